Source: an optimization exercise on an open RTL-to-GDS flow (aim: small area, a short achievable clock period and few clock cycles). Production flows keep margins and buffers that such runs may drop. Where RTL was checked, it was by simulation tests only, not by an equivalence proof against the original. Order is by start time. A run may have started before the one above it ended, and the first run may already hold edits. Some runs may be left out. An edit can pass the tests and still lose a function that they never use. The RTL of runs 4 to 6, 9 to 13, 17, 19, 24, 26, 28, 34 and 35 was laid out without a check of its function. Power figures rest on the tool's default switching activity, not on a simulated workload.

--- flow/run.sh ---
#!/bin/bash
# synth_recipe.tcl (not shown) runs the flow's synth.tcl, then flattens the netlist and writes it again
# the make line also repeats each setting of config.mk as NAME=value (left out here)
make -C /OpenROAD-flow-scripts/flow DESIGN_CONFIG=/design/flow/config.mk WORK_HOME=/design/flow/orfs CLKGATE_MAP_FILE= SYNTH_SCRIPT=/design/flow/synth_recipe.tcl finish
--- flow/config.mk ---
export PLATFORM = sky130hd
export DESIGN_NAME = booth_mul64
export DESIGN_NICKNAME = booth_mul64
export VERILOG_FILES = /design/flow/design.v
export SDC_FILE = /design/flow/constraint.sdc
export NUM_CORES = 4
export LEC_CHECK = 0
export CAP_MARGIN = 20
export CORE_MARGIN = 2
export CORE_UTILIZATION = 40
export SLEW_MARGIN = 20
--- flow/constraint.sdc ---
create_clock -name core_clock -period 7.0 [get_ports {clk}]
set_input_delay 1.4000 -clock core_clock [delete_from_list [all_inputs] [get_ports {clk}]]
set_output_delay 1.4000 -clock core_clock [all_outputs]
set_load 0.01 [all_outputs]
--- flow/design.v ---
module _inv(a,y); 
input a;
output y;
assign y=~a;
endmodule
module _nand2(a,b,y);
input a,b;
output y;
assign y=~(a&b);
endmodule
module _and2(a,b,y);
input a,b;
output y;
assign y=a&b;
endmodule
module _or2(a,b,y);
input a,b;
output y;
assign y=a|b;
endmodule
module _xor2(a,b,y);
input a, b;
output y;
wire inv_a, inv_b;
wire w0, w1;
_inv U0_inv(.a(a), .y(inv_a));
_inv U1_inv(.a(b), .y(inv_b));
_and2 U2_and2(.a(inv_a), .b(b), .y(w0));
_and2 U3_and2(.a(a),.b(inv_b), .y(w1));
_or2 U4_or2(.a(w0), .b(w1),.y(y));
endmodule
module _and3(a,b,c,y);
input a,b,c;
output y;
assign y=a&b&c;
endmodule
module _and4(a,b,c,d,y);
input a,b,c,d;
output y;
assign y=a&b&c&d;
endmodule
module _and5(a,b,c,d,e,y);
input a,b,c,d,e;
output y;
assign y=a&b&c&d&e;
endmodule
module _or3(a,b,c,y);
input a,b,c;
output y;
assign y=a|b|c;
endmodule
module _or4(a,b,c,d,y);
input a,b,c,d;
output y;
assign y=a|b|c|d;
endmodule
module _or5(a,b,c,d,e,y);
input a,b,c,d,e;
output y;
assign y=a|b|c|d|e;
endmodule
module _inv_4bits(a,y);
input [3:0] a;
output [3:0] y;
assign y=~a;
endmodule
module _and2_4bits(a,b,y);
input [3:0] a,b;
output [3:0] y;
assign y=a&b;
endmodule
module _or2_4bits(a,b,y);
input [3:0] a,b;
output [3:0] y;
assign y=a|b;
endmodule
module _xor2_4bits(a,b,y);
input [3:0] a,b;
output [3:0] y;
_xor2 U0_xor2(.a(a[0]), .b(b[0]), .y(y[0]));
_xor2 U1_xor2(.a(a[1]), .b(b[1]), .y(y[1]));
_xor2 U2_xor2(.a(a[2]), .b(b[2]), .y(y[2]));
_xor2 U3_xor2(.a(a[3]), .b(b[3]), .y(y[3]));
endmodule
module _xnor2_4bits(a,b,y);
input [3:0] a,b;
output [3:0] y;
wire [3:0] w0;
_xor2_4bits U0_xor2_4bits(.a(a), .b(b), .y(w0));
_inv_4bits U1_inv_4bits(.a(w0), .y(y));
endmodule
module _inv_32bits(a,y);
input [31:0] a;
output [31:0] y;
assign y=~a;
endmodule
module _and2_32bits(a,b,y);
input [31:0] a,b;
output [31:0] y;
assign y=a&b;
endmodule
module _or2_32bits(a,b,y);
input [31:0] a,b;
output [31:0] y;
assign y=a|b;
endmodule
module _xor2_32bits(a, b, y);
input [31:0] a, b;
output [31:0] y;
_xor2_4bits U0_xor2_4bits(.a(a[3:0]), .b(b[3:0]), .y(y[3:0]));
_xor2_4bits U1_xor2_4bits(.a(a[7:4]), .b(b[7:4]), .y(y[7:4]));
_xor2_4bits U2_xor2_4bits(.a(a[11:8]), .b(b[11:8]), .y(y[11:8]));
_xor2_4bits U3_xor2_4bits(.a(a[15:12]), .b(b[15:12]), .y(y[15:12]));
_xor2_4bits U4_xor2_4bits(.a(a[19:16]), .b(b[19:16]), .y(y[19:16]));
_xor2_4bits U5_xor2_4bits(.a(a[23:20]), .b(b[23:20]), .y(y[23:20]));
_xor2_4bits U6_xor2_4bits(.a(a[27:24]), .b(b[27:24]), .y(y[27:24]));
_xor2_4bits U7_xor2_4bits(.a(a[31:28]), .b(b[31:28]), .y(y[31:28]));
endmodule
module _xnor2_32bits(a, b, y);
input [31:0] a, b;
output [31:0] y;
_xnor2_4bits U0_xnor2_4bits(.a(a[3:0]), .b(b[3:0]), .y(y[3:0]));
_xnor2_4bits U1_xnor2_4bits(.a(a[7:4]), .b(b[7:4]), .y(y[7:4]));
_xnor2_4bits U2_xnor2_4bits(.a(a[11:8]), .b(b[11:8]), .y(y[11:8]));
_xnor2_4bits U3_xnor2_4bits(.a(a[15:12]), .b(b[15:12]), .y(y[15:12]));
_xnor2_4bits U4_xnor2_4bits(.a(a[19:16]), .b(b[19:16]), .y(y[19:16]));
_xnor2_4bits U5_xnor2_4bits(.a(a[23:20]), .b(b[23:20]), .y(y[23:20]));
_xnor2_4bits U6_xnor2_4bits(.a(a[27:24]), .b(b[27:24]), .y(y[27:24]));
_xnor2_4bits U7_xnor2_4bits(.a(a[31:28]), .b(b[31:28]), .y(y[31:28]));
endmodule
module fa_v2(a,b,ci,s);
input a,b,ci;
output s;
wire w0;
_xor2 xor20(.a(a), .b(b), .y(w0));
_xor2 xor21(.a(w0), .b(ci), .y(s));
endmodule
module clb4(a, b, ci, c1, c2, c3, co);	 
	input [3:0] a, b;							 
	input ci;									 
	output c1, c2, c3, co;					 
	wire [3:0] g, p;							 
	wire w0_c1;									 
	wire w0_c2, w1_c2;						 
	wire w0_c3, w1_c3, w2_c3;				 
	wire w0_co, w1_co, w2_co, w3_co; 	 
	_and2 U0_and2(a[0], b[0], g[0]);		 
	_and2 U1_and2(a[1], b[1], g[1]);		 
	_and2 U2_and2(a[2], b[2], g[2]);		 
	_and2 U3_and2(a[3], b[3], g[3]);		 
	_or2 	U4_or2(a[0], b[0], p[0]);		 
	_or2 	U5_or2(a[1], b[1], p[1]);		 
	_or2 	U6_or2(a[2], b[2], p[2]);		 
	_or2 	U7_or2(a[3], b[3], p[3]);		 
	_and2 U8_and2(p[0], ci, w0_c1);		 
	_or2 U9_or2(g[0], w0_c1, c1);			 
	_and2 U10_and2(p[1], g[0], w0_c2);	 
	_and3 U11_and3(p[1], p[0], ci, w1_c2 );  
	_or3 U12_or3(g[1], w0_c2, w1_c2, c2);	  
	_and2 U13_and2(p[2], g[1], w0_c3);	 
	_and3 U14_and3(p[2], p[1], g[0], w1_c3);	 
	_and4 U15_and4(p[2], p[1], p[0], ci, w2_c3);	 
	_or4 U16_or4(g[2], w0_c3, w1_c3, w2_c3, c3);	 
	_and2 U17_and2(p[3], g[2], w0_co);								 
	_and3 U18_and3(p[3], p[2], g[1], w1_co);						 
	_and4 U19_and4(p[3], p[2], p[1], g[0], w2_co);				 
	_and5 U20_and6(p[3], p[2], p[1], p[0], ci, w3_co);			 
	_or5 U21_or6(g[3], w0_co, w1_co, w2_co, w3_co, co);		 
endmodule									 
module cla4(a, b, ci, s, co);
input [3:0] a, b;
input ci;
output [3:0] s;
output co;
wire [3:0] c;
fa_v2 fa0 (.a(a[0]), .b(b[0]), .ci(ci), .s(s[0]));
fa_v2 fa1 (.a(a[1]), .b(b[1]), .ci(c[0]), .s(s[1]));
fa_v2 fa2 (.a(a[2]), .b(b[2]), .ci(c[1]), .s(s[2]));
fa_v2 fa3 (.a(a[3]), .b(b[3]), .ci(c[2]), .s(s[3]));
clb4 clb4 (.a(a), .b(b), .ci(ci), .c1(c[0]), .c2(c[1]), .c3(c[2]), .co(co));
endmodule
module cla32 (a, b, s, ci, co);
	input[31:0] a, b;
	input ci;
	output [31:0] s;
	output co;
	wire w0, w1, w2, w3, w4, w5, w6;
	cla4 U0_cla4(.a(a[3:0]), .b(b[3:0]), .s(s[3:0]), .ci(ci), .co(w0));
	cla4 U1_cla4(.a(a[7:4]), .b(b[7:4]), .s(s[7:4]), .ci(w0), .co(w1));
	cla4 U2_cla4(.a(a[11:8]), .b(b[11:8]), .s(s[11:8]), .ci(w1), .co(w2));
	cla4 U3_cla4(.a(a[15:12]), .b(b[15:12]), .s(s[15:12]), .ci(w2), .co(w3));
	cla4 U4_cla4(.a(a[19:16]), .b(b[19:16]), .s(s[19:16]), .ci(w3), .co(w4));
	cla4 U5_cla4(.a(a[23:20]), .b(b[23:20]), .s(s[23:20]), .ci(w4), .co(w5));
	cla4 U6_cla4(.a(a[27:24]), .b(b[27:24]), .s(s[27:24]), .ci(w5), .co(w6));
	cla4 U7_cla4(.a(a[31:28]), .b(b[31:28]), .s(s[31:28]), .ci(w6), .co(co));
endmodule
module cla64 (a, b, s, ci, co);
	input [63:0] a, b;
	input ci;
	output [63:0] s;
	output co;
	wire w;
	cla32 U0_cla32(.a(a[31:0]),.b(b[31:0]),.ci(ci),.s(s[31:0]),.co(w));
	cla32 U1_cla32(.a(a[63:32]),.b(b[63:32]),.ci(w),.s(s[63:32]),.co(co));
endmodule
module booth_mul64(clk, reset_n, multiplier, multiplicand, op_start, op_clear, op_done, result);
  input clk, reset_n;
  input op_start, op_clear;
  input [63:0] multiplier, multiplicand;
  output reg op_done;
  output [127:0] result;
  reg[1:0] state;
  reg[1:0] next_state;
  reg signed [127:0] result;
  reg [127:0] next_result;
  reg[63:0] count;
  reg[63:0] next_count;
  reg [64:0] r_multiplier;
  reg [64:0] next_r_multiplier;
  reg [63:0] r_multiplicand;
  wire w0;
  wire w_co;
  wire w_sign;
  parameter IDLE = 2'b00;
  parameter MULTIPLYING = 2'b01;
  parameter DONE = 2'b10;
	always @ (*) begin
	if(r_multiplier[1] == 1'b1 && r_multiplier[0] == 1'b0) begin
	r_multiplicand = ~(multiplicand);
	end
	else if(r_multiplier[1] == 1'b0 && r_multiplier[0] == 1'b1) begin
	r_multiplicand = multiplicand;
	end
	else if(r_multiplier[1] == 1'b0 && r_multiplier[0] == 1'b0) begin
	r_multiplicand = 64'b0;
	end
	else begin
	r_multiplicand = 64'b0;
	end
	end
  assign w0 = (r_multiplier[1] == 1'b1 && r_multiplier[0] == 1'b0);
  wire [127:0] w_result;
  assign w_result[63:0] = result[63:0];
  cla64 U0_cla64(.a(r_multiplicand[63:0]), .b(result[127:64]), .ci(w0), .s(w_result[127:64]), .co(w_co));
  assign w_sign = r_multiplicand[63] ^ result[127] ^ w_co;
  always @(posedge clk or negedge reset_n)
    if (reset_n == 0) begin
      state <= IDLE;
      result <= 128'b0;
      count <= 64'h8000_0000_0000_0000;
      r_multiplier <= 65'b0;
    end
    else begin
      state <= next_state;
      result <= next_result;
      count <= next_count;
      r_multiplier <= next_r_multiplier;
    end
  always @(*)
    case (state)
      IDLE :
			if (op_start == 1'b1)
				next_state = MULTIPLYING; 
			else
				next_state = IDLE;
      MULTIPLYING :
			if (op_clear == 1'b1) 
				next_state = IDLE; 
			else if (op_done == 1'b1) 
				next_state = DONE; 
			else
				next_state = MULTIPLYING;
      DONE :
			if (op_clear == 1'b1)
				next_state = IDLE; 
			else 
				next_state = DONE;
      default : next_state = 2'bx;
    endcase
  always @(*)
    case (state)
      IDLE : next_result = 128'b0;
      MULTIPLYING : 	if (count == 64'b0) next_result = result;
							else
									next_result={w_sign, w_result[127:1]};
      DONE : next_result = result;
      default : next_result = 128'bx;
    endcase
  always @(*)
	case(state)
		IDLE : next_count = 64'h8000_0000_0000_0000;
		MULTIPLYING : next_count = {1'b0, count[63:1]};
		DONE: if (op_clear == 1) next_count = 64'h8000_0000_0000_0000; else next_count = count;
		default : next_count = 64'bx;
  endcase
  always @(*)
    case (state)
      IDLE : next_r_multiplier = {multiplier[63:0], 1'b0};
      MULTIPLYING : next_r_multiplier = {r_multiplier[64], r_multiplier[64:1]};  
      DONE : next_r_multiplier = r_multiplier;
      default : next_r_multiplier = 65'bx;
    endcase
  always @(*) begin
    if (op_clear == 1) op_done = 0;
    else if (count == 64'b0) op_done = 1;
    else op_done = 0;
	end
endmodule
==> results of run 1 <==
worst register-to-register path, delay by kind of cell (launching register included):
family / cells / cell delay, ns
buffers and inverters: 2 / 0.69
AND/OR/NAND/NOR: 7 / 1.49
XOR/XNOR: 1 / 0.14
AO/OA/AOI/OAI: 7 / 1.51
adder cells (fa/ha/maj): 2 / 0.65
flip-flops: 1 / 0.48
layer usage:
metal,wire (um),up-vias
li1,-,6317
met1,18020,5978
met2,18770,277
met3,2453,59
met4,1048,2
met5,12,-
worst paths after layout:
| check | from | end | cells past startpoint |
|---|---|---|---|
| min in group asynchronous | reset_n | result[83]$_DFFE_PN0P_ | 1 |
| max reg2reg | r_multiplier[1]$_DFFE_PN0P_ | result[124]$_DFFE_PN0P_ | 19 |
| min | r_multiplier[4]$_DFFE_PN0P_ | r_multiplier[4]$_DFFE_PN0P_ | 2 |
| max in group asynchronous | reset_n | result[1]$_DFFE_PN0P_ | 2 |
| max | multiplicand[8] | result[124]$_DFFE_PN0P_ | 17 |
| min reg2reg | r_multiplier[4]$_DFFE_PN0P_ | r_multiplier[4]$_DFFE_PN0P_ | 2 |
cell families (layout without fill, tap and decap cells):
logic type	count (synthesis)	count (layout)	share of synthesized area, %
simple gates	620	620	16.79
compound gates	374	374	14.08
buf+inv	334	504	9.487
flops	259	259	41.13
fa+ha+maj	145	145	12.27
mux	64	64	4.073
xor+xnor	39	39	2.167
registers in the layout, indices dropped and copies added (netlist names):
register      cells
state             2
result          128
count            64
r_multiplier     65
layout make-up:
type	count	area, um2
Clock buffer	41	852.1
Sequential cell	259	6482
Timing Repair Buffer	274	2729
Fill cell	3708	19380
Clock inverter	15	158.9
Multi-Input combinational cell	1242	7838
Inverter	174	653.1
Tap cell	518	648.1
metrics by stage:
stage	setup WS [ns]	area, um2	power [mW]	cells
3_5_place_dp	1.142	18350	4.115	2467
6_report	1.698	19360	5.667	2523
3_3_place_gp	1.177	18340	4.063	2467
2_1_floorplan	2.060	15760	3.469	1835
5_1_grt	1.331	19360	6.077	2523
4_1_cts	1.731	19360	5.742	2523
layout by cell type (no fill, tap or decap), drive strengths merged, types with 31 or more instances in the layout:
cell	instances
a21oi	39
clkbuf	41
clkdlybuf4s50	259
dfrtp	258
ha	129
inv	173
mux2i	63
nand2	421
nand3	84
nor2	31
o21ai	219
xnor2	31
power by group through the flow:
stage / logic (mW) / clock network, mW / registers, mW
after floorplan: 1.56 / 0 / 1.91
after global placement: 2.08 / 0 / 1.98
after detailed placement: 2.12 / 0 / 1.99
after CTS: 2.14 / 1.64 / 1.97
after global routing: 2.38 / 1.70 / 2.00
final: 2.11 / 1.59 / 1.96
==> notes.md, run 1 <==
clock sink total 259; Post-CTS Setup Bufs 0; register area share after synthesis 41.13%; met1 GRT Util 26.28%; Slew HR 40.99%; layout cells sized above 1 4.339%; worst path arrival time 5.74 ns; vias per cell 5.007; DR iter-0 viols 786; Mapped Area 0.01576 mm2; Clock Tree Buf Depth 3; Distinct cells, synth 62; post-synth top area cell dfrtp_1; M2 GR Usage 32.31%; Post-synth EDFFs 0; Cell Chain, Critical Path clkdlybuf4s50_1 -> o21ai_0 -> inv_1 -> ha_1 -> or4_1 -> or4_1 -> a21o_1 -> a2111o_1 -> a21oi_2 -> nor2_1 -> o21bai_1 -> a21o_1 -> a21oi_1 -> fa_1 -> xnor2_1 -> nand3_1 -> o21ai_0; post-synthesis net count 2112; Finished Core Util 49.98%; height of the die 202.5 um; initial antenna violation count 1; Net Sw Frac 36.24%; # diodes 0; CTS tree yes; setup violators final 0; Slew @ Worst Pin 0.8852 ns; Hold Vio Cnt, Final 0; cell count after synthesis 1835; status finished clean; nets 2258; slowest CP cell or4_1; CTS Hold Bufs 0; Area Overhead vs Synth 22.85%; Clock Latency Late Sink 0.60 ns; Die Width 202.5 um; setup TNS 0 ns; Final period util 75.74%; highest clock rate 188.6 MHz; Worst R2R Setup Slack 1.88 ns; CTS clk-pin slew, worst paths 0.06 ns; largest net degree at the start of global routing 142; Initial Utilization 40.68%; HPWL after DPL 27.82 mm; CTS root buffer clkbuf_16; die footprint 0.04100 mm2; Routed WL 40.31 mm; hold_ws 0.4786 ns; top-count cell post-synth nand2_1; GP Congestion 0.8415; port bufs 260; commonest cells in the netlist nand2_1, dfrtp_1, o21ai_0; crit path kind in2reg; MaxCap Viol Count 0; Post-synth ARST share 100.0%; largest fanout on the critical path 4; DR WL/cell 15.98 um; vias in the first global route 12.61k; Synth Flop Type dfrtp_1; P_int 3.614 mW; I/O pin count 261; Syn Area/Cell 8.589 um2; met3 Resource Use GR 4.446%; Vias 12.63k; # DRC 0; Leak Pwr 8.465 nW; PostCTS Resize Cnt 0; CTS H-tree depth 1; pwr dens 292.7 mW/mm2; min Tclk post-route 5.302 ns; Synth Register Bits 259; post-synth top area share 40.97%; final setup skew 0.02930 ns; row count 72; core area 0.03874 mm2; top cells by area, synth dfrtp_1, ha_1, nand2_1; Pre-antenna DRT Iters 5; Seq pwr share 34.6%; worst min-delay path class reg2reg; Final ANT Viol Nets 0; GR Overflow Total 0; first-pass GRT wire length 65.96 mm; Crit path max-delay family compound AO/OA/AOI/OAI gates; Gate power share 37.3%; gr usage total 19.66%; Slew Limit Fails 0; NetSw 2.054 mW; TritonCTS Buffers 30; peak-usage layer in the global routing report met2; Yosys warning total 1; worst path bufs/invs 2; RSZ-0062 raised after global routing no; Clk pwr share 28.1%; Worst VDD drop 0.2057 mV; WP data required 7.44 ns; CP Capture Type register; crit-path max cell delay 0.56 ns; Startpoint Class input port
Testbench counts, summed over its fixed seeds: cycles 34,304.
==> run 2, diff against run 1 <==
==> flow/design.v (replaced) <==
module booth_mul64(clk, reset_n, multiplier, multiplicand, op_start, op_clear, op_done, result);
  input clk, reset_n;
  input op_start, op_clear;
  input [63:0] multiplier, multiplicand;
  output op_done;
  output [127:0] result;
  reg st_idle, st_busy, st_cpa, st_done;
  reg [2:0] cnt;
  reg [63:0] M;         
  reg [63:0] PL;        
  reg [64:0] S, C;      
  reg [7:0] SL, CL;     
  reg cin;
  reg [3:0] bone, btwo, bneg;   
  assign op_done = st_done;
  assign result = {S[63:0], PL};
  wire [65:0] xe  = {M[63], M[63], M};
  wire [65:0] x2e = {M[63], M, 1'b0};
  wire [64:0] sel0 = ({65{bone[0]}} & xe[64:0]) | ({65{btwo[0]}} & x2e[64:0]);
  wire [65:0] pp0;
  assign pp0[64:0] = sel0 ^ {65{bneg[0]}};
  assign pp0[65] = ~pp0[64];
  wire [64:0] sel1 = ({65{bone[1]}} & xe[64:0]) | ({65{btwo[1]}} & x2e[64:0]);
  wire [65:0] pp1;
  assign pp1[64:0] = sel1 ^ {65{bneg[1]}};
  assign pp1[65] = ~pp1[64];
  wire [64:0] sel2 = ({65{bone[2]}} & xe[64:0]) | ({65{btwo[2]}} & x2e[64:0]);
  wire [65:0] pp2;
  assign pp2[64:0] = sel2 ^ {65{bneg[2]}};
  assign pp2[65] = ~pp2[64];
  wire [64:0] sel3 = ({65{bone[3]}} & xe[64:0]) | ({65{btwo[3]}} & x2e[64:0]);
  wire [65:0] pp3;
  assign pp3[64:0] = sel3 ^ {65{bneg[3]}};
  assign pp3[65] = ~pp3[64];
  wire fs0, fc0, fs1, fc1, fs2, fc2, fs3, fc3, fs4, fc4, fs5, fc5, fs6, fc6, fs7, fc7, fs8, fc8, fs9, fc9, fs10, fc10, fs11, fc11, fs12, fc12, fs13, fc13, fs14, fc14, fs15, fc15, fs16, fc16, fs17, fc17, fs18, fc18, fs19, fc19, fs20, fc20, fs21, fc21, fs22, fc22, fs23, fc23, fs24, fc24, fs25, fc25, fs26, fc26, fs27, fc27, fs28, fc28, fs29, fc29, fs30, fc30, fs31, fc31, fs32, fc32, fs33, fc33, fs34, fc34, fs35, fc35, fs36, fc36, fs37, fc37, fs38, fc38, fs39, fc39, fs40, fc40, fs41, fc41, fs42, fc42, fs43, fc43, fs44, fc44, fs45, fc45, fs46, fc46, fs47, fc47, fs48, fc48, fs49, fc49, fs50, fc50, fs51, fc51, fs52, fc52, fs53, fc53, fs54, fc54, fs55, fc55, fs56, fc56, fs57, fc57, fs58, fc58, fs59, fc59, fs60, fc60, fs61, fc61, fs62, fc62, fs63, fc63, fs64, fc64, fs65, fc65, fs66, fc66, fs67, fc67, fs68, fc68, fs69, fc69, fs70, fc70, fs71, fc71, fs72, fc72, fs73, fc73, fs74, fc74, fs75, fc75, fs76, fc76, fs77, fc77, fs78, fc78, fs79, fc79, fs80, fc80, fs81, fc81, fs82, fc82, fs83, fc83, fs84, fc84, fs85, fc85, fs86, fc86, fs87, fc87, fs88, fc88, fs89, fc89, fs90, fc90, fs91, fc91, fs92, fc92, fs93, fc93, fs94, fc94, fs95, fc95, fs96, fc96, fs97, fc97, fs98, fc98, fs99, fc99, fs100, fc100, fs101, fc101, fs102, fc102, fs103, fc103, fs104, fc104, fs105, fc105, fs106, fc106, fs107, fc107, fs108, fc108, fs109, fc109, fs110, fc110, fs111, fc111, fs112, fc112, fs113, fc113, fs114, fc114, fs115, fc115, fs116, fc116, fs117, fc117, fs118, fc118, fs119, fc119, fs120, fc120, fs121, fc121, fs122, fc122, fs123, fc123, fs124, fc124, fs125, fc125, fs126, fc126, fs127, fc127, fs128, fc128, fs129, fc129, fs130, fc130, fs131, fc131, fs132, fc132, fs133, fc133, fs134, fc134, fs135, fc135, fs136, fc136, fs137, fc137, fs138, fc138, fs139, fc139, fs140, fc140, fs141, fc141, fs142, fc142, fs143, fc143, fs144, fc144, fs145, fc145, fs146, fc146, fs147, fc147, fs148, fc148, fs149, fc149, fs150, fc150, fs151, fc151, fs152, fc152, fs153, fc153, fs154, fc154, fs155, fc155, fs156, fc156, fs157, fc157, fs158, fc158, fs159, fc159, fs160, fc160, fs161, fc161, fs162, fc162, fs163, fc163, fs164, fc164, fs165, fc165, fs166, fc166, fs167, fc167, fs168, fc168, fs169, fc169, fs170, fc170, fs171, fc171, fs172, fc172, fs173, fc173, fs174, fc174, fs175, fc175, fs176, fc176, fs177, fc177, fs178, fc178, fs179, fc179, fs180, fc180, fs181, fc181, fs182, fc182, fs183, fc183, fs184, fc184, fs185, fc185, fs186, fc186, fs187, fc187, fs188, fc188, fs189, fc189, fs190, fc190, fs191, fc191, fs192, fc192, fs193, fc193, fs194, fc194, fs195, fc195, fs196, fc196, fs197, fc197, fs198, fc198, fs199, fc199, fs200, fc200, fs201, fc201, fs202, fc202, fs203, fc203, fs204, fc204, fs205, fc205, fs206, fc206, fs207, fc207, fs208, fc208, fs209, fc209, fs210, fc210, fs211, fc211, fs212, fc212, fs213, fc213, fs214, fc214, fs215, fc215, fs216, fc216, fs217, fc217, fs218, fc218, fs219, fc219, fs220, fc220, fs221, fc221, fs222, fc222, fs223, fc223, fs224, fc224, fs225, fc225, fs226, fc226, fs227, fc227, fs228, fc228, fs229, fc229, fs230, fc230, fs231, fc231, fs232, fc232, fs233, fc233, fs234, fc234, fs235, fc235, fs236, fc236, fs237, fc237, fs238, fc238, fs239, fc239, fs240, fc240, fs241, fc241, fs242, fc242, fs243, fc243, fs244, fc244, fs245, fc245, fs246, fc246, fs247, fc247, fs248, fc248, fs249, fc249, fs250, fc250, fs251, fc251, fs252, fc252, fs253, fc253, fs254, fc254, fs255, fc255, fs256, fc256;
  assign fs0 = S[0] ^ C[0] ^ bneg[0];
  assign fc0 = (S[0] & C[0]) | (S[0] & bneg[0]) | (C[0] & bneg[0]);
  assign fs1 = S[1] ^ C[1] ^ pp0[1];
  assign fc1 = (S[1] & C[1]) | (S[1] & pp0[1]) | (C[1] & pp0[1]);
  assign fs2 = S[2] ^ C[2] ^ bneg[1];
  assign fc2 = (S[2] & C[2]) | (S[2] & bneg[1]) | (C[2] & bneg[1]);
  assign fs3 = pp0[2] ^ pp1[0] ^ fs2;
  assign fc3 = (pp0[2] & pp1[0]) | (pp0[2] & fs2) | (pp1[0] & fs2);
  assign fs4 = S[3] ^ C[3] ^ pp0[3];
  assign fc4 = (S[3] & C[3]) | (S[3] & pp0[3]) | (C[3] & pp0[3]);
  assign fs5 = pp1[1] ^ fc2 ^ fs4;
  assign fc5 = (pp1[1] & fc2) | (pp1[1] & fs4) | (fc2 & fs4);
  assign fs6 = S[4] ^ C[4] ^ bneg[2];
  assign fc6 = (S[4] & C[4]) | (S[4] & bneg[2]) | (C[4] & bneg[2]);
  assign fs7 = pp0[4] ^ pp1[2] ^ pp2[0];
  assign fc7 = (pp0[4] & pp1[2]) | (pp0[4] & pp2[0]) | (pp1[2] & pp2[0]);
  assign fs8 = fs6 ^ fc4 ^ fs7;
  assign fc8 = (fs6 & fc4) | (fs6 & fs7) | (fc4 & fs7);
  assign fs9 = S[5] ^ C[5] ^ pp0[5];
  assign fc9 = (S[5] & C[5]) | (S[5] & pp0[5]) | (C[5] & pp0[5]);
  assign fs10 = pp1[3] ^ pp2[1] ^ fc6;
  assign fc10 = (pp1[3] & pp2[1]) | (pp1[3] & fc6) | (pp2[1] & fc6);
  assign fs11 = fc7 ^ fs9 ^ fs10;
  assign fc11 = (fc7 & fs9) | (fc7 & fs10) | (fs9 & fs10);
  assign fs12 = S[6] ^ C[6] ^ bneg[3];
  assign fc12 = (S[6] & C[6]) | (S[6] & bneg[3]) | (C[6] & bneg[3]);
  assign fs13 = pp0[6] ^ pp1[4] ^ pp2[2];
  assign fc13 = (pp0[6] & pp1[4]) | (pp0[6] & pp2[2]) | (pp1[4] & pp2[2]);
  assign fs14 = pp3[0] ^ fs12 ^ fc9;
  assign fc14 = (pp3[0] & fs12) | (pp3[0] & fc9) | (fs12 & fc9);
  assign fs15 = fc10 ^ fs13 ^ fs14;
  assign fc15 = (fc10 & fs13) | (fc10 & fs14) | (fs13 & fs14);
  assign fs16 = S[7] ^ C[7] ^ pp0[7];
  assign fc16 = (S[7] & C[7]) | (S[7] & pp0[7]) | (C[7] & pp0[7]);
  assign fs17 = pp1[5] ^ pp2[3] ^ pp3[1];
  assign fc17 = (pp1[5] & pp2[3]) | (pp1[5] & pp3[1]) | (pp2[3] & pp3[1]);
  assign fs18 = fc12 ^ fc13 ^ fs16;
  assign fc18 = (fc12 & fc13) | (fc12 & fs16) | (fc13 & fs16);
  assign fs19 = fs17 ^ fc14 ^ fs18;
  assign fc19 = (fs17 & fc14) | (fs17 & fs18) | (fc14 & fs18);
  assign fs20 = S[8] ^ C[8] ^ pp0[8];
  assign fc20 = (S[8] & C[8]) | (S[8] & pp0[8]) | (C[8] & pp0[8]);
  assign fs21 = pp1[6] ^ pp2[4] ^ pp3[2];
  assign fc21 = (pp1[6] & pp2[4]) | (pp1[6] & pp3[2]) | (pp2[4] & pp3[2]);
  assign fs22 = fc16 ^ fc17 ^ fs20;
  assign fc22 = (fc16 & fc17) | (fc16 & fs20) | (fc17 & fs20);
  assign fs23 = fs21 ^ fc18 ^ fs22;
  assign fc23 = (fs21 & fc18) | (fs21 & fs22) | (fc18 & fs22);
  assign fs24 = S[9] ^ C[9] ^ pp0[9];
  assign fc24 = (S[9] & C[9]) | (S[9] & pp0[9]) | (C[9] & pp0[9]);
  assign fs25 = pp1[7] ^ pp2[5] ^ pp3[3];
  assign fc25 = (pp1[7] & pp2[5]) | (pp1[7] & pp3[3]) | (pp2[5] & pp3[3]);
  assign fs26 = fc20 ^ fc21 ^ fs24;
  assign fc26 = (fc20 & fc21) | (fc20 & fs24) | (fc21 & fs24);
  assign fs27 = fs25 ^ fc22 ^ fs26;
  assign fc27 = (fs25 & fc22) | (fs25 & fs26) | (fc22 & fs26);
  assign fs28 = S[10] ^ C[10] ^ pp0[10];
  assign fc28 = (S[10] & C[10]) | (S[10] & pp0[10]) | (C[10] & pp0[10]);
  assign fs29 = pp1[8] ^ pp2[6] ^ pp3[4];
  assign fc29 = (pp1[8] & pp2[6]) | (pp1[8] & pp3[4]) | (pp2[6] & pp3[4]);
  assign fs30 = fc24 ^ fc25 ^ fs28;
  assign fc30 = (fc24 & fc25) | (fc24 & fs28) | (fc25 & fs28);
  assign fs31 = fs29 ^ fc26 ^ fs30;
  assign fc31 = (fs29 & fc26) | (fs29 & fs30) | (fc26 & fs30);
  assign fs32 = S[11] ^ C[11] ^ pp0[11];
  assign fc32 = (S[11] & C[11]) | (S[11] & pp0[11]) | (C[11] & pp0[11]);
  assign fs33 = pp1[9] ^ pp2[7] ^ pp3[5];
  assign fc33 = (pp1[9] & pp2[7]) | (pp1[9] & pp3[5]) | (pp2[7] & pp3[5]);
  assign fs34 = fc28 ^ fc29 ^ fs32;
  assign fc34 = (fc28 & fc29) | (fc28 & fs32) | (fc29 & fs32);
  assign fs35 = fs33 ^ fc30 ^ fs34;
  assign fc35 = (fs33 & fc30) | (fs33 & fs34) | (fc30 & fs34);
  assign fs36 = S[12] ^ C[12] ^ pp0[12];
  assign fc36 = (S[12] & C[12]) | (S[12] & pp0[12]) | (C[12] & pp0[12]);
  assign fs37 = pp1[10] ^ pp2[8] ^ pp3[6];
  assign fc37 = (pp1[10] & pp2[8]) | (pp1[10] & pp3[6]) | (pp2[8] & pp3[6]);
  assign fs38 = fc32 ^ fc33 ^ fs36;
  assign fc38 = (fc32 & fc33) | (fc32 & fs36) | (fc33 & fs36);
  assign fs39 = fs37 ^ fc34 ^ fs38;
  assign fc39 = (fs37 & fc34) | (fs37 & fs38) | (fc34 & fs38);
  assign fs40 = S[13] ^ C[13] ^ pp0[13];
  assign fc40 = (S[13] & C[13]) | (S[13] & pp0[13]) | (C[13] & pp0[13]);
  assign fs41 = pp1[11] ^ pp2[9] ^ pp3[7];
  assign fc41 = (pp1[11] & pp2[9]) | (pp1[11] & pp3[7]) | (pp2[9] & pp3[7]);
  assign fs42 = fc36 ^ fc37 ^ fs40;
  assign fc42 = (fc36 & fc37) | (fc36 & fs40) | (fc37 & fs40);
  assign fs43 = fs41 ^ fc38 ^ fs42;
  assign fc43 = (fs41 & fc38) | (fs41 & fs42) | (fc38 & fs42);
  assign fs44 = S[14] ^ C[14] ^ pp0[14];
  assign fc44 = (S[14] & C[14]) | (S[14] & pp0[14]) | (C[14] & pp0[14]);
  assign fs45 = pp1[12] ^ pp2[10] ^ pp3[8];
  assign fc45 = (pp1[12] & pp2[10]) | (pp1[12] & pp3[8]) | (pp2[10] & pp3[8]);
  assign fs46 = fc40 ^ fc41 ^ fs44;
  assign fc46 = (fc40 & fc41) | (fc40 & fs44) | (fc41 & fs44);
  assign fs47 = fs45 ^ fc42 ^ fs46;
  assign fc47 = (fs45 & fc42) | (fs45 & fs46) | (fc42 & fs46);
  assign fs48 = S[15] ^ C[15] ^ pp0[15];
  assign fc48 = (S[15] & C[15]) | (S[15] & pp0[15]) | (C[15] & pp0[15]);
  assign fs49 = pp1[13] ^ pp2[11] ^ pp3[9];
  assign fc49 = (pp1[13] & pp2[11]) | (pp1[13] & pp3[9]) | (pp2[11] & pp3[9]);
  assign fs50 = fc44 ^ fc45 ^ fs48;
  assign fc50 = (fc44 & fc45) | (fc44 & fs48) | (fc45 & fs48);
  assign fs51 = fs49 ^ fc46 ^ fs50;
  assign fc51 = (fs49 & fc46) | (fs49 & fs50) | (fc46 & fs50);
  assign fs52 = S[16] ^ C[16] ^ pp0[16];
  assign fc52 = (S[16] & C[16]) | (S[16] & pp0[16]) | (C[16] & pp0[16]);
  assign fs53 = pp1[14] ^ pp2[12] ^ pp3[10];
  assign fc53 = (pp1[14] & pp2[12]) | (pp1[14] & pp3[10]) | (pp2[12] & pp3[10]);
  assign fs54 = fc48 ^ fc49 ^ fs52;
  assign fc54 = (fc48 & fc49) | (fc48 & fs52) | (fc49 & fs52);
  assign fs55 = fs53 ^ fc50 ^ fs54;
  assign fc55 = (fs53 & fc50) | (fs53 & fs54) | (fc50 & fs54);
  assign fs56 = S[17] ^ C[17] ^ pp0[17];
  assign fc56 = (S[17] & C[17]) | (S[17] & pp0[17]) | (C[17] & pp0[17]);
  assign fs57 = pp1[15] ^ pp2[13] ^ pp3[11];
  assign fc57 = (pp1[15] & pp2[13]) | (pp1[15] & pp3[11]) | (pp2[13] & pp3[11]);
  assign fs58 = fc52 ^ fc53 ^ fs56;
  assign fc58 = (fc52 & fc53) | (fc52 & fs56) | (fc53 & fs56);
  assign fs59 = fs57 ^ fc54 ^ fs58;
  assign fc59 = (fs57 & fc54) | (fs57 & fs58) | (fc54 & fs58);
  assign fs60 = S[18] ^ C[18] ^ pp0[18];
  assign fc60 = (S[18] & C[18]) | (S[18] & pp0[18]) | (C[18] & pp0[18]);
  assign fs61 = pp1[16] ^ pp2[14] ^ pp3[12];
  assign fc61 = (pp1[16] & pp2[14]) | (pp1[16] & pp3[12]) | (pp2[14] & pp3[12]);
  assign fs62 = fc56 ^ fc57 ^ fs60;
  assign fc62 = (fc56 & fc57) | (fc56 & fs60) | (fc57 & fs60);
  assign fs63 = fs61 ^ fc58 ^ fs62;
  assign fc63 = (fs61 & fc58) | (fs61 & fs62) | (fc58 & fs62);
  assign fs64 = S[19] ^ C[19] ^ pp0[19];
  assign fc64 = (S[19] & C[19]) | (S[19] & pp0[19]) | (C[19] & pp0[19]);
  assign fs65 = pp1[17] ^ pp2[15] ^ pp3[13];
  assign fc65 = (pp1[17] & pp2[15]) | (pp1[17] & pp3[13]) | (pp2[15] & pp3[13]);
  assign fs66 = fc60 ^ fc61 ^ fs64;
  assign fc66 = (fc60 & fc61) | (fc60 & fs64) | (fc61 & fs64);
  assign fs67 = fs65 ^ fc62 ^ fs66;
  assign fc67 = (fs65 & fc62) | (fs65 & fs66) | (fc62 & fs66);
  assign fs68 = S[20] ^ C[20] ^ pp0[20];
  assign fc68 = (S[20] & C[20]) | (S[20] & pp0[20]) | (C[20] & pp0[20]);
  assign fs69 = pp1[18] ^ pp2[16] ^ pp3[14];
  assign fc69 = (pp1[18] & pp2[16]) | (pp1[18] & pp3[14]) | (pp2[16] & pp3[14]);
  assign fs70 = fc64 ^ fc65 ^ fs68;
  assign fc70 = (fc64 & fc65) | (fc64 & fs68) | (fc65 & fs68);
  assign fs71 = fs69 ^ fc66 ^ fs70;
  assign fc71 = (fs69 & fc66) | (fs69 & fs70) | (fc66 & fs70);
  assign fs72 = S[21] ^ C[21] ^ pp0[21];
  assign fc72 = (S[21] & C[21]) | (S[21] & pp0[21]) | (C[21] & pp0[21]);
  assign fs73 = pp1[19] ^ pp2[17] ^ pp3[15];
  assign fc73 = (pp1[19] & pp2[17]) | (pp1[19] & pp3[15]) | (pp2[17] & pp3[15]);
  assign fs74 = fc68 ^ fc69 ^ fs72;
  assign fc74 = (fc68 & fc69) | (fc68 & fs72) | (fc69 & fs72);
  assign fs75 = fs73 ^ fc70 ^ fs74;
  assign fc75 = (fs73 & fc70) | (fs73 & fs74) | (fc70 & fs74);
  assign fs76 = S[22] ^ C[22] ^ pp0[22];
  assign fc76 = (S[22] & C[22]) | (S[22] & pp0[22]) | (C[22] & pp0[22]);
  assign fs77 = pp1[20] ^ pp2[18] ^ pp3[16];
  assign fc77 = (pp1[20] & pp2[18]) | (pp1[20] & pp3[16]) | (pp2[18] & pp3[16]);
  assign fs78 = fc72 ^ fc73 ^ fs76;
  assign fc78 = (fc72 & fc73) | (fc72 & fs76) | (fc73 & fs76);
  assign fs79 = fs77 ^ fc74 ^ fs78;
  assign fc79 = (fs77 & fc74) | (fs77 & fs78) | (fc74 & fs78);
  assign fs80 = S[23] ^ C[23] ^ pp0[23];
  assign fc80 = (S[23] & C[23]) | (S[23] & pp0[23]) | (C[23] & pp0[23]);
  assign fs81 = pp1[21] ^ pp2[19] ^ pp3[17];
  assign fc81 = (pp1[21] & pp2[19]) | (pp1[21] & pp3[17]) | (pp2[19] & pp3[17]);
  assign fs82 = fc76 ^ fc77 ^ fs80;
  assign fc82 = (fc76 & fc77) | (fc76 & fs80) | (fc77 & fs80);
  assign fs83 = fs81 ^ fc78 ^ fs82;
  assign fc83 = (fs81 & fc78) | (fs81 & fs82) | (fc78 & fs82);
  assign fs84 = S[24] ^ C[24] ^ pp0[24];
  assign fc84 = (S[24] & C[24]) | (S[24] & pp0[24]) | (C[24] & pp0[24]);
  assign fs85 = pp1[22] ^ pp2[20] ^ pp3[18];
  assign fc85 = (pp1[22] & pp2[20]) | (pp1[22] & pp3[18]) | (pp2[20] & pp3[18]);
  assign fs86 = fc80 ^ fc81 ^ fs84;
  assign fc86 = (fc80 & fc81) | (fc80 & fs84) | (fc81 & fs84);
  assign fs87 = fs85 ^ fc82 ^ fs86;
  assign fc87 = (fs85 & fc82) | (fs85 & fs86) | (fc82 & fs86);
  assign fs88 = S[25] ^ C[25] ^ pp0[25];
  assign fc88 = (S[25] & C[25]) | (S[25] & pp0[25]) | (C[25] & pp0[25]);
  assign fs89 = pp1[23] ^ pp2[21] ^ pp3[19];
  assign fc89 = (pp1[23] & pp2[21]) | (pp1[23] & pp3[19]) | (pp2[21] & pp3[19]);
  assign fs90 = fc84 ^ fc85 ^ fs88;
  assign fc90 = (fc84 & fc85) | (fc84 & fs88) | (fc85 & fs88);
  assign fs91 = fs89 ^ fc86 ^ fs90;
  assign fc91 = (fs89 & fc86) | (fs89 & fs90) | (fc86 & fs90);
  assign fs92 = S[26] ^ C[26] ^ pp0[26];
  assign fc92 = (S[26] & C[26]) | (S[26] & pp0[26]) | (C[26] & pp0[26]);
  assign fs93 = pp1[24] ^ pp2[22] ^ pp3[20];
  assign fc93 = (pp1[24] & pp2[22]) | (pp1[24] & pp3[20]) | (pp2[22] & pp3[20]);
  assign fs94 = fc88 ^ fc89 ^ fs92;
  assign fc94 = (fc88 & fc89) | (fc88 & fs92) | (fc89 & fs92);
  assign fs95 = fs93 ^ fc90 ^ fs94;
  assign fc95 = (fs93 & fc90) | (fs93 & fs94) | (fc90 & fs94);
  assign fs96 = S[27] ^ C[27] ^ pp0[27];
  assign fc96 = (S[27] & C[27]) | (S[27] & pp0[27]) | (C[27] & pp0[27]);
  assign fs97 = pp1[25] ^ pp2[23] ^ pp3[21];
  assign fc97 = (pp1[25] & pp2[23]) | (pp1[25] & pp3[21]) | (pp2[23] & pp3[21]);
  assign fs98 = fc92 ^ fc93 ^ fs96;
  assign fc98 = (fc92 & fc93) | (fc92 & fs96) | (fc93 & fs96);
  assign fs99 = fs97 ^ fc94 ^ fs98;
  assign fc99 = (fs97 & fc94) | (fs97 & fs98) | (fc94 & fs98);
  assign fs100 = S[28] ^ C[28] ^ pp0[28];
  assign fc100 = (S[28] & C[28]) | (S[28] & pp0[28]) | (C[28] & pp0[28]);
  assign fs101 = pp1[26] ^ pp2[24] ^ pp3[22];
  assign fc101 = (pp1[26] & pp2[24]) | (pp1[26] & pp3[22]) | (pp2[24] & pp3[22]);
  assign fs102 = fc96 ^ fc97 ^ fs100;
  assign fc102 = (fc96 & fc97) | (fc96 & fs100) | (fc97 & fs100);
  assign fs103 = fs101 ^ fc98 ^ fs102;
  assign fc103 = (fs101 & fc98) | (fs101 & fs102) | (fc98 & fs102);
  assign fs104 = S[29] ^ C[29] ^ pp0[29];
  assign fc104 = (S[29] & C[29]) | (S[29] & pp0[29]) | (C[29] & pp0[29]);
  assign fs105 = pp1[27] ^ pp2[25] ^ pp3[23];
  assign fc105 = (pp1[27] & pp2[25]) | (pp1[27] & pp3[23]) | (pp2[25] & pp3[23]);
  assign fs106 = fc100 ^ fc101 ^ fs104;
  assign fc106 = (fc100 & fc101) | (fc100 & fs104) | (fc101 & fs104);
  assign fs107 = fs105 ^ fc102 ^ fs106;
  assign fc107 = (fs105 & fc102) | (fs105 & fs106) | (fc102 & fs106);
  assign fs108 = S[30] ^ C[30] ^ pp0[30];
  assign fc108 = (S[30] & C[30]) | (S[30] & pp0[30]) | (C[30] & pp0[30]);
  assign fs109 = pp1[28] ^ pp2[26] ^ pp3[24];
  assign fc109 = (pp1[28] & pp2[26]) | (pp1[28] & pp3[24]) | (pp2[26] & pp3[24]);
  assign fs110 = fc104 ^ fc105 ^ fs108;
  assign fc110 = (fc104 & fc105) | (fc104 & fs108) | (fc105 & fs108);
  assign fs111 = fs109 ^ fc106 ^ fs110;
  assign fc111 = (fs109 & fc106) | (fs109 & fs110) | (fc106 & fs110);
  assign fs112 = S[31] ^ C[31] ^ pp0[31];
  assign fc112 = (S[31] & C[31]) | (S[31] & pp0[31]) | (C[31] & pp0[31]);
  assign fs113 = pp1[29] ^ pp2[27] ^ pp3[25];
  assign fc113 = (pp1[29] & pp2[27]) | (pp1[29] & pp3[25]) | (pp2[27] & pp3[25]);
  assign fs114 = fc108 ^ fc109 ^ fs112;
  assign fc114 = (fc108 & fc109) | (fc108 & fs112) | (fc109 & fs112);
  assign fs115 = fs113 ^ fc110 ^ fs114;
  assign fc115 = (fs113 & fc110) | (fs113 & fs114) | (fc110 & fs114);
  assign fs116 = S[32] ^ C[32] ^ pp0[32];
  assign fc116 = (S[32] & C[32]) | (S[32] & pp0[32]) | (C[32] & pp0[32]);
  assign fs117 = pp1[30] ^ pp2[28] ^ pp3[26];
  assign fc117 = (pp1[30] & pp2[28]) | (pp1[30] & pp3[26]) | (pp2[28] & pp3[26]);
  assign fs118 = fc112 ^ fc113 ^ fs116;
  assign fc118 = (fc112 & fc113) | (fc112 & fs116) | (fc113 & fs116);
  assign fs119 = fs117 ^ fc114 ^ fs118;
  assign fc119 = (fs117 & fc114) | (fs117 & fs118) | (fc114 & fs118);
  assign fs120 = S[33] ^ C[33] ^ pp0[33];
  assign fc120 = (S[33] & C[33]) | (S[33] & pp0[33]) | (C[33] & pp0[33]);
  assign fs121 = pp1[31] ^ pp2[29] ^ pp3[27];
  assign fc121 = (pp1[31] & pp2[29]) | (pp1[31] & pp3[27]) | (pp2[29] & pp3[27]);
  assign fs122 = fc116 ^ fc117 ^ fs120;
  assign fc122 = (fc116 & fc117) | (fc116 & fs120) | (fc117 & fs120);
  assign fs123 = fs121 ^ fc118 ^ fs122;
  assign fc123 = (fs121 & fc118) | (fs121 & fs122) | (fc118 & fs122);
  assign fs124 = S[34] ^ C[34] ^ pp0[34];
  assign fc124 = (S[34] & C[34]) | (S[34] & pp0[34]) | (C[34] & pp0[34]);
  assign fs125 = pp1[32] ^ pp2[30] ^ pp3[28];
  assign fc125 = (pp1[32] & pp2[30]) | (pp1[32] & pp3[28]) | (pp2[30] & pp3[28]);
  assign fs126 = fc120 ^ fc121 ^ fs124;
  assign fc126 = (fc120 & fc121) | (fc120 & fs124) | (fc121 & fs124);
  assign fs127 = fs125 ^ fc122 ^ fs126;
  assign fc127 = (fs125 & fc122) | (fs125 & fs126) | (fc122 & fs126);
  assign fs128 = S[35] ^ C[35] ^ pp0[35];
  assign fc128 = (S[35] & C[35]) | (S[35] & pp0[35]) | (C[35] & pp0[35]);
  assign fs129 = pp1[33] ^ pp2[31] ^ pp3[29];
  assign fc129 = (pp1[33] & pp2[31]) | (pp1[33] & pp3[29]) | (pp2[31] & pp3[29]);
  assign fs130 = fc124 ^ fc125 ^ fs128;
  assign fc130 = (fc124 & fc125) | (fc124 & fs128) | (fc125 & fs128);
  assign fs131 = fs129 ^ fc126 ^ fs130;
  assign fc131 = (fs129 & fc126) | (fs129 & fs130) | (fc126 & fs130);
  assign fs132 = S[36] ^ C[36] ^ pp0[36];
  assign fc132 = (S[36] & C[36]) | (S[36] & pp0[36]) | (C[36] & pp0[36]);
  assign fs133 = pp1[34] ^ pp2[32] ^ pp3[30];
  assign fc133 = (pp1[34] & pp2[32]) | (pp1[34] & pp3[30]) | (pp2[32] & pp3[30]);
  assign fs134 = fc128 ^ fc129 ^ fs132;
  assign fc134 = (fc128 & fc129) | (fc128 & fs132) | (fc129 & fs132);
  assign fs135 = fs133 ^ fc130 ^ fs134;
  assign fc135 = (fs133 & fc130) | (fs133 & fs134) | (fc130 & fs134);
  assign fs136 = S[37] ^ C[37] ^ pp0[37];
  assign fc136 = (S[37] & C[37]) | (S[37] & pp0[37]) | (C[37] & pp0[37]);
  assign fs137 = pp1[35] ^ pp2[33] ^ pp3[31];
  assign fc137 = (pp1[35] & pp2[33]) | (pp1[35] & pp3[31]) | (pp2[33] & pp3[31]);
  assign fs138 = fc132 ^ fc133 ^ fs136;
  assign fc138 = (fc132 & fc133) | (fc132 & fs136) | (fc133 & fs136);
  assign fs139 = fs137 ^ fc134 ^ fs138;
  assign fc139 = (fs137 & fc134) | (fs137 & fs138) | (fc134 & fs138);
  assign fs140 = S[38] ^ C[38] ^ pp0[38];
  assign fc140 = (S[38] & C[38]) | (S[38] & pp0[38]) | (C[38] & pp0[38]);
  assign fs141 = pp1[36] ^ pp2[34] ^ pp3[32];
  assign fc141 = (pp1[36] & pp2[34]) | (pp1[36] & pp3[32]) | (pp2[34] & pp3[32]);
  assign fs142 = fc136 ^ fc137 ^ fs140;
  assign fc142 = (fc136 & fc137) | (fc136 & fs140) | (fc137 & fs140);
  assign fs143 = fs141 ^ fc138 ^ fs142;
  assign fc143 = (fs141 & fc138) | (fs141 & fs142) | (fc138 & fs142);
  assign fs144 = S[39] ^ C[39] ^ pp0[39];
  assign fc144 = (S[39] & C[39]) | (S[39] & pp0[39]) | (C[39] & pp0[39]);
  assign fs145 = pp1[37] ^ pp2[35] ^ pp3[33];
  assign fc145 = (pp1[37] & pp2[35]) | (pp1[37] & pp3[33]) | (pp2[35] & pp3[33]);
  assign fs146 = fc140 ^ fc141 ^ fs144;
  assign fc146 = (fc140 & fc141) | (fc140 & fs144) | (fc141 & fs144);
  assign fs147 = fs145 ^ fc142 ^ fs146;
  assign fc147 = (fs145 & fc142) | (fs145 & fs146) | (fc142 & fs146);
  assign fs148 = S[40] ^ C[40] ^ pp0[40];
  assign fc148 = (S[40] & C[40]) | (S[40] & pp0[40]) | (C[40] & pp0[40]);
  assign fs149 = pp1[38] ^ pp2[36] ^ pp3[34];
  assign fc149 = (pp1[38] & pp2[36]) | (pp1[38] & pp3[34]) | (pp2[36] & pp3[34]);
  assign fs150 = fc144 ^ fc145 ^ fs148;
  assign fc150 = (fc144 & fc145) | (fc144 & fs148) | (fc145 & fs148);
  assign fs151 = fs149 ^ fc146 ^ fs150;
  assign fc151 = (fs149 & fc146) | (fs149 & fs150) | (fc146 & fs150);
  assign fs152 = S[41] ^ C[41] ^ pp0[41];
  assign fc152 = (S[41] & C[41]) | (S[41] & pp0[41]) | (C[41] & pp0[41]);
  assign fs153 = pp1[39] ^ pp2[37] ^ pp3[35];
  assign fc153 = (pp1[39] & pp2[37]) | (pp1[39] & pp3[35]) | (pp2[37] & pp3[35]);
  assign fs154 = fc148 ^ fc149 ^ fs152;
  assign fc154 = (fc148 & fc149) | (fc148 & fs152) | (fc149 & fs152);
  assign fs155 = fs153 ^ fc150 ^ fs154;
  assign fc155 = (fs153 & fc150) | (fs153 & fs154) | (fc150 & fs154);
  assign fs156 = S[42] ^ C[42] ^ pp0[42];
  assign fc156 = (S[42] & C[42]) | (S[42] & pp0[42]) | (C[42] & pp0[42]);
  assign fs157 = pp1[40] ^ pp2[38] ^ pp3[36];
  assign fc157 = (pp1[40] & pp2[38]) | (pp1[40] & pp3[36]) | (pp2[38] & pp3[36]);
  assign fs158 = fc152 ^ fc153 ^ fs156;
  assign fc158 = (fc152 & fc153) | (fc152 & fs156) | (fc153 & fs156);
  assign fs159 = fs157 ^ fc154 ^ fs158;
  assign fc159 = (fs157 & fc154) | (fs157 & fs158) | (fc154 & fs158);
  assign fs160 = S[43] ^ C[43] ^ pp0[43];
  assign fc160 = (S[43] & C[43]) | (S[43] & pp0[43]) | (C[43] & pp0[43]);
  assign fs161 = pp1[41] ^ pp2[39] ^ pp3[37];
  assign fc161 = (pp1[41] & pp2[39]) | (pp1[41] & pp3[37]) | (pp2[39] & pp3[37]);
  assign fs162 = fc156 ^ fc157 ^ fs160;
  assign fc162 = (fc156 & fc157) | (fc156 & fs160) | (fc157 & fs160);
  assign fs163 = fs161 ^ fc158 ^ fs162;
  assign fc163 = (fs161 & fc158) | (fs161 & fs162) | (fc158 & fs162);
  assign fs164 = S[44] ^ C[44] ^ pp0[44];
  assign fc164 = (S[44] & C[44]) | (S[44] & pp0[44]) | (C[44] & pp0[44]);
  assign fs165 = pp1[42] ^ pp2[40] ^ pp3[38];
  assign fc165 = (pp1[42] & pp2[40]) | (pp1[42] & pp3[38]) | (pp2[40] & pp3[38]);
  assign fs166 = fc160 ^ fc161 ^ fs164;
  assign fc166 = (fc160 & fc161) | (fc160 & fs164) | (fc161 & fs164);
  assign fs167 = fs165 ^ fc162 ^ fs166;
  assign fc167 = (fs165 & fc162) | (fs165 & fs166) | (fc162 & fs166);
  assign fs168 = S[45] ^ C[45] ^ pp0[45];
  assign fc168 = (S[45] & C[45]) | (S[45] & pp0[45]) | (C[45] & pp0[45]);
  assign fs169 = pp1[43] ^ pp2[41] ^ pp3[39];
  assign fc169 = (pp1[43] & pp2[41]) | (pp1[43] & pp3[39]) | (pp2[41] & pp3[39]);
  assign fs170 = fc164 ^ fc165 ^ fs168;
  assign fc170 = (fc164 & fc165) | (fc164 & fs168) | (fc165 & fs168);
  assign fs171 = fs169 ^ fc166 ^ fs170;
  assign fc171 = (fs169 & fc166) | (fs169 & fs170) | (fc166 & fs170);
  assign fs172 = S[46] ^ C[46] ^ pp0[46];
  assign fc172 = (S[46] & C[46]) | (S[46] & pp0[46]) | (C[46] & pp0[46]);
  assign fs173 = pp1[44] ^ pp2[42] ^ pp3[40];
  assign fc173 = (pp1[44] & pp2[42]) | (pp1[44] & pp3[40]) | (pp2[42] & pp3[40]);
  assign fs174 = fc168 ^ fc169 ^ fs172;
  assign fc174 = (fc168 & fc169) | (fc168 & fs172) | (fc169 & fs172);
  assign fs175 = fs173 ^ fc170 ^ fs174;
  assign fc175 = (fs173 & fc170) | (fs173 & fs174) | (fc170 & fs174);
  assign fs176 = S[47] ^ C[47] ^ pp0[47];
  assign fc176 = (S[47] & C[47]) | (S[47] & pp0[47]) | (C[47] & pp0[47]);
  assign fs177 = pp1[45] ^ pp2[43] ^ pp3[41];
  assign fc177 = (pp1[45] & pp2[43]) | (pp1[45] & pp3[41]) | (pp2[43] & pp3[41]);
  assign fs178 = fc172 ^ fc173 ^ fs176;
  assign fc178 = (fc172 & fc173) | (fc172 & fs176) | (fc173 & fs176);
  assign fs179 = fs177 ^ fc174 ^ fs178;
  assign fc179 = (fs177 & fc174) | (fs177 & fs178) | (fc174 & fs178);
  assign fs180 = S[48] ^ C[48] ^ pp0[48];
  assign fc180 = (S[48] & C[48]) | (S[48] & pp0[48]) | (C[48] & pp0[48]);
  assign fs181 = pp1[46] ^ pp2[44] ^ pp3[42];
  assign fc181 = (pp1[46] & pp2[44]) | (pp1[46] & pp3[42]) | (pp2[44] & pp3[42]);
  assign fs182 = fc176 ^ fc177 ^ fs180;
  assign fc182 = (fc176 & fc177) | (fc176 & fs180) | (fc177 & fs180);
  assign fs183 = fs181 ^ fc178 ^ fs182;
  assign fc183 = (fs181 & fc178) | (fs181 & fs182) | (fc178 & fs182);
  assign fs184 = S[49] ^ C[49] ^ pp0[49];
  assign fc184 = (S[49] & C[49]) | (S[49] & pp0[49]) | (C[49] & pp0[49]);
  assign fs185 = pp1[47] ^ pp2[45] ^ pp3[43];
  assign fc185 = (pp1[47] & pp2[45]) | (pp1[47] & pp3[43]) | (pp2[45] & pp3[43]);
  assign fs186 = fc180 ^ fc181 ^ fs184;
  assign fc186 = (fc180 & fc181) | (fc180 & fs184) | (fc181 & fs184);
  assign fs187 = fs185 ^ fc182 ^ fs186;
  assign fc187 = (fs185 & fc182) | (fs185 & fs186) | (fc182 & fs186);
  assign fs188 = S[50] ^ C[50] ^ pp0[50];
  assign fc188 = (S[50] & C[50]) | (S[50] & pp0[50]) | (C[50] & pp0[50]);
  assign fs189 = pp1[48] ^ pp2[46] ^ pp3[44];
  assign fc189 = (pp1[48] & pp2[46]) | (pp1[48] & pp3[44]) | (pp2[46] & pp3[44]);
  assign fs190 = fc184 ^ fc185 ^ fs188;
  assign fc190 = (fc184 & fc185) | (fc184 & fs188) | (fc185 & fs188);
  assign fs191 = fs189 ^ fc186 ^ fs190;
  assign fc191 = (fs189 & fc186) | (fs189 & fs190) | (fc186 & fs190);
  assign fs192 = S[51] ^ C[51] ^ pp0[51];
  assign fc192 = (S[51] & C[51]) | (S[51] & pp0[51]) | (C[51] & pp0[51]);
  assign fs193 = pp1[49] ^ pp2[47] ^ pp3[45];
  assign fc193 = (pp1[49] & pp2[47]) | (pp1[49] & pp3[45]) | (pp2[47] & pp3[45]);
  assign fs194 = fc188 ^ fc189 ^ fs192;
  assign fc194 = (fc188 & fc189) | (fc188 & fs192) | (fc189 & fs192);
  assign fs195 = fs193 ^ fc190 ^ fs194;
  assign fc195 = (fs193 & fc190) | (fs193 & fs194) | (fc190 & fs194);
  assign fs196 = S[52] ^ C[52] ^ pp0[52];
  assign fc196 = (S[52] & C[52]) | (S[52] & pp0[52]) | (C[52] & pp0[52]);
  assign fs197 = pp1[50] ^ pp2[48] ^ pp3[46];
  assign fc197 = (pp1[50] & pp2[48]) | (pp1[50] & pp3[46]) | (pp2[48] & pp3[46]);
  assign fs198 = fc192 ^ fc193 ^ fs196;
  assign fc198 = (fc192 & fc193) | (fc192 & fs196) | (fc193 & fs196);
  assign fs199 = fs197 ^ fc194 ^ fs198;
  assign fc199 = (fs197 & fc194) | (fs197 & fs198) | (fc194 & fs198);
  assign fs200 = S[53] ^ C[53] ^ pp0[53];
  assign fc200 = (S[53] & C[53]) | (S[53] & pp0[53]) | (C[53] & pp0[53]);
  assign fs201 = pp1[51] ^ pp2[49] ^ pp3[47];
  assign fc201 = (pp1[51] & pp2[49]) | (pp1[51] & pp3[47]) | (pp2[49] & pp3[47]);
  assign fs202 = fc196 ^ fc197 ^ fs200;
  assign fc202 = (fc196 & fc197) | (fc196 & fs200) | (fc197 & fs200);
  assign fs203 = fs201 ^ fc198 ^ fs202;
  assign fc203 = (fs201 & fc198) | (fs201 & fs202) | (fc198 & fs202);
  assign fs204 = S[54] ^ C[54] ^ pp0[54];
  assign fc204 = (S[54] & C[54]) | (S[54] & pp0[54]) | (C[54] & pp0[54]);
  assign fs205 = pp1[52] ^ pp2[50] ^ pp3[48];
  assign fc205 = (pp1[52] & pp2[50]) | (pp1[52] & pp3[48]) | (pp2[50] & pp3[48]);
  assign fs206 = fc200 ^ fc201 ^ fs204;
  assign fc206 = (fc200 & fc201) | (fc200 & fs204) | (fc201 & fs204);
  assign fs207 = fs205 ^ fc202 ^ fs206;
  assign fc207 = (fs205 & fc202) | (fs205 & fs206) | (fc202 & fs206);
  assign fs208 = S[55] ^ C[55] ^ pp0[55];
  assign fc208 = (S[55] & C[55]) | (S[55] & pp0[55]) | (C[55] & pp0[55]);
  assign fs209 = pp1[53] ^ pp2[51] ^ pp3[49];
  assign fc209 = (pp1[53] & pp2[51]) | (pp1[53] & pp3[49]) | (pp2[51] & pp3[49]);
  assign fs210 = fc204 ^ fc205 ^ fs208;
  assign fc210 = (fc204 & fc205) | (fc204 & fs208) | (fc205 & fs208);
  assign fs211 = fs209 ^ fc206 ^ fs210;
  assign fc211 = (fs209 & fc206) | (fs209 & fs210) | (fc206 & fs210);
  assign fs212 = S[56] ^ C[56] ^ pp0[56];
  assign fc212 = (S[56] & C[56]) | (S[56] & pp0[56]) | (C[56] & pp0[56]);
  assign fs213 = pp1[54] ^ pp2[52] ^ pp3[50];
  assign fc213 = (pp1[54] & pp2[52]) | (pp1[54] & pp3[50]) | (pp2[52] & pp3[50]);
  assign fs214 = fc208 ^ fc209 ^ fs212;
  assign fc214 = (fc208 & fc209) | (fc208 & fs212) | (fc209 & fs212);
  assign fs215 = fs213 ^ fc210 ^ fs214;
  assign fc215 = (fs213 & fc210) | (fs213 & fs214) | (fc210 & fs214);
  assign fs216 = S[57] ^ C[57] ^ pp0[57];
  assign fc216 = (S[57] & C[57]) | (S[57] & pp0[57]) | (C[57] & pp0[57]);
  assign fs217 = pp1[55] ^ pp2[53] ^ pp3[51];
  assign fc217 = (pp1[55] & pp2[53]) | (pp1[55] & pp3[51]) | (pp2[53] & pp3[51]);
  assign fs218 = fc212 ^ fc213 ^ fs216;
  assign fc218 = (fc212 & fc213) | (fc212 & fs216) | (fc213 & fs216);
  assign fs219 = fs217 ^ fc214 ^ fs218;
  assign fc219 = (fs217 & fc214) | (fs217 & fs218) | (fc214 & fs218);
  assign fs220 = S[58] ^ C[58] ^ pp0[58];
  assign fc220 = (S[58] & C[58]) | (S[58] & pp0[58]) | (C[58] & pp0[58]);
  assign fs221 = pp1[56] ^ pp2[54] ^ pp3[52];
  assign fc221 = (pp1[56] & pp2[54]) | (pp1[56] & pp3[52]) | (pp2[54] & pp3[52]);
  assign fs222 = fc216 ^ fc217 ^ fs220;
  assign fc222 = (fc216 & fc217) | (fc216 & fs220) | (fc217 & fs220);
  assign fs223 = fs221 ^ fc218 ^ fs222;
  assign fc223 = (fs221 & fc218) | (fs221 & fs222) | (fc218 & fs222);
  assign fs224 = S[59] ^ C[59] ^ pp0[59];
  assign fc224 = (S[59] & C[59]) | (S[59] & pp0[59]) | (C[59] & pp0[59]);
  assign fs225 = pp1[57] ^ pp2[55] ^ pp3[53];
  assign fc225 = (pp1[57] & pp2[55]) | (pp1[57] & pp3[53]) | (pp2[55] & pp3[53]);
  assign fs226 = fc220 ^ fc221 ^ fs224;
  assign fc226 = (fc220 & fc221) | (fc220 & fs224) | (fc221 & fs224);
  assign fs227 = fs225 ^ fc222 ^ fs226;
  assign fc227 = (fs225 & fc222) | (fs225 & fs226) | (fc222 & fs226);
  assign fs228 = S[60] ^ C[60] ^ pp0[60];
  assign fc228 = (S[60] & C[60]) | (S[60] & pp0[60]) | (C[60] & pp0[60]);
  assign fs229 = pp1[58] ^ pp2[56] ^ pp3[54];
  assign fc229 = (pp1[58] & pp2[56]) | (pp1[58] & pp3[54]) | (pp2[56] & pp3[54]);
  assign fs230 = fc224 ^ fc225 ^ fs228;
  assign fc230 = (fc224 & fc225) | (fc224 & fs228) | (fc225 & fs228);
  assign fs231 = fs229 ^ fc226 ^ fs230;
  assign fc231 = (fs229 & fc226) | (fs229 & fs230) | (fc226 & fs230);
  assign fs232 = S[61] ^ C[61] ^ pp0[61];
  assign fc232 = (S[61] & C[61]) | (S[61] & pp0[61]) | (C[61] & pp0[61]);
  assign fs233 = pp1[59] ^ pp2[57] ^ pp3[55];
  assign fc233 = (pp1[59] & pp2[57]) | (pp1[59] & pp3[55]) | (pp2[57] & pp3[55]);
  assign fs234 = fc228 ^ fc229 ^ fs232;
  assign fc234 = (fc228 & fc229) | (fc228 & fs232) | (fc229 & fs232);
  assign fs235 = fs233 ^ fc230 ^ fs234;
  assign fc235 = (fs233 & fc230) | (fs233 & fs234) | (fc230 & fs234);
  assign fs236 = S[62] ^ C[62] ^ pp0[62];
  assign fc236 = (S[62] & C[62]) | (S[62] & pp0[62]) | (C[62] & pp0[62]);
  assign fs237 = pp1[60] ^ pp2[58] ^ pp3[56];
  assign fc237 = (pp1[60] & pp2[58]) | (pp1[60] & pp3[56]) | (pp2[58] & pp3[56]);
  assign fs238 = fc232 ^ fc233 ^ fs236;
  assign fc238 = (fc232 & fc233) | (fc232 & fs236) | (fc233 & fs236);
  assign fs239 = fs237 ^ fc234 ^ fs238;
  assign fc239 = (fs237 & fc234) | (fs237 & fs238) | (fc234 & fs238);
  assign fs240 = S[63] ^ C[63] ^ pp0[63];
  assign fc240 = (S[63] & C[63]) | (S[63] & pp0[63]) | (C[63] & pp0[63]);
  assign fs241 = pp1[61] ^ pp2[59] ^ pp3[57];
  assign fc241 = (pp1[61] & pp2[59]) | (pp1[61] & pp3[57]) | (pp2[59] & pp3[57]);
  assign fs242 = fc236 ^ fc237 ^ fs240;
  assign fc242 = (fc236 & fc237) | (fc236 & fs240) | (fc237 & fs240);
  assign fs243 = fs241 ^ fc238 ^ fs242;
  assign fc243 = (fs241 & fc238) | (fs241 & fs242) | (fc238 & fs242);
  assign fs244 = S[64] ^ C[64] ^ pp0[64];
  assign fc244 = (S[64] & C[64]) | (S[64] & pp0[64]) | (C[64] & pp0[64]);
  assign fs245 = pp1[62] ^ pp2[60] ^ pp3[58];
  assign fc245 = (pp1[62] & pp2[60]) | (pp1[62] & pp3[58]) | (pp2[60] & pp3[58]);
  assign fs246 = fc240 ^ fc241 ^ fs244;
  assign fc246 = (fc240 & fc241) | (fc240 & fs244) | (fc241 & fs244);
  assign fs247 = fs245 ^ fc242 ^ fs246;
  assign fc247 = (fs245 & fc242) | (fs245 & fs246) | (fc242 & fs246);
  assign fs248 = pp0[65] ^ pp1[63] ^ pp2[61];
  assign fc248 = (pp0[65] & pp1[63]) | (pp0[65] & pp2[61]) | (pp1[63] & pp2[61]);
  assign fs249 = pp3[59] ^ fc244 ^ fc245;
  assign fc249 = (pp3[59] & fc244) | (pp3[59] & fc245) | (fc244 & fc245);
  assign fs250 = fs248 ^ fc246 ^ fs249;
  assign fc250 = (fs248 & fc246) | (fs248 & fs249) | (fc246 & fs249);
  assign fs251 = pp1[64] ^ pp2[62] ^ pp3[60];
  assign fc251 = (pp1[64] & pp2[62]) | (pp1[64] & pp3[60]) | (pp2[62] & pp3[60]);
  assign fs252 = fc248 ^ fs251 ^ fc249;
  assign fc252 = (fc248 & fs251) | (fc248 & fc249) | (fs251 & fc249);
  assign fs253 = pp1[65] ^ pp2[63] ^ pp3[61];
  assign fc253 = (pp1[65] & pp2[63]) | (pp1[65] & pp3[61]) | (pp2[63] & pp3[61]);
  assign fs254 = fc251 ^ fs253 ^ fc252;
  assign fc254 = (fc251 & fs253) | (fc251 & fc252) | (fs253 & fc252);
  assign fs255 = pp2[64] ^ pp3[62] ^ fc253;
  assign fc255 = (pp2[64] & pp3[62]) | (pp2[64] & fc253) | (pp3[62] & fc253);
  assign fs256 = pp2[65] ^ pp3[63] ^ fc255;
  assign fc256 = (pp2[65] & pp3[63]) | (pp2[65] & fc255) | (pp3[63] & fc255);
  wire [72:0] TS = {1'b0, pp3[65], pp3[64], fs256, fc254, fs254, fc250, fc247, fc243, fc239, fc235, fc231, fc227, fc223, fc219, fc215, fc211, fc207, fc203, fc199, fc195, fc191, fc187, fc183, fc179, fc175, fc171, fc167, fc163, fc159, fc155, fc151, fc147, fc143, fc139, fc135, fc131, fc127, fc123, fc119, fc115, fc111, fc107, fc103, fc99, fc95, fc91, fc87, fc83, fc79, fc75, fc71, fc67, fc63, fc59, fc55, fc51, fc47, fc43, fc39, fc35, fc31, fc27, fc23, fc19, fc15, fc11, fc8, fc5, fc3, fc1, fc0, pp0[0]};
  wire [72:0] TC = {1'b0, 1'b0, fc256, 1'b0, fs255, 1'b0, fs252, fs250, fs247, fs243, fs239, fs235, fs231, fs227, fs223, fs219, fs215, fs211, fs207, fs203, fs199, fs195, fs191, fs187, fs183, fs179, fs175, fs171, fs167, fs163, fs159, fs155, fs151, fs147, fs143, fs139, fs135, fs131, fs127, fs123, fs119, fs115, fs111, fs107, fs103, fs99, fs95, fs91, fs87, fs83, fs79, fs75, fs71, fs67, fs63, fs59, fs55, fs51, fs47, fs43, fs39, fs35, fs31, fs27, fs23, fs19, fs15, fs11, fs8, fs5, fs3, fs1, fs0};
  wire [8:0] lsum = {1'b0, SL} + {1'b0, CL} + {8'd0, cin};
  localparam [63:0] KHI = 64'h5555555555555556;
  wire [63:0] k_s = S[63:0] ^ C[63:0] ^ KHI;
  wire [63:0] k_c = (S[63:0] & C[63:0]) | (S[63:0] & KHI) | (C[63:0] & KHI);
  wire [63:0] hi = k_s + {k_c[62:0], lsum[8]};
  wire [8:0] win = st_idle ? {multiplier[7:0], 1'b0} : PL[15:7];
  wire [3:0] n_one, n_two, n_neg;
  genvar g;
  generate for (g = 0; g < 4; g = g + 1) begin : enc
    wire b0 = win[2*g], b1 = win[2*g+1], b2 = win[2*g+2];
    assign n_one[g] = b1 ^ b0;
    assign n_two[g] = (b2 & ~b1 & ~b0) | (~b2 & b1 & b0);
    assign n_neg[g] = b2 & ~(b1 & b0);
  end endgenerate
  always @(posedge clk or negedge reset_n)
    if (!reset_n) begin
      st_idle <= 1'b1; st_busy <= 1'b0; st_cpa <= 1'b0; st_done <= 1'b0;
      cnt <= 3'd0;
    end else begin
      st_idle <= op_clear | (st_idle & ~op_start);
      st_busy <= ~op_clear & ((st_idle & op_start) | (st_busy & (cnt != 3'd7)));
      st_cpa  <= ~op_clear & st_busy & (cnt == 3'd7);
      st_done <= ~op_clear & (st_cpa | st_done);
      cnt <= st_busy ? cnt + 3'd1 : 3'd0;
    end
  always @(posedge clk) begin
    M <= multiplicand;
    bone <= n_one; btwo <= n_two; bneg <= n_neg;
    if (st_idle) PL <= multiplier;
    else if (st_busy | st_cpa) PL <= {lsum[7:0], PL[63:8]};
    if (st_idle) begin
      S <= 65'd0; C <= 65'd0; SL <= 8'd0; CL <= 8'd0; cin <= 1'b0;
    end else if (st_busy) begin
      S <= TS[72:8]; C <= TC[72:8];
      SL <= TS[7:0]; CL <= TC[7:0]; cin <= lsum[8];
    end else if (st_cpa) begin
      S[63:0] <= hi;
    end
  end
endmodule
==> run 2 against run 1 <==
  * Cell area grew 54%
  * Synthesized cell count grew 43%
  * Via count grew 59%
  * Largest cell class unchanged
  * Sequential power grew 33%
  * Sequential cell count grew 30
  * Critical path type is now reg2reg
  * Clock power grew 32%
  * Register-to-register slack is essentially flat
==> notes.md, run 2 <==
post-synth top area cell fa_1; Worst VDD drop 0.1736 mV; Post-synth ARST share 2.422%; MaxCap Viol Count 0; WP data required 7.48 ns; DR WL/cell 21.95 um; Slew HR 31.28%; most common cell after layout, fill and taps aside xnor2_1; largest net degree at the start of global routing 81; Cell Chain, Critical Path inv_1 -> fa_1 -> inv_1 -> fa_1 -> nand2_1 -> nand2_1 -> a21oi_1 -> o21bai_1 -> a21oi_1 -> o21bai_1 -> a21o_1 -> ha_1 -> inv_1 -> fa_1 -> nand2b_1 -> a21oi_1 -> o211ai_2 -> a211oi_2 -> or3_1 -> a21oi_2 -> o21ba_2 -> o31a_1 -> xnor2_1 -> a2111oi_2; layout cells sized above 1 6.650%; Synth Flop Type dfxtp_1; Startpoint Class register; top-count cell post-synth xnor2_1; RSZ-0062 raised after global routing no; # DRC 0; Post-synth EDFFs 64; Hold Vio Cnt, Final 0; PostCTS Resize Cnt 0; min Tclk post-route 5.106 ns; pre-CTS WS 1.936 ns; CTS clk-pin slew, worst paths 0.06 ns; worst min-delay path class reg2reg; core area 0.06308 mm2; top cells by area, synth fa_1, dfxtp_1, xnor2_1; gr usage total 23.63%; port bufs 260; Area after DPL 0.02844 mm2; Leak Pwr 11.73 nW; Post-CTS Setup Bufs 0; Routed WL 78.65 mm; crit path kind reg2reg; Clock Tree Buf Depth 3; worst path arrival time 5.59 ns; Distinct cells, synth 82; nets 3234; initial antenna violation count 1; Area Overhead vs Synth 16.56%; register area 0.006499 mm2; Vias 20.13k; register area share after synthesis 25.28%; Die Width 256.8 um; CTS tree yes; DR iter-0 viols 2025; post-synthesis net count 3147; total power 12.18 mW; HPWL after DPL 59.99 mm; I/O pin count 261; crit-path max cell delay 0.46 ns; CP Capture Type register; pwr dens 408.9 mW/mm2; setup violators final 0; GP Congestion 0.9006; setup TNS 0 ns; hold_ws 0.4485 ns; height of the die 256.8 um; slowest CP cell fa_1; CTS H-tree depth 2; status finished clean; # diodes 0; Pre-antenna DRT Iters 6; first-pass GRT wire length 122.9 mm; Synth Register Bits 289; PnR worst setup slack 1.894 ns; multi-input logic area 0.01738 mm2; final setup skew 0.04266 ns; fillcell total 5947; GR Overflow Total 0; CTS root buffer clkbuf_16; vias per cell 5.617; Final period util 72.94%; Final ANT Viol Nets 0; Slew Limit Fails 0; commonest cells after routing, fill and taps aside xnor2_1, clkdlybuf4s50_1, fa_1, a22oi_1, dfxtp_1; Yosys warning total 1; Finished Cell Area 0.02979 mm2; commonest cells in the netlist xnor2_1, fa_1, a22oi_1; vias in the first global route 20.61k; Initial Utilization 40.52%; row count 92; highest clock rate 195.9 MHz; largest fanout on the critical path 4; Clock Latency Late Sink 0.60 ns; Mapped Area 0.02556 mm2; TritonCTS Buffers 39; clock sink total 289; Slew @ Worst Pin 1.031 ns; CTS Hold Bufs 0; die footprint 0.06594 mm2; post-synth top area share 19.97%; cell count after synthesis 2621; Syn Area/Cell 9.752 um2
-- run 2: worst paths after layout --
path,end,cells after the start,from,slack (ns)
max reg2reg,S[38]$_SDFFE_PP0P_,24,SL[0]$_SDFFE_PP0P_,1.89
max in group asynchronous,st_idle$_DFF_PN1_,1,reset_n,5.66
max,S[38]$_SDFFE_PP0P_,24,SL[0]$_SDFFE_PP0P_,1.89
min in group asynchronous,cnt[1]$_DFF_PN0_,1,reset_n,1.06
min reg2reg,cnt[0]$_DFF_PN0_,1,cnt[0]$_DFF_PN0_,0.45
min,cnt[0]$_DFF_PN0_,1,cnt[0]$_DFF_PN0_,0.45
-- run 2: worst max-delay path, delay by kind of cell, from the launching register on --
kind	cells	cell delay, ns
xor gates and xnor gates	1	0.14
AOI/OAI and AO/OA	12	2.48
and+or+nand+nor	4	0.54
adders and majority gates	4	1.27
DFF	1	0.33
buffers and inverters	3	0.23
-- run 2: cells by family after synthesis --
| group | count (synthesis) | synth area share [%] |
|---|---|---|
| buffers and inverters | 436 | 6.721 |
| flip-flops | 289 | 25.28 |
| multiplexers | 151 | 6.173 |
| adder cells (fa/ha/maj) | 394 | 26.78 |
| AO/OA/AOI/OAI | 625 | 16.99 |
| AND/OR/NAND/NOR | 407 | 7.127 |
| XOR/XNOR | 319 | 10.93 |
-- run 2: through the flow --
step,cells,util [%]
floorplan,2621,-
global placement,3513,45.09
detailed placement,3513,45.09
CTS,3583,47.23
global route,3583,47.23
finish,3583,47.23
-- run 2: cell type report --
class | count | area share (%)
clock inverters | 18 | 0.7979
well taps | 846 | 3.553
flip-flops and latches | 289 | 21.81
repair buffers | 278 | 9.188
multi-input cells | 1896 | 58.34
inverters | 204 | 2.570
clock buffers | 52 | 3.742
-- run 2: power by group --
group,total (mW),switching (mW),internal [mW]
combinational,7.48,4.10,3.39
sequential,2.60,0.584,2.01
clock,2.10,0.856,1.25
total,12.2,5.54,6.65
-- run 2: per-layer routing --
metal,global-route usage [%],share of wire (%)
met1,33.31,45
met2,38.30,47
met3,3.233,6.2
met4,5.782,2.0
met5,0,0
Testbench counts for the RTL of run 2, summed over its fixed seeds: cycles 6,144.
==> run 3, diff against run 2 <==
--- a/flow/config.mk
+++ b/flow/config.mk
@@ -5,7 +5,9 @@
 export SDC_FILE = /design/flow/constraint.sdc
 export NUM_CORES = 4
 export LEC_CHECK = 0
+export ABC_CLOCK_PERIOD_IN_PS = 2200
 export CAP_MARGIN = 20
 export CORE_MARGIN = 2
 export CORE_UTILIZATION = 40
+export SETUP_SLACK_MARGIN = 4.6
 export SLEW_MARGIN = 20
==> run 3 against run 2 <==
  * Still clean on timing, DRC and antenna
  * Global-route usage up 5.5 points
  * Count of clock-buffer cells in the layout is the same
  * Register-to-register slack better by 0.62 ns
  * Routed wire length grew 24%
  * Synthesized area stayed put
  * Utilization grew 8.5 points
  * Sequential cell count stayed put
  * Fmax rose by 14%
  * Power increased by 12%
  * Largest cell class unchanged
  * Highest routed layer unchanged
==> notes.md, run 3 <==
status finished clean; Worst R2R Setup Slack 2.52 ns; Clk pwr share 16.4%; # DRC 0; largest fanout on the critical path 3; Mapped Area 0.02556 mm2; WP data required 7.47 ns; Highest Signal Layer met4; DR WL/cell 25.34 um; pwr dens 389.4 mW/mm2; nets 3483; post-synth top area share 19.97%; RSZ-0062 raised after global routing yes; met2 wire len 46.59 mm; NetSw 6.178 mW; setup TNS 0 ns; Post-synth EDFFs 64; Area Overhead vs Synth 37.55%; port bufs 260; HP Start cnt[0]$_DFF_PN0_; Slew HR 29.08%; Final period util 64.02%; Final ANT Viol Nets 0; I/O pin count 261; P_int 7.512 mW; CP Capture Type register; CTS root buffer clkbuf_16; fillcell total 5450; post-synthesis net count 3147; vias in the first global route 23.17k; hold_ws 0.4309 ns; setup violators final 0; Routed WL 97.20 mm; Distinct cells, synth 82; Yosys warning total 1; crit path kind reg2reg; TritonCTS Buffers 40; Net Sw Frac 45.13%; worst path arrival time 4.95 ns; register area 0.006769 mm2; Syn Area/Cell 9.752 um2; Hold Vio Cnt, Final 0; gr usage total 29.11%; largest net degree at the start of global routing 76; die footprint 0.06594 mm2; Critical Path Source SL[0]$_SDFFE_PP0P_; top cells by area, synth fa_1, dfxtp_1, xnor2_1; CTS H-tree depth 2; Die Width 256.8 um; Pre-antenna DRT Iters 6; commonest cells in the netlist xnor2_1, fa_1, a22oi_1; Synth Flop Type dfxtp_1; min Tclk post-route 4.482 ns; HPWL after DPL 61.53 mm; total power 13.69 mW; initial antenna violation count 6; register area share after synthesis 25.28%; Slew Limit Fails 0; GP Congestion 0.9162; Worst VDD drop 0.1975 mV; Leak Pwr 14.05 nW; Vias 22.16k; Post-synth ARST share 2.422%; Startpoint Class register; Clock Latency Late Sink 0.59 ns; CTS tree yes; most common cell after layout, fill and taps aside xnor2_1; Gate power share 65.6%; multi-input logic area 0.01956 mm2; CTS clk-pin slew, worst paths 0.06 ns; MaxCap Viol Count 0; core area 0.06308 mm2; clock sink total 289; Clock Tree Buf Depth 3; CTS Hold Bufs 0; commonest cells after routing, fill and taps aside xnor2_1, inv_1, nor2_1, a22oi_2, ha_1; top-count cell post-synth xnor2_1; layout cells sized above 1 35.54%; DRT met1 WL 39.01 mm; GR Overflow Total 0; Initial Utilization 40.52%; Synth Register Bits 289; final setup skew 0.02784 ns; length of routed met3 wiring 6.916 mm; post-synth top area cell fa_1; vias per cell 5.778; CP Capture Point S[63]$_SDFFE_PP0P_; Slew @ Worst Pin 1.064 ns; DR iter-0 viols 1948; worst r2r dst S[63]$_SDFFE_PP0P_; FF-to-FF Start SL[0]$_SDFFE_PP0P_; row count 92; worst min-delay path class reg2reg; height of the die 256.8 um; first-pass GRT wire length 147.1 mm; cell count after synthesis 2621; Seq pwr share 18.0%; R2R cell count 25; highest clock rate 223.1 MHz
[run 3: what timing repair did]
action                     4_1_cts  5_1_grt
gates cloned                    16        1
setup buffers                  192       37
setup endpoints to repair      335      265
pin swaps                      195      121
gates resized for setup       1002      144
[run 3: cell type report]
type	instances	share of cell area (%)
Clock buffer	52	3.206
Inverter	204	2.178
Sequential cell	289	19.25
Multi-Input combinational cell	1898	55.62
Tap cell	846	3.011
Timing Repair Buffer	524	15.83
Antenna cell	2	0.01423
Clock inverter	21	0.8861
[run 3: through the flow]
step,util [%],std cells,worst slack (ns),cell area (um2)
CTS,54.43,3796,2.547,34330
global route,55.74,3836,2.323,35160
global placement,46.33,3515,2.404,29220
floorplan,-,2621,2.870,26840
detailed placement,46.33,3515,2.302,29220
finish,55.74,3836,2.518,35160
[run 3: worst min path at each step]
stage | to | cells past startpoint
after global routing | cnt[0]$_DFF_PN0_ | 1
after detailed placement | cnt[0]$_DFF_PN0_ | 1
final | cnt[0]$_DFF_PN0_ | 1
after global placement | cnt[0]$_DFF_PN0_ | 1
after CTS | cnt[0]$_DFF_PN0_ | 1
after floorplan | cnt[0]$_DFF_PN0_ | 1
[run 3: layer usage]
layer,up-vias,global-route usage [%]
li1,9715,-
met1,11160,37.76
met2,1035,48.26
met3,254,3.954
met4,0,13.19
met5,-,0.2193
[run 3: critical path, cell delays in order (launching register included)]
cell and delay [ns]:
dfxtp_2 0.32, inv_2 0.06, fa_2 0.19, inv_2 0.04, fa_2 0.34, nand2_2 0.07, nand2_2 0.05, a21oi_2 0.16
o21bai_1 0.10, a21oi_2 0.16, o21bai_1 0.09, a21o_1 0.23, ha_4 0.19, buf_4 0.13, buf_6 0.11, a211oi_4 0.23
nor3_2 0.08, o2111ai_1 0.26, nand3_2 0.17, o22ai_4 0.28, buf_6 0.15, o21ba_4 0.17, o311ai_4 0.13, o31ai_2 0.29
nor4_2 0.08, a211o_1 0.26
[run 3: cells by family after synthesis]
group | synth area share (%)
simple gates | 7.127
compound gates | 16.99
buf+inv | 6.721
xor+xnor | 10.93
flops | 25.28
fa+ha+maj | 26.78
mux | 6.173
[run 3: power by group through the flow]
stage | Clock [mW] | Sequential [mW] | Combinational, mW
2_1_floorplan | 0 | 2.28 | 5.63
3_3_place_gp | 0 | 2.65 | 7.37
3_5_place_dp | 0 | 2.65 | 7.48
4_1_cts | 2.26 | 2.45 | 8.70
5_1_grt | 2.33 | 2.50 | 9.87
6_report | 2.24 | 2.47 | 8.99
## Run 4: large edit since run 3, in outline
flow/design.v: 591 -> 581 lines; modules unchanged: 0
  booth_mul64: edited, 591 -> 581 lines, shown in part
==> module booth_mul64, changes in run 4, first 35 of 980 lines <==
@@ -6,554 +6,544 @@
   output [127:0] result;
   reg st_idle, st_busy, st_cpa, st_done;
   reg [2:0] cnt;
-  reg [63:0] M;         
-  reg [63:0] PL;        
-  reg [64:0] S, C;      
-  reg [7:0] SL, CL;     
+  reg [63:0] M;           
+  reg [63:0] PL;          
+  reg [63:0] S, C;        
+  reg [7:0] SL, CL;       
   reg cin;
-  reg [3:0] bone, btwo, bneg;   
+  reg [3:0] bone0, btwo0, bneg0;   
   assign op_done = st_done;
-  assign result = {S[63:0], PL};
-  wire [65:0] xe  = {M[63], M[63], M};
-  wire [65:0] x2e = {M[63], M, 1'b0};
-  wire [64:0] sel0 = ({65{bone[0]}} & xe[64:0]) | ({65{btwo[0]}} & x2e[64:0]);
-  wire [65:0] pp0;
-  assign pp0[64:0] = sel0 ^ {65{bneg[0]}};
-  assign pp0[65] = ~pp0[64];
-  wire [64:0] sel1 = ({65{bone[1]}} & xe[64:0]) | ({65{btwo[1]}} & x2e[64:0]);
-  wire [65:0] pp1;
-  assign pp1[64:0] = sel1 ^ {65{bneg[1]}};
-  assign pp1[65] = ~pp1[64];
-  wire [64:0] sel2 = ({65{bone[2]}} & xe[64:0]) | ({65{btwo[2]}} & x2e[64:0]);
-  wire [65:0] pp2;
-  assign pp2[64:0] = sel2 ^ {65{bneg[2]}};
-  assign pp2[65] = ~pp2[64];
-  wire [64:0] sel3 = ({65{bone[3]}} & xe[64:0]) | ({65{btwo[3]}} & x2e[64:0]);
-  wire [65:0] pp3;
-  assign pp3[64:0] = sel3 ^ {65{bneg[3]}};
-  assign pp3[65] = ~pp3[64];
--- a/flow/config.mk
+++ b/flow/config.mk
@@ -5,9 +5,8 @@
 export SDC_FILE = /design/flow/constraint.sdc
 export NUM_CORES = 4
 export LEC_CHECK = 0
-export ABC_CLOCK_PERIOD_IN_PS = 2200
 export CAP_MARGIN = 20
 export CORE_MARGIN = 2
 export CORE_UTILIZATION = 40
-export SETUP_SLACK_MARGIN = 4.6
+export SETUP_SLACK_MARGIN = 4.3
 export SLEW_MARGIN = 20
==> run 4 against run 3 <==
  * Still clean
  * Clock skew rose by 0.011 ns
  * Combinational power rose by about 10%
  * Fmax rose by 27%
  * Die area rose by 2.1%
  * Utilization rose by 1.8 points
  * Non-clock buffer count rose by 9
  * Clock power fell by 5%
  * Critical path depth fell by 13
  * Critical endpoint is now S[62]$_SDFFE_PP0P_
  * Largest power group unchanged
==> notes.md, run 4 <==
status finished clean; worst path arrival time 3.97 ns; clock sink total 289; Post-synth EDFFs 64; post-synth top area share 19.18%; Pre-antenna DRT Iters 6; Slew @ Worst Pin 1.058 ns; HP Start cnt[0]$_DFF_PN0_; NetSw 6.684 mW; Area after DPL 0.02972 mm2; top-count cell post-synth inv_1; RSZ-0062 raised after global routing yes; Leak Pwr 15.16 nW; GP Congestion 0.9117; TritonCTS Buffers 38; pre-CTS WS 3.093 ns; Die Width 259.4 um; I/O pin count 261; Vias 23.75k; Slew Limit Fails 0; Hold Vio Cnt, Final 0; min Tclk post-route 3.531 ns; Area Overhead vs Synth 42.06%; Clk pwr share 14.7%; DR WL/cell 27.30 um; peak-usage layer in the global routing report met2; first-pass GRT wire length 158.6 mm; HPWL after DPL 66.56 mm; P_int 7.825 mW; Synth Flop Type dfxtp_1; Syn Area/Cell 9.484 um2; Yosys warning total 1; crit path kind reg2reg; most common cell after layout, fill and taps aside inv_1; Startpoint Class register; row count 93; CTS Hold Bufs 0; Synth Register Bits 289; post-synth top area cell fa_1; gr usage total 31.44%; Clock Tree Buf Depth 3; worst min-delay path class reg2reg; commonest cells in the netlist inv_1, a22oi_1, fa_1; WP data required 7.44 ns; CTS tree yes; Initial Utilization 40.49%; largest fanout on the critical path 4; core area 0.06446 mm2; nets 3621; layout cells sized above 1 35.51%; Worst VDD drop 0.2558 mV; MaxCap Viol Count 0; GR Overflow Total 0; Clock Latency Late Sink 0.60 ns; commonest cells after routing, fill and taps aside inv_1, nor2_1, fa_1, xnor2_1, buf_4; final setup skew 0.03871 ns; Distinct cells, synth 79; CTS clk-pin slew, worst paths 0.07 ns; highest clock rate 283.2 MHz; top cells by area, synth fa_1, dfxtp_1, xnor2_1; R2R cell count 12; die footprint 0.06731 mm2; setup violators final 0; Min-Delay Endpoint cnt[0]$_DFF_PN0_; Final period util 50.44%; M2 GR Usage 49.59%; port bufs 260; register area share after synthesis 24.76%; PnR worst setup slack 3.469 ns; Slew HR 29.50%; FF-to-FF Start S[7]$_SDFFE_PP0P_; vias in the first global route 24.62k; met1 GRT Util 39.93%; Finished Cell Area 0.03708 mm2; DR iter-0 viols 2423; height of the die 259.4 um; initial antenna violation count 3; post-synthesis net count 3282; pwr dens 391.3 mW/mm2; setup TNS 0 ns; Post-synth ARST share 2.422%; Gate power share 68.3%; Net Sw Frac 46.07%; Routed WL 108.6 mm; worst r2r dst S[62]$_SDFFE_PP0P_; Worst R2R Setup Slack 3.47 ns; Seq pwr share 17.0%; CTS H-tree depth 2; met3 Resource Use GR 8.807%; Mapped Area 0.02610 mm2; Final ANT Viol Nets 0; vias per cell 5.972; CTS root buffer clkbuf_16; largest net degree at the start of global routing 68; cell count after synthesis 2752; # DRC 0; CP Capture Type register; worst hold stages 1
-- run 4: repair_timing --
item,in CTS,in global routing
gates resized for setup,762,264
endpoints found under the setup margin,278,158
pin swaps,310,264
gates cloned,27,1
buffers inserted,168,52
-- run 4: per-stage QoR --
step,hold WS [ns],power (mW),std cells,utilization [%]
2_1_floorplan,0.4031,7.892,2752,-
3_3_place_gp,0.4148,10.02,3658,46.10
3_5_place_dp,0.4280,10.12,3658,46.10
4_1_cts,0.4371,13.71,3922,55.09
5_1_grt,0.4508,15.49,3975,57.51
6_report,0.4399,14.51,3977,57.52
-- run 4: kinds of logic after synthesis --
group / after synthesis / synth area share [%]
compound gates: 621 / 16.39
buf+inv: 545 / 8.207
simple gates: 420 / 7.244
xor+xnor: 321 / 10.80
mux: 156 / 6.247
fa+ha+maj: 400 / 26.35
flops: 289 / 24.76
-- run 4: layout make-up --
class / count / area (um2)
Clock inverter: 17 / 241.5
Antenna cell: 2 / 5.005
Multi-Input combinational cell: 1918 / 20830
Timing Repair Buffer: 533 / 5892
Clock buffer: 52 / 1086
Fill cell: 5322 / 27390
Tap cell: 855 / 1070
Inverter: 311 / 1217
Sequential cell: 289 / 6738
-- run 4: worst max-delay path by stage --
stage / startpoint / to / slack (ns) / cells past startpoint
after floorplan: S[13]$_SDFFE_PP0P_ / S[62]$_SDFFE_PP0P_ / 3.79 / 13
after detailed placement: S[2]$_SDFFE_PP0P_ / S[63]$_SDFFE_PP0P_ / 3.09 / 12
final: S[7]$_SDFFE_PP0P_ / S[62]$_SDFFE_PP0P_ / 3.47 / 12
after global placement: S[2]$_SDFFE_PP0P_ / S[63]$_SDFFE_PP0P_ / 3.07 / 12
after CTS: CL[0]$_SDFFE_PP0P_ / S[62]$_SDFFE_PP0P_ / 3.51 / 14
after global routing: SL[0]$_SDFFE_PP0P_ / S[20]$_SDFFE_PP0P_ / 3.41 / 17
-- run 4: power by group through the flow --
| stage | logic (mW) | registers [mW] | clock network, mW |
|---|---|---|---|
| 2_1_floorplan | 5.64 | 2.25 | 0 |
| 3_3_place_gp | 7.48 | 2.53 | 0 |
| 3_5_place_dp | 7.58 | 2.54 | 0 |
| 4_1_cts | 9.10 | 2.44 | 2.16 |
| 5_1_grt | 10.8 | 2.50 | 2.23 |
| 6_report | 9.90 | 2.47 | 2.13 |
-- run 4: layer usage --
| metal | vias to the layer above | wire, um |
|---|---|---|
| met2 | 1555 | 48700 |
| met3 | 404 | 12230 |
| met4 | 4 | 5902 |
| li1 | 10090 | - |
| met5 | - | 34 |
| met1 | 11700 | 41700 |
-- run 4: worst max-delay path, cell delays in order (launching register included) --
cell and delay [ns]:
dfxtp_4 0.37, inv_4 0.04, ha_4 0.28, inv_4 0.04
ha_4 0.28, nand4_4 0.08, or4_4 0.58, o311ai_4 0.41
a41oi_4 0.21, o41a_1 0.46, a21oi_2 0.26, mux2i_1 0.26
o311ai_2 0.10
==> run 5, diff against run 4 <==
--- a/flow/design.v
+++ b/flow/design.v
@@ -12,22 +12,27 @@
   reg [7:0] SL, CL;       
   reg cin;
   reg [3:0] bone0, btwo0, bneg0;   
+  reg [3:0] bone1, btwo1, bneg1;   
   assign op_done = st_done;
   assign result = {S, PL};
   wire [64:0] xe  = {M[63], M};
   wire [64:0] x2e = {M, 1'b0};
   wire [64:0] pp0;
   wire nb0 = bneg0[0];
-  assign pp0[64:0] = (({65{bone0[0]}} & xe[64:0]) | ({65{btwo0[0]}} & x2e[64:0])) ^ {65{bneg0[0]}};
+  assign pp0[32:0] = (({33{bone0[0]}} & xe[32:0]) | ({33{btwo0[0]}} & x2e[32:0])) ^ {33{bneg0[0]}};
+  assign pp0[64:33] = (({32{bone1[0]}} | ~xe[64:33]) & ({32{btwo1[0]}} | ~x2e[64:33])) ^ {32{bneg1[0]}};
   wire [64:0] pp1;
   wire nb1 = bneg0[1];
-  assign pp1[64:0] = (({65{bone0[1]}} & xe[64:0]) | ({65{btwo0[1]}} & x2e[64:0])) ^ {65{bneg0[1]}};
+  assign pp1[32:0] = (({33{bone0[1]}} & xe[32:0]) | ({33{btwo0[1]}} & x2e[32:0])) ^ {33{bneg0[1]}};
+  assign pp1[64:33] = (({32{bone1[1]}} | ~xe[64:33]) & ({32{btwo1[1]}} | ~x2e[64:33])) ^ {32{bneg1[1]}};
   wire [64:0] pp2;
   wire nb2 = bneg0[2];
-  assign pp2[64:0] = (({65{bone0[2]}} & xe[64:0]) | ({65{btwo0[2]}} & x2e[64:0])) ^ {65{bneg0[2]}};
+  assign pp2[32:0] = (({33{bone0[2]}} & xe[32:0]) | ({33{btwo0[2]}} & x2e[32:0])) ^ {33{bneg0[2]}};
+  assign pp2[64:33] = (({32{bone1[2]}} | ~xe[64:33]) & ({32{btwo1[2]}} | ~x2e[64:33])) ^ {32{bneg1[2]}};
   wire [64:0] pp3;
   wire nb3 = bneg0[3];
-  assign pp3[64:0] = (({65{bone0[3]}} & xe[64:0]) | ({65{btwo0[3]}} & x2e[64:0])) ^ {65{bneg0[3]}};
+  assign pp3[32:0] = (({33{bone0[3]}} & xe[32:0]) | ({33{btwo0[3]}} & x2e[32:0])) ^ {33{bneg0[3]}};
+  assign pp3[64:33] = (({32{bone1[3]}} | ~xe[64:33]) & ({32{btwo1[3]}} | ~x2e[64:33])) ^ {32{bneg1[3]}};
   wire fs0, fc0, fs1, fc1, fs2, fc2, fs3, fc3, fs4, fc4, fs5, fc5, fs6, fc6, fs7, fc7, fs8, fc8, fs9, fc9, fs10, fc10, fs11, fc11, fs12, fc12, fs13, fc13, fs14, fc14, fs15, fc15, fs16, fc16, fs17, fc17, fs18, fc18, fs19, fc19, fs20, fc20, fs21, fc21, fs22, fc22, fs23, fc23, fs24, fc24, fs25, fc25, fs26, fc26, fs27, fc27, fs28, fc28, fs29, fc29, fs30, fc30, fs31, fc31, fs32, fc32, fs33, fc33, fs34, fc34, fs35, fc35, fs36, fc36, fs37, fc37, fs38, fc38, fs39, fc39, fs40, fc40, fs41, fc41, fs42, fc42, fs43, fc43, fs44, fc44, fs45, fc45, fs46, fc46, fs47, fc47, fs48, fc48, fs49, fc49, fs50, fc50, fs51, fc51, fs52, fc52, fs53, fc53, fs54, fc54, fs55, fc55, fs56, fc56, fs57, fc57, fs58, fc58, fs59, fc59, fs60, fc60, fs61, fc61, fs62, fc62, fs63, fc63, fs64, fc64, fs65, fc65, fs66, fc66, fs67, fc67, fs68, fc68, fs69, fc69, fs70, fc70, fs71, fc71, fs72, fc72, fs73, fc73, fs74, fc74, fs75, fc75, fs76, fc76, fs77, fc77, fs78, fc78, fs79, fc79, fs80, fc80, fs81, fc81, fs82, fc82, fs83, fc83, fs84, fc84, fs85, fc85, fs86, fc86, fs87, fc87, fs88, fc88, fs89, fc89, fs90, fc90, fs91, fc91, fs92, fc92, fs93, fc93, fs94, fc94, fs95, fc95, fs96, fc96, fs97, fc97, fs98, fc98, fs99, fc99, fs100, fc100, fs101, fc101, fs102, fc102, fs103, fc103, fs104, fc104, fs105, fc105, fs106, fc106, fs107, fc107, fs108, fc108, fs109, fc109, fs110, fc110, fs111, fc111, fs112, fc112, fs113, fc113, fs114, fc114, fs115, fc115, fs116, fc116, fs117, fc117, fs118, fc118, fs119, fc119, fs120, fc120, fs121, fc121, fs122, fc122, fs123, fc123, fs124, fc124, fs125, fc125, fs126, fc126, fs127, fc127, fs128, fc128, fs129, fc129, fs130, fc130, fs131, fc131, fs132, fc132, fs133, fc133, fs134, fc134, fs135, fc135, fs136, fc136, fs137, fc137, fs138, fc138, fs139, fc139, fs140, fc140, fs141, fc141, fs142, fc142, fs143, fc143, fs144, fc144, fs145, fc145, fs146, fc146, fs147, fc147, fs148, fc148, fs149, fc149, fs150, fc150, fs151, fc151, fs152, fc152, fs153, fc153, fs154, fc154, fs155, fc155, fs156, fc156, fs157, fc157, fs158, fc158, fs159, fc159, fs160, fc160, fs161, fc161, fs162, fc162, fs163, fc163, fs164, fc164, fs165, fc165, fs166, fc166, fs167, fc167, fs168, fc168, fs169, fc169, fs170, fc170, fs171, fc171, fs172, fc172, fs173, fc173, fs174, fc174, fs175, fc175, fs176, fc176, fs177, fc177, fs178, fc178, fs179, fc179, fs180, fc180, fs181, fc181, fs182, fc182, fs183, fc183, fs184, fc184, fs185, fc185, fs186, fc186, fs187, fc187, fs188, fc188, fs189, fc189, fs190, fc190, fs191, fc191, fs192, fc192, fs193, fc193, fs194, fc194, fs195, fc195, fs196, fc196, fs197, fc197, fs198, fc198, fs199, fc199, fs200, fc200, fs201, fc201, fs202, fc202, fs203, fc203, fs204, fc204, fs205, fc205, fs206, fc206, fs207, fc207, fs208, fc208, fs209, fc209, fs210, fc210, fs211, fc211, fs212, fc212, fs213, fc213, fs214, fc214, fs215, fc215, fs216, fc216, fs217, fc217, fs218, fc218, fs219, fc219, fs220, fc220, fs221, fc221, fs222, fc222, fs223, fc223, fs224, fc224, fs225, fc225, fs226, fc226, fs227, fc227, fs228, fc228, fs229, fc229, fs230, fc230, fs231, fc231, fs232, fc232, fs233, fc233, fs234, fc234, fs235, fc235, fs236, fc236, fs237, fc237, fs238, fc238, fs239, fc239, fs240, fc240, fs241, fc241, fs242, fc242, fs243, fc243, fs244, fc244, fs245, fc245, fs246, fc246, fs247, fc247, fs248, fc248, fs249, fc249, hs250, hc250, fs251, fc251, fs252, fc252;
   assign fs0 = C[0] ^ S[0] ^ nb0;
   assign fc0 = (C[0] & S[0]) | (C[0] & nb0) | (S[0] & nb0);
@@ -567,6 +572,7 @@
   always @(posedge clk) begin
     M <= multiplicand;
     bone0 <= n_one; btwo0 <= n_two; bneg0 <= n_neg;
+    bone1 <= ~n_one; btwo1 <= ~n_two; bneg1 <= ~n_neg;
     if (st_idle) PL <= multiplier;
     else if (st_busy | st_cpa) PL <= {sum[7:0], PL[63:8]};
     if (st_idle) begin
==> run 5 against run 4 <==
  * Sequential share of layout area is 0.19 points higher
  * Setup slack gained 0.076 ns
  * Cell count is 2.3% higher
  * Critical endpoint is now S[52]$_SDFFE_PP0P_
  * Synthesized area up 1.5%
  * Combinational power down 1%
  * Largest cell class unchanged
  * Via count shrank 1.7%
  * Clock skew shrank 0.015 ns
  * Largest power group unchanged
  * Critical path depth increased by 2
  * Highest routed layer unchanged
  * Global-route usage down 3.0 points
  * Fmax increased by 2.2%
==> notes.md, run 5 <==
commonest cells in the netlist inv_1, fa_1, dfxtp_1; GR Overflow Total 0; die footprint 0.06830 mm2; GP Congestion 0.8796; Initial Utilization 40.36%; HPWL after DPL 61.27 mm; P_int 7.947 mW; Post-synth ARST share 2.326%; core area 0.06563 mm2; largest fanout on the critical path 6; Crit path max-delay family compound AO/OA/AOI/OAI gates; clock sink total 301; Leak Pwr 15.63 nW; fillcell total 5412; DR iter-0 viols 1611; Finished Core Util 57.53%; hold_ws 0.4325 ns; # diodes 0; Startpoint Class register; Slew HR 22.75%; status finished clean; row count 94; register area share after synthesis 25.30%; post-synth top area share 18.89%; Yosys warning total 1; final setup skew 0.02401 ns; pwr dens 386.3 mW/mm2; Cell Chain, Critical Path ha_1 -> ha_4 -> a21o_1 -> nand3_1 -> a32oi_2 -> o21ba_4 -> buf_4 -> o2111ai_2 -> nor3b_4 -> a21oi_4 -> o21ai_1 -> nand2b_1 -> xnor2_1 -> a2111oi_0; setup TNS 0 ns; CTS root buffer clkbuf_16; I/O pin count 261; port bufs 260; Worst R2R Setup Slack 3.55 ns; nets 3706; Vias 23.35k; post-synth top area cell fa_1; CTS clk-pin slew, worst paths 0.07 ns; Post-synth EDFFs 64; commonest cells after routing, fill and taps aside inv_1, fa_1, nor2_1, xnor2_1, buf_4; CTS tree yes; largest net degree at the start of global routing 87; Seq pwr share 17.3%; PnR worst setup slack 3.545 ns; highest clock rate 289.5 MHz; Mapped Area 0.02649 mm2; slowest CP cell nor3b_4; Area Overhead vs Synth 42.52%; crit path kind reg2reg; Final period util 49.35%; # DRC 0; vias in the first global route 24.30k; Synth Register Bits 301; register area 0.006934 mm2; top-count cell post-synth inv_1; Clk pwr share 15.7%; Clock Tree Buf Depth 3; Clock Latency Late Sink 0.58 ns; Placed Instances 3755; Syn Area/Cell 9.451 um2; TritonCTS Buffers 39; crit-path max cell delay 0.41 ns; DR WL/cell 24.95 um; Finished Cell Area 0.03776 mm2; Die Width 261.3 um; MaxCap Viol Count 0; Gate power share 67.0%; CTS H-tree depth 2; post-synthesis net count 3333; multi-input logic area 0.02086 mm2; Final ANT Viol Nets 0; Non-Filler Instances 4070; initial antenna violation count 1; top cells by area, synth fa_1, dfxtp_1, edfxtp_1; pre-CTS WS 3.365 ns; Pre-antenna DRT Iters 5; Distinct cells, synth 84; Routed WL 101.6 mm; Slew @ Worst Pin 1.159 ns; RSZ-0062 raised after global routing yes; height of the die 261.3 um; worst path bufs/invs 1; gr usage total 28.43%; CP Capture Type register; Synth Flop Type dfxtp_1; layout cells sized above 1 34.34%; min Tclk post-route 3.455 ns; cell count after synthesis 2803; most common cell after layout, fill and taps aside inv_1; Slew Limit Fails 0; Net Sw Frac 45.51%; Worst VDD drop 0.2143 mV; vias per cell 5.736; worst path arrival time 3.91 ns; setup violators final 0; first-pass GRT wire length 147.3 mm; NetSw 6.637 mW; worst min-delay path class reg2reg; Area after DPL 0.03005 mm2; WP data required 7.46 ns; total power 14.58 mW; Hold Vio Cnt, Final 0
==> run 5: cell types whose count changed in the layout (fill, tap and decap cells not counted), moves of 18 or more <==
| cell | change |
|---|---|
| a21oi_1 | +35 |
| a221oi_2 | +18 |
| a22oi_1 | -70 |
| a22oi_2 | -63 |
| buf_6 | +18 |
| dfxtp_1 | +27 |
| ha_1 | +27 |
| ha_4 | -30 |
| inv_1 | +49 |
| o22ai_1 | +44 |
| o22ai_2 | +39 |
| o22ai_4 | +36 |
| xnor2_1 | -28 |
| xor2_2 | +23 |
==> run 5: layer usage <==
metal	GRT usage [%]	vias to the layer above	share of wire [%]
met5	0	-	0.065
met4	11.74	2	5.5
met3	7.743	358	9.2
met2	47.74	1148	48
met1	34.44	11610	38
li1	-	10230	-
==> run 5: path summary, 6_finish.rpt <==
kind | from | end | cells past startpoint
worst max-delay path | CL[7]$_SDFFE_PP0P_ | S[52]$_SDFFE_PP0P_ | 14
worst min-delay path | cnt[0]$_DFF_PN0_ | cnt[0]$_DFF_PN0_ | 1
worst max register to register | CL[7]$_SDFFE_PP0P_ | S[52]$_SDFFE_PP0P_ | 14
worst min register to register | cnt[0]$_DFF_PN0_ | cnt[0]$_DFF_PN0_ | 1
max in group asynchronous | reset_n | st_idle$_DFF_PN1_ | 1
min in group asynchronous | reset_n | st_done$_DFF_PN0_ | 1
==> run 5: layout make-up <==
cell class | instances | area share (%)
multi-input cells | 1932 | 55.25
flip-flops and latches | 301 | 18.37
repair buffers | 532 | 15.87
inverters | 370 | 3.848
clock buffers | 54 | 3.062
well taps | 864 | 2.863
clock inverters | 17 | 0.7456
==> run 5: timing repair <==
item	CTS	global route
endpoints found under the setup margin	258	237
cloned	26	6
hold buffers	0	0
buffers inserted	139	71
pin swaps	262	219
gates resized for setup	698	365
==> run 5: logic make-up after synthesis <==
logic type                 Yosys count  share of synthesized area (%)
AOI/OAI and AO/OA                  634                          16.40
xor gates and xnor gates           324                          10.78
adders and majority gates          399                          25.92
buffers and inverters              571                          8.369
DFF                                301                          25.30
muxes                              150                          5.923
and+or+nand+nor                    424                          7.297
==> run 5: power groups by stage <==
stage          combinational (mW)  sequential [mW]  clock, mW
6_report                     9.77             2.53       2.29
5_1_grt                      10.7             2.56       2.39
2_1_floorplan                5.71             2.35          0
3_3_place_gp                 7.86             2.50          0
4_1_cts                      9.01             2.50       2.31
3_5_place_dp                 7.93             2.50          0
## Run 6: large edit since run 5, in outline
flow/design.v: 587 -> 588 lines; modules unchanged: 0
  booth_mul64: edited, 587 -> 588 lines, shown in part
==> module booth_mul64, changes in run 6, first 34 of 976 lines <==
@@ -8,547 +8,547 @@
   reg [2:0] cnt;
   reg [63:0] M;           
   reg [63:0] PL;          
-  reg [63:0] S, C;        
+  reg [64:0] S, C;        
   reg [7:0] SL, CL;       
   reg cin;
   reg [3:0] bone0, btwo0, bneg0;   
-  reg [3:0] bone1, btwo1, bneg1;   
   assign op_done = st_done;
-  assign result = {S, PL};
+  assign result = {S[63:0], PL};
   wire [64:0] xe  = {M[63], M};
   wire [64:0] x2e = {M, 1'b0};
   wire [64:0] pp0;
   wire nb0 = bneg0[0];
-  assign pp0[32:0] = (({33{bone0[0]}} & xe[32:0]) | ({33{btwo0[0]}} & x2e[32:0])) ^ {33{bneg0[0]}};
-  assign pp0[64:33] = (({32{bone1[0]}} | ~xe[64:33]) & ({32{btwo1[0]}} | ~x2e[64:33])) ^ {32{bneg1[0]}};
+  assign pp0[64:0] = (({65{bone0[0]}} & xe[64:0]) | ({65{btwo0[0]}} & x2e[64:0])) ^ {65{bneg0[0]}};
   wire [64:0] pp1;
   wire nb1 = bneg0[1];
-  assign pp1[32:0] = (({33{bone0[1]}} & xe[32:0]) | ({33{btwo0[1]}} & x2e[32:0])) ^ {33{bneg0[1]}};
-  assign pp1[64:33] = (({32{bone1[1]}} | ~xe[64:33]) & ({32{btwo1[1]}} | ~x2e[64:33])) ^ {32{bneg1[1]}};
+  assign pp1[64:0] = (({65{bone0[1]}} & xe[64:0]) | ({65{btwo0[1]}} & x2e[64:0])) ^ {65{bneg0[1]}};
   wire [64:0] pp2;
   wire nb2 = bneg0[2];
-  assign pp2[32:0] = (({33{bone0[2]}} & xe[32:0]) | ({33{btwo0[2]}} & x2e[32:0])) ^ {33{bneg0[2]}};
-  assign pp2[64:33] = (({32{bone1[2]}} | ~xe[64:33]) & ({32{btwo1[2]}} | ~x2e[64:33])) ^ {32{bneg1[2]}};
+  assign pp2[64:0] = (({65{bone0[2]}} & xe[64:0]) | ({65{btwo0[2]}} & x2e[64:0])) ^ {65{bneg0[2]}};
   wire [64:0] pp3;
   wire nb3 = bneg0[3];
-  assign pp3[32:0] = (({33{bone0[3]}} & xe[32:0]) | ({33{btwo0[3]}} & x2e[32:0])) ^ {33{bneg0[3]}};
-  assign pp3[64:33] = (({32{bone1[3]}} | ~xe[64:33]) & ({32{btwo1[3]}} | ~x2e[64:33])) ^ {32{bneg1[3]}};
==> run 6 against run 5 <==
  * Power decreased by 14%
  * Sequential cell count down 10
  * Combinational power decreased by 22%
  * Setup slack lost 0.081 ns
  * Synthesized area down 8.9%
  * Still clean on timing, DRC and antenna
  * Largest cell class unchanged
  * Sequential power is 3% higher
  * Die area decreased by 8.8%
  * Routed wire length shrank 1.6%
  * Critical path depth is 2 lower
==> notes.md, run 6 <==
status finished clean; setup TNS 0 ns; Die Width 249.6 um; Pre-antenna DRT Iters 6; initial antenna violation count 3; crit path kind reg2reg; Slew Limit Fails 0; HPWL after DPL 56.86 mm; Mapped Area 0.02413 mm2; MaxCap Viol Count 0; Clock Latency Late Sink 0.59 ns; I/O pin count 261; vias in the first global route 21.86k; Clock Tree Buf Depth 3; Final period util 50.51%; Worst VDD drop 0.2080 mV; height of the die 249.6 um; DR WL/cell 28.03 um; top cells by area, synth fa_1, dfxtp_1, xnor2_1; CP Capture Point S[56]$_SDFF_PP0_; mux share of post-synthesis cell area 2.774%; hold_ws 0.4516 ns; worst r2r dst S[56]$_SDFF_PP0_; Seq pwr share 20.8%; CTS clk-pin slew, worst paths 0.06 ns; CTS tree yes; Startpoint Class register; Yosys warning total 1; Vias 20.99k; WP data required 7.47 ns; NetSw 5.448 mW; post-synthesis net count 2950; total power 12.50 mW; RSZ-0062 raised after global routing yes; Net Sw Frac 43.59%; DR iter-0 viols 1867; Hold Vio Cnt, Final 0; CTS H-tree depth 2; Worst R2R Setup Slack 3.46 ns; highest clock rate 282.8 MHz; largest reg by FF count S; row count 90; final setup skew 0.01983 ns; nets 3216; vias per cell 5.884; GR Overflow Total 0; setup violators final 0; Initial Utilization 40.20%; top-count cell post-synth a22oi_1; pwr dens 368.2 mW/mm2; FF-to-FF Start SL[0]$_SDFF_PP0_; Compound-Gate Fraction of Synth Area 16.59%; layout cells sized above 1 34.21%; post-synth top area share 20.91%; P_int 7.050 mW; port bufs 260; largest net degree at the start of global routing 83; Routed WL 99.97 mm; area share of fa/ha/maj cells after synthesis 25.16%; Clk pwr share 18.2%; xor/xnor share of the synthesized area 11.69%; worst min-delay path class reg2reg; Syn Area/Cell 9.713 um2; commonest cells after routing, fill and taps aside inv_1, xnor2_1, a22oi_2, fa_1, clkdlybuf4s50_1; R2R cell count 12; # DRC 0; main combinational cell family by area after synthesis adder cells; clock sink total 291; min Tclk post-route 3.536 ns; Finished Core Util 56.56%; most common cell after layout, fill and taps aside inv_1; max reg flops 65; gr usage total 31.12%; Leak Pwr 13.47 nW; Critical Path Source SL[0]$_SDFF_PP0_; die footprint 0.06230 mm2; TritonCTS Buffers 41; Gate power share 61.0%; Synth Flop Type dfxtp_1; synthesized-area fraction occupied by and/or/nand/nor cells 7.867%; Synth Register Bits 291; Slew @ Worst Pin 0.9553 ns; Post-synth ARST share 2.405%; Slew HR 36.25%; CTS root buffer clkbuf_16; Distinct cells, synth 68; core area 0.06002 mm2; Post-synth EDFFs 64; Final ANT Viol Nets 0; commonest cells in the netlist a22oi_1, fa_1, xnor2_1; CP Capture Type register; post-synth top area cell fa_1; first-pass GRT wire length 144.0 mm; largest fanout on the critical path 3; register area share after synthesis 26.95%; GP Congestion 0.8839; Area Overhead vs Synth 40.69%; cell count after synthesis 2484; worst path arrival time 4.00 ns
## run 6: power by group through the flow
| stage | clock (mW) | combinational [mW] | sequential [mW] |
|---|---|---|---|
| 2_1_floorplan | 0 | 4.48 | 2.28 |
| 3_3_place_gp | 0 | 5.84 | 2.60 |
| 3_5_place_dp | 0 | 5.98 | 2.60 |
| 4_1_cts | 2.29 | 7.19 | 2.58 |
| 5_1_grt | 2.36 | 8.41 | 2.62 |
| 6_report | 2.27 | 7.62 | 2.60 |
## run 6: kinds of logic (layout without fill, tap and decap cells)
| kind of cell | count (synthesis) | after routing |
|---|---|---|
| fa+ha+maj | 334 | 334 |
| flops | 291 | 291 |
| xor+xnor | 322 | 322 |
| other cells | 0 | 2 |
| simple gates | 391 | 392 |
| mux | 60 | 60 |
| compound gates | 597 | 597 |
| buf+inv | 489 | 787 |
## run 6: worst min path at each step
| stage | from | endpoint | slack [ns] | depth (start not counted) |
|---|---|---|---|---|
| final | cnt[0]$_DFF_PN0_ | cnt[0]$_DFF_PN0_ | 0.45 | 1 |
| after global routing | cnt[0]$_DFF_PN0_ | cnt[0]$_DFF_PN0_ | 0.49 | 1 |
| after CTS | cnt[0]$_DFF_PN0_ | cnt[0]$_DFF_PN0_ | 0.46 | 1 |
| after detailed placement | cnt[0]$_DFF_PN0_ | cnt[0]$_DFF_PN0_ | 0.43 | 1 |
| after global placement | cnt[0]$_DFF_PN0_ | cnt[0]$_DFF_PN0_ | 0.41 | 1 |
| after floorplan | cnt[0]$_DFF_PN0_ | cnt[0]$_DFF_PN0_ | 0.40 | 1 |
## run 6: metal layers
metal / track usage [%] / routed length (um)
met5: 0 / 0
met3: 6.393 / 9252
met1: 38.59 / 37550
met4: 19.26 / 6936
met2: 49.85 / 46240
## run 6: repair_timing
item,4_1_cts,5_1_grt
gates cloned,35,3
resized for setup,750,243
pin swaps,270,213
endpoints found under the setup margin,278,162
buffers inserted,153,28
hold buffers,0,0
## run 6: cell type report
| cell class | instances | area (um2) |
|---|---|---|
| repair buffers | 496 | 6051 |
| inverters | 215 | 835.8 |
| clock buffers | 54 | 1197 |
| flip-flops and latches | 291 | 6698 |
| diodes | 2 | 5.005 |
| clock inverters | 22 | 281.5 |
| well taps | 782 | 978.4 |
| fillers | 4886 | 26080 |
| multi-input cells | 1705 | 17900 |
## run 6: through the flow
step / cells / setup slack [ns] / cell area (um2)
global placement: 3270 / 3.157 / 26630
CTS: 3534 / 3.528 / 32720
global route: 3566 / 3.446 / 33940
floorplan: 2484 / 3.794 / 24380
detailed placement: 3270 / 3.117 / 26630
finish: 3567 / 3.464 / 33950
## run 6: critical path, stage by stage, from the launching register on
cell,delay [ns]
dfxtp_2,0.32
fa_2,0.40
fa_2,0.36
a211o_1,0.28
a211o_1,0.35
a211o_1,0.38
a31oi_4,0.23
or4_4,0.20
a21oi_4,0.08
a21oi_4,0.21
o31a_1,0.28
mux2i_1,0.27
nand2_1,0.07
## Run 7: large edit since run 6, in outline
flow/design.v: 588 -> 1016 lines; modules unchanged: 0
  booth_mul64: edited, 588 -> 1016 lines, shown in part
==> module booth_mul64, changes in run 7, first 33 of 437 lines <==
@@ -547,7 +547,435 @@
   wire [72:0] TC = {1'b0, 1'b0, fc256, 1'b0, fs255, hs254, fs252, fs250, fs247, fs243, fs239, fs235, fs231, fs227, fs223, fs219, fs215, fs211, fs207, fs203, fs199, fs195, fs191, fs187, fs183, fs179, fs175, fs171, fs167, fs163, fs159, fs155, fs151, fs147, fs143, fs139, fs135, fs131, fs127, fs123, fs119, fs115, fs111, fs107, fs103, fs99, fs95, fs91, fs87, fs83, fs79, fs75, fs71, fs67, fs63, fs59, fs55, fs51, fs47, fs43, fs39, fs35, fs31, fs27, fs23, fs19, fs15, fs11, fs8, fs5, fs3, fs1, fs0};
   wire [71:0] aa = {S[63:0], SL};
   wire [71:0] bb = {C[63:0], CL};
-  wire [71:0] sum = aa + bb + {71'd0, cin};
+  wire [71:0] pg_p = aa ^ bb;
+  wire [71:0] pg_g = aa & bb;
+  wire g0c = pg_g[0] | (pg_p[0] & cin);
+  wire G1_1 = pg_g[1] | (pg_p[1] & g0c);
+  wire P1_1 = pg_p[1] & pg_p[0];
+  wire G1_3 = pg_g[3] | (pg_p[3] & pg_g[2]);
+  wire P1_3 = pg_p[3] & pg_p[2];
+  wire G1_5 = pg_g[5] | (pg_p[5] & pg_g[4]);
+  wire P1_5 = pg_p[5] & pg_p[4];
+  wire G1_7 = pg_g[7] | (pg_p[7] & pg_g[6]);
+  wire P1_7 = pg_p[7] & pg_p[6];
+  wire G1_9 = pg_g[9] | (pg_p[9] & pg_g[8]);
+  wire P1_9 = pg_p[9] & pg_p[8];
+  wire G1_11 = pg_g[11] | (pg_p[11] & pg_g[10]);
+  wire P1_11 = pg_p[11] & pg_p[10];
+  wire G1_13 = pg_g[13] | (pg_p[13] & pg_g[12]);
+  wire P1_13 = pg_p[13] & pg_p[12];
+  wire G1_15 = pg_g[15] | (pg_p[15] & pg_g[14]);
+  wire P1_15 = pg_p[15] & pg_p[14];
+  wire G1_17 = pg_g[17] | (pg_p[17] & pg_g[16]);
+  wire P1_17 = pg_p[17] & pg_p[16];
+  wire G1_19 = pg_g[19] | (pg_p[19] & pg_g[18]);
+  wire P1_19 = pg_p[19] & pg_p[18];
+  wire G1_21 = pg_g[21] | (pg_p[21] & pg_g[20]);
+  wire P1_21 = pg_p[21] & pg_p[20];
+  wire G1_23 = pg_g[23] | (pg_p[23] & pg_g[22]);
+  wire P1_23 = pg_p[23] & pg_p[22];
+  wire G1_25 = pg_g[25] | (pg_p[25] & pg_g[24]);
==> run 7 against run 6 <==
  * Still clean on timing, DRC and antenna
  * Sequential cell count unchanged
  * Fmax up 5.6%
  * Count of clock-buffer cells in the layout decreased by 2
  * Die area decreased by 4.4%
  * Critical path depth rose by 4
  * Clock skew grew 0.0044 ns
  * Clock power decreased by 8.8%
  * Register-to-register slack better by 0.19 ns
  * Worst hold slack got worse by 0.016 ns
  * Critical endpoint unchanged
  * Largest power group unchanged
==> notes.md, run 7 <==
min Tclk post-route 3.349 ns; gr usage total 28.73%; Mapped Area 0.02304 mm2; I/O pin count 261; crit-path max cell delay 0.56 ns; WP data required 7.43 ns; vias in the first global route 19.97k; Final period util 47.84%; post-synth top area share 22.42%; post-synth top area cell fa_1; TritonCTS Buffers 37; largest reg by FF count S; top-count cell post-synth fa_1; peak-usage layer in the global routing report met2; max reg flops 65; initial antenna violation count 3; largest fanout on the critical path 2; status finished clean; highest clock rate 298.6 MHz; register area share after synthesis 28.22%; critical path's most frequent cell fa_2; Post-synth EDFFs 64; Routed WL 88.12 mm; pwr dens 376.4 mW/mm2; Die Width 244.0 um; core area 0.05671 mm2; M2 GR Usage 46.71%; Post-synth ARST share 2.405%; clock sink total 291; Worst VDD drop 0.2096 mV; Area Overhead vs Synth 38.61%; Vias 19.03k; setup violators final 0; Initial Utilization 40.62%; die footprint 0.05953 mm2; CTS clk-pin slew, worst paths 0.06 ns; CP Capture Type register; row count 87; vias per cell 5.790; Leak Pwr 13.13 nW; register area 0.006640 mm2; met1 GRT Util 35.73%; RSZ-0062 raised after global routing yes; port bufs 260; Final ANT Viol Nets 0; multi-input logic area 0.01636 mm2; Crit path max-delay family compound AO/OA/AOI/OAI gates; largest net degree at the start of global routing 78; CTS root buffer clkbuf_16; cell count after synthesis 2225; Synth Register Bits 291; height of the die 244.0 um; Synth Flop Type dfxtp_1; GR Overflow Total 0; Slew @ Worst Pin 1.106 ns; setup TNS 0 ns; post-synthesis net count 2696; GP Congestion 0.9479; Pre-antenna DRT Iters 6; most common cell after layout, fill and taps aside inv_1; fillcell total 4673; Cell Chain, Critical Path inv_2 -> fa_2 -> inv_2 -> fa_2 -> nand2_4 -> a211oi_4 -> o21ai_2 -> a2111oi_4 -> buf_6 -> o2111ai_4 -> a21oi_2 -> nor2_2 -> fa_2 -> nor2_2 -> a21oi_1 -> nor2_1; CTS tree yes; Slew HR 25.78%; total power 12.02 mW; worst path arrival time 3.78 ns; Hold Vio Cnt, Final 0; commonest cells after routing, fill and taps aside inv_1, xnor2_1, fa_1, dfxtp_1, a22oi_2; Clock Latency Late Sink 0.58 ns; DR WL/cell 26.81 um; Slew Limit Fails 0; top cells by area, synth fa_1, dfxtp_1, edfxtp_1; Distinct cells, synth 69; HPWL after DPL 52.16 mm; Clock Tree Buf Depth 3; CTS H-tree depth 2; commonest cells in the netlist fa_1, a22oi_1, dfxtp_1; Syn Area/Cell 10.35 um2; final setup skew 0.02427 ns; DR iter-0 viols 1890; nets 2971; worst min-delay path class reg2reg; MaxCap Viol Count 0; # DRC 0; first-pass GRT wire length 127.9 mm; Yosys warning total 1; Startpoint Class register; met3 Resource Use GR 6.563%; crit path kind reg2reg; layout cells sized above 1 34.12%; worst path bufs/invs 3; slowest CP cell fa_2
run 7: changes by cell type after synthesis, sizes merged, moves of 11 or more:
cell / delta
buf: -21
a21o: -11
nor2: -26
nand4: -20
o21ai: -47
or3: +12
a31oi: -11
a32o: +15
xnor2: -28
a21oi: -67
o21bai: -12
nand2: -54
run 7: kinds of logic (layout without fill, tap and decap cells):
logic type / count (synthesis) / after routing / share of synthesized area (%)
compound gates: 479 / 479 / 15.40
buf+inv: 463 / 767 / 8.890
fa+ha+maj: 339 / 339 / 26.82
simple gates: 303 / 303 / 6.745
flops: 291 / 291 / 28.22
xor+xnor: 286 / 286 / 10.87
mux: 64 / 64 / 3.052
other cells: 0 / 2 / 0
run 7: stage by stage:
| stage | hold slack [ns] | area (um2) | setup slack, ns | std cells | utilization, % |
|---|---|---|---|---|---|
| CTS | 0.4308 | 30650 | 3.705 | 3236 | 54.04 |
| finish | 0.4356 | 31930 | 3.651 | 3287 | 56.31 |
| global route | 0.4559 | 31930 | 3.508 | 3287 | 56.31 |
| global placement | 0.4155 | 25720 | 3.373 | 3016 | 45.35 |
| floorplan | 0.4031 | 23530 | 3.931 | 2225 | - |
| detailed placement | 0.4220 | 25720 | 3.348 | 3016 | 45.35 |
run 7: layer usage:
metal / part of all wire (%) / vias to the layer above
met5: 0 / -
met4: 6.1 / 0
met3: 9.4 / 321
met2: 47 / 1094
met1: 38 / 9581
li1: - / 8037
run 7: cell type report:
cell class,count,share of cell area (%)
Clock inverter,16,0.6857
Timing Repair Buffer,481,18.28
Antenna cell,2,0.01567
Multi-Input combinational cell,1471,51.22
Inverter,218,2.617
Clock buffer,52,3.428
Tap cell,756,2.962
Sequential cell,291,20.79
run 7: path summary, 6_finish.rpt:
path                       cells past startpoint           endpoint  slack [ns]             start
hold / removal                                 1   cnt[0]$_DFF_PN0_        0.44  cnt[0]$_DFF_PN0_
setup reg to reg                              16   S[56]$_SDFF_PP0_        3.65  SL[0]$_SDFF_PP0_
max in group asynchronous                      1  st_idle$_DFF_PN1_        5.63           reset_n
hold reg to reg                                1   cnt[0]$_DFF_PN0_        0.44  cnt[0]$_DFF_PN0_
setup / recovery                              16   S[56]$_SDFF_PP0_        3.65  SL[0]$_SDFF_PP0_
min in group asynchronous                      1   cnt[1]$_DFF_PN0_        1.08           reset_n
run 7: where the power goes:
part           leakage [nW]  switching [mW]  total [mW]  internal [mW]
sequential             2.58           0.417        2.48           2.06
clock                 0.641           0.852        2.07           1.22
combinational          9.91            3.88        7.46           3.59
run 7: timing repair:
action,CTS,global route
endpoints found under the setup margin,269,165
resized for setup,580,244
hold buffers,0,0
buffers inserted,108,46
pin swaps,269,191
cloned,44,3
Testbench counts for the RTL of run 7, summed over its fixed seeds: cycles 6,144.
--- run 8: outline of the changes from run 7 ---
flow/design.v: 1016 -> 1083 lines; modules unchanged: 0
  booth_mul64: edited, 1016 -> 1083 lines, shown in part
==> module booth_mul64 as of run 8, first 30 of 1083 lines <==
module booth_mul64(clk, reset_n, multiplier, multiplicand, op_start, op_clear, op_done, result);
  input clk, reset_n;
  input op_start, op_clear;
  input [63:0] multiplier, multiplicand;
  output op_done;
  output [127:0] result;
  reg st_idle, st_busy, st_cpa, st_done;
  reg [2:0] cnt;
  reg [63:0] M;           
  reg [63:0] PL;          
  reg [64:0] S, C;        
  reg [7:0] SL, CL;       
  reg [3:0] bone0, btwo0, bneg0;   
  assign op_done = st_done;
  assign result = {S[63:0], PL};
  wire [64:0] xe  = {M[63], M};
  wire [64:0] x2e = {M, 1'b0};
  wire [64:0] pp0;
  wire nb0 = bneg0[0];
  assign pp0[64:0] = (({65{bone0[0]}} & xe[64:0]) | ({65{btwo0[0]}} & x2e[64:0])) ^ {65{bneg0[0]}};
  wire [64:0] pp1;
  wire nb1 = bneg0[1];
  assign pp1[64:0] = (({65{bone0[1]}} & xe[64:0]) | ({65{btwo0[1]}} & x2e[64:0])) ^ {65{bneg0[1]}};
  wire [64:0] pp2;
  wire nb2 = bneg0[2];
  assign pp2[64:0] = (({65{bone0[2]}} & xe[64:0]) | ({65{btwo0[2]}} & x2e[64:0])) ^ {65{bneg0[2]}};
  wire [64:0] pp3;
  wire nb3 = bneg0[3];
  assign pp3[64:0] = (({65{bone0[3]}} & xe[64:0]) | ({65{btwo0[3]}} & x2e[64:0])) ^ {65{bneg0[3]}};
  wire c8;
removed: flow/run.sh
==> flow/flow/run.sh (new file) <==
#!/bin/bash
# Layout flow: the standard flow, with the port buffers made of the
# smallest plain buffer instead of the default delay buffer, and no dummy
# loads in the clock tree.
set -o pipefail
export BUFFER_PORTS_ARGS="-buffer_cell sky130_fd_sc_hd__buf_1"
export CTS_ARGS="-sink_clustering_enable -repair_clock_nets -dont_use_dummy_load"
bash standard.sh > standard.log 2>&1
==> flow/standard.sh (new file) <==
#!/bin/bash
# synth_recipe.tcl (not shown) runs the flow's synth.tcl, then flattens the netlist and writes it again
# the make line also repeats each setting of config.mk as NAME=value (left out here)
make -C /OpenROAD-flow-scripts/flow DESIGN_CONFIG=/design/flow/config.mk WORK_HOME=/design/flow/orfs CLKGATE_MAP_FILE= SYNTH_SCRIPT=/design/flow/synth_recipe.tcl "${@:-finish}"
--- a/flow/config.mk
+++ b/flow/config.mk
@@ -8,5 +8,5 @@
 export CAP_MARGIN = 20
 export CORE_MARGIN = 2
 export CORE_UTILIZATION = 40
-export SETUP_SLACK_MARGIN = 4.3
+export SETUP_SLACK_MARGIN = 4.0
 export SLEW_MARGIN = 20
==> run 8 against run 7 <==
  * Still clean
  * Fmax up 9.5%
  * Sequential power fell by 3%
  * Non-clock buffer count shrank 135
  * Via count decreased by 10%
  * Cell area down 16%
  * Highest routed layer unchanged
==> notes.md, run 8 <==
Clock Tree Buf Depth 3; Net Sw Frac 44.02%; CP Capture Type register; worst path arrival time 3.46 ns; Initial Utilization 40.51%; post-synthesis net count 2642; Post-synth EDFFs 64; synthesized-area fraction occupied by and/or/nand/nor cells 6.146%; Seq pwr share 23.2%; first-pass GRT wire length 107.1 mm; Mapped Area 0.02284 mm2; Slew @ Worst Pin 1.044 ns; Distinct cells, synth 71; highest clock rate 327.0 MHz; Startpoint Class register; mux share of post-synthesis cell area 3.084%; WP data required 7.40 ns; Final period util 43.69%; min Tclk post-route 3.058 ns; xor/xnor share of the synthesized area 12.04%; Compound-Gate Fraction of Synth Area 13.70%; HP Start cnt[0]$_DFF_PN0_; I/O pin count 261; register area 0.006571 mm2; layout cells sized above 1 13.60%; Synth Flop Type dfxtp_1; Worst R2R Setup Slack 3.94 ns; most common cell after layout, fill and taps aside fa_1; Finished Core Util 47.44%; post-synth top area share 25.07%; FF-to-FF Start S[49]$_SDFF_PP0_; vias in the first global route 17.53k; row count 87; Clk pwr share 15.8%; multi-input logic area 0.01546 mm2; DR iter-0 viols 1620; Gate power share 61.0%; Slew HR 30.43%; CTS tree yes; Clock Latency Late Sink 0.56 ns; GP Congestion 0.9134; top-count cell post-synth fa_1; Worst VDD drop 0.2009 mV; setup TNS 0 ns; Synth Register Bits 291; Leak Pwr 10.48 nW; area share of fa/ha/maj cells after synthesis 29.78%; nets 2845; register area share after synthesis 28.47%; commonest cells in the netlist fa_1, a22oi_1, xnor2_1; crit path kind reg2reg; height of the die 243.0 um; RSZ-0062 raised after global routing yes; cell count after synthesis 2138; Critical Path Source S[49]$_SDFF_PP0_; # DRC 0; P_int 5.808 mW; clock sink total 291; worst min-delay path class reg2reg; largest fanout on the critical path 3; main combinational cell family by area after synthesis adder cells; HPWL after DPL 49.55 mm; Area Overhead vs Synth 17.12%; Pre-antenna DRT Iters 6; CTS root buffer clkbuf_16; Vias 17.04k; Area after DPL 0.02417 mm2; setup violators final 0; R2R cell count 10; core area 0.05639 mm2; TritonCTS Buffers 37; vias per cell 5.500; Routed WL 72.04 mm; CTS clk-pin slew, worst paths 0.05 ns; gr usage total 23.64%; CTS H-tree depth 2; Finished Cell Area 0.02675 mm2; Min-Delay Endpoint cnt[0]$_DFF_PN0_; initial antenna violation count 4; DR WL/cell 23.24 um; top cells by area, synth fa_1, dfxtp_1, xnor2_1; Final ANT Viol Nets 0; largest net degree at the start of global routing 94; Hold Vio Cnt, Final 0; Slew Limit Fails 0; Syn Area/Cell 10.68 um2; status finished clean; port bufs 260; worst hold stages 1; post-synth top area cell fa_1; MaxCap Viol Count 0; max reg flops 65; Die Width 243.0 um; worst r2r dst S[61]$_SDFF_PP0_; GR Overflow Total 0; final setup skew 0.05541 ns; fillcell total 5272; NetSw 4.568 mW; pwr dens 387.9 mW/mm2; Yosys warning total 1; die footprint 0.05903 mm2; commonest cells after routing, fill and taps aside fa_1, buf_1, xnor2_1, a22oi_1, inv_1; largest reg by FF count S; Post-synth ARST share 2.405%
==> run 8: changes by cell type after synthesis, sizes merged, moves of 15 or more <==
| cell | change |
|---|---|
| fa | +28 |
| buf | -65 |
| nand2 | +15 |
| or3 | -19 |
| a21oi | -17 |
| xnor2 | +37 |
==> run 8: cells by family (layout without fill, tap and decap cells) <==
kind of cell,after synthesis,in the layout
xor+xnor,314,314
fa+ha+maj,372,372
mux,64,64
other cells,0,4
flops,291,291
buf+inv,392,593
simple gates,276,276
compound gates,429,429
==> run 8: critical path, cell delays in order (launching register included) <==
cell and delay (ns):
dfxtp_1 0.33, ha_1 0.26, fa_1 0.41, a31o_4 0.23
and3_4 0.18, o21ba_4 0.20, a211oi_4 0.36, o21ai_2 0.14
a31o_2 0.27, or3_1 0.30, a32o_1 0.25
==> run 8: timing repair <==
item / 4_1_cts / 5_1_grt
pin swaps: 27 / 76
buffers inserted: 26 / 37
setup endpoints to repair: 194 / 88
gates resized for setup: 92 / 96
hold buffers: 0 / 0
gates cloned: 2 / 4
==> run 8: final cells by class <==
cell class | count | share of cell area, %
diodes | 4 | 0.03742
clock buffers | 37 | 3.461
inverters | 210 | 2.947
multi-input cells | 1455 | 57.78
flip-flops and latches | 291 | 24.56
well taps | 756 | 3.536
repair buffers | 346 | 7.675
==> run 8: power by group through the flow <==
stage | clock network (mW) | logic [mW] | registers, mW
after floorplan | 0 | 4.28 | 2.33
after global placement | 0 | 5.87 | 2.45
after detailed placement | 0 | 5.93 | 2.46
after CTS | 1.68 | 6.19 | 2.41
after global routing | 1.73 | 7.18 | 2.45
final | 1.64 | 6.33 | 2.41
==> run 8: how the worst max path moves through the flow <==
stage,depth (start not counted),end,slack [ns]
finish,10,S[61]$_SDFF_PP0_,3.94
global route,10,S[62]$_SDFF_PP0_,3.89
CTS,10,S[62]$_SDFF_PP0_,3.96
detailed placement,8,S[42]$_SDFF_PP0_,3.45
global placement,10,S[31]$_SDFF_PP0_,3.44
floorplan,10,S[54]$_SDFF_PP0_,3.93
==> run 8: through the flow <==
stage                     hold slack [ns]  total power, mW  instances  worst slack, ns
after floorplan                    0.4031            6.613       2138            3.931
after global placement             0.4143            8.321       2989            3.445
after detailed placement           0.4186            8.391       2989            3.448
after CTS                          0.4261            10.27       3054            3.961
after global routing               0.4501            11.36       3097            3.885
final                              0.4248            10.38       3099            3.942
==> run 8: per-layer routing <==
| layer | track usage [%] | part of all wire (%) | vias to the layer above |
|---|---|---|---|
| li1 | - | - | 7504 |
| met2 | 38.13 | 48 | 750 |
| met4 | 7.055 | 2.5 | 0 |
| met3 | 3.826 | 7.1 | 112 |
| met1 | 32.73 | 43 | 8678 |
| met5 | 0 | 0 | - |
==> run 9, diff against run 8 <==
--- a/flow/design.v
+++ b/flow/design.v
@@ -28,137 +28,141 @@
   wire nb3 = bneg0[3];
   assign pp3[64:0] = (({65{bone0[3]}} & xe[64:0]) | ({65{btwo0[3]}} & x2e[64:0])) ^ {65{bneg0[3]}};
   wire c8;
+  reg first;
+  wire [64:0] Si = first ? {1'b1, 64'd0} : S;
+  wire [64:0] Ci = first ? 65'd0 : C;
+  wire gl = (st_busy & ~first) | st_cpa;
   wire hs0, hc0, hs1, hc1, hs2, hc2, hs3, hc3, hs4, hc4, hs5, hc5, hs6, hc6, hs7, hc7, hs8, hc8, hs9, hc9, hs10, hc10, hs11, hc11, hs12, hc12, hs13, hc13, hs14, hc14, hs15, hc15, hs16, hc16, hs17, hc17, hs18, hc18, hs19, hc19, hs20, hc20, hs21, hc21, hs22, hc22, hs23, hc23, hs24, hc24, hs25, hc25, hs26, hc26, hs27, hc27, hs28, hc28, hs29, hc29, hs30, hc30, hs31, hc31, hs32, hc32, hs33, hc33, hs34, hc34, hs35, hc35, hs36, hc36, hs37, hc37, hs38, hc38, hs39, hc39, hs40, hc40, hs41, hc41, hs42, hc42, hs43, hc43, hs44, hc44, hs45, hc45, hs46, hc46, hs47, hc47, hs48, hc48, hs49, hc49, hs50, hc50, hs51, hc51, hs52, hc52, hs53, hc53, hs54, hc54, hs55, hc55, hs56, hc56, hs57, hc57, hs58, hc58, hs59, hc59, hs60, hc60, hs61, hc61, fs62, fc62, hs63, hc63, fs64, fc64, hs65, hc65, fs66, fc66, fs67, fc67, fs68, fc68, fs69, fc69, fs70, fc70, fs71, fc71, fs72, fc72, fs73, fc73, fs74, fc74, fs75, fc75, fs76, fc76, fs77, fc77, fs78, fc78, fs79, fc79, fs80, fc80, fs81, fc81, fs82, fc82, fs83, fc83, fs84, fc84, fs85, fc85, fs86, fc86, fs87, fc87, fs88, fc88, fs89, fc89, fs90, fc90, fs91, fc91, fs92, fc92, fs93, fc93, fs94, fc94, fs95, fc95, fs96, fc96, fs97, fc97, fs98, fc98, fs99, fc99, fs100, fc100, fs101, fc101, fs102, fc102, fs103, fc103, fs104, fc104, fs105, fc105, fs106, fc106, fs107, fc107, fs108, fc108, fs109, fc109, fs110, fc110, fs111, fc111, fs112, fc112, fs113, fc113, fs114, fc114, fs115, fc115, fs116, fc116, fs117, fc117, fs118, fc118, fs119, fc119, fs120, fc120, fs121, fc121, fs122, fc122, fs123, fc123, fs124, fc124, fs125, fc125, fs126, fc126, fs127, fc127, fs128, fc128, fs129, fc129, fs130, fc130, fs131, fc131, fs132, fc132, fs133, fc133, fs134, fc134, fs135, fc135, fs136, fc136, fs137, fc137, fs138, fc138, fs139, fc139, fs140, fc140, fs141, fc141, fs142, fc142, fs143, fc143, fs144, fc144, fs145, fc145, fs146, fc146, fs147, fc147, fs148, fc148, fs149, fc149, fs150, fc150, fs151, fc151, fs152, fc152, fs153, fc153, fs154, fc154, fs155, fc155, fs156, fc156, fs157, fc157, fs158, fc158, fs159, fc159, fs160, fc160, fs161, fc161, fs162, fc162, fs163, fc163, fs164, fc164, fs165, fc165, fs166, fc166, fs167, fc167, fs168, fc168, fs169, fc169, fs170, fc170, fs171, fc171, fs172, fc172, fs173, fc173, fs174, fc174, fs175, fc175, fs176, fc176, fs177, fc177, fs178, fc178, fs179, fc179, fs180, fc180, fs181, fc181, fs182, fc182, fs183, fc183, fs184, fc184, hs185, hc185, hs186, hc186, hs187, hc187, fs188, fc188, fs189, fc189, fs190, fc190, fs191, fc191, fs192, fc192, fs193, fc193, fs194, fc194, fs195, fc195, fs196, fc196, fs197, fc197, fs198, fc198, fs199, fc199, fs200, fc200, fs201, fc201, fs202, fc202, fs203, fc203, fs204, fc204, fs205, fc205, fs206, fc206, fs207, fc207, fs208, fc208, fs209, fc209, fs210, fc210, fs211, fc211, fs212, fc212, fs213, fc213, fs214, fc214, fs215, fc215, fs216, fc216, fs217, fc217, fs218, fc218, fs219, fc219, fs220, fc220, fs221, fc221, fs222, fc222, fs223, fc223, fs224, fc224, fs225, fc225, fs226, fc226, fs227, fc227, fs228, fc228, fs229, fc229, fs230, fc230, fs231, fc231, fs232, fc232, fs233, fc233, fs234, fc234, fs235, fc235, fs236, fc236, fs237, fc237, fs238, fc238, fs239, fc239, fs240, fc240, fs241, fc241, fs242, fc242, fs243, fc243, fs244, fc244, fs245, fc245, fs246, fc246, fs247, fc247, fs248, fc248, fs249, fc249, fs250, fc250, fs251, fc251, fs252, fc252, fs253, fc253, fs254, fc254, hs255, hc255, fs256, fc256, fs257, fc257, fs258, fc258, fs259, fc259, fs260, fc260, fs261, fc261, fs262, fc262, fs263, fc263, fs264, fc264, fs265, fc265, fs266, fc266, fs267, fc267, fs268, fc268, fs269, fc269, fs270, fc270, fs271, fc271, fs272, fc272, fs273, fc273, fs274, fc274, fs275, fc275, fs276, fc276, fs277, fc277, fs278, fc278, fs279, fc279, fs280, fc280, fs281, fc281, fs282, fc282, fs283, fc283, fs284, fc284, fs285, fc285, fs286, fc286, fs287, fc287, fs288, fc288, fs289, fc289, fs290, fc290, fs291, fc291, fs292, fc292, fs293, fc293, fs294, fc294, fs295, fc295, fs296, fc296, fs297, fc297, fs298, fc298, fs299, fc299, fs300, fc300, fs301, fc301, fs302, fc302, fs303, fc303, fs304, fc304, fs305, fc305, fs306, fc306, fs307, fc307, fs308, fc308, fs309, fc309, fs310, fc310, fs311, fc311, fs312, fc312, fs313, fc313, fs314, fc314, fs315, fc315, fs316, fc316, fs317, fc317, fs318, fc318, fs319, fc319, fs320, fc320, fs321, fc321, fs322, fc322, fs323, fc323, hs324, hc324;
-  assign hs0 = S[6] ^ C[6];
-  assign hc0 = S[6] & C[6];
-  assign hs1 = S[7] ^ C[7];
-  assign hc1 = S[7] & C[7];
-  assign hs2 = S[8] ^ C[8];
-  assign hc2 = S[8] & C[8];
-  assign hs3 = S[9] ^ C[9];
-  assign hc3 = S[9] & C[9];
-  assign hs4 = S[10] ^ C[10];
-  assign hc4 = S[10] & C[10];
-  assign hs5 = S[11] ^ C[11];
-  assign hc5 = S[11] & C[11];
-  assign hs6 = S[12] ^ C[12];
-  assign hc6 = S[12] & C[12];
-  assign hs7 = S[13] ^ C[13];
-  assign hc7 = S[13] & C[13];
-  assign hs8 = S[14] ^ C[14];
-  assign hc8 = S[14] & C[14];
-  assign hs9 = S[15] ^ C[15];
-  assign hc9 = S[15] & C[15];
-  assign hs10 = S[16] ^ C[16];
-  assign hc10 = S[16] & C[16];
-  assign hs11 = S[17] ^ C[17];
-  assign hc11 = S[17] & C[17];
-  assign hs12 = S[18] ^ C[18];
-  assign hc12 = S[18] & C[18];
-  assign hs13 = S[19] ^ C[19];
-  assign hc13 = S[19] & C[19];
-  assign hs14 = S[20] ^ C[20];
-  assign hc14 = S[20] & C[20];
-  assign hs15 = S[21] ^ C[21];
-  assign hc15 = S[21] & C[21];
-  assign hs16 = S[22] ^ C[22];
-  assign hc16 = S[22] & C[22];
-  assign hs17 = S[23] ^ C[23];
-  assign hc17 = S[23] & C[23];
-  assign hs18 = S[24] ^ C[24];
-  assign hc18 = S[24] & C[24];
-  assign hs19 = S[25] ^ C[25];
-  assign hc19 = S[25] & C[25];
-  assign hs20 = S[26] ^ C[26];
-  assign hc20 = S[26] & C[26];
-  assign hs21 = S[27] ^ C[27];
-  assign hc21 = S[27] & C[27];
-  assign hs22 = S[28] ^ C[28];
-  assign hc22 = S[28] & C[28];
-  assign hs23 = S[29] ^ C[29];
-  assign hc23 = S[29] & C[29];
-  assign hs24 = S[30] ^ C[30];
-  assign hc24 = S[30] & C[30];
-  assign hs25 = S[31] ^ C[31];
-  assign hc25 = S[31] & C[31];
-  assign hs26 = S[32] ^ C[32];
-  assign hc26 = S[32] & C[32];
-  assign hs27 = S[33] ^ C[33];
-  assign hc27 = S[33] & C[33];
-  assign hs28 = S[34] ^ C[34];
-  assign hc28 = S[34] & C[34];
-  assign hs29 = S[35] ^ C[35];
-  assign hc29 = S[35] & C[35];
-  assign hs30 = S[36] ^ C[36];
-  assign hc30 = S[36] & C[36];
-  assign hs31 = S[37] ^ C[37];
-  assign hc31 = S[37] & C[37];
-  assign hs32 = S[38] ^ C[38];
-  assign hc32 = S[38] & C[38];
-  assign hs33 = S[39] ^ C[39];
-  assign hc33 = S[39] & C[39];
-  assign hs34 = S[40] ^ C[40];
-  assign hc34 = S[40] & C[40];
-  assign hs35 = S[41] ^ C[41];
-  assign hc35 = S[41] & C[41];
-  assign hs36 = S[42] ^ C[42];
-  assign hc36 = S[42] & C[42];
-  assign hs37 = S[43] ^ C[43];
-  assign hc37 = S[43] & C[43];
-  assign hs38 = S[44] ^ C[44];
-  assign hc38 = S[44] & C[44];
-  assign hs39 = S[45] ^ C[45];
-  assign hc39 = S[45] & C[45];
-  assign hs40 = S[46] ^ C[46];
-  assign hc40 = S[46] & C[46];
-  assign hs41 = S[47] ^ C[47];
-  assign hc41 = S[47] & C[47];
-  assign hs42 = S[48] ^ C[48];
-  assign hc42 = S[48] & C[48];
-  assign hs43 = S[49] ^ C[49];
-  assign hc43 = S[49] & C[49];
-  assign hs44 = S[50] ^ C[50];
-  assign hc44 = S[50] & C[50];
-  assign hs45 = S[51] ^ C[51];
-  assign hc45 = S[51] & C[51];
-  assign hs46 = S[52] ^ C[52];
-  assign hc46 = S[52] & C[52];
-  assign hs47 = S[53] ^ C[53];
-  assign hc47 = S[53] & C[53];
-  assign hs48 = S[54] ^ C[54];
-  assign hc48 = S[54] & C[54];
-  assign hs49 = S[55] ^ C[55];
-  assign hc49 = S[55] & C[55];
-  assign hs50 = S[56] ^ C[56];
-  assign hc50 = S[56] & C[56];
-  assign hs51 = S[57] ^ C[57];
-  assign hc51 = S[57] & C[57];
-  assign hs52 = S[58] ^ C[58];
-  assign hc52 = S[58] & C[58];
-  assign hs53 = S[59] ^ C[59];
-  assign hc53 = S[59] & C[59];
-  assign hs54 = S[60] ^ C[60];
-  assign hc54 = S[60] & C[60];
-  assign hs55 = S[61] ^ C[61];
-  assign hc55 = S[61] & C[61];
-  assign hs56 = S[62] ^ C[62];
-  assign hc56 = S[62] & C[62];
-  assign hs57 = S[63] ^ C[63];
-  assign hc57 = S[63] & C[63];
-  assign hs58 = S[64] ^ C[64];
-  assign hc58 = S[64] & C[64];
-  assign hs59 = S[0] ^ C[0];
-  assign hc59 = S[0] & C[0];
-  assign hs60 = S[2] ^ C[2];
-  assign hc60 = S[2] & C[2];
-  assign hs61 = S[3] ^ C[3];
-  assign hc61 = S[3] & C[3];
-  assign fs62 = S[4] ^ C[4] ^ nb2;
-  assign fc62 = (S[4] & C[4]) | (S[4] & nb2) | (C[4] & nb2);
+  assign hs0 = Si[6] ^ Ci[6];
+  assign hc0 = Si[6] & Ci[6];
+  assign hs1 = Si[7] ^ Ci[7];
+  assign hc1 = Si[7] & Ci[7];
+  assign hs2 = Si[8] ^ Ci[8];
+  assign hc2 = Si[8] & Ci[8];
+  assign hs3 = Si[9] ^ Ci[9];
+  assign hc3 = Si[9] & Ci[9];
+  assign hs4 = Si[10] ^ Ci[10];
+  assign hc4 = Si[10] & Ci[10];
+  assign hs5 = Si[11] ^ Ci[11];
+  assign hc5 = Si[11] & Ci[11];
+  assign hs6 = Si[12] ^ Ci[12];
+  assign hc6 = Si[12] & Ci[12];
+  assign hs7 = Si[13] ^ Ci[13];
+  assign hc7 = Si[13] & Ci[13];
+  assign hs8 = Si[14] ^ Ci[14];
+  assign hc8 = Si[14] & Ci[14];
+  assign hs9 = Si[15] ^ Ci[15];
+  assign hc9 = Si[15] & Ci[15];
+  assign hs10 = Si[16] ^ Ci[16];
+  assign hc10 = Si[16] & Ci[16];
+  assign hs11 = Si[17] ^ Ci[17];
+  assign hc11 = Si[17] & Ci[17];
+  assign hs12 = Si[18] ^ Ci[18];
+  assign hc12 = Si[18] & Ci[18];
+  assign hs13 = Si[19] ^ Ci[19];
+  assign hc13 = Si[19] & Ci[19];
+  assign hs14 = Si[20] ^ Ci[20];
+  assign hc14 = Si[20] & Ci[20];
+  assign hs15 = Si[21] ^ Ci[21];
+  assign hc15 = Si[21] & Ci[21];
+  assign hs16 = Si[22] ^ Ci[22];
+  assign hc16 = Si[22] & Ci[22];
+  assign hs17 = Si[23] ^ Ci[23];
+  assign hc17 = Si[23] & Ci[23];
+  assign hs18 = Si[24] ^ Ci[24];
+  assign hc18 = Si[24] & Ci[24];
+  assign hs19 = Si[25] ^ Ci[25];
+  assign hc19 = Si[25] & Ci[25];
+  assign hs20 = Si[26] ^ Ci[26];
+  assign hc20 = Si[26] & Ci[26];
+  assign hs21 = Si[27] ^ Ci[27];
+  assign hc21 = Si[27] & Ci[27];
+  assign hs22 = Si[28] ^ Ci[28];
+  assign hc22 = Si[28] & Ci[28];
+  assign hs23 = Si[29] ^ Ci[29];
+  assign hc23 = Si[29] & Ci[29];
+  assign hs24 = Si[30] ^ Ci[30];
+  assign hc24 = Si[30] & Ci[30];
+  assign hs25 = Si[31] ^ Ci[31];
+  assign hc25 = Si[31] & Ci[31];
+  assign hs26 = Si[32] ^ Ci[32];
+  assign hc26 = Si[32] & Ci[32];
+  assign hs27 = Si[33] ^ Ci[33];
+  assign hc27 = Si[33] & Ci[33];
+  assign hs28 = Si[34] ^ Ci[34];
+  assign hc28 = Si[34] & Ci[34];
+  assign hs29 = Si[35] ^ Ci[35];
+  assign hc29 = Si[35] & Ci[35];
+  assign hs30 = Si[36] ^ Ci[36];
+  assign hc30 = Si[36] & Ci[36];
+  assign hs31 = Si[37] ^ Ci[37];
+  assign hc31 = Si[37] & Ci[37];
+  assign hs32 = Si[38] ^ Ci[38];
+  assign hc32 = Si[38] & Ci[38];
+  assign hs33 = Si[39] ^ Ci[39];
+  assign hc33 = Si[39] & Ci[39];
+  assign hs34 = Si[40] ^ Ci[40];
+  assign hc34 = Si[40] & Ci[40];
+  assign hs35 = Si[41] ^ Ci[41];
+  assign hc35 = Si[41] & Ci[41];
+  assign hs36 = Si[42] ^ Ci[42];
+  assign hc36 = Si[42] & Ci[42];
+  assign hs37 = Si[43] ^ Ci[43];
+  assign hc37 = Si[43] & Ci[43];
+  assign hs38 = Si[44] ^ Ci[44];
+  assign hc38 = Si[44] & Ci[44];
+  assign hs39 = Si[45] ^ Ci[45];
+  assign hc39 = Si[45] & Ci[45];
+  assign hs40 = Si[46] ^ Ci[46];
+  assign hc40 = Si[46] & Ci[46];
+  assign hs41 = Si[47] ^ Ci[47];
+  assign hc41 = Si[47] & Ci[47];
+  assign hs42 = Si[48] ^ Ci[48];
+  assign hc42 = Si[48] & Ci[48];
+  assign hs43 = Si[49] ^ Ci[49];
+  assign hc43 = Si[49] & Ci[49];
+  assign hs44 = Si[50] ^ Ci[50];
+  assign hc44 = Si[50] & Ci[50];
+  assign hs45 = Si[51] ^ Ci[51];
+  assign hc45 = Si[51] & Ci[51];
+  assign hs46 = Si[52] ^ Ci[52];
+  assign hc46 = Si[52] & Ci[52];
+  assign hs47 = Si[53] ^ Ci[53];
+  assign hc47 = Si[53] & Ci[53];
+  assign hs48 = Si[54] ^ Ci[54];
+  assign hc48 = Si[54] & Ci[54];
+  assign hs49 = Si[55] ^ Ci[55];
+  assign hc49 = Si[55] & Ci[55];
+  assign hs50 = Si[56] ^ Ci[56];
+  assign hc50 = Si[56] & Ci[56];
+  assign hs51 = Si[57] ^ Ci[57];
+  assign hc51 = Si[57] & Ci[57];
+  assign hs52 = Si[58] ^ Ci[58];
+  assign hc52 = Si[58] & Ci[58];
+  assign hs53 = Si[59] ^ Ci[59];
+  assign hc53 = Si[59] & Ci[59];
+  assign hs54 = Si[60] ^ Ci[60];
+  assign hc54 = Si[60] & Ci[60];
+  assign hs55 = Si[61] ^ Ci[61];
+  assign hc55 = Si[61] & Ci[61];
+  assign hs56 = Si[62] ^ Ci[62];
+  assign hc56 = Si[62] & Ci[62];
+  assign hs57 = Si[63] ^ Ci[63];
+  assign hc57 = Si[63] & Ci[63];
+  assign hs58 = Si[64] ^ Ci[64];
+  assign hc58 = Si[64] & Ci[64];
+  assign hs59 = Si[0] ^ Ci[0];
+  assign hc59 = Si[0] & Ci[0];
+  assign hs60 = Si[2] ^ Ci[2];
+  assign hc60 = Si[2] & Ci[2];
+  assign hs61 = Si[3] ^ Ci[3];
+  assign hc61 = Si[3] & Ci[3];
+  assign fs62 = Si[4] ^ Ci[4] ^ nb2;
+  assign fc62 = (Si[4] & Ci[4]) | (Si[4] & nb2) | (Ci[4] & nb2);
   assign hs63 = pp0[4] ^ pp1[2];
   assign hc63 = pp0[4] & pp1[2];
-  assign fs64 = S[5] ^ C[5] ^ pp0[5];
-  assign fc64 = (S[5] & C[5]) | (S[5] & pp0[5]) | (C[5] & pp0[5]);
+  assign fs64 = Si[5] ^ Ci[5] ^ pp0[5];
+  assign fc64 = (Si[5] & Ci[5]) | (Si[5] & pp0[5]) | (Ci[5] & pp0[5]);
   assign hs65 = pp1[3] ^ pp2[1];
   assign hc65 = pp1[3] & pp2[1];
   assign fs66 = nb3 ^ hs0 ^ pp0[6];
@@ -405,8 +409,8 @@
   assign hc186 = ~pp1[64] & pp2[62];
   assign hs187 = nb0 ^ hs59;
   assign hc187 = nb0 & hs59;
-  assign fs188 = S[1] ^ C[1] ^ hc59;
-  assign fc188 = (S[1] & C[1]) | (S[1] & hc59) | (C[1] & hc59);
+  assign fs188 = Si[1] ^ Ci[1] ^ hc59;
+  assign fc188 = (Si[1] & Ci[1]) | (Si[1] & hc59) | (Ci[1] & hc59);
   assign fs189 = nb1 ^ hs60 ^ pp0[2];
   assign fc189 = (nb1 & hs60) | (nb1 & pp0[2]) | (hs60 & pp0[2]);
   assign fs190 = hc60 ^ hs61 ^ pp0[3];
@@ -681,8 +685,8 @@
   assign hc324 = 1'b1 & pp3[63];
   wire [72:0] TS = {1'b0, 1'b1, hc324, fc323, fc322, fc321, fc320, fc319, fc318, fc317, fc316, fc315, fc314, fc313, fc312, fc311, fc310, fc309, fc308, fc307, fc306, fc305, fc304, fc303, fc302, fc301, fc300, fc299, fc298, fc297, fc296, fc295, fc294, fc293, fc292, fc291, fc290, fc289, fc288, fc287, fc286, fc285, fc284, fc283, fc282, fc281, fc280, fc279, fc278, fc277, fc276, fc275, fc274, fc273, fc272, fc271, fc270, fc269, fc268, fc267, fc266, fc265, fc264, fc263, fc262, fc261, fc260, fc259, fc258, fc257, fc256, hc255, hs255};
   wire [72:0] TC = {1'b0, 1'b0, ~pp3[64], hs324, fs323, fs322, fs321, fs320, fs319, fs318, fs317, fs316, fs315, fs314, fs313, fs312, fs311, fs310, fs309, fs308, fs307, fs306, fs305, fs304, fs303, fs302, fs301, fs300, fs299, fs298, fs297, fs296, fs295, fs294, fs293, fs292, fs291, fs290, fs289, fs288, fs287, fs286, fs285, fs284, fs283, fs282, fs281, fs280, fs279, fs278, fs277, fs276, fs275, fs274, fs273, fs272, fs271, fs270, fs269, fs268, fs267, fs266, fs265, fs264, fs263, fs262, fs261, fs260, fs259, fs258, fs257, fs256, c8};
-  wire [71:0] aa = {S[63:0], SL};
-  wire [71:0] bb = {C[63:0], CL};
+  wire [71:0] aa = {S[63:0], SL & {8{gl}}};
+  wire [71:0] bb = {C[63:0] & {64{st_cpa}}, CL & {8{gl}}};
   wire [71:0] pg_p = aa ^ bb;
   wire [71:0] pg_g = aa & bb;
   wire G1_1 = pg_g[0] | (pg_p[0] & 1'b0);
@@ -1043,7 +1047,7 @@
   wire G7_72 = G4_72 | (P4_72 & G6_63);
   wire [71:0] carry = {G7_71, G7_70, G7_69, G7_68, G7_67, G7_66, G7_65, G7_64, G6_63, G6_62, G6_61, G6_60, G6_59, G6_58, G6_57, G6_56, G6_55, G6_54, G6_53, G6_52, G6_51, G6_50, G6_49, G6_48, G6_47, G6_46, G6_45, G6_44, G6_43, G6_42, G6_41, G6_40, G6_39, G6_38, G6_37, G6_36, G6_35, G6_34, G6_33, G6_32, G5_31, G5_30, G5_29, G5_28, G5_27, G5_26, G5_25, G5_24, G5_23, G5_22, G5_21, G5_20, G5_19, G5_18, G5_17, G5_16, G4_15, G4_14, G4_13, G4_12, G4_11, G4_10, G4_9, G4_8, G3_7, G3_6, G3_5, G3_4, G2_3, G2_2, G1_1, 1'b0};
   wire [71:0] sum = pg_p ^ carry;
-  assign c8 = sum[8] ^ S[0] ^ C[0];    
+  assign c8 = carry[8];    
   wire [8:0] win = st_idle ? {multiplier[7:0], 1'b0} : PL[15:7];
   wire [3:0] n_one, n_two, n_neg;
   genvar g;
@@ -1057,27 +1061,23 @@
     if (!reset_n) begin
       st_idle <= 1'b1; st_busy <= 1'b0; st_cpa <= 1'b0; st_done <= 1'b0;
       cnt <= 3'd0;
+      first <= 1'b0;
     end else begin
       st_idle <= op_clear | (st_idle & ~op_start);
       st_busy <= ~op_clear & ((st_idle & op_start) | (st_busy & (cnt != 3'd7)));
       st_cpa  <= ~op_clear & st_busy & (cnt == 3'd7);
       st_done <= ~op_clear & (st_cpa | st_done);
       cnt <= st_busy ? cnt + 3'd1 : 3'd0;
+      first <= st_idle;
     end
   always @(posedge clk) begin
     M <= multiplicand;
     bone0 <= n_one; btwo0 <= n_two; bneg0 <= n_neg;
     if (st_idle) PL <= multiplier;
     else if (st_busy | st_cpa) PL <= {sum[7:0], PL[63:8]};
-    if (st_idle) begin
-      S <= {1'b1, 64'd0};
-      C <= 65'd0; SL <= 8'd0; CL <= 8'd0;
-    end else if (st_busy) begin
-      S <= TS[72:8]; C <= TC[72:8];
-      SL <= TS[7:0]; CL <= TC[7:0];
-    end else begin
-      S[63:0] <= sum[71:8];
-      C <= 65'd0; SL <= 8'd0; CL <= 8'd0;
-    end
+    if (st_busy) S <= TS[72:8];
+    else S[63:0] <= sum[71:8];
+    C <= TC[72:8];
+    SL <= TS[7:0]; CL <= TC[7:0];
   end
 endmodule
==> run 9 against run 8 <==
  * Die area up 5.4%
  * Count of clock-buffer cells in the layout is 2 higher
  * Critical path depth increased by 6
  * Sequential power increased by 18%
  * Global-route usage up 0.54 points
  * Combinational power down 0.9%
  * Sequential share of layout area shrank 2.2 points
  * Clock skew rose by 0.018 ns
  * Utilization grew 2.1 points
  * Routed wire length grew 7.3%
  * Power is 4.2% higher
==> notes.md, run 9 <==
critical path's most frequent cell a21oi_1; DR WL/cell 22.80 um; Worst R2R Setup Slack 3.18 ns; Synth Register Bits 291; Post-synth ARST share 2.749%; vias per cell 5.488; Slew HR 41.20%; Crit path max-delay family compound AO/OA/AOI/OAI gates; post-synth top area cell fa_1; Routed WL 77.30 mm; MaxCap Viol Count 0; Vias 18.61k; Syn Area/Cell 10.15 um2; status finished clean; top cells by area, synth fa_1, dfxtp_1, xnor2_1; register area share after synthesis 27.00%; Min-Delay Endpoint cnt[0]$_DFF_PN0_; Distinct cells, synth 68; Area Overhead vs Synth 21.73%; crit path kind reg2reg; row count 89; hold_ws 0.4254 ns; worst min-delay path class reg2reg; CP Capture Type register; HPWL after DPL 50.72 mm; Slew Limit Fails 0; DR iter-0 viols 1146; gr usage total 24.19%; cell count after synthesis 2375; FF-to-FF Start st_cpa$_DFF_PN0_; first-pass GRT wire length 116.3 mm; I/O pin count 261; CTS clk-pin slew, worst paths 0.06 ns; HP Start cnt[0]$_DFF_PN0_; Worst VDD drop 0.2089 mV; height of the die 249.5 um; TritonCTS Buffers 39; worst r2r dst result[119]$_DFF_P_; WP data required 7.48 ns; GR Overflow Total 0; Pre-antenna DRT Iters 5; Final period util 54.60%; Clock Latency Late Sink 0.59 ns; worst hold stages 1; CTS H-tree depth 2; post-synthesis net count 2911; Slew @ Worst Pin 0.8821 ns; CTS tree yes; vias in the first global route 19.49k; die footprint 0.06223 mm2; GP Congestion 0.8791; Synth Flop Type dfxtp_1; R2R cell count 16; Post-synth EDFFs 64; port bufs 260; clock sink total 291; largest fanout on the critical path 13; worst path arrival time 4.30 ns; Die Width 249.5 um; CTS Hold Bufs 0; Hold Vio Cnt, Final 0; setup violators final 0; highest clock rate 261.6 MHz; post-synth top area share 21.51%; final setup skew 0.07359 ns; Clock Tree Buf Depth 3; largest net degree at the start of global routing 69; # DRC 0; core area 0.05924 mm2; CTS root buffer clkbuf_16; Final ANT Viol Nets 0; pwr dens 368.7 mW/mm2; Mapped Area 0.02410 mm2; top-count cell post-synth inv_1; total power 10.82 mW; slowest CP cell dfrtp_4; min Tclk post-route 3.822 ns; crit-path max cell delay 0.52 ns; Startpoint Class register; Initial Utilization 40.68%; nets 3154; most common cell after layout, fill and taps aside buf_1; RSZ-0062 raised after global routing yes; layout cells sized above 1 19.53%; Cell Chain, Critical Path buf_6 -> buf_12 -> bufbuf_16 -> and2_1 -> ha_1 -> a21oi_1 -> o21ai_0 -> a21oi_1 -> o21ai_1 -> a2bb2oi_4 -> a21oi_2 -> nor3_2 -> o21ai_2 -> a21o_1 -> fa_2 -> mux2_4; commonest cells in the netlist inv_1, fa_1, a22oi_1; Leak Pwr 11.90 nW; initial antenna violation count 4; Yosys warning total 1; worst path bufs/invs 3; commonest cells after routing, fill and taps aside buf_1, a22oi_1, fa_1, xnor2_1, inv_1; setup TNS 0 ns
## run 9: per-layer routing
| layer | part of all wire [%] | global-route usage, % |
|---|---|---|
| met4 | 4.0 | 8.640 |
| met3 | 6.7 | 2.931 |
| met1 | 41 | 32.07 |
| met5 | 0 | 0 |
| met2 | 48 | 40.73 |
## run 9: where the power goes
part | internal (mW) | switching (mW)
Clock | 0.971 | 0.722
Combinational | 2.86 | 3.41
Sequential | 2.33 | 0.522
Total | 6.16 | 4.65
## run 9: what timing repair did
| item | 4_1_cts | 5_1_grt |
|---|---|---|
| gates resized for setup | 181 | 206 |
| buffers inserted | 60 | 41 |
| gates cloned | 11 | 5 |
| pin swaps | 86 | 140 |
| endpoints found under the setup margin | 137 | 109 |
## run 9: through the flow
stage	setup WS (ns)	std cells	utilization (%)	area (um2)
after floorplan	3.468	2375	-	24300
after global placement	2.355	3233	43.12	25550
after detailed placement	2.249	3233	43.12	25550
after CTS	3.237	3343	47.50	28140
after global routing	3.051	3390	49.52	29340
final	3.178	3390	49.52	29340
## run 9: worst max path at each step
stage	start	to	slack, ns	cells past startpoint
6_report	st_cpa$_DFF_PN0_	result[119]$_DFF_P_	3.18	16
3_5_place_dp	st_cpa$_DFF_PN0_	result[119]$_DFF_P_	2.25	15
5_1_grt	st_cpa$_DFF_PN0_	result[123]$_DFF_P_	3.05	17
2_1_floorplan	first$_DFF_PN0_	result[119]$_DFF_P_	3.47	16
4_1_cts	st_cpa$_DFF_PN0_	result[119]$_DFF_P_	3.24	15
3_3_place_gp	st_cpa$_DFF_PN0_	result[119]$_DFF_P_	2.36	15
## run 9: layout make-up
type	instances	area (um2)
Multi-Input combinational cell	1623	17000
Clock buffer	39	975.9
Timing Repair Buffer	393	2818
Inverter	270	1018
Tap cell	773	967.2
Antenna cell	1	2.502
Sequential cell	291	6554
Fill cell	5392	29910
## run 9: cells by family (layout without fill, tap and decap cells)
group | count (synthesis) | after routing | synth area share (%)
buffers and inverters | 462 | 702 | 7.502
AOI/OAI and AO/OA | 460 | 461 | 13.67
adders and majority gates | 404 | 404 | 29.04
and+or+nand+nor | 392 | 392 | 8.883
xor gates and xnor gates | 305 | 305 | 11.08
DFF | 291 | 291 | 27.00
muxes | 61 | 61 | 2.814
other | 0 | 1 | 0
==> run 10, diff against run 9 <==
--- a/flow/design.v
+++ b/flow/design.v
@@ -11,158 +11,161 @@
   reg [64:0] S, C;        
   reg [7:0] SL, CL;       
   reg [3:0] bone0, btwo0, bneg0;   
+  reg [3:0] bone1, btwo1, bneg1;   
   assign op_done = st_done;
   assign result = {S[63:0], PL};
   wire [64:0] xe  = {M[63], M};
   wire [64:0] x2e = {M, 1'b0};
   wire [64:0] pp0;
   wire nb0 = bneg0[0];
-  assign pp0[64:0] = (({65{bone0[0]}} & xe[64:0]) | ({65{btwo0[0]}} & x2e[64:0])) ^ {65{bneg0[0]}};
+  assign pp0[32:0] = (({33{bone0[0]}} & xe[32:0]) | ({33{btwo0[0]}} & x2e[32:0])) ^ {33{bneg0[0]}};
+  assign pp0[64:33] = (({32{bone1[0]}} | ~xe[64:33]) & ({32{btwo1[0]}} | ~x2e[64:33])) ^ {32{bneg1[0]}};
   wire [64:0] pp1;
   wire nb1 = bneg0[1];
-  assign pp1[64:0] = (({65{bone0[1]}} & xe[64:0]) | ({65{btwo0[1]}} & x2e[64:0])) ^ {65{bneg0[1]}};
+  assign pp1[32:0] = (({33{bone0[1]}} & xe[32:0]) | ({33{btwo0[1]}} & x2e[32:0])) ^ {33{bneg0[1]}};
+  assign pp1[64:33] = (({32{bone1[1]}} | ~xe[64:33]) & ({32{btwo1[1]}} | ~x2e[64:33])) ^ {32{bneg1[1]}};
   wire [64:0] pp2;
   wire nb2 = bneg0[2];
-  assign pp2[64:0] = (({65{bone0[2]}} & xe[64:0]) | ({65{btwo0[2]}} & x2e[64:0])) ^ {65{bneg0[2]}};
+  assign pp2[32:0] = (({33{bone0[2]}} & xe[32:0]) | ({33{btwo0[2]}} & x2e[32:0])) ^ {33{bneg0[2]}};
+  assign pp2[64:33] = (({32{bone1[2]}} | ~xe[64:33]) & ({32{btwo1[2]}} | ~x2e[64:33])) ^ {32{bneg1[2]}};
   wire [64:0] pp3;
   wire nb3 = bneg0[3];
-  assign pp3[64:0] = (({65{bone0[3]}} & xe[64:0]) | ({65{btwo0[3]}} & x2e[64:0])) ^ {65{bneg0[3]}};
+  assign pp3[32:0] = (({33{bone0[3]}} & xe[32:0]) | ({33{btwo0[3]}} & x2e[32:0])) ^ {33{bneg0[3]}};
+  assign pp3[64:33] = (({32{bone1[3]}} | ~xe[64:33]) & ({32{btwo1[3]}} | ~x2e[64:33])) ^ {32{bneg1[3]}};
   wire c8;
   reg first;
   wire [64:0] Si = first ? {1'b1, 64'd0} : S;
-  wire [64:0] Ci = first ? 65'd0 : C;
-  wire gl = (st_busy & ~first) | st_cpa;
   wire hs0, hc0, hs1, hc1, hs2, hc2, hs3, hc3, hs4, hc4, hs5, hc5, hs6, hc6, hs7, hc7, hs8, hc8, hs9, hc9, hs10, hc10, hs11, hc11, hs12, hc12, hs13, hc13, hs14, hc14, hs15, hc15, hs16, hc16, hs17, hc17, hs18, hc18, hs19, hc19, hs20, hc20, hs21, hc21, hs22, hc22, hs23, hc23, hs24, hc24, hs25, hc25, hs26, hc26, hs27, hc27, hs28, hc28, hs29, hc29, hs30, hc30, hs31, hc31, hs32, hc32, hs33, hc33, hs34, hc34, hs35, hc35, hs36, hc36, hs37, hc37, hs38, hc38, hs39, hc39, hs40, hc40, hs41, hc41, hs42, hc42, hs43, hc43, hs44, hc44, hs45, hc45, hs46, hc46, hs47, hc47, hs48, hc48, hs49, hc49, hs50, hc50, hs51, hc51, hs52, hc52, hs53, hc53, hs54, hc54, hs55, hc55, hs56, hc56, hs57, hc57, hs58, hc58, hs59, hc59, hs60, hc60, hs61, hc61, fs62, fc62, hs63, hc63, fs64, fc64, hs65, hc65, fs66, fc66, fs67, fc67, fs68, fc68, fs69, fc69, fs70, fc70, fs71, fc71, fs72, fc72, fs73, fc73, fs74, fc74, fs75, fc75, fs76, fc76, fs77, fc77, fs78, fc78, fs79, fc79, fs80, fc80, fs81, fc81, fs82, fc82, fs83, fc83, fs84, fc84, fs85, fc85, fs86, fc86, fs87, fc87, fs88, fc88, fs89, fc89, fs90, fc90, fs91, fc91, fs92, fc92, fs93, fc93, fs94, fc94, fs95, fc95, fs96, fc96, fs97, fc97, fs98, fc98, fs99, fc99, fs100, fc100, fs101, fc101, fs102, fc102, fs103, fc103, fs104, fc104, fs105, fc105, fs106, fc106, fs107, fc107, fs108, fc108, fs109, fc109, fs110, fc110, fs111, fc111, fs112, fc112, fs113, fc113, fs114, fc114, fs115, fc115, fs116, fc116, fs117, fc117, fs118, fc118, fs119, fc119, fs120, fc120, fs121, fc121, fs122, fc122, fs123, fc123, fs124, fc124, fs125, fc125, fs126, fc126, fs127, fc127, fs128, fc128, fs129, fc129, fs130, fc130, fs131, fc131, fs132, fc132, fs133, fc133, fs134, fc134, fs135, fc135, fs136, fc136, fs137, fc137, fs138, fc138, fs139, fc139, fs140, fc140, fs141, fc141, fs142, fc142, fs143, fc143, fs144, fc144, fs145, fc145, fs146, fc146, fs147, fc147, fs148, fc148, fs149, fc149, fs150, fc150, fs151, fc151, fs152, fc152, fs153, fc153, fs154, fc154, fs155, fc155, fs156, fc156, fs157, fc157, fs158, fc158, fs159, fc159, fs160, fc160, fs161, fc161, fs162, fc162, fs163, fc163, fs164, fc164, fs165, fc165, fs166, fc166, fs167, fc167, fs168, fc168, fs169, fc169, fs170, fc170, fs171, fc171, fs172, fc172, fs173, fc173, fs174, fc174, fs175, fc175, fs176, fc176, fs177, fc177, fs178, fc178, fs179, fc179, fs180, fc180, fs181, fc181, fs182, fc182, fs183, fc183, fs184, fc184, hs185, hc185, hs186, hc186, hs187, hc187, fs188, fc188, fs189, fc189, fs190, fc190, fs191, fc191, fs192, fc192, fs193, fc193, fs194, fc194, fs195, fc195, fs196, fc196, fs197, fc197, fs198, fc198, fs199, fc199, fs200, fc200, fs201, fc201, fs202, fc202, fs203, fc203, fs204, fc204, fs205, fc205, fs206, fc206, fs207, fc207, fs208, fc208, fs209, fc209, fs210, fc210, fs211, fc211, fs212, fc212, fs213, fc213, fs214, fc214, fs215, fc215, fs216, fc216, fs217, fc217, fs218, fc218, fs219, fc219, fs220, fc220, fs221, fc221, fs222, fc222, fs223, fc223, fs224, fc224, fs225, fc225, fs226, fc226, fs227, fc227, fs228, fc228, fs229, fc229, fs230, fc230, fs231, fc231, fs232, fc232, fs233, fc233, fs234, fc234, fs235, fc235, fs236, fc236, fs237, fc237, fs238, fc238, fs239, fc239, fs240, fc240, fs241, fc241, fs242, fc242, fs243, fc243, fs244, fc244, fs245, fc245, fs246, fc246, fs247, fc247, fs248, fc248, fs249, fc249, fs250, fc250, fs251, fc251, fs252, fc252, fs253, fc253, fs254, fc254, hs255, hc255, fs256, fc256, fs257, fc257, fs258, fc258, fs259, fc259, fs260, fc260, fs261, fc261, fs262, fc262, fs263, fc263, fs264, fc264, fs265, fc265, fs266, fc266, fs267, fc267, fs268, fc268, fs269, fc269, fs270, fc270, fs271, fc271, fs272, fc272, fs273, fc273, fs274, fc274, fs275, fc275, fs276, fc276, fs277, fc277, fs278, fc278, fs279, fc279, fs280, fc280, fs281, fc281, fs282, fc282, fs283, fc283, fs284, fc284, fs285, fc285, fs286, fc286, fs287, fc287, fs288, fc288, fs289, fc289, fs290, fc290, fs291, fc291, fs292, fc292, fs293, fc293, fs294, fc294, fs295, fc295, fs296, fc296, fs297, fc297, fs298, fc298, fs299, fc299, fs300, fc300, fs301, fc301, fs302, fc302, fs303, fc303, fs304, fc304, fs305, fc305, fs306, fc306, fs307, fc307, fs308, fc308, fs309, fc309, fs310, fc310, fs311, fc311, fs312, fc312, fs313, fc313, fs314, fc314, fs315, fc315, fs316, fc316, fs317, fc317, fs318, fc318, fs319, fc319, fs320, fc320, fs321, fc321, fs322, fc322, fs323, fc323, hs324, hc324;
-  assign hs0 = Si[6] ^ Ci[6];
-  assign hc0 = Si[6] & Ci[6];
-  assign hs1 = Si[7] ^ Ci[7];
-  assign hc1 = Si[7] & Ci[7];
-  assign hs2 = Si[8] ^ Ci[8];
-  assign hc2 = Si[8] & Ci[8];
-  assign hs3 = Si[9] ^ Ci[9];
-  assign hc3 = Si[9] & Ci[9];
-  assign hs4 = Si[10] ^ Ci[10];
-  assign hc4 = Si[10] & Ci[10];
-  assign hs5 = Si[11] ^ Ci[11];
-  assign hc5 = Si[11] & Ci[11];
-  assign hs6 = Si[12] ^ Ci[12];
-  assign hc6 = Si[12] & Ci[12];
-  assign hs7 = Si[13] ^ Ci[13];
-  assign hc7 = Si[13] & Ci[13];
-  assign hs8 = Si[14] ^ Ci[14];
-  assign hc8 = Si[14] & Ci[14];
-  assign hs9 = Si[15] ^ Ci[15];
-  assign hc9 = Si[15] & Ci[15];
-  assign hs10 = Si[16] ^ Ci[16];
-  assign hc10 = Si[16] & Ci[16];
-  assign hs11 = Si[17] ^ Ci[17];
-  assign hc11 = Si[17] & Ci[17];
-  assign hs12 = Si[18] ^ Ci[18];
-  assign hc12 = Si[18] & Ci[18];
-  assign hs13 = Si[19] ^ Ci[19];
-  assign hc13 = Si[19] & Ci[19];
-  assign hs14 = Si[20] ^ Ci[20];
-  assign hc14 = Si[20] & Ci[20];
-  assign hs15 = Si[21] ^ Ci[21];
-  assign hc15 = Si[21] & Ci[21];
-  assign hs16 = Si[22] ^ Ci[22];
-  assign hc16 = Si[22] & Ci[22];
-  assign hs17 = Si[23] ^ Ci[23];
-  assign hc17 = Si[23] & Ci[23];
-  assign hs18 = Si[24] ^ Ci[24];
-  assign hc18 = Si[24] & Ci[24];
-  assign hs19 = Si[25] ^ Ci[25];
-  assign hc19 = Si[25] & Ci[25];
-  assign hs20 = Si[26] ^ Ci[26];
-  assign hc20 = Si[26] & Ci[26];
-  assign hs21 = Si[27] ^ Ci[27];
-  assign hc21 = Si[27] & Ci[27];
-  assign hs22 = Si[28] ^ Ci[28];
-  assign hc22 = Si[28] & Ci[28];
-  assign hs23 = Si[29] ^ Ci[29];
-  assign hc23 = Si[29] & Ci[29];
-  assign hs24 = Si[30] ^ Ci[30];
-  assign hc24 = Si[30] & Ci[30];
-  assign hs25 = Si[31] ^ Ci[31];
-  assign hc25 = Si[31] & Ci[31];
-  assign hs26 = Si[32] ^ Ci[32];
-  assign hc26 = Si[32] & Ci[32];
-  assign hs27 = Si[33] ^ Ci[33];
-  assign hc27 = Si[33] & Ci[33];
-  assign hs28 = Si[34] ^ Ci[34];
-  assign hc28 = Si[34] & Ci[34];
-  assign hs29 = Si[35] ^ Ci[35];
-  assign hc29 = Si[35] & Ci[35];
-  assign hs30 = Si[36] ^ Ci[36];
-  assign hc30 = Si[36] & Ci[36];
-  assign hs31 = Si[37] ^ Ci[37];
-  assign hc31 = Si[37] & Ci[37];
-  assign hs32 = Si[38] ^ Ci[38];
-  assign hc32 = Si[38] & Ci[38];
-  assign hs33 = Si[39] ^ Ci[39];
-  assign hc33 = Si[39] & Ci[39];
-  assign hs34 = Si[40] ^ Ci[40];
-  assign hc34 = Si[40] & Ci[40];
-  assign hs35 = Si[41] ^ Ci[41];
-  assign hc35 = Si[41] & Ci[41];
-  assign hs36 = Si[42] ^ Ci[42];
-  assign hc36 = Si[42] & Ci[42];
-  assign hs37 = Si[43] ^ Ci[43];
-  assign hc37 = Si[43] & Ci[43];
-  assign hs38 = Si[44] ^ Ci[44];
-  assign hc38 = Si[44] & Ci[44];
-  assign hs39 = Si[45] ^ Ci[45];
-  assign hc39 = Si[45] & Ci[45];
-  assign hs40 = Si[46] ^ Ci[46];
-  assign hc40 = Si[46] & Ci[46];
-  assign hs41 = Si[47] ^ Ci[47];
-  assign hc41 = Si[47] & Ci[47];
-  assign hs42 = Si[48] ^ Ci[48];
-  assign hc42 = Si[48] & Ci[48];
-  assign hs43 = Si[49] ^ Ci[49];
-  assign hc43 = Si[49] & Ci[49];
-  assign hs44 = Si[50] ^ Ci[50];
-  assign hc44 = Si[50] & Ci[50];
-  assign hs45 = Si[51] ^ Ci[51];
-  assign hc45 = Si[51] & Ci[51];
-  assign hs46 = Si[52] ^ Ci[52];
-  assign hc46 = Si[52] & Ci[52];
-  assign hs47 = Si[53] ^ Ci[53];
-  assign hc47 = Si[53] & Ci[53];
-  assign hs48 = Si[54] ^ Ci[54];
-  assign hc48 = Si[54] & Ci[54];
-  assign hs49 = Si[55] ^ Ci[55];
-  assign hc49 = Si[55] & Ci[55];
-  assign hs50 = Si[56] ^ Ci[56];
-  assign hc50 = Si[56] & Ci[56];
-  assign hs51 = Si[57] ^ Ci[57];
-  assign hc51 = Si[57] & Ci[57];
-  assign hs52 = Si[58] ^ Ci[58];
-  assign hc52 = Si[58] & Ci[58];
-  assign hs53 = Si[59] ^ Ci[59];
-  assign hc53 = Si[59] & Ci[59];
-  assign hs54 = Si[60] ^ Ci[60];
-  assign hc54 = Si[60] & Ci[60];
-  assign hs55 = Si[61] ^ Ci[61];
-  assign hc55 = Si[61] & Ci[61];
-  assign hs56 = Si[62] ^ Ci[62];
-  assign hc56 = Si[62] & Ci[62];
-  assign hs57 = Si[63] ^ Ci[63];
-  assign hc57 = Si[63] & Ci[63];
-  assign hs58 = Si[64] ^ Ci[64];
-  assign hc58 = Si[64] & Ci[64];
-  assign hs59 = Si[0] ^ Ci[0];
-  assign hc59 = Si[0] & Ci[0];
-  assign hs60 = Si[2] ^ Ci[2];
-  assign hc60 = Si[2] & Ci[2];
-  assign hs61 = Si[3] ^ Ci[3];
-  assign hc61 = Si[3] & Ci[3];
-  assign fs62 = Si[4] ^ Ci[4] ^ nb2;
-  assign fc62 = (Si[4] & Ci[4]) | (Si[4] & nb2) | (Ci[4] & nb2);
+  assign hs0 = Si[6] ^ C[6];
+  assign hc0 = Si[6] & C[6];
+  assign hs1 = Si[7] ^ C[7];
+  assign hc1 = Si[7] & C[7];
+  assign hs2 = Si[8] ^ C[8];
+  assign hc2 = Si[8] & C[8];
+  assign hs3 = Si[9] ^ C[9];
+  assign hc3 = Si[9] & C[9];
+  assign hs4 = Si[10] ^ C[10];
+  assign hc4 = Si[10] & C[10];
+  assign hs5 = Si[11] ^ C[11];
+  assign hc5 = Si[11] & C[11];
+  assign hs6 = Si[12] ^ C[12];
+  assign hc6 = Si[12] & C[12];
+  assign hs7 = Si[13] ^ C[13];
+  assign hc7 = Si[13] & C[13];
+  assign hs8 = Si[14] ^ C[14];
+  assign hc8 = Si[14] & C[14];
+  assign hs9 = Si[15] ^ C[15];
+  assign hc9 = Si[15] & C[15];
+  assign hs10 = Si[16] ^ C[16];
+  assign hc10 = Si[16] & C[16];
+  assign hs11 = Si[17] ^ C[17];
+  assign hc11 = Si[17] & C[17];
+  assign hs12 = Si[18] ^ C[18];
+  assign hc12 = Si[18] & C[18];
+  assign hs13 = Si[19] ^ C[19];
+  assign hc13 = Si[19] & C[19];
+  assign hs14 = Si[20] ^ C[20];
+  assign hc14 = Si[20] & C[20];
+  assign hs15 = Si[21] ^ C[21];
+  assign hc15 = Si[21] & C[21];
+  assign hs16 = Si[22] ^ C[22];
+  assign hc16 = Si[22] & C[22];
+  assign hs17 = Si[23] ^ C[23];
+  assign hc17 = Si[23] & C[23];
+  assign hs18 = Si[24] ^ C[24];
+  assign hc18 = Si[24] & C[24];
+  assign hs19 = Si[25] ^ C[25];
+  assign hc19 = Si[25] & C[25];
+  assign hs20 = Si[26] ^ C[26];
+  assign hc20 = Si[26] & C[26];
+  assign hs21 = Si[27] ^ C[27];
+  assign hc21 = Si[27] & C[27];
+  assign hs22 = Si[28] ^ C[28];
+  assign hc22 = Si[28] & C[28];
+  assign hs23 = Si[29] ^ C[29];
+  assign hc23 = Si[29] & C[29];
+  assign hs24 = Si[30] ^ C[30];
+  assign hc24 = Si[30] & C[30];
+  assign hs25 = Si[31] ^ C[31];
+  assign hc25 = Si[31] & C[31];
+  assign hs26 = Si[32] ^ C[32];
+  assign hc26 = Si[32] & C[32];
+  assign hs27 = Si[33] ^ C[33];
+  assign hc27 = Si[33] & C[33];
+  assign hs28 = Si[34] ^ C[34];
+  assign hc28 = Si[34] & C[34];
+  assign hs29 = Si[35] ^ C[35];
+  assign hc29 = Si[35] & C[35];
+  assign hs30 = Si[36] ^ C[36];
+  assign hc30 = Si[36] & C[36];
+  assign hs31 = Si[37] ^ C[37];
+  assign hc31 = Si[37] & C[37];
+  assign hs32 = Si[38] ^ C[38];
+  assign hc32 = Si[38] & C[38];
+  assign hs33 = Si[39] ^ C[39];
+  assign hc33 = Si[39] & C[39];
+  assign hs34 = Si[40] ^ C[40];
+  assign hc34 = Si[40] & C[40];
+  assign hs35 = Si[41] ^ C[41];
+  assign hc35 = Si[41] & C[41];
+  assign hs36 = Si[42] ^ C[42];
+  assign hc36 = Si[42] & C[42];
+  assign hs37 = Si[43] ^ C[43];
+  assign hc37 = Si[43] & C[43];
+  assign hs38 = Si[44] ^ C[44];
+  assign hc38 = Si[44] & C[44];
+  assign hs39 = Si[45] ^ C[45];
+  assign hc39 = Si[45] & C[45];
+  assign hs40 = Si[46] ^ C[46];
+  assign hc40 = Si[46] & C[46];
+  assign hs41 = Si[47] ^ C[47];
+  assign hc41 = Si[47] & C[47];
+  assign hs42 = Si[48] ^ C[48];
+  assign hc42 = Si[48] & C[48];
+  assign hs43 = Si[49] ^ C[49];
+  assign hc43 = Si[49] & C[49];
+  assign hs44 = Si[50] ^ C[50];
+  assign hc44 = Si[50] & C[50];
+  assign hs45 = Si[51] ^ C[51];
+  assign hc45 = Si[51] & C[51];
+  assign hs46 = Si[52] ^ C[52];
+  assign hc46 = Si[52] & C[52];
+  assign hs47 = Si[53] ^ C[53];
+  assign hc47 = Si[53] & C[53];
+  assign hs48 = Si[54] ^ C[54];
+  assign hc48 = Si[54] & C[54];
+  assign hs49 = Si[55] ^ C[55];
+  assign hc49 = Si[55] & C[55];
+  assign hs50 = Si[56] ^ C[56];
+  assign hc50 = Si[56] & C[56];
+  assign hs51 = Si[57] ^ C[57];
+  assign hc51 = Si[57] & C[57];
+  assign hs52 = Si[58] ^ C[58];
+  assign hc52 = Si[58] & C[58];
+  assign hs53 = Si[59] ^ C[59];
+  assign hc53 = Si[59] & C[59];
+  assign hs54 = Si[60] ^ C[60];
+  assign hc54 = Si[60] & C[60];
+  assign hs55 = Si[61] ^ C[61];
+  assign hc55 = Si[61] & C[61];
+  assign hs56 = Si[62] ^ C[62];
+  assign hc56 = Si[62] & C[62];
+  assign hs57 = Si[63] ^ C[63];
+  assign hc57 = Si[63] & C[63];
+  assign hs58 = Si[64] ^ C[64];
+  assign hc58 = Si[64] & C[64];
+  assign hs59 = Si[0] ^ C[0];
+  assign hc59 = Si[0] & C[0];
+  assign hs60 = Si[2] ^ C[2];
+  assign hc60 = Si[2] & C[2];
+  assign hs61 = Si[3] ^ C[3];
+  assign hc61 = Si[3] & C[3];
+  assign fs62 = Si[4] ^ C[4] ^ nb2;
+  assign fc62 = (Si[4] & C[4]) | (Si[4] & nb2) | (C[4] & nb2);
   assign hs63 = pp0[4] ^ pp1[2];
   assign hc63 = pp0[4] & pp1[2];
-  assign fs64 = Si[5] ^ Ci[5] ^ pp0[5];
-  assign fc64 = (Si[5] & Ci[5]) | (Si[5] & pp0[5]) | (Ci[5] & pp0[5]);
+  assign fs64 = Si[5] ^ C[5] ^ pp0[5];
+  assign fc64 = (Si[5] & C[5]) | (Si[5] & pp0[5]) | (C[5] & pp0[5]);
   assign hs65 = pp1[3] ^ pp2[1];
   assign hc65 = pp1[3] & pp2[1];
   assign fs66 = nb3 ^ hs0 ^ pp0[6];
@@ -409,8 +412,8 @@
   assign hc186 = ~pp1[64] & pp2[62];
   assign hs187 = nb0 ^ hs59;
   assign hc187 = nb0 & hs59;
-  assign fs188 = Si[1] ^ Ci[1] ^ hc59;
-  assign fc188 = (Si[1] & Ci[1]) | (Si[1] & hc59) | (Ci[1] & hc59);
+  assign fs188 = Si[1] ^ C[1] ^ hc59;
+  assign fc188 = (Si[1] & C[1]) | (Si[1] & hc59) | (C[1] & hc59);
   assign fs189 = nb1 ^ hs60 ^ pp0[2];
   assign fc189 = (nb1 & hs60) | (nb1 & pp0[2]) | (hs60 & pp0[2]);
   assign fs190 = hc60 ^ hs61 ^ pp0[3];
@@ -685,8 +688,8 @@
   assign hc324 = 1'b1 & pp3[63];
   wire [72:0] TS = {1'b0, 1'b1, hc324, fc323, fc322, fc321, fc320, fc319, fc318, fc317, fc316, fc315, fc314, fc313, fc312, fc311, fc310, fc309, fc308, fc307, fc306, fc305, fc304, fc303, fc302, fc301, fc300, fc299, fc298, fc297, fc296, fc295, fc294, fc293, fc292, fc291, fc290, fc289, fc288, fc287, fc286, fc285, fc284, fc283, fc282, fc281, fc280, fc279, fc278, fc277, fc276, fc275, fc274, fc273, fc272, fc271, fc270, fc269, fc268, fc267, fc266, fc265, fc264, fc263, fc262, fc261, fc260, fc259, fc258, fc257, fc256, hc255, hs255};
   wire [72:0] TC = {1'b0, 1'b0, ~pp3[64], hs324, fs323, fs322, fs321, fs320, fs319, fs318, fs317, fs316, fs315, fs314, fs313, fs312, fs311, fs310, fs309, fs308, fs307, fs306, fs305, fs304, fs303, fs302, fs301, fs300, fs299, fs298, fs297, fs296, fs295, fs294, fs293, fs292, fs291, fs290, fs289, fs288, fs287, fs286, fs285, fs284, fs283, fs282, fs281, fs280, fs279, fs278, fs277, fs276, fs275, fs274, fs273, fs272, fs271, fs270, fs269, fs268, fs267, fs266, fs265, fs264, fs263, fs262, fs261, fs260, fs259, fs258, fs257, fs256, c8};
-  wire [71:0] aa = {S[63:0], SL & {8{gl}}};
-  wire [71:0] bb = {C[63:0] & {64{st_cpa}}, CL & {8{gl}}};
+  wire [71:0] aa = {S[63:0], SL};
+  wire [71:0] bb = {C[63:0], CL};
   wire [71:0] pg_p = aa ^ bb;
   wire [71:0] pg_g = aa & bb;
   wire G1_1 = pg_g[0] | (pg_p[0] & 1'b0);
@@ -1073,11 +1076,15 @@
   always @(posedge clk) begin
     M <= multiplicand;
     bone0 <= n_one; btwo0 <= n_two; bneg0 <= n_neg;
+    bone1 <= ~n_one; btwo1 <= ~n_two; bneg1 <= ~n_neg;
     if (st_idle) PL <= multiplier;
     else if (st_busy | st_cpa) PL <= {sum[7:0], PL[63:8]};
     if (st_busy) S <= TS[72:8];
     else S[63:0] <= sum[71:8];
-    C <= TC[72:8];
-    SL <= TS[7:0]; CL <= TC[7:0];
+    if (st_busy) begin
+      C <= TC[72:8]; SL <= TS[7:0]; CL <= TC[7:0];
+    end else begin
+      C <= 65'd0; SL <= 8'd0; CL <= 8'd0;
+    end
   end
 endmodule
==> run 10 against run 9 <==
  * Sequential cell count grew 12
  * Cell area down 4.1%
  * Register-to-register slack gained 0.70 ns
  * Critical path type unchanged
  * First-iteration DRC count decreased by 1.0%
  * Setup slack gained 0.70 ns
  * Sequential share of layout area grew 1.8 points
  * Count of clock-buffer cells in the layout unchanged
  * Combinational power grew 24%
  * Synthesized area down 0.99%
  * Die area is 0.97% lower
  * Largest power group unchanged
  * Largest cell class unchanged
==> notes.md, run 10 <==
status finished clean; Post-synth EDFFs 64; final setup skew 0.05748 ns; DR iter-0 viols 1134; slowest CP cell fa_2; post-synth top area share 21.73%; I/O pin count 261; pwr dens 437.3 mW/mm2; core area 0.05902 mm2; Hold Vio Cnt, Final 0; Routed WL 70.81 mm; Vias 17.90k; setup violators final 0; met3 Resource Use GR 5.171%; largest net degree at the start of global routing 87; Cell Chain, Critical Path buf_12 -> buf_12 -> buf_16 -> nor2b_2 -> ha_1 -> inv_2 -> fa_1 -> inv_2 -> fa_2 -> fa_2 -> and2_1; Worst VDD drop 0.2449 mV; PnR worst setup slack 3.882 ns; Startpoint Class register; P_int 6.890 mW; CTS H-tree depth 2; CP Capture Type register; # diodes 0; Initial Utilization 40.43%; CTS root buffer clkbuf_16; Distinct cells, synth 74; commonest cells in the netlist inv_1, fa_1, dfxtp_1; first-pass GRT wire length 107.7 mm; clock sink total 303; Post-synth ARST share 2.640%; cell count after synthesis 2343; Seq pwr share 22.8%; height of the die 248.2 um; TritonCTS Buffers 39; row count 89; Syn Area/Cell 10.18 um2; register area share after synthesis 28.28%; Worst R2R Setup Slack 3.88 ns; M2 GR Usage 38.13%; WP data required 7.43 ns; top-count cell post-synth inv_1; met1 GRT Util 28.67%; Leak Pwr 11.19 nW; nets 3072; setup TNS 0 ns; GP Congestion 0.9095; peak-usage layer in the global routing report met2; Slew @ Worst Pin 0.9124 ns; largest fanout on the critical path 8; Die Width 248.2 um; NetSw 5.419 mW; Area Overhead vs Synth 17.95%; Slew HR 39.17%; highest clock rate 320.7 MHz; Net Sw Frac 44.02%; die footprint 0.06162 mm2; Area after DPL 0.02537 mm2; port bufs 260; Synth Register Bits 303; # DRC 0; CTS clk-pin slew, worst paths 0.05 ns; initial antenna violation count 0; top cells by area, synth fa_1, dfxtp_1, xnor2_1; Gate power share 63.4%; vias per cell 5.412; Clock Latency Late Sink 0.58 ns; DR WL/cell 21.41 um; total power 12.31 mW; CTS tree yes; commonest cells after routing, fill and taps aside buf_1, inv_1, xnor2_1, dfxtp_1, fa_1; Slew Limit Fails 0; Final period util 44.54%; crit path kind reg2reg; MaxCap Viol Count 0; worst path arrival time 3.55 ns; pre-CTS WS 3.424 ns; CTS Hold Bufs 0; crit-path max cell delay 0.57 ns; RSZ-0062 raised after global routing yes; post-synthesis net count 2879; GR Overflow Total 0; worst min-delay path class reg2reg; Yosys warning total 1; Finished Cell Area 0.02815 mm2; HPWL after DPL 50.22 mm; layout cells sized above 1 19.10%; Final ANT Viol Nets 0; Synth Flop Type dfxtp_1; vias in the first global route 18.77k; Crit path max-delay family adder cells; post-synth top area cell fa_1; Pre-antenna DRT Iters 7; Clock Tree Buf Depth 3; Mapped Area 0.02386 mm2; worst path bufs/invs 5; gr usage total 22.73%; most common cell after layout, fill and taps aside buf_1; min Tclk post-route 3.118 ns; Clk pwr share 13.8%
==> run 10: final timing paths <==
path | from | cells after the start | to
max | first$_DFF_PN0_ | 11 | C[36]$_SDFF_PN0_
min | cnt[0]$_DFF_PN0_ | 1 | cnt[0]$_DFF_PN0_
max reg2reg | first$_DFF_PN0_ | 11 | C[36]$_SDFF_PN0_
min reg2reg | cnt[0]$_DFF_PN0_ | 1 | cnt[0]$_DFF_PN0_
max in group asynchronous | reset_n | 1 | st_busy$_DFF_PN0_
min in group asynchronous | reset_n | 1 | st_done$_DFF_PN0_
==> run 10: routing by layer <==
layer | vias to the layer above | part of all wire [%]
met5 | - | 0
met4 | 0 | 3.5
met3 | 134 | 7.9
met2 | 687 | 48
met1 | 8934 | 40
li1 | 8142 | -
==> run 10: cells by family after synthesis <==
logic type | count (synthesis) | share of synthesized area [%]
XOR/XNOR | 297 | 10.90
flip-flops | 303 | 28.28
adder cells (fa/ha/maj) | 404 | 29.33
multiplexers | 64 | 2.978
AO/OA/AOI/OAI | 460 | 13.29
AND/OR/NAND/NOR | 349 | 7.771
buffers and inverters | 466 | 7.451
==> run 10: stage by stage <==
step	utilization (%)	hold slack, ns	instances
2_1_floorplan	-	0.3879	2343
3_3_place_gp	42.98	0.4139	3242
3_5_place_dp	42.98	0.4280	3242
4_1_cts	45.88	0.4362	3299
5_1_grt	47.69	0.4512	3307
6_report	47.69	0.4367	3307
==> run 10: power by group through the flow <==
| stage | logic (mW) | registers, mW | clock network (mW) |
|---|---|---|---|
| final | 7.80 | 2.80 | 1.70 |
| after global routing | 8.77 | 2.85 | 1.81 |
| after CTS | 7.33 | 2.75 | 1.75 |
| after detailed placement | 7.01 | 2.77 | 0 |
| after global placement | 6.92 | 2.76 | 0 |
| after floorplan | 4.87 | 2.60 | 0 |
==> run 10: what timing repair did <==
item	4_1_cts	5_1_grt
pin swaps	139	86
hold endpoints to repair	0	0
gates resized for setup	143	256
cloned	6	1
setup buffers	12	7
endpoints found under the setup margin	127	123
==> run 10: layout make-up <==
cell class	instances	area, um2
fillers	5444	30870
repair buffers	307	1608
well taps	773	967.2
multi-input cells	1574	16620
flip-flops and latches	303	6804
clock buffers	39	975.9
inverters	311	1167
==> run 11, diff against run 10 <==
--- a/flow/design.v
+++ b/flow/design.v
@@ -6,7 +6,6 @@
   output [127:0] result;
   reg st_idle, st_busy, st_cpa, st_done;
   reg [2:0] cnt;
-  reg [63:0] M;           
   reg [63:0] PL;          
   reg [64:0] S, C;        
   reg [7:0] SL, CL;       
@@ -14,6 +13,7 @@
   reg [3:0] bone1, btwo1, bneg1;   
   assign op_done = st_done;
   assign result = {S[63:0], PL};
+  wire [63:0] M = multiplicand;
   wire [64:0] xe  = {M[63], M};
   wire [64:0] x2e = {M, 1'b0};
   wire [64:0] pp0;
@@ -1074,7 +1074,6 @@
       first <= st_idle;
     end
   always @(posedge clk) begin
-    M <= multiplicand;
     bone0 <= n_one; btwo0 <= n_two; bneg0 <= n_neg;
     bone1 <= ~n_one; btwo1 <= ~n_two; bneg1 <= ~n_neg;
     if (st_idle) PL <= multiplier;
==> run 11 against run 10 <==
  * Count of clock-buffer cells in the layout decreased by 10
  * Cell count decreased by 0.45%
  * Power decreased by 6.4%
  * Die area decreased by 4.9%
  * Worst hold slack got worse by 0.011 ns
  * Non-clock buffer count increased by 80
  * Synthesized area decreased by 5.0%
  * Clock skew decreased by 0.031 ns
  * Critical endpoint is now C[42]$_SDFF_PN0_
  * Largest cell class unchanged
  * Highest routed layer is now met5
==> notes.md, run 11 <==
Syn Area/Cell 9.975 um2; area share of fa/ha/maj cells after synthesis 30.87%; post-synth top area cell fa_1; # DRC 0; initial antenna violation count 6; Synth Register Bits 239; worst hold stages 1; multi-input logic area 0.01761 mm2; top cells by area, synth fa_1, dfxtp_1, edfxtp_1; synthesized-area fraction occupied by and/or/nand/nor cells 8.256%; layout cells sized above 1 32.58%; Finished Cell Area 0.02871 mm2; Vias 17.63k; Clock Latency Late Sink 0.58 ns; post-synth top area share 22.87%; pwr dens 401.4 mW/mm2; fillcell total 5049; setup violators final 0; Slew Limit Fails 0; CTS clk-pin slew, worst paths 0.06 ns; Clock Tree Buf Depth 3; xor/xnor share of the synthesized area 11.74%; Final ANT Viol Nets 0; nets 3073; HP Start cnt[0]$_DFF_PN0_; Compound-Gate Fraction of Synth Area 14.11%; Min-Delay Endpoint cnt[0]$_DFF_PN0_; Post-synth EDFFs 64; hold_ws 0.4256 ns; Final period util 48.70%; worst path arrival time 3.86 ns; Synth Flop Type dfxtp_1; min Tclk post-route 3.409 ns; worst r2r dst result[117]$_DFF_P_; height of the die 242.1 um; row count 87; commonest cells after routing, fill and taps aside inv_1, buf_1, xnor2_1, fa_2, dfxtp_1; TritonCTS Buffers 29; port bufs 260; Worst VDD drop 0.2891 mV; worst min-delay path class reg2reg; R2R cell count 6; commonest cells in the netlist inv_1, fa_1, xnor2_1; DR iter-0 viols 1257; RSZ-0062 raised after global routing yes; Distinct cells, synth 80; top-count cell post-synth inv_1; main combinational cell family by area after synthesis adder cells; first-pass GRT wire length 105.8 mm; highest clock rate 293.3 MHz; setup TNS 0 ns; Yosys warning total 1; DR WL/cell 20.98 um; crit path kind in2reg; Mapped Area 0.02267 mm2; HPWL after DPL 48.78 mm; Pre-antenna DRT Iters 5; Hold Vio Cnt, Final 0; post-synthesis net count 2809; Initial Utilization 40.37%; CTS root buffer clkbuf_16; GP Congestion 0.9056; Routed WL 69.05 mm; largest fanout on the critical path 3; pre-CTS WS 2.832 ns; Die Width 242.1 um; Startpoint Class input port; WP data required 7.45 ns; Area Overhead vs Synth 26.63%; Area after DPL 0.02492 mm2; Worst R2R Setup Slack 3.65 ns; total power 11.53 mW; gr usage total 22.78%; Slew HR 18.64%; vias in the first global route 18.65k; CTS tree yes; PnR worst setup slack 3.591 ns; largest net degree at the start of global routing 87; Post-synth ARST share 3.347%; Leak Pwr 11.36 nW; mux share of post-synthesis cell area 3.090%; I/O pin count 261; CTS H-tree depth 1; FF-to-FF Start bneg1[3]$_DFF_P_; most common cell after layout, fill and taps aside inv_1; register area 0.005509 mm2; Slew @ Worst Pin 1.220 ns; cell count after synthesis 2273; MaxCap Viol Count 0; GR Overflow Total 0; status finished clean; final setup skew 0.02669 ns; register area share after synthesis 24.11%; die footprint 0.05860 mm2; vias per cell 5.355; core area 0.05617 mm2; clock sink total 239; CP Capture Type register
[run 11: cell count changes after synthesis, sizes merged, moves of 5 or more]
cell   change
a21oi     -11
a21o      +10
xnor2      -8
nand2      -6
nor2       +9
xor2      +15
o21ai      -5
dfxtp     -64
[run 11: cell type report]
class	count	area share [%]
well taps	756	3.295
repair buffers	387	9.230
diodes	1	0.008716
multi-input cells	1571	61.32
inverters	309	4.428
clock buffers	29	2.528
flip-flops and latches	239	19.19
[run 11: stage by stage]
stage,std cells,utilization (%)
finish,3292,51.11
global route,3291,51.11
CTS,3258,48.74
detailed placement,3158,44.36
global placement,3158,44.36
floorplan,2273,-
[run 11: repair_timing]
item / CTS / global route
setup endpoints to repair: 127 / 123
hold buffers: 0 / 0
gates resized for setup: 318 / 240
gates cloned: 0 / 3
pin swaps: 110 / 105
setup buffers: 71 / 30
[run 11: logic make-up (layout without fill, tap and decap cells)]
group,after synthesis,in the layout
buf+inv,463,725
compound gates,449,449
fa+ha+maj,404,404
simple gates,351,351
xor+xnor,304,304
flops,239,239
mux,63,63
other cells,0,1
[run 11: worst max path at each step]
stage | start | end | cells past startpoint
floorplan | multiplicand[60] | result[117]$_DFF_P_ | 9
global placement | multiplicand[62] | result[119]$_DFF_P_ | 9
detailed placement | multiplicand[60] | result[117]$_DFF_P_ | 10
CTS | multiplicand[59] | result[117]$_DFF_P_ | 11
global route | multiplicand[49] | C[42]$_SDFF_PN0_ | 11
finish | multiplicand[49] | C[42]$_SDFF_PN0_ | 11
[run 11: worst max-delay path: stages]
cell and delay, ns:
buf_6 0.08, clkinvlp_4 0.11, buf_6 0.14, buf_6 0.11, o22ai_2 0.21, xor2_2 0.12
fa_1 0.52, inv_1 0.06, fa_2 0.52, fa_2 0.44, and2_1 0.15
[run 11: power by group]
part	switching (mW)	leakage, nW	internal, mW
logic	4.18	8.86	3.73
registers	0.454	2.15	1.87
clock network	0.577	0.357	0.718
total	5.21	11.4	6.31
[run 11: metal layers]
metal  wire, um  part of all wire (%)  global-route usage (%)  vias up
met5         63                 0.091                       0        -
met4       2169                   3.1                   6.681       10
met3       4035                   5.8                   4.531      138
met2      34700                    50                   39.07      575
met1      28080                    41                   29.03     8874
li1           -                     -                       -     8031
--- run 12: outline of the changes from run 11 ---
flow/design.v: 1089 -> 953 lines; modules unchanged: 0
  booth_mul64: edited, 1089 -> 953 lines, shown in part
==> module booth_mul64, changes in run 12, first 34 of 1259 lines <==
@@ -6,688 +6,545 @@
   output [127:0] result;
   reg st_idle, st_busy, st_cpa, st_done;
   reg [2:0] cnt;
+  reg [63:0] M;           
   reg [63:0] PL;          
   reg [64:0] S, C;        
   reg [7:0] SL, CL;       
   reg [3:0] bone0, btwo0, bneg0;   
-  reg [3:0] bone1, btwo1, bneg1;   
   assign op_done = st_done;
   assign result = {S[63:0], PL};
-  wire [63:0] M = multiplicand;
   wire [64:0] xe  = {M[63], M};
   wire [64:0] x2e = {M, 1'b0};
   wire [64:0] pp0;
-  wire nb0 = bneg0[0];
-  assign pp0[32:0] = (({33{bone0[0]}} & xe[32:0]) | ({33{btwo0[0]}} & x2e[32:0])) ^ {33{bneg0[0]}};
-  assign pp0[64:33] = (({32{bone1[0]}} | ~xe[64:33]) & ({32{btwo1[0]}} | ~x2e[64:33])) ^ {32{bneg1[0]}};
+  assign pp0[64:0] = (({65{bone0[0]}} & xe[64:0]) | ({65{btwo0[0]}} & x2e[64:0])) ^ {65{bneg0[0]}};
   wire [64:0] pp1;
-  wire nb1 = bneg0[1];
-  assign pp1[32:0] = (({33{bone0[1]}} & xe[32:0]) | ({33{btwo0[1]}} & x2e[32:0])) ^ {33{bneg0[1]}};
-  assign pp1[64:33] = (({32{bone1[1]}} | ~xe[64:33]) & ({32{btwo1[1]}} | ~x2e[64:33])) ^ {32{bneg1[1]}};
+  assign pp1[64:0] = (({65{bone0[1]}} & xe[64:0]) | ({65{btwo0[1]}} & x2e[64:0])) ^ {65{bneg0[1]}};
   wire [64:0] pp2;
-  wire nb2 = bneg0[2];
-  assign pp2[32:0] = (({33{bone0[2]}} & xe[32:0]) | ({33{btwo0[2]}} & x2e[32:0])) ^ {33{bneg0[2]}};
-  assign pp2[64:33] = (({32{bone1[2]}} | ~xe[64:33]) & ({32{btwo1[2]}} | ~x2e[64:33])) ^ {32{bneg1[2]}};
+  assign pp2[64:0] = (({65{bone0[2]}} & xe[64:0]) | ({65{btwo0[2]}} & x2e[64:0])) ^ {65{bneg0[2]}};
   wire [64:0] pp3;
-  wire nb3 = bneg0[3];
-  assign pp3[32:0] = (({33{bone0[3]}} & xe[32:0]) | ({33{btwo0[3]}} & x2e[32:0])) ^ {33{bneg0[3]}};
-  assign pp3[64:33] = (({32{bone1[3]}} | ~xe[64:33]) & ({32{btwo1[3]}} | ~x2e[64:33])) ^ {32{bneg1[3]}};
==> run 12 against run 11 <==
  * Clock power increased by 28%
  * Combinational power decreased by 11%
  * Register-to-register slack improved by 0.24 ns
  * Via count increased by 6.4%
  * Cell count decreased by 0.97%
  * Synthesized cell count increased by 2.2%
  * Clock skew increased by 0.018 ns
  * Worst hold slack improved by 0.021 ns
  * Synthesized area increased by 2.9%
  * Global-route usage increased by 5.1 points
  * Power decreased by 2.8%
==> notes.md, run 12 <==
status finished clean; largest net degree at the start of global routing 65; Hold Vio Cnt, Final 0; largest reg by FF count S; setup TNS 0 ns; MaxCap Viol Count 0; largest fanout on the critical path 4; worst hold stages 1; CTS root buffer clkbuf_16; main combinational cell family by area after synthesis adder cells; pwr dens 403.4 mW/mm2; most common cell after layout, fill and taps aside buf_1; Slew HR 38.94%; nets 2966; Net Sw Frac 45.96%; row count 88; height of the die 245.5 um; die footprint 0.06028 mm2; area share of fa/ha/maj cells after synthesis 26.28%; vias in the first global route 19.23k; Yosys warning total 1; met1 GRT Util 37.08%; total power 11.20 mW; crit-path max cell delay 0.41 ns; Initial Utilization 40.44%; CTS clk-pin slew, worst paths 0.06 ns; Routed WL 87.02 mm; P_int 6.053 mW; CTS Hold Bufs 0; Area after DPL 0.02423 mm2; Final ANT Viol Nets 0; Clock Tree Buf Depth 3; Gate power share 62.5%; Post-synth ARST share 2.405%; xor/xnor share of the synthesized area 11.71%; Cell Chain, Critical Path ha_2 -> a21oi_2 -> o21ai_2 -> a221o_1 -> a211o_4 -> o21ai_4 -> o21ai_4 -> nand3_1 -> o21ai_2 -> fa_2 -> xnor2_2 -> nor2_1 -> a21oi_2 -> o21ai_1; layout cells sized above 1 19.12%; Final period util 44.42%; post-synthesis net count 2793; Synth Flop Type dfxtp_1; slowest CP cell a211o_4; register area share after synthesis 27.87%; Die Width 245.5 um; worst path arrival time 3.52 ns; Synth Register Bits 291; NetSw 5.148 mW; commonest cells after routing, fill and taps aside buf_1, inv_1, fa_1, a22oi_1, dfxtp_1; I/O pin count 261; GR Overflow Total 0; Pre-antenna DRT Iters 5; initial antenna violation count 0; hold_ws 0.4467 ns; mux share of post-synthesis cell area 3.089%; peak-usage layer in the global routing report met2; post-synth top area cell fa_1; GP Congestion 0.8988; Leak Pwr 11.34 nW; top-count cell post-synth inv_1; Slew @ Worst Pin 0.9159 ns; Compound-Gate Fraction of Synth Area 14.98%; met3 Resource Use GR 8.065%; clock sink total 291; crit path kind reg2reg; M2 GR Usage 41.99%; CP Capture Type register; CTS tree yes; DR iter-0 viols 1777; Syn Area/Cell 10.04 um2; Distinct cells, synth 70; Worst VDD drop 0.1609 mV; synthesized-area fraction occupied by and/or/nand/nor cells 6.403%; cell count after synthesis 2324; Finished Cell Area 0.02777 mm2; Startpoint Class register; # diodes 0; DR WL/cell 26.69 um; Mapped Area 0.02333 mm2; RSZ-0062 raised after global routing yes; first-pass GRT wire length 124.9 mm; Seq pwr share 22.7%; setup violators final 0; Clock Latency Late Sink 0.57 ns; Clk pwr share 14.8%; commonest cells in the netlist inv_1, a22oi_1, fa_1; Slew Limit Fails 0; post-synth top area share 21.88%; HPWL after DPL 54.62 mm; max reg flops 65; Post-synth EDFFs 64; final setup skew 0.04422 ns; top cells by area, synth fa_1, dfxtp_1, a22oi_1; # DRC 0; fillcell total 5374; vias per cell 5.756; min Tclk post-route 3.110 ns; port bufs 260; core area 0.05770 mm2; highest clock rate 321.6 MHz; worst min-delay path class reg2reg; Non-Filler Instances 3260; TritonCTS Buffers 37; gr usage total 27.91%; Placed Instances 3123; CTS H-tree depth 2; Vias 18.76k; R2R cell count 14; Area Overhead vs Synth 19.02%; WP data required 7.41 ns
-- run 12: repair_timing --
| action | in CTS | in global routing |
|---|---|---|
| setup buffers | 57 | 23 |
| cloned | 11 | 9 |
| setup endpoints to repair | 127 | 162 |
| pin swaps | 26 | 132 |
| resized for setup | 133 | 197 |
-- run 12: layer usage --
layer	vias to the layer above	wire length [um]
li1	7982	-
met1	9400	34660
met2	1105	38130
met3	277	9546
met4	0	4691
met5	-	0
-- run 12: critical path, delay by kind of cell (launching register included) --
| kind | cells | cell delay, ns |
|---|---|---|
| compound gates | 9 | 1.68 |
| xor+xnor | 1 | 0.14 |
| fa+ha+maj | 2 | 0.60 |
| flops | 1 | 0.37 |
| simple gates | 2 | 0.18 |
-- run 12: power by group through the flow --
stage	Sequential, mW	Clock, mW	Combinational, mW
3_5_place_dp	2.58	0	5.90
4_1_cts	2.51	1.67	6.53
6_report	2.54	1.65	7.01
3_3_place_gp	2.58	0	5.84
2_1_floorplan	2.28	0	4.43
5_1_grt	2.58	1.73	7.86
-- run 12: cell families (layout without fill, tap and decap cells) --
kind of cell | after synthesis | after routing
buffers and inverters | 519 | 689
and+or+nand+nor | 307 | 308
xor gates and xnor gates | 312 | 312
AOI/OAI and AO/OA | 493 | 493
adders and majority gates | 337 | 337
muxes | 65 | 65
DFF | 291 | 291
-- run 12: area by class of cell --
class / count / area [um2] / share of cell area, %
multi-input combinational: 1515 / 15580 / 56.12
sequential: 291 / 6599 / 23.76
clock buffer: 37 / 925.9 / 3.334
timing repair buffer: 381 / 2686 / 9.674
tap: 765 / 957.2 / 3.447
inverter: 271 / 1017 / 3.663
-- run 12: through the flow --
stage / util, % / setup WS [ns]
floorplan: - / 3.888
CTS: 46.19 / 3.947
global route: 48.13 / 3.789
global placement: 42.00 / 3.275
finish: 48.13 / 3.890
detailed placement: 42.00 / 3.225
-- run 12: final timing paths --
kind	start	end	slack [ns]
setup reg to reg	C[7]$_SDFF_PP0_	S[56]$_DFF_P_	3.89
setup / recovery	C[7]$_SDFF_PP0_	S[56]$_DFF_P_	3.89
min in group asynchronous	reset_n	st_cpa$_DFF_PN0_	0.78
max in group asynchronous	reset_n	st_busy$_DFF_PN0_	5.85
hold reg to reg	cnt[0]$_DFF_PN0_	cnt[0]$_DFF_PN0_	0.45
hold / removal	cnt[0]$_DFF_PN0_	cnt[0]$_DFF_PN0_	0.45
==> run 13, diff against run 12 <==
--- a/flow/design.v
+++ b/flow/design.v
@@ -11,18 +11,23 @@
   reg [64:0] S, C;        
   reg [7:0] SL, CL;       
   reg [3:0] bone0, btwo0, bneg0;   
+  reg [3:0] bone1, btwo1, bneg1;   
   assign op_done = st_done;
   assign result = {S[63:0], PL};
   wire [64:0] xe  = {M[63], M};
   wire [64:0] x2e = {M, 1'b0};
   wire [64:0] pp0;
-  assign pp0[64:0] = (({65{bone0[0]}} & xe[64:0]) | ({65{btwo0[0]}} & x2e[64:0])) ^ {65{bneg0[0]}};
+  assign pp0[32:0] = (({33{bone0[0]}} & xe[32:0]) | ({33{btwo0[0]}} & x2e[32:0])) ^ {33{bneg0[0]}};
+  assign pp0[64:33] = (({32{bone1[0]}} | ~xe[64:33]) & ({32{btwo1[0]}} | ~x2e[64:33])) ^ {32{bneg1[0]}};
   wire [64:0] pp1;
-  assign pp1[64:0] = (({65{bone0[1]}} & xe[64:0]) | ({65{btwo0[1]}} & x2e[64:0])) ^ {65{bneg0[1]}};
+  assign pp1[32:0] = (({33{bone0[1]}} & xe[32:0]) | ({33{btwo0[1]}} & x2e[32:0])) ^ {33{bneg0[1]}};
+  assign pp1[64:33] = (({32{bone1[1]}} | ~xe[64:33]) & ({32{btwo1[1]}} | ~x2e[64:33])) ^ {32{bneg1[1]}};
   wire [64:0] pp2;
-  assign pp2[64:0] = (({65{bone0[2]}} & xe[64:0]) | ({65{btwo0[2]}} & x2e[64:0])) ^ {65{bneg0[2]}};
+  assign pp2[32:0] = (({33{bone0[2]}} & xe[32:0]) | ({33{btwo0[2]}} & x2e[32:0])) ^ {33{bneg0[2]}};
+  assign pp2[64:33] = (({32{bone1[2]}} | ~xe[64:33]) & ({32{btwo1[2]}} | ~x2e[64:33])) ^ {32{bneg1[2]}};
   wire [64:0] pp3;
-  assign pp3[64:0] = (({65{bone0[3]}} & xe[64:0]) | ({65{btwo0[3]}} & x2e[64:0])) ^ {65{bneg0[3]}};
+  assign pp3[32:0] = (({33{bone0[3]}} & xe[32:0]) | ({33{btwo0[3]}} & x2e[32:0])) ^ {33{bneg0[3]}};
+  assign pp3[64:33] = (({32{bone1[3]}} | ~xe[64:33]) & ({32{btwo1[3]}} | ~x2e[64:33])) ^ {32{bneg1[3]}};
   wire c8;
   wire hs0, hc0, fs1, fc1, fs2, fc2, hs3, hc3, fs4, fc4, fs5, fc5, fs6, fc6, fs7, fc7, fs8, fc8, fs9, fc9, fs10, fc10, fs11, fc11, fs12, fc12, fs13, fc13, fs14, fc14, fs15, fc15, fs16, fc16, fs17, fc17, fs18, fc18, fs19, fc19, fs20, fc20, fs21, fc21, fs22, fc22, fs23, fc23, fs24, fc24, fs25, fc25, fs26, fc26, fs27, fc27, fs28, fc28, fs29, fc29, fs30, fc30, fs31, fc31, fs32, fc32, fs33, fc33, fs34, fc34, fs35, fc35, fs36, fc36, fs37, fc37, fs38, fc38, fs39, fc39, fs40, fc40, fs41, fc41, fs42, fc42, fs43, fc43, fs44, fc44, fs45, fc45, fs46, fc46, fs47, fc47, fs48, fc48, fs49, fc49, fs50, fc50, fs51, fc51, fs52, fc52, fs53, fc53, fs54, fc54, fs55, fc55, fs56, fc56, fs57, fc57, fs58, fc58, fs59, fc59, fs60, fc60, fs61, fc61, fs62, fc62, fs63, fc63, fs64, fc64, fs65, fc65, fs66, fc66, fs67, fc67, fs68, fc68, fs69, fc69, fs70, fc70, fs71, fc71, fs72, fc72, fs73, fc73, fs74, fc74, fs75, fc75, fs76, fc76, fs77, fc77, fs78, fc78, fs79, fc79, fs80, fc80, fs81, fc81, fs82, fc82, fs83, fc83, fs84, fc84, fs85, fc85, fs86, fc86, fs87, fc87, fs88, fc88, fs89, fc89, fs90, fc90, fs91, fc91, fs92, fc92, fs93, fc93, fs94, fc94, fs95, fc95, fs96, fc96, fs97, fc97, fs98, fc98, fs99, fc99, fs100, fc100, fs101, fc101, fs102, fc102, fs103, fc103, fs104, fc104, fs105, fc105, fs106, fc106, fs107, fc107, fs108, fc108, fs109, fc109, fs110, fc110, fs111, fc111, fs112, fc112, fs113, fc113, fs114, fc114, fs115, fc115, fs116, fc116, fs117, fc117, fs118, fc118, fs119, fc119, fs120, fc120, hs121, hc121, hs122, hc122, fs123, fc123, fs124, fc124, fs125, fc125, fs126, fc126, fs127, fc127, fs128, fc128, fs129, fc129, fs130, fc130, fs131, fc131, fs132, fc132, fs133, fc133, fs134, fc134, fs135, fc135, fs136, fc136, fs137, fc137, fs138, fc138, fs139, fc139, fs140, fc140, fs141, fc141, fs142, fc142, fs143, fc143, fs144, fc144, fs145, fc145, fs146, fc146, fs147, fc147, fs148, fc148, fs149, fc149, fs150, fc150, fs151, fc151, fs152, fc152, fs153, fc153, fs154, fc154, fs155, fc155, fs156, fc156, fs157, fc157, fs158, fc158, fs159, fc159, fs160, fc160, fs161, fc161, fs162, fc162, fs163, fc163, fs164, fc164, fs165, fc165, fs166, fc166, fs167, fc167, fs168, fc168, fs169, fc169, fs170, fc170, fs171, fc171, fs172, fc172, fs173, fc173, fs174, fc174, fs175, fc175, fs176, fc176, fs177, fc177, fs178, fc178, fs179, fc179, fs180, fc180, fs181, fc181, fs182, fc182, fs183, fc183, fs184, fc184, fs185, fc185, fs186, fc186, fs187, fc187, hs188, hc188, hs189, hc189, fs190, fc190, fs191, fc191, fs192, fc192, fs193, fc193, fs194, fc194, fs195, fc195, fs196, fc196, fs197, fc197, fs198, fc198, fs199, fc199, fs200, fc200, fs201, fc201, fs202, fc202, fs203, fc203, fs204, fc204, fs205, fc205, fs206, fc206, fs207, fc207, fs208, fc208, fs209, fc209, fs210, fc210, fs211, fc211, fs212, fc212, fs213, fc213, fs214, fc214, fs215, fc215, fs216, fc216, fs217, fc217, fs218, fc218, fs219, fc219, fs220, fc220, fs221, fc221, fs222, fc222, fs223, fc223, fs224, fc224, fs225, fc225, fs226, fc226, fs227, fc227, fs228, fc228, fs229, fc229, fs230, fc230, fs231, fc231, fs232, fc232, fs233, fc233, fs234, fc234, fs235, fc235, fs236, fc236, fs237, fc237, fs238, fc238, fs239, fc239, fs240, fc240, fs241, fc241, fs242, fc242, fs243, fc243, fs244, fc244, fs245, fc245, fs246, fc246, fs247, fc247, fs248, fc248, fs249, fc249, fs250, fc250, fs251, fc251, fs252, fc252, fs253, fc253, fs254, fc254, fs255, fc255, fs256, fc256, fs257, fc257, hs258, hc258;
   assign hs0 = S[4] ^ C[4];
@@ -937,6 +942,7 @@
   always @(posedge clk) begin
     M <= multiplicand;
     bone0 <= n_one; btwo0 <= n_two; bneg0 <= n_neg;
+    bone1 <= ~n_one; btwo1 <= ~n_two; bneg1 <= ~n_neg;
     if (st_idle) PL <= multiplier;
     else if (st_busy | st_cpa) PL <= {sum[7:0], PL[63:8]};
     if (st_idle) begin
==> run 13 against run 12 <==
  * Still clean on timing, DRC and antenna
  * Utilization is 1.9 points lower
  * Non-clock buffer count is 43 lower
  * Clock skew is 0.020 ns lower
==> notes.md, run 13 <==
I/O pin count 261; Hold Vio Cnt, Final 0; Min-Delay Endpoint cnt[0]$_DFF_PN0_; Worst R2R Setup Slack 3.99 ns; HP Start cnt[0]$_DFF_PN0_; CP Capture Type register; top-count cell post-synth inv_1; die footprint 0.06103 mm2; DR WL/cell 24.00 um; Worst VDD drop 0.2209 mV; WP data required 7.47 ns; vias in the first global route 18.86k; Area Overhead vs Synth 14.80%; commonest cells in the netlist inv_1, fa_1, dfxtp_1; post-synth top area share 21.60%; Clk pwr share 15.4%; post-synthesis net count 2869; hold_ws 0.4286 ns; # DRC 0; Synth Register Bits 303; worst min-delay path class reg2reg; MaxCap Viol Count 0; worst r2r dst S[50]$_DFF_P_; cell count after synthesis 2400; Post-synth ARST share 2.310%; Mapped Area 0.02363 mm2; Post-synth EDFFs 64; FF-to-FF Start C[17]$_SDFF_PP0_; Leak Pwr 11.26 nW; height of the die 247.0 um; Vias 18.46k; largest fanout on the critical path 5; worst hold stages 1; nets 3031; Clock Latency Late Sink 0.56 ns; post-synth top area cell fa_1; DR iter-0 viols 1788; crit path kind reg2reg; final setup skew 0.02381 ns; Final ANT Viol Nets 0; initial antenna violation count 0; Gate power share 60.7%; gr usage total 25.09%; Startpoint Class register; register area share after synthesis 28.54%; status finished clean; CTS tree yes; most common cell after layout, fill and taps aside inv_1; setup violators final 0; Syn Area/Cell 9.845 um2; Clock Tree Buf Depth 3; Synth Flop Type dfxtp_1; NetSw 4.897 mW; setup TNS 0 ns; min Tclk post-route 3.008 ns; Routed WL 80.00 mm; highest clock rate 332.5 MHz; GR Overflow Total 0; TritonCTS Buffers 37; RSZ-0062 raised after global routing yes; row count 89; Slew Limit Fails 0; layout cells sized above 1 12.62%; CTS root buffer clkbuf_16; Distinct cells, synth 72; HPWL after DPL 55.96 mm; Pre-antenna DRT Iters 5; first-pass GRT wire length 115.8 mm; total power 10.72 mW; Critical Path Source C[17]$_SDFF_PP0_; Seq pwr share 23.9%; vias per cell 5.536; Die Width 247.0 um; commonest cells after routing, fill and taps aside inv_1, buf_1, fa_1, dfxtp_1, xor2_1; clock sink total 303; pwr dens 395.2 mW/mm2; Net Sw Frac 45.68%; largest net degree at the start of global routing 65; Slew HR 25.77%; core area 0.05869 mm2; largest reg by FF count S; max reg flops 65; GP Congestion 0.9371; port bufs 260; Yosys warning total 1; CTS clk-pin slew, worst paths 0.06 ns; Slew @ Worst Pin 1.111 ns; CTS H-tree depth 2; Final period util 42.97%; P_int 5.822 mW; top cells by area, synth fa_1, dfxtp_1, edfxtp_1; R2R cell count 12; worst path arrival time 3.48 ns; Initial Utilization 40.26%
==> run 13: cell type report <==
cell class                      count  area, um2
Antenna cell                        1      2.502
Clock buffer                       37      925.9
Fill cell                        5545      31560
Inverter                          346       1303
Multi-Input combinational cell   1536      15090
Sequential cell                   303       6843
Tap cell                          773      967.2
Timing Repair Buffer              338       1991
==> run 13: power groups by stage <==
stage | logic, mW | registers [mW] | clock network (mW)
floorplan | 4.47 | 2.36 | 0
global placement | 6.08 | 2.53 | 0
detailed placement | 6.12 | 2.54 | 0
CTS | 6.29 | 2.52 | 1.69
global route | 7.48 | 2.59 | 1.74
finish | 6.51 | 2.56 | 1.66
==> run 13: how the worst max path moves through the flow <==
stage                          endpoint  slack [ns]  cells past startpoint
after floorplan           S[22]$_DFF_P_        4.01                     10
after global placement    S[18]$_DFF_P_        3.43                      7
after detailed placement  S[18]$_DFF_P_        3.42                      7
after CTS                 S[18]$_DFF_P_        3.97                      9
after global routing      S[50]$_DFF_P_        3.91                     11
final                     S[50]$_DFF_P_        3.99                     12
==> run 13: cells by family after synthesis <==
kind of cell	share of synthesized area (%)
XOR/XNOR	11.60
buffers and inverters	10.08
AND/OR/NAND/NOR	6.873
AO/OA/AOI/OAI	13.92
multiplexers	3.050
flip-flops	28.54
adder cells (fa/ha/maj)	25.95
==> run 13: through the flow <==
step	instance area [um2]	std cells	utilization [%]	worst slack [ns]
floorplan	23630	2400	-	4.007
global placement	24740	3246	42.16	3.427
detailed placement	24740	3246	42.16	3.416
CTS	26180	3299	44.61	3.969
global route	27120	3333	46.22	3.912
finish	27130	3334	46.22	3.992
==> run 13: worst max-delay path: stages, from the launching register on <==
cell	delay, ns
dfxtp_1	0.33
ha_1	0.37
nand4_1	0.27
nor2_2	0.08
buf_4	0.15
a2bb2oi_2	0.20
o21ai_4	0.12
o21ai_4	0.22
o21bai_4	0.11
a211o_4	0.35
o311ai_4	0.23
mux2_4	0.33
o221ai_2	0.15
==> run 13: timing repair <==
action,CTS,global route
pin swaps,21,30
hold buffers,0,0
gates cloned,1,11
gates resized for setup,81,143
endpoints found under the setup margin,123,57
setup buffers,15,22
==> run 13: routing by layer <==
metal | vias up | wire length (um) | global-route usage [%] | share of wire [%]
met5 | - | 0 | 0 | 0
met1 | 9169 | 32210 | 33.51 | 40
met3 | 199 | 6639 | 3.657 | 8.3
met2 | 957 | 36970 | 39.81 | 46
li1 | 8133 | - | - | -
met4 | 0 | 4183 | 12.26 | 5.2
## Run 14: large edit since run 13, in outline
flow/design.v: 959 -> 960 lines; modules unchanged: 0
  booth_mul64: edited, 959 -> 960 lines, shown in part
==> module booth_mul64, changes in run 14, first 6 of 474 lines <==
@@ -29,261 +29,263 @@
   assign pp3[32:0] = (({33{bone0[3]}} & xe[32:0]) | ({33{btwo0[3]}} & x2e[32:0])) ^ {33{bneg0[3]}};
   assign pp3[64:33] = (({32{bone1[3]}} | ~xe[64:33]) & ({32{btwo1[3]}} | ~x2e[64:33])) ^ {32{bneg1[3]}};
   wire c8;
+  reg first;
+  wire [64:0] Si = S & {65{~first}};
--- a/flow/config.mk
+++ b/flow/config.mk
@@ -8,5 +8,5 @@
 export CAP_MARGIN = 20
 export CORE_MARGIN = 2
 export CORE_UTILIZATION = 40
-export SETUP_SLACK_MARGIN = 4.0
+export SETUP_SLACK_MARGIN = 3.7
 export SLEW_MARGIN = 20
==> run 14 against run 13 <==
  * Still clean
  * Sequential share of layout area is 2.0 points higher
  * Critical path depth is 3 lower
  * Die area is 4.7% lower
  * Synthesized cell count is 10% lower
  * Routed wire length is 13% lower
  * Clock skew is 0.0031 ns lower
  * Sequential power is 12% higher
  * Critical endpoint is now result[119]$_DFF_P_
  * Largest cell class unchanged
==> notes.md, run 14 <==
Die Width 241.2 um; final setup skew 0.02073 ns; Synth Register Bits 304; DR iter-0 viols 1368; status finished clean; Clock Tree Buf Depth 3; vias per cell 5.574; Clock Latency Late Sink 0.56 ns; FF-to-FF Start C[21]$_SDFF_PN0_; most common cell after layout, fill and taps aside xnor2_1; total power 11.95 mW; gr usage total 24.30%; post-synth top area share 22.69%; clock sink total 304; Final period util 45.73%; CTS H-tree depth 2; Post-CTS Setup Bufs 0; Leak Pwr 9.597 nW; crit path kind reg2reg; Slew Limit Fails 0; Post-synth ARST share 2.632%; Mapped Area 0.02250 mm2; CTS clk-pin slew, worst paths 0.06 ns; CP Capture Type register; nets 2780; pwr dens 477.4 mW/mm2; HPWL after DPL 52.73 mm; Worst VDD drop 0.2315 mV; HP Start cnt[0]$_DFF_PN0_; commonest cells after routing, fill and taps aside xnor2_1, buf_1, fa_1, dfxtp_1, nand2_1; Pre-antenna DRT Iters 6; Area Overhead vs Synth 11.25%; fillcell total 5347; initial antenna violation count 1; Slew HR 29.31%; Gate power share 61.7%; hold_ws 0.4456 ns; port bufs 260; Net Sw Frac 44.98%; Post-synth EDFFs 64; commonest cells in the netlist xnor2_1, fa_1, dfxtp_1; Critical Path Source C[21]$_SDFF_PN0_; Startpoint Class register; Initial Utilization 40.68%; CTS tree yes; WP data required 7.44 ns; Distinct cells, synth 61; GP Congestion 0.9084; PnR worst setup slack 3.799 ns; Synth Flop Type dfxtp_1; register area share after synthesis 30.08%; Clk pwr share 14.3%; cell count after synthesis 2149; MaxCap Viol Count 0; CTS root buffer clkbuf_16; first-pass GRT wire length 106.7 mm; Slew @ Worst Pin 1.060 ns; Seq pwr share 23.9%; Finished Cell Area 0.02503 mm2; min Tclk post-route 3.201 ns; largest fanout on the critical path 4; core area 0.05531 mm2; P_int 6.575 mW; RSZ-0062 raised after global routing yes; top-count cell post-synth xnor2_1; highest clock rate 312.4 MHz; Final ANT Viol Nets 0; worst min-delay path class reg2reg; setup TNS 0 ns; post-synthesis net count 2621; Area after DPL 0.02394 mm2; height of the die 241.2 um; Hold Vio Cnt, Final 0; Yosys warning total 1; worst path arrival time 3.65 ns; post-synth top area cell fa_1; Syn Area/Cell 10.47 um2; layout cells sized above 1 6.852%; die footprint 0.05817 mm2; row count 86; top cells by area, synth fa_1, dfxtp_1, xnor2_1; I/O pin count 261; Vias 17.02k; TritonCTS Buffers 39; vias in the first global route 17.43k; Routed WL 69.90 mm; # DRC 0; largest net degree at the start of global routing 93; DR WL/cell 22.89 um; NetSw 5.376 mW; GR Overflow Total 0; pre-CTS WS 3.433 ns; # diodes 0; setup violators final 0
==> run 14: what timing repair did <==
action,in CTS,in global routing
gates cloned,0,0
pin swaps,0,2
resized for setup,11,17
hold buffers,0,0
endpoints found under the setup margin,80,38
==> run 14: worst max-delay path: stages (launching register included) <==
cell and delay, ns:
dfxtp_1 0.33, ha_1 0.35, and4_1 0.27, nand2_1 0.16
nor4_4 0.39, o21ai_2 0.18, a2111oi_4 0.44, a21o_1 0.27
fa_1 0.44, mux2_2 0.26
==> run 14: logic make-up (layout without fill, tap and decap cells) <==
| logic type | count (synthesis) | in the layout | share of synthesized area (%) |
|---|---|---|---|
| AOI/OAI and AO/OA | 488 | 488 | 14.31 |
| buffers and inverters | 250 | 407 | 4.304 |
| muxes | 62 | 62 | 3.069 |
| DFF | 304 | 304 | 30.08 |
| and+or+nand+nor | 390 | 390 | 8.563 |
| xor gates and xnor gates | 315 | 315 | 12.26 |
| adders and majority gates | 340 | 340 | 27.41 |
==> run 14: layer usage <==
layer	vias up	track usage, %	share of wire, %
met2	681	41.15	50
met5	-	0	0.014
li1	7693	-	-
met1	8524	31.63	41
met3	123	3.832	6.2
met4	2	8.268	3.4
==> run 14: layout make-up <==
class | count | area, um2 | share of cell area, %
Clock buffer | 39 | 975.9 | 3.899
Inverter | 89 | 334.1 | 1.335
Multi-Input combinational cell | 1595 | 14850 | 59.33
Tap cell | 748 | 935.9 | 3.739
Timing Repair Buffer | 279 | 1122 | 4.483
Sequential cell | 304 | 6813 | 27.22
==> run 14: metrics by stage <==
stage / cells / util, %
2_1_floorplan: 2149 / -
3_3_place_gp: 3015 / 43.29
3_5_place_dp: 3015 / 43.29
4_1_cts: 3054 / 45.14
5_1_grt: 3054 / 45.26
6_report: 3054 / 45.26
==> run 14: power by group through the flow <==
stage	Sequential (mW)	Combinational, mW	Clock, mW
final	2.86	7.38	1.71
after CTS	2.86	7.41	1.77
after global placement	2.87	7.23	0
after floorplan	2.70	5.12	0
after detailed placement	2.89	7.33	0
after global routing	2.92	8.27	1.83
==> run 14: worst paths after layout <==
path	to	slack (ns)	cells past startpoint
worst max-delay path	result[119]$_DFF_P_	3.80	9
worst min-delay path	cnt[0]$_DFF_PN0_	0.45	1
worst max register to register	result[119]$_DFF_P_	3.80	9
worst min register to register	cnt[0]$_DFF_PN0_	0.45	1
max in group asynchronous	st_busy$_DFF_PN0_	5.90	1
min in group asynchronous	st_cpa$_DFF_PN0_	0.75	1
Testbench counts for the RTL of run 14, summed over its fixed seeds: cycles 6,144.
==> run 15, diff against run 14 <==
--- a/flow/config.mk
+++ b/flow/config.mk
@@ -8,5 +8,5 @@
 export CAP_MARGIN = 20
 export CORE_MARGIN = 2
 export CORE_UTILIZATION = 40
-export SETUP_SLACK_MARGIN = 3.7
+export SETUP_SLACK_MARGIN = 4.0
 export SLEW_MARGIN = 20
==> run 15 against run 14 <==
  * Routed wire length increased by 4.2%
  * Highest routed layer unchanged
  * Sequential cell count unchanged
  * Still clean
  * Global-route usage increased by 0.34 points
==> notes.md, run 15 <==
status finished clean; Slew Limit Fails 0; top cells by area, synth fa_1, dfxtp_1, xnor2_1; vias in the first global route 17.68k; Final period util 42.99%; Seq pwr share 23.7%; CTS root buffer clkbuf_16; TritonCTS Buffers 38; P_int 6.803 mW; highest clock rate 332.3 MHz; Post-synth EDFFs 64; post-synth top area cell fa_1; Synth Flop Type dfxtp_1; GR Overflow Total 0; multi-input logic area 0.01536 mm2; row count 86; gr usage total 24.65%; fillcell total 5283; Vias 17.36k; cell count after synthesis 2149; met3 Resource Use GR 3.500%; register area share after synthesis 30.08%; largest fanout on the critical path 5; post-synthesis net count 2621; vias per cell 5.639; Net Sw Frac 44.82%; largest net degree at the start of global routing 87; Die Width 241.2 um; Worst VDD drop 0.2867 mV; layout cells sized above 1 11.93%; DR WL/cell 23.64 um; final setup skew 0.04748 ns; Yosys warning total 1; commonest cells in the netlist xnor2_1, fa_1, dfxtp_1; Gate power share 62.5%; Initial Utilization 40.68%; Hold Vio Cnt, Final 0; # diodes 0; Pre-antenna DRT Iters 6; Clock Latency Late Sink 0.57 ns; Post-synth ARST share 2.632%; post-synth top area share 22.69%; Syn Area/Cell 10.47 um2; I/O pin count 261; commonest cells after routing, fill and taps aside xnor2_1, buf_1, fa_1, dfxtp_1, nand2_1; setup violators final 0; met1 GRT Util 32.29%; core area 0.05531 mm2; Mapped Area 0.02250 mm2; Leak Pwr 9.821 nW; setup TNS 0 ns; worst min-delay path class reg2reg; Non-Filler Instances 3079; NetSw 5.526 mW; Area Overhead vs Synth 15.38%; CTS Hold Bufs 0; nets 2805; CTS clk-pin slew, worst paths 0.05 ns; crit path kind reg2reg; clock sink total 304; pwr dens 474.9 mW/mm2; worst path arrival time 3.45 ns; Distinct cells, synth 61; RSZ-0062 raised after global routing yes; min Tclk post-route 3.009 ns; first-pass GRT wire length 108.7 mm; HPWL after DPL 52.86 mm; # DRC 0; die footprint 0.05817 mm2; DR iter-0 viols 1582; Slew @ Worst Pin 0.7812 ns; Slew HR 46.43%; Final ANT Viol Nets 0; Startpoint Class register; Clk pwr share 13.7%; most common cell after layout, fill and taps aside xnor2_1; height of the die 241.2 um; CTS tree yes; WP data required 7.45 ns; top-count cell post-synth xnor2_1; port bufs 260; M2 GR Usage 41.94%; Clock Tree Buf Depth 3; CP Capture Type register; peak-usage layer in the global routing report met2; Placed Instances 3017; Routed WL 72.80 mm; MaxCap Viol Count 0; GP Congestion 0.9125; CTS H-tree depth 2; Synth Register Bits 304; register area 0.006863 mm2; initial antenna violation count 1
-- run 15: cell counts after synthesis --
No cell type changed its count.
-- run 15: worst paths after layout --
path | end | start | cells after the start | slack (ns)
max | result[119]$_DFF_P_ | result[107]$_DFF_P_ | 7 | 3.99
min reg2reg | cnt[0]$_DFF_PN0_ | cnt[0]$_DFF_PN0_ | 1 | 0.43
min | cnt[0]$_DFF_PN0_ | cnt[0]$_DFF_PN0_ | 1 | 0.43
min in group asynchronous | cnt[2]$_DFF_PN0_ | reset_n | 1 | 0.74
max reg2reg | result[119]$_DFF_P_ | result[107]$_DFF_P_ | 7 | 3.99
max in group asynchronous | first$_DFF_PN0_ | reset_n | 1 | 5.92
-- run 15: layer usage --
metal  wire [um]  share of wire [%]
met5          13              0.018
met4        2558                3.5
met3        4611                6.3
met2       35810                 49
met1       29810                 41
-- run 15: final cells by class --
| cell class | instances | share of cell area (%) |
|---|---|---|
| Sequential cell | 304 | 26.43 |
| Timing Repair Buffer | 305 | 5.860 |
| Clock buffer | 38 | 3.663 |
| Tap cell | 748 | 3.605 |
| Inverter | 89 | 1.287 |
| Multi-Input combinational cell | 1595 | 59.15 |
-- run 15: kinds of logic (layout without fill, tap and decap cells) --
group	count (synthesis)	in the layout	share of synthesized area, %
AOI/OAI and AO/OA	488	488	14.31
xor gates and xnor gates	315	315	12.26
adders and majority gates	340	340	27.41
buffers and inverters	250	432	4.304
DFF	304	304	30.08
muxes	62	62	3.069
and+or+nand+nor	390	390	8.563
-- run 15: power groups by stage --
stage / Clock [mW] / Combinational, mW / Sequential (mW)
CTS: 1.74 / 7.44 / 2.86
finish: 1.69 / 7.71 / 2.93
detailed placement: 0 / 7.27 / 2.88
global placement: 0 / 7.19 / 2.86
global route: 1.79 / 8.63 / 2.99
floorplan: 0 / 5.12 / 2.70
-- run 15: repair_timing --
action | 4_1_cts | 5_1_grt
gates resized for setup | 59 | 117
pin swaps | 11 | 33
setup buffers | 7 | 13
gates cloned | 0 | 4
setup endpoints to repair | 135 | 81
-- run 15: per-stage QoR --
stage                     instance area [um2]  util (%)  power (mW)  hold slack [ns]  setup slack, ns
final                                   25960     46.94       12.33           0.4313            3.991
after global routing                    25960     46.94       13.41           0.4544            3.914
after CTS                               25230     45.62       12.04           0.4378            3.970
after detailed placement                23960     43.32       10.16           0.4270            3.393
after global placement                  23960     43.32       10.05           0.4140            3.411
after floorplan                         22510         -       7.826           0.4031            3.972
-- run 15: worst max-delay path: stages (launching register included) --
cell and delay [ns]:
dfxtp_1 0.36, ha_4 0.31, nand4_1 0.21, or4_4 0.62, a2111oi_4 0.41, a21o_1 0.27, fa_1 0.43, mux2_2 0.27
==> run 16, diff against run 15 <==
==> flow/flow/run.sh (replaced) <==
#!/bin/bash
# Layout flow: the standard flow, with the port buffers made of the
# smallest plain buffer instead of the default delay buffer, and a clock tree
# of fewer, smaller buffers without dummy loads.
set -o pipefail
export BUFFER_PORTS_ARGS="-buffer_cell sky130_fd_sc_hd__buf_1"
export CTS_ARGS="-sink_clustering_enable -repair_clock_nets -dont_use_dummy_load -buf_list {sky130_fd_sc_hd__clkbuf_8 sky130_fd_sc_hd__clkbuf_16} -sink_clustering_size 20"
bash standard.sh > standard.log 2>&1
==> run 16 against run 15 <==
  * Still clean on timing, DRC and antenna
  * Register-to-register slack is essentially flat
  * Power is the same
  * Sequential share of layout area unchanged
  * Clock skew is the same
  * Sequential cell count unchanged
  * Sequential power hardly changed
  * Clock power barely moved
  * Combinational power hardly changed
  * Critical path depth did not move
  * Critical endpoint unchanged
==> notes.md, run 16 <==
status finished clean; Worst VDD drop 0.2867 mV; Synth Flop Type dfxtp_1; pre-CTS WS 3.393 ns; final setup skew 0.04748 ns; Final period util 42.99%; fillcell total 5283; RSZ-0062 raised after global routing yes; slowest CP cell or4_4; worst path bufs/invs 0; CTS H-tree depth 2; Highest Signal Layer met5; CTS tree yes; Pre-antenna DRT Iters 6; # diodes 0; CTS clk-pin slew, worst paths 0.05 ns; most common cell after layout, fill and taps aside xnor2_1; CTS Hold Bufs 0; register area share after synthesis 30.08%; worst path arrival time 3.45 ns; crit-path max cell delay 0.62 ns; layout cells sized above 1 11.93%; DR WL/cell 23.64 um; largest fanout on the critical path 5; largest net degree at the start of global routing 87; row count 86; initial antenna violation count 1; multi-input logic area 0.01536 mm2; crit path kind reg2reg; Mapped Area 0.02250 mm2; Vias 17.36k; Syn Area/Cell 10.47 um2; Yosys warning total 1; Non-Filler Instances 3079; MaxCap Viol Count 0; pwr dens 474.9 mW/mm2; setup TNS 0 ns; Routed WL 72.80 mm; min Tclk post-route 3.009 ns; top-count cell post-synth xnor2_1; register area 0.006863 mm2; Clock Tree Buf Depth 3; Clock Latency Late Sink 0.57 ns; Leak Pwr 9.821 nW; commonest cells in the netlist xnor2_1, fa_1, dfxtp_1; height of the die 241.2 um; Distinct cells, synth 61; WP data required 7.45 ns; Slew Limit Fails 0; setup violators final 0; CTS root buffer clkbuf_16; vias in the first global route 17.68k; Cell Chain, Critical Path ha_4 -> nand4_1 -> or4_4 -> a2111oi_4 -> a21o_1 -> fa_1 -> mux2_2; Synth Register Bits 304; cell count after synthesis 2149; post-synth top area share 22.69%; highest clock rate 332.3 MHz; post-synth top area cell fa_1; GP Congestion 0.9125; PnR worst setup slack 3.991 ns; GR Overflow Total 0; met2 wire len 35.81 mm; port bufs 260; HPWL after DPL 52.86 mm; TritonCTS Buffers 38; Slew HR 46.43%; post-synthesis net count 2621; clock sink total 304; Post-synth EDFFs 64; commonest cells after routing, fill and taps aside xnor2_1, buf_1, fa_1, dfxtp_1, nand2_1; DR iter-0 viols 1582; Hold Vio Cnt, Final 0; Startpoint Class register; nets 2805; die footprint 0.05817 mm2; I/O pin count 261; Post-synth ARST share 2.632%; Initial Utilization 40.68%; Slew @ Worst Pin 0.7812 ns; # DRC 0; top cells by area, synth fa_1, dfxtp_1, xnor2_1; length of routed met3 wiring 4.611 mm; CP Capture Type register; Placed Instances 3017; worst min-delay path class reg2reg; Die Width 241.2 um; vias per cell 5.639; gr usage total 24.65%; Final ANT Viol Nets 0; DRT met1 WL 29.81 mm; first-pass GRT wire length 108.7 mm; Crit path max-delay family simple AND/OR/NAND/NOR gates; Area Overhead vs Synth 15.38%; core area 0.05531 mm2
run 16: cell counts after synthesis:
No cell type changed its count.
run 16: metal layers:
layer / up-vias / global-route usage (%)
met1: 8833 / 32.29
met4: 2 / 8.025
met5: - / 0
met2: 671 / 41.94
li1: 7725 / -
met3: 131 / 3.500
run 16: logic make-up after synthesis:
group	after synthesis	synth area share, %
adder cells (fa/ha/maj)	340	27.41
multiplexers	62	3.069
XOR/XNOR	315	12.26
flip-flops	304	30.08
AND/OR/NAND/NOR	390	8.563
AO/OA/AOI/OAI	488	14.31
buffers and inverters	250	4.304
run 16: where the power goes:
group / internal (mW) / switching, mW
Clock: 0.949 / 0.744
Sequential: 2.31 / 0.613
Combinational: 3.54 / 4.17
run 16: worst paths after layout:
path / startpoint / end / slack [ns] / cells after the start
setup / recovery: result[107]$_DFF_P_ / result[119]$_DFF_P_ / 3.99 / 7
hold / removal: cnt[0]$_DFF_PN0_ / cnt[0]$_DFF_PN0_ / 0.43 / 1
setup reg to reg: result[107]$_DFF_P_ / result[119]$_DFF_P_ / 3.99 / 7
hold reg to reg: cnt[0]$_DFF_PN0_ / cnt[0]$_DFF_PN0_ / 0.43 / 1
max in group asynchronous: reset_n / first$_DFF_PN0_ / 5.92 / 1
min in group asynchronous: reset_n / cnt[2]$_DFF_PN0_ / 0.74 / 1
run 16: repair_timing:
action / in CTS / in global routing
gates cloned: 0 / 4
setup endpoints to repair: 135 / 81
pin swaps: 11 / 33
buffers inserted: 7 / 13
gates resized for setup: 59 / 117
run 16: metrics by stage:
stage / cell area, um2 / hold slack, ns / total power [mW] / util, %
after floorplan: 22510 / 0.4031 / 7.826 / -
after global placement: 23960 / 0.4140 / 10.05 / 43.32
after detailed placement: 23960 / 0.4270 / 10.16 / 43.32
after CTS: 25230 / 0.4378 / 12.04 / 45.62
after global routing: 25960 / 0.4544 / 13.41 / 46.94
final: 25960 / 0.4313 / 12.33 / 46.94
run 16: worst register-to-register path: cells and delay by family (launching register included):
kind | cells | cell delay, ns
muxes | 1 | 0.27
and+or+nand+nor | 2 | 0.83
DFF | 1 | 0.36
AOI/OAI and AO/OA | 2 | 0.68
adders and majority gates | 2 | 0.75
run 16: layout make-up:
cell class	instances	share of cell area, %
clock buffers	38	3.663
well taps	748	3.605
multi-input cells	1595	59.15
inverters	89	1.287
flip-flops and latches	304	26.43
repair buffers	305	5.860
## Run 17: large edit since run 16, in outline
flow/design.v: 960 -> 957 lines; modules unchanged: 0
  booth_mul64: edited, 960 -> 957 lines, shown in part
==> module booth_mul64, changes in run 17, first 43 of 424 lines <==
@@ -556,216 +556,216 @@
   wire [71:0] bb = {C[63:0], CL};
   wire [71:0] pg_p = aa ^ bb;
   wire [71:0] pg_g = aa & bb;
-  wire G1_1 = pg_g[0] | (pg_p[0] & 1'b0);
-  wire G1_3 = pg_g[2] | (pg_p[2] & pg_g[1]);
-  wire P1_3 = pg_p[2] & pg_p[1];
-  wire G1_5 = pg_g[4] | (pg_p[4] & pg_g[3]);
-  wire P1_5 = pg_p[4] & pg_p[3];
-  wire G1_7 = pg_g[6] | (pg_p[6] & pg_g[5]);
-  wire P1_7 = pg_p[6] & pg_p[5];
-  wire G1_9 = pg_g[8] | (pg_p[8] & pg_g[7]);
-  wire P1_9 = pg_p[8] & pg_p[7];
-  wire G1_11 = pg_g[10] | (pg_p[10] & pg_g[9]);
-  wire P1_11 = pg_p[10] & pg_p[9];
-  wire G1_13 = pg_g[12] | (pg_p[12] & pg_g[11]);
-  wire P1_13 = pg_p[12] & pg_p[11];
-  wire G1_15 = pg_g[14] | (pg_p[14] & pg_g[13]);
-  wire P1_15 = pg_p[14] & pg_p[13];
-  wire G1_17 = pg_g[16] | (pg_p[16] & pg_g[15]);
-  wire P1_17 = pg_p[16] & pg_p[15];
-  wire G1_19 = pg_g[18] | (pg_p[18] & pg_g[17]);
-  wire P1_19 = pg_p[18] & pg_p[17];
-  wire G1_21 = pg_g[20] | (pg_p[20] & pg_g[19]);
-  wire P1_21 = pg_p[20] & pg_p[19];
-  wire G1_23 = pg_g[22] | (pg_p[22] & pg_g[21]);
-  wire P1_23 = pg_p[22] & pg_p[21];
-  wire G1_25 = pg_g[24] | (pg_p[24] & pg_g[23]);
-  wire P1_25 = pg_p[24] & pg_p[23];
-  wire G1_27 = pg_g[26] | (pg_p[26] & pg_g[25]);
-  wire P1_27 = pg_p[26] & pg_p[25];
-  wire G1_29 = pg_g[28] | (pg_p[28] & pg_g[27]);
-  wire P1_29 = pg_p[28] & pg_p[27];
-  wire G1_31 = pg_g[30] | (pg_p[30] & pg_g[29]);
-  wire P1_31 = pg_p[30] & pg_p[29];
-  wire G1_33 = pg_g[32] | (pg_p[32] & pg_g[31]);
-  wire P1_33 = pg_p[32] & pg_p[31];
-  wire G1_35 = pg_g[34] | (pg_p[34] & pg_g[33]);
-  wire P1_35 = pg_p[34] & pg_p[33];
-  wire G1_37 = pg_g[36] | (pg_p[36] & pg_g[35]);
-  wire P1_37 = pg_p[36] & pg_p[35];
-  wire G1_39 = pg_g[38] | (pg_p[38] & pg_g[37]);
-  wire P1_39 = pg_p[38] & pg_p[37];
==> flow/flow/run.sh (replaced) <==
#!/bin/bash
# Layout flow: the standard flow, with the port buffers made of the
# smallest plain buffer instead of the default delay buffer, and no dummy
# loads in the clock tree.
set -o pipefail
export BUFFER_PORTS_ARGS="-buffer_cell sky130_fd_sc_hd__buf_1"
export CTS_ARGS="-sink_clustering_enable -repair_clock_nets -dont_use_dummy_load"
bash standard.sh > standard.log 2>&1
==> run 17 against run 16 <==
  * Still clean
  * Setup slack got worse by 0.18 ns
  * Utilization decreased by 0.28 points
  * Routed wire length increased by 1.9%
  * Critical path depth increased by 6
  * Fmax decreased by 5.7%
  * Sequential cell count unchanged
  * Sequential share of layout area decreased by 0.67 points
  * Global-route usage decreased by 0.21 points
==> notes.md, run 17 <==
status finished clean; Mapped Area 0.02308 mm2; setup violators final 0; Post-synth EDFFs 64; pwr dens 467.2 mW/mm2; die footprint 0.05964 mm2; HP Start cnt[0]$_DFF_PN0_; register area share after synthesis 29.32%; nets 2977; crit path kind reg2reg; DR iter-0 viols 1605; Cell Chain, Critical Path ha_4 -> a21o_1 -> a21o_1 -> a221o_1 -> a221oi_4 -> buf_12 -> buf_6 -> a21o_4 -> a21oi_4 -> o21a_1 -> o21a_2 -> or4_4 -> nand3_1; Crit path max-delay family compound AO/OA/AOI/OAI gates; Leak Pwr 11.08 nW; worst path bufs/invs 2; Hold Vio Cnt, Final 0; top-count cell post-synth fa_1; gr usage total 24.44%; port bufs 260; Initial Utilization 40.24%; CTS H-tree depth 2; worst r2r dst result[103]$_DFF_P_; # DRC 0; cell count after synthesis 2296; I/O pin count 261; min Tclk post-route 3.192 ns; Vias 18.24k; # diodes 0; worst hold stages 1; Slew @ Worst Pin 1.082 ns; CTS clk-pin slew, worst paths 0.06 ns; FF-to-FF Start C[21]$_SDFF_PN0_; Syn Area/Cell 10.05 um2; GR Overflow Total 0; mux share of post-synthesis cell area 2.846%; xor/xnor share of the synthesized area 10.97%; layout cells sized above 1 12.92%; Finished Core Util 46.66%; R2R cell count 13; setup TNS 0 ns; DR WL/cell 22.67 um; synthesized-area fraction occupied by and/or/nand/nor cells 9.551%; CP Capture Type register; initial antenna violation count 0; post-synth top area cell fa_1; top cells by area, synth fa_1, dfxtp_1, edfxtp_1; final setup skew 0.04570 ns; post-synthesis net count 2763; crit-path max cell delay 0.48 ns; WP data required 7.47 ns; Min-Delay Endpoint cnt[0]$_DFF_PN0_; Slew Limit Fails 0; Final period util 45.59%; Final ANT Viol Nets 0; Post-synth ARST share 2.632%; PnR worst setup slack 3.809 ns; Compound-Gate Fraction of Synth Area 14.86%; largest fanout on the critical path 5; worst min-delay path class reg2reg; GP Congestion 0.9074; row count 88; hold_ws 0.4380 ns; fillcell total 5400; HPWL after DPL 54.65 mm; clock sink total 304; Non-Filler Instances 3273; total power 12.51 mW; Worst VDD drop 0.2181 mV; worst path arrival time 3.66 ns; Worst R2R Setup Slack 3.81 ns; critical path's most frequent cell a21o_1; Distinct cells, synth 73; largest net degree at the start of global routing 111; MaxCap Viol Count 0; Routed WL 74.20 mm; slowest CP cell or4_4; highest clock rate 313.3 MHz; post-synth top area share 21.68%; Area after DPL 0.02457 mm2; vias per cell 5.572; CTS Hold Bufs 0; Die Width 244.2 um; first-pass GRT wire length 112.3 mm; CTS root buffer clkbuf_16; Pre-antenna DRT Iters 6; Synth Flop Type dfxtp_1; commonest cells after routing, fill and taps aside buf_1, fa_1, inv_1, xor2_1, dfxtp_1; area share of fa/ha/maj cells after synthesis 26.29%; Synth Register Bits 304; most common cell after layout, fill and taps aside buf_1; main combinational cell family by area after synthesis adder cells; TritonCTS Buffers 39; Area Overhead vs Synth 15.96%; height of the die 244.2 um; CTS tree yes; RSZ-0062 raised after global routing yes; Startpoint Class register; Yosys warning total 1; commonest cells in the netlist fa_1, dfxtp_1, inv_1; Placed Instances 3182; core area 0.05737 mm2; Finished Cell Area 0.02677 mm2; Clock Latency Late Sink 0.57 ns; Slew HR 27.90%; Clock Tree Buf Depth 3; pre-CTS WS 3.412 ns; vias in the first global route 18.64k
## run 17: report_power, final
group          switching (mW)  internal [mW]
combinational            4.37           3.53
clock                   0.731          0.973
sequential              0.580           2.32
## run 17: routing by layer
layer	track usage (%)	vias to the layer above	wire length, um
li1	-	8167	-
met5	0	-	0
met1	33.20	9094	31270
met3	3.907	149	5387
met4	10.37	0	3267
met2	38.68	827	34270
## run 17: kinds of logic (layout without fill, tap and decap cells)
logic type                 count (synthesis)  in the layout
DFF                                      304            304
xor gates and xnor gates                 289            289
buffers and inverters                    371            583
AOI/OAI and AO/OA                        505            505
adders and majority gates                335            335
and+or+nand+nor                          433            433
muxes                                     59             59
## run 17: worst max path at each step
stage               cells after the start              from                   to
detailed placement                      8  btwo0[0]$_DFF_P_        C[22]$_DFF_P_
CTS                                    14  C[19]$_SDFF_PN0_  result[123]$_DFF_P_
finish                                 13  C[21]$_SDFF_PN0_  result[103]$_DFF_P_
global placement                        8  btwo0[0]$_DFF_P_        C[22]$_DFF_P_
floorplan                               9  bneg1[3]$_DFF_P_  result[103]$_DFF_P_
global route                           14  C[21]$_SDFF_PN0_  result[126]$_DFF_P_
## run 17: repair_timing
item                                   4_1_cts  5_1_grt
buffers inserted                            33       17
endpoints found under the hold margin        0        0
gates resized for setup                    119       69
pin swaps                                   32       43
setup endpoints to repair                  119       72
gates cloned                                 0        2
## run 17: layout make-up
| class | count | area (um2) | share of cell area, % |
|---|---|---|---|
| well taps | 765 | 957.2 | 3.576 |
| inverters | 209 | 784.5 | 2.931 |
| repair buffers | 335 | 1738 | 6.493 |
| multi-input cells | 1621 | 15420 | 57.59 |
| flip-flops and latches | 304 | 6895 | 25.76 |
| clock buffers | 39 | 975.9 | 3.646 |
==> run 18, diff against run 17 <==
==> flow/design.v: back to that of run 14 <==
==> flow/flow/run.sh (replaced) <==
#!/bin/bash
# Layout flow: the standard flow, with the port buffers made of the
# smallest plain buffer instead of the default delay buffer, and a clock tree
# of fewer buffers without dummy loads.
set -o pipefail
export BUFFER_PORTS_ARGS="-buffer_cell sky130_fd_sc_hd__buf_1"
export CTS_ARGS="-sink_clustering_enable -repair_clock_nets -dont_use_dummy_load -buf_list sky130_fd_sc_hd__clkbuf_16 -sink_clustering_size 22 -sink_clustering_max_diameter 110"
bash standard.sh > standard.log 2>&1
==> run 18 against run 17 <==
  * Clock skew decreased by 0.0051 ns
  * Routed wire length down 2.0%
  * Synthesized cell count decreased by 6.4%
  * Sequential cell count unchanged
  * Cell area is 4.9% lower
  * Die area shrank 2.5%
==> notes.md, run 18 <==
status finished clean; height of the die 241.2 um; Critical Path Source C[37]$_SDFF_PN0_; Worst VDD drop 0.2091 mV; largest net degree at the start of global routing 87; CTS clk-pin slew, worst paths 0.09 ns; RSZ-0062 raised after global routing yes; worst path bufs/invs 0; met1 GRT Util 32.55%; Distinct cells, synth 61; FF-to-FF Start C[37]$_SDFF_PN0_; Yosys warning total 1; register area share after synthesis 30.08%; port bufs 260; DR WL/cell 23.78 um; top cells by area, synth fa_1, dfxtp_1, xnor2_1; R2R cell count 11; post-synthesis net count 2621; fillcell total 5353; vias per cell 5.663; CP Capture Type register; HPWL after DPL 52.86 mm; Initial Utilization 40.68%; min Tclk post-route 3.036 ns; met3 Resource Use GR 2.333%; worst path arrival time 3.45 ns; cell count after synthesis 2149; Non-Filler Instances 3058; setup TNS 0 ns; CTS H-tree depth 1; Slew HR 46.34%; M2 GR Usage 42.05%; final setup skew 0.04063 ns; setup violators final 0; worst hold stages 1; Startpoint Class register; commonest cells after routing, fill and taps aside xnor2_1, buf_1, fa_1, dfxtp_1, nand2_1; Post-synth EDFFs 64; Worst R2R Setup Slack 3.96 ns; Routed WL 72.71 mm; pwr dens 460.8 mW/mm2; initial antenna violation count 1; first-pass GRT wire length 108.3 mm; Mapped Area 0.02250 mm2; Placed Instances 3017; highest clock rate 329.4 MHz; TritonCTS Buffers 19; peak-usage layer in the global routing report met2; I/O pin count 261; commonest cells in the netlist xnor2_1, fa_1, dfxtp_1; multi-input logic area 0.01532 mm2; Crit path max-delay family compound AO/OA/AOI/OAI gates; worst min-delay path class reg2reg; GP Congestion 0.9125; post-synth top area share 22.69%; layout cells sized above 1 10.95%; Post-synth ARST share 2.632%; Syn Area/Cell 10.47 um2; Die Width 241.2 um; Final period util 43.37%; MaxCap Viol Count 0; Cell Chain, Critical Path ha_2 -> nor4_2 -> nand3_1 -> a21oi_2 -> a31oi_4 -> a211o_1 -> a21o_1 -> a221o_2 -> a211oi_2 -> xor2_1 -> a21oi_1; nets 2784; crit path kind reg2reg; Final ANT Viol Nets 0; crit-path max cell delay 0.45 ns; Min-Delay Endpoint cnt[0]$_DFF_PN0_; CTS tree yes; post-synth top area cell fa_1; # diodes 0; Slew Limit Fails 0; core area 0.05531 mm2; row count 86; Clock Latency Late Sink 0.55 ns; Clock Tree Buf Depth 3; # DRC 0; clock sink total 304; DR iter-0 viols 1684; slowest CP cell a221o_2; vias in the first global route 17.55k; top-count cell post-synth xnor2_1; Area Overhead vs Synth 13.18%; most common cell after layout, fill and taps aside xnor2_1; die footprint 0.05817 mm2; Pre-antenna DRT Iters 6; Hold Vio Cnt, Final 0; GR Overflow Total 0; worst r2r dst result[126]$_DFF_P_; Vias 17.32k; Leak Pwr 9.564 nW; Synth Flop Type dfxtp_1; WP data required 7.41 ns; HP Start cnt[0]$_DFF_PN0_; largest fanout on the critical path 5; gr usage total 24.43%; CTS root buffer clkbuf_16; Synth Register Bits 304; Slew @ Worst Pin 0.8049 ns; register area 0.006869 mm2
run 18: what timing repair did:
item                       in CTS  in global routing
setup endpoints to repair     126                111
hold buffers                    0                  0
pin swaps                      12                 27
gates resized for setup        77                 93
gates cloned                    0                  4
buffers inserted                9                  9
run 18: stage by stage:
stage	power [mW]	worst slack (ns)	area (um2)	utilization, %	hold slack, ns
CTS	11.53	3.967	24910	45.04	0.4425
finish	11.74	3.964	25470	46.05	0.4445
global route	12.78	3.857	25470	46.05	0.4599
global placement	10.05	3.411	23960	43.32	0.4140
detailed placement	10.16	3.393	23960	43.32	0.4270
floorplan	7.826	3.972	22510	-	0.4031
run 18: cell type report:
cell class / count / area share [%]
Sequential cell: 304 / 26.97
Multi-Input combinational cell: 1595 / 60.17
Inverter: 89 / 1.312
Tap cell: 748 / 3.675
Clock buffer: 19 / 1.867
Timing Repair Buffer: 303 / 5.999
run 18: metal layers:
layer  vias up  share of wire [%]  routed length, um
li1       7685                  -                  -
met1      8804                 41              29880
met2       698                 50              36100
met3       127                5.6               4066
met4         2                3.6               2639
met5         -              0.033                 24
run 18: worst max path at each step:
stage                                      to  cells after the start
after floorplan            result[93]$_DFF_P_                      8
after global placement     result[93]$_DFF_P_                      7
after detailed placement   result[93]$_DFF_P_                      7
after CTS                  result[93]$_DFF_P_                      8
after global routing       result[93]$_DFF_P_                      8
final                     result[126]$_DFF_P_                     11
run 18: cells by family after synthesis:
kind of cell | share of synthesized area (%)
multiplexers | 3.069
AND/OR/NAND/NOR | 8.563
XOR/XNOR | 12.26
adder cells (fa/ha/maj) | 27.41
AO/OA/AOI/OAI | 14.31
flip-flops | 30.08
buffers and inverters | 4.304
run 18: power by group:
part           switching (mW)  total (mW)  internal [mW]
registers               0.603        2.91           2.31
clock network           0.634        1.12          0.485
logic                    4.18        7.70           3.52
Testbench counts for the RTL of run 18, summed over its fixed seeds: cycles 6,144.
==> run 19, diff against run 18 <==
--- a/flow/design.v
+++ b/flow/design.v
@@ -554,367 +554,9 @@
   wire [72:0] TC = {1'b0, 1'b0, ~pp3[64], hs258, fs257, fs256, fs255, fs254, fs253, fs252, fs251, fs250, fs249, fs248, fs247, fs246, fs245, fs244, fs243, fs242, fs241, fs240, fs239, fs238, fs237, fs236, fs235, fs234, fs233, fs232, fs231, fs230, fs229, fs228, fs227, fs226, fs225, fs224, fs223, fs222, fs221, fs220, fs219, fs218, fs217, fs216, fs215, fs214, fs213, fs212, fs211, fs210, fs209, fs208, fs207, fs206, fs205, fs204, fs203, fs202, fs201, fs200, fs199, fs198, fs197, fs196, fs195, fs194, fs193, fs192, fs191, fs190, hs189};
   wire [71:0] aa = {S[63:0], SL};
   wire [71:0] bb = {C[63:0], CL};
-  wire [71:0] pg_p = aa ^ bb;
-  wire [71:0] pg_g = aa & bb;
-  wire G1_1 = pg_g[0] | (pg_p[0] & 1'b0);
-  wire G1_3 = pg_g[2] | (pg_p[2] & pg_g[1]);
-  wire P1_3 = pg_p[2] & pg_p[1];
-  wire G1_5 = pg_g[4] | (pg_p[4] & pg_g[3]);
-  wire P1_5 = pg_p[4] & pg_p[3];
-  wire G1_7 = pg_g[6] | (pg_p[6] & pg_g[5]);
-  wire P1_7 = pg_p[6] & pg_p[5];
-  wire G1_9 = pg_g[8] | (pg_p[8] & pg_g[7]);
-  wire P1_9 = pg_p[8] & pg_p[7];
-  wire G1_11 = pg_g[10] | (pg_p[10] & pg_g[9]);
-  wire P1_11 = pg_p[10] & pg_p[9];
-  wire G1_13 = pg_g[12] | (pg_p[12] & pg_g[11]);
-  wire P1_13 = pg_p[12] & pg_p[11];
-  wire G1_15 = pg_g[14] | (pg_p[14] & pg_g[13]);
-  wire P1_15 = pg_p[14] & pg_p[13];
-  wire G1_17 = pg_g[16] | (pg_p[16] & pg_g[15]);
-  wire P1_17 = pg_p[16] & pg_p[15];
-  wire G1_19 = pg_g[18] | (pg_p[18] & pg_g[17]);
-  wire P1_19 = pg_p[18] & pg_p[17];
-  wire G1_21 = pg_g[20] | (pg_p[20] & pg_g[19]);
-  wire P1_21 = pg_p[20] & pg_p[19];
-  wire G1_23 = pg_g[22] | (pg_p[22] & pg_g[21]);
-  wire P1_23 = pg_p[22] & pg_p[21];
-  wire G1_25 = pg_g[24] | (pg_p[24] & pg_g[23]);
-  wire P1_25 = pg_p[24] & pg_p[23];
-  wire G1_27 = pg_g[26] | (pg_p[26] & pg_g[25]);
-  wire P1_27 = pg_p[26] & pg_p[25];
-  wire G1_29 = pg_g[28] | (pg_p[28] & pg_g[27]);
-  wire P1_29 = pg_p[28] & pg_p[27];
-  wire G1_31 = pg_g[30] | (pg_p[30] & pg_g[29]);
-  wire P1_31 = pg_p[30] & pg_p[29];
-  wire G1_33 = pg_g[32] | (pg_p[32] & pg_g[31]);
-  wire P1_33 = pg_p[32] & pg_p[31];
-  wire G1_35 = pg_g[34] | (pg_p[34] & pg_g[33]);
-  wire P1_35 = pg_p[34] & pg_p[33];
-  wire G1_37 = pg_g[36] | (pg_p[36] & pg_g[35]);
-  wire P1_37 = pg_p[36] & pg_p[35];
-  wire G1_39 = pg_g[38] | (pg_p[38] & pg_g[37]);
-  wire P1_39 = pg_p[38] & pg_p[37];
-  wire G1_41 = pg_g[40] | (pg_p[40] & pg_g[39]);
-  wire P1_41 = pg_p[40] & pg_p[39];
-  wire G1_43 = pg_g[42] | (pg_p[42] & pg_g[41]);
-  wire P1_43 = pg_p[42] & pg_p[41];
-  wire G1_45 = pg_g[44] | (pg_p[44] & pg_g[43]);
-  wire P1_45 = pg_p[44] & pg_p[43];
-  wire G1_47 = pg_g[46] | (pg_p[46] & pg_g[45]);
-  wire P1_47 = pg_p[46] & pg_p[45];
-  wire G1_49 = pg_g[48] | (pg_p[48] & pg_g[47]);
-  wire P1_49 = pg_p[48] & pg_p[47];
-  wire G1_51 = pg_g[50] | (pg_p[50] & pg_g[49]);
-  wire P1_51 = pg_p[50] & pg_p[49];
-  wire G1_53 = pg_g[52] | (pg_p[52] & pg_g[51]);
-  wire P1_53 = pg_p[52] & pg_p[51];
-  wire G1_55 = pg_g[54] | (pg_p[54] & pg_g[53]);
-  wire P1_55 = pg_p[54] & pg_p[53];
-  wire G1_57 = pg_g[56] | (pg_p[56] & pg_g[55]);
-  wire P1_57 = pg_p[56] & pg_p[55];
-  wire G1_59 = pg_g[58] | (pg_p[58] & pg_g[57]);
-  wire P1_59 = pg_p[58] & pg_p[57];
-  wire G1_61 = pg_g[60] | (pg_p[60] & pg_g[59]);
-  wire P1_61 = pg_p[60] & pg_p[59];
-  wire G1_63 = pg_g[62] | (pg_p[62] & pg_g[61]);
-  wire P1_63 = pg_p[62] & pg_p[61];
-  wire G1_65 = pg_g[64] | (pg_p[64] & pg_g[63]);
-  wire P1_65 = pg_p[64] & pg_p[63];
-  wire G1_67 = pg_g[66] | (pg_p[66] & pg_g[65]);
-  wire P1_67 = pg_p[66] & pg_p[65];
-  wire G1_69 = pg_g[68] | (pg_p[68] & pg_g[67]);
-  wire P1_69 = pg_p[68] & pg_p[67];
-  wire G1_71 = pg_g[70] | (pg_p[70] & pg_g[69]);
-  wire P1_71 = pg_p[70] & pg_p[69];
-  wire G2_2 = pg_g[1] | (pg_p[1] & G1_1);
-  wire G2_3 = G1_3 | (P1_3 & G1_1);
-  wire G2_6 = pg_g[5] | (pg_p[5] & G1_5);
-  wire P2_6 = pg_p[5] & P1_5;
-  wire G2_7 = G1_7 | (P1_7 & G1_5);
-  wire P2_7 = P1_7 & P1_5;
-  wire G2_10 = pg_g[9] | (pg_p[9] & G1_9);
-  wire P2_10 = pg_p[9] & P1_9;
-  wire G2_11 = G1_11 | (P1_11 & G1_9);
-  wire P2_11 = P1_11 & P1_9;
-  wire G2_14 = pg_g[13] | (pg_p[13] & G1_13);
-  wire P2_14 = pg_p[13] & P1_13;
-  wire G2_15 = G1_15 | (P1_15 & G1_13);
-  wire P2_15 = P1_15 & P1_13;
-  wire G2_18 = pg_g[17] | (pg_p[17] & G1_17);
-  wire P2_18 = pg_p[17] & P1_17;
-  wire G2_19 = G1_19 | (P1_19 & G1_17);
-  wire P2_19 = P1_19 & P1_17;
-  wire G2_22 = pg_g[21] | (pg_p[21] & G1_21);
-  wire P2_22 = pg_p[21] & P1_21;
-  wire G2_23 = G1_23 | (P1_23 & G1_21);
-  wire P2_23 = P1_23 & P1_21;
-  wire G2_26 = pg_g[25] | (pg_p[25] & G1_25);
-  wire P2_26 = pg_p[25] & P1_25;
-  wire G2_27 = G1_27 | (P1_27 & G1_25);
-  wire P2_27 = P1_27 & P1_25;
-  wire G2_30 = pg_g[29] | (pg_p[29] & G1_29);
-  wire P2_30 = pg_p[29] & P1_29;
-  wire G2_31 = G1_31 | (P1_31 & G1_29);
-  wire P2_31 = P1_31 & P1_29;
-  wire G2_34 = pg_g[33] | (pg_p[33] & G1_33);
-  wire P2_34 = pg_p[33] & P1_33;
-  wire G2_35 = G1_35 | (P1_35 & G1_33);
-  wire P2_35 = P1_35 & P1_33;
-  wire G2_38 = pg_g[37] | (pg_p[37] & G1_37);
-  wire P2_38 = pg_p[37] & P1_37;
-  wire G2_39 = G1_39 | (P1_39 & G1_37);
-  wire P2_39 = P1_39 & P1_37;
-  wire G2_42 = pg_g[41] | (pg_p[41] & G1_41);
-  wire P2_42 = pg_p[41] & P1_41;
-  wire G2_43 = G1_43 | (P1_43 & G1_41);
-  wire P2_43 = P1_43 & P1_41;
-  wire G2_46 = pg_g[45] | (pg_p[45] & G1_45);
-  wire P2_46 = pg_p[45] & P1_45;
-  wire G2_47 = G1_47 | (P1_47 & G1_45);
-  wire P2_47 = P1_47 & P1_45;
-  wire G2_50 = pg_g[49] | (pg_p[49] & G1_49);
-  wire P2_50 = pg_p[49] & P1_49;
-  wire G2_51 = G1_51 | (P1_51 & G1_49);
-  wire P2_51 = P1_51 & P1_49;
-  wire G2_54 = pg_g[53] | (pg_p[53] & G1_53);
-  wire P2_54 = pg_p[53] & P1_53;
-  wire G2_55 = G1_55 | (P1_55 & G1_53);
-  wire P2_55 = P1_55 & P1_53;
-  wire G2_58 = pg_g[57] | (pg_p[57] & G1_57);
-  wire P2_58 = pg_p[57] & P1_57;
-  wire G2_59 = G1_59 | (P1_59 & G1_57);
-  wire P2_59 = P1_59 & P1_57;
-  wire G2_62 = pg_g[61] | (pg_p[61] & G1_61);
-  wire P2_62 = pg_p[61] & P1_61;
-  wire G2_63 = G1_63 | (P1_63 & G1_61);
-  wire P2_63 = P1_63 & P1_61;
-  wire G2_66 = pg_g[65] | (pg_p[65] & G1_65);
-  wire P2_66 = pg_p[65] & P1_65;
-  wire G2_67 = G1_67 | (P1_67 & G1_65);
-  wire P2_67 = P1_67 & P1_65;
-  wire G2_70 = pg_g[69] | (pg_p[69] & G1_69);
-  wire P2_70 = pg_p[69] & P1_69;
-  wire G2_71 = G1_71 | (P1_71 & G1_69);
-  wire P2_71 = P1_71 & P1_69;
-  wire G3_4 = pg_g[3] | (pg_p[3] & G2_3);
-  wire G3_5 = G1_5 | (P1_5 & G2_3);
-  wire G3_6 = G2_6 | (P2_6 & G2_3);
-  wire G3_7 = G2_7 | (P2_7 & G2_3);
-  wire G3_12 = pg_g[11] | (pg_p[11] & G2_11);
-  wire P3_12 = pg_p[11] & P2_11;
-  wire G3_13 = G1_13 | (P1_13 & G2_11);
-  wire P3_13 = P1_13 & P2_11;
-  wire G3_14 = G2_14 | (P2_14 & G2_11);
-  wire P3_14 = P2_14 & P2_11;
-  wire G3_15 = G2_15 | (P2_15 & G2_11);
-  wire P3_15 = P2_15 & P2_11;
-  wire G3_20 = pg_g[19] | (pg_p[19] & G2_19);
-  wire P3_20 = pg_p[19] & P2_19;
-  wire G3_21 = G1_21 | (P1_21 & G2_19);
-  wire P3_21 = P1_21 & P2_19;
-  wire G3_22 = G2_22 | (P2_22 & G2_19);
-  wire P3_22 = P2_22 & P2_19;
-  wire G3_23 = G2_23 | (P2_23 & G2_19);
-  wire P3_23 = P2_23 & P2_19;
-  wire G3_28 = pg_g[27] | (pg_p[27] & G2_27);
-  wire P3_28 = pg_p[27] & P2_27;
-  wire G3_29 = G1_29 | (P1_29 & G2_27);
-  wire P3_29 = P1_29 & P2_27;
-  wire G3_30 = G2_30 | (P2_30 & G2_27);
-  wire P3_30 = P2_30 & P2_27;
-  wire G3_31 = G2_31 | (P2_31 & G2_27);
-  wire P3_31 = P2_31 & P2_27;
-  wire G3_36 = pg_g[35] | (pg_p[35] & G2_35);
-  wire P3_36 = pg_p[35] & P2_35;
-  wire G3_37 = G1_37 | (P1_37 & G2_35);
-  wire P3_37 = P1_37 & P2_35;
-  wire G3_38 = G2_38 | (P2_38 & G2_35);
-  wire P3_38 = P2_38 & P2_35;
-  wire G3_39 = G2_39 | (P2_39 & G2_35);
-  wire P3_39 = P2_39 & P2_35;
-  wire G3_44 = pg_g[43] | (pg_p[43] & G2_43);
-  wire P3_44 = pg_p[43] & P2_43;
-  wire G3_45 = G1_45 | (P1_45 & G2_43);
-  wire P3_45 = P1_45 & P2_43;
-  wire G3_46 = G2_46 | (P2_46 & G2_43);
-  wire P3_46 = P2_46 & P2_43;
-  wire G3_47 = G2_47 | (P2_47 & G2_43);
-  wire P3_47 = P2_47 & P2_43;
-  wire G3_52 = pg_g[51] | (pg_p[51] & G2_51);
-  wire P3_52 = pg_p[51] & P2_51;
-  wire G3_53 = G1_53 | (P1_53 & G2_51);
-  wire P3_53 = P1_53 & P2_51;
-  wire G3_54 = G2_54 | (P2_54 & G2_51);
-  wire P3_54 = P2_54 & P2_51;
-  wire G3_55 = G2_55 | (P2_55 & G2_51);
-  wire P3_55 = P2_55 & P2_51;
-  wire G3_60 = pg_g[59] | (pg_p[59] & G2_59);
-  wire P3_60 = pg_p[59] & P2_59;
-  wire G3_61 = G1_61 | (P1_61 & G2_59);
-  wire P3_61 = P1_61 & P2_59;
-  wire G3_62 = G2_62 | (P2_62 & G2_59);
-  wire P3_62 = P2_62 & P2_59;
-  wire G3_63 = G2_63 | (P2_63 & G2_59);
-  wire P3_63 = P2_63 & P2_59;
-  wire G3_68 = pg_g[67] | (pg_p[67] & G2_67);
-  wire P3_68 = pg_p[67] & P2_67;
-  wire G3_69 = G1_69 | (P1_69 & G2_67);
-  wire P3_69 = P1_69 & P2_67;
-  wire G3_70 = G2_70 | (P2_70 & G2_67);
-  wire P3_70 = P2_70 & P2_67;
-  wire G3_71 = G2_71 | (P2_71 & G2_67);
-  wire P3_71 = P2_71 & P2_67;
-  wire G4_8 = pg_g[7] | (pg_p[7] & G3_7);
-  wire G4_9 = G1_9 | (P1_9 & G3_7);
-  wire G4_10 = G2_10 | (P2_10 & G3_7);
-  wire G4_11 = G2_11 | (P2_11 & G3_7);
-  wire G4_12 = G3_12 | (P3_12 & G3_7);
-  wire G4_13 = G3_13 | (P3_13 & G3_7);
-  wire G4_14 = G3_14 | (P3_14 & G3_7);
-  wire G4_15 = G3_15 | (P3_15 & G3_7);
-  wire G4_24 = pg_g[23] | (pg_p[23] & G3_23);
-  wire P4_24 = pg_p[23] & P3_23;
-  wire G4_25 = G1_25 | (P1_25 & G3_23);
-  wire P4_25 = P1_25 & P3_23;
-  wire G4_26 = G2_26 | (P2_26 & G3_23);
-  wire P4_26 = P2_26 & P3_23;
-  wire G4_27 = G2_27 | (P2_27 & G3_23);
-  wire P4_27 = P2_27 & P3_23;
-  wire G4_28 = G3_28 | (P3_28 & G3_23);
-  wire P4_28 = P3_28 & P3_23;
-  wire G4_29 = G3_29 | (P3_29 & G3_23);
-  wire P4_29 = P3_29 & P3_23;
-  wire G4_30 = G3_30 | (P3_30 & G3_23);
-  wire P4_30 = P3_30 & P3_23;
-  wire G4_31 = G3_31 | (P3_31 & G3_23);
-  wire P4_31 = P3_31 & P3_23;
-  wire G4_40 = pg_g[39] | (pg_p[39] & G3_39);
-  wire P4_40 = pg_p[39] & P3_39;
-  wire G4_41 = G1_41 | (P1_41 & G3_39);
-  wire P4_41 = P1_41 & P3_39;
-  wire G4_42 = G2_42 | (P2_42 & G3_39);
-  wire P4_42 = P2_42 & P3_39;
-  wire G4_43 = G2_43 | (P2_43 & G3_39);
-  wire P4_43 = P2_43 & P3_39;
-  wire G4_44 = G3_44 | (P3_44 & G3_39);
-  wire P4_44 = P3_44 & P3_39;
-  wire G4_45 = G3_45 | (P3_45 & G3_39);
-  wire P4_45 = P3_45 & P3_39;
-  wire G4_46 = G3_46 | (P3_46 & G3_39);
-  wire P4_46 = P3_46 & P3_39;
-  wire G4_47 = G3_47 | (P3_47 & G3_39);
-  wire P4_47 = P3_47 & P3_39;
-  wire G4_56 = pg_g[55] | (pg_p[55] & G3_55);
-  wire P4_56 = pg_p[55] & P3_55;
-  wire G4_57 = G1_57 | (P1_57 & G3_55);
-  wire P4_57 = P1_57 & P3_55;
-  wire G4_58 = G2_58 | (P2_58 & G3_55);
-  wire P4_58 = P2_58 & P3_55;
-  wire G4_59 = G2_59 | (P2_59 & G3_55);
-  wire P4_59 = P2_59 & P3_55;
-  wire G4_60 = G3_60 | (P3_60 & G3_55);
-  wire P4_60 = P3_60 & P3_55;
-  wire G4_61 = G3_61 | (P3_61 & G3_55);
-  wire P4_61 = P3_61 & P3_55;
-  wire G4_62 = G3_62 | (P3_62 & G3_55);
-  wire P4_62 = P3_62 & P3_55;
-  wire G4_63 = G3_63 | (P3_63 & G3_55);
-  wire P4_63 = P3_63 & P3_55;
-  wire G4_72 = pg_g[71] | (pg_p[71] & G3_71);
-  wire P4_72 = pg_p[71] & P3_71;
-  wire G5_16 = pg_g[15] | (pg_p[15] & G4_15);
-  wire G5_17 = G1_17 | (P1_17 & G4_15);
-  wire G5_18 = G2_18 | (P2_18 & G4_15);
-  wire G5_19 = G2_19 | (P2_19 & G4_15);
-  wire G5_20 = G3_20 | (P3_20 & G4_15);
-  wire G5_21 = G3_21 | (P3_21 & G4_15);
-  wire G5_22 = G3_22 | (P3_22 & G4_15);
-  wire G5_23 = G3_23 | (P3_23 & G4_15);
-  wire G5_24 = G4_24 | (P4_24 & G4_15);
-  wire G5_25 = G4_25 | (P4_25 & G4_15);
-  wire G5_26 = G4_26 | (P4_26 & G4_15);
-  wire G5_27 = G4_27 | (P4_27 & G4_15);
-  wire G5_28 = G4_28 | (P4_28 & G4_15);
-  wire G5_29 = G4_29 | (P4_29 & G4_15);
-  wire G5_30 = G4_30 | (P4_30 & G4_15);
-  wire G5_31 = G4_31 | (P4_31 & G4_15);
-  wire G5_48 = pg_g[47] | (pg_p[47] & G4_47);
-  wire P5_48 = pg_p[47] & P4_47;
-  wire G5_49 = G1_49 | (P1_49 & G4_47);
-  wire P5_49 = P1_49 & P4_47;
-  wire G5_50 = G2_50 | (P2_50 & G4_47);
-  wire P5_50 = P2_50 & P4_47;
-  wire G5_51 = G2_51 | (P2_51 & G4_47);
-  wire P5_51 = P2_51 & P4_47;
-  wire G5_52 = G3_52 | (P3_52 & G4_47);
-  wire P5_52 = P3_52 & P4_47;
-  wire G5_53 = G3_53 | (P3_53 & G4_47);
-  wire P5_53 = P3_53 & P4_47;
-  wire G5_54 = G3_54 | (P3_54 & G4_47);
-  wire P5_54 = P3_54 & P4_47;
-  wire G5_55 = G3_55 | (P3_55 & G4_47);
-  wire P5_55 = P3_55 & P4_47;
-  wire G5_56 = G4_56 | (P4_56 & G4_47);
-  wire P5_56 = P4_56 & P4_47;
-  wire G5_57 = G4_57 | (P4_57 & G4_47);
-  wire P5_57 = P4_57 & P4_47;
-  wire G5_58 = G4_58 | (P4_58 & G4_47);
-  wire P5_58 = P4_58 & P4_47;
-  wire G5_59 = G4_59 | (P4_59 & G4_47);
-  wire P5_59 = P4_59 & P4_47;
-  wire G5_60 = G4_60 | (P4_60 & G4_47);
-  wire P5_60 = P4_60 & P4_47;
-  wire G5_61 = G4_61 | (P4_61 & G4_47);
-  wire P5_61 = P4_61 & P4_47;
-  wire G5_62 = G4_62 | (P4_62 & G4_47);
-  wire P5_62 = P4_62 & P4_47;
-  wire G5_63 = G4_63 | (P4_63 & G4_47);
-  wire P5_63 = P4_63 & P4_47;
-  wire G6_32 = pg_g[31] | (pg_p[31] & G5_31);
-  wire G6_33 = G1_33 | (P1_33 & G5_31);
-  wire G6_34 = G2_34 | (P2_34 & G5_31);
-  wire G6_35 = G2_35 | (P2_35 & G5_31);
-  wire G6_36 = G3_36 | (P3_36 & G5_31);
-  wire G6_37 = G3_37 | (P3_37 & G5_31);
-  wire G6_38 = G3_38 | (P3_38 & G5_31);
-  wire G6_39 = G3_39 | (P3_39 & G5_31);
-  wire G6_40 = G4_40 | (P4_40 & G5_31);
-  wire G6_41 = G4_41 | (P4_41 & G5_31);
-  wire G6_42 = G4_42 | (P4_42 & G5_31);
-  wire G6_43 = G4_43 | (P4_43 & G5_31);
-  wire G6_44 = G4_44 | (P4_44 & G5_31);
-  wire G6_45 = G4_45 | (P4_45 & G5_31);
-  wire G6_46 = G4_46 | (P4_46 & G5_31);
-  wire G6_47 = G4_47 | (P4_47 & G5_31);
-  wire G6_48 = G5_48 | (P5_48 & G5_31);
-  wire G6_49 = G5_49 | (P5_49 & G5_31);
-  wire G6_50 = G5_50 | (P5_50 & G5_31);
-  wire G6_51 = G5_51 | (P5_51 & G5_31);
-  wire G6_52 = G5_52 | (P5_52 & G5_31);
-  wire G6_53 = G5_53 | (P5_53 & G5_31);
-  wire G6_54 = G5_54 | (P5_54 & G5_31);
-  wire G6_55 = G5_55 | (P5_55 & G5_31);
-  wire G6_56 = G5_56 | (P5_56 & G5_31);
-  wire G6_57 = G5_57 | (P5_57 & G5_31);
-  wire G6_58 = G5_58 | (P5_58 & G5_31);
-  wire G6_59 = G5_59 | (P5_59 & G5_31);
-  wire G6_60 = G5_60 | (P5_60 & G5_31);
-  wire G6_61 = G5_61 | (P5_61 & G5_31);
-  wire G6_62 = G5_62 | (P5_62 & G5_31);
-  wire G6_63 = G5_63 | (P5_63 & G5_31);
-  wire G7_64 = pg_g[63] | (pg_p[63] & G6_63);
-  wire G7_65 = G1_65 | (P1_65 & G6_63);
-  wire G7_66 = G2_66 | (P2_66 & G6_63);
-  wire G7_67 = G2_67 | (P2_67 & G6_63);
-  wire G7_68 = G3_68 | (P3_68 & G6_63);
-  wire G7_69 = G3_69 | (P3_69 & G6_63);
-  wire G7_70 = G3_70 | (P3_70 & G6_63);
-  wire G7_71 = G3_71 | (P3_71 & G6_63);
-  wire G7_72 = G4_72 | (P4_72 & G6_63);
-  wire [71:0] carry = {G7_71, G7_70, G7_69, G7_68, G7_67, G7_66, G7_65, G7_64, G6_63, G6_62, G6_61, G6_60, G6_59, G6_58, G6_57, G6_56, G6_55, G6_54, G6_53, G6_52, G6_51, G6_50, G6_49, G6_48, G6_47, G6_46, G6_45, G6_44, G6_43, G6_42, G6_41, G6_40, G6_39, G6_38, G6_37, G6_36, G6_35, G6_34, G6_33, G6_32, G5_31, G5_30, G5_29, G5_28, G5_27, G5_26, G5_25, G5_24, G5_23, G5_22, G5_21, G5_20, G5_19, G5_18, G5_17, G5_16, G4_15, G4_14, G4_13, G4_12, G4_11, G4_10, G4_9, G4_8, G3_7, G3_6, G3_5, G3_4, G2_3, G2_2, G1_1, 1'b0};
-  wire [71:0] sum = pg_p ^ carry;
-  assign c8 = carry[8];    
+  wire [71:0] sum = aa + bb;
+  wire [8:0] lowsum = {1'b0, aa[7:0]} + {1'b0, bb[7:0]};
+  assign c8 = lowsum[8];    
   wire [8:0] win = st_idle ? {multiplier[7:0], 1'b0} : PL[15:7];
   wire [3:0] n_one, n_two, n_neg;
   genvar g;
==> flow/flow/run.sh (replaced) <==
#!/bin/bash
# Layout flow: the standard flow, with the port buffers made of the
# smallest plain buffer instead of the default delay buffer, and no dummy
# loads in the clock tree.
set -o pipefail
export BUFFER_PORTS_ARGS="-buffer_cell sky130_fd_sc_hd__buf_1"
export CTS_ARGS="-sink_clustering_enable -repair_clock_nets -dont_use_dummy_load"
bash standard.sh > standard.log 2>&1
==> run 19 against run 18 <==
  * Power is 13% higher
  * Via count up 10%
  * Sequential share of layout area is 2.1 points lower
  * Setup slack gained 0.022 ns
  * Largest power group unchanged
  * Clock power grew 55%
  * Cell count grew 9.1%
  * Synthesized area grew 6.6%
  * Sequential power rose by 2%
  * First-iteration DRC count shrank 9.7%
==> notes.md, run 19 <==
Hold Vio Cnt, Final 0; Clock Tree Buf Depth 3; Final ANT Viol Nets 0; Area Overhead vs Synth 14.54%; fillcell total 5554; Worst VDD drop 0.2187 mV; Vias 19.12k; vias in the first global route 19.31k; pre-CTS WS 3.395 ns; top cells by area, synth fa_1, dfxtp_1, xnor2_1; gr usage total 24.69%; cell count after synthesis 2396; GP Congestion 0.9697; nets 3032; Syn Area/Cell 10.01 um2; FF-to-FF Start result[92]$_DFF_P_; CTS tree yes; PnR worst setup slack 3.986 ns; Leak Pwr 10.44 nW; Post-synth ARST share 2.632%; status finished clean; Yosys warning total 1; Clock Latency Late Sink 0.58 ns; Slew HR 49.28%; die footprint 0.06192 mm2; post-synth top area share 20.87%; TritonCTS Buffers 40; setup TNS 0 ns; Synth Register Bits 304; Post-synth EDFFs 64; DR iter-0 viols 1521; CTS H-tree depth 2; MaxCap Viol Count 0; Finished Cell Area 0.02747 mm2; clock sink total 304; core area 0.05913 mm2; Critical Path Source result[92]$_DFF_P_; Area after DPL 0.02524 mm2; first-pass GRT wire length 118.6 mm; commonest cells in the netlist xnor2_1, fa_1, dfxtp_1; crit path kind reg2reg; commonest cells after routing, fill and taps aside xnor2_1, buf_1, fa_1, dfxtp_1, nand2_1; pwr dens 481.5 mW/mm2; largest net degree at the start of global routing 125; Pre-antenna DRT Iters 6; Routed WL 78.31 mm; port bufs 260; Slew @ Worst Pin 0.7608 ns; total power 13.22 mW; vias per cell 5.731; Slew Limit Fails 0; GR Overflow Total 0; largest fanout on the critical path 10; highest clock rate 331.8 MHz; worst path arrival time 3.46 ns; Die Width 248.8 um; Startpoint Class register; RSZ-0062 raised after global routing yes; Final period util 43.06%; setup violators final 0; register area share after synthesis 28.22%; # DRC 0; worst r2r dst result[126]$_DFF_P_; post-synthesis net count 2863; layout cells sized above 1 12.25%; R2R cell count 11; CTS root buffer clkbuf_16; CP Capture Type register; I/O pin count 261; min Tclk post-route 3.014 ns; Initial Utilization 40.55%; height of the die 248.8 um; top-count cell post-synth xnor2_1; Synth Flop Type dfxtp_1; HPWL after DPL 59.05 mm; WP data required 7.44 ns; row count 89; Distinct cells, synth 79; DR WL/cell 23.47 um; CP Capture Point result[126]$_DFF_P_; post-synth top area cell fa_1; most common cell after layout, fill and taps aside xnor2_1; Worst R2R Setup Slack 3.99 ns; initial antenna violation count 0; final setup skew 0.05214 ns; CTS clk-pin slew, worst paths 0.06 ns; worst min-delay path class reg2reg; Mapped Area 0.02398 mm2
[run 19: cell types whose count changed in the layout (fill, tap and decap cells not counted), sizes merged, moves of 10 or more]
| cell | delta |
|---|---|
| a21o | +34 |
| nand2 | +39 |
| a21oi | +35 |
| o21ai | +28 |
| and3 | +10 |
| nand4 | +16 |
| clkbuf | +16 |
| buf | +25 |
[run 19: metrics by stage]
stage                     instances  hold WS [ns]  utilization [%]
after floorplan                2396        0.4031                -
after global placement         3256        0.4137            42.66
after detailed placement       3257        0.4373            42.69
after CTS                      3312        0.4463            45.26
after global routing           3336        0.4636            46.45
final                          3337        0.4404            46.45
[run 19: where the power goes]
| part | leakage, nW | internal (mW) | switching, mW |
|---|---|---|---|
| combinational | 7.24 | 3.84 | 4.66 |
| sequential | 2.71 | 2.31 | 0.670 |
| clock | 0.493 | 0.996 | 0.746 |
| total | 10.4 | 7.14 | 6.08 |
[run 19: worst max-delay path, cell delays in order (launching register included)]
cell and delay, ns:
dfxtp_1 0.36, ha_4 0.36, nand4_1 0.20, or4_4 0.63, o22ai_4 0.22, o21ai_4 0.11
a311oi_2 0.33, o211ai_1 0.12, buf_4 0.16, a21oi_4 0.16, nor3_1 0.07, nand3b_1 0.16
[run 19: layout make-up]
type                            instances  area [um2]  area share, %
Multi-Input combinational cell       1810       16740          60.96
Sequential cell                       304        6842          24.91
Timing Repair Buffer                  323        1587          5.776
Clock buffer                           40        1001          3.644
Tap cell                              773       967.2          3.521
Inverter                               86       322.8          1.175
Antenna cell                            1       2.502       0.009111
[run 19: layer usage]
layer | vias to the layer above | GRT usage, % | part of all wire (%)
met3 | 134 | 3.887 | 6.7
li1 | 8612 | - | -
met2 | 804 | 41.46 | 49
met5 | - | 0 | 0
met4 | 0 | 9.177 | 3.6
met1 | 9574 | 32.12 | 41
[run 19: cell families after synthesis]
| kind of cell | Yosys count | synth area share, % |
|---|---|---|
| muxes | 58 | 2.698 |
| adders and majority gates | 335 | 25.31 |
| and+or+nand+nor | 478 | 9.867 |
| buffers and inverters | 282 | 5.067 |
| xor gates and xnor gates | 327 | 11.94 |
| AOI/OAI and AO/OA | 612 | 16.90 |
| DFF | 304 | 28.22 |
[run 19: worst min-delay path by stage]
stage | start | end | slack [ns] | cells past startpoint
floorplan | cnt[0]$_DFF_PN0_ | cnt[0]$_DFF_PN0_ | 0.40 | 1
global placement | cnt[0]$_DFF_PN0_ | cnt[0]$_DFF_PN0_ | 0.41 | 1
detailed placement | cnt[0]$_DFF_PN0_ | cnt[0]$_DFF_PN0_ | 0.44 | 1
CTS | cnt[0]$_DFF_PN0_ | cnt[0]$_DFF_PN0_ | 0.45 | 1
global route | cnt[0]$_DFF_PN0_ | cnt[0]$_DFF_PN0_ | 0.46 | 1
finish | cnt[0]$_DFF_PN0_ | cnt[0]$_DFF_PN0_ | 0.44 | 1
[run 19: repair_timing]
item | 4_1_cts | 5_1_grt
endpoints found under the setup margin | 126 | 82
setup buffers | 15 | 23
endpoints found under the hold margin | 0 | 0
hold buffers | 0 | 0
gates resized for setup | 84 | 112
pin swaps | 27 | 41
==> run 20, diff against run 19 <==
==> flow/design.v: back to that of run 14 <==
==> flow/flow/run.sh (replaced) <==
#!/bin/bash
# Layout flow: the standard flow, with the port buffers made of the
# smallest plain buffer instead of the default delay buffer, and a clock tree
# of fewer buffers without dummy loads.
set -o pipefail
export BUFFER_PORTS_ARGS="-buffer_cell sky130_fd_sc_hd__buf_1"
export CTS_ARGS="-sink_clustering_enable -repair_clock_nets -dont_use_dummy_load -buf_list sky130_fd_sc_hd__clkbuf_16 -sink_clustering_size 22 -sink_clustering_max_diameter 110"
bash standard.sh > standard.log 2>&1
--- a/flow/config.mk
+++ b/flow/config.mk
@@ -8,5 +8,5 @@
 export CAP_MARGIN = 20
 export CORE_MARGIN = 2
 export CORE_UTILIZATION = 40
-export SETUP_SLACK_MARGIN = 4.0
+export SETUP_SLACK_MARGIN = 4.2
 export SLEW_MARGIN = 20
==> run 20 against run 19 <==
  * Die area decreased by 6.1%
  * Sequential power decreased by 3%
  * Critical endpoint is now result[119]$_DFF_P_
  * Largest cell class unchanged
  * Cell area increased by 4.9%
  * Cell count decreased by 4.6%
  * Still clean on timing, DRC and antenna
==> notes.md, run 20 <==
MaxCap Viol Count 0; Final period util 43.41%; Initial Utilization 40.68%; # diodes 0; min Tclk post-route 3.039 ns; crit path kind reg2reg; cell count after synthesis 2149; TritonCTS Buffers 19; Min-Delay Endpoint cnt[0]$_DFF_PN0_; Placed Instances 3015; post-synth top area share 22.69%; height of the die 241.2 um; setup TNS 0 ns; top-count cell post-synth xnor2_1; Die Width 241.2 um; Synth Flop Type dfxtp_1; worst hold stages 1; Vias 18.40k; PnR worst setup slack 3.961 ns; worst path arrival time 3.48 ns; Leak Pwr 10.80 nW; die footprint 0.05817 mm2; CTS Hold Bufs 0; row count 86; Worst R2R Setup Slack 3.96 ns; port bufs 260; layout cells sized above 1 29.62%; FF-to-FF Start C[46]$_DFF_P_; core area 0.05531 mm2; Yosys warning total 1; DR iter-0 viols 1923; Mapped Area 0.02250 mm2; worst min-delay path class reg2reg; register area share after synthesis 30.08%; Clock Tree Buf Depth 3; initial antenna violation count 1; status finished clean; vias in the first global route 18.14k; worst r2r dst result[119]$_DFF_P_; vias per cell 5.783; Startpoint Class register; Non-Filler Instances 3182; Area Overhead vs Synth 27.99%; CP Capture Type register; pre-CTS WS 3.365 ns; Distinct cells, synth 61; Worst VDD drop 0.2488 mV; I/O pin count 261; CTS tree yes; WP data required 7.44 ns; HP Start cnt[0]$_DFF_PN0_; highest clock rate 329.1 MHz; Post-synth ARST share 2.632%; largest net degree at the start of global routing 107; post-synthesis net count 2621; R2R cell count 9; Final ANT Viol Nets 0; CTS clk-pin slew, worst paths 0.11 ns; first-pass GRT wire length 113.0 mm; Slew HR 40.79%; nets 2908; final setup skew 0.05996 ns; Synth Register Bits 304; Slew @ Worst Pin 0.8872 ns; Clock Latency Late Sink 0.57 ns; CTS H-tree depth 1; most common cell after layout, fill and taps aside buf_1; commonest cells after routing, fill and taps aside buf_1, xnor2_1, fa_1, nand2_1, dfxtp_1; # DRC 0; hold_ws 0.4378 ns; pwr dens 450.7 mW/mm2; Routed WL 80.76 mm; commonest cells in the netlist xnor2_1, fa_1, dfxtp_1; GR Overflow Total 0; RSZ-0062 raised after global routing yes; Hold Vio Cnt, Final 0; gr usage total 25.94%; largest fanout on the critical path 4; Slew Limit Fails 0; top cells by area, synth fa_1, dfxtp_1, xnor2_1; Post-synth EDFFs 64; CTS root buffer clkbuf_16; clock sink total 304; post-synth top area cell fa_1; Critical Path Source C[46]$_DFF_P_; Syn Area/Cell 10.47 um2; HPWL after DPL 52.68 mm; GP Congestion 0.9245; Pre-antenna DRT Iters 5; DR WL/cell 25.38 um; setup violators final 0
## run 20: cell types whose count changed after synthesis, moves of 8 or more
cell | before | now
nand2_1 | 201 | 162
nor2b_1 | 72 | 64
nand4_1 | 25 | 9
a211oi_1 | 14 | 3
a21oi_1 | 74 | 40
and3_1 | 10 | 1
clkbuf_1 | 122 | 112
nor2_1 | 32 | 24
buf_2 | 12 | 0
o21ai_0 | 121 | 95
a21o_1 | 55 | 22
## run 20: how the worst max path moves through the flow
stage / endpoint / depth (start not counted)
CTS: result[119]$_DFF_P_ / 9
detailed placement: result[93]$_DFF_P_ / 7
global placement: result[93]$_DFF_P_ / 7
global route: result[126]$_DFF_P_ / 11
floorplan: result[93]$_DFF_P_ / 8
finish: result[119]$_DFF_P_ / 9
## run 20: kinds of logic after synthesis
kind of cell / after synthesis / share of synthesized area [%]
buffers and inverters: 250 / 4.304
AOI/OAI and AO/OA: 488 / 14.31
muxes: 62 / 3.069
DFF: 304 / 30.08
adders and majority gates: 340 / 27.41
and+or+nand+nor: 390 / 8.563
xor gates and xnor gates: 315 / 12.26
## run 20: worst max-delay path, stage by stage, from the launching register on
cell	delay, ns
dfxtp_4	0.38
ha_4	0.28
nand4_1	0.21
nor2_2	0.24
nand4_1	0.38
a31oi_4	0.41
a211o_1	0.15
a21o_1	0.17
fa_1	0.43
mux2_2	0.26
## run 20: layout make-up
cell class	count	area (um2)
fill	4873	26510
inverter	89	380.4
tap	748	935.9
sequential	304	6954
timing repair buffer	427	3273
clock buffer	19	475.5
multi-input combinational	1595	16780
## run 20: stage by stage
step	power [mW]	instance area, um2	utilization, %
floorplan	7.830	22520	-
global placement	10.09	23940	43.29
detailed placement	10.17	23940	43.29
CTS	11.97	26140	47.26
global route	14.01	28800	52.07
finish	12.98	28800	52.07
## run 20: where the power goes
part | switching (mW) | internal [mW]
Combinational | 4.66 | 4.30
Sequential | 0.571 | 2.33
Clock | 0.630 | 0.485
Total | 5.87 | 7.11
## run 20: per-layer routing
metal  share of wire, %  track usage (%)  vias up
li1                   -                -     7944
met1                 38            33.01     9291
met2                 48            42.13      939
met3                8.1            5.101      226
met4                6.0            12.98        0
met5                  0                0        -
## run 20: what timing repair did
item	in CTS	in global routing
setup buffers	32	96
resized for setup	249	420
hold endpoints to repair	0	0
endpoints found under the setup margin	129	128
gates cloned	9	11
pin swaps	120	254
Testbench counts for the RTL of run 20, summed over its fixed seeds: cycles 6,144.
==> run 21, diff against run 20 <==
--- a/flow/config.mk
+++ b/flow/config.mk
@@ -7,6 +7,6 @@
 export LEC_CHECK = 0
 export CAP_MARGIN = 20
 export CORE_MARGIN = 2
-export CORE_UTILIZATION = 40
-export SETUP_SLACK_MARGIN = 4.2
+export CORE_UTILIZATION = 55
+export SETUP_SLACK_MARGIN = 4.0
 export SLEW_MARGIN = 20
==> run 21 against run 20 <==
  * Still clean on timing, DRC and antenna
  * Cell count shrank 10%
  * Synthesized area is the same
  * Sequential cell count is the same
  * Sequential power is essentially flat
  * Worst hold slack gained 0.0090 ns
  * Synthesized cell count is the same
  * Critical path type unchanged
  * Critical endpoint unchanged
  * Largest power group unchanged
==> notes.md, run 21 <==
Final period util 42.66%; vias in the first global route 16.98k; status finished clean; Synth Flop Type dfxtp_1; Post-synth EDFFs 64; Syn Area/Cell 10.47 um2; height of the die 206.3 um; Die Width 206.3 um; GP Congestion 0.9150; WP data required 7.40 ns; Leak Pwr 9.627 nW; TritonCTS Buffers 18; worst path bufs/invs 0; Crit path max-delay family compound AO/OA/AOI/OAI gates; first-pass GRT wire length 102.6 mm; Routed WL 69.33 mm; Area Overhead vs Synth 12.69%; total power 11.70 mW; highest clock rate 334.9 MHz; gr usage total 31.95%; most common cell after layout, fill and taps aside xnor2_1; Slew HR 43.01%; DR WL/cell 24.34 um; Placed Instances 2801; Post-synth ARST share 2.632%; crit path kind reg2reg; Hold Vio Cnt, Final 0; setup violators final 0; largest fanout on the critical path 4; core area 0.04065 mm2; Startpoint Class register; Vias 17.25k; row count 74; CTS clk-pin slew, worst paths 0.09 ns; setup TNS 0 ns; Synth Register Bits 304; HPWL after DPL 50.14 mm; Slew Limit Fails 0; Finished Core Util 62.38%; initial antenna violation count 1; port bufs 260; register area share after synthesis 30.08%; CTS tree yes; Clock Tree Buf Depth 3; commonest cells in the netlist xnor2_1, fa_1, dfxtp_1; # diodes 0; pwr dens 461.3 mW/mm2; Cell Chain, Critical Path ha_4 -> and4_4 -> nand2_2 -> nor4_4 -> o21ai_4 -> a2111oi_4 -> a21o_4 -> fa_1 -> mux2_4; Slew @ Worst Pin 0.8548 ns; CTS Hold Bufs 0; final setup skew 0.04404 ns; CTS H-tree depth 1; CTS root buffer clkbuf_16; Area after DPL 0.02369 mm2; Pre-antenna DRT Iters 6; Distinct cells, synth 61; Clock Latency Late Sink 0.55 ns; top cells by area, synth fa_1, dfxtp_1, xnor2_1; Non-Filler Instances 2848; RSZ-0062 raised after global routing yes; clock sink total 304; slowest CP cell fa_1; top-count cell post-synth xnor2_1; crit-path max cell delay 0.42 ns; die footprint 0.04255 mm2; largest net degree at the start of global routing 87; multi-input logic area 0.01541 mm2; post-synthesis net count 2621; register area 0.006903 mm2; commonest cells after routing, fill and taps aside xnor2_1, buf_1, fa_1, dfxtp_1, nand2_1; layout cells sized above 1 12.39%; MaxCap Viol Count 0; Final ANT Viol Nets 0; Worst VDD drop 0.2770 mV; I/O pin count 261; Finished Cell Area 0.02536 mm2; nets 2790; post-synth top area share 22.69%; vias per cell 6.058; DR iter-0 viols 1500; min Tclk post-route 2.986 ns; CP Capture Type register; # DRC 0; Initial Utilization 55.36%; fillcell total 3481; worst min-delay path class reg2reg; Yosys warning total 1; Mapped Area 0.02250 mm2; worst path arrival time 3.39 ns; cell count after synthesis 2149; GR Overflow Total 0; post-synth top area cell fa_1
run 21: changes by cell type in the layout (fill, tap and decap cells not counted), moves of 33 or more:
cell / previous run / this run
xnor2_2: 37 / 1
nor2b_1: 23 / 64
o22ai_1: 90 / 123
o21ai_1: 44 / 8
xnor2_1: 250 / 286
fa_2: 81 / 0
buf_4: 81 / 25
o21ai_0: 48 / 89
fa_1: 174 / 255
run 21: path summary, 6_finish.rpt:
| kind | startpoint | to | slack, ns | cells after the start |
|---|---|---|---|---|
| max | C[19]$_SDFF_PN0_ | result[119]$_DFF_P_ | 4.01 | 9 |
| min | cnt[0]$_DFF_PN0_ | cnt[0]$_DFF_PN0_ | 0.45 | 1 |
| max reg2reg | C[19]$_SDFF_PN0_ | result[119]$_DFF_P_ | 4.01 | 9 |
| min reg2reg | cnt[0]$_DFF_PN0_ | cnt[0]$_DFF_PN0_ | 0.45 | 1 |
| max in group asynchronous | reset_n | first$_DFF_PN0_ | 5.87 | 1 |
| min in group asynchronous | reset_n | st_busy$_DFF_PN0_ | 0.77 | 1 |
run 21: layer usage:
| metal | wire [um] | global-route usage, % |
|---|---|---|
| met1 | 29720 | 45.38 |
| met2 | 33140 | 52.29 |
| met3 | 4362 | 3.374 |
| met4 | 2088 | 8.520 |
| met5 | 13 | 0 |
run 21: what timing repair did:
item | CTS | global route
gates resized for setup | 82 | 130
pin swaps | 19 | 32
gates cloned | 0 | 3
endpoints found under the setup margin | 126 | 55
buffers inserted | 12 | 14
run 21: kinds of logic (layout without fill, tap and decap cells):
group                      count (synthesis)  in the layout  synth area share, %
DFF                                      304            304                30.08
muxes                                     62             62                3.069
AOI/OAI and AO/OA                        488            488                14.31
buffers and inverters                    250            417                4.304
xor gates and xnor gates                 315            315                12.26
and+or+nand+nor                          390            390                8.563
adders and majority gates                340            340                27.41
run 21: area by class of cell:
| cell class | count | share of cell area, % |
|---|---|---|
| clock buffer | 18 | 1.776 |
| inverter | 89 | 1.317 |
| tap | 532 | 2.625 |
| sequential | 304 | 27.22 |
| multi-input combinational | 1595 | 60.76 |
| timing repair buffer | 310 | 6.301 |
run 21: through the flow:
stage / hold WS, ns / worst slack, ns
floorplan: 0.4031 / 3.972
global placement: 0.4167 / 3.502
detailed placement: 0.4323 / 3.392
CTS: 0.4462 / 3.935
global route: 0.4978 / 3.946
finish: 0.4467 / 4.014
run 21: where the power goes:
group | switching [mW] | internal (mW)
logic | 4.14 | 3.56
clock network | 0.610 | 0.461
registers | 0.599 | 2.33
run 21: worst reg2reg max path, stage by stage, from the launching register on:
cell	delay [ns]
dfxtp_1	0.36
ha_4	0.30
and4_4	0.26
nand2_2	0.11
nor4_4	0.35
o21ai_4	0.15
a2111oi_4	0.39
a21o_4	0.22
fa_1	0.43
mux2_4	0.27
==> run 22, diff against run 21 <==
--- a/flow/config.mk
+++ b/flow/config.mk
@@ -5,8 +5,9 @@
 export SDC_FILE = /design/flow/constraint.sdc
 export NUM_CORES = 4
 export LEC_CHECK = 0
+export ABC_AREA = 1
 export CAP_MARGIN = 20
 export CORE_MARGIN = 2
-export CORE_UTILIZATION = 55
+export CORE_UTILIZATION = 40
 export SETUP_SLACK_MARGIN = 4.0
 export SLEW_MARGIN = 20
==> run 22 against run 21 <==
  * Largest power group unchanged
  * Clock skew is 0.0082 ns higher
  * Global-route usage is 6.1 points lower
  * Still clean on timing, DRC and antenna
  * Count of clock-buffer cells in the layout is 1 higher
  * Fmax is 1.2% higher
  * Cell count is 27% higher
  * Highest routed layer unchanged
  * Worst hold slack better by 0.0054 ns
==> notes.md, run 22 <==
CTS root buffer clkbuf_16; gr usage total 25.81%; CTS tree yes; vias in the first global route 19.86k; post-synth top area cell fa_1; CTS H-tree depth 1; setup violators final 0; Die Width 244.7 um; crit path kind reg2reg; Final ANT Viol Nets 0; Clock Latency Late Sink 0.56 ns; R2R cell count 6; row count 88; worst hold stages 1; pwr dens 450.9 mW/mm2; vias per cell 5.433; TritonCTS Buffers 19; Final period util 42.15%; Syn Area/Cell 8.778 um2; worst path bufs/invs 1; nets 3328; main combinational cell family by area after synthesis adder cells; Worst VDD drop 0.2230 mV; slowest CP cell fa_1; Slew Limit Fails 0; DR WL/cell 21.80 um; HPWL after DPL 58.03 mm; largest net degree at the start of global routing 65; Finished Core Util 44.97%; CP Capture Point C[26]$_DFF_P_; Cell Chain, Critical Path clkbuf_8 -> nor2_1 -> fa_1 -> fa_1 -> fa_1 -> a32o_1; Compound-Gate Fraction of Synth Area 11.22%; HP Start cnt[0]$_DFF_PN0_; Leak Pwr 12.38 nW; Hold Vio Cnt, Final 0; cell count after synthesis 2640; most common cell after layout, fill and taps aside nand2_1; Area Overhead vs Synth 11.54%; DR iter-0 viols 1803; Post-synth EDFFs 64; area share of fa/ha/maj cells after synthesis 26.62%; critical path's most frequent cell fa_1; GR Overflow Total 0; final setup skew 0.05228 ns; I/O pin count 261; mux share of post-synthesis cell area 0%; initial antenna violation count 2; CTS clk-pin slew, worst paths 0.09 ns; GP Congestion 0.9360; port bufs 260; top-count cell post-synth nand2_1; Slew HR 33.73%; first-pass GRT wire length 119.4 mm; min Tclk post-route 2.950 ns; FF-to-FF Start first$_DFF_PN0_; commonest cells after routing, fill and taps aside nand2_1, inv_1, xor2_1, buf_1, fa_1; top cells by area, synth fa_1, dfxtp_1, xor2_1; largest fanout on the critical path 62; CTS Hold Bufs 0; Worst R2R Setup Slack 4.05 ns; post-synthesis net count 3112; MaxCap Viol Count 0; highest clock rate 338.9 MHz; status finished clean; CP Capture Type register; Mapped Area 0.02317 mm2; worst path arrival time 3.39 ns; Slew @ Worst Pin 0.9836 ns; crit-path max cell delay 0.52 ns; post-synth top area share 22.03%; register area share after synthesis 29.20%; Post-synth ARST share 2.632%; Distinct cells, synth 46; Vias 19.67k; Critical Path Source first$_DFF_PN0_; die footprint 0.05988 mm2; height of the die 244.7 um; # DRC 0; worst min-delay path class reg2reg; Yosys warning total 1; Crit path max-delay family adder cells; layout cells sized above 1 5.781%; Routed WL 78.91 mm; core area 0.05748 mm2; Clock Tree Buf Depth 3; RSZ-0062 raised after global routing yes; worst r2r dst C[26]$_DFF_P_; Levels on crit path 6; commonest cells in the netlist nand2_1, inv_1, xor2_1; Pre-antenna DRT Iters 7; synthesized-area fraction occupied by and/or/nand/nor cells 14.91%; Startpoint Class register; WP data required 7.44 ns; clock sink total 304; setup TNS 0 ns; Synth Register Bits 304; Synth Flop Type dfxtp_1; xor/xnor share of the synthesized area 10.39%; Initial Utilization 40.32%
==> run 22: changes by cell type after synthesis, sizes merged, moves of 122 or more <==
| cell | before | now |
|---|---|---|
| nand2 | 162 | 606 |
| xnor2 | 287 | 4 |
| inv | 89 | 333 |
| xor2 | 28 | 271 |
| a22oi | 129 | 0 |
| o22ai | 124 | 252 |
| nor2 | 24 | 146 |
==> run 22: cell families after synthesis <==
| logic type | after synthesis |
|---|---|
| AND/OR/NAND/NOR | 847 |
| flip-flops | 304 |
| AO/OA/AOI/OAI | 411 |
| buffers and inverters | 463 |
| adder cells (fa/ha/maj) | 340 |
| XOR/XNOR | 275 |
==> run 22: timing repair <==
item	in CTS	in global routing
setup endpoints to repair	179	78
resized for setup	26	32
buffers inserted	22	8
pin swaps	0	13
cloned	8	1
==> run 22: layer usage <==
metal	GRT usage [%]	up-vias	part of all wire, %
met5	0	-	0.019
met2	42.26	924	46
met3	4.428	138	8.7
li1	-	8924	-
met4	8.411	2	3.7
met1	34.67	9680	41
==> run 22: power by group <==
| group | switching, mW | internal (mW) | total (mW) | leakage (nW) |
|---|---|---|---|---|
| Combinational | 4.47 | 3.21 | 7.68 | 9.43 |
| Sequential | 0.562 | 2.29 | 2.86 | 2.71 |
| Clock | 0.631 | 0.485 | 1.12 | 0.234 |
==> run 22: metrics by stage <==
step | instances | hold WS [ns] | setup WS [ns] | area, um2 | power [mW]
2_1_floorplan | 2640 | 0.3953 | 4.151 | 23170 | 8.029
3_3_place_gp | 3561 | 0.4238 | 3.290 | 24790 | 10.11
3_5_place_dp | 3561 | 0.4284 | 3.214 | 24790 | 10.28
4_1_cts | 3610 | 0.4479 | 4.002 | 25660 | 11.58
5_1_grt | 3620 | 0.4629 | 3.975 | 25850 | 12.77
6_report | 3620 | 0.4522 | 4.050 | 25850 | 11.66
==> run 22: cell type report <==
type / instances / area (um2)
Antenna cell: 1 / 2.502
Clock buffer: 19 / 475.5
Fill cell: 5617 / 31630
Inverter: 337 / 1301
Multi-Input combinational cell: 1874 / 14730
Sequential cell: 304 / 6798
Tap cell: 765 / 957.2
Timing Repair Buffer: 312 / 1523
Timing Repair inverter: 8 / 57.56
==> run 22: worst register-to-register path: cells and delay by family, from the launching register on <==
kind	cells	cell delay (ns)
fa+ha+maj	3	1.50
flops	1	0.40
simple gates	1	0.39
buf+inv	1	0.32
compound gates	1	0.22
==> run 22: worst min-delay path by stage <==
stage               slack (ns)          endpoint
CTS                       0.45  cnt[0]$_DFF_PN0_
detailed placement        0.43  cnt[0]$_DFF_PN0_
floorplan                 0.40   first$_DFF_PN0_
finish                    0.45  cnt[0]$_DFF_PN0_
global placement          0.42  cnt[0]$_DFF_PN0_
global route              0.46  cnt[0]$_DFF_PN0_
==> run 23, diff against run 22 <==
==> flow/flow/run.sh (replaced) <==
#!/bin/bash
# Layout flow: the standard flow, with the port buffers made of the
# smallest plain buffer instead of the default delay buffer, a clock tree of
# fewer buffers without dummy loads, and no four-high transistor stacks
# (slow under load) among the cells the mapper and resizer may pick.
set -o pipefail
export BUFFER_PORTS_ARGS="-buffer_cell sky130_fd_sc_hd__buf_1"
export CTS_ARGS="-sink_clustering_enable -repair_clock_nets -dont_use_dummy_load -buf_list sky130_fd_sc_hd__clkbuf_16 -sink_clustering_size 22 -sink_clustering_max_diameter 110"
export DONT_USE_CELLS="sky130_fd_sc_hd__a2111o_1 sky130_fd_sc_hd__a2111o_2 sky130_fd_sc_hd__a2111o_4 sky130_fd_sc_hd__a2111oi_0 sky130_fd_sc_hd__a2111oi_1 sky130_fd_sc_hd__a2111oi_2 sky130_fd_sc_hd__a2111oi_4 sky130_fd_sc_hd__a41o_1 sky130_fd_sc_hd__a41o_2 sky130_fd_sc_hd__a41o_4 sky130_fd_sc_hd__a41oi_1 sky130_fd_sc_hd__a41oi_2 sky130_fd_sc_hd__a41oi_4 sky130_fd_sc_hd__nor4_1 sky130_fd_sc_hd__nor4_2 sky130_fd_sc_hd__nor4_4 sky130_fd_sc_hd__nor4b_1 sky130_fd_sc_hd__nor4b_2 sky130_fd_sc_hd__nor4b_4 sky130_fd_sc_hd__nor4bb_1 sky130_fd_sc_hd__nor4bb_2 sky130_fd_sc_hd__nor4bb_4 sky130_fd_sc_hd__o2111a_1 sky130_fd_sc_hd__o2111a_2 sky130_fd_sc_hd__o2111a_4 sky130_fd_sc_hd__o2111ai_1 sky130_fd_sc_hd__o2111ai_2 sky130_fd_sc_hd__o2111ai_4 sky130_fd_sc_hd__o41a_1 sky130_fd_sc_hd__o41a_2 sky130_fd_sc_hd__o41a_4 sky130_fd_sc_hd__o41ai_1 sky130_fd_sc_hd__o41ai_2 sky130_fd_sc_hd__o41ai_4 sky130_fd_sc_hd__or4_1 sky130_fd_sc_hd__or4_2 sky130_fd_sc_hd__or4_4 sky130_fd_sc_hd__or4b_1 sky130_fd_sc_hd__or4b_2 sky130_fd_sc_hd__or4b_4 sky130_fd_sc_hd__or4bb_1 sky130_fd_sc_hd__or4bb_2 sky130_fd_sc_hd__or4bb_4 "
bash standard.sh > standard.log 2>&1
--- a/flow/config.mk
+++ b/flow/config.mk
@@ -5,7 +5,6 @@
 export SDC_FILE = /design/flow/constraint.sdc
 export NUM_CORES = 4
 export LEC_CHECK = 0
-export ABC_AREA = 1
 export CAP_MARGIN = 20
 export CORE_MARGIN = 2
 export CORE_UTILIZATION = 40
==> run 23 against run 22 <==
  * Utilization grew 1.1 points
  * Die area fell by 2.9%
  * Power rose by 0.69%
  * Via count fell by 12%
  * Setup slack got worse by 0.085 ns
  * Still clean on timing, DRC and antenna
==> notes.md, run 23 <==
Area Overhead vs Synth 13.18%; gr usage total 24.43%; Final period util 43.37%; GP Congestion 0.9125; CP Capture Type register; Clk pwr share 9.5%; # diodes 0; Clock Latency Late Sink 0.55 ns; post-synth top area cell fa_1; most common cell after layout, fill and taps aside xnor2_1; MaxCap Viol Count 0; core area 0.05531 mm2; CTS root buffer clkbuf_16; DR WL/cell 23.78 um; Final ANT Viol Nets 0; peak-usage layer in the global routing report met2; Post-synth EDFFs 64; largest fanout on the critical path 5; vias per cell 5.663; met3 Resource Use GR 2.333%; first-pass GRT wire length 108.3 mm; Gate power share 65.6%; pwr dens 460.8 mW/mm2; worst path arrival time 3.45 ns; Mapped Area 0.02250 mm2; Pre-antenna DRT Iters 6; # DRC 0; Finished Cell Area 0.02547 mm2; Area after DPL 0.02396 mm2; CTS clk-pin slew, worst paths 0.09 ns; I/O pin count 261; P_int 6.318 mW; min Tclk post-route 3.036 ns; Distinct cells, synth 61; Worst VDD drop 0.2091 mV; Initial Utilization 40.68%; cell count after synthesis 2149; post-synthesis net count 2621; Synth Flop Type dfxtp_1; commonest cells in the netlist xnor2_1, fa_1, dfxtp_1; row count 86; NetSw 5.418 mW; Slew Limit Fails 0; DR iter-0 viols 1684; status finished clean; GR Overflow Total 0; top-count cell post-synth xnor2_1; Post-synth ARST share 2.632%; Syn Area/Cell 10.47 um2; crit path kind reg2reg; setup violators final 0; Die Width 241.2 um; Clock Tree Buf Depth 3; Startpoint Class register; CTS Hold Bufs 0; Net Sw Frac 46.16%; Non-Filler Instances 3058; Leak Pwr 9.564 nW; CTS tree yes; top cells by area, synth fa_1, dfxtp_1, xnor2_1; WP data required 7.41 ns; Synth Register Bits 304; setup TNS 0 ns; Vias 17.32k; post-synth top area share 22.69%; register area share after synthesis 30.08%; HPWL after DPL 52.86 mm; worst min-delay path class reg2reg; highest clock rate 329.4 MHz; port bufs 260; vias in the first global route 17.55k; Yosys warning total 1; CTS H-tree depth 1; nets 2784; die footprint 0.05817 mm2; met1 GRT Util 32.55%; Seq pwr share 24.8%; height of the die 241.2 um; final setup skew 0.04063 ns; Slew @ Worst Pin 0.8049 ns; Hold Vio Cnt, Final 0; layout cells sized above 1 10.95%; Routed WL 72.71 mm; Placed Instances 3017; clock sink total 304; commonest cells after routing, fill and taps aside xnor2_1, buf_1, fa_1, dfxtp_1, nand2_1; initial antenna violation count 1; M2 GR Usage 42.05%; RSZ-0062 raised after global routing yes; Slew HR 46.34%; TritonCTS Buffers 19; largest net degree at the start of global routing 87
==> run 23: per-layer routing <==
metal  vias to the layer above  share of wire (%)  routed length [um]
met5                         -              0.033                  24
met4                         2                3.6                2639
met3                       127                5.6                4066
met2                       698                 50               36100
met1                      8804                 41               29880
li1                       7685                  -                   -
==> run 23: layout make-up <==
type,instances,area (um2)
well taps,748,935.9
repair buffers,303,1528
flip-flops and latches,304,6869
fillers,5353,29840
clock buffers,19,475.5
multi-input cells,1595,15320
inverters,89,334.1
==> run 23: power by group through the flow <==
| stage | clock, mW | sequential (mW) | combinational, mW |
|---|---|---|---|
| 6_report | 1.12 | 2.91 | 7.70 |
| 5_1_grt | 1.20 | 2.97 | 8.61 |
| 4_1_cts | 1.15 | 2.87 | 7.51 |
| 3_5_place_dp | 0 | 2.88 | 7.27 |
| 3_3_place_gp | 0 | 2.86 | 7.19 |
| 2_1_floorplan | 0 | 2.70 | 5.12 |
==> run 23: final timing paths <==
check / start / end / slack (ns) / cells past startpoint
worst min-delay path: cnt[0]$_DFF_PN0_ / cnt[0]$_DFF_PN0_ / 0.44 / 1
worst max register to register: C[37]$_SDFF_PN0_ / result[126]$_DFF_P_ / 3.96 / 11
worst min register to register: cnt[0]$_DFF_PN0_ / cnt[0]$_DFF_PN0_ / 0.44 / 1
max in group asynchronous: reset_n / first$_DFF_PN0_ / 5.89 / 1
min in group asynchronous: reset_n / st_done$_DFF_PN0_ / 0.76 / 1
worst max-delay path: C[37]$_SDFF_PN0_ / result[126]$_DFF_P_ / 3.96 / 11
==> run 23: critical path: stages, from the launching register on <==
cell	delay (ns)
dfxtp_1	0.37
ha_2	0.25
nor4_2	0.30
nand3_1	0.14
a21oi_2	0.23
a31oi_4	0.16
a211o_1	0.29
a21o_1	0.21
a221o_2	0.45
a211oi_2	0.26
xor2_1	0.17
a21oi_1	0.08
==> run 23: per-stage QoR <==
step | total power [mW] | setup WS (ns) | hold slack, ns | util [%]
6_report | 11.74 | 3.964 | 0.4445 | 46.05
2_1_floorplan | 7.826 | 3.972 | 0.4031 | -
3_3_place_gp | 10.05 | 3.411 | 0.4140 | 43.32
5_1_grt | 12.78 | 3.857 | 0.4599 | 46.05
3_5_place_dp | 10.16 | 3.393 | 0.4270 | 43.32
4_1_cts | 11.53 | 3.967 | 0.4425 | 45.04
==> run 23: repair_timing <==
item,CTS,global route
gates resized for setup,77,93
gates cloned,0,4
pin swaps,12,27
endpoints found under the setup margin,126,111
buffers inserted,9,9
==> run 23: kinds of logic (layout without fill, tap and decap cells) <==
logic type,Yosys count,after routing,share of synthesized area [%]
xor gates and xnor gates,315,315,12.26
adders and majority gates,340,340,27.41
buffers and inverters,250,411,4.304
muxes,62,62,3.069
and+or+nand+nor,390,390,8.563
AOI/OAI and AO/OA,488,488,14.31
DFF,304,304,30.08
==> run 24, diff against run 23 <==
==> flow/design.v: back to that of run 17 <==
==> flow/flow/run.sh (replaced) <==
#!/bin/bash
# Layout flow: the standard flow, with the port buffers made of the
# smallest plain buffer instead of the default delay buffer, and a clock tree
# of fewer buffers without dummy loads.
set -o pipefail
export BUFFER_PORTS_ARGS="-buffer_cell sky130_fd_sc_hd__buf_1"
export CTS_ARGS="-sink_clustering_enable -repair_clock_nets -dont_use_dummy_load -buf_list sky130_fd_sc_hd__clkbuf_16 -sink_clustering_size 22 -sink_clustering_max_diameter 110"
bash standard.sh > standard.log 2>&1
--- a/flow/config.mk
+++ b/flow/config.mk
@@ -5,6 +5,7 @@
 export SDC_FILE = /design/flow/constraint.sdc
 export NUM_CORES = 4
 export LEC_CHECK = 0
+export ABC_AREA = 1
 export CAP_MARGIN = 20
 export CORE_MARGIN = 2
 export CORE_UTILIZATION = 40
==> run 24 against run 23 <==
  * Register-to-register slack better by 0.09 ns
  * Fmax up 3.1%
  * Setup slack better by 0.092 ns
  * Sequential cell count unchanged
  * Cell count up 22%
  * Non-clock buffer count down 3
  * Sequential share of layout area down 0.87 points
  * Combinational power about the same
  * Worst hold slack better by 0.0055 ns
  * Count of clock-buffer cells in the layout unchanged
  * Clock skew down 0.013 ns
  * Largest power group unchanged
  * Via count up 16%
==> notes.md, run 24 <==
Die Width 246.7 um; Synth Register Bits 304; register area share after synthesis 28.72%; DR WL/cell 20.80 um; initial antenna violation count 0; RSZ-0062 raised after global routing no; nets 3440; first-pass GRT wire length 117.6 mm; Finished Core Util 45.04%; die footprint 0.06087 mm2; hold_ws 0.4501 ns; core area 0.05803 mm2; gr usage total 25.10%; Hold Vio Cnt, Final 0; I/O pin count 261; post-synth top area share 21.24%; pre-CTS WS 3.524 ns; vias in the first global route 19.95k; commonest cells after routing, fill and taps aside nand2_1, inv_1, xor2_1, buf_1, fa_1; WP data required 7.44 ns; layout cells sized above 1 4.847%; Routed WL 77.69 mm; MaxCap Viol Count 0; CTS clk-pin slew, worst paths 0.10 ns; # diodes 0; worst min-delay path class reg2reg; Min-Delay Endpoint cnt[0]$_DFF_PN0_; GP Congestion 0.9163; clock sink total 304; top cells by area, synth fa_1, dfxtp_1, nand2_1; Distinct cells, synth 43; Startpoint Class register; post-synth top area cell fa_1; Non-Filler Instances 3736; # DRC 0; Syn Area/Cell 8.511 um2; Slew Limit Fails 0; top-count cell post-synth nand2_1; Initial Utilization 40.61%; Pre-antenna DRT Iters 5; GR Overflow Total 0; Area Overhead vs Synth 10.91%; crit path kind reg2reg; height of the die 246.7 um; Worst VDD drop 0.2076 mV; final setup skew 0.02744 ns; largest fanout on the critical path 25; highest clock rate 339.7 MHz; Placed Instances 3687; cell count after synthesis 2769; row count 88; Mapped Area 0.02357 mm2; Clock Tree Buf Depth 3; Leak Pwr 12.76 nW; largest net degree at the start of global routing 64; Final period util 42.05%; Finished Cell Area 0.02614 mm2; total power 11.68 mW; worst hold stages 1; CP Capture Type register; CTS Hold Bufs 0; Final ANT Viol Nets 0; Post-synth EDFFs 64; Synth Flop Type dfxtp_1; Slew HR 21.47%; TritonCTS Buffers 19; min Tclk post-route 2.944 ns; pwr dens 447.0 mW/mm2; Area after DPL 0.02516 mm2; Slew @ Worst Pin 1.166 ns; commonest cells in the netlist nand2_1, inv_1, xor2_1; status finished clean; HPWL after DPL 58.35 mm; R2R cell count 8; Yosys warning total 1; setup TNS 0 ns; CTS root buffer clkbuf_16; vias per cell 5.360; Clock Latency Late Sink 0.56 ns; FF-to-FF Start bneg0[2]$_DFF_P_; Vias 20.03k; setup violators final 0; port bufs 260; worst path arrival time 3.38 ns; DR iter-0 viols 1864; CTS H-tree depth 1; PnR worst setup slack 4.056 ns; Post-synth ARST share 2.632%; CTS tree yes; post-synthesis net count 3236; worst r2r dst C[2]$_DFF_P_; most common cell after layout, fill and taps aside nand2_1; Worst R2R Setup Slack 4.06 ns; HP Start cnt[0]$_DFF_PN0_
==> run 24: timing repair <==
| item | in CTS | in global routing |
|---|---|---|
| gates resized for setup | 38 | 33 |
| setup buffers | 19 | 4 |
| endpoints found under the setup margin | 127 | 87 |
| pin swaps | 3 | 4 |
| gates cloned | 6 | 1 |
==> run 24: worst max path at each step <==
stage	from	endpoint	slack, ns
global route	bone1[0]$_DFF_P_	C[50]$_DFF_P_	3.98
floorplan	bneg1[3]$_DFF_P_	C[32]$_DFF_P_	4.14
finish	bneg0[2]$_DFF_P_	C[2]$_DFF_P_	4.06
CTS	bone0[1]$_DFF_P_	C[2]$_DFF_P_	4.00
global placement	btwo0[3]$_DFF_P_	C[2]$_DFF_P_	3.55
detailed placement	btwo0[2]$_DFF_P_	C[2]$_DFF_P_	3.52
==> run 24: cell families after synthesis <==
| family | share of synthesized area (%) |
|---|---|
| xor+xnor | 9.997 |
| simple gates | 15.35 |
| fa+ha+maj | 25.75 |
| buf+inv | 9.360 |
| compound gates | 10.82 |
| flops | 28.72 |
==> run 24: area by class of cell <==
| type | instances | area, um2 |
|---|---|---|
| fillers | 5801 | 31890 |
| multi-input cells | 1889 | 14650 |
| flip-flops and latches | 304 | 6823 |
| inverters | 453 | 1733 |
| repair buffers | 300 | 1454 |
| well taps | 765 | 957.2 |
| clock buffers | 19 | 475.5 |
| repair inverters | 6 | 45.04 |
==> run 24: layer usage <==
layer	vias to the layer above	routed length [um]	GRT usage (%)
li1	9195	-	-
met1	9728	32270	34.16
met2	970	35900	40.65
met3	132	6640	4.406
met4	0	2890	7.814
met5	-	0	0
==> run 24: power breakdown <==
group | switching [mW] | leakage [nW] | total, mW | internal, mW
combinational | 4.53 | 9.82 | 7.70 | 3.17
clock | 0.640 | 0.234 | 1.12 | 0.485
sequential | 0.562 | 2.71 | 2.86 | 2.30
==> run 24: critical path, stage by stage (launching register included) <==
cell and delay (ns):
dfxtp_2 0.41, clkinv_2 0.17, buf_6 0.25, xor2_1 0.22, fa_1 0.43, inv_1 0.10, fa_1 0.45, fa_1 0.51
a32o_1 0.28
==> run 25, diff against run 24 <==
==> flow/design.v: back to that of run 14 <==
--- a/flow/config.mk
+++ b/flow/config.mk
@@ -9,5 +9,5 @@
 export CAP_MARGIN = 20
 export CORE_MARGIN = 2
 export CORE_UTILIZATION = 40
-export SETUP_SLACK_MARGIN = 4.0
+export SETUP_SLACK_MARGIN = 4.2
 export SLEW_MARGIN = 20
==> run 25 against run 24 <==
  * Still clean on timing, DRC and antenna
  * Sequential share of layout area fell by 0.52 points
  * Global-route usage rose by 1.0 points
  * Die area fell by 1.6%
  * Synthesized area fell by 1.7%
==> notes.md, run 25 <==
GP Congestion 0.9549; Worst VDD drop 0.2139 mV; top cells by area, synth fa_1, dfxtp_1, xor2_1; Finished Cell Area 0.02670 mm2; largest net degree at the start of global routing 72; Placed Instances 3560; Routed WL 80.80 mm; post-synth top area cell fa_1; core area 0.05748 mm2; Synth Flop Type dfxtp_1; pwr dens 440.1 mW/mm2; worst min-delay path class reg2reg; DR iter-0 viols 1556; layout cells sized above 1 10.29%; Hold Vio Cnt, Final 0; Startpoint Class register; nets 3342; status finished clean; die footprint 0.05988 mm2; crit-path max cell delay 0.53 ns; Critical Path Source bone0[0]$_DFF_P_; Crit path max-delay family adder cells; Post-synth EDFFs 64; HP Start cnt[0]$_DFF_PN0_; TritonCTS Buffers 20; pre-CTS WS 3.532 ns; cell count after synthesis 2640; Clk pwr share 9.8%; Seq pwr share 24.3%; Final period util 41.53%; # DRC 0; HPWL after DPL 58.42 mm; slowest CP cell fa_1; DR WL/cell 22.24 um; gr usage total 26.13%; Post-synth ARST share 2.632%; commonest cells in the netlist nand2_1, inv_1, xor2_1; Yosys warning total 1; first-pass GRT wire length 120.0 mm; Net Sw Frac 48.22%; Clock Tree Buf Depth 3; setup violators final 0; I/O pin count 261; M2 GR Usage 42.83%; Syn Area/Cell 8.778 um2; Final ANT Viol Nets 0; post-synth top area share 22.03%; Slew @ Worst Pin 1.072 ns; commonest cells after routing, fill and taps aside nand2_1, inv_1, buf_1, xor2_1, fa_1; fillcell total 5565; Die Width 244.7 um; P_int 6.084 mW; register area 0.006830 mm2; Non-Filler Instances 3633; multi-input logic area 0.01516 mm2; peak-usage layer in the global routing report met2; Slew Limit Fails 0; NetSw 5.665 mW; WP data required 7.40 ns; Slew HR 28.51%; Synth Register Bits 304; PnR worst setup slack 4.093 ns; crit path kind reg2reg; setup TNS 0 ns; Cell Chain, Critical Path clkinvlp_4 -> buf_12 -> o22ai_1 -> xor2_1 -> fa_1 -> fa_1 -> fa_1 -> nand2_1 -> o21ai_0; vias in the first global route 19.93k; RSZ-0062 raised after global routing yes; CTS root buffer clkbuf_16; CTS H-tree depth 1; Area Overhead vs Synth 15.20%; vias per cell 5.461; FF-to-FF Start bone0[0]$_DFF_P_; top-count cell post-synth nand2_1; Clock Latency Late Sink 0.56 ns; GR Overflow Total 0; CP Capture Type register; critical path's most frequent cell fa_1; MaxCap Viol Count 0; worst path arrival time 3.31 ns; largest fanout on the critical path 16; clock sink total 304; Initial Utilization 40.32%; register area share after synthesis 29.20%; highest clock rate 344.0 MHz; row count 88; CTS clk-pin slew, worst paths 0.09 ns; initial antenna violation count 0; Pre-antenna DRT Iters 9; met1 GRT Util 34.50%; port bufs 260; worst path bufs/invs 2; Worst R2R Setup Slack 4.09 ns; height of the die 244.7 um; Area after DPL 0.02478 mm2; most common cell after layout, fill and taps aside nand2_1; Vias 19.84k; min Tclk post-route 2.907 ns; final setup skew 0.04488 ns; post-synthesis net count 3112; Gate power share 65.9%; met3 Resource Use GR 5.642%; Mapped Area 0.02317 mm2; CTS tree yes; Distinct cells, synth 46; # diodes 0; Leak Pwr 12.53 nW
-- run 25: timing repair --
action / CTS / global route
pin swaps: 68 / 109
cloned: 9 / 4
endpoints found under the setup margin: 214 / 118
setup buffers: 35 / 5
hold buffers: 0 / 0
resized for setup: 91 / 132
-- run 25: power groups by stage --
stage          Combinational, mW  Clock, mW  Sequential [mW]
2_1_floorplan               5.31          0             2.72
5_1_grt                     8.74       1.23             2.90
4_1_cts                     7.58       1.18             2.85
3_5_place_dp                7.35          0             2.86
6_report                    7.74       1.16             2.85
3_3_place_gp                7.20          0             2.86
-- run 25: area by class of cell --
cell class                 instances  share of cell area [%]
inverter                         337                   4.921
clock buffer                      20                   1.875
multi-input combinational       1873                   56.79
sequential                       304                   25.58
tap                              765                   3.585
timing repair buffer             326                   7.016
timing repair inverter             8                  0.2250
-- run 25: metrics by stage --
stage	hold slack, ns	util, %	total power [mW]
finish	0.4510	46.45	11.75
floorplan	0.3953	-	8.029
global placement	0.4197	43.11	10.06
detailed placement	0.4322	43.11	10.21
global route	0.4961	46.45	12.86
CTS	0.4575	45.26	11.60
-- run 25: kinds of logic (layout without fill, tap and decap cells) --
kind of cell | after synthesis | after routing | share of synthesized area (%)
AO/OA/AOI/OAI | 411 | 411 | 11.22
XOR/XNOR | 275 | 275 | 10.39
adder cells (fa/ha/maj) | 340 | 340 | 26.62
buffers and inverters | 463 | 691 | 7.650
flip-flops | 304 | 304 | 29.20
AND/OR/NAND/NOR | 847 | 847 | 14.91
-- run 25: worst register-to-register path, stage by stage, from the launching register on --
cell,delay [ns]
dfxtp_4,0.40
clkinvlp_4,0.11
buf_12,0.16
o22ai_1,0.23
xor2_1,0.22
fa_1,0.49
fa_1,0.53
fa_1,0.43
nand2_1,0.09
o21ai_0,0.11
-- run 25: per-layer routing --
layer,wire (um),share of wire (%)
met1,32580,40
met4,2707,3.4
met2,37730,47
met3,7786,9.6
met5,0,0
-- run 25: final timing paths --
| kind | end | cells past startpoint |
|---|---|---|
| worst max register to register | result[88]$_DFF_P_ | 9 |
| worst min register to register | cnt[0]$_DFF_PN0_ | 1 |
| max in group asynchronous | st_busy$_DFF_PN0_ | 1 |
| worst max-delay path | result[88]$_DFF_P_ | 9 |
| min in group asynchronous | st_done$_DFF_PN0_ | 1 |
| worst min-delay path | cnt[0]$_DFF_PN0_ | 1 |
Testbench counts for the RTL of run 25, summed over its fixed seeds: cycles 6,144.
==> run 26, diff against run 25 <==
--- a/flow/design.v
+++ b/flow/design.v
@@ -12,22 +12,32 @@
   reg [7:0] SL, CL;       
   reg [3:0] bone0, btwo0, bneg0;   
   reg [3:0] bone1, btwo1, bneg1;   
+  reg [3:0] bone2, btwo2, bneg2;   
+  reg [3:0] bone3, btwo3, bneg3;   
   assign op_done = st_done;
   assign result = {S[63:0], PL};
   wire [64:0] xe  = {M[63], M};
   wire [64:0] x2e = {M, 1'b0};
   wire [64:0] pp0;
-  assign pp0[32:0] = (({33{bone0[0]}} & xe[32:0]) | ({33{btwo0[0]}} & x2e[32:0])) ^ {33{bneg0[0]}};
-  assign pp0[64:33] = (({32{bone1[0]}} | ~xe[64:33]) & ({32{btwo1[0]}} | ~x2e[64:33])) ^ {32{bneg1[0]}};
+  assign pp0[16:0] = (({17{bone0[0]}} & xe[16:0]) | ({17{btwo0[0]}} & x2e[16:0])) ^ {17{bneg0[0]}};
+  assign pp0[32:17] = (({16{bone1[0]}} | ~xe[32:17]) & ({16{btwo1[0]}} | ~x2e[32:17])) ^ {16{bneg1[0]}};
+  assign pp0[48:33] = (({16{bone2[0]}} & xe[48:33]) | ({16{btwo2[0]}} & x2e[48:33])) ^ {16{bneg2[0]}};
+  assign pp0[64:49] = (({16{bone3[0]}} | ~xe[64:49]) & ({16{btwo3[0]}} | ~x2e[64:49])) ^ {16{bneg3[0]}};
   wire [64:0] pp1;
-  assign pp1[32:0] = (({33{bone0[1]}} & xe[32:0]) | ({33{btwo0[1]}} & x2e[32:0])) ^ {33{bneg0[1]}};
-  assign pp1[64:33] = (({32{bone1[1]}} | ~xe[64:33]) & ({32{btwo1[1]}} | ~x2e[64:33])) ^ {32{bneg1[1]}};
+  assign pp1[16:0] = (({17{bone0[1]}} & xe[16:0]) | ({17{btwo0[1]}} & x2e[16:0])) ^ {17{bneg0[1]}};
+  assign pp1[32:17] = (({16{bone1[1]}} | ~xe[32:17]) & ({16{btwo1[1]}} | ~x2e[32:17])) ^ {16{bneg1[1]}};
+  assign pp1[48:33] = (({16{bone2[1]}} & xe[48:33]) | ({16{btwo2[1]}} & x2e[48:33])) ^ {16{bneg2[1]}};
+  assign pp1[64:49] = (({16{bone3[1]}} | ~xe[64:49]) & ({16{btwo3[1]}} | ~x2e[64:49])) ^ {16{bneg3[1]}};
   wire [64:0] pp2;
-  assign pp2[32:0] = (({33{bone0[2]}} & xe[32:0]) | ({33{btwo0[2]}} & x2e[32:0])) ^ {33{bneg0[2]}};
-  assign pp2[64:33] = (({32{bone1[2]}} | ~xe[64:33]) & ({32{btwo1[2]}} | ~x2e[64:33])) ^ {32{bneg1[2]}};
+  assign pp2[16:0] = (({17{bone0[2]}} & xe[16:0]) | ({17{btwo0[2]}} & x2e[16:0])) ^ {17{bneg0[2]}};
+  assign pp2[32:17] = (({16{bone1[2]}} | ~xe[32:17]) & ({16{btwo1[2]}} | ~x2e[32:17])) ^ {16{bneg1[2]}};
+  assign pp2[48:33] = (({16{bone2[2]}} & xe[48:33]) | ({16{btwo2[2]}} & x2e[48:33])) ^ {16{bneg2[2]}};
+  assign pp2[64:49] = (({16{bone3[2]}} | ~xe[64:49]) & ({16{btwo3[2]}} | ~x2e[64:49])) ^ {16{bneg3[2]}};
   wire [64:0] pp3;
-  assign pp3[32:0] = (({33{bone0[3]}} & xe[32:0]) | ({33{btwo0[3]}} & x2e[32:0])) ^ {33{bneg0[3]}};
-  assign pp3[64:33] = (({32{bone1[3]}} | ~xe[64:33]) & ({32{btwo1[3]}} | ~x2e[64:33])) ^ {32{bneg1[3]}};
+  assign pp3[16:0] = (({17{bone0[3]}} & xe[16:0]) | ({17{btwo0[3]}} & x2e[16:0])) ^ {17{bneg0[3]}};
+  assign pp3[32:17] = (({16{bone1[3]}} | ~xe[32:17]) & ({16{btwo1[3]}} | ~x2e[32:17])) ^ {16{bneg1[3]}};
+  assign pp3[48:33] = (({16{bone2[3]}} & xe[48:33]) | ({16{btwo2[3]}} & x2e[48:33])) ^ {16{bneg2[3]}};
+  assign pp3[64:49] = (({16{bone3[3]}} | ~xe[64:49]) & ({16{btwo3[3]}} | ~x2e[64:49])) ^ {16{bneg3[3]}};
   wire c8;
   reg first;
   wire [64:0] Si = S & {65{~first}};
@@ -947,6 +957,8 @@
     M <= multiplicand;
     bone0 <= n_one; btwo0 <= n_two; bneg0 <= n_neg;
     bone1 <= ~n_one; btwo1 <= ~n_two; bneg1 <= ~n_neg;
+    bone2 <= n_one; btwo2 <= n_two; bneg2 <= n_neg;
+    bone3 <= ~n_one; btwo3 <= ~n_two; bneg3 <= ~n_neg;
     if (st_idle) PL <= multiplier;
     else if (st_busy | st_cpa) PL <= {sum[7:0], PL[63:8]};
     if (st_busy) S <= TS[72:8];
==> run 26 against run 25 <==
  * Worst hold slack got worse by 0.012 ns
  * Count of clock-buffer cells in the layout shrank 2
  * Critical path depth unchanged
  * Largest power group unchanged
  * Highest routed layer unchanged
==> notes.md, run 26 <==
status finished clean; WP data required 7.47 ns; Synth Register Bits 304; CTS root buffer clkbuf_16; Post-synth ARST share 2.632%; final setup skew 0.09976 ns; TritonCTS Buffers 18; Routed WL 83.13 mm; CTS tree yes; Slew Limit Fails 0; MaxCap Viol Count 0; post-synth top area share 22.15%; gr usage total 26.56%; die footprint 0.05956 mm2; # diodes 0; top-count cell post-synth nand2_1; commonest cells after routing, fill and taps aside nand2_1, inv_1, buf_1, xor2_1, dfxtp_1; CTS H-tree depth 1; setup violators final 0; post-synthesis net count 3102; first-pass GRT wire length 121.2 mm; Distinct cells, synth 41; worst min-delay path class reg2reg; cell count after synthesis 2630; Clock Latency Late Sink 0.58 ns; Area Overhead vs Synth 16.64%; P_int 6.188 mW; Vias 20.01k; core area 0.05671 mm2; fillcell total 5338; CP Capture Type register; Gate power share 67.7%; Slew @ Worst Pin 1.032 ns; register area share after synthesis 29.36%; Post-synth EDFFs 64; Final ANT Viol Nets 0; crit path kind reg2reg; pwr dens 447.3 mW/mm2; vias per cell 5.536; I/O pin count 261; worst hold stages 1; port bufs 260; highest clock rate 343.8 MHz; Seq pwr share 23.2%; setup TNS 0 ns; Leak Pwr 12.70 nW; Clock Tree Buf Depth 3; vias in the first global route 20.10k; Die Width 244.1 um; DR iter-0 viols 1938; Startpoint Class register; top cells by area, synth fa_1, dfxtp_1, xor2_1; clock sink total 304; Yosys warning total 1; Clk pwr share 9.1%; hold_ws 0.4390 ns; NetSw 5.838 mW; height of the die 244.1 um; RSZ-0062 raised after global routing yes; row count 87; nets 3332; GR Overflow Total 0; largest net degree at the start of global routing 89; largest fanout on the critical path 8; commonest cells in the netlist nand2_1, inv_1, xor2_1; Worst VDD drop 0.2240 mV; layout cells sized above 1 10.46%; CTS clk-pin slew, worst paths 0.10 ns; Mapped Area 0.02305 mm2; Slew HR 31.21%; GP Congestion 0.9459; min Tclk post-route 2.909 ns; Syn Area/Cell 8.765 um2; Final period util 41.55%; Pre-antenna DRT Iters 8; post-synth top area cell fa_1; Hold Vio Cnt, Final 0; Synth Flop Type dfxtp_1; HPWL after DPL 59.17 mm; # DRC 0; Net Sw Frac 48.54%; most common cell after layout, fill and taps aside nand2_1; DR WL/cell 23.00 um; R2R cell count 9; Initial Utilization 40.64%; initial antenna violation count 2; worst path arrival time 3.38 ns
run 26: cell count changes after synthesis, sizes merged, moves of 3 or more:
| cell | delta |
|---|---|
| nand2 | +5 |
| nor2 | -3 |
| a21oi | -4 |
| o21ai | +4 |
| a21boi | -5 |
| nor3 | +3 |
| xor2 | -4 |
run 26: repair_timing:
action                                  4_1_cts  5_1_grt
endpoints found under the setup margin      122      114
gates resized for setup                     131      118
gates cloned                                  7       10
hold buffers                                  0        0
pin swaps                                    76      105
setup buffers                                 6       20
run 26: path summary, 6_finish.rpt:
kind / from / endpoint / slack [ns]
setup / recovery: bone0[0]$_DFF_P_ / C[26]$_DFF_P_ / 4.09
min in group asynchronous: reset_n / st_done$_DFF_PN0_ / 0.73
max in group asynchronous: reset_n / first$_DFF_PN0_ / 5.92
hold / removal: cnt[0]$_DFF_PN0_ / cnt[0]$_DFF_PN0_ / 0.44
setup reg to reg: bone0[0]$_DFF_P_ / C[26]$_DFF_P_ / 4.09
hold reg to reg: cnt[0]$_DFF_PN0_ / cnt[0]$_DFF_PN0_ / 0.44
run 26: final cells by class:
class / count / area [um2] / area share (%)
clock buffer: 18 / 450.4 / 1.675
tap: 756 / 945.9 / 3.518
multi-input combinational: 1867 / 15220 / 56.61
inverter: 335 / 1295 / 4.817
timing repair buffer: 334 / 2162 / 8.042
sequential: 304 / 6812 / 25.34
run 26: cells by family after synthesis:
kind of cell | Yosys count | synth area share (%)
fa+ha+maj | 340 | 26.76
xor+xnor | 271 | 10.30
flops | 304 | 29.36
buf+inv | 459 | 7.550
compound gates | 404 | 10.99
simple gates | 852 | 15.05
run 26: per-layer routing:
| layer | track usage (%) | part of all wire, % | up-vias | routed length, um |
|---|---|---|---|---|
| met3 | 3.051 | 7.8 | 227 | 6507 |
| met1 | 32.89 | 37 | 9827 | 31020 |
| li1 | - | - | 8910 | - |
| met2 | 45.05 | 48 | 1044 | 40120 |
| met4 | 14.96 | 6.6 | 0 | 5489 |
| met5 | 0 | 0 | - | 0 |
run 26: power groups by stage:
stage / logic (mW) / registers (mW) / clock network [mW]
finish: 8.14 / 2.79 / 1.10
global route: 9.07 / 2.84 / 1.19
CTS: 7.86 / 2.78 / 1.12
detailed placement: 7.60 / 2.82 / 0
global placement: 7.40 / 2.81 / 0
floorplan: 5.27 / 2.72 / 0
run 26: per-stage QoR:
stage	setup slack [ns]	cells	total power [mW]	area, um2	utilization (%)
2_1_floorplan	4.151	2630	7.986	23060	-
3_3_place_gp	3.462	3552	10.21	24740	43.61
3_5_place_dp	3.421	3553	10.41	24770	43.67
4_1_cts	4.132	3584	11.76	25970	45.79
5_1_grt	4.065	3614	13.10	26890	47.41
6_report	4.091	3614	12.03	26890	47.41
run 26: critical path, cell delays in order, from the launching register on:
cell and delay (ns):
dfxtp_4 0.39, inv_8 0.06, buf_12 0.16, buf_4 0.15
o22ai_4 0.15, xor2_2 0.18, fa_1 0.45, fa_1 0.49
fa_2 0.53, a32o_1 0.22
==> run 27, diff against run 26 <==
==> flow/design.v: back to that of run 14 <==
--- a/flow/config.mk
+++ b/flow/config.mk
@@ -9,5 +9,5 @@
 export CAP_MARGIN = 20
 export CORE_MARGIN = 2
 export CORE_UTILIZATION = 40
-export SETUP_SLACK_MARGIN = 4.2
+export SETUP_SLACK_MARGIN = 3.9
 export SLEW_MARGIN = 20
==> run 27 against run 26 <==
  * Non-clock buffer count fell by 28
  * Global-route usage fell by 0.88 points
  * Sequential power grew 2%
  * Power decreased by 3.9%
  * Register-to-register slack got worse by 0.11 ns
  * Combinational power shrank 6.8%
  * Fmax decreased by 3.6%
  * Critical path depth shrank 1
  * Sequential share of layout area up 1.1 points
  * Die area rose by 0.53%
  * Clock skew fell by 0.050 ns
  * Utilization is 2.7 points lower
  * Critical endpoint is now C[16]$_DFF_P_
  * Largest cell class unchanged
  * Largest power group unchanged
==> notes.md, run 27 <==
status finished clean; Startpoint Class register; # DRC 0; GR Overflow Total 0; Worst VDD drop 0.2255 mV; layout cells sized above 1 4.884%; setup violators final 0; hold_ws 0.4522 ns; Pre-antenna DRT Iters 5; CP Capture Type register; main combinational cell family by area after synthesis adder cells; pre-CTS WS 3.214 ns; PnR worst setup slack 3.982 ns; setup TNS 0 ns; register area share after synthesis 29.20%; Area Overhead vs Synth 10.89%; top cells by area, synth fa_1, dfxtp_1, xor2_1; # diodes 0; CTS root buffer clkbuf_16; Area after DPL 0.02479 mm2; MaxCap Viol Count 0; Leak Pwr 12.31 nW; post-synth top area share 22.03%; TritonCTS Buffers 19; worst hold stages 1; Placed Instances 3561; gr usage total 25.68%; Compound-Gate Fraction of Synth Area 11.22%; Worst R2R Setup Slack 3.98 ns; xor/xnor share of the synthesized area 10.39%; vias in the first global route 19.73k; Finished Cell Area 0.02570 mm2; first-pass GRT wire length 118.8 mm; most common cell after layout, fill and taps aside nand2_1; HPWL after DPL 58.03 mm; crit-path max cell delay 0.53 ns; Non-Filler Instances 3611; CTS tree yes; Mapped Area 0.02317 mm2; vias per cell 5.442; mux share of post-synthesis cell area 0%; Min-Delay Endpoint cnt[0]$_DFF_PN0_; DR WL/cell 21.58 um; Cell Chain, Critical Path clkinvlp_4 -> buf_12 -> o22ai_1 -> xor2_1 -> fa_1 -> fa_1 -> fa_1 -> a32o_1; crit path kind reg2reg; Initial Utilization 40.32%; Slew @ Worst Pin 1.047 ns; row count 88; clock sink total 304; R2R cell count 8; area share of fa/ha/maj cells after synthesis 26.62%; CTS clk-pin slew, worst paths 0.09 ns; slowest CP cell fa_1; highest clock rate 331.3 MHz; Routed WL 77.93 mm; CTS Hold Bufs 0; largest net degree at the start of global routing 65; Post-synth EDFFs 64; worst path bufs/invs 2; Synth Flop Type dfxtp_1; total power 11.56 mW; Post-synth ARST share 2.632%; post-synth top area cell fa_1; Synth Register Bits 304; DR iter-0 viols 1742; critical path's most frequent cell fa_1; cell count after synthesis 2640; CTS H-tree depth 1; Clock Tree Buf Depth 3; largest fanout on the critical path 15; Slew HR 29.45%; synthesized-area fraction occupied by and/or/nand/nor cells 14.91%; Syn Area/Cell 8.778 um2; Final ANT Viol Nets 0; Yosys warning total 1; WP data required 7.45 ns; Die Width 244.7 um; post-synthesis net count 3112; nets 3320; worst min-delay path class reg2reg; Crit path max-delay family adder cells; Finished Core Util 44.71%; HP Start cnt[0]$_DFF_PN0_; top-count cell post-synth nand2_1; height of the die 244.7 um; Slew Limit Fails 0; Hold Vio Cnt, Final 0; port bufs 260; core area 0.05748 mm2; Distinct cells, synth 46; initial antenna violation count 0; Clock Latency Late Sink 0.56 ns; pwr dens 449.9 mW/mm2; min Tclk post-route 3.018 ns; die footprint 0.05988 mm2; commonest cells in the netlist nand2_1, inv_1, xor2_1; worst r2r dst C[16]$_DFF_P_; commonest cells after routing, fill and taps aside nand2_1, inv_1, xor2_1, buf_1, fa_1; FF-to-FF Start bone0[3]$_DFF_P_; final setup skew 0.05011 ns; worst path arrival time 3.47 ns; GP Congestion 0.9360; Vias 19.65k; I/O pin count 261; RSZ-0062 raised after global routing yes; Final period util 43.12%
run 27: changes by cell type after synthesis, sizes merged, moves of 4 or more:
cell / before / now
o21ai: 44 / 40
nand2: 611 / 606
a21boi: 0 / 5
xor2: 267 / 271
a21oi: 62 / 66
run 27: cells by family after synthesis:
kind of cell,count (synthesis)
compound gates,411
xor+xnor,275
fa+ha+maj,340
flops,304
buf+inv,463
simple gates,847
run 27: per-layer routing:
layer	routed length (um)	GRT usage [%]	share of wire, %	vias to the layer above
met5	0	0	0	-
met2	36390	42.13	47	973
met1	32640	34.71	42	9633
met3	6228	4.166	8.0	132
met4	2659	8.106	3.4	0
li1	-	-	-	8913
run 27: how the worst max path moves through the flow:
stage | depth (start not counted) | start | slack (ns) | endpoint
after floorplan | 7 | bneg0[0]$_DFF_P_ | 4.15 | C[10]$_DFF_P_
after global placement | 7 | bneg1[0]$_DFF_P_ | 3.29 | C[36]$_DFF_P_
after detailed placement | 7 | bneg1[0]$_DFF_P_ | 3.21 | C[36]$_DFF_P_
after CTS | 7 | bone0[2]$_DFF_P_ | 3.91 | C[2]$_DFF_P_
after global routing | 9 | bone0[0]$_DFF_P_ | 3.85 | result[71]$_DFF_P_
final | 8 | bone0[3]$_DFF_P_ | 3.98 | C[16]$_DFF_P_
run 27: repair_timing:
action,4_1_cts,5_1_grt
resized for setup,18,9
cloned,7,0
setup buffers,12,12
setup endpoints to repair,118,142
run 27: cell type report:
| class | instances | area [um2] |
|---|---|---|
| multi-input cells | 1873 | 14660 |
| repair buffers | 306 | 1453 |
| fillers | 5632 | 31780 |
| flip-flops and latches | 304 | 6785 |
| inverters | 337 | 1318 |
| repair inverters | 7 | 52.55 |
| clock buffers | 19 | 475.5 |
| well taps | 765 | 957.2 |
run 27: where the power goes:
part | leakage, nW | switching [mW] | internal (mW)
logic | 9.36 | 4.42 | 3.17
registers | 2.71 | 0.563 | 2.29
clock network | 0.234 | 0.635 | 0.485
Testbench counts for the RTL of run 27, summed over its fixed seeds: cycles 6,144.
==> run 28, diff against run 27 <==
--- a/flow/design.v
+++ b/flow/design.v
@@ -10,24 +10,24 @@
   reg [63:0] PL;          
   reg [64:0] S, C;        
   reg [7:0] SL, CL;       
-  reg [3:0] bone0, btwo0, bneg0;   
-  reg [3:0] bone1, btwo1, bneg1;   
+  reg [3:0] bop0, bon0, btp0, btn0;   
+  reg [3:0] bop1, bon1, btp1, btn1;   
   assign op_done = st_done;
   assign result = {S[63:0], PL};
   wire [64:0] xe  = {M[63], M};
   wire [64:0] x2e = {M, 1'b0};
   wire [64:0] pp0;
-  assign pp0[32:0] = (({33{bone0[0]}} & xe[32:0]) | ({33{btwo0[0]}} & x2e[32:0])) ^ {33{bneg0[0]}};
-  assign pp0[64:33] = (({32{bone1[0]}} | ~xe[64:33]) & ({32{btwo1[0]}} | ~x2e[64:33])) ^ {32{bneg1[0]}};
+  assign pp0[32:0] = ({33{bop0[0]}} & xe[32:0]) | ({33{bon0[0]}} & ~xe[32:0]) | ({33{btp0[0]}} & x2e[32:0]) | ({33{btn0[0]}} & ~x2e[32:0]);
+  assign pp0[64:33] = ~(({32{bop1[0]}} | ~xe[64:33]) & ({32{bon1[0]}} | xe[64:33]) & ({32{btp1[0]}} | ~x2e[64:33]) & ({32{btn1[0]}} | x2e[64:33]));
   wire [64:0] pp1;
-  assign pp1[32:0] = (({33{bone0[1]}} & xe[32:0]) | ({33{btwo0[1]}} & x2e[32:0])) ^ {33{bneg0[1]}};
-  assign pp1[64:33] = (({32{bone1[1]}} | ~xe[64:33]) & ({32{btwo1[1]}} | ~x2e[64:33])) ^ {32{bneg1[1]}};
+  assign pp1[32:0] = ({33{bop0[1]}} & xe[32:0]) | ({33{bon0[1]}} & ~xe[32:0]) | ({33{btp0[1]}} & x2e[32:0]) | ({33{btn0[1]}} & ~x2e[32:0]);
+  assign pp1[64:33] = ~(({32{bop1[1]}} | ~xe[64:33]) & ({32{bon1[1]}} | xe[64:33]) & ({32{btp1[1]}} | ~x2e[64:33]) & ({32{btn1[1]}} | x2e[64:33]));
   wire [64:0] pp2;
-  assign pp2[32:0] = (({33{bone0[2]}} & xe[32:0]) | ({33{btwo0[2]}} & x2e[32:0])) ^ {33{bneg0[2]}};
-  assign pp2[64:33] = (({32{bone1[2]}} | ~xe[64:33]) & ({32{btwo1[2]}} | ~x2e[64:33])) ^ {32{bneg1[2]}};
+  assign pp2[32:0] = ({33{bop0[2]}} & xe[32:0]) | ({33{bon0[2]}} & ~xe[32:0]) | ({33{btp0[2]}} & x2e[32:0]) | ({33{btn0[2]}} & ~x2e[32:0]);
+  assign pp2[64:33] = ~(({32{bop1[2]}} | ~xe[64:33]) & ({32{bon1[2]}} | xe[64:33]) & ({32{btp1[2]}} | ~x2e[64:33]) & ({32{btn1[2]}} | x2e[64:33]));
   wire [64:0] pp3;
-  assign pp3[32:0] = (({33{bone0[3]}} & xe[32:0]) | ({33{btwo0[3]}} & x2e[32:0])) ^ {33{bneg0[3]}};
-  assign pp3[64:33] = (({32{bone1[3]}} | ~xe[64:33]) & ({32{btwo1[3]}} | ~x2e[64:33])) ^ {32{bneg1[3]}};
+  assign pp3[32:0] = ({33{bop0[3]}} & xe[32:0]) | ({33{bon0[3]}} & ~xe[32:0]) | ({33{btp0[3]}} & x2e[32:0]) | ({33{btn0[3]}} & ~x2e[32:0]);
+  assign pp3[64:33] = ~(({32{bop1[3]}} | ~xe[64:33]) & ({32{bon1[3]}} | xe[64:33]) & ({32{btp1[3]}} | ~x2e[64:33]) & ({32{btn1[3]}} | x2e[64:33]));
   wire c8;
   reg first;
   wire [64:0] Si = S & {65{~first}};
@@ -945,8 +945,8 @@
     end
   always @(posedge clk) begin
     M <= multiplicand;
-    bone0 <= n_one; btwo0 <= n_two; bneg0 <= n_neg;
-    bone1 <= ~n_one; btwo1 <= ~n_two; bneg1 <= ~n_neg;
+    bop0 <= (n_one & ~n_neg); bon0 <= (n_one & n_neg); btp0 <= (n_two & ~n_neg); btn0 <= (n_two & n_neg);
+    bop1 <= ~(n_one & ~n_neg); bon1 <= ~(n_one & n_neg); btp1 <= ~(n_two & ~n_neg); btn1 <= ~(n_two & n_neg);
     if (st_idle) PL <= multiplier;
     else if (st_busy | st_cpa) PL <= {sum[7:0], PL[63:8]};
     if (st_busy) S <= TS[72:8];
--- a/flow/config.mk
+++ b/flow/config.mk
@@ -9,5 +9,5 @@
 export CAP_MARGIN = 20
 export CORE_MARGIN = 2
 export CORE_UTILIZATION = 40
-export SETUP_SLACK_MARGIN = 3.9
+export SETUP_SLACK_MARGIN = 4.0
 export SLEW_MARGIN = 20
==> run 28 against run 27 <==
  * Global-route usage is 1.3 points higher
  * Utilization about the same
  * Largest cell class unchanged
  * Cell area grew 9.4%
  * Fmax up 2.2%
  * Sequential cell count up 8
  * Power down 5.4%
  * Count of clock-buffer cells in the layout grew 1
  * First-iteration DRC count grew 44%
  * Setup slack better by 0.066 ns
  * Routed wire length rose by 17%
  * Register-to-register slack better by 0.07 ns
==> notes.md, run 28 <==
status finished clean; Post-synth EDFFs 64; top-count cell post-synth nand2_1; post-synthesis net count 3812; Clk pwr share 10.9%; I/O pin count 261; GR Overflow Total 0; Worst VDD drop 0.2255 mV; first-pass GRT wire length 136.4 mm; nets 3945; Non-Filler Instances 4317; HPWL after DPL 66.74 mm; RSZ-0062 raised after global routing yes; commonest cells after routing, fill and taps aside nand2_1, inv_1, nor2_1, buf_1, fa_1; fillcell total 6459; clock sink total 312; MaxCap Viol Count 0; most common cell after layout, fill and taps aside nand2_1; Leak Pwr 13.14 nW; vias per cell 5.395; crit path kind reg2reg; Slew Limit Fails 0; core area 0.06285 mm2; # diodes 0; Final ANT Viol Nets 0; post-synth top area cell fa_1; Initial Utilization 40.35%; Routed WL 91.22 mm; Die Width 255.8 um; Syn Area/Cell 7.592 um2; Startpoint Class register; Pre-antenna DRT Iters 7; row count 92; Clock Tree Buf Depth 3; Final period util 42.17%; largest fanout on the critical path 16; P_int 5.504 mW; highest clock rate 338.7 MHz; GP Congestion 0.9268; CTS tree yes; cell count after synthesis 3340; worst min-delay path class reg2reg; CTS clk-pin slew, worst paths 0.10 ns; total power 10.94 mW; vias in the first global route 21.69k; # DRC 0; Gate power share 62.1%; Synth Register Bits 312; min Tclk post-route 2.952 ns; Area Overhead vs Synth 10.86%; layout cells sized above 1 7.087%; top cells by area, synth fa_1, dfxtp_1, nand2_1; pwr dens 389.1 mW/mm2; Seq pwr share 27.1%; worst path arrival time 3.42 ns; largest net degree at the start of global routing 75; Post-synth ARST share 2.564%; gr usage total 27.03%; die footprint 0.06543 mm2; Mapped Area 0.02536 mm2; CTS root buffer clkbuf_16; DR WL/cell 21.13 um; Placed Instances 4266; Hold Vio Cnt, Final 0; CTS Hold Bufs 0; CP Capture Type register; Distinct cells, synth 47; final setup skew 0.03788 ns; TritonCTS Buffers 20; register area share after synthesis 27.32%; post-synth top area share 20.13%; Slew HR 24.13%; NetSw 5.434 mW; initial antenna violation count 1; DR iter-0 viols 2515; commonest cells in the netlist nand2_1, inv_1, nor2_1; WP data required 7.47 ns; setup TNS 0 ns; Vias 23.29k; hold_ws 0.4460 ns; Yosys warning total 1; setup violators final 0; Net Sw Frac 49.68%; Finished Core Util 44.73%; Clock Latency Late Sink 0.57 ns; height of the die 255.8 um; Slew @ Worst Pin 1.126 ns; port bufs 260; Synth Flop Type dfxtp_1; CTS H-tree depth 1
[run 28: cell types whose count changed after synthesis, moves of 30 or more]
| cell | before | now |
|---|---|---|
| o211ai_1 | 0 | 38 |
| o21ai_0 | 39 | 266 |
| a2111oi_0 | 0 | 30 |
| a211oi_1 | 1 | 101 |
| a221oi_1 | 1 | 86 |
| nor2_1 | 140 | 346 |
| clkbuf_1 | 110 | 191 |
| nand2_1 | 587 | 839 |
| o22ai_1 | 252 | 0 |
| inv_1 | 325 | 508 |
| xor2_1 | 271 | 6 |
[run 28: logic make-up (layout without fill, tap and decap cells)]
logic type | Yosys count | in the layout | synth area share [%]
buffers and inverters | 727 | 858 | 10.83
multiplexers | 1 | 1 | 0.03947
AO/OA/AOI/OAI | 631 | 631 | 16.38
flip-flops | 312 | 312 | 27.32
AND/OR/NAND/NOR | 1320 | 1320 | 20.80
XOR/XNOR | 9 | 9 | 0.3109
adder cells (fa/ha/maj) | 340 | 340 | 24.33
[run 28: area by class of cell]
class	count	area, um2	area share [%]
Inverter	520	1994	7.095
Timing Repair Buffer	314	1580	5.622
Tap cell	846	1059	3.766
Multi-Input combinational cell	2301	15890	56.54
Timing Repair inverter	4	28.78	0.1024
Sequential cell	312	7056	25.10
Clock buffer	20	500.5	1.780
[run 28: path summary, 6_finish.rpt]
path,to,from,cells after the start,slack [ns]
worst max-delay path,C[16]$_DFF_P_,bon0[0]$_DFF_P_,10,4.05
worst min-delay path,cnt[0]$_DFF_PN0_,cnt[0]$_DFF_PN0_,1,0.45
worst max register to register,C[16]$_DFF_P_,bon0[0]$_DFF_P_,10,4.05
worst min register to register,cnt[0]$_DFF_PN0_,cnt[0]$_DFF_PN0_,1,0.45
max in group asynchronous,st_busy$_DFF_PN0_,reset_n,1,5.92
min in group asynchronous,st_done$_DFF_PN0_,reset_n,1,0.74
[run 28: worst max-delay path, cell delays in order, from the launching register on]
cell and delay, ns:
dfxtp_1 0.32, inv_2 0.10, buf_12 0.12, clkbuf_16 0.19, nand2_1 0.06, o21ai_0 0.08
o211ai_1 0.13, fa_1 0.55, fa_1 0.47, fa_1 0.60, a32o_1 0.26
[run 28: timing repair]
action,4_1_cts,5_1_grt
buffers inserted,16,10
pin swaps,0,12
gates cloned,4,1
setup endpoints to repair,210,94
resized for setup,81,107
[run 28: power groups by stage]
stage	Clock (mW)	Sequential, mW	Combinational [mW]
2_1_floorplan	0	2.76	4.63
3_3_place_gp	0	3.02	6.55
3_5_place_dp	0	3.00	6.62
4_1_cts	1.21	2.97	6.73
5_1_grt	1.27	3.01	7.76
6_report	1.19	2.96	6.79
[run 28: through the flow]
step                      worst slack [ns]  area (um2)
after CTS                            3.931       27720
after global routing                 3.952       28110
final                                4.048       28110
after global placement               3.327       26830
after detailed placement             3.253       26830
after floorplan                      4.031       25360
[run 28: per-layer routing]
metal | track usage, % | vias up | share of wire, %
li1 | - | 10940 | -
met1 | 37.99 | 11050 | 43
met2 | 43.40 | 1167 | 46
met3 | 4.417 | 132 | 8.9
met4 | 6.725 | 0 | 2.8
met5 | 0 | - | 0
==> run 29, diff against run 28 <==
==> flow/design.v: back to that of run 14 <==
--- a/flow/config.mk
+++ b/flow/config.mk
@@ -8,6 +8,6 @@
 export ABC_AREA = 1
 export CAP_MARGIN = 20
 export CORE_MARGIN = 2
-export CORE_UTILIZATION = 40
+export CORE_UTILIZATION = 55
 export SETUP_SLACK_MARGIN = 4.0
 export SLEW_MARGIN = 20
==> run 29 against run 28 <==
  * Power increased by 5.3%
  * First-iteration DRC count is 20% lower
  * Sequential power is 4% lower
  * Routed wire length shrank 17%
  * Cell area shrank 9.3%
  * Critical path depth shrank 3
  * Critical path type unchanged
  * Sequential share of layout area grew 1.6 points
  * Clock skew is 0.0020 ns higher
  * Cell count fell by 22%
==> notes.md, run 29 <==
status finished clean; Clock Latency Late Sink 0.55 ns; Vias 19.68k; commonest cells in the netlist nand2_1, inv_1, xor2_1; CTS clk-pin slew, worst paths 0.09 ns; register area share after synthesis 29.20%; I/O pin count 261; Worst VDD drop 0.3463 mV; Die Width 209.3 um; MaxCap Viol Count 0; Pre-antenna DRT Iters 6; Finished Cell Area 0.02550 mm2; Placed Instances 3333; worst min-delay path class reg2reg; Finished Core Util 61.06%; DR WL/cell 22.37 um; top cells by area, synth fa_1, dfxtp_1, xor2_1; Post-synth ARST share 2.632%; TritonCTS Buffers 18; Slew @ Worst Pin 1.007 ns; crit path kind reg2reg; WP data required 7.42 ns; Syn Area/Cell 8.778 um2; Initial Utilization 55.50%; CTS tree yes; Area Overhead vs Synth 10.02%; RSZ-0062 raised after global routing yes; Yosys warning total 1; worst path arrival time 3.35 ns; R2R cell count 7; nets 3320; worst hold stages 1; post-synth top area share 22.03%; die footprint 0.04379 mm2; Startpoint Class register; Routed WL 75.74 mm; CTS root buffer clkbuf_16; Final period util 41.88%; layout cells sized above 1 5.798%; Distinct cells, synth 46; post-synthesis net count 3112; vias per cell 5.814; GP Congestion 0.9290; CTS H-tree depth 1; gr usage total 34.66%; height of the die 209.3 um; Slew HR 32.88%; setup TNS 0 ns; row count 75; final setup skew 0.03986 ns; Clock Tree Buf Depth 3; most common cell after layout, fill and taps aside nand2_1; HPWL after DPL 55.11 mm; CP Capture Type register; commonest cells after routing, fill and taps aside nand2_1, inv_1, xor2_1, buf_1, fa_1; GR Overflow Total 0; setup violators final 0; Non-Filler Instances 3385; DR iter-0 viols 2011; highest clock rate 341.1 MHz; Hold Vio Cnt, Final 0; # diodes 0; Slew Limit Fails 0; Mapped Area 0.02317 mm2; top-count cell post-synth nand2_1; min Tclk post-route 2.932 ns; initial antenna violation count 1; port bufs 260; cell count after synthesis 2640; pwr dens 451.6 mW/mm2; Synth Register Bits 304; vias in the first global route 19.47k; core area 0.04176 mm2; Synth Flop Type dfxtp_1; Leak Pwr 12.30 nW; # DRC 0; largest net degree at the start of global routing 82; first-pass GRT wire length 116.3 mm; Area after DPL 0.02449 mm2; Post-synth EDFFs 64; clock sink total 304; largest fanout on the critical path 32; Final ANT Viol Nets 0; post-synth top area cell fa_1
-- run 29: final cells by class --
type	instances	area [um2]
well taps	539	674.4
inverters	337	1297
fillers	3780	16260
repair inverters	6	45.04
clock buffers	18	450.4
multi-input cells	1873	14740
flip-flops and latches	304	6802
repair buffers	308	1490
-- run 29: critical path, stage by stage, from the launching register on --
cell,delay [ns]
dfxtp_1,0.33
buf_4,0.39
o22ai_1,0.17
xor2_1,0.18
fa_1,0.43
fa_1,0.50
fa_1,0.54
a32o_1,0.26
-- run 29: path summary, 6_finish.rpt --
check                            startpoint           endpoint  slack [ns]
min in group asynchronous           reset_n    first$_DFF_PN0_        0.78
max reg2reg                btwo1[1]$_DFF_P_      C[52]$_DFF_P_        4.07
max in group asynchronous           reset_n  st_busy$_DFF_PN0_        5.82
max                        btwo1[1]$_DFF_P_      C[52]$_DFF_P_        4.07
min reg2reg                cnt[0]$_DFF_PN0_   cnt[0]$_DFF_PN0_        0.44
min                        cnt[0]$_DFF_PN0_   cnt[0]$_DFF_PN0_        0.44
-- run 29: per-layer routing --
metal	part of all wire, %	wire [um]	global-route usage (%)	vias up
met5	0.017	13	0	-
met4	3.6	2717	10.54	2
met3	9.1	6897	7.287	155
met2	47	35690	57.45	973
met1	40	30420	45.89	9619
li1	-	-	-	8930
-- run 29: stage by stage --
stage,hold slack [ns],setup WS (ns),power [mW]
floorplan,0.3953,4.151,8.029
finish,0.4384,4.068,11.52
global route,0.4614,3.981,12.61
CTS,0.4377,4.000,11.45
global placement,0.4220,3.655,10.08
detailed placement,0.4253,3.601,10.24
-- run 29: timing repair --
action / CTS / global route
setup buffers: 20 / 8
cloned: 6 / 0
pin swaps: 0 / 12
hold buffers: 0 / 0
gates resized for setup: 22 / 41
setup endpoints to repair: 97 / 89
-- run 29: report_power, final --
group | internal [mW] | leakage, nW | switching, mW | total (mW)
sequential | 2.29 | 2.71 | 0.537 | 2.83
combinational | 3.18 | 9.37 | 4.42 | 7.60
clock | 0.461 | 0.222 | 0.621 | 1.08
-- run 29: cells by family (layout without fill, tap and decap cells) --
logic type | count (synthesis) | count (layout) | share of synthesized area, %
buf+inv | 463 | 669 | 7.650
flops | 304 | 304 | 29.20
compound gates | 411 | 411 | 11.22
xor+xnor | 275 | 275 | 10.39
simple gates | 847 | 847 | 14.91
fa+ha+maj | 340 | 340 | 26.62
Testbench counts for the RTL of run 29, summed over its fixed seeds: cycles 6,144.
==> run 30, diff against run 29 <==
--- a/flow/config.mk
+++ b/flow/config.mk
@@ -8,6 +8,6 @@
 export ABC_AREA = 1
 export CAP_MARGIN = 20
 export CORE_MARGIN = 2
-export CORE_UTILIZATION = 55
+export CORE_UTILIZATION = 65
 export SETUP_SLACK_MARGIN = 4.0
 export SLEW_MARGIN = 20
==> run 30 against run 29 <==
  * Still clean
  * Sequential power about the same
  * Global-route usage up 4.9 points
  * Register-to-register slack worse by 0.02 ns
  * Fmax down 0.84%
  * Power up 0.34%
  * Critical path depth up 2
  * Largest cell class unchanged
  * Largest power group unchanged
  * Highest routed layer is now met4
==> notes.md, run 30 <==
status finished clean; port bufs 260; layout cells sized above 1 5.174%; highest clock rate 338.2 MHz; CTS H-tree depth 1; Clk pwr share 9.3%; initial antenna violation count 0; FF-to-FF Start bone0[0]$_DFF_P_; post-synth top area share 22.03%; P_int 5.932 mW; most common cell after layout, fill and taps aside nand2_1; Min-Delay Endpoint cnt[0]$_DFF_PN0_; nets 3315; gr usage total 39.53%; I/O pin count 261; R2R cell count 9; largest net degree at the start of global routing 76; commonest cells in the netlist nand2_1, inv_1, xor2_1; CTS clk-pin slew, worst paths 0.09 ns; worst hold stages 1; Distinct cells, synth 46; DR iter-0 viols 2450; CTS tree yes; setup violators final 0; Hold Vio Cnt, Final 0; Slew @ Worst Pin 0.9736 ns; worst min-delay path class reg2reg; Post-synth ARST share 2.632%; top cells by area, synth fa_1, dfxtp_1, xor2_1; # DRC 0; # diodes 0; vias per cell 6.135; final setup skew 0.05420 ns; Mapped Area 0.02317 mm2; Initial Utilization 65.63%; Yosys warning total 1; HPWL after DPL 53.08 mm; Worst VDD drop 0.2653 mV; Leak Pwr 12.27 nW; GP Congestion 0.9572; vias in the first global route 19.93k; Post-synth EDFFs 64; Gate power share 66.3%; register area 0.006795 mm2; Vias 20.26k; Slew Limit Fails 0; setup TNS 0 ns; post-synthesis net count 3112; top-count cell post-synth nand2_1; TritonCTS Buffers 18; core area 0.03531 mm2; hold_ws 0.4481 ns; CP Capture Type register; worst r2r dst C[7]$_SDFF_PN0_; Net Sw Frac 48.66%; Synth Register Bits 304; RSZ-0062 raised after global routing yes; Final ANT Viol Nets 0; commonest cells after routing, fill and taps aside nand2_1, inv_1, xor2_1, buf_1, fa_1; min Tclk post-route 2.957 ns; Final period util 42.24%; HP Start cnt[0]$_DFF_PN0_; Syn Area/Cell 8.778 um2; MaxCap Viol Count 0; GR Overflow Total 0; row count 69; NetSw 5.622 mW; height of the die 192.8 um; largest fanout on the critical path 32; first-pass GRT wire length 111.9 mm; Clock Latency Late Sink 0.56 ns; WP data required 7.47 ns; DR WL/cell 22.15 um; pwr dens 456.6 mW/mm2; die footprint 0.03718 mm2; register area share after synthesis 29.20%; Seq pwr share 24.4%; post-synth top area cell fa_1; Worst R2R Setup Slack 4.04 ns; CTS Hold Bufs 0; clock sink total 304; Pre-antenna DRT Iters 7; Area Overhead vs Synth 9.184%; CTS root buffer clkbuf_16; Startpoint Class register; Die Width 192.8 um; worst path arrival time 3.43 ns; Routed WL 73.15 mm; multi-input logic area 0.01470 mm2; Synth Flop Type dfxtp_1; Clock Tree Buf Depth 3; cell count after synthesis 2640; Slew HR 35.09%; fillcell total 2838; crit path kind reg2reg
## run 30: worst max-delay path, stage by stage, from the launching register on
cell and delay, ns:
dfxtp_1 0.32, inv_1 0.08, buf_8 0.25, o22ai_2 0.16, xor2_2 0.18, fa_1 0.56, fa_1 0.54, fa_1 0.63
nand2_1 0.07, inv_1 0.07
## run 30: final cells by class
| cell class | instances | area share (%) |
|---|---|---|
| flip-flops and latches | 304 | 26.86 |
| clock buffers | 18 | 1.780 |
| repair buffers | 303 | 5.706 |
| well taps | 461 | 2.280 |
| inverters | 337 | 5.103 |
| repair inverters | 6 | 0.1780 |
| multi-input cells | 1873 | 58.10 |
## run 30: logic make-up after synthesis
logic type / count (synthesis) / share of synthesized area [%]
and+or+nand+nor: 847 / 14.91
buffers and inverters: 463 / 7.650
AOI/OAI and AO/OA: 411 / 11.22
adders and majority gates: 340 / 26.62
DFF: 304 / 29.20
xor gates and xnor gates: 275 / 10.39
## run 30: worst max path at each step
| stage | slack [ns] | startpoint | endpoint | cells past startpoint |
|---|---|---|---|---|
| after global placement | 3.68 | bone0[3]$_DFF_P_ | C[30]$_DFF_P_ | 7 |
| after floorplan | 4.15 | bneg0[0]$_DFF_P_ | C[10]$_DFF_P_ | 7 |
| after CTS | 3.97 | bone0[3]$_DFF_P_ | C[16]$_DFF_P_ | 8 |
| after global routing | 3.98 | btwo1[0]$_DFF_P_ | C[54]$_DFF_P_ | 7 |
| final | 4.04 | bone0[0]$_DFF_P_ | C[7]$_SDFF_PN0_ | 9 |
| after detailed placement | 3.60 | bone0[3]$_DFF_P_ | C[16]$_DFF_P_ | 7 |
## run 30: routing by layer
metal / share of wire [%] / vias to the layer above / GRT usage (%)
met5: 0 / - / 0
met4: 4.8 / 0 / 15.65
met3: 11 / 283 / 9.311
met2: 47 / 1365 / 63.91
met1: 37 / 9708 / 51.45
li1: - / 8902 / -
## run 30: power by group through the flow
stage | clock [mW] | sequential [mW] | combinational, mW
final | 1.07 | 2.82 | 7.66
after global routing | 1.13 | 2.86 | 8.61
after CTS | 1.09 | 2.80 | 7.52
after detailed placement | 0 | 2.83 | 7.38
after global placement | 0 | 2.82 | 7.16
after floorplan | 0 | 2.72 | 5.31
## run 30: what timing repair did
action                                  in CTS  in global routing
endpoints found under the setup margin     117                101
gates resized for setup                     22                 29
gates cloned                                 6                  0
buffers inserted                            15                  6
pin swaps                                    0                  5
## run 30: metrics by stage
step	instance area (um2)	total power, mW	util, %	setup WS, ns	instances
2_1_floorplan	23170	8.029	-	4.151	2640
6_report	25300	11.55	71.66	4.044	3302
3_5_place_dp	24410	10.20	69.13	3.596	3257
5_1_grt	25300	12.60	71.66	3.982	3302
4_1_cts	25130	11.41	71.16	3.972	3296
3_3_place_gp	24410	9.983	69.13	3.678	3257
==> run 31, diff against run 30 <==
--- a/flow/design.v
+++ b/flow/design.v
@@ -30,7 +30,14 @@
   assign pp3[64:33] = (({32{bone1[3]}} | ~xe[64:33]) & ({32{btwo1[3]}} | ~x2e[64:33])) ^ {32{bneg1[3]}};
   wire c8;
   reg first;
-  wire [64:0] Si = S & {65{~first}};
+  wire [64:0] px = {PL, 1'b0};
+  wire [63:0] npl;
+  genvar q;
+  generate for (q = 0; q < 32; q = q + 1) begin : nq
+    assign npl[2*q] = px[2*q+2] & ~(px[2*q+1] & px[2*q]);
+    assign npl[2*q+1] = 1'b0;
+  end endgenerate
+  wire [64:0] Si = first ? {1'b1, npl} : S;
   wire hs0, hc0, fs1, fc1, fs2, fc2, hs3, hc3, fs4, fc4, fs5, fc5, fs6, fc6, fs7, fc7, fs8, fc8, fs9, fc9, fs10, fc10, fs11, fc11, fs12, fc12, fs13, fc13, fs14, fc14, fs15, fc15, fs16, fc16, fs17, fc17, fs18, fc18, fs19, fc19, fs20, fc20, fs21, fc21, fs22, fc22, fs23, fc23, fs24, fc24, fs25, fc25, fs26, fc26, fs27, fc27, fs28, fc28, fs29, fc29, fs30, fc30, fs31, fc31, fs32, fc32, fs33, fc33, fs34, fc34, fs35, fc35, fs36, fc36, fs37, fc37, fs38, fc38, fs39, fc39, fs40, fc40, fs41, fc41, fs42, fc42, fs43, fc43, fs44, fc44, fs45, fc45, fs46, fc46, fs47, fc47, fs48, fc48, fs49, fc49, fs50, fc50, fs51, fc51, fs52, fc52, fs53, fc53, fs54, fc54, fs55, fc55, fs56, fc56, fs57, fc57, fs58, fc58, fs59, fc59, fs60, fc60, fs61, fc61, fs62, fc62, fs63, fc63, fs64, fc64, fs65, fc65, fs66, fc66, fs67, fc67, fs68, fc68, fs69, fc69, fs70, fc70, fs71, fc71, fs72, fc72, fs73, fc73, fs74, fc74, fs75, fc75, fs76, fc76, fs77, fc77, fs78, fc78, fs79, fc79, fs80, fc80, fs81, fc81, fs82, fc82, fs83, fc83, fs84, fc84, fs85, fc85, fs86, fc86, fs87, fc87, fs88, fc88, fs89, fc89, fs90, fc90, fs91, fc91, fs92, fc92, fs93, fc93, fs94, fc94, fs95, fc95, fs96, fc96, fs97, fc97, fs98, fc98, fs99, fc99, fs100, fc100, fs101, fc101, fs102, fc102, fs103, fc103, fs104, fc104, fs105, fc105, fs106, fc106, fs107, fc107, fs108, fc108, fs109, fc109, fs110, fc110, fs111, fc111, fs112, fc112, fs113, fc113, fs114, fc114, fs115, fc115, fs116, fc116, fs117, fc117, fs118, fc118, fs119, fc119, fs120, fc120, hs121, hc121, hs122, hc122, fs123, fc123, fs124, fc124, fs125, fc125, fs126, fc126, fs127, fc127, fs128, fc128, fs129, fc129, fs130, fc130, fs131, fc131, fs132, fc132, fs133, fc133, fs134, fc134, fs135, fc135, fs136, fc136, fs137, fc137, fs138, fc138, fs139, fc139, fs140, fc140, fs141, fc141, fs142, fc142, fs143, fc143, fs144, fc144, fs145, fc145, fs146, fc146, fs147, fc147, fs148, fc148, fs149, fc149, fs150, fc150, fs151, fc151, fs152, fc152, fs153, fc153, fs154, fc154, fs155, fc155, fs156, fc156, fs157, fc157, fs158, fc158, fs159, fc159, fs160, fc160, fs161, fc161, fs162, fc162, fs163, fc163, fs164, fc164, fs165, fc165, fs166, fc166, fs167, fc167, fs168, fc168, fs169, fc169, fs170, fc170, fs171, fc171, fs172, fc172, fs173, fc173, fs174, fc174, fs175, fc175, fs176, fc176, fs177, fc177, fs178, fc178, fs179, fc179, fs180, fc180, fs181, fc181, fs182, fc182, fs183, fc183, fs184, fc184, fs185, fc185, fs186, fc186, fs187, fc187, hs188, hc188, hs189, hc189, fs190, fc190, fs191, fc191, fs192, fc192, fs193, fc193, fs194, fc194, fs195, fc195, fs196, fc196, fs197, fc197, fs198, fc198, fs199, fc199, fs200, fc200, fs201, fc201, fs202, fc202, fs203, fc203, fs204, fc204, fs205, fc205, fs206, fc206, fs207, fc207, fs208, fc208, fs209, fc209, fs210, fc210, fs211, fc211, fs212, fc212, fs213, fc213, fs214, fc214, fs215, fc215, fs216, fc216, fs217, fc217, fs218, fc218, fs219, fc219, fs220, fc220, fs221, fc221, fs222, fc222, fs223, fc223, fs224, fc224, fs225, fc225, fs226, fc226, fs227, fc227, fs228, fc228, fs229, fc229, fs230, fc230, fs231, fc231, fs232, fc232, fs233, fc233, fs234, fc234, fs235, fc235, fs236, fc236, fs237, fc237, fs238, fc238, fs239, fc239, fs240, fc240, fs241, fc241, fs242, fc242, fs243, fc243, fs244, fc244, fs245, fc245, fs246, fc246, fs247, fc247, fs248, fc248, fs249, fc249, fs250, fc250, fs251, fc251, fs252, fc252, fs253, fc253, fs254, fc254, fs255, fc255, fs256, fc256, fs257, fc257, hs258, hc258;
   assign hs0 = C[4] ^ Si[4];
   assign hc0 = C[4] & Si[4];
@@ -924,12 +931,6 @@
     assign n_two[g] = (b2 & ~b1 & ~b0) | (~b2 & b1 & b0);
     assign n_neg[g] = b2 & ~(b1 & b0);
   end endgenerate
-  wire [64:0] mx = {multiplier, 1'b0};
-  wire [63:0] ninit;
-  generate for (g = 0; g < 32; g = g + 1) begin : ni
-    assign ninit[2*g] = mx[2*g+2] & ~(mx[2*g+1] & mx[2*g]);
-    assign ninit[2*g+1] = 1'b0;
-  end endgenerate
   always @(posedge clk or negedge reset_n)
     if (!reset_n) begin
       st_idle <= 1'b1; st_busy <= 1'b0; st_cpa <= 1'b0; st_done <= 1'b0;
@@ -954,7 +955,7 @@
     if (st_busy) begin
       C <= TC[72:8]; SL <= TS[7:0]; CL <= TC[7:0];
     end else begin
-      C <= {st_idle, ninit & {64{st_idle}}}; SL <= 8'd0; CL <= 8'd0;
+      C <= 65'd0; SL <= 8'd0; CL <= 8'd0;
     end
   end
 endmodule
--- a/flow/config.mk
+++ b/flow/config.mk
@@ -8,6 +8,6 @@
 export ABC_AREA = 1
 export CAP_MARGIN = 20
 export CORE_MARGIN = 2
-export CORE_UTILIZATION = 65
+export CORE_UTILIZATION = 55
 export SETUP_SLACK_MARGIN = 4.0
 export SLEW_MARGIN = 20
==> run 31 against run 30 <==
  * Still clean on timing, DRC and antenna
  * Die area increased by 19%
  * Utilization fell by 11 points
  * Synthesized cell count increased by 4.6%
  * Cell area grew 1.1%
  * Largest cell class unchanged
  * Largest power group unchanged
  * Highest routed layer unchanged
==> notes.md, run 31 <==
top-count cell post-synth nand2_1; largest net degree at the start of global routing 78; Slew HR 40.61%; Worst VDD drop 0.2153 mV; Gate power share 63.8%; Non-Filler Instances 3497; height of the die 210.7 um; clock sink total 303; Area after DPL 0.02483 mm2; HPWL after DPL 55.11 mm; core area 0.04204 mm2; CP Capture Type register; crit path kind reg2reg; WP data required 7.44 ns; Worst R2R Setup Slack 4.02 ns; Clk pwr share 10.0%; highest clock rate 336.1 MHz; Post-synth EDFFs 64; nets 3432; Mapped Area 0.02350 mm2; die footprint 0.04439 mm2; Syn Area/Cell 8.507 um2; commonest cells after routing, fill and taps aside nand2_1, inv_1, xor2_1, buf_1, fa_1; final setup skew 0.03935 ns; worst min-delay path class reg2reg; Distinct cells, synth 51; top cells by area, synth fa_1, dfxtp_1, nand2_1; MaxCap Viol Count 0; worst path arrival time 3.42 ns; GP Congestion 0.9496; worst r2r dst result[105]$_DFF_P_; vias per cell 5.666; first-pass GRT wire length 114.3 mm; NetSw 5.194 mW; # diodes 0; Initial Utilization 55.89%; Clock Tree Buf Depth 3; largest fanout on the critical path 12; Synth Flop Type dfxtp_1; initial antenna violation count 0; Die Width 210.7 um; RSZ-0062 raised after global routing yes; total power 10.72 mW; cell count after synthesis 2762; P_int 5.527 mW; min Tclk post-route 2.976 ns; row count 75; worst hold stages 1; Post-synth ARST share 2.640%; PnR worst setup slack 4.024 ns; CP Capture Point result[105]$_DFF_P_; I/O pin count 261; pre-CTS WS 3.338 ns; setup violators final 0; Area Overhead vs Synth 8.908%; port bufs 260; post-synth top area share 21.73%; Slew Limit Fails 0; Finished Core Util 60.87%; Seq pwr share 26.2%; Hold Vio Cnt, Final 0; register area share after synthesis 28.72%; # DRC 0; vias in the first global route 19.70k; Critical Path Source first$_DFF_PN0_; hold_ws 0.4408 ns; Clock Latency Late Sink 0.55 ns; setup TNS 0 ns; Synth Register Bits 303; post-synthesis net count 3234; R2R cell count 9; Final period util 42.51%; most common cell after layout, fill and taps aside nand2_1; Leak Pwr 12.72 nW; GR Overflow Total 0; pwr dens 419.0 mW/mm2; Yosys warning total 1; CTS H-tree depth 1; commonest cells in the netlist nand2_1, inv_1, xor2_1; gr usage total 33.84%; CTS root buffer clkbuf_16; Slew @ Worst Pin 0.8908 ns; CTS tree yes; TritonCTS Buffers 18; Startpoint Class register; layout cells sized above 1 4.429%; Routed WL 74.28 mm; post-synth top area cell fa_1; Final ANT Viol Nets 0; Net Sw Frac 48.45%; CTS clk-pin slew, worst paths 0.09 ns; DR iter-0 viols 1844; Finished Cell Area 0.02559 mm2; Placed Instances 3458; Vias 19.81k; DR WL/cell 21.24 um; status finished clean; HP Start cnt[0]$_DFF_PN0_; FF-to-FF Start first$_DFF_PN0_; Pre-antenna DRT Iters 5
run 31: how the worst min path moves through the flow:
stage	slack (ns)	to
2_1_floorplan	0.41	cnt[0]$_DFF_PN0_
3_3_place_gp	0.42	cnt[0]$_DFF_PN0_
3_5_place_dp	0.43	cnt[0]$_DFF_PN0_
6_report	0.44	cnt[0]$_DFF_PN0_
5_1_grt	0.47	cnt[0]$_DFF_PN0_
4_1_cts	0.45	cnt[0]$_DFF_PN0_
run 31: final cells by class:
cell class                 instances  area (um2)
clock buffer                      18       450.4
fill                            3836       16450
inverter                         420        1613
multi-input combinational       1915       14680
sequential                       303        6779
tap                              539       674.4
timing repair buffer             300        1376
timing repair inverter             2       15.01
run 31: cell families after synthesis:
kind of cell    synth area share [%]
simple gates                   15.20
buf+inv                        8.866
compound gates                 10.75
fa+ha+maj                      26.25
flops                          28.72
xor+xnor                       10.18
mux                          0.04260
run 31: worst max-delay path, stage by stage (launching register included):
cell      delay (ns)
dfrtp_4         0.58
buf_8           0.20
nand2_1         0.08
o221ai_1        0.22
fa_1            0.55
inv_1           0.06
fa_1            0.51
fa_1            0.49
nand2_1         0.12
nand2_1         0.08
run 31: power by group through the flow:
stage / Sequential, mW / Combinational, mW / Clock (mW)
detailed placement: 2.83 / 6.78 / 0
global placement: 2.83 / 6.64 / 0
finish: 2.81 / 6.84 / 1.07
global route: 2.84 / 7.92 / 1.16
CTS: 2.80 / 6.86 / 1.10
floorplan: 2.64 / 5.02 / 0
run 31: what timing repair did:
| item | CTS | global route |
|---|---|---|
| hold endpoints to repair | 0 | 0 |
| cloned | 2 | 0 |
| setup buffers | 13 | 6 |
| hold buffers | 0 | 0 |
| pin swaps | 0 | 5 |
| endpoints found under the setup margin | 118 | 100 |
| resized for setup | 19 | 26 |
run 31: layer usage:
metal | vias up | GRT usage (%) | part of all wire [%]
met5 | - | 0 | 0
met4 | 0 | 13.43 | 4.5
met3 | 151 | 5.293 | 7.8
met2 | 868 | 54.66 | 47
met1 | 9646 | 45.92 | 41
li1 | 9149 | - | -
Testbench counts for the RTL of run 31, summed over its fixed seeds: cycles 6,144.
==> run 32, diff against run 31 <==
--- a/flow/config.mk
+++ b/flow/config.mk
@@ -9,5 +9,5 @@
 export CAP_MARGIN = 20
 export CORE_MARGIN = 2
 export CORE_UTILIZATION = 55
-export SETUP_SLACK_MARGIN = 4.0
+export SETUP_SLACK_MARGIN = 4.1
 export SLEW_MARGIN = 20
==> run 32 against run 31 <==
  * First-iteration DRC count grew 7.3%
  * Critical path depth unchanged
  * Synthesized cell count unchanged
  * Non-clock buffer count fell by 2
  * Clock skew is 0.0087 ns higher
  * Critical path type unchanged
  * Via count up 1.1%
  * Sequential power barely moved
  * Power up 0.82%
  * Cell count about the same
  * Fmax is 2.4% higher
==> notes.md, run 32 <==
multi-input logic area 0.01485 mm2; Startpoint Class register; top-count cell post-synth nand2_1; crit path kind reg2reg; Routed WL 75.25 mm; setup violators final 0; Worst R2R Setup Slack 4.09 ns; Final ANT Viol Nets 0; GP Congestion 0.9504; xor/xnor share of the synthesized area 10.18%; cell count after synthesis 2762; setup TNS 0 ns; WP data required 7.50 ns; post-synth top area cell fa_1; DR WL/cell 21.53 um; Final period util 41.52%; CTS tree yes; Area after DPL 0.02481 mm2; # diodes 0; Vias 20.02k; core area 0.04204 mm2; Clk pwr share 9.9%; Initial Utilization 55.89%; Leak Pwr 12.76 nW; most common cell after layout, fill and taps aside nand2_1; Hold Vio Cnt, Final 0; Compound-Gate Fraction of Synth Area 10.75%; Net Sw Frac 48.59%; Synth Register Bits 303; mux share of post-synthesis cell area 0.04260%; register area 0.006780 mm2; port bufs 260; DR iter-0 viols 1978; CTS root buffer clkbuf_16; CTS H-tree depth 1; Post-synth ARST share 2.640%; height of the die 210.7 um; commonest cells after routing, fill and taps aside nand2_1, inv_1, xor2_1, buf_1, fa_1; # DRC 0; Worst VDD drop 0.2940 mV; Post-synth EDFFs 64; post-synthesis net count 3234; nets 3430; I/O pin count 261; NetSw 5.252 mW; CP Capture Type register; CTS clk-pin slew, worst paths 0.09 ns; first-pass GRT wire length 115.3 mm; P_int 5.557 mW; main combinational cell family by area after synthesis adder cells; vias per cell 5.729; highest clock rate 344.1 MHz; Slew @ Worst Pin 0.8725 ns; layout cells sized above 1 5.683%; Clock Tree Buf Depth 3; largest net degree at the start of global routing 78; gr usage total 33.87%; Slew Limit Fails 0; final setup skew 0.04800 ns; total power 10.81 mW; Clock Latency Late Sink 0.56 ns; Mapped Area 0.02350 mm2; top cells by area, synth fa_1, dfxtp_1, nand2_1; area share of fa/ha/maj cells after synthesis 26.25%; vias in the first global route 19.78k; pwr dens 418.8 mW/mm2; Syn Area/Cell 8.507 um2; Distinct cells, synth 51; GR Overflow Total 0; Yosys warning total 1; row count 75; Area Overhead vs Synth 9.840%; Seq pwr share 26.0%; initial antenna violation count 0; synthesized-area fraction occupied by and/or/nand/nor cells 15.20%; Synth Flop Type dfxtp_1; register area share after synthesis 28.72%; commonest cells in the netlist nand2_1, inv_1, xor2_1; Finished Cell Area 0.02581 mm2; MaxCap Viol Count 0; post-synth top area share 21.73%; status finished clean; min Tclk post-route 2.906 ns; Slew HR 41.83%; largest fanout on the critical path 11; die footprint 0.04439 mm2; Die Width 210.7 um; RSZ-0062 raised after global routing yes; HPWL after DPL 54.96 mm; worst path arrival time 3.40 ns; CTS Hold Bufs 0; TritonCTS Buffers 18; Pre-antenna DRT Iters 6; Gate power share 64.1%; clock sink total 303; fillcell total 3839; worst min-delay path class reg2reg
run 32: per-stage QoR:
step / util [%] / setup slack (ns) / hold WS [ns] / cells
final: 61.39 / 4.094 / 0.4424 / 3495
after floorplan: - / 4.130 / 0.4099 / 2762
after global placement: 59.00 / 3.298 / 0.4205 / 3457
after CTS: 60.79 / 4.089 / 0.4397 / 3494
after global routing: 61.39 / 4.032 / 0.4521 / 3495
after detailed placement: 59.00 / 3.237 / 0.4275 / 3457
run 32: power by group through the flow:
stage / clock network [mW] / registers, mW / logic [mW]
global placement: 0 / 2.84 / 6.64
CTS: 1.10 / 2.79 / 6.90
finish: 1.07 / 2.81 / 6.93
global route: 1.15 / 2.84 / 7.95
detailed placement: 0 / 2.83 / 6.80
floorplan: 0 / 2.64 / 5.02
run 32: timing repair:
item                                    CTS  global route
gates resized for setup                  36            66
gates cloned                              2             1
setup buffers                            17             0
endpoints found under the setup margin  124           137
pin swaps                                 1            40
run 32: cells by family after synthesis:
kind of cell             after synthesis
adder cells (fa/ha/maj)              340
flip-flops                           303
XOR/XNOR                             273
AND/OR/NAND/NOR                      875
AO/OA/AOI/OAI                        426
multiplexers                           1
buffers and inverters                544
run 32: cell type report:
cell class	count	share of cell area, %
Tap cell	539	2.613
Timing Repair inverter	2	0.05817
Multi-Input combinational cell	1915	57.55
Sequential cell	303	26.27
Clock buffer	18	1.745
Inverter	420	6.263
Timing Repair Buffer	298	5.502
run 32: worst max-delay path, cell delays in order (launching register included):
cell     delay [ns]
dfrtp_4        0.55
buf_6          0.19
nand2_1        0.21
o21ai_0        0.16
fa_1           0.54
inv_1          0.07
fa_1           0.51
fa_1           0.54
nand2_1        0.05
inv_1          0.07
run 32: worst paths after layout:
kind,cells past startpoint,from,end
min,1,cnt[0]$_DFF_PN0_,cnt[0]$_DFF_PN0_
min reg2reg,1,cnt[0]$_DFF_PN0_,cnt[0]$_DFF_PN0_
max reg2reg,9,first$_DFF_PN0_,C[36]$_SDFF_PN0_
max,9,first$_DFF_PN0_,C[36]$_SDFF_PN0_
min in group asynchronous,1,reset_n,cnt[1]$_DFF_PN0_
max in group asynchronous,1,reset_n,first$_DFF_PN0_
run 32: per-layer routing:
metal,track usage [%],up-vias,wire length [um]
met5,0,-,0
met3,4.282,142,6009
met2,55.88,949,35620
li1,-,9137,-
met1,46.62,9796,30720
met4,10.93,0,2904
==> run 33, diff against run 32 <==
--- a/flow/config.mk
+++ b/flow/config.mk
@@ -9,5 +9,5 @@
 export CAP_MARGIN = 20
 export CORE_MARGIN = 2
 export CORE_UTILIZATION = 55
-export SETUP_SLACK_MARGIN = 4.1
+export SETUP_SLACK_MARGIN = 4.2
 export SLEW_MARGIN = 20
==> run 33 against run 32 <==
  * Still clean
  * Synthesized cell count unchanged
  * Sequential share of layout area down 1.2 points
  * Sequential cell count unchanged
  * Via count up 1.1%
  * Synthesized area unchanged
  * Non-clock buffer count up 33
  * First-iteration DRC count down 3.5%
  * Routed wire length up 2.7%
  * Combinational power up 6.1%
  * Power up 4.3%
  * Register-to-register slack worse by 0.03 ns
  * Critical endpoint is now C[38]$_SDFF_PN0_
==> notes.md, run 33 <==
Hold Vio Cnt, Final 0; Synth Flop Type dfxtp_1; die footprint 0.04439 mm2; MaxCap Viol Count 0; Non-Filler Instances 3530; mux share of post-synthesis cell area 0.04260%; DRT met1 WL 32.09 mm; Placed Instances 3458; Area after DPL 0.02482 mm2; CTS root buffer clkbuf_16; DR iter-0 viols 1909; row count 75; nets 3465; Final ANT Viol Nets 0; PnR worst setup slack 4.064 ns; gr usage total 34.35%; Clock Tree Buf Depth 3; Routed WL 77.25 mm; Vias 20.24k; Worst R2R Setup Slack 4.06 ns; CTS clk-pin slew, worst paths 0.09 ns; Area Overhead vs Synth 15.72%; critical path's most frequent cell fa_1; worst hold stages 1; Slew HR 33.95%; TritonCTS Buffers 18; height of the die 210.7 um; crit-path max cell delay 0.60 ns; setup TNS 0 ns; area share of fa/ha/maj cells after synthesis 26.25%; CTS Hold Bufs 0; Syn Area/Cell 8.507 um2; Finished Cell Area 0.02719 mm2; Yosys warning total 1; Worst VDD drop 0.2392 mV; Distinct cells, synth 51; CTS tree yes; port bufs 260; post-synthesis net count 3234; largest fanout on the critical path 7; CP Capture Type register; core area 0.04204 mm2; commonest cells in the netlist nand2_1, inv_1, xor2_1; post-synth top area share 21.73%; largest net degree at the start of global routing 87; I/O pin count 261; crit path kind reg2reg; Compound-Gate Fraction of Synth Area 10.75%; total power 11.27 mW; # DRC 0; clock sink total 303; GR Overflow Total 0; pre-CTS WS 3.266 ns; worst min-delay path class reg2reg; GP Congestion 0.9355; length of routed met3 wiring 5.629 mm; most common cell after layout, fill and taps aside nand2_1; FF-to-FF Start first$_DFF_PN0_; HP Start cnt[0]$_DFF_PN0_; final setup skew 0.05143 ns; Slew Limit Fails 0; first-pass GRT wire length 116.5 mm; Initial Utilization 55.89%; Cell Chain, Critical Path buf_16 -> clkinvlp_4 -> buf_6 -> a21oi_4 -> fa_1 -> inv_2 -> fa_2 -> fa_1 -> nand2_1 -> inv_1; setup violators final 0; register area share after synthesis 28.72%; commonest cells after routing, fill and taps aside nand2_1, inv_1, xor2_1, buf_1, o22ai_1; RSZ-0062 raised after global routing yes; status finished clean; Clock Latency Late Sink 0.56 ns; slowest CP cell dfrtp_4; main combinational cell family by area after synthesis adder cells; CTS H-tree depth 1; xor/xnor share of the synthesized area 10.18%; layout cells sized above 1 12.04%; HPWL after DPL 55.23 mm; met2 wire len 36.71 mm; highest clock rate 340.6 MHz; Die Width 210.7 um; Min-Delay Endpoint cnt[0]$_DFF_PN0_; initial antenna violation count 0; Post-synth ARST share 2.640%; hold_ws 0.4546 ns; WP data required 7.45 ns; Pre-antenna DRT Iters 6; Mapped Area 0.02350 mm2; worst path arrival time 3.39 ns; Final period util 41.95%; pwr dens 414.5 mW/mm2; min Tclk post-route 2.936 ns; top cells by area, synth fa_1, dfxtp_1, nand2_1; Highest Signal Layer met4; cell count after synthesis 2762; synthesized-area fraction occupied by and/or/nand/nor cells 15.20%; vias in the first global route 19.81k; R2R cell count 10; Synth Register Bits 303; post-synth top area cell fa_1; # diodes 0; Post-synth EDFFs 64; Slew @ Worst Pin 0.9908 ns; Finished Core Util 64.68%; top-count cell post-synth nand2_1; Startpoint Class register; worst r2r dst C[38]$_SDFF_PN0_; vias per cell 5.734; Leak Pwr 13.08 nW; DR WL/cell 21.88 um
[run 33: cell types whose count changed in the layout (fill, tap and decap cells not counted), moves of 16 or more]
cell	before	now
inv_1	400	384
fa_1	250	204
nor2_1	117	92
fa_2	5	51
dfxtp_1	221	202
nand2_1	633	613
nor2_4	3	21
dfxtp_2	5	22
o21ai_0	58	37
[run 33: worst max-delay path by stage]
stage | startpoint | endpoint | cells after the start | slack [ns]
2_1_floorplan | first$_DFF_PN0_ | C[46]$_SDFF_PN0_ | 11 | 4.21
3_3_place_gp | first$_DFF_PN0_ | C[38]$_SDFF_PN0_ | 9 | 3.30
3_5_place_dp | first$_DFF_PN0_ | C[38]$_SDFF_PN0_ | 9 | 3.27
4_1_cts | first$_DFF_PN0_ | C[48]$_SDFF_PN0_ | 10 | 4.11
5_1_grt | bone0[0]$_DFF_P_ | result[71]$_DFF_P_ | 10 | 3.98
6_report | first$_DFF_PN0_ | C[38]$_SDFF_PN0_ | 10 | 4.06
[run 33: timing repair]
action,4_1_cts,5_1_grt
hold endpoints to repair,0,0
pin swaps,50,105
gates cloned,8,4
setup endpoints to repair,130,122
setup buffers,27,15
gates resized for setup,152,210
[run 33: critical path: cells and delay by family (launching register included)]
family / cells / cell delay [ns]
compound gates: 1 / 0.05
fa+ha+maj: 3 / 1.52
buf+inv: 5 / 0.58
flops: 1 / 0.60
simple gates: 1 / 0.08
[run 33: cell families after synthesis]
logic type,Yosys count
xor+xnor,273
mux,1
simple gates,875
compound gates,426
fa+ha+maj,340
buf+inv,544
flops,303
[run 33: final cells by class]
class                      count  area, um2
clock buffer                  18      450.4
fill                        3657      14850
inverter                     420       1629
multi-input combinational   1915      15590
sequential                   303       6809
tap                          539      674.4
timing repair buffer         331       2009
timing repair inverter         4      30.03
[run 33: where the power goes]
group / leakage, nW / internal [mW] / total (mW) / switching, mW
Combinational: 10.2 / 3.08 / 7.35 / 4.26
Clock: 0.222 / 0.461 / 1.07 / 0.607
Sequential: 2.70 / 2.26 / 2.86 / 0.596
Total: 13.1 / 5.80 / 11.3 / 5.47
[run 33: metal layers]
layer | global-route usage, % | up-vias
li1 | - | 9199
met2 | 56.23 | 910
met4 | 11.22 | 0
met3 | 4.698 | 150
met5 | 0 | -
met1 | 47.41 | 9982
==> run 34, diff against run 33 <==
--- a/flow/design.v
+++ b/flow/design.v
@@ -37,7 +37,9 @@
     assign npl[2*q] = px[2*q+2] & ~(px[2*q+1] & px[2*q]);
     assign npl[2*q+1] = 1'b0;
   end endgenerate
-  wire [64:0] Si = first ? {1'b1, npl} : S;
+  reg first_n;   
+  wire [64:0] init = {1'b1, npl};
+  wire [64:0] Si = {first_n ? S[64:32] : init[64:32], first ? init[31:0] : S[31:0]};
   wire hs0, hc0, fs1, fc1, fs2, fc2, hs3, hc3, fs4, fc4, fs5, fc5, fs6, fc6, fs7, fc7, fs8, fc8, fs9, fc9, fs10, fc10, fs11, fc11, fs12, fc12, fs13, fc13, fs14, fc14, fs15, fc15, fs16, fc16, fs17, fc17, fs18, fc18, fs19, fc19, fs20, fc20, fs21, fc21, fs22, fc22, fs23, fc23, fs24, fc24, fs25, fc25, fs26, fc26, fs27, fc27, fs28, fc28, fs29, fc29, fs30, fc30, fs31, fc31, fs32, fc32, fs33, fc33, fs34, fc34, fs35, fc35, fs36, fc36, fs37, fc37, fs38, fc38, fs39, fc39, fs40, fc40, fs41, fc41, fs42, fc42, fs43, fc43, fs44, fc44, fs45, fc45, fs46, fc46, fs47, fc47, fs48, fc48, fs49, fc49, fs50, fc50, fs51, fc51, fs52, fc52, fs53, fc53, fs54, fc54, fs55, fc55, fs56, fc56, fs57, fc57, fs58, fc58, fs59, fc59, fs60, fc60, fs61, fc61, fs62, fc62, fs63, fc63, fs64, fc64, fs65, fc65, fs66, fc66, fs67, fc67, fs68, fc68, fs69, fc69, fs70, fc70, fs71, fc71, fs72, fc72, fs73, fc73, fs74, fc74, fs75, fc75, fs76, fc76, fs77, fc77, fs78, fc78, fs79, fc79, fs80, fc80, fs81, fc81, fs82, fc82, fs83, fc83, fs84, fc84, fs85, fc85, fs86, fc86, fs87, fc87, fs88, fc88, fs89, fc89, fs90, fc90, fs91, fc91, fs92, fc92, fs93, fc93, fs94, fc94, fs95, fc95, fs96, fc96, fs97, fc97, fs98, fc98, fs99, fc99, fs100, fc100, fs101, fc101, fs102, fc102, fs103, fc103, fs104, fc104, fs105, fc105, fs106, fc106, fs107, fc107, fs108, fc108, fs109, fc109, fs110, fc110, fs111, fc111, fs112, fc112, fs113, fc113, fs114, fc114, fs115, fc115, fs116, fc116, fs117, fc117, fs118, fc118, fs119, fc119, fs120, fc120, hs121, hc121, hs122, hc122, fs123, fc123, fs124, fc124, fs125, fc125, fs126, fc126, fs127, fc127, fs128, fc128, fs129, fc129, fs130, fc130, fs131, fc131, fs132, fc132, fs133, fc133, fs134, fc134, fs135, fc135, fs136, fc136, fs137, fc137, fs138, fc138, fs139, fc139, fs140, fc140, fs141, fc141, fs142, fc142, fs143, fc143, fs144, fc144, fs145, fc145, fs146, fc146, fs147, fc147, fs148, fc148, fs149, fc149, fs150, fc150, fs151, fc151, fs152, fc152, fs153, fc153, fs154, fc154, fs155, fc155, fs156, fc156, fs157, fc157, fs158, fc158, fs159, fc159, fs160, fc160, fs161, fc161, fs162, fc162, fs163, fc163, fs164, fc164, fs165, fc165, fs166, fc166, fs167, fc167, fs168, fc168, fs169, fc169, fs170, fc170, fs171, fc171, fs172, fc172, fs173, fc173, fs174, fc174, fs175, fc175, fs176, fc176, fs177, fc177, fs178, fc178, fs179, fc179, fs180, fc180, fs181, fc181, fs182, fc182, fs183, fc183, fs184, fc184, fs185, fc185, fs186, fc186, fs187, fc187, hs188, hc188, hs189, hc189, fs190, fc190, fs191, fc191, fs192, fc192, fs193, fc193, fs194, fc194, fs195, fc195, fs196, fc196, fs197, fc197, fs198, fc198, fs199, fc199, fs200, fc200, fs201, fc201, fs202, fc202, fs203, fc203, fs204, fc204, fs205, fc205, fs206, fc206, fs207, fc207, fs208, fc208, fs209, fc209, fs210, fc210, fs211, fc211, fs212, fc212, fs213, fc213, fs214, fc214, fs215, fc215, fs216, fc216, fs217, fc217, fs218, fc218, fs219, fc219, fs220, fc220, fs221, fc221, fs222, fc222, fs223, fc223, fs224, fc224, fs225, fc225, fs226, fc226, fs227, fc227, fs228, fc228, fs229, fc229, fs230, fc230, fs231, fc231, fs232, fc232, fs233, fc233, fs234, fc234, fs235, fc235, fs236, fc236, fs237, fc237, fs238, fc238, fs239, fc239, fs240, fc240, fs241, fc241, fs242, fc242, fs243, fc243, fs244, fc244, fs245, fc245, fs246, fc246, fs247, fc247, fs248, fc248, fs249, fc249, fs250, fc250, fs251, fc251, fs252, fc252, fs253, fc253, fs254, fc254, fs255, fc255, fs256, fc256, fs257, fc257, hs258, hc258;
   assign hs0 = C[4] ^ Si[4];
   assign hc0 = C[4] & Si[4];
@@ -935,16 +937,15 @@
     if (!reset_n) begin
       st_idle <= 1'b1; st_busy <= 1'b0; st_cpa <= 1'b0; st_done <= 1'b0;
       cnt <= 3'd0;
-      first <= 1'b0;
     end else begin
       st_idle <= op_clear | (st_idle & ~op_start);
       st_busy <= ~op_clear & ((st_idle & op_start) | (st_busy & (cnt != 3'd7)));
       st_cpa  <= ~op_clear & st_busy & (cnt == 3'd7);
       st_done <= ~op_clear & (st_cpa | st_done);
       cnt <= st_busy ? cnt + 3'd1 : 3'd0;
-      first <= st_idle;
     end
   always @(posedge clk) begin
+    first <= st_idle; first_n <= ~st_idle;
     M <= multiplicand;
     bone0 <= n_one; btwo0 <= n_two; bneg0 <= n_neg;
     bone1 <= ~n_one; btwo1 <= ~n_two; bneg1 <= ~n_neg;
--- a/flow/config.mk
+++ b/flow/config.mk
@@ -9,5 +9,5 @@
 export CAP_MARGIN = 20
 export CORE_MARGIN = 2
 export CORE_UTILIZATION = 55
-export SETUP_SLACK_MARGIN = 4.2
+export SETUP_SLACK_MARGIN = 4.1
 export SLEW_MARGIN = 20
==> run 34 against run 33 <==
  * Global-route usage fell by 1.1 points
  * Critical path depth increased by 1
  * Setup slack worse by 0.021 ns
  * Sequential cell count increased by 1
  * Synthesized cell count down 0.29%
  * Highest routed layer unchanged
==> notes.md, run 34 <==
post-synth top area share 21.72%; top-count cell post-synth nand2_1; DR iter-0 viols 1582; crit path kind reg2reg; final setup skew 0.03970 ns; I/O pin count 261; vias per cell 5.612; # DRC 0; Distinct cells, synth 47; setup violators final 0; register area share after synthesis 28.77%; commonest cells after routing, fill and taps aside nand2_1, inv_1, xor2_1, buf_1, fa_1; Initial Utilization 55.91%; Routed WL 74.77 mm; pwr dens 421.8 mW/mm2; Hold Vio Cnt, Final 0; min Tclk post-route 2.958 ns; setup TNS 0 ns; Synth Flop Type dfxtp_1; HPWL after DPL 54.20 mm; post-synthesis net count 3226; core area 0.04204 mm2; Pre-antenna DRT Iters 6; clock sink total 304; Yosys warning total 1; highest clock rate 338.1 MHz; largest fanout on the critical path 11; CTS tree yes; worst min-delay path class reg2reg; commonest cells in the netlist nand2_1, inv_1, xor2_1; Post-synth EDFFs 64; Crit path max-delay family adder cells; row count 75; Worst VDD drop 0.2534 mV; CTS clk-pin slew, worst paths 0.09 ns; Clock Latency Late Sink 0.55 ns; Post-synth ARST share 2.303%; Slew @ Worst Pin 0.8695 ns; height of the die 210.7 um; Finished Core Util 62.49%; Cell Chain, Critical Path clkinvlp_4 -> buf_12 -> buf_6 -> o22ai_2 -> xor2_1 -> fa_1 -> inv_1 -> fa_1 -> fa_2 -> nand2_1 -> inv_1; Vias 19.69k; WP data required 7.48 ns; Synth Register Bits 304; Slew Limit Fails 0; first-pass GRT wire length 112.8 mm; Area Overhead vs Synth 11.76%; Die Width 210.7 um; top cells by area, synth fa_1, dfxtp_1, xor2_1; slowest CP cell fa_2; RSZ-0062 raised after global routing yes; CTS Hold Bufs 0; crit-path max cell delay 0.59 ns; Finished Cell Area 0.02627 mm2; Mapped Area 0.02351 mm2; Startpoint Class register; total power 11.08 mW; GP Congestion 0.9239; port bufs 260; most common cell after layout, fill and taps aside nand2_1; nets 3442; largest net degree at the start of global routing 89; vias in the first global route 19.64k; Final period util 42.25%; status finished clean; TritonCTS Buffers 18; cell count after synthesis 2754; CTS H-tree depth 1; layout cells sized above 1 7.143%; Syn Area/Cell 8.535 um2; worst path arrival time 3.44 ns; CP Capture Type register; Clock Tree Buf Depth 3; die footprint 0.04441 mm2; Area after DPL 0.02480 mm2; Final ANT Viol Nets 0; Leak Pwr 12.86 nW; Slew HR 42.03%; DR WL/cell 21.31 um; CTS root buffer clkbuf_16; initial antenna violation count 2; GR Overflow Total 0; worst path bufs/invs 5; gr usage total 33.30%; post-synth top area cell fa_1; MaxCap Viol Count 0
## run 34: changes by cell type in the layout (fill, tap and decap cells not counted), moves of 15 or more
cell	before	now
fa_2	51	14
inv_1	384	412
dfxtp_2	22	6
o21ai_0	37	64
nor2_1	92	111
dfxtp_1	202	217
nor2_4	21	0
fa_1	204	241
## run 34: layout make-up
class | instances | area (um2)
inverter | 434 | 1672
multi-input combinational | 1892 | 14980
clock buffer | 18 | 450.4
fill | 3820 | 15770
timing repair inverter | 6 | 45.04
tap | 539 | 674.4
sequential | 304 | 6812
antenna | 2 | 5.005
timing repair buffer | 314 | 1638
## run 34: timing repair
item                                    CTS  global route
setup buffers                            22            11
resized for setup                        42            85
gates cloned                              6             3
pin swaps                                 3            62
endpoints found under the setup margin  200           163
## run 34: metal layers
metal  track usage (%)  part of all wire, %  up-vias
met5                 0                    0        -
met4             17.05                  6.0        0
met3             3.003                  5.9      173
met2             57.16                   49      843
met1             42.18                   39     9504
li1                  -                    -     9174
## run 34: power breakdown
group          internal (mW)  switching (mW)
registers               2.26           0.549
clock network          0.461           0.608
logic                   3.00            4.21
## run 34: path summary, 6_finish.rpt
path	start	endpoint	slack [ns]	depth (start not counted)
max reg2reg	bone0[0]$_DFF_P_	C[0]$_SDFF_PN0_	4.04	11
max	bone0[0]$_DFF_P_	C[0]$_SDFF_PN0_	4.04	11
min in group asynchronous	reset_n	cnt[0]$_DFF_PN0_	0.73	1
min reg2reg	cnt[0]$_DFF_PN0_	cnt[0]$_DFF_PN0_	0.45	1
max in group asynchronous	reset_n	st_idle$_DFF_PN1_	5.96	1
min	cnt[0]$_DFF_PN0_	cnt[0]$_DFF_PN0_	0.45	1
## run 34: cell families after synthesis
group | count (synthesis) | share of synthesized area, %
adders and majority gates | 340 | 26.24
and+or+nand+nor | 839 | 14.48
xor gates and xnor gates | 274 | 10.21
AOI/OAI and AO/OA | 437 | 11.11
buffers and inverters | 558 | 9.102
DFF | 304 | 28.77
muxes | 2 | 0.08517
## run 34: metrics by stage
| stage | hold WS, ns | setup slack [ns] | std cells |
|---|---|---|---|
| final | 0.4476 | 4.042 | 3509 |
| after global routing | 0.4602 | 3.978 | 3509 |
| after CTS | 0.4484 | 4.034 | 3493 |
| after detailed placement | 0.4275 | 3.317 | 3447 |
| after global placement | 0.4245 | 3.406 | 3447 |
| after floorplan | 0.4099 | 4.132 | 2754 |
## run 34: worst reg2reg max path: stages, from the launching register on
cell,delay (ns)
dfxtp_2,0.36
clkinvlp_4,0.10
buf_12,0.15
buf_6,0.16
o22ai_2,0.22
xor2_1,0.11
fa_1,0.52
inv_1,0.06
fa_1,0.52
fa_2,0.59
nand2_1,0.05
inv_1,0.06
==> run 35, diff against run 34 <==
--- a/flow/config.mk
+++ b/flow/config.mk
@@ -9,5 +9,5 @@
 export CAP_MARGIN = 20
 export CORE_MARGIN = 2
 export CORE_UTILIZATION = 55
-export SETUP_SLACK_MARGIN = 4.1
+export SETUP_SLACK_MARGIN = 4.0
 export SLEW_MARGIN = 20
==> run 35 against run 34 <==
  * Still clean on timing, DRC and antenna
  * Power shrank 0.93%
  * Non-clock buffer count down 1
  * Die area stayed put
  * Cell area down 1.9%
  * Global-route usage up 0.26 points
  * First-iteration DRC count increased by 23%
  * Synthesized cell count stayed put
  * Cell count about the same
  * Sequential power hardly changed
  * Setup slack worse by 0.012 ns
  * Highest routed layer unchanged
==> notes.md, run 35 <==
status finished clean; Slew HR 42.31%; NetSw 5.345 mW; top-count cell post-synth nand2_1; Initial Utilization 55.91%; Mapped Area 0.02351 mm2; Clk pwr share 9.7%; length of routed met3 wiring 4.381 mm; CTS root buffer clkbuf_16; DRT met1 WL 29.51 mm; Yosys warning total 1; synthesized-area fraction occupied by and/or/nand/nor cells 14.48%; xor/xnor share of the synthesized area 10.21%; Clock Latency Late Sink 0.54 ns; vias in the first global route 19.52k; commonest cells in the netlist nand2_1, inv_1, xor2_1; register area 0.006802 mm2; Post-synth EDFFs 64; setup TNS 0 ns; Clock Tree Buf Depth 3; pwr dens 425.9 mW/mm2; Area Overhead vs Synth 9.656%; commonest cells after routing, fill and taps aside nand2_1, inv_1, xor2_1, buf_1, fa_1; main combinational cell family by area after synthesis adder cells; met2 wire len 36.28 mm; post-synth top area share 21.72%; Final ANT Viol Nets 0; CP Capture Type register; P_int 5.632 mW; Pre-antenna DRT Iters 6; Startpoint Class register; worst min-delay path class reg2reg; layout cells sized above 1 5.325%; CTS clk-pin slew, worst paths 0.09 ns; Highest Signal Layer met4; GP Congestion 0.9023; fillcell total 3846; crit path kind reg2reg; height of the die 210.7 um; Synth Flop Type dfxtp_1; I/O pin count 261; RSZ-0062 raised after global routing yes; TritonCTS Buffers 18; Net Sw Frac 48.69%; PnR worst setup slack 4.030 ns; Worst VDD drop 0.2539 mV; port bufs 260; DR WL/cell 21.29 um; Hold Vio Cnt, Final 0; DR iter-0 viols 1944; Gate power share 64.6%; setup violators final 0; HPWL after DPL 54.95 mm; area share of fa/ha/maj cells after synthesis 26.24%; mux share of post-synthesis cell area 0.08517%; Leak Pwr 12.76 nW; final setup skew 0.02633 ns; pre-CTS WS 3.352 ns; vias per cell 5.657; die footprint 0.04441 mm2; Slew Limit Fails 0; MaxCap Viol Count 0; core area 0.04204 mm2; clock sink total 304; min Tclk post-route 2.970 ns; post-synth top area cell fa_1; Compound-Gate Fraction of Synth Area 11.11%; Syn Area/Cell 8.535 um2; Seq pwr share 25.7%; most common cell after layout, fill and taps aside nand2_1; CTS tree yes; Slew @ Worst Pin 0.8654 ns; Distinct cells, synth 47; Final period util 42.42%; largest fanout on the critical path 21; nets 3441; post-synthesis net count 3226; row count 75; highest clock rate 336.7 MHz; initial antenna violation count 1; # DRC 0; Routed WL 74.67 mm; Die Width 210.7 um; register area share after synthesis 28.77%; CTS H-tree depth 1; Vias 19.84k; GR Overflow Total 0; WP data required 7.39 ns; gr usage total 33.55%; largest net degree at the start of global routing 89; cell count after synthesis 2754; Synth Register Bits 304; top cells by area, synth fa_1, dfxtp_1, xor2_1; first-pass GRT wire length 113.6 mm; Post-synth ARST share 2.303%; worst path arrival time 3.36 ns; multi-input logic area 0.01465 mm2
-- run 35: critical path, cell delays in order (launching register included) --
cell        delay (ns)
dfxtp_2           0.36
clkinvlp_4        0.12
buf_6             0.20
o22ai_2           0.20
xor2_1            0.18
fa_1              0.51
fa_1              0.54
fa_1              0.46
nor2_1            0.19
a31oi_1           0.06
-- run 35: area by class of cell --
| class | instances | share of cell area (%) |
|---|---|---|
| antenna | 2 | 0.01942 |
| multi-input combinational | 1892 | 56.82 |
| timing repair inverter | 6 | 0.1747 |
| tap | 539 | 2.616 |
| sequential | 304 | 26.39 |
| inverter | 434 | 6.485 |
| timing repair buffer | 313 | 5.752 |
| clock buffer | 18 | 1.747 |
-- run 35: power by group through the flow --
| stage | combinational [mW] | clock, mW | sequential (mW) |
|---|---|---|---|
| after global routing | 8.09 | 1.14 | 2.85 |
| after detailed placement | 6.96 | 0 | 2.84 |
| final | 7.09 | 1.07 | 2.82 |
| after global placement | 6.75 | 0 | 2.84 |
| after CTS | 7.07 | 1.09 | 2.82 |
| after floorplan | 5.02 | 0 | 2.65 |
-- run 35: per-stage QoR --
step | hold WS [ns] | util (%) | std cells | total power, mW | area, um2
floorplan | 0.4099 | - | 2754 | 7.671 | 23510
global placement | 0.4214 | 58.97 | 3447 | 9.592 | 24790
detailed placement | 0.4250 | 58.98 | 3447 | 9.802 | 24800
CTS | 0.4386 | 60.95 | 3495 | 10.98 | 25620
global route | 0.4772 | 61.31 | 3507 | 12.08 | 25770
finish | 0.4354 | 61.31 | 3508 | 10.98 | 25780
-- run 35: final timing paths --
| kind | start | end | slack, ns | depth (start not counted) |
|---|---|---|---|---|
| min in group asynchronous | reset_n | st_cpa$_DFF_PN0_ | 0.74 | 1 |
| max in group asynchronous | reset_n | st_idle$_DFF_PN1_ | 5.94 | 1 |
| setup reg to reg | bone0[0]$_DFF_P_ | result[74]$_DFF_P_ | 4.03 | 9 |
| hold reg to reg | cnt[0]$_DFF_PN0_ | cnt[0]$_DFF_PN0_ | 0.44 | 1 |
| hold / removal | cnt[0]$_DFF_PN0_ | cnt[0]$_DFF_PN0_ | 0.44 | 1 |
| setup / recovery | bone0[0]$_DFF_P_ | result[74]$_DFF_P_ | 4.03 | 9 |
-- run 35: what timing repair did --
action	4_1_cts	5_1_grt
resized for setup	30	20
setup endpoints to repair	129	84
gates cloned	6	0
pin swaps	1	10
hold buffers	0	0
setup buffers	24	11
-- run 35: layer usage --
| layer | GRT usage, % | vias up |
|---|---|---|
| met5 | 0 | - |
| met2 | 56.94 | 845 |
| met3 | 3.657 | 187 |
| met1 | 42.60 | 9649 |
| li1 | - | 9163 |
| met4 | 17.31 | 0 |
-- run 35: kinds of logic (layout without fill, tap and decap cells) --
kind of cell | count (synthesis) | in the layout
and+or+nand+nor | 839 | 839
buffers and inverters | 558 | 771
AOI/OAI and AO/OA | 437 | 437
adders and majority gates | 340 | 340
DFF | 304 | 304
xor gates and xnor gates | 274 | 274
muxes | 2 | 2
other | 0 | 2

separate check: timing with driven ports:
How much do the figures lean on ideal ports? The routed layouts below were timed once more, with nothing changed but the port constraints. Step 1, drivers: a clkbuf_16 drives clk and a buf_2 each remaining input, both assumed. Step 2 adds t to the input delays and takes it off the output delays; t is the mean of the earliest and latest rising clock arrival at the registers after step 1. Input paths then give back, and output paths get back, about the clock's delay inside the block. Three values: no drivers, after step 1, after step 2; two values: the first two.
run | t (ns) | slack for setup (ns) | slew at the worst register clock pin (ns)
run 1 | 0.636 | 1.698 / 1.717 / 1.081 | 0.07 / 0.07
run 2 | 0.633 | 1.894 / 1.894 / 1.894 | 0.07 / 0.07
run 3 | 0.623 | 2.518 / 2.518 / 2.518 | 0.07 / 0.07
run 4 | 0.641 | 3.469 / 3.469 / 3.469 | 0.07 / 0.07
run 5 | 0.631 | 3.545 / 3.545 / 3.545 | 0.07 / 0.07
run 6 | 0.645 | 3.464 / 3.464 / 3.464 | 0.07 / 0.07
run 7 | 0.641 | 3.651 / 3.651 / 3.651 | 0.07 / 0.07
run 8 | 0.599 | 3.942 / 3.942 / 3.942 | 0.06 / 0.06
run 9 | 0.611 | 3.178 / 3.178 / 3.178 | 0.06 / 0.06
run 10 | 0.609 | 3.882 / 3.882 / 3.882 | 0.06 / 0.06
run 11 | 0.621 | 3.591 / 3.610 / 2.988 | 0.06 / 0.06
run 12 | 0.609 | 3.890 / 3.890 / 3.890 | 0.06 / 0.06
run 13 | 0.607 | 3.992 / 3.992 / 3.992 | 0.06 / 0.06
run 14 | 0.603 | 3.799 / 3.799 / 3.799 | 0.06 / 0.06
run 15 | 0.606 | 3.991 / 3.991 / 3.788 | 0.06 / 0.06
run 16 | 0.606 | 3.991 / 3.991 / 3.788 | 0.06 / 0.06
run 17 | 0.602 | 3.808 / 3.808 / 3.808 | 0.06 / 0.06
run 18 | 0.583 | 3.964 / 3.964 / 3.838 | 0.10 / 0.10
run 19 | 0.611 | 3.986 / 3.986 / 3.986 | 0.06 / 0.06
run 20 | 0.595 | 3.961 / 3.961 / 3.923 | 0.11 / 0.11
run 21 | 0.587 | 4.014 / 4.014 / 4.014 | 0.12 / 0.12
run 22 | 0.595 | 4.050 / 4.050 / 4.023 | 0.11 / 0.11
run 23 | 0.583 | 3.964 / 3.964 / 3.838 | 0.10 / 0.10
run 24 | 0.601 | 4.056 / 4.056 / 4.039 | 0.10 / 0.10
run 25 | 0.595 | 4.093 / 4.093 / 4.093 | 0.10 / 0.10
run 26 | 0.591 | 4.091 / 4.091 / 4.091 | 0.10 / 0.10
run 27 | 0.596 | 3.982 / 3.982 / 3.982 | 0.10 / 0.10
run 28 | 0.613 | 4.048 / 4.048 / 3.782 | 0.10 / 0.10
run 29 | 0.593 | 4.068 / 4.068 / 4.068 | 0.10 / 0.10
run 30 | 0.584 | 4.044 / 4.044 / 4.044 | 0.11 / 0.11
run 31 | 0.593 | 4.024 / 4.024 / 4.024 | 0.11 / 0.11
run 32 | 0.590 | 4.094 / 4.094 / 4.094 | 0.11 / 0.11
run 33 | 0.587 | 4.064 / 4.064 / 4.064 | 0.10 / 0.10
run 34 | 0.593 | 4.042 / 4.042 / 4.042 | 0.10 / 0.10
run 35 | 0.589 | 4.030 / 4.030 / 4.030 | 0.10 / 0.10
After both steps every run listed still meets setup and hold. The setup slack of run 1, which loses most, moves by +0.019 ns with the drivers and by -0.617 ns with both steps.
